Context: an optimization exercise on an open-source flow, tuned for small area. The choices shown serve that exercise and are no tape-out recipe. The RTL was checked by simulation tests, not by an equivalence proof against the original design. The runs stand in the order in which they began. Some may have run side by side, so a run need not build on the results above it, and the first need not be the original design. Not every run is shown, and edits may drop behaviour that the tests do not exercise. Power is estimated from default activity; no workload was simulated.

## run.sh

```bash
#!/bin/bash
# synth_recipe.tcl (not shown) runs the flow's synth.tcl, then flattens the netlist and writes it again
# the make line also repeats each setting of config.mk as NAME=value (left out here)
make -C /OpenROAD-flow-scripts/flow DESIGN_CONFIG=/design/flow/config.mk WORK_HOME=/design/flow/orfs CLKGATE_MAP_FILE= SYNTH_SCRIPT=/design/flow/synth_recipe.tcl finish
```

## config.mk

```make
export PLATFORM = sky130hd
export DESIGN_NAME = pe_unit
export DESIGN_NICKNAME = pe_unit
export VERILOG_FILES = /design/flow/design.v
export SDC_FILE = /design/flow/constraint.sdc
export NUM_CORES = 4
export LEC_CHECK = 0
export CAP_MARGIN = 20
export CORE_MARGIN = 2
export CORE_UTILIZATION = 25
export PLACE_DENSITY = 0.38
export SLEW_MARGIN = 20
```

## constraint.sdc

```tcl
create_clock -name core_clock -period 9.5 [get_ports {clk}]
set_input_delay 1.9000 -clock core_clock [delete_from_list [all_inputs] [get_ports {clk}]]
set_output_delay 1.9000 -clock core_clock [all_outputs]
set_load 0.01 [all_outputs]
```

## design.v

```verilog
package poly_arith_pkg;
    parameter int DWIDTH        = 256;           
    parameter int KEEP_WIDTH    = DWIDTH / 8;    
    parameter int BYTE_SIZE     = 8;
    parameter int Q             = 3329;          
    parameter int N             = 256;           
    parameter int LOG_N         = 8;             
    parameter int COEFF_WIDTH   = 12;            
    parameter int STORE_WIDTH   = 16;            
    parameter int COEFFS_PER_BEAT = DWIDTH / STORE_WIDTH;
    parameter int BEATS_PER_POLY  = N / COEFFS_PER_BEAT;
    typedef logic [11:0] coeff_t;  
    parameter logic [11:0] OMEGA_4_NTT  = 12'd1729;    
    parameter logic [11:0] OMEGA_4_INTT = 12'd1600;    
    parameter logic [11:0] INV_2_MOD_Q  = 12'd1665;    
    typedef enum logic [3:0] {
        PE_MODE_CWM    = 4'b1000,  
        PE_MODE_NTT    = 4'b1010,  
        PE_MODE_INTT   = 4'b1111,  
        PE_MODE_ADDSUB = 4'b0011,  
        PE_MODE_COMP   = 4'b1100,  
        PE_MODE_DECOMP = 4'b0100   
    } pe_mode_e;
endpackage : poly_arith_pkg
module mod_add(
    input   poly_arith_pkg::coeff_t op1_i,
    input   poly_arith_pkg::coeff_t op2_i,
    output  poly_arith_pkg::coeff_t result_o
);
    logic [12:0] sum;
    logic [12:0] sum_minus_q;
    always_comb begin
        sum = op1_i + op2_i;
        sum_minus_q = sum - 13'(poly_arith_pkg::Q);
        if (sum >= 13'(poly_arith_pkg::Q)) begin
            result_o = sum_minus_q[11:0];
        end else begin
            result_o = sum[11:0];
        end
    end
endmodule
module mod_sub(
    input   poly_arith_pkg::coeff_t op1_i,
    input   poly_arith_pkg::coeff_t op2_i,
    output  poly_arith_pkg::coeff_t result_o
);
    logic [12:0] diff;
    logic [12:0] diff_plus_q;
    always_comb begin
        diff = op1_i - op2_i;
        diff_plus_q = diff + 13'(poly_arith_pkg::Q);
        if (diff[12]) begin
            result_o = diff_plus_q[11:0];
        end else begin
            result_o = diff[11:0];
        end
    end
endmodule
module mod_uni_add_sub(
    input   poly_arith_pkg::coeff_t op1_i,
    input   poly_arith_pkg::coeff_t op2_i,
    input   logic   is_sub_i,  
    output  poly_arith_pkg::coeff_t result_o
);
    poly_arith_pkg::coeff_t         op2_final;
    logic [12:0]    sum_raw;
    logic [12:0]    sum_reduced;
    always_comb begin
        if (is_sub_i) begin
            op2_final = 13'(poly_arith_pkg::Q) - op2_i;
        end else begin
            op2_final = op2_i;
        end
        sum_raw = op1_i + op2_final;
        sum_reduced = sum_raw - 13'(poly_arith_pkg::Q);
        if (sum_raw >= 13'(poly_arith_pkg::Q)) begin
            result_o = sum_reduced[11:0];
        end else begin
            result_o = sum_raw[11:0];
        end
    end
endmodule
module mod_div_by_2 (
    input   poly_arith_pkg::coeff_t op_i,
    output  poly_arith_pkg::coeff_t op_o
);
    logic [12:0] intermediate;  
    always_comb begin
        if (op_i[0]) begin
            intermediate = op_i + 12'(poly_arith_pkg::Q);
        end else begin
            intermediate = {1'b0, op_i};
        end
        op_o = intermediate[12:1];
    end
endmodule
module mod_mul (
    input   logic   clk,
    input   logic   rst,
    input   poly_arith_pkg::coeff_t op1_i,
    input   poly_arith_pkg::coeff_t op2_i,
    input   logic   valid_i,
    output  poly_arith_pkg::coeff_t result_o,
    output  logic   valid_o
);
    poly_arith_pkg::coeff_t op1_reg, op2_reg;
    logic   valid_reg1;
    always_ff @(posedge clk) begin
        if (rst) begin
            op1_reg    <= '0;
            op2_reg    <= '0;
            valid_reg1 <= 1'b0;
        end else begin
            op1_reg    <= op1_i;
            op2_reg    <= op2_i;
            valid_reg1 <= valid_i;
        end
    end
    logic [23:0] mul_result;
    assign mul_result = op1_reg * op2_reg;
    logic [3:0]  chunk_23_20, chunk_19_16, chunk_15_12;
    logic [11:0] chunk_11_00;
    assign chunk_23_20 = mul_result[23:20];
    assign chunk_19_16 = mul_result[19:16];
    assign chunk_15_12 = mul_result[15:12];
    assign chunk_11_00 = mul_result[11:0];
    logic [11:0] lut_val_15_12, lut_val_19_16, lut_val_23_20;
    always_comb begin
        case(chunk_15_12)
            4'd0:    lut_val_15_12 = 12'd0;    4'd1:    lut_val_15_12 = 12'd767;
            4'd2:    lut_val_15_12 = 12'd1534; 4'd3:    lut_val_15_12 = 12'd2301;
            4'd4:    lut_val_15_12 = 12'd3068; 4'd5:    lut_val_15_12 = 12'd506;
            4'd6:    lut_val_15_12 = 12'd1273; 4'd7:    lut_val_15_12 = 12'd2040;
            4'd8:    lut_val_15_12 = 12'd2807; 4'd9:    lut_val_15_12 = 12'd245;
            4'd10:   lut_val_15_12 = 12'd1012; 4'd11:   lut_val_15_12 = 12'd1779;
            4'd12:   lut_val_15_12 = 12'd2546; 4'd13:   lut_val_15_12 = 12'd3313;
            4'd14:   lut_val_15_12 = 12'd751;  4'd15:   lut_val_15_12 = 12'd1518;
            default: lut_val_15_12 = '0;
        endcase
        case(chunk_19_16)
            4'd0:    lut_val_19_16 = 12'd0;    4'd1:    lut_val_19_16 = 12'd2285;
            4'd2:    lut_val_19_16 = 12'd1241; 4'd3:    lut_val_19_16 = 12'd197;
            4'd4:    lut_val_19_16 = 12'd2482; 4'd5:    lut_val_19_16 = 12'd1438;
            4'd6:    lut_val_19_16 = 12'd394;  4'd7:    lut_val_19_16 = 12'd2679;
            4'd8:    lut_val_19_16 = 12'd1635; 4'd9:    lut_val_19_16 = 12'd591;
            4'd10:   lut_val_19_16 = 12'd2876; 4'd11:   lut_val_19_16 = 12'd1832;
            4'd12:   lut_val_19_16 = 12'd788;  4'd13:   lut_val_19_16 = 12'd3073;
            4'd14:   lut_val_19_16 = 12'd2029; 4'd15:   lut_val_19_16 = 12'd985;
            default: lut_val_19_16 = '0;
        endcase
        case(chunk_23_20)
            4'd0:    lut_val_23_20 = 12'd0;    4'd1:    lut_val_23_20 = 12'd3270;
            4'd2:    lut_val_23_20 = 12'd3211; 4'd3:    lut_val_23_20 = 12'd3152;
            4'd4:    lut_val_23_20 = 12'd3093; 4'd5:    lut_val_23_20 = 12'd3034;
            4'd6:    lut_val_23_20 = 12'd2975; 4'd7:    lut_val_23_20 = 12'd2916;
            4'd8:    lut_val_23_20 = 12'd2857; 4'd9:    lut_val_23_20 = 12'd2798;
            4'd10:   lut_val_23_20 = 12'd2739; 4'd11:   lut_val_23_20 = 12'd2680;
            4'd12:   lut_val_23_20 = 12'd2621; 4'd13:   lut_val_23_20 = 12'd2562;
            4'd14:   lut_val_23_20 = 12'd2503; 4'd15:   lut_val_23_20 = 12'd2444;
            default: lut_val_23_20 = '0;
        endcase
    end
    logic [13:0] stage1_sum;
    assign stage1_sum = lut_val_23_20 + lut_val_19_16 + lut_val_15_12 + chunk_11_00;
    logic [13:0] stage2_sum;
    logic valid_reg2;
    always_ff @(posedge clk) begin
        if (rst) begin
            stage2_sum <= '0;
            valid_reg2 <= 1'b0;
        end else begin
            stage2_sum <= stage1_sum;
            valid_reg2 <= valid_reg1;
        end
    end
    logic [1:0] stage2_sum_13_12;
    assign stage2_sum_13_12 = stage2_sum[13:12];
    logic [11:0] stage2_sum_11_0;
    assign stage2_sum_11_0 = stage2_sum[11:0];
    logic [11:0] lut_val_13_12;
    always_comb begin
        case (stage2_sum_13_12)
            2'd0:    lut_val_13_12 = 12'd0;
            2'd1:    lut_val_13_12 = 12'd767;
            2'd2:    lut_val_13_12 = 12'd1534;
            2'd3:    lut_val_13_12 = 12'd2301;
            default: lut_val_13_12 = 12'd0;
        endcase
    end
    logic [12:0] final_sum;
    assign final_sum = stage2_sum_11_0 + lut_val_13_12;
    logic [12:0] final_sub;
    assign final_sub = final_sum - 13'(poly_arith_pkg::Q);
    logic [11:0] final_result_wire;
    assign final_result_wire = (final_sub[12]) ? final_sum[11:0] : final_sub[11:0];
    always_ff @(posedge clk) begin
        if (rst) begin
            result_o <= '0;
            valid_o  <= 1'b0;
        end else begin
            result_o <= final_result_wire;
            valid_o  <= valid_reg2;
        end
    end
endmodule
module delay_n #(
    parameter int DWIDTH = 12,
    parameter int DEPTH = 3
) (
    input  logic                clk,
    input  logic                rst,
    input  logic [DWIDTH-1:0]   data_i,
    output logic [DWIDTH-1:0]   data_o
);
    logic [DEPTH-1:0][DWIDTH-1:0] shift_reg;
    always_ff @(posedge clk) begin
        if (rst) begin
            shift_reg <= '0;
        end else begin
            shift_reg[0] <= data_i;
            for (int i = 1; i < DEPTH; i++) begin
                shift_reg[i] <= shift_reg[i-1];
            end
        end
    end
    assign data_o = shift_reg[DEPTH-1];
endmodule
module pe0 (
    input   logic           clk,
    input   logic           rst,
    input   poly_arith_pkg::coeff_t         a0_i,
    input   poly_arith_pkg::coeff_t         b0_i,
    input   poly_arith_pkg::coeff_t         w0_i,
    input   poly_arith_pkg::pe_mode_e       ctrl_i,
    input   logic           valid_i,
    output  poly_arith_pkg::coeff_t         u0_o,
    output  poly_arith_pkg::coeff_t         v0_o,
    output  logic           valid_o
);
    logic   delay_4_valid_data_i;
    logic   delay_4_valid_data_o;
    logic   delay_3_valid_data_i;
    logic   delay_3_valid_data_o;
    logic   delay_1_valid_data_i;
    logic   delay_1_valid_data_o;
    poly_arith_pkg::coeff_t delay_1_w0_data_i;
    poly_arith_pkg::coeff_t delay_1_w0_data_o;
    poly_arith_pkg::coeff_t delay_3_data_i;
    poly_arith_pkg::coeff_t delay_3_data_o;
    poly_arith_pkg::coeff_t delay_1_add_data_i;
    poly_arith_pkg::coeff_t delay_1_add_data_o;
    poly_arith_pkg::coeff_t delay_1_sub_data_i;
    poly_arith_pkg::coeff_t delay_1_sub_data_o;
    poly_arith_pkg::coeff_t mod_add_op1_i;
    poly_arith_pkg::coeff_t mod_add_op2_i;
    poly_arith_pkg::coeff_t mod_add_result_o;
    poly_arith_pkg::coeff_t mod_sub_op1_i;
    poly_arith_pkg::coeff_t mod_sub_op2_i;
    poly_arith_pkg::coeff_t mod_sub_result_o;
    poly_arith_pkg::coeff_t mod_mul_op1_i;
    poly_arith_pkg::coeff_t mod_mul_op2_i;
    poly_arith_pkg::coeff_t mod_mul_result_o;
    poly_arith_pkg::coeff_t mod_div_by_2_op_i;
    poly_arith_pkg::coeff_t mod_div_by_2_op_o;
    delay_n #(
        .DWIDTH (1),
        .DEPTH  (4)
    ) u_delay_4_valid (
        .clk(clk),
        .rst(rst),
        .data_i(delay_4_valid_data_i),
        .data_o(delay_4_valid_data_o)
    );
    assign delay_4_valid_data_i = ( ctrl_i == poly_arith_pkg::PE_MODE_NTT ||
                                    ctrl_i == poly_arith_pkg::PE_MODE_INTT ||
                                    ctrl_i == poly_arith_pkg::PE_MODE_CWM) ? valid_i : 1'b0;
    delay_n #(
        .DWIDTH (1),
        .DEPTH  (3)
    ) u_delay_3_valid (
        .clk(clk),
        .rst(rst),
        .data_i(delay_3_valid_data_i),
        .data_o(delay_3_valid_data_o)
    );
    assign delay_3_valid_data_i = ( ctrl_i == poly_arith_pkg::PE_MODE_COMP ||
                                    ctrl_i == poly_arith_pkg::PE_MODE_DECOMP) ? valid_i : 1'b0;
    delay_n #(
        .DWIDTH (1),
        .DEPTH  (1)
    ) u_delay_1_valid (
        .clk(clk),
        .rst(rst),
        .data_i(delay_1_valid_data_i),
        .data_o(delay_1_valid_data_o)
    );
    assign delay_1_valid_data_i = (ctrl_i == poly_arith_pkg::PE_MODE_ADDSUB) ? valid_i : 1'b0;
    delay_n #(
        .DWIDTH (poly_arith_pkg::COEFF_WIDTH),  
        .DEPTH  (1)
    ) u_delay_1_w0 (
        .clk(clk),
        .rst(rst),
        .data_i(delay_1_w0_data_i),
        .data_o(delay_1_w0_data_o)
    );
    assign delay_1_w0_data_i    = w0_i;
    delay_n #(
        .DWIDTH (poly_arith_pkg::COEFF_WIDTH),  
        .DEPTH  (3)
    ) u_delay_3 (
        .clk(clk),
        .rst(rst),
        .data_i(delay_3_data_i),
        .data_o(delay_3_data_o)
    );
    assign delay_3_data_i = ctrl_i[0] ? mod_div_by_2_op_o : a0_i;
    delay_n #(
        .DWIDTH (poly_arith_pkg::COEFF_WIDTH),  
        .DEPTH  (1)
    ) u_delay_1_add (
        .clk(clk),
        .rst(rst),
        .data_i(delay_1_add_data_i),
        .data_o(delay_1_add_data_o)
    );
    assign delay_1_add_data_i = mod_add_result_o;
    delay_n #(
        .DWIDTH (poly_arith_pkg::COEFF_WIDTH),  
        .DEPTH  (1)
    ) u_delay_1_sub (
        .clk(clk),
        .rst(rst),
        .data_i(delay_1_sub_data_i),
        .data_o(delay_1_sub_data_o)
    );
    assign delay_1_sub_data_i = mod_sub_result_o;
    mod_add u_mod_add (
        .op1_i      (mod_add_op1_i),
        .op2_i      (mod_add_op2_i),
        .result_o   (mod_add_result_o)
    );
    assign mod_add_op1_i    = ctrl_i[0] ? a0_i : delay_3_data_o;
    assign mod_add_op2_i    = ctrl_i[0] ? b0_i : mod_mul_result_o;
    mod_sub u_mod_sub (
        .op1_i      (mod_sub_op1_i),
        .op2_i      (mod_sub_op2_i),
        .result_o   (mod_sub_result_o)
    );
    always_comb begin
        case(ctrl_i)
            poly_arith_pkg::PE_MODE_CWM : begin
                mod_sub_op1_i = mod_mul_result_o;
                mod_sub_op2_i = delay_3_data_o;
            end
            default : begin
                mod_sub_op1_i = ctrl_i[0] ? a0_i : delay_3_data_o;
                mod_sub_op2_i = ctrl_i[0] ? b0_i : mod_mul_result_o;
            end
        endcase
    end
    mod_mul u_mod_mul (
        .clk        (clk),
        .rst        (rst),
        .valid_i    (),
        .op1_i      (mod_mul_op1_i),
        .op2_i      (mod_mul_op2_i),
        .result_o   (mod_mul_result_o),
        .valid_o     ()
    );
    assign mod_mul_op1_i    = ctrl_i[0] ? delay_1_w0_data_o : w0_i;
    assign mod_mul_op2_i    = ctrl_i[0] ? delay_1_sub_data_o : b0_i;
    mod_div_by_2 u_mod_div_by_2 (
        .op_i       (mod_div_by_2_op_i),
        .op_o       (mod_div_by_2_op_o)
    );
    assign mod_div_by_2_op_i = delay_1_add_data_o;
    assign u0_o     = ctrl_i[2] ? delay_3_data_o : delay_1_add_data_o;
    assign v0_o     = ctrl_i[2] ? mod_mul_result_o : delay_1_sub_data_o;
    always_comb begin
        if (ctrl_i == poly_arith_pkg::PE_MODE_ADDSUB) begin
            valid_o = delay_1_valid_data_o;
        end else if (ctrl_i == poly_arith_pkg::PE_MODE_COMP || ctrl_i == poly_arith_pkg::PE_MODE_DECOMP) begin
            valid_o = delay_3_valid_data_o;
        end else begin
            valid_o = delay_4_valid_data_o;
        end
    end
endmodule
module pe1 (
    input   logic           clk,
    input   logic           rst,
    input   poly_arith_pkg::coeff_t         a1_i,
    input   poly_arith_pkg::coeff_t         b1_i,
    input   poly_arith_pkg::coeff_t         c0_i,
    input   poly_arith_pkg::coeff_t         c1_i,
    input   poly_arith_pkg::pe_mode_e       ctrl_i,
    input   logic           valid_i,
    output  poly_arith_pkg::coeff_t         u1_o,
    output  poly_arith_pkg::coeff_t         v1_o,
    output  logic           valid_o
);
    logic delay_4_valid_data_i, delay_4_valid_data_o;
    logic delay_1_valid_data_i, delay_1_valid_data_o;
    poly_arith_pkg::coeff_t delay_1_add_data_i, delay_1_add_data_o;
    poly_arith_pkg::coeff_t delay_1_uni_add_sub_data_i, delay_1_uni_add_sub_data_o;
    poly_arith_pkg::coeff_t delay_3_u1_data_i, delay_3_u1_data_o;
    poly_arith_pkg::coeff_t delay_3_v1_data_i, delay_3_v1_data_o;
    poly_arith_pkg::coeff_t mod_add_op1_i, mod_add_op2_i, mod_add_result_o;
    poly_arith_pkg::coeff_t mod_div_by_2_op_i, mod_div_by_2_op_o;
    poly_arith_pkg::coeff_t mod_uni_add_sub_op1_i, mod_uni_add_sub_op2_i, mod_uni_add_sub_result_o;
    logic   mod_uni_add_sub_is_sub_i;
    delay_n #(
        .DWIDTH(1),
        .DEPTH(4)
    ) u_delay_4_valid (
        .clk(clk),
        .rst(rst),
        .data_i(delay_4_valid_data_i),
        .data_o(delay_4_valid_data_o)
    );
    assign delay_4_valid_data_i = (ctrl_i[3] == 1'b1) ? valid_i : 1'b0;
    delay_n #(
        .DWIDTH(1),
        .DEPTH(1)
    ) u_delay_1_valid (
        .clk(clk),
        .rst(rst),
        .data_i(delay_1_valid_data_i),
        .data_o(delay_1_valid_data_o)
    );
    assign delay_1_valid_data_i = (ctrl_i[3] == 1'b0) ? valid_i : 1'b0;
    delay_n #(
        .DWIDTH(poly_arith_pkg::COEFF_WIDTH),
        .DEPTH(1)
    ) u_delay_1_add (
        .clk(clk),
        .rst(rst),
        .data_i(delay_1_add_data_i),
        .data_o(delay_1_add_data_o)
    );
    assign delay_1_add_data_i = mod_add_result_o;
    delay_n #(
        .DWIDTH(poly_arith_pkg::COEFF_WIDTH),
        .DEPTH(1)
    ) u_delay_1_uni_add_sub (
        .clk(clk),
        .rst(rst),
        .data_i(delay_1_uni_add_sub_data_i),
        .data_o(delay_1_uni_add_sub_data_o)
    );
    assign delay_1_uni_add_sub_data_i = mod_uni_add_sub_result_o;
    delay_n #(
        .DWIDTH(poly_arith_pkg::COEFF_WIDTH),
        .DEPTH(3)
    ) u_delay_3_u1 (
        .clk(clk),
        .rst(rst),
        .data_i(delay_3_u1_data_i),
        .data_o(delay_3_u1_data_o)
    );
    assign delay_3_u1_data_i = ctrl_i[2] ? mod_div_by_2_op_o : delay_1_add_data_o;
    delay_n #(
        .DWIDTH(poly_arith_pkg::COEFF_WIDTH),
        .DEPTH(3)
    ) u_delay_3_v1 (
        .clk(clk),
        .rst(rst),
        .data_i(delay_3_v1_data_i),
        .data_o(delay_3_v1_data_o)
    );
    assign delay_3_v1_data_i = delay_1_uni_add_sub_data_o;
    mod_add u_mod_add (
        .op1_i      (mod_add_op1_i),
        .op2_i      (mod_add_op2_i),
        .result_o   (mod_add_result_o)
    );
    assign mod_add_op1_i    = a1_i;
    assign mod_add_op2_i    = ctrl_i[1] ? b1_i : c1_i;
    mod_div_by_2 u_mod_div_by_2 (
        .op_i       (mod_div_by_2_op_i),
        .op_o       (mod_div_by_2_op_o)
    );
    assign mod_div_by_2_op_i = delay_1_add_data_o;
    mod_uni_add_sub u_uni_add_sub(
        .op1_i      (mod_uni_add_sub_op1_i),
        .op2_i      (mod_uni_add_sub_op2_i),
        .is_sub_i   (mod_uni_add_sub_is_sub_i),
        .result_o   (mod_uni_add_sub_result_o)
    );
    assign mod_uni_add_sub_op1_i = ctrl_i[1] ? a1_i : c0_i;
    assign mod_uni_add_sub_op2_i = b1_i;
    assign mod_uni_add_sub_is_sub_i = ctrl_i[1];
    assign u1_o = ctrl_i[3] ? delay_3_u1_data_o : delay_1_add_data_o;
    assign v1_o = ctrl_i[3] ? delay_3_v1_data_o : delay_1_uni_add_sub_data_o;
    always_comb begin
        if (ctrl_i[3] == 1'b1) begin
            valid_o = delay_4_valid_data_o;
        end else begin
            valid_o = delay_1_valid_data_o;
        end
    end
endmodule
module pe2 (
    input   logic           clk,
    input   logic           rst,
    input   poly_arith_pkg::coeff_t         a2_i,
    input   poly_arith_pkg::coeff_t         b2_i,
    input   poly_arith_pkg::coeff_t         w1_i,
    input   poly_arith_pkg::coeff_t         w2_i,
    input   poly_arith_pkg::pe_mode_e       ctrl_i,
    input   logic           valid_i,
    output  poly_arith_pkg::coeff_t         u2_o,
    output  poly_arith_pkg::coeff_t         v2_o,
    output  logic           valid_o,
    output  poly_arith_pkg::coeff_t         m_o,
    output  logic           valid_m_o
);
    logic delay_4_valid_data_i;
    logic delay_4_valid_data_o;
    logic delay_3_valid_data_i;
    logic delay_3_valid_data_o;
    logic delay_1_valid_data_i;
    logic delay_1_valid_data_o;
    poly_arith_pkg::coeff_t delay_1_w1_data_i;
    poly_arith_pkg::coeff_t delay_1_w1_data_o;
    poly_arith_pkg::coeff_t delay_1_w2_data_i;
    poly_arith_pkg::coeff_t delay_1_w2_data_o;
    poly_arith_pkg::coeff_t delay_1_add_data_i;
    poly_arith_pkg::coeff_t delay_1_add_data_o;
    poly_arith_pkg::coeff_t delay_1_sub_data_i;
    poly_arith_pkg::coeff_t delay_1_sub_data_o;
    poly_arith_pkg::coeff_t mod_mul_1_op1_i;
    poly_arith_pkg::coeff_t mod_mul_1_op2_i;
    poly_arith_pkg::coeff_t mod_mul_1_result_o;
    poly_arith_pkg::coeff_t mod_mul_2_op1_i;
    poly_arith_pkg::coeff_t mod_mul_2_op2_i;
    poly_arith_pkg::coeff_t mod_mul_2_result_o;
    poly_arith_pkg::coeff_t mod_add_op1_i;
    poly_arith_pkg::coeff_t mod_add_op2_i;
    poly_arith_pkg::coeff_t mod_add_result_o;
    poly_arith_pkg::coeff_t mod_sub_op1_i;
    poly_arith_pkg::coeff_t mod_sub_op2_i;
    poly_arith_pkg::coeff_t mod_sub_result_o;
    poly_arith_pkg::coeff_t u2_mux_i;
    poly_arith_pkg::coeff_t v2_mux_i;
    delay_n #(
        .DWIDTH(1),
        .DEPTH(4)
    ) u_delay_4_valid (
        .clk(clk),
        .rst(rst),
        .data_i(delay_4_valid_data_i),
        .data_o(delay_4_valid_data_o)
    );
    assign delay_4_valid_data_i = ( ctrl_i == poly_arith_pkg::PE_MODE_NTT  ||
                                    ctrl_i == poly_arith_pkg::PE_MODE_INTT ||
                                    ctrl_i == poly_arith_pkg::PE_MODE_CWM) ? valid_i : 1'b0;
    delay_n #(
        .DWIDTH(1),
        .DEPTH(3)
    ) u_delay_3_valid (
        .clk(clk),
        .rst(rst),
        .data_i(delay_3_valid_data_i),
        .data_o(delay_3_valid_data_o)
    );
    assign delay_3_valid_data_i = ( ctrl_i == poly_arith_pkg::PE_MODE_CWM  ||
                                    ctrl_i == poly_arith_pkg::PE_MODE_COMP ||
                                    ctrl_i == poly_arith_pkg::PE_MODE_DECOMP) ? valid_i : 1'b0;
    delay_n #(
        .DWIDTH(1),
        .DEPTH(1)
    ) u_delay_1_valid (
        .clk(clk),
        .rst(rst),
        .data_i(delay_1_valid_data_i),
        .data_o(delay_1_valid_data_o)
    );
    assign delay_1_valid_data_i = (ctrl_i == poly_arith_pkg::PE_MODE_ADDSUB) ? valid_i : 1'b0;
    delay_n #(
        .DWIDTH (poly_arith_pkg::COEFF_WIDTH),  
        .DEPTH  (1)
    ) u_delay_1_w1 (
        .clk(clk),
        .rst(rst),
        .data_i(delay_1_w1_data_i),
        .data_o(delay_1_w1_data_o)
    );
    assign delay_1_w1_data_i = w1_i;
    delay_n #(
        .DWIDTH (poly_arith_pkg::COEFF_WIDTH),  
        .DEPTH  (1)
    ) u_delay_1_w2 (
        .clk(clk),
        .rst(rst),
        .data_i(delay_1_w2_data_i),
        .data_o(delay_1_w2_data_o)
    );
    assign delay_1_w2_data_i = w2_i;
    delay_n #(
        .DWIDTH (poly_arith_pkg::COEFF_WIDTH),  
        .DEPTH  (1)
    ) u_delay_1_add (
        .clk(clk),
        .rst(rst),
        .data_i(delay_1_add_data_i),
        .data_o(delay_1_add_data_o)
    );
    assign delay_1_add_data_i = mod_add_result_o;
    delay_n #(
        .DWIDTH (poly_arith_pkg::COEFF_WIDTH),  
        .DEPTH  (1)
    ) u_delay_1_sub (
        .clk(clk),
        .rst(rst),
        .data_i(delay_1_sub_data_i),
        .data_o(delay_1_sub_data_o)
    );
    assign delay_1_sub_data_i = mod_sub_result_o;
    mod_mul u_mod_mul_1 (
        .clk           (clk),
        .rst           (rst),
        .valid_i       (),
        .op1_i         (mod_mul_1_op1_i),
        .op2_i         (mod_mul_1_op2_i),
        .result_o      (mod_mul_1_result_o),
        .valid_o       ()
    );
    assign mod_mul_1_op1_i = ctrl_i[0] ? delay_1_add_data_o : a2_i;
    assign mod_mul_1_op2_i = ctrl_i[0] ? delay_1_w1_data_o : w1_i;
    mod_mul u_mod_mul_2 (
        .clk           (clk),
        .rst           (rst),
        .valid_i       (),
        .op1_i         (mod_mul_2_op1_i),
        .op2_i         (mod_mul_2_op2_i),
        .result_o      (mod_mul_2_result_o),
        .valid_o       ()
    );
    assign mod_mul_2_op1_i = ctrl_i[0] ? delay_1_w2_data_o : w2_i;
    assign mod_mul_2_op2_i = ctrl_i[0] ? delay_1_sub_data_o : b2_i;
    mod_add u_mod_add (
        .op1_i      (mod_add_op1_i),
        .op2_i      (mod_add_op2_i),
        .result_o   (mod_add_result_o)
    );
    assign mod_add_op1_i    = ctrl_i[0] ? a2_i : mod_mul_1_result_o;
    assign mod_add_op2_i    = ctrl_i[0] ? b2_i : mod_mul_2_result_o;
    mod_sub u_mod_sub (
        .op1_i      (mod_sub_op1_i),
        .op2_i      (mod_sub_op2_i),
        .result_o   (mod_sub_result_o)
    );
    assign mod_sub_op1_i    = ctrl_i[0] ? a2_i : mod_mul_1_result_o;
    assign mod_sub_op2_i    = ctrl_i[0] ? b2_i : mod_mul_2_result_o;
    assign u2_mux_i = ctrl_i[2] ? mod_mul_1_result_o : delay_1_add_data_o;
    assign v2_mux_i = ctrl_i[2] ? mod_mul_2_result_o : delay_1_sub_data_o;
    assign u2_o = ctrl_i[1] ? u2_mux_i : mod_mul_1_result_o;
    assign v2_o = ctrl_i[1] ? v2_mux_i : mod_mul_2_result_o;
    assign m_o = delay_1_add_data_o;
    always_comb begin
        if (ctrl_i == poly_arith_pkg::PE_MODE_ADDSUB) begin
            valid_o = delay_1_valid_data_o;
        end else if (   ctrl_i == poly_arith_pkg::PE_MODE_CWM ||
                        ctrl_i == poly_arith_pkg::PE_MODE_COMP ||
                        ctrl_i == poly_arith_pkg::PE_MODE_DECOMP) begin
            valid_o = delay_3_valid_data_o;
        end else begin
            valid_o = delay_4_valid_data_o;
        end
    end
    assign valid_m_o = (ctrl_i == poly_arith_pkg::PE_MODE_CWM) ? delay_4_valid_data_o : 1'b0;
endmodule
module pe3 (
    input   logic           clk,
    input   logic           rst,
    input   poly_arith_pkg::coeff_t         a3_i,
    input   poly_arith_pkg::coeff_t         b3_i,
    input   poly_arith_pkg::coeff_t         w3_i,
    input   poly_arith_pkg::coeff_t         tf_omega_4_i,
    input   poly_arith_pkg::pe_mode_e       ctrl_i,
    input   logic           valid_i,
    output  poly_arith_pkg::coeff_t         u3_o,
    output  poly_arith_pkg::coeff_t         v3_o,
    output  logic           valid_o
);
    logic   delay_4_valid_data_i;
    logic   delay_4_valid_data_o;
    logic   delay_3_valid_data_i;
    logic   delay_3_valid_data_o;
    logic   delay_1_valid_data_i;
    logic   delay_1_valid_data_o;
    poly_arith_pkg::coeff_t delay_1_w_data_i;
    poly_arith_pkg::coeff_t delay_1_w_data_o;
    poly_arith_pkg::coeff_t delay_3_data_i;
    poly_arith_pkg::coeff_t delay_3_data_o;
    poly_arith_pkg::coeff_t delay_1_add_data_i;
    poly_arith_pkg::coeff_t delay_1_add_data_o;
    poly_arith_pkg::coeff_t delay_1_sub_data_i;
    poly_arith_pkg::coeff_t delay_1_sub_data_o;
    poly_arith_pkg::coeff_t mod_add_op1_i;
    poly_arith_pkg::coeff_t mod_add_op2_i;
    poly_arith_pkg::coeff_t mod_add_result_o;
    poly_arith_pkg::coeff_t mod_sub_op1_i;
    poly_arith_pkg::coeff_t mod_sub_op2_i;
    poly_arith_pkg::coeff_t mod_sub_result_o;
    poly_arith_pkg::coeff_t mod_mul_op1_i;
    poly_arith_pkg::coeff_t mod_mul_op2_i;
    poly_arith_pkg::coeff_t mod_mul_result_o;
    poly_arith_pkg::coeff_t mod_div_by_2_op_i;
    poly_arith_pkg::coeff_t mod_div_by_2_op_o;
    delay_n #(
        .DWIDTH (1),
        .DEPTH  (4)
    ) u_delay_4_valid (
        .clk(clk),
        .rst(rst),
        .data_i(delay_4_valid_data_i),
        .data_o(delay_4_valid_data_o)
    );
    assign delay_4_valid_data_i = ( ctrl_i == poly_arith_pkg::PE_MODE_NTT ||
                                    ctrl_i == poly_arith_pkg::PE_MODE_INTT ||
                                    ctrl_i == poly_arith_pkg::PE_MODE_CWM) ? valid_i : 1'b0;
    delay_n #(
        .DWIDTH (1),
        .DEPTH  (3)
    ) u_delay_3_valid (
        .clk(clk),
        .rst(rst),
        .data_i(delay_3_valid_data_i),
        .data_o(delay_3_valid_data_o)
    );
    assign delay_3_valid_data_i = ( ctrl_i == poly_arith_pkg::PE_MODE_COMP ||
                                    ctrl_i == poly_arith_pkg::PE_MODE_DECOMP) ? valid_i : 1'b0;
    delay_n #(
        .DWIDTH (1),
        .DEPTH  (1)
    ) u_delay_1_valid (
        .clk(clk),
        .rst(rst),
        .data_i(delay_1_valid_data_i),
        .data_o(delay_1_valid_data_o)
    );
    assign delay_1_valid_data_i = (ctrl_i == poly_arith_pkg::PE_MODE_ADDSUB) ? valid_i : 1'b0;
    delay_n #(
        .DWIDTH (poly_arith_pkg::COEFF_WIDTH),  
        .DEPTH  (1)
    ) u_delay_1_w (
        .clk(clk),
        .rst(rst),
        .data_i(delay_1_w_data_i),
        .data_o(delay_1_w_data_o)
    );
    assign delay_1_w_data_i = ctrl_i[1] ? tf_omega_4_i : w3_i;
    delay_n #(
        .DWIDTH (poly_arith_pkg::COEFF_WIDTH),  
        .DEPTH  (3)
    ) u_delay_3 (
        .clk(clk),
        .rst(rst),
        .data_i(delay_3_data_i),
        .data_o(delay_3_data_o)
    );
    assign delay_3_data_i = ctrl_i[0] ? mod_div_by_2_op_o : a3_i;
    delay_n #(
        .DWIDTH (poly_arith_pkg::COEFF_WIDTH),  
        .DEPTH  (1)
    ) u_delay_1_add (
        .clk(clk),
        .rst(rst),
        .data_i(delay_1_add_data_i),
        .data_o(delay_1_add_data_o)
    );
    assign delay_1_add_data_i = mod_add_result_o;
    delay_n #(
        .DWIDTH (poly_arith_pkg::COEFF_WIDTH),  
        .DEPTH  (1)
    ) u_delay_1_sub (
        .clk(clk),
        .rst(rst),
        .data_i(delay_1_sub_data_i),
        .data_o(delay_1_sub_data_o)
    );
    assign delay_1_sub_data_i = mod_sub_result_o;
    mod_add u_mod_add (
        .op1_i      (mod_add_op1_i),
        .op2_i      (mod_add_op2_i),
        .result_o   (mod_add_result_o)
    );
    assign mod_add_op1_i    = ctrl_i[0] ? a3_i : delay_3_data_o;
    assign mod_add_op2_i    = ctrl_i[0] ? b3_i : mod_mul_result_o;
    mod_sub u_mod_sub (
        .op1_i      (mod_sub_op1_i),
        .op2_i      (mod_sub_op2_i),
        .result_o   (mod_sub_result_o)
    );
    assign mod_sub_op1_i    = ctrl_i[0] ? a3_i : delay_3_data_o;
    assign mod_sub_op2_i    = ctrl_i[0] ? b3_i : mod_mul_result_o;
    mod_mul u_mod_mul (
        .clk        (clk),
        .rst        (rst),
        .valid_i    (),
        .op1_i      (mod_mul_op1_i),
        .op2_i      (mod_mul_op2_i),
        .result_o   (mod_mul_result_o),
        .valid_o     ()
    );
    assign mod_mul_op1_i    =   ctrl_i[0] ?
                                delay_1_w_data_o :
                                delay_1_w_data_i;
    assign mod_mul_op2_i    = ctrl_i[0] ? delay_1_sub_data_o : b3_i;
    mod_div_by_2 u_mod_div_by_2 (
        .op_i       (mod_div_by_2_op_i),
        .op_o       (mod_div_by_2_op_o)
    );
    assign mod_div_by_2_op_i = delay_1_add_data_o;
    assign u3_o     = ctrl_i[2] ? delay_3_data_o : delay_1_add_data_o;
    assign v3_o     = ctrl_i[2] ? mod_mul_result_o : delay_1_sub_data_o;
    always_comb begin
        if (ctrl_i == poly_arith_pkg::PE_MODE_ADDSUB) begin
            valid_o = delay_1_valid_data_o;
        end else if (ctrl_i == poly_arith_pkg::PE_MODE_COMP || ctrl_i == poly_arith_pkg::PE_MODE_DECOMP) begin
            valid_o = delay_3_valid_data_o;
        end else begin
            valid_o = delay_4_valid_data_o;
        end
    end
endmodule
module pe_unit (
    input   logic           clk,
    input   logic           rst,
    input   logic           valid_i,
    input   logic [3:0]                     ctrl_i,    
    input   logic           mode_i,
    input   poly_arith_pkg::coeff_t         op_a0_i,
    input   poly_arith_pkg::coeff_t         op_a1_i,
    input   poly_arith_pkg::coeff_t         op_a2_i,
    input   poly_arith_pkg::coeff_t         op_a3_i,
    input   poly_arith_pkg::coeff_t         op_b0_i,
    input   poly_arith_pkg::coeff_t         op_b1_i,
    input   poly_arith_pkg::coeff_t         op_b2_i,
    input   poly_arith_pkg::coeff_t         op_b3_i,
    output  poly_arith_pkg::coeff_t         z0_o,
    output  poly_arith_pkg::coeff_t         z1_o,
    output  poly_arith_pkg::coeff_t         z2_o,
    output  poly_arith_pkg::coeff_t         z3_o,
    output  logic           valid_o
);
    poly_arith_pkg::coeff_t     pe0_a0_i, pe0_b0_i, pe0_w0_i;
    poly_arith_pkg::coeff_t     pe0_u0_o, pe0_v0_o;
    poly_arith_pkg::pe_mode_e   pe0_ctrl_i;
    logic       pe0_valid_i, pe0_valid_o;
    poly_arith_pkg::coeff_t     pe1_a1_i, pe1_b1_i, pe1_c0_i, pe1_c1_i;
    poly_arith_pkg::coeff_t     pe1_u1_o, pe1_v1_o;
    poly_arith_pkg::pe_mode_e   pe1_ctrl_i;
    logic       pe1_valid_i, pe1_valid_o;
    poly_arith_pkg::coeff_t     pe2_a2_i, pe2_b2_i, pe2_w1_i, pe2_w2_i;
    poly_arith_pkg::coeff_t     pe2_u2_o, pe2_v2_o, pe2_m_o;
    poly_arith_pkg::pe_mode_e   pe2_ctrl_i;
    logic       pe2_valid_i, pe2_valid_o, pe2_valid_m_o;
    poly_arith_pkg::coeff_t     pe3_a3_i, pe3_b3_i, pe3_w3_i, pe3_tf_omega_4_i;
    poly_arith_pkg::coeff_t     pe3_u3_o, pe3_v3_o;
    poly_arith_pkg::pe_mode_e   pe3_ctrl_i;
    logic       pe3_valid_i, pe3_valid_o;
    poly_arith_pkg::coeff_t op_b0_d3, op_b0_d4;
    poly_arith_pkg::coeff_t op_b1_d4;
    poly_arith_pkg::coeff_t op_b2_d4;
    poly_arith_pkg::coeff_t op_b3_d4;
    delay_n #(.DWIDTH(12), .DEPTH(3)) u_delay_b0_3 (
        .clk(clk), .rst(rst), .data_i(op_b0_i), .data_o(op_b0_d3)
    );
    delay_n #(.DWIDTH(12), .DEPTH(1)) u_delay_b0_4 (
        .clk(clk), .rst(rst), .data_i(op_b0_d3), .data_o(op_b0_d4)  
    );
    delay_n #(.DWIDTH(12), .DEPTH(4)) u_delay_b1_4 (
        .clk(clk), .rst(rst), .data_i(op_b1_i), .data_o(op_b1_d4)
    );
    delay_n #(.DWIDTH(12), .DEPTH(4)) u_delay_b2_4 (
        .clk(clk), .rst(rst), .data_i(op_b2_i), .data_o(op_b2_d4)
    );
    delay_n #(.DWIDTH(12), .DEPTH(4)) u_delay_b3_4 (
        .clk(clk), .rst(rst), .data_i(op_b3_i), .data_o(op_b3_d4)
    );
    poly_arith_pkg::coeff_t pe3_u3_o_d1;
    logic   pe3_valid_o_d1;
    delay_n #(.DWIDTH(12), .DEPTH(1)) u_delay_pe3_u3_out (
        .clk(clk), .rst(rst), .data_i(pe3_u3_o), .data_o(pe3_u3_o_d1)
    );
    delay_n #(.DWIDTH(1), .DEPTH(1)) u_delay_pe3_valid_out (
        .clk(clk), .rst(rst), .data_i(pe3_valid_o), .data_o(pe3_valid_o_d1)
    );
    pe0 u_pe0 (
        .clk        (clk),
        .rst        (rst),
        .a0_i       (pe0_a0_i),
        .b0_i       (pe0_b0_i),
        .w0_i       (pe0_w0_i),
        .ctrl_i     (pe0_ctrl_i),
        .valid_i    (pe0_valid_i),
        .u0_o       (pe0_u0_o),
        .v0_o       (pe0_v0_o),
        .valid_o    (pe0_valid_o)
    );
    pe1 u_pe1 (
        .clk        (clk),
        .rst        (rst),
        .a1_i       (pe1_a1_i),
        .b1_i       (pe1_b1_i),
        .c0_i       (pe1_c0_i),
        .c1_i       (pe1_c1_i),
        .ctrl_i     (pe1_ctrl_i),
        .valid_i    (pe1_valid_i),
        .u1_o       (pe1_u1_o),
        .v1_o       (pe1_v1_o),
        .valid_o    (pe1_valid_o)
    );
    pe2 u_pe2 (
        .clk        (clk),
        .rst        (rst),
        .a2_i       (pe2_a2_i),
        .b2_i       (pe2_b2_i),
        .w1_i       (pe2_w1_i),
        .w2_i       (pe2_w2_i),
        .ctrl_i     (pe2_ctrl_i),
        .valid_i    (pe2_valid_i),
        .u2_o       (pe2_u2_o),
        .v2_o       (pe2_v2_o),
        .valid_o    (pe2_valid_o),
        .m_o        (pe2_m_o),
        .valid_m_o  (pe2_valid_m_o)
    );
    pe3 u_pe3 (
        .clk            (clk),
        .rst            (rst),
        .a3_i           (pe3_a3_i),
        .b3_i           (pe3_b3_i),
        .w3_i           (pe3_w3_i),
        .tf_omega_4_i   (pe3_tf_omega_4_i),
        .ctrl_i         (pe3_ctrl_i),
        .valid_i        (pe3_valid_i),
        .u3_o           (pe3_u3_o),
        .v3_o           (pe3_v3_o),
        .valid_o        (pe3_valid_o)
    );
    always_comb begin
        pe0_a0_i = '0; pe0_b0_i = '0; pe0_w0_i = '0;
        pe1_a1_i = '0; pe1_b1_i = '0; pe1_c0_i = '0; pe1_c1_i = '0;
        pe2_a2_i = '0; pe2_b2_i = '0; pe2_w1_i = '0; pe2_w2_i = '0;
        pe3_a3_i = '0; pe3_b3_i = '0; pe3_w3_i = '0; pe3_tf_omega_4_i = '0;
        z0_o = '0; z1_o = '0; z2_o = '0; z3_o = '0;
        pe0_ctrl_i = poly_arith_pkg::pe_mode_e'(ctrl_i); pe1_ctrl_i = poly_arith_pkg::pe_mode_e'(ctrl_i);
        pe2_ctrl_i = poly_arith_pkg::pe_mode_e'(ctrl_i); pe3_ctrl_i = poly_arith_pkg::pe_mode_e'(ctrl_i);
        pe0_valid_i = 1'b0; pe1_valid_i = 1'b0;
        pe2_valid_i = 1'b0; pe3_valid_i = 1'b0;
        valid_o = 1'b0;
        case(ctrl_i)
            poly_arith_pkg::PE_MODE_CWM : begin
                pe1_valid_i = valid_i;
                pe2_valid_i = valid_i;
                pe0_valid_i = pe1_valid_o & pe2_valid_m_o;  
                pe3_valid_i = pe2_valid_o;                  
                pe0_a0_i = pe2_m_o;    
                pe0_b0_i = pe1_u1_o;   
                pe0_w0_i = pe1_v1_o;   
                pe1_a1_i = op_a2_i;    
                pe1_b1_i = op_a1_i;    
                pe1_c0_i = op_a0_i;    
                pe1_c1_i = op_a3_i;    
                pe2_a2_i = op_a0_i;    
                pe2_b2_i = op_a3_i;    
                pe2_w1_i = op_a2_i;    
                pe2_w2_i = op_a1_i;    
                pe3_a3_i = pe2_u2_o;   
                pe3_b3_i = pe2_v2_o;   
                pe3_w3_i = op_b0_d3;   
                z1_o = pe3_u3_o_d1;    
                z2_o = pe0_v0_o;       
                valid_o = pe0_valid_o & pe3_valid_o_d1;  
            end
            poly_arith_pkg::PE_MODE_NTT : begin
                if (mode_i == 1'b0) begin
                    pe0_valid_i = valid_i;
                    pe2_valid_i = valid_i;
                    pe1_valid_i = pe0_valid_o & pe2_valid_o;
                    pe3_valid_i = pe0_valid_o & pe2_valid_o;
                    pe0_a0_i = op_a0_i;    
                    pe0_b0_i = op_a2_i;    
                    pe0_w0_i = op_b0_i;    
                    pe1_a1_i = pe0_u0_o;   
                    pe1_b1_i = pe2_u2_o;   
                    pe2_a2_i = op_a1_i;    
                    pe2_b2_i = op_a3_i;    
                    pe2_w1_i = op_b1_i;    
                    pe2_w2_i = op_b2_i;    
                    pe3_a3_i = pe0_v0_o;   
                    pe3_b3_i = pe2_v2_o;   
                    pe3_tf_omega_4_i = op_b3_d4;  
                    z0_o = pe1_u1_o;       
                    z1_o = pe1_v1_o;       
                    z2_o = pe3_u3_o;       
                    z3_o = pe3_v3_o;       
                    valid_o = pe1_valid_o & pe3_valid_o;
                end else begin
                    pe0_valid_i = valid_i;
                    pe2_valid_i = valid_i;
                    pe0_a0_i = op_a0_i;
                    pe0_b0_i = op_a2_i;
                    pe0_w0_i = op_b0_i;
                    pe2_a2_i = op_a1_i;
                    pe2_b2_i = op_a3_i;
                    pe2_w1_i = op_b1_i;  
                    pe2_w2_i = op_b2_i;
                    z0_o = pe0_u0_o;
                    z1_o = pe0_v0_o;
                    z2_o = pe2_u2_o;
                    z3_o = pe2_v2_o;
                    valid_o = pe0_valid_o & pe2_valid_o;
                end
            end
            poly_arith_pkg::PE_MODE_INTT : begin
                if (mode_i == 1'b0) begin
                    pe1_valid_i = valid_i;
                    pe3_valid_i = valid_i;
                    pe0_valid_i = pe1_valid_o & pe3_valid_o;
                    pe2_valid_i = pe1_valid_o & pe3_valid_o;
                    pe0_a0_i = pe3_u3_o;   
                    pe0_b0_i = pe1_u1_o;   
                    pe0_w0_i = op_b0_d4;   
                    pe1_a1_i = op_a2_i;    
                    pe1_b1_i = op_a3_i;    
                    pe2_a2_i = pe3_v3_o;   
                    pe2_b2_i = pe1_v1_o;   
                    pe2_w1_i = op_b1_d4;   
                    pe2_w2_i = op_b2_d4;   
                    pe3_a3_i = op_a0_i;    
                    pe3_b3_i = op_a1_i;    
                    pe3_tf_omega_4_i = op_b3_i;  
                    z0_o = pe0_u0_o;       
                    z1_o = pe2_u2_o;       
                    z2_o = pe0_v0_o;       
                    z3_o = pe2_v2_o;       
                    valid_o = pe0_valid_o & pe2_valid_o;
                end else begin
                    pe0_valid_i = valid_i;
                    pe2_valid_i = valid_i;
                    pe0_a0_i = op_a0_i;    
                    pe0_b0_i = op_a1_i;    
                    pe0_w0_i = op_b0_i;
                    pe2_a2_i = op_a2_i;    
                    pe2_b2_i = op_a3_i;    
                    pe2_w1_i = op_b1_i;    
                    pe2_w2_i = op_b2_i;
                    z0_o = pe0_u0_o;
                    z1_o = pe0_v0_o;
                    z2_o = pe2_u2_o;
                    z3_o = pe2_v2_o;
                    valid_o = pe0_valid_o & pe2_valid_o;
                end
            end
            poly_arith_pkg::PE_MODE_ADDSUB : begin
                pe0_valid_i = valid_i;
                pe1_valid_i = valid_i;
                pe2_valid_i = valid_i;
                pe3_valid_i = valid_i;
                pe0_a0_i = op_a0_i;
                pe0_b0_i = op_b0_i;
                pe1_a1_i = op_a1_i;
                pe1_b1_i = op_b1_i;
                pe2_a2_i = op_a2_i;
                pe2_b2_i = op_b2_i;
                pe3_a3_i = op_a3_i;
                pe3_b3_i = op_b3_i;
                if (mode_i == 1'b0) begin
                    z0_o = pe0_u0_o;
                    z1_o = pe1_u1_o;
                    z2_o = pe2_u2_o;
                    z3_o = pe3_u3_o;
                end else begin
                    z0_o = pe0_v0_o;
                    z1_o = pe1_v1_o;
                    z2_o = pe2_v2_o;
                    z3_o = pe3_v3_o;
                end
                valid_o = pe0_valid_o & pe1_valid_o & pe2_valid_o & pe3_valid_o;
            end
            poly_arith_pkg::PE_MODE_COMP, poly_arith_pkg::PE_MODE_DECOMP : begin
                pe0_valid_i = valid_i;
                pe2_valid_i = valid_i;
                pe3_valid_i = valid_i;
                pe0_b0_i = op_a0_i;    
                pe0_w0_i = op_b0_i;    
                pe2_a2_i = op_a1_i;    
                pe2_b2_i = op_a2_i;    
                pe2_w1_i = op_b1_i;    
                pe2_w2_i = op_b2_i;    
                pe3_b3_i = op_a3_i;    
                pe3_w3_i = op_b3_i;    
                z0_o = pe0_v0_o;       
                z1_o = pe2_u2_o;       
                z2_o = pe2_v2_o;       
                z3_o = pe3_v3_o;       
                valid_o = pe0_valid_o & pe2_valid_o & pe3_valid_o;
            end
            default : begin
            end
        endcase
    end
endmodule
```

==> impl_metrics.yaml, run 1 <==
synth:
  synth_top_family_by_area: "adder cells"
  synthSimpleGateAreaFrac: 0.1888
  synth_seq_cells: 722
  synthFlopType: "sky130_fd_sc_hd__dfxtp_1"
  synth_fp_nets: 8933
  synth_adder_area_share: 0.2678
  post_synth_instance_area_sq_um: 64560
  share_of_the_synthesized_area_in_compound_gates_ao_oa_aoi_oai: 0.1707
  yosys-mux-area-fraction: 0.03330
  yosys.area.top_type: "sky130_fd_sc_hd__dfxtp_1"
  yosys-top-cells-count: "878 x sky130_fd_sc_hd__inv_1, 789 x sky130_fd_sc_hd__nor2_1, 722 x sky130_fd_sc_hd__dfxtp_1"
  synth_sequential_area_ratio: 0.2239
  postSynth.asyncResetShare: 0
  yosys.area_share.xor_xnor: 0.04023
  count_of_flip_flops_with_a_built_in_enable_after_synthesis: 0
  yosysWarnings: 16
  synthesis.instances: 7752
  synth.avg_cell_area_sq_um: 8.328
  synth_cell_type_count: 93
  synth.most_common_cell: "sky130_fd_sc_hd__inv_1"
  synth_top_area_share: 0.2239
  synthTopCellsByArea: "sky130_fd_sc_hd__dfxtp_1 22%, sky130_fd_sc_hd__fa_1 16%, sky130_fd_sc_hd__ha_1 11%"
pwr:
  sw_frac_of_total: 0.3756
  power.switching_mw: 3.869
  cellPowerDensity_nw_per_um2: 140.5
  design_power_total_mw: 10.30
  ir_worst_vdd_v: 0.0001265
  seq_power_share: 0.355
  clockPowerShare: 0.329
  combinationalPowerShare: 0.316
  int_power_mw: 6.432
  total_leakage_power_nw: 31.63
hold_path:
  holdPathEnd: "u_pe1.u_delay_3_u1.shift_reg[18]"
  origin_of_the_worst_min_delay_path: "u_pe1.u_delay_3_u1.shift_reg[6]"
  whs_path_depth: 1
  min_path_type: "flop to flop"
sta:
  grt_setup_unrepaired: "no"
  timing_hold_violations_final: 0
  final_period_minus_worst_setup_slack_ns: 8.930
  normalized_max_slew_margin: 0.07479
  final_setup_violations: 0
  max_clock_freq_mhz: 112.0
  maxSlewViolCount: 0
  fin_crit_sh: 0.9400
  timing.clock.skew_ns: 0.05079
  worst-slew-pin-transition_ns: 1.349
  setup_tns_ns: 0
clocking:
  clockRootBuffer: "sky130_fd_sc_hd__clkbuf_16"
  cts_buffers: 89
  clkSlewWorstSetupHoldPaths_ns: 0.06
  worstSkewPairLatency_ns: 0.74
  cts_buffer_depth: 3
  tritoncts: "done"
  ctsHoldBuffers: 0
  cts.htree.levels: 3
  number_of_setup_buffers_added_after_cts: 0
  clock_sinks: 722
  cts-resized-gates: 0
placement:
  total_placed_cells_including_tap_cells: 11050
  detailed_place_hpwl_um: 204800
  place_congestion: 0.9342
  placement.cell_area_sq_um: 70110
  number_of_buffer_cells_added_on_primary_ports: 152
run_status:
  result_of_the_run: "timing/DRC/antenna clean"
floorplanning:
  std_cell_rows: 186
  top_level_ports: 153
  floorplan.die_area_sq_um: 262300
  fp.dieW_um: 512.2
  initial_utilization: 0.2513
  die_height_um: 512.2
  fp.coreArea_sq_um: 256900
worst_setup_path:
  worst_path_max_stage_delay_ns: 0.55
  biggest_fanout_along_the_worst_timing_path: 7
  cell_type_with_the_highest_occurrence_count_on_the_critical_path: "sky130_fd_sc_hd__fa_1"
  crit_slowest_cell: "sky130_fd_sc_hd__fa_1"
  critPathBufInv: 7
  worst_ep_required_time_ns: 10.12
  r2r.worst_path.cells: 35
  worst_r2r_endpoint: "u_pe2.u_mod_mul_2.stage2_sum[11]"
  critPathTopFamily: "adder cells"
  worst-r2r-setup-slack_ns: 0.57
  timing.rr.start: "u_pe2.u_mod_mul_2.op2_reg[5]"
  crit_cells: 35
  setup.worst_path.start_class: "flop"
  arr_time_crit_path_ns: 9.55
  worstSetupPathType: "flop to flop"
  worstSetupEndpointType: "flop"
global_routing:
  antenna_found_initial: 19
  track_usage: 0.1939
  grt_max_degree: 106
  grt_pass1_vias: 55660
  globalRoute.totalOverflow: 0
  global_route_wire_length_before_repair_um: 380200
route:
  vias: 55330
  detailedRoute.firstPassIterationCount: 11
  wl_um: 259100
  wl_per_cell_um: 23.09
  detail_route.drc_violations: 0
  drt_iter0_markers: 4694
  avgViaCountPerCell: 4.932
  count_of_antenna_violating_nets_left_after_detailed_routing: 0
finish:
  drive_above_1_share: 0.06836
  finish.utilization: 0.2853
  areaGrowthSynthToFinish_pct: 13.55
  layoutNonFillerInstCount: 11220
  final_area_sq_um: 73300
  nets: 8938
run:
  maxCapViolCount: 0
[cells by family (layout without fill, tap and decap cells)]
logic type      Yosys count  after routing
simple gates           2552           2552
compound gates         1627           1627
buf+inv                1289           1363
fa+ha+maj              1077           1077
flops                   722            722
xor+xnor                295            295
mux                     190            190
other cells               0              9
[final cells by class]
type                       count  area (sq um)
multi-input combinational   5741         45510
antenna                        9         22.52
inverter                     884          3318
tap                         3384          4234
clock buffer                 124          2549
clock inverter                36         361.6
fill                       27710        183600
timing repair buffer         319          2818
sequential                   722         14490
[per-layer routing]
metal	GRT usage	wire length, um
met1	0.2488	112600
met2	0.3166	118400
met3	0.02713	12820
met4	0.09857	15230
met5	0	29
[power groups by stage]
stage                     logic, mW  clock network [mW]  registers (mW)
after CTS                      3.23                3.49            3.65
after global placement         3.20                   0            3.71
after global routing           3.57                3.60            3.67
after floorplan                2.18                   0            3.46
final                          3.26                3.38            3.66
after detailed placement       3.20                   0            3.71
[cells in the final DEF (no fill, tap or decap), types with 58 or more instances in the layout]
cell type                         count
sky130_fd_sc_hd__inv_1              874
sky130_fd_sc_hd__and2_1             269
sky130_fd_sc_hd__a21o_1             101
sky130_fd_sc_hd__fa_1               508
sky130_fd_sc_hd__dfxtp_1            693
sky130_fd_sc_hd__nor2_1             789
sky130_fd_sc_hd__nand2_1            656
sky130_fd_sc_hd__a222oi_1            99
sky130_fd_sc_hd__o21ai_0            262
sky130_fd_sc_hd__a211oi_1            70
sky130_fd_sc_hd__nand3_1            105
sky130_fd_sc_hd__a31oi_1             58
sky130_fd_sc_hd__o21a_1              58
sky130_fd_sc_hd__buf_4              165
sky130_fd_sc_hd__nor3_1             100
sky130_fd_sc_hd__a21oi_1            456
sky130_fd_sc_hd__nor2b_1            368
sky130_fd_sc_hd__xnor2_1            193
sky130_fd_sc_hd__mux2i_1            121
sky130_fd_sc_hd__xor2_1              87
sky130_fd_sc_hd__ha_1               569
sky130_fd_sc_hd__clkbuf_16           89
sky130_fd_sc_hd__clkdlybuf4s50_1    147
[worst max path at each step]
stage | startpoint | endpoint | slack (ns)
CTS | u_pe0.u_mod_mul.op1_reg[3] | u_pe0.u_mod_mul.stage2_sum[12] | 0.16
global placement | u_pe0.u_mod_mul.op1_reg[3] | u_pe0.u_mod_mul.stage2_sum[12] | 0.22
finish | u_pe2.u_mod_mul_2.op2_reg[5] | u_pe2.u_mod_mul_2.stage2_sum[11] | 0.57
floorplan | u_pe3.u_mod_mul.op1_reg[7] | u_pe3.u_mod_mul.stage2_sum[12] | 0.73
detailed placement | u_pe0.u_mod_mul.op1_reg[3] | u_pe0.u_mod_mul.stage2_sum[12] | 0.15
global route | u_pe2.u_mod_mul_1.op2_reg[7] | u_pe2.u_mod_mul_1.stage2_sum[11] | 0.002
[worst register-to-register path: cells and delay by family, from the launching register on]
family | cells | cell delay, ns
AO/OA/AOI/OAI | 10 | 1.59
XOR/XNOR | 1 | 0.21
adder cells (fa/ha/maj) | 11 | 4.61
buffers and inverters | 7 | 0.61
flip-flops | 1 | 0.47
multiplexers | 2 | 0.76
AND/OR/NAND/NOR | 4 | 0.56
[per-stage QoR]
| step | hold WS [ns] | setup WS [ns] |
|---|---|---|
| 2_1_floorplan | 0.4138 | 0.7279 |
| 3_3_place_gp | 0.4148 | 0.2207 |
| 3_5_place_dp | 0.4212 | 0.1472 |
| 4_1_cts | 0.4104 | 0.1622 |
| 5_1_grt | 0.4315 | 0.001856 |
| 6_report | 0.4128 | 0.5704 |
==> run 2, diff against run 1 <==
==> design.v (replaced) <==
package poly_arith_pkg;
    parameter int DWIDTH        = 256;           
    parameter int KEEP_WIDTH    = DWIDTH / 8;    
    parameter int BYTE_SIZE     = 8;
    parameter int Q             = 3329;          
    parameter int N             = 256;           
    parameter int LOG_N         = 8;             
    parameter int COEFF_WIDTH   = 12;            
    parameter int STORE_WIDTH   = 16;            
    parameter int COEFFS_PER_BEAT = DWIDTH / STORE_WIDTH;
    parameter int BEATS_PER_POLY  = N / COEFFS_PER_BEAT;
    typedef logic [11:0] coeff_t;  
    parameter logic [11:0] OMEGA_4_NTT  = 12'd1729;    
    parameter logic [11:0] OMEGA_4_INTT = 12'd1600;    
    parameter logic [11:0] INV_2_MOD_Q  = 12'd1665;    
    typedef enum logic [3:0] {
        PE_MODE_CWM    = 4'b1000,  
        PE_MODE_NTT    = 4'b1010,  
        PE_MODE_INTT   = 4'b1111,  
        PE_MODE_ADDSUB = 4'b0011,  
        PE_MODE_COMP   = 4'b1100,  
        PE_MODE_DECOMP = 4'b0100   
    } pe_mode_e;
endpackage : poly_arith_pkg
module mod_uni_add_sub (
    input  logic [11:0] op1_i,
    input  logic [11:0] op2_i,
    input  logic        is_sub_i,
    output logic [11:0] result_o
);
    logic [12:0] op2, sum, red;
    assign op2 = is_sub_i ? (13'd3329 - 13'(op2_i)) : 13'(op2_i);
    assign sum = 13'(op1_i) + op2;
    assign red = sum - 13'd3329;
    assign result_o = red[12] ? sum[11:0] : red[11:0];
endmodule
module mod_div_by_2 (
    input  logic [11:0] op_i,
    output logic [11:0] op_o
);
    assign op_o = {1'b0, op_i[11:1]} + (op_i[0] ? 12'd1665 : 12'd0);
endmodule
module mm_stage1 (
    input  logic [11:0] a_i,
    input  logic [11:0] b_i,
    output logic [13:0] s_o
);
    logic [23:0] p;
    mul12 u_mul (.a(a_i), .b(b_i), .p(p));
    wire [3:0] l1_s = p[15:12];
    wire [11:0] l1;
    assign l1[0] = (l1_s == 4'd1) | (l1_s == 4'd3) | (l1_s == 4'd6) | (l1_s == 4'd8) | (l1_s == 4'd9) | (l1_s == 4'd11) | (l1_s == 4'd13) | (l1_s == 4'd14);
    assign l1[1] = (l1_s == 4'd1) | (l1_s == 4'd2) | (l1_s == 4'd5) | (l1_s == 4'd8) | (l1_s == 4'd11) | (l1_s == 4'd12) | (l1_s == 4'd14) | (l1_s == 4'd15);
    assign l1[2] = (l1_s == 4'd1) | (l1_s == 4'd2) | (l1_s == 4'd3) | (l1_s == 4'd4) | (l1_s == 4'd8) | (l1_s == 4'd9) | (l1_s == 4'd10) | (l1_s == 4'd14) | (l1_s == 4'd15);
    assign l1[3] = (l1_s == 4'd1) | (l1_s == 4'd2) | (l1_s == 4'd3) | (l1_s == 4'd4) | (l1_s == 4'd5) | (l1_s == 4'd6) | (l1_s == 4'd7) | (l1_s == 4'd14) | (l1_s == 4'd15);
    assign l1[4] = (l1_s == 4'd1) | (l1_s == 4'd2) | (l1_s == 4'd3) | (l1_s == 4'd4) | (l1_s == 4'd5) | (l1_s == 4'd6) | (l1_s == 4'd7) | (l1_s == 4'd8) | (l1_s == 4'd9) | (l1_s == 4'd10) | (l1_s == 4'd11) | (l1_s == 4'd12) | (l1_s == 4'd13);
    assign l1[5] = (l1_s == 4'd1) | (l1_s == 4'd2) | (l1_s == 4'd3) | (l1_s == 4'd4) | (l1_s == 4'd5) | (l1_s == 4'd6) | (l1_s == 4'd7) | (l1_s == 4'd8) | (l1_s == 4'd9) | (l1_s == 4'd10) | (l1_s == 4'd11) | (l1_s == 4'd12) | (l1_s == 4'd13) | (l1_s == 4'd14) | (l1_s == 4'd15);
    assign l1[6] = (l1_s == 4'd1) | (l1_s == 4'd2) | (l1_s == 4'd3) | (l1_s == 4'd4) | (l1_s == 4'd5) | (l1_s == 4'd6) | (l1_s == 4'd7) | (l1_s == 4'd8) | (l1_s == 4'd9) | (l1_s == 4'd10) | (l1_s == 4'd11) | (l1_s == 4'd12) | (l1_s == 4'd13) | (l1_s == 4'd14) | (l1_s == 4'd15);
    assign l1[7] = (l1_s == 4'd1) | (l1_s == 4'd2) | (l1_s == 4'd3) | (l1_s == 4'd4) | (l1_s == 4'd5) | (l1_s == 4'd6) | (l1_s == 4'd7) | (l1_s == 4'd8) | (l1_s == 4'd9) | (l1_s == 4'd10) | (l1_s == 4'd11) | (l1_s == 4'd12) | (l1_s == 4'd13) | (l1_s == 4'd14) | (l1_s == 4'd15);
    assign l1[8] = (l1_s == 4'd2) | (l1_s == 4'd4) | (l1_s == 4'd5) | (l1_s == 4'd7) | (l1_s == 4'd10) | (l1_s == 4'd12) | (l1_s == 4'd15);
    assign l1[9] = (l1_s == 4'd1) | (l1_s == 4'd4) | (l1_s == 4'd7) | (l1_s == 4'd8) | (l1_s == 4'd10) | (l1_s == 4'd11) | (l1_s == 4'd14);
    assign l1[10] = (l1_s == 4'd2) | (l1_s == 4'd6) | (l1_s == 4'd7) | (l1_s == 4'd11) | (l1_s == 4'd13) | (l1_s == 4'd15);
    assign l1[11] = (l1_s == 4'd3) | (l1_s == 4'd4) | (l1_s == 4'd8) | (l1_s == 4'd12) | (l1_s == 4'd13);
    wire [3:0] l2_s = p[19:16];
    wire [11:0] l2;
    assign l2[0] = (l2_s == 4'd1) | (l2_s == 4'd2) | (l2_s == 4'd3) | (l2_s == 4'd7) | (l2_s == 4'd8) | (l2_s == 4'd9) | (l2_s == 4'd13) | (l2_s == 4'd14) | (l2_s == 4'd15);
    assign l2[1] = (l2_s == 4'd4) | (l2_s == 4'd5) | (l2_s == 4'd6) | (l2_s == 4'd7) | (l2_s == 4'd8) | (l2_s == 4'd9);
    assign l2[2] = (l2_s == 4'd1) | (l2_s == 4'd3) | (l2_s == 4'd5) | (l2_s == 4'd7) | (l2_s == 4'd9) | (l2_s == 4'd10) | (l2_s == 4'd12) | (l2_s == 4'd14);
    assign l2[3] = (l2_s == 4'd1) | (l2_s == 4'd2) | (l2_s == 4'd5) | (l2_s == 4'd6) | (l2_s == 4'd9) | (l2_s == 4'd10) | (l2_s == 4'd11) | (l2_s == 4'd14) | (l2_s == 4'd15);
    assign l2[4] = (l2_s == 4'd2) | (l2_s == 4'd4) | (l2_s == 4'd5) | (l2_s == 4'd7) | (l2_s == 4'd10) | (l2_s == 4'd12) | (l2_s == 4'd15);
    assign l2[5] = (l2_s == 4'd1) | (l2_s == 4'd4) | (l2_s == 4'd7) | (l2_s == 4'd8) | (l2_s == 4'd10) | (l2_s == 4'd11) | (l2_s == 4'd14);
    assign l2[6] = (l2_s == 4'd1) | (l2_s == 4'd2) | (l2_s == 4'd3) | (l2_s == 4'd7) | (l2_s == 4'd8) | (l2_s == 4'd9) | (l2_s == 4'd14) | (l2_s == 4'd15);
    assign l2[7] = (l2_s == 4'd1) | (l2_s == 4'd2) | (l2_s == 4'd3) | (l2_s == 4'd4) | (l2_s == 4'd5) | (l2_s == 4'd6) | (l2_s == 4'd14) | (l2_s == 4'd15);
    assign l2[8] = (l2_s == 4'd4) | (l2_s == 4'd5) | (l2_s == 4'd6) | (l2_s == 4'd10) | (l2_s == 4'd11) | (l2_s == 4'd12) | (l2_s == 4'd14) | (l2_s == 4'd15);
    assign l2[9] = (l2_s == 4'd7) | (l2_s == 4'd8) | (l2_s == 4'd9) | (l2_s == 4'd10) | (l2_s == 4'd11) | (l2_s == 4'd12) | (l2_s == 4'd14) | (l2_s == 4'd15);
    assign l2[10] = (l2_s == 4'd2) | (l2_s == 4'd5) | (l2_s == 4'd8) | (l2_s == 4'd11) | (l2_s == 4'd13) | (l2_s == 4'd14);
    assign l2[11] = (l2_s == 4'd1) | (l2_s == 4'd4) | (l2_s == 4'd7) | (l2_s == 4'd10) | (l2_s == 4'd13);
    wire [3:0] l3_s = p[23:20];
    wire [11:0] l3;
    assign l3[0] = (l3_s == 4'd2) | (l3_s == 4'd4) | (l3_s == 4'd6) | (l3_s == 4'd8) | (l3_s == 4'd10);
    assign l3[1] = (l3_s == 4'd1) | (l3_s == 4'd2) | (l3_s == 4'd5) | (l3_s == 4'd6) | (l3_s == 4'd9) | (l3_s == 4'd10);
    assign l3[2] = (l3_s == 4'd1) | (l3_s == 4'd4) | (l3_s == 4'd6) | (l3_s == 4'd7) | (l3_s == 4'd9);
    assign l3[3] = (l3_s == 4'd2) | (l3_s == 4'd5) | (l3_s == 4'd6) | (l3_s == 4'd8) | (l3_s == 4'd9);
    assign l3[4] = (l3_s == 4'd3) | (l3_s == 4'd4) | (l3_s == 4'd5) | (l3_s == 4'd6) | (l3_s == 4'd10);
    assign l3[5] = (l3_s == 4'd7) | (l3_s == 4'd8) | (l3_s == 4'd9) | (l3_s == 4'd10);
    assign l3[6] = (l3_s == 4'd1) | (l3_s == 4'd3) | (l3_s == 4'd5) | (l3_s == 4'd7) | (l3_s == 4'd9);
    assign l3[7] = (l3_s == 4'd1) | (l3_s == 4'd2) | (l3_s == 4'd5) | (l3_s == 4'd6) | (l3_s == 4'd9) | (l3_s == 4'd10);
    assign l3[8] = (l3_s == 4'd5) | (l3_s == 4'd6) | (l3_s == 4'd7) | (l3_s == 4'd8);
    assign l3[9] = (l3_s == 4'd5) | (l3_s == 4'd6) | (l3_s == 4'd7) | (l3_s == 4'd8) | (l3_s == 4'd9) | (l3_s == 4'd10);
    assign l3[10] = (l3_s == 4'd1) | (l3_s == 4'd2) | (l3_s == 4'd3) | (l3_s == 4'd4);
    assign l3[11] = (l3_s == 4'd1) | (l3_s == 4'd2) | (l3_s == 4'd3) | (l3_s == 4'd4) | (l3_s == 4'd5) | (l3_s == 4'd6) | (l3_s == 4'd7) | (l3_s == 4'd8) | (l3_s == 4'd9) | (l3_s == 4'd10);
    assign s_o = 14'(l1) + 14'(l2) + 14'(l3) + 14'(p[11:0]);
endmodule
module mm_stage2 (
    input  logic [13:0] s_i,
    output logic [11:0] r_o
);
    logic [11:0] l4;
    logic [12:0] f, g;
    always_comb begin
        case (s_i[13:12])
            2'd0: l4 = 12'd0;
            2'd1: l4 = 12'd767;
            2'd2: l4 = 12'd1534;
            default: l4 = 12'd2301;
        endcase
    end
    assign f = 13'(s_i[11:0]) + 13'(l4);
    assign g = f - 13'd3329;
    assign r_o = g[12] ? f[11:0] : g[11:0];
endmodule
module mul12(input [11:0] a, input [11:0] b, output [23:0] p);
  wire [143:0] pp;
  assign pp[0] = (a[0] & b[0]);
  assign pp[1] = (a[0] & b[1]);
  assign pp[2] = (a[0] & b[2]);
  assign pp[3] = (a[0] & b[3]);
  assign pp[4] = (a[0] & b[4]);
  assign pp[5] = (a[0] & b[5]);
  assign pp[6] = (a[0] & b[6]);
  assign pp[7] = (a[0] & b[7]);
  assign pp[8] = (a[0] & b[8]);
  assign pp[9] = (a[0] & b[9]);
  assign pp[10] = (a[0] & b[10]);
  assign pp[11] = (a[0] & b[11]);
  assign pp[12] = (a[1] & b[0]);
  assign pp[13] = (a[1] & b[1]);
  assign pp[14] = (a[1] & b[2]);
  assign pp[15] = (a[1] & b[3]);
  assign pp[16] = (a[1] & b[4]);
  assign pp[17] = (a[1] & b[5]);
  assign pp[18] = (a[1] & b[6]);
  assign pp[19] = (a[1] & b[7]);
  assign pp[20] = (a[1] & b[8]);
  assign pp[21] = (a[1] & b[9]);
  assign pp[22] = (a[1] & b[10]);
  assign pp[23] = (a[1] & b[11]);
  assign pp[24] = (a[2] & b[0]);
  assign pp[25] = (a[2] & b[1]);
  assign pp[26] = (a[2] & b[2]);
  assign pp[27] = (a[2] & b[3]);
  assign pp[28] = (a[2] & b[4]);
  assign pp[29] = (a[2] & b[5]);
  assign pp[30] = (a[2] & b[6]);
  assign pp[31] = (a[2] & b[7]);
  assign pp[32] = (a[2] & b[8]);
  assign pp[33] = (a[2] & b[9]);
  assign pp[34] = (a[2] & b[10]);
  assign pp[35] = (a[2] & b[11]);
  assign pp[36] = (a[3] & b[0]);
  assign pp[37] = (a[3] & b[1]);
  assign pp[38] = (a[3] & b[2]);
  assign pp[39] = (a[3] & b[3]);
  assign pp[40] = (a[3] & b[4]);
  assign pp[41] = (a[3] & b[5]);
  assign pp[42] = (a[3] & b[6]);
  assign pp[43] = (a[3] & b[7]);
  assign pp[44] = (a[3] & b[8]);
  assign pp[45] = (a[3] & b[9]);
  assign pp[46] = (a[3] & b[10]);
  assign pp[47] = (a[3] & b[11]);
  assign pp[48] = (a[4] & b[0]);
  assign pp[49] = (a[4] & b[1]);
  assign pp[50] = (a[4] & b[2]);
  assign pp[51] = (a[4] & b[3]);
  assign pp[52] = (a[4] & b[4]);
  assign pp[53] = (a[4] & b[5]);
  assign pp[54] = (a[4] & b[6]);
  assign pp[55] = (a[4] & b[7]);
  assign pp[56] = (a[4] & b[8]);
  assign pp[57] = (a[4] & b[9]);
  assign pp[58] = (a[4] & b[10]);
  assign pp[59] = (a[4] & b[11]);
  assign pp[60] = (a[5] & b[0]);
  assign pp[61] = (a[5] & b[1]);
  assign pp[62] = (a[5] & b[2]);
  assign pp[63] = (a[5] & b[3]);
  assign pp[64] = (a[5] & b[4]);
  assign pp[65] = (a[5] & b[5]);
  assign pp[66] = (a[5] & b[6]);
  assign pp[67] = (a[5] & b[7]);
  assign pp[68] = (a[5] & b[8]);
  assign pp[69] = (a[5] & b[9]);
  assign pp[70] = (a[5] & b[10]);
  assign pp[71] = (a[5] & b[11]);
  assign pp[72] = (a[6] & b[0]);
  assign pp[73] = (a[6] & b[1]);
  assign pp[74] = (a[6] & b[2]);
  assign pp[75] = (a[6] & b[3]);
  assign pp[76] = (a[6] & b[4]);
  assign pp[77] = (a[6] & b[5]);
  assign pp[78] = (a[6] & b[6]);
  assign pp[79] = (a[6] & b[7]);
  assign pp[80] = (a[6] & b[8]);
  assign pp[81] = (a[6] & b[9]);
  assign pp[82] = (a[6] & b[10]);
  assign pp[83] = (a[6] & b[11]);
  assign pp[84] = (a[7] & b[0]);
  assign pp[85] = (a[7] & b[1]);
  assign pp[86] = (a[7] & b[2]);
  assign pp[87] = (a[7] & b[3]);
  assign pp[88] = (a[7] & b[4]);
  assign pp[89] = (a[7] & b[5]);
  assign pp[90] = (a[7] & b[6]);
  assign pp[91] = (a[7] & b[7]);
  assign pp[92] = (a[7] & b[8]);
  assign pp[93] = (a[7] & b[9]);
  assign pp[94] = (a[7] & b[10]);
  assign pp[95] = (a[7] & b[11]);
  assign pp[96] = (a[8] & b[0]);
  assign pp[97] = (a[8] & b[1]);
  assign pp[98] = (a[8] & b[2]);
  assign pp[99] = (a[8] & b[3]);
  assign pp[100] = (a[8] & b[4]);
  assign pp[101] = (a[8] & b[5]);
  assign pp[102] = (a[8] & b[6]);
  assign pp[103] = (a[8] & b[7]);
  assign pp[104] = (a[8] & b[8]);
  assign pp[105] = (a[8] & b[9]);
  assign pp[106] = (a[8] & b[10]);
  assign pp[107] = (a[8] & b[11]);
  assign pp[108] = (a[9] & b[0]);
  assign pp[109] = (a[9] & b[1]);
  assign pp[110] = (a[9] & b[2]);
  assign pp[111] = (a[9] & b[3]);
  assign pp[112] = (a[9] & b[4]);
  assign pp[113] = (a[9] & b[5]);
  assign pp[114] = (a[9] & b[6]);
  assign pp[115] = (a[9] & b[7]);
  assign pp[116] = (a[9] & b[8]);
  assign pp[117] = (a[9] & b[9]);
  assign pp[118] = (a[9] & b[10]);
  assign pp[119] = (a[9] & b[11]);
  assign pp[120] = (a[10] & b[0]);
  assign pp[121] = (a[10] & b[1]);
  assign pp[122] = (a[10] & b[2]);
  assign pp[123] = (a[10] & b[3]);
  assign pp[124] = (a[10] & b[4]);
  assign pp[125] = (a[10] & b[5]);
  assign pp[126] = (a[10] & b[6]);
  assign pp[127] = (a[10] & b[7]);
  assign pp[128] = (a[10] & b[8]);
  assign pp[129] = (a[10] & b[9]);
  assign pp[130] = (a[10] & b[10]);
  assign pp[131] = (a[10] & b[11]);
  assign pp[132] = (a[11] & b[0]);
  assign pp[133] = (a[11] & b[1]);
  assign pp[134] = (a[11] & b[2]);
  assign pp[135] = (a[11] & b[3]);
  assign pp[136] = (a[11] & b[4]);
  assign pp[137] = (a[11] & b[5]);
  assign pp[138] = (a[11] & b[6]);
  assign pp[139] = (a[11] & b[7]);
  assign pp[140] = (a[11] & b[8]);
  assign pp[141] = (a[11] & b[9]);
  assign pp[142] = (a[11] & b[10]);
  assign pp[143] = (a[11] & b[11]);
  wire mul12_t1 = pp[9] ^ pp[20];
  wire mul12_t2 = pp[9] & pp[20];
  wire mul12_t3 = pp[10] ^ pp[21] ^ pp[32];
  wire mul12_t4 = (pp[10] & pp[21]) | (pp[10] & pp[32]) | (pp[21] & pp[32]);
  wire mul12_t5 = pp[43] ^ pp[54];
  wire mul12_t6 = pp[43] & pp[54];
  wire mul12_t7 = pp[11] ^ pp[22] ^ pp[33];
  wire mul12_t8 = (pp[11] & pp[22]) | (pp[11] & pp[33]) | (pp[22] & pp[33]);
  wire mul12_t9 = pp[44] ^ pp[55] ^ pp[66];
  wire mul12_t10 = (pp[44] & pp[55]) | (pp[44] & pp[66]) | (pp[55] & pp[66]);
  wire mul12_t11 = pp[77] ^ pp[88];
  wire mul12_t12 = pp[77] & pp[88];
  wire mul12_t13 = pp[23] ^ pp[34] ^ pp[45];
  wire mul12_t14 = (pp[23] & pp[34]) | (pp[23] & pp[45]) | (pp[34] & pp[45]);
  wire mul12_t15 = pp[56] ^ pp[67] ^ pp[78];
  wire mul12_t16 = (pp[56] & pp[67]) | (pp[56] & pp[78]) | (pp[67] & pp[78]);
  wire mul12_t17 = pp[89] ^ pp[100];
  wire mul12_t18 = pp[89] & pp[100];
  wire mul12_t19 = pp[35] ^ pp[46] ^ pp[57];
  wire mul12_t20 = (pp[35] & pp[46]) | (pp[35] & pp[57]) | (pp[46] & pp[57]);
  wire mul12_t21 = pp[68] ^ pp[79] ^ pp[90];
  wire mul12_t22 = (pp[68] & pp[79]) | (pp[68] & pp[90]) | (pp[79] & pp[90]);
  wire mul12_t23 = pp[47] ^ pp[58] ^ pp[69];
  wire mul12_t24 = (pp[47] & pp[58]) | (pp[47] & pp[69]) | (pp[58] & pp[69]);
  wire mul12_t25 = pp[6] ^ pp[17];
  wire mul12_t26 = pp[6] & pp[17];
  wire mul12_t27 = pp[7] ^ pp[18] ^ pp[29];
  wire mul12_t28 = (pp[7] & pp[18]) | (pp[7] & pp[29]) | (pp[18] & pp[29]);
  wire mul12_t29 = pp[40] ^ pp[51];
  wire mul12_t30 = pp[40] & pp[51];
  wire mul12_t31 = pp[8] ^ pp[19] ^ pp[30];
  wire mul12_t32 = (pp[8] & pp[19]) | (pp[8] & pp[30]) | (pp[19] & pp[30]);
  wire mul12_t33 = pp[41] ^ pp[52] ^ pp[63];
  wire mul12_t34 = (pp[41] & pp[52]) | (pp[41] & pp[63]) | (pp[52] & pp[63]);
  wire mul12_t35 = pp[74] ^ pp[85];
  wire mul12_t36 = pp[74] & pp[85];
  wire mul12_t37 = mul12_t1 ^ pp[31] ^ pp[42];
  wire mul12_t38 = (mul12_t1 & pp[31]) | (mul12_t1 & pp[42]) | (pp[31] & pp[42]);
  wire mul12_t39 = pp[53] ^ pp[64] ^ pp[75];
  wire mul12_t40 = (pp[53] & pp[64]) | (pp[53] & pp[75]) | (pp[64] & pp[75]);
  wire mul12_t41 = pp[86] ^ pp[97] ^ pp[108];
  wire mul12_t42 = (pp[86] & pp[97]) | (pp[86] & pp[108]) | (pp[97] & pp[108]);
  wire mul12_t43 = mul12_t2 ^ mul12_t3 ^ mul12_t5;
  wire mul12_t44 = (mul12_t2 & mul12_t3) | (mul12_t2 & mul12_t5) | (mul12_t3 & mul12_t5);
  wire mul12_t45 = pp[65] ^ pp[76] ^ pp[87];
  wire mul12_t46 = (pp[65] & pp[76]) | (pp[65] & pp[87]) | (pp[76] & pp[87]);
  wire mul12_t47 = pp[98] ^ pp[109] ^ pp[120];
  wire mul12_t48 = (pp[98] & pp[109]) | (pp[98] & pp[120]) | (pp[109] & pp[120]);
  wire mul12_t49 = mul12_t4 ^ mul12_t6 ^ mul12_t7;
  wire mul12_t50 = (mul12_t4 & mul12_t6) | (mul12_t4 & mul12_t7) | (mul12_t6 & mul12_t7);
  wire mul12_t51 = mul12_t9 ^ mul12_t11 ^ pp[99];
  wire mul12_t52 = (mul12_t9 & mul12_t11) | (mul12_t9 & pp[99]) | (mul12_t11 & pp[99]);
  wire mul12_t53 = pp[110] ^ pp[121] ^ pp[132];
  wire mul12_t54 = (pp[110] & pp[121]) | (pp[110] & pp[132]) | (pp[121] & pp[132]);
  wire mul12_t55 = mul12_t8 ^ mul12_t10 ^ mul12_t12;
  wire mul12_t56 = (mul12_t8 & mul12_t10) | (mul12_t8 & mul12_t12) | (mul12_t10 & mul12_t12);
  wire mul12_t57 = mul12_t13 ^ mul12_t15 ^ mul12_t17;
  wire mul12_t58 = (mul12_t13 & mul12_t15) | (mul12_t13 & mul12_t17) | (mul12_t15 & mul12_t17);
  wire mul12_t59 = pp[111] ^ pp[122] ^ pp[133];
  wire mul12_t60 = (pp[111] & pp[122]) | (pp[111] & pp[133]) | (pp[122] & pp[133]);
  wire mul12_t61 = mul12_t14 ^ mul12_t16 ^ mul12_t18;
  wire mul12_t62 = (mul12_t14 & mul12_t16) | (mul12_t14 & mul12_t18) | (mul12_t16 & mul12_t18);
  wire mul12_t63 = mul12_t19 ^ mul12_t21 ^ pp[101];
  wire mul12_t64 = (mul12_t19 & mul12_t21) | (mul12_t19 & pp[101]) | (mul12_t21 & pp[101]);
  wire mul12_t65 = pp[112] ^ pp[123] ^ pp[134];
  wire mul12_t66 = (pp[112] & pp[123]) | (pp[112] & pp[134]) | (pp[123] & pp[134]);
  wire mul12_t67 = mul12_t20 ^ mul12_t22 ^ mul12_t23;
  wire mul12_t68 = (mul12_t20 & mul12_t22) | (mul12_t20 & mul12_t23) | (mul12_t22 & mul12_t23);
  wire mul12_t69 = pp[80] ^ pp[91] ^ pp[102];
  wire mul12_t70 = (pp[80] & pp[91]) | (pp[80] & pp[102]) | (pp[91] & pp[102]);
  wire mul12_t71 = pp[113] ^ pp[124] ^ pp[135];
  wire mul12_t72 = (pp[113] & pp[124]) | (pp[113] & pp[135]) | (pp[124] & pp[135]);
  wire mul12_t73 = mul12_t24 ^ pp[59] ^ pp[70];
  wire mul12_t74 = (mul12_t24 & pp[59]) | (mul12_t24 & pp[70]) | (pp[59] & pp[70]);
  wire mul12_t75 = pp[81] ^ pp[92] ^ pp[103];
  wire mul12_t76 = (pp[81] & pp[92]) | (pp[81] & pp[103]) | (pp[92] & pp[103]);
  wire mul12_t77 = pp[114] ^ pp[125] ^ pp[136];
  wire mul12_t78 = (pp[114] & pp[125]) | (pp[114] & pp[136]) | (pp[125] & pp[136]);
  wire mul12_t79 = pp[71] ^ pp[82] ^ pp[93];
  wire mul12_t80 = (pp[71] & pp[82]) | (pp[71] & pp[93]) | (pp[82] & pp[93]);
  wire mul12_t81 = pp[104] ^ pp[115] ^ pp[126];
  wire mul12_t82 = (pp[104] & pp[115]) | (pp[104] & pp[126]) | (pp[115] & pp[126]);
  wire mul12_t83 = pp[83] ^ pp[94] ^ pp[105];
  wire mul12_t84 = (pp[83] & pp[94]) | (pp[83] & pp[105]) | (pp[94] & pp[105]);
  wire mul12_t85 = pp[4] ^ pp[15];
  wire mul12_t86 = pp[4] & pp[15];
  wire mul12_t87 = pp[5] ^ pp[16] ^ pp[27];
  wire mul12_t88 = (pp[5] & pp[16]) | (pp[5] & pp[27]) | (pp[16] & pp[27]);
  wire mul12_t89 = pp[38] ^ pp[49];
  wire mul12_t90 = pp[38] & pp[49];
  wire mul12_t91 = mul12_t25 ^ pp[28] ^ pp[39];
  wire mul12_t92 = (mul12_t25 & pp[28]) | (mul12_t25 & pp[39]) | (pp[28] & pp[39]);
  wire mul12_t93 = pp[50] ^ pp[61] ^ pp[72];
  wire mul12_t94 = (pp[50] & pp[61]) | (pp[50] & pp[72]) | (pp[61] & pp[72]);
  wire mul12_t95 = mul12_t26 ^ mul12_t27 ^ mul12_t29;
  wire mul12_t96 = (mul12_t26 & mul12_t27) | (mul12_t26 & mul12_t29) | (mul12_t27 & mul12_t29);
  wire mul12_t97 = pp[62] ^ pp[73] ^ pp[84];
  wire mul12_t98 = (pp[62] & pp[73]) | (pp[62] & pp[84]) | (pp[73] & pp[84]);
  wire mul12_t99 = mul12_t28 ^ mul12_t30 ^ mul12_t31;
  wire mul12_t100 = (mul12_t28 & mul12_t30) | (mul12_t28 & mul12_t31) | (mul12_t30 & mul12_t31);
  wire mul12_t101 = mul12_t33 ^ mul12_t35 ^ pp[96];
  wire mul12_t102 = (mul12_t33 & mul12_t35) | (mul12_t33 & pp[96]) | (mul12_t35 & pp[96]);
  wire mul12_t103 = mul12_t32 ^ mul12_t34 ^ mul12_t36;
  wire mul12_t104 = (mul12_t32 & mul12_t34) | (mul12_t32 & mul12_t36) | (mul12_t34 & mul12_t36);
  wire mul12_t105 = mul12_t37 ^ mul12_t39 ^ mul12_t41;
  wire mul12_t106 = (mul12_t37 & mul12_t39) | (mul12_t37 & mul12_t41) | (mul12_t39 & mul12_t41);
  wire mul12_t107 = mul12_t38 ^ mul12_t40 ^ mul12_t42;
  wire mul12_t108 = (mul12_t38 & mul12_t40) | (mul12_t38 & mul12_t42) | (mul12_t40 & mul12_t42);
  wire mul12_t109 = mul12_t43 ^ mul12_t45 ^ mul12_t47;
  wire mul12_t110 = (mul12_t43 & mul12_t45) | (mul12_t43 & mul12_t47) | (mul12_t45 & mul12_t47);
  wire mul12_t111 = mul12_t44 ^ mul12_t46 ^ mul12_t48;
  wire mul12_t112 = (mul12_t44 & mul12_t46) | (mul12_t44 & mul12_t48) | (mul12_t46 & mul12_t48);
  wire mul12_t113 = mul12_t49 ^ mul12_t51 ^ mul12_t53;
  wire mul12_t114 = (mul12_t49 & mul12_t51) | (mul12_t49 & mul12_t53) | (mul12_t51 & mul12_t53);
  wire mul12_t115 = mul12_t50 ^ mul12_t52 ^ mul12_t54;
  wire mul12_t116 = (mul12_t50 & mul12_t52) | (mul12_t50 & mul12_t54) | (mul12_t52 & mul12_t54);
  wire mul12_t117 = mul12_t55 ^ mul12_t57 ^ mul12_t59;
  wire mul12_t118 = (mul12_t55 & mul12_t57) | (mul12_t55 & mul12_t59) | (mul12_t57 & mul12_t59);
  wire mul12_t119 = mul12_t56 ^ mul12_t58 ^ mul12_t60;
  wire mul12_t120 = (mul12_t56 & mul12_t58) | (mul12_t56 & mul12_t60) | (mul12_t58 & mul12_t60);
  wire mul12_t121 = mul12_t61 ^ mul12_t63 ^ mul12_t65;
  wire mul12_t122 = (mul12_t61 & mul12_t63) | (mul12_t61 & mul12_t65) | (mul12_t63 & mul12_t65);
  wire mul12_t123 = mul12_t62 ^ mul12_t64 ^ mul12_t66;
  wire mul12_t124 = (mul12_t62 & mul12_t64) | (mul12_t62 & mul12_t66) | (mul12_t64 & mul12_t66);
  wire mul12_t125 = mul12_t67 ^ mul12_t69 ^ mul12_t71;
  wire mul12_t126 = (mul12_t67 & mul12_t69) | (mul12_t67 & mul12_t71) | (mul12_t69 & mul12_t71);
  wire mul12_t127 = mul12_t68 ^ mul12_t70 ^ mul12_t72;
  wire mul12_t128 = (mul12_t68 & mul12_t70) | (mul12_t68 & mul12_t72) | (mul12_t70 & mul12_t72);
  wire mul12_t129 = mul12_t73 ^ mul12_t75 ^ mul12_t77;
  wire mul12_t130 = (mul12_t73 & mul12_t75) | (mul12_t73 & mul12_t77) | (mul12_t75 & mul12_t77);
  wire mul12_t131 = mul12_t74 ^ mul12_t76 ^ mul12_t78;
  wire mul12_t132 = (mul12_t74 & mul12_t76) | (mul12_t74 & mul12_t78) | (mul12_t76 & mul12_t78);
  wire mul12_t133 = mul12_t79 ^ mul12_t81 ^ pp[137];
  wire mul12_t134 = (mul12_t79 & mul12_t81) | (mul12_t79 & pp[137]) | (mul12_t81 & pp[137]);
  wire mul12_t135 = mul12_t80 ^ mul12_t82 ^ mul12_t83;
  wire mul12_t136 = (mul12_t80 & mul12_t82) | (mul12_t80 & mul12_t83) | (mul12_t82 & mul12_t83);
  wire mul12_t137 = pp[116] ^ pp[127] ^ pp[138];
  wire mul12_t138 = (pp[116] & pp[127]) | (pp[116] & pp[138]) | (pp[127] & pp[138]);
  wire mul12_t139 = mul12_t84 ^ pp[95] ^ pp[106];
  wire mul12_t140 = (mul12_t84 & pp[95]) | (mul12_t84 & pp[106]) | (pp[95] & pp[106]);
  wire mul12_t141 = pp[117] ^ pp[128] ^ pp[139];
  wire mul12_t142 = (pp[117] & pp[128]) | (pp[117] & pp[139]) | (pp[128] & pp[139]);
  wire mul12_t143 = pp[107] ^ pp[118] ^ pp[129];
  wire mul12_t144 = (pp[107] & pp[118]) | (pp[107] & pp[129]) | (pp[118] & pp[129]);
  wire mul12_t145 = pp[3] ^ pp[14];
  wire mul12_t146 = pp[3] & pp[14];
  wire mul12_t147 = mul12_t85 ^ pp[26] ^ pp[37];
  wire mul12_t148 = (mul12_t85 & pp[26]) | (mul12_t85 & pp[37]) | (pp[26] & pp[37]);
  wire mul12_t149 = mul12_t86 ^ mul12_t87 ^ mul12_t89;
  wire mul12_t150 = (mul12_t86 & mul12_t87) | (mul12_t86 & mul12_t89) | (mul12_t87 & mul12_t89);
  wire mul12_t151 = mul12_t88 ^ mul12_t90 ^ mul12_t91;
  wire mul12_t152 = (mul12_t88 & mul12_t90) | (mul12_t88 & mul12_t91) | (mul12_t90 & mul12_t91);
  wire mul12_t153 = mul12_t92 ^ mul12_t94 ^ mul12_t95;
  wire mul12_t154 = (mul12_t92 & mul12_t94) | (mul12_t92 & mul12_t95) | (mul12_t94 & mul12_t95);
  wire mul12_t155 = mul12_t96 ^ mul12_t98 ^ mul12_t99;
  wire mul12_t156 = (mul12_t96 & mul12_t98) | (mul12_t96 & mul12_t99) | (mul12_t98 & mul12_t99);
  wire mul12_t157 = mul12_t100 ^ mul12_t102 ^ mul12_t103;
  wire mul12_t158 = (mul12_t100 & mul12_t102) | (mul12_t100 & mul12_t103) | (mul12_t102 & mul12_t103);
  wire mul12_t159 = mul12_t104 ^ mul12_t106 ^ mul12_t107;
  wire mul12_t160 = (mul12_t104 & mul12_t106) | (mul12_t104 & mul12_t107) | (mul12_t106 & mul12_t107);
  wire mul12_t161 = mul12_t108 ^ mul12_t110 ^ mul12_t111;
  wire mul12_t162 = (mul12_t108 & mul12_t110) | (mul12_t108 & mul12_t111) | (mul12_t110 & mul12_t111);
  wire mul12_t163 = mul12_t112 ^ mul12_t114 ^ mul12_t115;
  wire mul12_t164 = (mul12_t112 & mul12_t114) | (mul12_t112 & mul12_t115) | (mul12_t114 & mul12_t115);
  wire mul12_t165 = mul12_t116 ^ mul12_t118 ^ mul12_t119;
  wire mul12_t166 = (mul12_t116 & mul12_t118) | (mul12_t116 & mul12_t119) | (mul12_t118 & mul12_t119);
  wire mul12_t167 = mul12_t120 ^ mul12_t122 ^ mul12_t123;
  wire mul12_t168 = (mul12_t120 & mul12_t122) | (mul12_t120 & mul12_t123) | (mul12_t122 & mul12_t123);
  wire mul12_t169 = mul12_t124 ^ mul12_t126 ^ mul12_t127;
  wire mul12_t170 = (mul12_t124 & mul12_t126) | (mul12_t124 & mul12_t127) | (mul12_t126 & mul12_t127);
  wire mul12_t171 = mul12_t128 ^ mul12_t130 ^ mul12_t131;
  wire mul12_t172 = (mul12_t128 & mul12_t130) | (mul12_t128 & mul12_t131) | (mul12_t130 & mul12_t131);
  wire mul12_t173 = mul12_t132 ^ mul12_t134 ^ mul12_t135;
  wire mul12_t174 = (mul12_t132 & mul12_t134) | (mul12_t132 & mul12_t135) | (mul12_t134 & mul12_t135);
  wire mul12_t175 = mul12_t136 ^ mul12_t138 ^ mul12_t139;
  wire mul12_t176 = (mul12_t136 & mul12_t138) | (mul12_t136 & mul12_t139) | (mul12_t138 & mul12_t139);
  wire mul12_t177 = mul12_t140 ^ mul12_t142 ^ mul12_t143;
  wire mul12_t178 = (mul12_t140 & mul12_t142) | (mul12_t140 & mul12_t143) | (mul12_t142 & mul12_t143);
  wire mul12_t179 = mul12_t144 ^ pp[119] ^ pp[130];
  wire mul12_t180 = (mul12_t144 & pp[119]) | (mul12_t144 & pp[130]) | (pp[119] & pp[130]);
  wire mul12_t181 = pp[2] ^ pp[13];
  wire mul12_t182 = pp[2] & pp[13];
  wire mul12_t183 = mul12_t145 ^ pp[25] ^ pp[36];
  wire mul12_t184 = (mul12_t145 & pp[25]) | (mul12_t145 & pp[36]) | (pp[25] & pp[36]);
  wire mul12_t185 = mul12_t146 ^ mul12_t147 ^ pp[48];
  wire mul12_t186 = (mul12_t146 & mul12_t147) | (mul12_t146 & pp[48]) | (mul12_t147 & pp[48]);
  wire mul12_t187 = mul12_t148 ^ mul12_t149 ^ pp[60];
  wire mul12_t188 = (mul12_t148 & mul12_t149) | (mul12_t148 & pp[60]) | (mul12_t149 & pp[60]);
  wire mul12_t189 = mul12_t150 ^ mul12_t151 ^ mul12_t93;
  wire mul12_t190 = (mul12_t150 & mul12_t151) | (mul12_t150 & mul12_t93) | (mul12_t151 & mul12_t93);
  wire mul12_t191 = mul12_t152 ^ mul12_t153 ^ mul12_t97;
  wire mul12_t192 = (mul12_t152 & mul12_t153) | (mul12_t152 & mul12_t97) | (mul12_t153 & mul12_t97);
  wire mul12_t193 = mul12_t154 ^ mul12_t155 ^ mul12_t101;
  wire mul12_t194 = (mul12_t154 & mul12_t155) | (mul12_t154 & mul12_t101) | (mul12_t155 & mul12_t101);
  wire mul12_t195 = mul12_t156 ^ mul12_t157 ^ mul12_t105;
  wire mul12_t196 = (mul12_t156 & mul12_t157) | (mul12_t156 & mul12_t105) | (mul12_t157 & mul12_t105);
  wire mul12_t197 = mul12_t158 ^ mul12_t159 ^ mul12_t109;
  wire mul12_t198 = (mul12_t158 & mul12_t159) | (mul12_t158 & mul12_t109) | (mul12_t159 & mul12_t109);
  wire mul12_t199 = mul12_t160 ^ mul12_t161 ^ mul12_t113;
  wire mul12_t200 = (mul12_t160 & mul12_t161) | (mul12_t160 & mul12_t113) | (mul12_t161 & mul12_t113);
  wire mul12_t201 = mul12_t162 ^ mul12_t163 ^ mul12_t117;
  wire mul12_t202 = (mul12_t162 & mul12_t163) | (mul12_t162 & mul12_t117) | (mul12_t163 & mul12_t117);
  wire mul12_t203 = mul12_t164 ^ mul12_t165 ^ mul12_t121;
  wire mul12_t204 = (mul12_t164 & mul12_t165) | (mul12_t164 & mul12_t121) | (mul12_t165 & mul12_t121);
  wire mul12_t205 = mul12_t166 ^ mul12_t167 ^ mul12_t125;
  wire mul12_t206 = (mul12_t166 & mul12_t167) | (mul12_t166 & mul12_t125) | (mul12_t167 & mul12_t125);
  wire mul12_t207 = mul12_t168 ^ mul12_t169 ^ mul12_t129;
  wire mul12_t208 = (mul12_t168 & mul12_t169) | (mul12_t168 & mul12_t129) | (mul12_t169 & mul12_t129);
  wire mul12_t209 = mul12_t170 ^ mul12_t171 ^ mul12_t133;
  wire mul12_t210 = (mul12_t170 & mul12_t171) | (mul12_t170 & mul12_t133) | (mul12_t171 & mul12_t133);
  wire mul12_t211 = mul12_t172 ^ mul12_t173 ^ mul12_t137;
  wire mul12_t212 = (mul12_t172 & mul12_t173) | (mul12_t172 & mul12_t137) | (mul12_t173 & mul12_t137);
  wire mul12_t213 = mul12_t174 ^ mul12_t175 ^ mul12_t141;
  wire mul12_t214 = (mul12_t174 & mul12_t175) | (mul12_t174 & mul12_t141) | (mul12_t175 & mul12_t141);
  wire mul12_t215 = mul12_t176 ^ mul12_t177 ^ pp[140];
  wire mul12_t216 = (mul12_t176 & mul12_t177) | (mul12_t176 & pp[140]) | (mul12_t177 & pp[140]);
  wire mul12_t217 = mul12_t178 ^ mul12_t179 ^ pp[141];
  wire mul12_t218 = (mul12_t178 & mul12_t179) | (mul12_t178 & pp[141]) | (mul12_t179 & pp[141]);
  wire mul12_t219 = mul12_t180 ^ pp[131] ^ pp[142];
  wire mul12_t220 = (mul12_t180 & pp[131]) | (mul12_t180 & pp[142]) | (pp[131] & pp[142]);
  wire [23:0] ra = {1'b0, mul12_t220, mul12_t218, mul12_t216, mul12_t214, mul12_t212, mul12_t210, mul12_t208, mul12_t206, mul12_t204, mul12_t202, mul12_t200, mul12_t198, mul12_t196, mul12_t194, mul12_t192, mul12_t190, mul12_t188, mul12_t186, mul12_t184, mul12_t182, mul12_t181, pp[1], pp[0]};
  wire [23:0] rb = {1'b0, pp[143], mul12_t219, mul12_t217, mul12_t215, mul12_t213, mul12_t211, mul12_t209, mul12_t207, mul12_t205, mul12_t203, mul12_t201, mul12_t199, mul12_t197, mul12_t195, mul12_t193, mul12_t191, mul12_t189, mul12_t187, mul12_t185, mul12_t183, pp[24], pp[12], 1'b0};
  assign p = ra + rb;
endmodule
module pe_unit (
    input   logic           clk,
    input   logic           rst,
    input   logic           valid_i,
    input   logic [3:0]     ctrl_i,
    input   logic           mode_i,
    input   poly_arith_pkg::coeff_t         op_a0_i,
    input   poly_arith_pkg::coeff_t         op_a1_i,
    input   poly_arith_pkg::coeff_t         op_a2_i,
    input   poly_arith_pkg::coeff_t         op_a3_i,
    input   poly_arith_pkg::coeff_t         op_b0_i,
    input   poly_arith_pkg::coeff_t         op_b1_i,
    input   poly_arith_pkg::coeff_t         op_b2_i,
    input   poly_arith_pkg::coeff_t         op_b3_i,
    output  poly_arith_pkg::coeff_t         z0_o,
    output  poly_arith_pkg::coeff_t         z1_o,
    output  poly_arith_pkg::coeff_t         z2_o,
    output  poly_arith_pkg::coeff_t         z3_o,
    output  logic           valid_o
);
    logic m_as, m_comp, m_intt, m_ntt, m_cwm;
    assign m_as   = ~ctrl_i[3] & ~ctrl_i[2];                
    assign m_comp =  ctrl_i[2] & ~ctrl_i[1];                
    assign m_intt =  ctrl_i[2] &  ctrl_i[1];                
    assign m_ntt  =  ctrl_i[3] & ~ctrl_i[2] &  ctrl_i[1];   
    assign m_cwm  =  ctrl_i[3] & ~ctrl_i[2] & ~ctrl_i[1];   
    logic r_as, r_comp, r_intt, r_ntt, r_cwm, r_intt4, r_lat4, r_mode;
    always_ff @(posedge clk) begin
        r_as    <= m_as;
        r_comp  <= m_comp;
        r_intt  <= m_intt;
        r_ntt   <= m_ntt;
        r_cwm   <= m_cwm;
        r_intt4 <= m_intt & ~mode_i;                 
        r_lat4  <= (m_ntt | m_intt) & mode_i;        
        r_mode  <= mode_i;
    end
    logic [8:1] v;
    always_ff @(posedge clk) begin
        if (rst) begin
            v <= '0;
        end else begin
            v[1] <= valid_i;
            v[2] <= v[1] & ~r_as;
            v[3] <= v[2];
            v[4] <= v[3] & ~r_comp;
            v[5] <= v[4] & ~r_lat4;
            v[6] <= v[5];
            v[7] <= v[6];
            v[8] <= v[7];
        end
    end
    assign valid_o = r_as ? v[1] : r_comp ? v[3] : r_lat4 ? v[4] : v[8];
    logic [7:0][11:0] b1;
    logic [13:0] s0, s1, s2, s3;
    logic [5:0][11:0] c2;
    logic [5:0][11:0] c3;
    logic [2:0][11:0] c4;
    logic [3:0][11:0] c5;
    logic [3:0][11:0] c6;
    logic [3:0][11:0] c7;
    logic [3:0][11:0] z;
    logic [11:0] ma0_a, ma0_b, ma1_a, ma1_b, ma2_a, ma2_b, ma3_a, ma3_b;
    logic [13:0] ma0_s, ma1_s, ma2_s, ma3_s;
    logic [11:0] rb0, rb1, rb2, rb3;
    assign ma0_a = r_intt4 ? c2[1] : b1[2];
    assign ma0_b = r_intt4 ? c2[3] : b1[4];
    assign ma1_a = r_intt4 ? c3[1] : b1[1];
    assign ma1_b = r_intt4 ? c3[5] : b1[5];
    assign ma2_a = r_intt4 ? c3[2] : b1[3];
    assign ma2_b = r_intt4 ? c3[4] : b1[6];
    assign ma3_a = (r_ntt | r_cwm) ? c3[3] : r_comp ? b1[0] : b1[2];
    assign ma3_b = (r_ntt | r_cwm) ? c3[4] : b1[7];
    mm_stage1 u_ma0 (.a_i(ma0_a), .b_i(ma0_b), .s_o(ma0_s));
    mm_stage1 u_ma1 (.a_i(ma1_a), .b_i(ma1_b), .s_o(ma1_s));
    mm_stage1 u_ma2 (.a_i(ma2_a), .b_i(ma2_b), .s_o(ma2_s));
    mm_stage1 u_ma3 (.a_i(ma3_a), .b_i(ma3_b), .s_o(ma3_s));
    mm_stage2 u_rb0 (.s_i(s0), .r_o(rb0));
    mm_stage2 u_rb1 (.s_i(s1), .r_o(rb1));
    mm_stage2 u_rb2 (.s_i(s2), .r_o(rb2));
    mm_stage2 u_rb3 (.s_i(s3), .r_o(rb3));
    logic [7:0][11:0] as_a;
    logic [7:0][11:0] as_b;
    logic [7:0]  as_sub;
    logic [7:0][11:0] as_r;
    assign as_a[0] = m_ntt ? c2[0] : op_a0_i;
    assign as_b[0] = m_ntt ? rb0 : m_as ? op_b0_i : op_a1_i;
    assign as_sub[0] = m_as & mode_i;
    assign as_a[1] = m_ntt ? c2[0] : m_as ? op_a1_i : op_a0_i;
    assign as_b[1] = m_ntt ? rb0 : m_as ? op_b1_i : op_a1_i;
    assign as_sub[1] = ~m_as | mode_i;
    assign as_a[2] = m_ntt ? rb1 : op_a2_i;
    assign as_b[2] = m_ntt ? rb2 : m_as ? op_b2_i : op_a3_i;
    assign as_sub[2] = m_as & mode_i;
    assign as_a[3] = (m_ntt | m_cwm) ? rb1 : m_as ? op_a3_i : op_a2_i;
    assign as_b[3] = (m_ntt | m_cwm) ? rb2 : m_as ? op_b3_i : op_a3_i;
    assign as_sub[3] = m_as ? mode_i : ~m_cwm;      
    assign as_a[4] = r_intt ? b1[0] : c4[0];
    assign as_b[4] = r_intt ? b1[1] : c4[2];
    assign as_sub[4] = 1'b0;
    assign as_a[5] = r_intt ? b1[0] : c4[0];
    assign as_b[5] = r_intt ? b1[1] : r_cwm ? rb3 : c4[2];
    assign as_sub[5] = ~r_cwm;
    assign as_a[6] = r_intt ? c2[2] : c4[1];
    assign as_b[6] = rb3;
    assign as_sub[6] = 1'b0;
    assign as_a[7] = r_cwm ? c3[1] : r_intt ? rb3 : c4[1];
    assign as_b[7] = r_cwm ? c3[5] : r_intt ? c2[2] : rb3;
    assign as_sub[7] = 1'b1;
    for (genvar k = 0; k < 8; k++) begin : g_as
        mod_uni_add_sub u_as (.op1_i(as_a[k]), .op2_i(as_b[k]), .is_sub_i(as_sub[k]), .result_o(as_r[k]));
    end
    logic [11:0] d_q, d_h, d_f;
    mod_div_by_2 u_div_q (.op_i(as_r[4]), .op_o(d_q));
    mod_div_by_2 u_div_h (.op_i(r_intt4 ? d_q : b1[0]), .op_o(d_h));
    mod_div_by_2 u_div_f (.op_i(as_r[5]), .op_o(d_f));
    always_ff @(posedge clk) begin
        b1[0] <= m_intt ? as_r[0] : op_a0_i;
        b1[1] <= m_intt ? as_r[2] : m_cwm ? op_a0_i : op_a1_i;
        b1[2] <= m_intt ? as_r[1] : m_cwm ? as_r[0] : op_a2_i;
        b1[3] <= m_intt ? as_r[3] : m_cwm ? op_a1_i : op_a3_i;
        b1[4] <= m_comp ? op_b2_i : m_cwm ? as_r[2] : op_b0_i;
        b1[5] <= m_cwm ? op_a2_i : op_b1_i;
        b1[6] <= m_cwm ? op_a3_i : m_comp ? op_b3_i : op_b2_i;
        b1[7] <= (m_comp | m_cwm) ? op_b0_i : op_b3_i;
        s0 <= ma0_s;
        s1 <= ma1_s;
        s2 <= ma2_s;
        s3 <= ma3_s;
        c2[0] <= r_intt ? d_h : b1[0];
        c2[1] <= r_intt ? d_f : b1[7];
        c2[2] <= b1[3];
        c2[3] <= r_cwm ? b1[7] : b1[4];
        c2[4] <= b1[5];
        c2[5] <= b1[6];
        c3[0] <= r_ntt ? as_r[0] : r_cwm ? rb1 : c2[0];
        c3[1] <= r_ntt ? as_r[1] : r_intt4 ? as_r[6] : rb0;
        c3[2] <= r_ntt ? as_r[2] : r_intt4 ? as_r[7] : rb1;
        c3[3] <= r_ntt ? as_r[3] : rb2;
        c3[4] <= r_ntt ? c2[1] : r_cwm ? c2[3] : c2[5];
        c3[5] <= r_cwm ? as_r[3] : c2[4];
        c4[0] <= c3[0];
        c4[1] <= r_ntt ? c3[1] : r_intt ? rb0 : as_r[7];
        c4[2] <= c3[2];
        c5[0] <= r_ntt ? as_r[4] : c4[0];
        c5[1] <= r_intt ? rb1 : as_r[5];
        c5[2] <= r_ntt ? as_r[6] : c4[1];
        c5[3] <= r_ntt ? as_r[7] : rb2;
        c6 <= c5;
        c7 <= c6;
        if (m_as) begin
            z[0] <= as_r[0]; z[1] <= as_r[1]; z[2] <= as_r[2]; z[3] <= as_r[3];
        end else if (r_comp) begin
            z[0] <= rb3; z[1] <= rb1; z[2] <= rb0; z[3] <= rb2;
        end else if (r_lat4) begin
            z[0] <= c3[0]; z[1] <= c3[1]; z[2] <= c3[2]; z[3] <= c3[3];
        end else begin
            z <= c7;
        end
    end
    assign z0_o = z[0];
    assign z1_o = z[1];
    assign z2_o = z[2];
    assign z3_o = z[3];
endmodule
==> run 2 against run 1 <==
Compared with the run above:
- clock skew fell by 0.0064 ns
- synthesized cell count fell by 8.4%
- fmax decreased by 2.4%
==> impl_metrics.yaml, run 2 <==
run_status:
  result_of_the_run: "timing/DRC/antenna clean"
sta:
  timing.clock.skew_ns: 0.04441
  worst-slew-pin-transition_ns: 1.178
  final_setup_violations: 0
  timing_hold_violations_final: 0
  final_period_minus_worst_setup_slack_ns: 9.151
  max_clock_freq_mhz: 109.3
  maxSlewViolCount: 0
  whs_ns: 0.2920
  setup_ws_ns: 0.3494
  normalized_max_slew_margin: 0.2092
  fin_crit_sh: 0.9632
  grt_setup_unrepaired: "yes"
synth:
  postSynth.asyncResetShare: 0
  synth_seq_cells: 539
  synth_fp_nets: 8103
  yosysWarnings: 2
  synth.avg_cell_area_sq_um: 8.075
  synth_sequential_area_ratio: 0.1882
  synth_cell_type_count: 110
  yosys-top-cells-count: "863 x sky130_fd_sc_hd__inv_1, 813 x sky130_fd_sc_hd__nor2_1, 617 x sky130_fd_sc_hd__nand2_1"
  synth.most_common_cell: "sky130_fd_sc_hd__inv_1"
  yosys.area.top_type: "sky130_fd_sc_hd__dfxtp_1"
  count_of_flip_flops_with_a_built_in_enable_after_synthesis: 0
  synthTopCellsByArea: "sky130_fd_sc_hd__dfxtp_1 19%, sky130_fd_sc_hd__fa_1 16%, sky130_fd_sc_hd__ha_1 9.4%"
  post_synth_instance_area_sq_um: 57330
  synthFlopType: "sky130_fd_sc_hd__dfxtp_1"
  synth_top_area_share: 0.1882
  synthesis.instances: 7100
floorplanning:
  floorplan.die_area_sq_um: 233200
  std_cell_rows: 175
  top_level_ports: 153
  initial_utilization: 0.2518
  die_height_um: 482.9
  fp.coreArea_sq_um: 227700
  fp.dieW_um: 482.9
worst_setup_path:
  critPathCapture: "s3[13]"
  cell_type_with_the_highest_occurrence_count_on_the_critical_path: "sky130_fd_sc_hd__a21oi_2"
  critical_path.startpoint: "r_comp"
  crit_slowest_cell: "sky130_fd_sc_hd__fa_1"
  worstSetupEndpointType: "flop"
  setup.worst_path.start_class: "flop"
  critPathTopFamily: "adder cells"
  biggest_fanout_along_the_worst_timing_path: 6
  worst_ep_required_time_ns: 10.07
  worst_path_max_stage_delay_ns: 0.56
  arr_time_crit_path_ns: 9.72
  timing.rr.start: "r_comp"
  worst_r2r_endpoint: "s3[13]"
  worst-r2r-setup-slack_ns: 0.35
  r2r.worst_path.cells: 42
  critPathBufInv: 9
  worstSetupPathType: "flop to flop"
  crit_cells: 42
clocking:
  worstSkewPairLatency_ns: 0.70
  cts_buffers: 74
  clockRootBuffer: "sky130_fd_sc_hd__clkbuf_16"
  clock_sinks: 539
  cts.htree.levels: 3
  cts_buffer_depth: 3
  tritoncts: "done"
  clkSlewWorstSetupHoldPaths_ns: 0.06
placement:
  number_of_buffer_cells_added_on_primary_ports: 151
  detailed_place_hpwl_um: 213200
  dpl_worst_slack_ns: -0.3913
  total_placed_cells_including_tap_cells: 10880
  place_congestion: 0.9915
finish:
  registers.top_by_ff_count: "b1"
  commonest_non_fill_non_tap_cell_in_the_layout: "sky130_fd_sc_hd__buf_4"
  register_area_sq_um: 10810
  drive_above_1_share: 0.2095
  mostFrequentLayoutCells: "901 x sky130_fd_sc_hd__buf_4, 830 x sky130_fd_sc_hd__inv_1, 806 x sky130_fd_sc_hd__nor2_1, 604 x sky130_fd_sc_hd__nand2_1, 532 x sky130_fd_sc_hd__dfxtp_1"
  areaGrowthSynthToFinish_pct: 28.88
  flip_flop_count_of_the_largest_register_after_layout: 96
  layoutNonFillerInstCount: 11090
  multi_input_comb_area_sq_um: 44210
  fillCellCount: 24200
  nets: 9015
route:
  vias: 53180
  count_of_antenna_violating_nets_left_after_detailed_routing: 0
  avgViaCountPerCell: 4.794
  wl_per_cell_um: 22.98
  drt_iter0_markers: 3463
  wl_um: 254900
  detail_route.drc_violations: 0
  detailedRoute.firstPassIterationCount: 6
global_routing:
  antenna_found_initial: 23
  grt_max_degree: 73
  globalRoute.totalOverflow: 0
  track_usage: 0.2144
  grt_pass1_vias: 52740
  global_route_wire_length_before_repair_um: 365700
run:
  maxCapViolCount: 0
hold_path:
  min_path_type: "flop to flop"
run 2: cell families after synthesis:
family                     Yosys count  share of synthesized area
AOI/OAI and AO/OA                 1601                     0.1759
xor gates and xnor gates           489                    0.07494
buffers and inverters             1138                    0.07488
and+or+nand+nor                   2068                     0.1620
adders and majority gates          899                     0.2575
muxes                              366                    0.06659
DFF                                539                     0.1882
run 2: final cells by class:
class,count,share of cell area
clock inverter,43,0.007722
timing repair buffer,1110,0.1253
antenna,15,0.0005080
multi-input combinational,5423,0.5983
tap,3009,0.05096
inverter,864,0.04393
sequential,539,0.1464
clock buffer,91,0.02687
run 2: routing by layer:
layer / track usage / share of wire / vias up
met5: 0 / 0.00010 / -
met4: 0.1279 / 0.066 / 4
met3: 0.01891 / 0.037 / 417
met2: 0.3480 / 0.46 / 1208
met1: 0.2767 / 0.43 / 25980
li1: - / - / 25570
run 2: through the flow:
step	TNS (ns)	util	cell area, sq um
floorplan	-0.02469	-	57470
global placement	-3.703	0.3018	68730
detailed placement	-3.509	0.3019	68740
CTS	0	0.3141	71520
global route	-0.5755	0.3244	73880
finish	0	0.3245	73890
run 2: timing repair:
item | in CTS | in global routing
setup endpoints to repair | 28 | 180
gates cloned | 0 | 3
setup buffers | 3 | 58
gates resized for setup | 55 | 401
hold buffers | 0 | 0
pin swaps | 10 | 181
run 2: how the worst min path moves through the flow:
stage | startpoint | to | slack, ns | cells after the start
after floorplan | c5[0] | c6[0] | 0.31 | 0
after global placement | c5[32] | c6[32] | 0.31 | 0
after CTS | c5[44] | c6[44] | 0.29 | 0
after global routing | c5[44] | c6[44] | 0.29 | 0
final | c5[44] | c6[44] | 0.29 | 0
after detailed placement | c5[3] | c6[3] | 0.31 | 0
Power of run 2 is left out: the tool's default activity adds up to more than one toggle a clock period on the data nets, which glitch-free logic cannot reach.
==> run 3, diff against run 2 <==
--- a/design.v
+++ b/design.v
@@ -23,4 +23,33 @@
     } pe_mode_e;
 endpackage : poly_arith_pkg
+module mod_add_sub_rc (
+    input  logic [11:0] op1_i,
+    input  logic [11:0] op2_i,
+    input  logic        is_sub_i,
+    output logic [11:0] result_o
+);
+    logic [12:0] t, u, k;
+    logic [13:0] c;
+    logic [12:0] cu;
+    logic [11:0] bx;
+    assign bx = op2_i ^ {12{is_sub_i}};
+    assign c[0] = is_sub_i;
+    for (genvar i = 0; i < 12; i++) begin : g_t
+        assign t[i] = op1_i[i] ^ bx[i] ^ c[i];
+        assign c[i+1] = (op1_i[i] & bx[i]) | (c[i] & (op1_i[i] ^ bx[i]));
+    end
+    assign t[12] = c[12] ^ is_sub_i;
+    assign k = is_sub_i ? 13'd3329 : 13'd4863;
+    assign cu[0] = 1'b0;
+    for (genvar i = 0; i < 13; i++) begin : g_u
+        assign u[i] = t[i] ^ k[i] ^ cu[i];
+        if (i < 12) begin : g_c
+            assign cu[i+1] = (t[i] & k[i]) | (cu[i] & (t[i] ^ k[i]));
+        end
+    end
+    logic sel;
+    assign sel = is_sub_i ? t[12] : ~u[12];
+    assign result_o = sel ? u[11:0] : t[11:0];
+endmodule
 module mod_uni_add_sub (
     input  logic [11:0] op1_i,
@@ -41,13 +70,18 @@
     assign op_o = {1'b0, op_i[11:1]} + (op_i[0] ? 12'd1665 : 12'd0);
 endmodule
-module mm_stage1 (
+module mm_mul (
     input  logic [11:0] a_i,
     input  logic [11:0] b_i,
-    output logic [13:0] s_o
+    output logic [23:0] p_o
 );
-    logic [23:0] p;
-    mul12 u_mul (.a(a_i), .b(b_i), .p(p));
-    wire [3:0] l1_s = p[15:12];
-    wire [11:0] l1;
+    mul12 u_mul (.a(a_i), .b(b_i), .p(p_o));
+endmodule
+module mm_red (
+    input  logic [23:0] p_i,
+    output logic [11:0] r_o
+);
+    logic [3:0] l1_s;
+    logic [11:0] l1;
+    assign l1_s = p_i[15:12];
     assign l1[0] = (l1_s == 4'd1) | (l1_s == 4'd3) | (l1_s == 4'd6) | (l1_s == 4'd8) | (l1_s == 4'd9) | (l1_s == 4'd11) | (l1_s == 4'd13) | (l1_s == 4'd14);
     assign l1[1] = (l1_s == 4'd1) | (l1_s == 4'd2) | (l1_s == 4'd5) | (l1_s == 4'd8) | (l1_s == 4'd11) | (l1_s == 4'd12) | (l1_s == 4'd14) | (l1_s == 4'd15);
@@ -62,6 +96,7 @@
     assign l1[10] = (l1_s == 4'd2) | (l1_s == 4'd6) | (l1_s == 4'd7) | (l1_s == 4'd11) | (l1_s == 4'd13) | (l1_s == 4'd15);
     assign l1[11] = (l1_s == 4'd3) | (l1_s == 4'd4) | (l1_s == 4'd8) | (l1_s == 4'd12) | (l1_s == 4'd13);
-    wire [3:0] l2_s = p[19:16];
-    wire [11:0] l2;
+    logic [3:0] l2_s;
+    logic [11:0] l2;
+    assign l2_s = p_i[19:16];
     assign l2[0] = (l2_s == 4'd1) | (l2_s == 4'd2) | (l2_s == 4'd3) | (l2_s == 4'd7) | (l2_s == 4'd8) | (l2_s == 4'd9) | (l2_s == 4'd13) | (l2_s == 4'd14) | (l2_s == 4'd15);
     assign l2[1] = (l2_s == 4'd4) | (l2_s == 4'd5) | (l2_s == 4'd6) | (l2_s == 4'd7) | (l2_s == 4'd8) | (l2_s == 4'd9);
@@ -76,6 +111,7 @@
     assign l2[10] = (l2_s == 4'd2) | (l2_s == 4'd5) | (l2_s == 4'd8) | (l2_s == 4'd11) | (l2_s == 4'd13) | (l2_s == 4'd14);
     assign l2[11] = (l2_s == 4'd1) | (l2_s == 4'd4) | (l2_s == 4'd7) | (l2_s == 4'd10) | (l2_s == 4'd13);
-    wire [3:0] l3_s = p[23:20];
-    wire [11:0] l3;
+    logic [3:0] l3_s;
+    logic [11:0] l3;
+    assign l3_s = p_i[23:20];
     assign l3[0] = (l3_s == 4'd2) | (l3_s == 4'd4) | (l3_s == 4'd6) | (l3_s == 4'd8) | (l3_s == 4'd10);
     assign l3[1] = (l3_s == 4'd1) | (l3_s == 4'd2) | (l3_s == 4'd5) | (l3_s == 4'd6) | (l3_s == 4'd9) | (l3_s == 4'd10);
@@ -90,23 +126,18 @@
     assign l3[10] = (l3_s == 4'd1) | (l3_s == 4'd2) | (l3_s == 4'd3) | (l3_s == 4'd4);
     assign l3[11] = (l3_s == 4'd1) | (l3_s == 4'd2) | (l3_s == 4'd3) | (l3_s == 4'd4) | (l3_s == 4'd5) | (l3_s == 4'd6) | (l3_s == 4'd7) | (l3_s == 4'd8) | (l3_s == 4'd9) | (l3_s == 4'd10);
-    assign s_o = 14'(l1) + 14'(l2) + 14'(l3) + 14'(p[11:0]);
-endmodule
-module mm_stage2 (
-    input  logic [13:0] s_i,
-    output logic [11:0] r_o
-);
-    logic [11:0] l4;
-    logic [12:0] f, g;
+    logic [13:0] s;
+    assign s = 14'(l1) + 14'(l2) + 14'(l3) + 14'(p_i[11:0]);
+    logic [12:0] k0, k1, f0, f1;
     always_comb begin
-        case (s_i[13:12])
-            2'd0: l4 = 12'd0;
-            2'd1: l4 = 12'd767;
-            2'd2: l4 = 12'd1534;
-            default: l4 = 12'd2301;
+        case (s[13:12])
+            2'd0: begin k0 = 13'd0; k1 = 13'd4863; end
+            2'd1: begin k0 = 13'd767; k1 = 13'd5630; end
+            2'd2: begin k0 = 13'd1534; k1 = 13'd6397; end
+            default: begin k0 = 13'd2301; k1 = 13'd7164; end
         endcase
     end
-    assign f = 13'(s_i[11:0]) + 13'(l4);
-    assign g = f - 13'd3329;
-    assign r_o = g[12] ? f[11:0] : g[11:0];
+    assign f0 = 13'(s[11:0]) + k0;    
+    assign f1 = 13'(s[11:0]) + k1;    
+    assign r_o = f1[12] ? f0[11:0] : f1[11:0];
 endmodule
 module mul12(input [11:0] a, input [11:0] b, output [23:0] p);
@@ -506,5 +537,5 @@
     assign m_ntt  =  ctrl_i[3] & ~ctrl_i[2] &  ctrl_i[1];   
     assign m_cwm  =  ctrl_i[3] & ~ctrl_i[2] & ~ctrl_i[1];   
-    logic r_as, r_comp, r_intt, r_ntt, r_cwm, r_intt4, r_lat4, r_mode;
+    logic r_as, r_comp, r_intt, r_ntt, r_cwm, r_intt4, r_lat4;
     always_ff @(posedge clk) begin
         r_as    <= m_as;
@@ -515,5 +546,4 @@
         r_intt4 <= m_intt & ~mode_i;                 
         r_lat4  <= (m_ntt | m_intt) & mode_i;        
-        r_mode  <= mode_i;
     end
     logic [8:1] v;
@@ -534,108 +564,111 @@
     assign valid_o = r_as ? v[1] : r_comp ? v[3] : r_lat4 ? v[4] : v[8];
     logic [7:0][11:0] b1;
-    logic [13:0] s0, s1, s2, s3;
-    logic [5:0][11:0] c2;
-    logic [5:0][11:0] c3;
-    logic [2:0][11:0] c4;
-    logic [3:0][11:0] c5;
-    logic [3:0][11:0] c6;
-    logic [3:0][11:0] c7;
+    logic [5:0][11:0] d2;
+    logic [3:0][11:0] d3;
+    logic [4:0][11:0] d4;
+    logic [2:0][11:0] d5;
+    logic [2:0][11:0] d6;
+    logic [3:0][11:0] d7;
     logic [3:0][11:0] z;
-    logic [11:0] ma0_a, ma0_b, ma1_a, ma1_b, ma2_a, ma2_b, ma3_a, ma3_b;
-    logic [13:0] ma0_s, ma1_s, ma2_s, ma3_s;
-    logic [11:0] rb0, rb1, rb2, rb3;
-    assign ma0_a = r_intt4 ? c2[1] : b1[2];
-    assign ma0_b = r_intt4 ? c2[3] : b1[4];
-    assign ma1_a = r_intt4 ? c3[1] : b1[1];
-    assign ma1_b = r_intt4 ? c3[5] : b1[5];
-    assign ma2_a = r_intt4 ? c3[2] : b1[3];
-    assign ma2_b = r_intt4 ? c3[4] : b1[6];
-    assign ma3_a = (r_ntt | r_cwm) ? c3[3] : r_comp ? b1[0] : b1[2];
-    assign ma3_b = (r_ntt | r_cwm) ? c3[4] : b1[7];
-    mm_stage1 u_ma0 (.a_i(ma0_a), .b_i(ma0_b), .s_o(ma0_s));
-    mm_stage1 u_ma1 (.a_i(ma1_a), .b_i(ma1_b), .s_o(ma1_s));
-    mm_stage1 u_ma2 (.a_i(ma2_a), .b_i(ma2_b), .s_o(ma2_s));
-    mm_stage1 u_ma3 (.a_i(ma3_a), .b_i(ma3_b), .s_o(ma3_s));
-    mm_stage2 u_rb0 (.s_i(s0), .r_o(rb0));
-    mm_stage2 u_rb1 (.s_i(s1), .r_o(rb1));
-    mm_stage2 u_rb2 (.s_i(s2), .r_o(rb2));
-    mm_stage2 u_rb3 (.s_i(s3), .r_o(rb3));
-    logic [7:0][11:0] as_a;
-    logic [7:0][11:0] as_b;
-    logic [7:0]  as_sub;
-    logic [7:0][11:0] as_r;
-    assign as_a[0] = m_ntt ? c2[0] : op_a0_i;
-    assign as_b[0] = m_ntt ? rb0 : m_as ? op_b0_i : op_a1_i;
+    logic [3:0][23:0] p;      
+    logic [3:0][11:0] r;      
+    logic [3:0][11:0] ma, mb;
+    logic [3:0][23:0] mp;
+    logic [3:0][11:0] mr;
+    assign ma[0] = r_intt4 ? d2[1] : b1[2];
+    assign mb[0] = r_intt4 ? d2[3] : b1[4];
+    assign ma[1] = r_intt4 ? d4[1] : b1[1];
+    assign mb[1] = r_intt4 ? d4[3] : b1[5];
+    assign ma[2] = r_intt4 ? d4[2] : b1[3];
+    assign mb[2] = r_intt4 ? d4[4] : b1[6];
+    assign ma[3] = (r_ntt | r_cwm) ? d4[3] : r_comp ? b1[0] : b1[2];
+    assign mb[3] = (r_ntt | r_cwm) ? d4[4] : b1[7];
+    for (genvar k = 0; k < 4; k++) begin : g_mm
+        mm_mul u_mul (.a_i(ma[k]), .b_i(mb[k]), .p_o(mp[k]));
+        mm_red u_red (.p_i(p[k]), .r_o(mr[k]));
+    end
+    logic [7:0][11:0] as_a, as_b, as_r;
+    logic [7:0]       as_sub;
+    assign as_a[0]   = m_ntt ? d3[0] : op_a0_i;
+    assign as_b[0]   = m_ntt ? r[0] : m_as ? op_b0_i : op_a1_i;
     assign as_sub[0] = m_as & mode_i;
-    assign as_a[1] = m_ntt ? c2[0] : m_as ? op_a1_i : op_a0_i;
-    assign as_b[1] = m_ntt ? rb0 : m_as ? op_b1_i : op_a1_i;
-    assign as_sub[1] = ~m_as | mode_i;
-    assign as_a[2] = m_ntt ? rb1 : op_a2_i;
-    assign as_b[2] = m_ntt ? rb2 : m_as ? op_b2_i : op_a3_i;
+    assign as_a[1]   = m_ntt ? d3[0] : m_as ? op_a1_i : op_a0_i;
+    assign as_b[1]   = m_ntt ? r[0] : m_as ? op_b1_i : op_a1_i;
+    assign as_sub[1] = m_as ? mode_i : ~m_cwm;
+    assign as_a[2]   = (m_ntt | m_cwm) ? r[1] : op_a2_i;
+    assign as_b[2]   = (m_ntt | m_cwm) ? r[2] : m_as ? op_b2_i : op_a3_i;
     assign as_sub[2] = m_as & mode_i;
-    assign as_a[3] = (m_ntt | m_cwm) ? rb1 : m_as ? op_a3_i : op_a2_i;
-    assign as_b[3] = (m_ntt | m_cwm) ? rb2 : m_as ? op_b3_i : op_a3_i;
-    assign as_sub[3] = m_as ? mode_i : ~m_cwm;      
-    assign as_a[4] = r_intt ? b1[0] : c4[0];
-    assign as_b[4] = r_intt ? b1[1] : c4[2];
+    assign as_a[3]   = m_ntt ? r[1] : m_as ? op_a3_i : op_a2_i;
+    assign as_b[3]   = m_ntt ? r[2] : m_as ? op_b3_i : op_a3_i;
+    assign as_sub[3] = m_as ? mode_i : ~m_cwm;
+    assign as_a[4]   = r_intt ? b1[0] : d4[0];
+    assign as_b[4]   = r_intt ? b1[1] : d4[2];
     assign as_sub[4] = 1'b0;
-    assign as_a[5] = r_intt ? b1[0] : c4[0];
-    assign as_b[5] = r_intt ? b1[1] : r_cwm ? rb3 : c4[2];
-    assign as_sub[5] = ~r_cwm;
-    assign as_a[6] = r_intt ? c2[2] : c4[1];
-    assign as_b[6] = rb3;
+    assign as_a[5]   = as_a[4];
+    assign as_b[5]   = as_b[4];
+    assign as_sub[5] = 1'b1;
+    assign as_a[6]   = r_intt ? d3[1] : d6[2];
+    assign as_b[6]   = r[3];
     assign as_sub[6] = 1'b0;
-    assign as_a[7] = r_cwm ? c3[1] : r_intt ? rb3 : c4[1];
-    assign as_b[7] = r_cwm ? c3[5] : r_intt ? c2[2] : rb3;
+    assign as_a[7]   = r_intt ? r[3] : d6[2];
+    assign as_b[7]   = r_intt ? d3[1] : r[3];
     assign as_sub[7] = 1'b1;
-    for (genvar k = 0; k < 8; k++) begin : g_as
+    for (genvar k = 0; k < 4; k++) begin : g_as_fast
         mod_uni_add_sub u_as (.op1_i(as_a[k]), .op2_i(as_b[k]), .is_sub_i(as_sub[k]), .result_o(as_r[k]));
     end
-    logic [11:0] d_q, d_h, d_f;
-    mod_div_by_2 u_div_q (.op_i(as_r[4]), .op_o(d_q));
-    mod_div_by_2 u_div_h (.op_i(r_intt4 ? d_q : b1[0]), .op_o(d_h));
-    mod_div_by_2 u_div_f (.op_i(as_r[5]), .op_o(d_f));
+    for (genvar k = 4; k < 8; k++) begin : g_as_rc
+        mod_add_sub_rc u_as (.op1_i(as_a[k]), .op2_i(as_b[k]), .is_sub_i(as_sub[k]), .result_o(as_r[k]));
+    end
+    logic [11:0] h_in, h_q, h_z0, h_z2;
+    mod_div_by_2 u_div_q  (.op_i(d2[0]), .op_o(h_q));
+    assign h_in = r_intt4 ? h_q : d2[0];
+    mod_div_by_2 u_div_z0 (.op_i(h_in), .op_o(h_z0));
+    mod_div_by_2 u_div_z2 (.op_i(r[0]), .op_o(h_z2));
     always_ff @(posedge clk) begin
         b1[0] <= m_intt ? as_r[0] : op_a0_i;
         b1[1] <= m_intt ? as_r[2] : m_cwm ? op_a0_i : op_a1_i;
-        b1[2] <= m_intt ? as_r[1] : m_cwm ? as_r[0] : op_a2_i;
+        b1[2] <= (m_intt | m_cwm) ? as_r[1] : op_a2_i;
         b1[3] <= m_intt ? as_r[3] : m_cwm ? op_a1_i : op_a3_i;
-        b1[4] <= m_comp ? op_b2_i : m_cwm ? as_r[2] : op_b0_i;
+        b1[4] <= m_cwm ? as_r[3] : m_comp ? op_b2_i : op_b0_i;
         b1[5] <= m_cwm ? op_a2_i : op_b1_i;
         b1[6] <= m_cwm ? op_a3_i : m_comp ? op_b3_i : op_b2_i;
         b1[7] <= (m_comp | m_cwm) ? op_b0_i : op_b3_i;
-        s0 <= ma0_s;
-        s1 <= ma1_s;
-        s2 <= ma2_s;
-        s3 <= ma3_s;
-        c2[0] <= r_intt ? d_h : b1[0];
-        c2[1] <= r_intt ? d_f : b1[7];
-        c2[2] <= b1[3];
-        c2[3] <= r_cwm ? b1[7] : b1[4];
-        c2[4] <= b1[5];
-        c2[5] <= b1[6];
-        c3[0] <= r_ntt ? as_r[0] : r_cwm ? rb1 : c2[0];
-        c3[1] <= r_ntt ? as_r[1] : r_intt4 ? as_r[6] : rb0;
-        c3[2] <= r_ntt ? as_r[2] : r_intt4 ? as_r[7] : rb1;
-        c3[3] <= r_ntt ? as_r[3] : rb2;
-        c3[4] <= r_ntt ? c2[1] : r_cwm ? c2[3] : c2[5];
-        c3[5] <= r_cwm ? as_r[3] : c2[4];
-        c4[0] <= c3[0];
-        c4[1] <= r_ntt ? c3[1] : r_intt ? rb0 : as_r[7];
-        c4[2] <= c3[2];
-        c5[0] <= r_ntt ? as_r[4] : c4[0];
-        c5[1] <= r_intt ? rb1 : as_r[5];
-        c5[2] <= r_ntt ? as_r[6] : c4[1];
-        c5[3] <= r_ntt ? as_r[7] : rb2;
-        c6 <= c5;
-        c7 <= c6;
+        p <= mp;
+        r <= mr;
+        d2[0] <= r_intt4 ? as_r[4] : b1[0];
+        d2[1] <= r_intt4 ? as_r[5] : b1[7];
+        d2[2] <= b1[3];
+        d2[3] <= b1[4];
+        d2[4] <= b1[5];
+        d2[5] <= b1[6];
+        d3[0] <= r_intt ? h_z0 : d2[0];
+        d3[1] <= r_intt4 ? d2[2] : d2[1];
+        d3[2] <= d2[4];
+        d3[3] <= d2[5];
+        d4[0] <= r_ntt ? as_r[0] : r_cwm ? r[0] : d3[0];
+        d4[1] <= r_ntt ? as_r[1] : r_cwm ? r[1] : as_r[6];
+        d4[2] <= r_intt ? as_r[7] : as_r[2];
+        d4[3] <= r_ntt ? as_r[3] : r_cwm ? r[2] : d3[2];
+        d4[4] <= r_intt ? d3[3] : d3[1];
+        d5[0] <= r_intt ? d4[0] : as_r[4];
+        d5[1] <= r_intt ? h_z2 : as_r[5];
+        d5[2] <= d4[1];
+        d6 <= d5;
+        d7[0] <= d6[0];
+        d7[1] <= r_intt ? r[1] : r_cwm ? as_r[6] : d6[1];
+        d7[2] <= r_ntt ? as_r[6] : d6[1];
+        d7[3] <= r_intt ? r[2] : as_r[7];
         if (m_as) begin
-            z[0] <= as_r[0]; z[1] <= as_r[1]; z[2] <= as_r[2]; z[3] <= as_r[3];
+            z <= as_r[3:0];
         end else if (r_comp) begin
-            z[0] <= rb3; z[1] <= rb1; z[2] <= rb0; z[3] <= rb2;
+            z[0] <= mr[3]; z[1] <= mr[1]; z[2] <= mr[0]; z[3] <= mr[2];
         end else if (r_lat4) begin
-            z[0] <= c3[0]; z[1] <= c3[1]; z[2] <= c3[2]; z[3] <= c3[3];
+            if (r_ntt) begin
+                z <= as_r[3:0];
+            end else begin
+                z[0] <= d3[0]; z[1] <= r[0]; z[2] <= r[1]; z[3] <= r[2];
+            end
         end else begin
-            z <= c7;
+            z <= d7;
         end
     end
==> run 3 against run 2 <==
Compared with the run above:
- clock skew up 0.012 ns
- core utilization is 3.8 points lower
- still clean
- highest routed layer unchanged
- sequential share of layout area up 3.7 points
- global-route usage shrank 2.2 points
- final cell count shrank 9.7%
- die area rose by 0.38%
- setup slack better by 0.39 ns
- count of clock-buffer cells in the layout up 9
- wire length is 10% lower
- largest cell class unchanged
==> impl_metrics.yaml, run 3 <==
global_routing:
  global_route.peak_usage_layer: "met2"
  track_usage: 0.1920
  globalRoute.totalOverflow: 0
  grt_util_met1: 0.2720
  grt_pass1_vias: 47710
  antenna_found_initial: 15
  grt_max_degree: 104
  met3_usage: 0.02361
  global_route_wire_length_before_repair_um: 332200
  met2_usage: 0.3049
synth:
  postSynth.asyncResetShare: 0
  yosysWarnings: 2
  synth_seq_cells: 603
  synth_fp_nets: 7888
  synthesis.instances: 6845
  synthFlopType: "sky130_fd_sc_hd__dfxtp_1"
  yosys.area.top_type: "sky130_fd_sc_hd__dfxtp_1"
  synth_cell_type_count: 92
  synthTopCellsByArea: "sky130_fd_sc_hd__dfxtp_1 21%, sky130_fd_sc_hd__fa_1 18%, sky130_fd_sc_hd__ha_1 9.3%"
  post_synth_instance_area_sq_um: 57550
  synth_top_area_share: 0.2098
  synth.avg_cell_area_sq_um: 8.408
  yosys-top-cells-count: "986 x sky130_fd_sc_hd__inv_1, 819 x sky130_fd_sc_hd__nor2_1, 603 x sky130_fd_sc_hd__dfxtp_1"
  synth_sequential_area_ratio: 0.2098
  synth.most_common_cell: "sky130_fd_sc_hd__inv_1"
  count_of_flip_flops_with_a_built_in_enable_after_synthesis: 0
floorplanning:
  fp.coreArea_sq_um: 229500
  top_level_ports: 153
  fp.dieW_um: 483.8
  std_cell_rows: 176
  die_height_um: 483.8
  initial_utilization: 0.2508
  floorplan.die_area_sq_um: 234100
run:
  maxCapViolCount: 0
worst_setup_path:
  crit_slowest_cell: "sky130_fd_sc_hd__a21oi_1"
  worstSetupPathType: "flop to flop"
  r2r.worst_path.cells: 39
  biggest_fanout_along_the_worst_timing_path: 10
  worstSetupEndpointType: "flop"
  timing.rr.start: "p[19]"
  cell_type_with_the_highest_occurrence_count_on_the_critical_path: "sky130_fd_sc_hd__a21oi_1"
  critPathTopFamily: "compound AO/OA/AOI/OAI gates"
  critPathBufInv: 3
  worst_ep_required_time_ns: 10.03
  critical_path.startpoint: "p[19]"
  setup.worst_path.start_class: "flop"
  worst_path_max_stage_delay_ns: 0.54
  crit_cells: 39
  arr_time_crit_path_ns: 9.29
route:
  vias: 47830
  wl_per_cell_um: 22.83
  detailedRoute.firstPassIterationCount: 7
  avgViaCountPerCell: 4.775
  detail_route.drc_violations: 0
  drt_iter0_markers: 3214
  count_of_antenna_violating_nets_left_after_detailed_routing: 0
  wl_um: 228700
finish:
  areaGrowthSynthToFinish_pct: 14.34
  drive_above_1_share: 0.09405
  mostFrequentLayoutCells: "986 x sky130_fd_sc_hd__inv_1, 816 x sky130_fd_sc_hd__nor2_1, 595 x sky130_fd_sc_hd__dfxtp_1, 512 x sky130_fd_sc_hd__fa_1, 427 x sky130_fd_sc_hd__ha_1"
  fillCellCount: 24730
  commonest_non_fill_non_tap_cell_in_the_layout: "sky130_fd_sc_hd__inv_1"
  multi_input_comb_area_sq_um: 40610
  register_area_sq_um: 12090
  nets: 7970
  final_area_sq_um: 65800
placement:
  detailed_place_hpwl_um: 185000
  place_congestion: 0.9030
  placement.cell_area_sq_um: 63050
  number_of_buffer_cells_added_on_primary_ports: 151
sta:
  timing_hold_violations_final: 0
  setup_tns_ns: 0
  normalized_max_slew_margin: 0.1791
  max_clock_freq_mhz: 114.2
  timing.clock.skew_ns: 0.05613
  worst-slew-pin-transition_ns: 1.223
  final_period_minus_worst_setup_slack_ns: 8.760
  whs_ns: 0.3217
  final_setup_violations: 0
  grt_setup_unrepaired: "no"
  maxSlewViolCount: 0
  fin_crit_sh: 0.9221
clocking:
  clkSlewWorstSetupHoldPaths_ns: 0.06
  cts_buffer_depth: 3
  cts_buffers: 75
  clockRootBuffer: "sky130_fd_sc_hd__clkbuf_16"
  clock_sinks: 603
  ctsHoldBuffers: 0
  tritoncts: "done"
  worstSkewPairLatency_ns: 0.70
  cts.htree.levels: 3
hold_path:
  min_path_type: "flop to flop"
  whs_path_depth: 0
  origin_of_the_worst_min_delay_path: "d2[48]"
run_status:
  result_of_the_run: "timing/DRC/antenna clean"
-- run 3: changes by cell type after synthesis, sizes merged, moves of 34 or more --
| cell | before | now |
|---|---|---|
| xnor2 | 326 | 230 |
| mux2 | 123 | 175 |
| fa | 468 | 512 |
| xor2 | 162 | 128 |
| clkbuf | 234 | 277 |
| o21ai | 422 | 349 |
| inv | 864 | 987 |
| nor2b | 59 | 108 |
| a21oi | 505 | 391 |
| dfxtp | 539 | 603 |
| nand2 | 618 | 394 |
| and3 | 59 | 20 |
-- run 3: final timing paths --
check,endpoint,slack (ns)
worst max-delay path,z[34],0.74
worst min-delay path,d3[24],0.32
worst max register to register,z[34],0.74
worst min register to register,d3[24],0.32
-- run 3: cell families (layout without fill, tap and decap cells) --
kind of cell | count (synthesis) | in the layout | share of synthesized area
xor gates and xnor gates | 365 | 365 | 0.05777
and+or+nand+nor | 1803 | 1803 | 0.1415
other | 0 | 5 | 0
muxes | 436 | 436 | 0.07964
adders and majority gates | 939 | 939 | 0.2709
buffers and inverters | 1315 | 1456 | 0.08694
AOI/OAI and AO/OA | 1384 | 1384 | 0.1535
DFF | 603 | 603 | 0.2098
-- run 3: layout make-up --
type	count	share of cell area
Antenna cell	5	0.0001901
Clock buffer	100	0.03179
Clock inverter	36	0.009260
Inverter	990	0.05647
Multi-Input combinational cell	4927	0.6172
Sequential cell	603	0.1838
Tap cell	3026	0.05754
Timing Repair Buffer	330	0.04377
-- run 3: routing by layer --
layer,wire length (um),vias up
li1,-,22780
met1,108800,23520
met2,101800,1278
met3,11150,251
met4,6925,4
met5,25,-
-- run 3: through the flow --
step	setup WS, ns	std cells	util
detailed placement	0.2889	9876	0.2748
global route	0.002077	10010	0.2867
global placement	0.3587	9876	0.2748
CTS	0.2520	10010	0.2866
floorplan	1.672	6845	-
finish	0.7402	10020	0.2868
-- run 3: what timing repair did --
| item | CTS | global route |
|---|---|---|
| setup buffers | 0 | 0 |
| endpoints found under the setup margin | 0 | 18 |
| resized for setup | 0 | 12 |
Power of run 3 is left out for the same reason.
==> run 4, diff against run 3 <==
--- a/design.v
+++ b/design.v
@@ -126,6 +126,14 @@
     assign l3[10] = (l3_s == 4'd1) | (l3_s == 4'd2) | (l3_s == 4'd3) | (l3_s == 4'd4);
     assign l3[11] = (l3_s == 4'd1) | (l3_s == 4'd2) | (l3_s == 4'd3) | (l3_s == 4'd4) | (l3_s == 4'd5) | (l3_s == 4'd6) | (l3_s == 4'd7) | (l3_s == 4'd8) | (l3_s == 4'd9) | (l3_s == 4'd10);
+    logic [11:0] x1, y1;
+    assign x1 = l1 ^ l2 ^ l3;
+    assign y1 = (l1 & l2) | (l1 & l3) | (l2 & l3);
+    logic [12:0] x2, y2, e1, e2;
+    assign e1 = {y1, 1'b0};
+    assign e2 = {1'b0, p_i[11:0]};
+    assign x2 = {1'b0, x1} ^ e1 ^ e2;
+    assign y2 = ({1'b0, x1} & e1) | ({1'b0, x1} & e2) | (e1 & e2);
     logic [13:0] s;
-    assign s = 14'(l1) + 14'(l2) + 14'(l3) + 14'(p_i[11:0]);
+    assign s = 14'(x2) + {y2, 1'b0};
     logic [12:0] k0, k1, f0, f1;
     always_comb begin
@@ -137,6 +145,15 @@
         endcase
     end
-    assign f0 = 13'(s[11:0]) + k0;    
-    assign f1 = 13'(s[11:0]) + k1;    
+    logic [13:0] c0, c1;
+    logic [12:0] sl;
+    assign sl = {1'b0, s[11:0]};
+    assign c0[0] = 1'b0;
+    assign c1[0] = 1'b0;
+    for (genvar i = 0; i < 13; i++) begin : g_f
+        assign f0[i] = sl[i] ^ k0[i] ^ c0[i];
+        assign c0[i+1] = (sl[i] & k0[i]) | (c0[i] & (sl[i] ^ k0[i]));
+        assign f1[i] = sl[i] ^ k1[i] ^ c1[i];
+        assign c1[i+1] = (sl[i] & k1[i]) | (c1[i] & (sl[i] ^ k1[i]));
+    end
     assign r_o = f1[12] ? f0[11:0] : f1[11:0];
 endmodule
@@ -509,5 +526,20 @@
   wire [23:0] ra = {1'b0, mul12_t220, mul12_t218, mul12_t216, mul12_t214, mul12_t212, mul12_t210, mul12_t208, mul12_t206, mul12_t204, mul12_t202, mul12_t200, mul12_t198, mul12_t196, mul12_t194, mul12_t192, mul12_t190, mul12_t188, mul12_t186, mul12_t184, mul12_t182, mul12_t181, pp[1], pp[0]};
   wire [23:0] rb = {1'b0, pp[143], mul12_t219, mul12_t217, mul12_t215, mul12_t213, mul12_t211, mul12_t209, mul12_t207, mul12_t205, mul12_t203, mul12_t201, mul12_t199, mul12_t197, mul12_t195, mul12_t193, mul12_t191, mul12_t189, mul12_t187, mul12_t185, mul12_t183, pp[24], pp[12], 1'b0};
-  assign p = ra + rb;
+  wire [6:0] lc; assign lc[0] = 1'b0;
+  wire [5:0] lo;
+  assign lo[0] = ra[0] ^ rb[0] ^ lc[0];
+  assign lc[1] = (ra[0] & rb[0]) | (lc[0] & (ra[0] ^ rb[0]));
+  assign lo[1] = ra[1] ^ rb[1] ^ lc[1];
+  assign lc[2] = (ra[1] & rb[1]) | (lc[1] & (ra[1] ^ rb[1]));
+  assign lo[2] = ra[2] ^ rb[2] ^ lc[2];
+  assign lc[3] = (ra[2] & rb[2]) | (lc[2] & (ra[2] ^ rb[2]));
+  assign lo[3] = ra[3] ^ rb[3] ^ lc[3];
+  assign lc[4] = (ra[3] & rb[3]) | (lc[3] & (ra[3] ^ rb[3]));
+  assign lo[4] = ra[4] ^ rb[4] ^ lc[4];
+  assign lc[5] = (ra[4] & rb[4]) | (lc[4] & (ra[4] ^ rb[4]));
+  assign lo[5] = ra[5] ^ rb[5] ^ lc[5];
+  assign lc[6] = (ra[5] & rb[5]) | (lc[5] & (ra[5] ^ rb[5]));
+  wire [17:0] hi = ra[23:6] + rb[23:6] + lc[6];
+  assign p = {hi, lo};
 endmodule
 module pe_unit (
==> run 4 against run 3 <==
Compared with the run above:
- still clean on timing, DRC and antenna
- count of clock-buffer cells in the layout rose by 2
- global-route usage is 0.46 points higher
- die area is 5.1% lower
- hold slack worse by 0.0089 ns
- fmax down 2.9%
- first-iteration DRC count up 3.4%
- design area fell by 3.1%
- core utilization increased by 0.67 points
- synthesized cell count shrank 9.9%
- sequential cell count did not move
- critical path type unchanged
==> impl_metrics.yaml, run 4 <==
route:
  detailedRoute.firstPassIterationCount: 6
  count_of_antenna_violating_nets_left_after_detailed_routing: 0
  detail_route.drc_violations: 0
  drt_iter0_markers: 3323
  wl_um: 221700
  vias: 44560
  avgViaCountPerCell: 4.776
  wl_per_cell_um: 23.76
clocking:
  clockRootBuffer: "sky130_fd_sc_hd__clkbuf_16"
  ctsHoldBuffers: 0
  clock_sinks: 603
  cts_buffer_depth: 3
  clkSlewWorstSetupHoldPaths_ns: 0.06
  cts.htree.levels: 3
  tritoncts: "done"
  worstSkewPairLatency_ns: 0.73
  cts_buffers: 79
worst_setup_path:
  worst_path_max_stage_delay_ns: 0.53
  worstSetupPathType: "flop to flop"
  cell_type_with_the_highest_occurrence_count_on_the_critical_path: "sky130_fd_sc_hd__fa_1"
  arr_time_crit_path_ns: 9.67
  setup.worst_path.start_class: "flop"
  worstSetupEndpointType: "flop"
  biggest_fanout_along_the_worst_timing_path: 7
  crit_slowest_cell: "sky130_fd_sc_hd__fa_1"
  worst_ep_required_time_ns: 10.15
synth:
  synth_seq_cells: 603
  count_of_flip_flops_with_a_built_in_enable_after_synthesis: 0
  synth_cell_type_count: 104
  synthFlopType: "sky130_fd_sc_hd__dfxtp_1"
  synth.avg_cell_area_sq_um: 8.849
  synth.most_common_cell: "sky130_fd_sc_hd__nor2_1"
  yosysWarnings: 2
  yosys.area.top_type: "sky130_fd_sc_hd__fa_1"
  postSynth.asyncResetShare: 0
  post_synth_instance_area_sq_um: 54570
  synth_top_area_share: 0.2289
  synthesis.instances: 6167
  synth_fp_nets: 7218
  synthTopCellsByArea: "sky130_fd_sc_hd__fa_1 23%, sky130_fd_sc_hd__dfxtp_1 22%, sky130_fd_sc_hd__ha_1 7.4%"
  yosys-top-cells-count: "803 x sky130_fd_sc_hd__nor2_1, 772 x sky130_fd_sc_hd__inv_1, 624 x sky130_fd_sc_hd__fa_1"
  synth_sequential_area_ratio: 0.2212
placement:
  total_placed_cells_including_tap_cells: 9181
  detailed_place_hpwl_um: 182100
  number_of_buffer_cells_added_on_primary_ports: 151
  placement.cell_area_sq_um: 60850
  place_congestion: 0.9197
  dpl_worst_slack_ns: -0.1688
sta:
  normalized_max_slew_margin: 0.2360
  final_setup_violations: 0
  worst-slew-pin-transition_ns: 1.114
  timing.clock.skew_ns: 0.06294
  setup_ws_ns: 0.4799
  max_clock_freq_mhz: 110.9
  maxSlewViolCount: 0
  timing_hold_violations_final: 0
  final_period_minus_worst_setup_slack_ns: 9.020
  fin_crit_sh: 0.9495
floorplanning:
  die_height_um: 471.2
  top_level_ports: 153
  fp.dieW_um: 471.2
  std_cell_rows: 171
  fp.coreArea_sq_um: 217200
  floorplan.die_area_sq_um: 222100
  initial_utilization: 0.2513
finish:
  commonest_non_fill_non_tap_cell_in_the_layout: "sky130_fd_sc_hd__nor2_1"
  register_area_sq_um: 12100
  multi_input_comb_area_sq_um: 38600
  final_area_sq_um: 63740
  nets: 7460
  fillCellCount: 22990
  layoutNonFillerInstCount: 9330
  drive_above_1_share: 0.1282
  areaGrowthSynthToFinish_pct: 16.79
  mostFrequentLayoutCells: "796 x sky130_fd_sc_hd__nor2_1, 772 x sky130_fd_sc_hd__inv_1, 600 x sky130_fd_sc_hd__fa_1, 591 x sky130_fd_sc_hd__dfxtp_1, 341 x sky130_fd_sc_hd__nand2_1"
global_routing:
  track_usage: 0.1966
  antenna_found_initial: 16
  global_route_wire_length_before_repair_um: 319400
  grt_max_degree: 62
  globalRoute.totalOverflow: 0
  grt_pass1_vias: 44760
run:
  maxCapViolCount: 0
run_status:
  result_of_the_run: "timing/DRC/antenna clean"
hold_path:
  min_path_type: "flop to flop"
[run 4: path summary, 6_finish.rpt]
path | start | to | slack, ns | cells past startpoint
setup / recovery | p[36] | z[23] | 0.48 | 38
hold / removal | d6[10] | d7[10] | 0.31 | 0
setup reg to reg | p[36] | z[23] | 0.48 | 38
hold reg to reg | d6[10] | d7[10] | 0.31 | 0
[run 4: timing repair]
| item | CTS | global route |
|---|---|---|
| gates resized for setup | 11 | 56 |
| setup buffers | 0 | 1 |
| pin swaps | 0 | 7 |
| endpoints found under the setup margin | 9 | 42 |
[run 4: critical path, delay by kind of cell (launching register included)]
kind | cells | cell delay, ns
xor gates and xnor gates | 3 | 0.46
DFF | 1 | 0.35
and+or+nand+nor | 3 | 0.28
adders and majority gates | 14 | 5.24
AOI/OAI and AO/OA | 10 | 1.59
buffers and inverters | 8 | 1.03
[run 4: area by class of cell]
type	count	area share
sequential	603	0.1899
antenna	4	0.0001570
clock buffer	102	0.03394
multi-input combinational	4477	0.6055
clock inverter	42	0.007479
tap	2854	0.05602
timing repair buffer	469	0.06109
inverter	779	0.04592
[run 4: metrics by stage]
step	TNS [ns]	util	hold slack (ns)
finish	0	0.2935	0.3129
detailed placement	-0.4056	0.2802	0.3121
global route	-0.04499	0.2935	0.3230
CTS	0	0.2925	0.3082
global placement	-0.3427	0.2802	0.3111
floorplan	0	-	0.3096
[run 4: metal layers]
layer  track usage  up-vias  share of wire
met5             0        -        0.00030
met4       0.06028       10          0.033
met3       0.02945      238          0.056
met2        0.3070     1178           0.44
met1        0.2779    22360           0.47
li1              -    20770              -
[run 4: kinds of logic (layout without fill, tap and decap cells)]
logic type                 after synthesis  in the layout  share of synthesized area
adders and majority gates              947            947                     0.3029
xor gates and xnor gates               260            260                    0.04370
AOI/OAI and AO/OA                     1172           1172                     0.1364
other                                    0              4                          0
DFF                                    603            603                     0.2212
muxes                                  413            413                    0.07926
buffers and inverters                 1087           1392                    0.07676
and+or+nand+nor                       1685           1685                     0.1398
Power of run 4 is left out for the same reason.
==> run 5, diff against run 4 <==
--- a/config.mk
+++ b/config.mk
@@ -8,5 +8,5 @@
 export CAP_MARGIN = 20
 export CORE_MARGIN = 2
-export CORE_UTILIZATION = 25
-export PLACE_DENSITY = 0.38
+export CORE_UTILIZATION = 45
+export PLACE_DENSITY = 0.65
 export SLEW_MARGIN = 20
==> run 5 against run 4 <==
Compared with the run above:
- design area is 3.0% lower
- via count is 3.3% higher
- critical path depth is 1 lower
- synthesized cell count stayed put
- sequential share of layout area is 0.58 points higher
- setup slack worse by 0.094 ns
- die area is 44% lower
==> impl_metrics.yaml, run 5 <==
sta:
  worst-slew-pin-transition_ns: 1.214
  fin_crit_sh: 0.9594
  maxSlewViolCount: 0
  timing_hold_violations_final: 0
  setup_tns_ns: 0
  final_setup_violations: 0
  normalized_max_slew_margin: 0.1823
  max_clock_freq_mhz: 109.7
  final_period_minus_worst_setup_slack_ns: 9.114
  timing.clock.skew_ns: 0.02721
clocking:
  clock_sinks: 603
  tritoncts: "done"
  clockRootBuffer: "sky130_fd_sc_hd__clkbuf_16"
  worstSkewPairLatency_ns: 0.69
  cts_buffers: 72
  cts_buffer_depth: 3
  clkSlewWorstSetupHoldPaths_ns: 0.06
  cts.htree.levels: 3
  ctsHoldBuffers: 0
synth:
  synth_sequential_area_ratio: 0.2212
  synthFlopType: "sky130_fd_sc_hd__dfxtp_1"
  synth_adder_area_share: 0.3029
  synth_fp_nets: 7218
  synthSimpleGateAreaFrac: 0.1398
  share_of_the_synthesized_area_in_compound_gates_ao_oa_aoi_oai: 0.1364
  yosys-top-cells-count: "803 x sky130_fd_sc_hd__nor2_1, 772 x sky130_fd_sc_hd__inv_1, 624 x sky130_fd_sc_hd__fa_1"
  synth_cell_type_count: 104
  synthTopCellsByArea: "sky130_fd_sc_hd__fa_1 23%, sky130_fd_sc_hd__dfxtp_1 22%, sky130_fd_sc_hd__ha_1 7.4%"
  synth_top_area_share: 0.2289
  synth.avg_cell_area_sq_um: 8.849
  yosys.area_share.xor_xnor: 0.04370
  count_of_flip_flops_with_a_built_in_enable_after_synthesis: 0
  synth_seq_cells: 603
  postSynth.asyncResetShare: 0
  synth_top_family_by_area: "adder cells"
  yosys-mux-area-fraction: 0.07926
  synthesis.instances: 6167
  post_synth_instance_area_sq_um: 54570
  yosysWarnings: 2
  synth.most_common_cell: "sky130_fd_sc_hd__nor2_1"
  yosys.area.top_type: "sky130_fd_sc_hd__fa_1"
route:
  detailedRoute.firstPassIterationCount: 6
  detail_route.drc_violations: 0
  wl_um: 195200
  count_of_antenna_violating_nets_left_after_detailed_routing: 0
  drt_iter0_markers: 4760
  avgViaCountPerCell: 5.716
  wl_per_cell_um: 24.24
  vias: 46050
placement:
  place_congestion: 1.022
  number_of_buffer_cells_added_on_primary_ports: 151
  detailed_place_hpwl_um: 157000
finish:
  commonest_non_fill_non_tap_cell_in_the_layout: "sky130_fd_sc_hd__nor2_1"
  mostFrequentLayoutCells: "796 x sky130_fd_sc_hd__nor2_1, 772 x sky130_fd_sc_hd__inv_1, 610 x sky130_fd_sc_hd__fa_1, 589 x sky130_fd_sc_hd__dfxtp_1, 340 x sky130_fd_sc_hd__nand2_1"
  nets: 7431
  areaGrowthSynthToFinish_pct: 13.32
  drive_above_1_share: 0.1240
worst_setup_path:
  r2r.worst_path.cells: 37
  setup.worst_path.start_class: "flop"
  worstSetupPathType: "flop to flop"
  timing.rr.start: "p[91]"
  worstSetupEndpointType: "flop"
  crit_slowest_cell: "sky130_fd_sc_hd__fa_1"
  worst_r2r_endpoint: "z[9]"
  biggest_fanout_along_the_worst_timing_path: 4
  worst_ep_required_time_ns: 10.13
  worst_path_max_stage_delay_ns: 0.48
  cell_type_with_the_highest_occurrence_count_on_the_critical_path: "sky130_fd_sc_hd__fa_1"
  arr_time_crit_path_ns: 9.74
  worst-r2r-setup-slack_ns: 0.39
global_routing:
  antenna_found_initial: 18
  globalRoute.totalOverflow: 0
  global_route_wire_length_before_repair_um: 288400
  track_usage: 0.3111
  grt_max_degree: 107
  grt_pass1_vias: 45210
floorplanning:
  top_level_ports: 153
  initial_utilization: 0.4543
  fp.coreArea_sq_um: 120100
  fp.dieW_um: 352.3
  std_cell_rows: 127
  floorplan.die_area_sq_um: 124100
  die_height_um: 352.3
hold_path:
  min_path_type: "flop to flop"
  whs_path_depth: 0
  holdPathEnd: "d6[10]"
  origin_of_the_worst_min_delay_path: "d5[10]"
run:
  maxCapViolCount: 0
run_status:
  result_of_the_run: "timing/DRC/antenna clean"
-- run 5: metal layers --
layer / track usage / part of all wire / vias up
met5: 0 / 0.00066 / -
met1: 0.4054 / 0.40 / 22730
met3: 0.07607 / 0.098 / 485
li1: - / - / 20740
met2: 0.4739 / 0.43 / 2072
met4: 0.1721 / 0.064 / 18
-- run 5: timing repair --
item                       4_1_cts  5_1_grt
setup buffers                    0        6
gates resized for setup          8       66
setup endpoints to repair        5       34
pin swaps                        3       14
-- run 5: how the worst max path moves through the flow --
stage,start,to,slack [ns],cells after the start
after floorplan,p[60],z[47],0.36,37
after global placement,p[60],z[47],-0.13,37
after detailed placement,p[36],z[21],-0.16,37
after CTS,p[91],z[9],0.01,37
after global routing,p[91],z[9],-0.03,37
final,p[91],z[9],0.39,37
-- run 5: final cells by class --
class	count	area, sq um
Clock inverter	43	510.5
Timing Repair Buffer	447	3754
Multi-Input combinational cell	4477	38610
Sequential cell	603	12100
Inverter	779	2927
Tap cell	1612	2017
Fill cell	11340	58290
Clock buffer	89	1916
Antenna cell	5	12.51
-- run 5: critical path, delay by kind of cell, from the launching register on --
family	cells	cell delay, ns
AOI/OAI and AO/OA	14	2.22
adders and majority gates	14	5.46
buffers and inverters	5	0.51
DFF	1	0.32
muxes	1	0.27
and+or+nand+nor	3	0.26
-- run 5: metrics by stage --
| stage | std cells | util | hold WS (ns) | cell area [sq um] | worst slack [ns] |
|---|---|---|---|---|---|
| global placement | 7912 | 0.4921 | 0.3098 | 59110 | -0.1339 |
| finish | 8055 | 0.5148 | 0.3200 | 61840 | 0.3858 |
| global route | 8050 | 0.5147 | 0.3274 | 61830 | -0.03066 |
| detailed placement | 7912 | 0.4921 | 0.3121 | 59110 | -0.1581 |
| floorplan | 6167 | - | 0.3096 | 54570 | 0.3582 |
| CTS | 8044 | 0.5125 | 0.3187 | 61560 | 0.01097 |
-- run 5: cell families (layout without fill, tap and decap cells) --
| kind of cell | count (synthesis) | after routing |
|---|---|---|
| simple gates | 1685 | 1685 |
| compound gates | 1172 | 1172 |
| buf+inv | 1087 | 1358 |
| fa+ha+maj | 947 | 947 |
| flops | 603 | 603 |
| mux | 413 | 413 |
| xor+xnor | 260 | 260 |
| other cells | 0 | 5 |
Power of run 5 is left out for the same reason.
==> run 6, diff against run 5 <==
--- a/config.mk
+++ b/config.mk
@@ -9,4 +9,5 @@
 export CORE_MARGIN = 2
 export CORE_UTILIZATION = 45
+export GPL_TIMING_DRIVEN = 0
 export PLACE_DENSITY = 0.65
 export SLEW_MARGIN = 20
==> run 6 against run 5 <==
Compared with the run above:
- design area shrank 0.17%
- sequential share of layout area grew 0.062 points
- register-to-register slack got worse by 0.15 ns
- critical path depth is 15 lower
- via count rose by 2.5%
- largest cell class unchanged
==> impl_metrics.yaml, run 6 <==
clocking:
  cts.htree.levels: 3
  clock_sinks: 603
  cts_buffer_depth: 3
  clkSlewWorstSetupHoldPaths_ns: 0.07
  worstSkewPairLatency_ns: 0.68
  cts_buffers: 73
  clockRootBuffer: "sky130_fd_sc_hd__clkbuf_16"
  tritoncts: "done"
synth:
  synth_sequential_area_ratio: 0.2212
  count_of_flip_flops_with_a_built_in_enable_after_synthesis: 0
  synthSimpleGateAreaFrac: 0.1398
  synth_adder_area_share: 0.3029
  yosysWarnings: 2
  synth_seq_cells: 603
  synth_top_family_by_area: "adder cells"
  postSynth.asyncResetShare: 0
  synth_cell_type_count: 104
  synth.most_common_cell: "sky130_fd_sc_hd__nor2_1"
  yosys-top-cells-count: "803 x sky130_fd_sc_hd__nor2_1, 772 x sky130_fd_sc_hd__inv_1, 624 x sky130_fd_sc_hd__fa_1"
  post_synth_instance_area_sq_um: 54570
  synth_top_area_share: 0.2289
  synthesis.instances: 6167
  synth_fp_nets: 7218
  yosys.area.top_type: "sky130_fd_sc_hd__fa_1"
  synthFlopType: "sky130_fd_sc_hd__dfxtp_1"
  yosys.area_share.xor_xnor: 0.04370
  share_of_the_synthesized_area_in_compound_gates_ao_oa_aoi_oai: 0.1364
  synthTopCellsByArea: "sky130_fd_sc_hd__fa_1 23%, sky130_fd_sc_hd__dfxtp_1 22%, sky130_fd_sc_hd__ha_1 7.4%"
  yosys-mux-area-fraction: 0.07926
  synth.avg_cell_area_sq_um: 8.849
route:
  drt_iter0_markers: 5081
  detail_route.drc_violations: 0
  vias: 47190
  wl_per_cell_um: 27.40
  wl_um: 221500
  avgViaCountPerCell: 5.836
  detailedRoute.firstPassIterationCount: 14
  count_of_antenna_violating_nets_left_after_detailed_routing: 0
sta:
  max_clock_freq_mhz: 107.9
  maxSlewViolCount: 0
  worst-slew-pin-transition_ns: 1.362
  final_setup_violations: 0
  final_period_minus_worst_setup_slack_ns: 9.264
  normalized_max_slew_margin: 0.06594
  timing.clock.skew_ns: 0.04077
  timing_hold_violations_final: 0
  fin_crit_sh: 0.9752
floorplanning:
  fp.coreArea_sq_um: 120100
  fp.dieW_um: 352.3
  floorplan.die_area_sq_um: 124100
  initial_utilization: 0.4543
  die_height_um: 352.3
  top_level_ports: 153
  std_cell_rows: 127
global_routing:
  global_route_wire_length_before_repair_um: 316500
  grt_pass1_vias: 46400
  grt_max_degree: 15
  globalRoute.totalOverflow: 0
  antenna_found_initial: 27
  track_usage: 0.3502
worst_setup_path:
  crit_path_cell_trace: "clkdlybuf4s50_1 -> or2_1 -> buf_4 -> inv_4 -> buf_4 -> clkbuf_1 -> buf_1 -> nand2_1 -> a31oi_1 -> ha_1 -> inv_1 -> fa_1 -> nor2b_1 -> o21a_1 -> o21a_1 -> nor2_1 -> nor3_1 -> nand4b_1 -> a21oi_1 -> mux2_2 -> o22ai_1 -> a21oi_1"
  biggest_fanout_along_the_worst_timing_path: 10
  arr_time_crit_path_ns: 9.66
  r2r.worst_path.cells: 37
  setup.worst_path.start_class: "input pin"
  critPathBufInv: 7
  worstSetupPathType: "input pin to flop"
  worstSetupEndpointType: "flop"
  worst_ep_required_time_ns: 9.89
  worst_path_max_stage_delay_ns: 1.04
  critPathTopFamily: "buffers and inverters"
  worst-r2r-setup-slack_ns: 0.24
  crit_slowest_cell: "sky130_fd_sc_hd__o22ai_1"
  worst_r2r_endpoint: "z[46]"
  timing.rr.start: "p[68]"
finish:
  drive_above_1_share: 0.1047
  multi_input_comb_area_sq_um: 39160
  commonest_non_fill_non_tap_cell_in_the_layout: "sky130_fd_sc_hd__nor2_1"
  mostFrequentLayoutCells: "795 x sky130_fd_sc_hd__nor2_1, 768 x sky130_fd_sc_hd__inv_1, 591 x sky130_fd_sc_hd__fa_1, 579 x sky130_fd_sc_hd__dfxtp_1, 340 x sky130_fd_sc_hd__nand2_1"
  areaGrowthSynthToFinish_pct: 13.13
  finish.utilization: 0.5139
  register_area_sq_um: 12120
  nets: 7453
  fillCellCount: 11340
run_status:
  result_of_the_run: "timing/DRC/antenna clean"
placement:
  place_congestion: 1.101
  number_of_buffer_cells_added_on_primary_ports: 149
  detailed_place_hpwl_um: 182500
hold_path:
  origin_of_the_worst_min_delay_path: "d5[13]"
  whs_path_depth: 0
  holdPathEnd: "d6[13]"
  min_path_type: "flop to flop"
run:
  maxCapViolCount: 0
-- run 6: changes by cell type in the layout (fill, tap and decap cells not counted), sizes merged --
cell,previous run,this run
diode,5,19
buf,297,81
clkbuf,89,328
inv,790,785
bufinv,5,7
clkdlybuf4s50,150,149
clkinvlp,5,2
clkinv,22,23
-- run 6: what timing repair did --
| action | in CTS | in global routing |
|---|---|---|
| hold buffers | 0 | 0 |
| setup endpoints to repair | 86 | 62 |
| setup buffers | 9 | 14 |
| pin swaps | 17 | 35 |
| gates resized for setup | 151 | 127 |
-- run 6: per-layer routing --
| metal | GRT usage | wire [um] | vias to the layer above |
|---|---|---|---|
| li1 | - | - | 20800 |
| met1 | 0.4346 | 85560 | 23080 |
| met2 | 0.5229 | 93740 | 2513 |
| met3 | 0.1134 | 24560 | 777 |
| met4 | 0.2233 | 17380 | 16 |
| met5 | 0.01231 | 271 | - |
-- run 6: worst max-delay path by stage --
stage / to / slack [ns] / depth (start not counted) / startpoint
global placement: z[46] / -1.65 / 35 / p[66]
floorplan: z[47] / 0.36 / 37 / p[60]
detailed placement: z[46] / -1.40 / 35 / p[66]
CTS: z[34] / -0.005 / 37 / p[19]
finish: b1[59] / 0.24 / 22 / ctrl_i[2]
global route: z[46] / -0.13 / 37 / p[69]
-- run 6: cell families after synthesis --
group | Yosys count
simple gates | 1685
compound gates | 1172
buf+inv | 1087
fa+ha+maj | 947
flops | 603
mux | 413
xor+xnor | 260
-- run 6: per-stage QoR --
stage | setup slack, ns | std cells | hold WS [ns] | cell area, sq um | setup TNS, ns
2_1_floorplan | 0.3582 | 6167 | 0.3096 | 54570 | 0
3_3_place_gp | -1.654 | 7928 | 0.3096 | 58080 | -39.25
3_5_place_dp | -1.396 | 7929 | 0.3121 | 58110 | -47.89
4_1_cts | -0.005105 | 8054 | 0.3011 | 61140 | -0.005105
5_1_grt | -0.1334 | 8079 | 0.3118 | 61720 | -0.2832
6_report | 0.2355 | 8086 | 0.3066 | 61740 | 0
-- run 6: worst register-to-register path, delay by kind of cell (launching register included) --
kind                     cells  cell delay (ns)
multiplexers                 1             0.18
AND/OR/NAND/NOR              6             0.80
AO/OA/AOI/OAI                9             1.78
flip-flops                   1             0.35
adder cells (fa/ha/maj)     15             5.50
buffers and inverters        6             0.50
-- run 6: area by class of cell --
class / instances / area share
buffer: 294 / 0.02118
antenna: 19 / 0.0007701
timing repair buffer: 174 / 0.02780
clock buffer: 90 / 0.03226
sequential: 603 / 0.1963
multi-input combinational: 4477 / 0.6342
clock inverter: 38 / 0.007417
tap: 1612 / 0.03267
inverter: 779 / 0.04740
Power of run 6 is left out for the same reason.
==> run 7, diff against run 6 <==
==> flow/run.sh (new file) <==
#!/bin/bash
# Standard layout, with one netlist clean-up between synthesis and floorplan:
# flow/fixinv.py removes the inverters that synthesis leaves between full-adder
# cells (a full adder is self-dual, so a cell can take complemented inputs and
# give complemented outputs). Registers, ports and all other cells are kept.
set -euo pipefail
R=orfs/results/${FLOW_PLATFORM}/pe_unit/base
bash standard.sh synth > synth.log 2>&1
cp "$R/1_2_yosys.v" "$R/1_2_yosys.orig.v"
python3 flow/fixinv.py "$R/1_2_yosys.orig.v" "$R/1_2_yosys.v" > fixinv.log 2>&1
rm -f "$R/1_synth.odb" "$R/1_synth.sdc"
bash standard.sh finish > finish.log 2>&1
==> flow/fixinv.py (new file) <==
#!/usr/bin/env python3
"""Remove inverters around full adders in a mapped sky130 netlist.

A full adder is self-dual: FA(~a, ~b, ~c) = (~sum, ~cout). Each FA cell may
therefore be "flipped" (fed complemented inputs, giving complemented outputs)
without changing what the design computes. This script collapses every
inverter, chooses by local search which FA cells to flip so that as few
signals as possible are needed in both polarities, and then puts back one
inverter for each signal that some load needs complemented. Flip-flops, ports
and every other cell keep their connections and polarity.

usage: fixinv.py IN.v OUT.v
"""
import re
import sys

INV = re.compile(r"^sky130_fd_sc_hd__(inv|clkinv)_\d+$")
FA = re.compile(r"^sky130_fd_sc_hd__fa_\d+$")
OUTPINS = {"X", "Y", "Q", "Q_N", "SUM", "COUT", "HI", "LO"}
FA_IN = ("A", "B", "CIN")


def main(src, dst):
    text = open(src).read()
    m = re.search(r"\bmodule\s+(\w+)\s*\((.*?)\);", text, re.S)
    body_start = m.end()
    end = text.rindex("endmodule")
    header, body = text[:body_start], text[body_start:end]
    ports = set()
    for d in re.finditer(r"^\s*(input|output|inout)\s+(\[[^\]]*\]\s*)?([^;]+);", body, re.M):
        for nm in d.group(3).split(","):
            ports.add(nm.strip())
    cell_re = re.compile(r"^\s*(sky130_fd_sc_hd__\w+)\s+(\S+)\s*\((.*?)\);\s*$", re.S | re.M)
    cells, order, decl_parts = {}, [], []
    pos = 0
    for cm in cell_re.finditer(body):
        decl_parts.append(body[pos:cm.start()])
        pos = cm.end()
        conns = {}
        for pm in re.finditer(r"\.(\w+)\(\s*(.*?)\s*\)\s*(,|$)", cm.group(3), re.S):
            conns[pm.group(1)] = pm.group(2)
        cells[cm.group(2)] = [cm.group(1), conns]
        order.append(cm.group(2))
    tail = body[pos:]
    decls = "".join(decl_parts)

    def is_port(net):
        return net.split("[")[0].strip() in ports

    drv = {}
    for n, (t, c) in cells.items():
        for p, net in c.items():
            if p in OUTPINS:
                drv[net] = (n, p)

    def is_inv(n):
        return INV.match(cells[n][0]) is not None

    # resolve a net through inverter chains to (source net, inverted)
    def resolve(net):
        inv = False
        seen = 0
        while True:
            d = drv.get(net)
            if d is None or not is_inv(d[0]) or seen > 50:
                return net, inv
            net = cells[d[0]][1]["A"]
            inv = not inv
            seen += 1

    # inverters whose output is a port must stay as they are (their input keeps
    # its polarity); keep them as ordinary cells
    keep_inv = set()
    for n in order:
        if is_inv(n) and is_port(cells[n][1]["Y"]):
            keep_inv.add(n)

    # loads in resolved form: list of (cell, pin, source, inverted)
    loads = []
    for n in order:
        t, c = cells[n]
        if is_inv(n) and n not in keep_inv:
            continue
        for p, net in c.items():
            if p in OUTPINS:
                continue
            if n in keep_inv:
                src_, inv = net, False   # keep exactly
            else:
                src_, inv = resolve(net)
            loads.append((n, p, src_, inv))
    # port outputs driven through inverters: the port net itself is a load
    # of its resolved source
    port_loads = []
    for net, (dn, dp) in drv.items():
        if is_port(net) and is_inv(dn) and dn not in keep_inv:
            pass  # (covered by keep_inv)

    fas = [n for n in order if FA.match(cells[n][0])
           and not is_port(cells[n][1]["SUM"]) and not is_port(cells[n][1]["COUT"])]
    x = {f: False for f in fas}

    # signal polarity: a signal driven by a flipped FA carries its complement
    def drv_flip(s):
        d = drv.get(s)
        return d is not None and d[0] in x and x[d[0]]

    by_src = {}
    for ld in loads:
        by_src.setdefault(ld[2], []).append(ld)

    def need_comp(s):
        # does any load of s need the complement of what the net carries?
        df = drv_flip(s)
        for (c, p, _, inv) in by_src.get(s, []):
            want = inv ^ (x[c] if c in x and p in FA_IN else False)
            if want ^ df:
                return True
        return False

    def touched(f):
        ss = set()
        c = cells[f][1]
        for p in FA_IN:
            ss.add(resolve(c[p])[0])
        for p in ("SUM", "COUT"):
            ss.add(c[p])
        return ss

    def cost(ss):
        return sum(1 for s in ss if need_comp(s))

    improved = True
    rounds = 0
    while improved and rounds < 20:
        improved = False
        rounds += 1
        for f in fas:
            ss = touched(f)
            before = cost(ss)
            x[f] = not x[f]
            after = cost(ss)
            if after < before:
                improved = True
            else:
                x[f] = not x[f]

    # rebuild the netlist
    newcells = {}
    neworder = []
    comp = {}
    newwires = []
    cnt = [0]

    def comp_net(s):
        if s not in comp:
            cnt[0] += 1
            nn = f"fixinv_n{cnt[0]}"
            newwires.append(nn)
            comp[s] = nn
            newcells[f"fixinv_i{cnt[0]}"] = ["sky130_fd_sc_hd__inv_1", {"A": R(s), "Y": nn}]
            neworder.append(f"fixinv_i{cnt[0]}")
        return comp[s]

    # outputs of flipped FAs carry the complement of the old net: new names
    ren = {}
    for f in fas:
        if x[f]:
            for p in ("SUM", "COUT"):
                cnt[0] += 1
                ren[cells[f][1][p]] = f"fixinv_c{cnt[0]}"
                newwires.append(f"fixinv_c{cnt[0]}")

    def R(net):
        return ren.get(net, net)

    n_inv_before = sum(1 for n in order if is_inv(n))
    for n in order:
        if is_inv(n) and n not in keep_inv:
            continue
        t, c = cells[n]
        nc = dict(c)
        if n not in keep_inv:
            for p, net in c.items():
                if p in OUTPINS:
                    continue
                s, inv = resolve(net)
                want = inv ^ (x[n] if n in x and p in FA_IN else False)
                nc[p] = comp_net(s) if (want ^ drv_flip(s)) else R(s)
        else:
            for p, net in c.items():
                if p not in OUTPINS:
                    nc[p] = R(net)
        for p, net in c.items():
            if p in OUTPINS:
                nc[p] = R(net)
        newcells[n] = [t, nc]
        neworder.insert(len(neworder), n)
    # a net that was driven by a removed inverter and read by nobody now needs no driver;
    # nets of flipped FA outputs keep their names (they now carry the complement)
    n_inv_after = sum(1 for n in neworder if INV.match(newcells[n][0]))
    out = [header, decls.rstrip("\n") + "\n"]
    for nn in newwires:
        out.append(f"  wire {nn};\n")
    for n in neworder:
        t, c = newcells[n]
        pins = ",\n".join(f"    .{p}({v} )" if v.startswith("\\") else f"    .{p}({v})"
                          for p, v in c.items())
        out.append(f"  {t} {n} (\n{pins}\n  );\n")
    out.append(tail)
    out.append(text[end:])
    open(dst, "w").write("".join(out))
    print(f"fixinv: {sum(x.values())} of {len(fas)} full adders flipped; "
          f"inverters {n_inv_before} -> {n_inv_after}", file=sys.stderr)


if __name__ == "__main__":
    main(sys.argv[1], sys.argv[2])
==> standard.sh (new file) <==
#!/bin/bash
# synth_recipe.tcl (not shown) runs the flow's synth.tcl, then flattens the netlist and writes it again
# the make line also repeats each setting of config.mk as NAME=value (left out here)
make -C /OpenROAD-flow-scripts/flow DESIGN_CONFIG=/design/flow/config.mk WORK_HOME=/design/flow/orfs CLKGATE_MAP_FILE= SYNTH_SCRIPT=/design/flow/synth_recipe.tcl "${@:-finish}"
--- a/config.mk
+++ b/config.mk
@@ -9,5 +9,4 @@
 export CORE_MARGIN = 2
 export CORE_UTILIZATION = 45
-export GPL_TIMING_DRIVEN = 0
 export PLACE_DENSITY = 0.65
 export SLEW_MARGIN = 20
removed: run.sh
==> run 7 against run 6 <==
Compared with the run above:
- setup slack gained 0.20 ns
- first-iteration DRC count shrank 6.7%
- via count shrank 6.5%
- register-to-register slack gained 0.20 ns
- sequential cell count is the same
- design area shrank 2.8%
- global-route usage shrank 3.4 points
- non-clock buffer count shrank 36
- clock skew grew 0.013 ns
- fmax grew 2.3%
- core utilization grew 0.18 points
- critical path depth grew 12
- highest routed layer unchanged
==> impl_metrics.yaml, run 7 <==
clocking:
  cts.htree.levels: 3
  clock_sinks: 603
  clkSlewWorstSetupHoldPaths_ns: 0.06
  cts_buffer_depth: 3
  ctsHoldBuffers: 0
  worstSkewPairLatency_ns: 0.67
  cts_buffers: 71
  tritoncts: "done"
  clockRootBuffer: "sky130_fd_sc_hd__clkbuf_16"
finish:
  commonest_non_fill_non_tap_cell_in_the_layout: "sky130_fd_sc_hd__nor2_1"
  finish.utilization: 0.5158
  nets: 6976
  final_area_sq_um: 60010
  areaGrowthSynthToFinish_pct: 13.40
  mostFrequentLayoutCells: "799 x sky130_fd_sc_hd__nor2_1, 600 x sky130_fd_sc_hd__fa_1, 589 x sky130_fd_sc_hd__dfxtp_1, 341 x sky130_fd_sc_hd__nand2_1, 335 x sky130_fd_sc_hd__inv_1"
  drive_above_1_share: 0.1301
global_routing:
  track_usage: 0.3158
  grt_pass1_vias: 43400
  met2_usage: 0.4763
  grt_util_met1: 0.4251
  antenna_found_initial: 9
  global_route_wire_length_before_repair_um: 282400
  met3_usage: 0.06702
  globalRoute.totalOverflow: 0
  grt_max_degree: 108
  global_route.peak_usage_layer: "met2"
worst_setup_path:
  setup.worst_path.start_class: "flop"
  cell_type_with_the_highest_occurrence_count_on_the_critical_path: "sky130_fd_sc_hd__fa_1"
  arr_time_crit_path_ns: 9.65
  worst-r2r-setup-slack_ns: 0.44
  worst_ep_required_time_ns: 10.09
  biggest_fanout_along_the_worst_timing_path: 5
  crit_slowest_cell: "sky130_fd_sc_hd__fa_1"
  critPathBufInv: 3
  worst_path_max_stage_delay_ns: 0.46
  critPathTopFamily: "adder cells"
  worstSetupPathType: "flop to flop"
  worstSetupEndpointType: "flop"
route:
  wl_per_cell_um: 25.55
  wl_um: 191800
  detailedRoute.firstPassIterationCount: 6
  count_of_antenna_violating_nets_left_after_detailed_routing: 0
  vias: 44100
  detail_route.drc_violations: 0
  avgViaCountPerCell: 5.873
  drt_iter0_markers: 4742
floorplanning:
  fp.coreArea_sq_um: 116400
  die_height_um: 346.9
  top_level_ports: 153
  fp.dieW_um: 346.9
  floorplan.die_area_sq_um: 120400
  std_cell_rows: 125
  initial_utilization: 0.4548
sta:
  timing_hold_violations_final: 0
  grt_setup_unrepaired: "yes"
  final_period_minus_worst_setup_slack_ns: 9.060
  setup_tns_ns: 0
  fin_crit_sh: 0.9537
  max_clock_freq_mhz: 110.4
  maxSlewViolCount: 0
  normalized_max_slew_margin: 0.2192
  final_setup_violations: 0
  timing.clock.skew_ns: 0.05387
  worst-slew-pin-transition_ns: 1.139
  whs_ns: 0.3076
synth:
  synth_fp_nets: 6779
  post_synth_instance_area_sq_um: 52920
  synthesis.instances: 5728
  synth.avg_cell_area_sq_um: 9.240
  yosysWarnings: 2
run:
  maxCapViolCount: 0
placement:
  detailed_place_hpwl_um: 154800
  placement.cell_area_sq_um: 57240
  number_of_buffer_cells_added_on_primary_ports: 151
  place_congestion: 1.046
hold_path:
  min_path_type: "flop to flop"
run_status:
  result_of_the_run: "timing/DRC/antenna clean"
[run 7: cell count changes in the layout (fill, tap and decap cells not counted), moves of 15 or more]
cell	delta
sky130_fd_sc_hd__inv_1	-433
sky130_fd_sc_hd__diode_2	-16
sky130_fd_sc_hd__buf_1	-20
sky130_fd_sc_hd__mux2i_1	+18
sky130_fd_sc_hd__clkbuf_1	-214
sky130_fd_sc_hd__buf_4	+242
sky130_fd_sc_hd__clkbuf_2	-15
[run 7: worst paths after layout]
check	endpoint	cells after the start	startpoint
setup / recovery	z[9]	34	p[91]
hold / removal	d3[27]	0	d2[51]
setup reg to reg	z[9]	34	p[91]
hold reg to reg	d3[27]	0	d2[51]
[run 7: cell type report]
| type | instances | area, sq um |
|---|---|---|
| inverters | 340 | 1276 |
| well taps | 1524 | 1907 |
| diodes | 3 | 7.507 |
| fillers | 10780 | 56350 |
| repair buffers | 432 | 3655 |
| flip-flops and latches | 603 | 12100 |
| clock buffers | 91 | 1942 |
| multi-input cells | 4477 | 38600 |
| clock inverters | 39 | 524.3 |
[run 7: worst reg2reg max path: cells and delay by family, from the launching register on]
| family | cells | cell delay, ns |
|---|---|---|
| AOI/OAI and AO/OA | 13 | 2.09 |
| adders and majority gates | 14 | 5.54 |
| buffers and inverters | 3 | 0.32 |
| DFF | 1 | 0.40 |
| muxes | 1 | 0.26 |
| and+or+nand+nor | 3 | 0.39 |
[run 7: through the flow]
| stage | setup slack, ns | std cells |
|---|---|---|
| finish | 0.4396 | 7509 |
| global route | -0.02253 | 7507 |
| CTS | 0.005246 | 7501 |
| detailed placement | -0.3646 | 7371 |
| global placement | -0.3533 | 7370 |
| floorplan | 0.003622 | 5728 |
[run 7: metal layers]
layer | part of all wire | vias up
met5 | 0.000068 | -
met4 | 0.063 | 2
met3 | 0.094 | 472
met2 | 0.43 | 2049
met1 | 0.41 | 21750
li1 | - | 19840
[run 7: repair_timing]
item / CTS / global route
resized for setup: 15 / 61
pin swaps: 2 / 19
buffers inserted: 0 / 5
endpoints found under the setup margin: 7 / 39
gates cloned: 0 / 0
Power of run 7 is left out for the same reason.
==> run 8, diff against run 7 <==
--- a/flow/run.sh
+++ b/flow/run.sh
@@ -4,4 +4,6 @@
 # cells (a full adder is self-dual, so a cell can take complemented inputs and
 # give complemented outputs). Registers, ports and all other cells are kept.
+# The port buffers that placement inserts are buf_1 cells (the standard flow
+# picks a larger cell for them); each port still gets its own buffer.
 set -euo pipefail
 R=orfs/results/${FLOW_PLATFORM}/pe_unit/base
@@ -10,3 +12,3 @@
 python3 flow/fixinv.py "$R/1_2_yosys.orig.v" "$R/1_2_yosys.v" > fixinv.log 2>&1
 rm -f "$R/1_synth.odb" "$R/1_synth.sdc"
-bash standard.sh finish > finish.log 2>&1
+bash standard.sh finish "BUFFER_PORTS_ARGS=-buffer_cell sky130_fd_sc_hd__buf_1" > finish.log 2>&1
--- a/config.mk
+++ b/config.mk
@@ -9,4 +9,5 @@
 export CORE_MARGIN = 2
 export CORE_UTILIZATION = 45
+export CTS_BUF_LIST = sky130_fd_sc_hd__clkbuf_4 sky130_fd_sc_hd__clkbuf_8
 export PLACE_DENSITY = 0.65
 export SLEW_MARGIN = 20
==> run 8 against run 7 <==
Compared with the run above:
- still clean on timing, DRC and antenna
- fmax is 1.0% lower
- global-route usage down 0.35 points
- wire length shrank 1.2%
- die area unchanged
- critical endpoint is now z[13]
==> impl_metrics.yaml, run 8 <==
run_status:
  result_of_the_run: "timing/DRC/antenna clean"
finish:
  mostFrequentLayoutCells: "797 x sky130_fd_sc_hd__nor2_1, 598 x sky130_fd_sc_hd__fa_1, 585 x sky130_fd_sc_hd__dfxtp_1, 340 x sky130_fd_sc_hd__nand2_1, 336 x sky130_fd_sc_hd__inv_1"
  areaGrowthSynthToFinish_pct: 11.94
  layoutNonFillerInstCount: 7579
  final_area_sq_um: 59240
  nets: 7019
  drive_above_1_share: 0.1438
  commonest_non_fill_non_tap_cell_in_the_layout: "sky130_fd_sc_hd__nor2_1"
  fillCellCount: 10800
global_routing:
  global_route_wire_length_before_repair_um: 280900
  globalRoute.totalOverflow: 0
  grt_max_degree: 74
  track_usage: 0.3124
  grt_pass1_vias: 43370
  antenna_found_initial: 16
route:
  detailedRoute.firstPassIterationCount: 6
  avgViaCountPerCell: 5.845
  drt_iter0_markers: 4875
  wl_per_cell_um: 25.00
  detail_route.drc_violations: 0
  count_of_antenna_violating_nets_left_after_detailed_routing: 0
  wl_um: 189500
  vias: 44300
placement:
  place_congestion: 1.032
  number_of_buffer_cells_added_on_primary_ports: 151
  detailed_place_hpwl_um: 152100
  total_placed_cells_including_tap_cells: 7380
  placement.cell_area_sq_um: 56340
sta:
  maxSlewViolCount: 0
  normalized_max_slew_margin: 0.2405
  fin_crit_sh: 0.9634
  timing_hold_violations_final: 0
  max_clock_freq_mhz: 109.3
  setup_tns_ns: 0
  final_setup_violations: 0
  worst-slew-pin-transition_ns: 1.117
  timing.clock.skew_ns: 0.06956
  final_period_minus_worst_setup_slack_ns: 9.152
run:
  maxCapViolCount: 0
worst_setup_path:
  biggest_fanout_along_the_worst_timing_path: 12
  worst_r2r_endpoint: "z[13]"
  r2r.worst_path.cells: 41
  timing.rr.start: "p[36]"
  setup.worst_path.start_class: "flop"
  arr_time_crit_path_ns: 9.80
  worst_ep_required_time_ns: 10.15
  worst-r2r-setup-slack_ns: 0.35
  worstSetupPathType: "flop to flop"
  crit_slowest_cell: "sky130_fd_sc_hd__fa_1"
  cell_type_with_the_highest_occurrence_count_on_the_critical_path: "sky130_fd_sc_hd__fa_1"
  worst_path_max_stage_delay_ns: 0.56
  worstSetupEndpointType: "flop"
floorplanning:
  fp.coreArea_sq_um: 116400
  die_height_um: 346.9
  fp.dieW_um: 346.9
  top_level_ports: 153
  initial_utilization: 0.4548
  floorplan.die_area_sq_um: 120400
  std_cell_rows: 125
hold_path:
  holdPathEnd: "d6[16]"
  whs_path_depth: 0
  origin_of_the_worst_min_delay_path: "d5[16]"
  min_path_type: "flop to flop"
clocking:
  worstSkewPairLatency_ns: 0.82
  cts_buffer_depth: 3
  clkSlewWorstSetupHoldPaths_ns: 0.07
  tritoncts: "done"
  cts.htree.levels: 3
  clockRootBuffer: "sky130_fd_sc_hd__clkbuf_8"
  cts_buffers: 104
  clock_sinks: 603
synth:
  synth_fp_nets: 6779
  synth.avg_cell_area_sq_um: 9.240
  synthesis.instances: 5728
  yosysWarnings: 2
  post_synth_instance_area_sq_um: 52920
[run 8: what timing repair did]
action / in CTS / in global routing
setup endpoints to repair: 11 / 45
endpoints found under the hold margin: 0 / 0
hold buffers: 0 / 0
pin swaps: 2 / 15
buffers inserted: 0 / 5
resized for setup: 14 / 68
[run 8: stage by stage]
| stage | hold WS [ns] | util | setup WS (ns) |
|---|---|---|---|
| final | 0.3240 | 0.5091 | 0.3481 |
| after CTS | 0.3172 | 0.5066 | 0.006473 |
| after detailed placement | 0.3121 | 0.4842 | -0.3905 |
| after global placement | 0.3099 | 0.4842 | -0.3806 |
| after floorplan | 0.3096 | - | 0.003622 |
| after global routing | 0.3269 | 0.5091 | -0.01034 |
[run 8: how the worst max path moves through the flow]
stage | slack (ns) | end | startpoint
after floorplan | 0.004 | z[47] | p[63]
after global placement | -0.38 | z[47] | p[60]
after detailed placement | -0.39 | z[47] | p[60]
after CTS | 0.006 | z[21] | p[36]
after global routing | -0.01 | z[9] | p[90]
final | 0.35 | z[13] | p[36]
[run 8: layer usage]
layer / track usage / part of all wire / up-vias
met2: 0.4694 / 0.43 / 2134
met4: 0.1700 / 0.065 / 8
met5: 0 / 0.00027 / -
li1: - / - / 19920
met1: 0.4154 / 0.41 / 21700
met3: 0.07340 / 0.098 / 533
[run 8: critical path: cells and delay by family, from the launching register on]
kind,cells,cell delay [ns]
AO/OA/AOI/OAI,9,1.72
XOR/XNOR,1,0.17
AND/OR/NAND/NOR,5,0.54
adder cells (fa/ha/maj),16,4.59
buffers and inverters,8,0.88
flip-flops,1,0.37
multiplexers,2,0.72
[run 8: cell type report]
class / instances / area (sq um) / share of cell area
antenna: 5 / 12.51 / 0.0002112
tap: 1524 / 1907 / 0.03219
timing repair buffer: 442 / 2791 / 0.04712
clock buffer: 153 / 1956 / 0.03301
sequential: 603 / 12110 / 0.2044
multi-input combinational: 4477 / 38590 / 0.6513
inverter: 340 / 1276 / 0.02154
clock inverter: 35 / 604.3 / 0.01020
Power of run 8 is left out for the same reason.
==> run 9, diff against run 8 <==
==> flow/run.sh (replaced) <==
#!/bin/bash
# Standard layout, with one netlist clean-up between synthesis and floorplan:
# flow/fixinv.py removes the inverters that synthesis leaves between full-adder
# cells (a full adder is self-dual, so a cell can take complemented inputs and
# give complemented outputs). Registers, ports and all other cells are kept.
set -euo pipefail
R=orfs/results/${FLOW_PLATFORM}/pe_unit/base
bash standard.sh synth > synth.log 2>&1
cp "$R/1_2_yosys.v" "$R/1_2_yosys.orig.v"
python3 flow/fixinv.py "$R/1_2_yosys.orig.v" "$R/1_2_yosys.v" > fixinv.log 2>&1
rm -f "$R/1_synth.odb" "$R/1_synth.sdc"
bash standard.sh finish > finish.log 2>&1
--- a/config.mk
+++ b/config.mk
@@ -9,5 +9,5 @@
 export CORE_MARGIN = 2
 export CORE_UTILIZATION = 45
-export CTS_BUF_LIST = sky130_fd_sc_hd__clkbuf_4 sky130_fd_sc_hd__clkbuf_8
+export CTS_BUF_LIST = sky130_fd_sc_hd__clkbuf_8
 export PLACE_DENSITY = 0.65
 export SLEW_MARGIN = 20
==> run 9 against run 8 <==
Compared with the run above:
- first-iteration DRC count shrank 5.7%
- register-to-register slack improved by 0.05 ns
- sequential share of layout area down 0.21 points
- global-route usage up 0.37 points
- wire length up 1.4%
- final cell count decreased by 0.15%
- critical path type unchanged
- critical endpoint is now z[47]
==> impl_metrics.yaml, run 9 <==
worst_setup_path:
  worstSetupPathType: "flop to flop"
  critical_path.startpoint: "p[60]"
  setup.worst_path.start_class: "flop"
  cell_type_with_the_highest_occurrence_count_on_the_critical_path: "sky130_fd_sc_hd__fa_2"
  arr_time_crit_path_ns: 9.77
  timing.rr.start: "p[60]"
  worst_path_max_stage_delay_ns: 0.56
  biggest_fanout_along_the_worst_timing_path: 5
  crit_slowest_cell: "sky130_fd_sc_hd__fa_1"
  worstSetupEndpointType: "flop"
  worst_ep_required_time_ns: 10.17
sta:
  maxSlewViolCount: 0
  worst-slew-pin-transition_ns: 1.216
  setup_tns_ns: 0
  timing.clock.skew_ns: 0.05839
  max_clock_freq_mhz: 109.8
  timing_hold_violations_final: 0
  normalized_max_slew_margin: 0.1890
  final_period_minus_worst_setup_slack_ns: 9.103
  final_setup_violations: 0
  fin_crit_sh: 0.9583
finish:
  areaGrowthSynthToFinish_pct: 13.08
  nets: 7008
  mostFrequentLayoutCells: "798 x sky130_fd_sc_hd__nor2_1, 600 x sky130_fd_sc_hd__fa_1, 589 x sky130_fd_sc_hd__dfxtp_1, 362 x sky130_fd_sc_hd__inv_1, 341 x sky130_fd_sc_hd__nand2_1"
  drive_above_1_share: 0.1364
  commonest_non_fill_non_tap_cell_in_the_layout: "sky130_fd_sc_hd__nor2_1"
clocking:
  clock_sinks: 603
  cts.htree.levels: 3
  worstSkewPairLatency_ns: 0.81
  clockRootBuffer: "sky130_fd_sc_hd__clkbuf_8"
  tritoncts: "done"
  clkSlewWorstSetupHoldPaths_ns: 0.06
  cts_buffers: 105
  ctsHoldBuffers: 0
  cts_buffer_depth: 3
placement:
  number_of_buffer_cells_added_on_primary_ports: 151
  place_congestion: 1.046
  detailed_place_hpwl_um: 154800
route:
  detail_route.drc_violations: 0
  drt_iter0_markers: 4599
  avgViaCountPerCell: 5.816
  wl_um: 192100
  count_of_antenna_violating_nets_left_after_detailed_routing: 0
  detailedRoute.firstPassIterationCount: 8
  vias: 44010
  wl_per_cell_um: 25.38
global_routing:
  track_usage: 0.3161
  global_route_wire_length_before_repair_um: 282500
  grt_pass1_vias: 43600
  grt_max_degree: 108
  globalRoute.totalOverflow: 0
  antenna_found_initial: 7
floorplanning:
  fp.dieW_um: 346.9
  floorplan.die_area_sq_um: 120400
  top_level_ports: 153
  die_height_um: 346.9
  std_cell_rows: 125
  initial_utilization: 0.4548
  fp.coreArea_sq_um: 116400
hold_path:
  origin_of_the_worst_min_delay_path: "d2[68]"
  min_path_type: "flop to flop"
synth:
  synth.avg_cell_area_sq_um: 9.240
  post_synth_instance_area_sq_um: 52920
  synth_fp_nets: 6779
  synthesis.instances: 5728
  yosysWarnings: 2
run_status:
  result_of_the_run: "timing/DRC/antenna clean"
run:
  maxCapViolCount: 0
## run 9: worst paths after layout
check / endpoint / slack, ns / cells past startpoint
max reg2reg: z[47] / 0.40 / 37
min: d3[44] / 0.28 / 0
max: z[47] / 0.40 / 37
min reg2reg: d3[44] / 0.28 / 0
## run 9: final cells by class
class                   instances  area, sq um
fillers                     10840        56520
multi-input cells            4477        38590
flip-flops and latches        603        12100
repair buffers                430         3640
well taps                    1524         1907
clock buffers                 130         1789
inverters                     340         1276
clock inverters                62        530.5
diodes                          2        5.005
## run 9: layer usage
metal / track usage / wire, um
met5: 0 / 39
met4: 0.1711 / 12220
met3: 0.07131 / 18640
met2: 0.4747 / 82580
met1: 0.4230 / 78630
## run 9: worst max-delay path, delay by kind of cell, from the launching register on
| family | cells | cell delay [ns] |
|---|---|---|
| AO/OA/AOI/OAI | 9 | 1.43 |
| XOR/XNOR | 3 | 0.45 |
| adder cells (fa/ha/maj) | 15 | 5.52 |
| flip-flops | 1 | 0.36 |
| AND/OR/NAND/NOR | 4 | 0.43 |
| buffers and inverters | 4 | 0.27 |
| multiplexers | 2 | 0.51 |
## run 9: per-stage QoR
step / std cells / util / hold WS [ns] / cell area [sq um] / setup WS [ns]
6_report: 7568 / 0.5143 / 0.2829 / 59840 / 0.3965
3_5_place_dp: 7371 / 0.4919 / 0.3121 / 57240 / -0.3646
2_1_floorplan: 5728 / - / 0.3096 / 52930 / 0.003622
5_1_grt: 7567 / 0.5143 / 0.3060 / 59840 / -0.01653
3_3_place_gp: 7370 / 0.4918 / 0.3098 / 57230 / -0.3533
4_1_cts: 7563 / 0.5123 / 0.2919 / 59610 / 0.001178
## run 9: timing repair
action / 4_1_cts / 5_1_grt
resized for setup: 14 / 63
setup buffers: 0 / 2
pin swaps: 2 / 19
setup endpoints to repair: 6 / 38
endpoints found under the hold margin: 0 / 0
Power of run 9 is left out for the same reason.
==> run 10, diff against run 9 <==
--- a/design.v
+++ b/design.v
@@ -68,16 +68,29 @@
     output logic [11:0] op_o
 );
-    assign op_o = {1'b0, op_i[11:1]} + (op_i[0] ? 12'd1665 : 12'd0);
+    localparam logic [11:0] H = 12'd1665;
+    logic [11:0] x, k;
+    logic [12:0] c;
+    assign x = {1'b0, op_i[11:1]};
+    assign k = H & {12{op_i[0]}};
+    assign c[0] = 1'b0;
+    for (genvar i = 0; i < 12; i++) begin : g_r
+        assign op_o[i] = x[i] ^ k[i] ^ c[i];
+        assign c[i+1] = (x[i] & k[i]) | (c[i] & (x[i] ^ k[i]));
+    end
 endmodule
 module mm_mul (
     input  logic [11:0] a_i,
     input  logic [11:0] b_i,
-    output logic [23:0] p_o
+    output logic [12:0] x_o,
+    output logic [12:0] y_o
 );
-    mul12 u_mul (.a(a_i), .b(b_i), .p(p_o));
+    logic [23:0] p;
+    mul12 u_mul (.a(a_i), .b(b_i), .p(p));
+    mm_red_a u_red_a (.p_i(p), .x_o(x_o), .y_o(y_o));
 endmodule
-module mm_red (
+module mm_red_a (
     input  logic [23:0] p_i,
-    output logic [11:0] r_o
+    output logic [12:0] x_o,
+    output logic [12:0] y_o
 );
     logic [3:0] l1_s;
@@ -129,11 +142,18 @@
     assign x1 = l1 ^ l2 ^ l3;
     assign y1 = (l1 & l2) | (l1 & l3) | (l2 & l3);
-    logic [12:0] x2, y2, e1, e2;
+    logic [12:0] e0, e1, e2;
+    assign e0 = {1'b0, x1};
     assign e1 = {y1, 1'b0};
     assign e2 = {1'b0, p_i[11:0]};
-    assign x2 = {1'b0, x1} ^ e1 ^ e2;
-    assign y2 = ({1'b0, x1} & e1) | ({1'b0, x1} & e2) | (e1 & e2);
+    assign x_o = e0 ^ e1 ^ e2;
+    assign y_o = (e0 & e1) | (e0 & e2) | (e1 & e2);
+endmodule
+module mm_red_b (
+    input  logic [12:0] x_i,
+    input  logic [12:0] y_i,
+    output logic [11:0] r_o
+);
     logic [13:0] s;
-    assign s = 14'(x2) + {y2, 1'b0};
+    assign s = 14'(x_i) + {y_i, 1'b0};
     logic [12:0] k0, k1, f0, f1;
     always_comb begin
@@ -603,8 +623,8 @@
     logic [3:0][11:0] d7;
     logic [3:0][11:0] z;
-    logic [3:0][23:0] p;      
+    logic [3:0][12:0] px, py;  
     logic [3:0][11:0] r;      
     logic [3:0][11:0] ma, mb;
-    logic [3:0][23:0] mp;
+    logic [3:0][12:0] mx, my;
     logic [3:0][11:0] mr;
     assign ma[0] = r_intt4 ? d2[1] : b1[2];
@@ -614,23 +634,23 @@
     assign ma[2] = r_intt4 ? d4[2] : b1[3];
     assign mb[2] = r_intt4 ? d4[4] : b1[6];
-    assign ma[3] = (r_ntt | r_cwm) ? d4[3] : r_comp ? b1[0] : b1[2];
+    assign ma[3] = ({12{r_ntt | r_cwm}} & d4[3]) | ({12{r_comp}} & b1[0]) | ({12{r_intt}} & b1[2]);
     assign mb[3] = (r_ntt | r_cwm) ? d4[4] : b1[7];
     for (genvar k = 0; k < 4; k++) begin : g_mm
-        mm_mul u_mul (.a_i(ma[k]), .b_i(mb[k]), .p_o(mp[k]));
-        mm_red u_red (.p_i(p[k]), .r_o(mr[k]));
+        mm_mul  u_mul (.a_i(ma[k]), .b_i(mb[k]), .x_o(mx[k]), .y_o(my[k]));
+        mm_red_b u_red (.x_i(px[k]), .y_i(py[k]), .r_o(mr[k]));
     end
     logic [7:0][11:0] as_a, as_b, as_r;
     logic [7:0]       as_sub;
     assign as_a[0]   = m_ntt ? d3[0] : op_a0_i;
-    assign as_b[0]   = m_ntt ? r[0] : m_as ? op_b0_i : op_a1_i;
+    assign as_b[0]   = ({12{m_ntt}} & r[0]) | ({12{m_as}} & op_b0_i) | ({12{m_intt | m_cwm}} & op_a1_i);
     assign as_sub[0] = m_as & mode_i;
-    assign as_a[1]   = m_ntt ? d3[0] : m_as ? op_a1_i : op_a0_i;
-    assign as_b[1]   = m_ntt ? r[0] : m_as ? op_b1_i : op_a1_i;
+    assign as_a[1]   = ({12{m_ntt}} & d3[0]) | ({12{m_as}} & op_a1_i) | ({12{m_intt | m_cwm}} & op_a0_i);
+    assign as_b[1]   = ({12{m_ntt}} & r[0]) | ({12{m_as}} & op_b1_i) | ({12{m_intt | m_cwm}} & op_a1_i);
     assign as_sub[1] = m_as ? mode_i : ~m_cwm;
     assign as_a[2]   = (m_ntt | m_cwm) ? r[1] : op_a2_i;
-    assign as_b[2]   = (m_ntt | m_cwm) ? r[2] : m_as ? op_b2_i : op_a3_i;
+    assign as_b[2]   = ({12{m_ntt | m_cwm}} & r[2]) | ({12{m_as}} & op_b2_i) | ({12{m_intt}} & op_a3_i);
     assign as_sub[2] = m_as & mode_i;
-    assign as_a[3]   = m_ntt ? r[1] : m_as ? op_a3_i : op_a2_i;
-    assign as_b[3]   = m_ntt ? r[2] : m_as ? op_b3_i : op_a3_i;
+    assign as_a[3]   = ({12{m_ntt}} & r[1]) | ({12{m_as}} & op_a3_i) | ({12{m_intt | m_cwm}} & op_a2_i);
+    assign as_b[3]   = ({12{m_ntt}} & r[2]) | ({12{m_as}} & op_b3_i) | ({12{m_intt | m_cwm}} & op_a3_i);
     assign as_sub[3] = m_as ? mode_i : ~m_cwm;
     assign as_a[4]   = r_intt ? b1[0] : d4[0];
@@ -659,12 +679,13 @@
     always_ff @(posedge clk) begin
         b1[0] <= m_intt ? as_r[0] : op_a0_i;
-        b1[1] <= m_intt ? as_r[2] : m_cwm ? op_a0_i : op_a1_i;
+        b1[1] <= ({12{m_intt}} & as_r[2]) | ({12{m_cwm}} & op_a0_i) | ({12{m_ntt | m_comp}} & op_a1_i);
         b1[2] <= (m_intt | m_cwm) ? as_r[1] : op_a2_i;
-        b1[3] <= m_intt ? as_r[3] : m_cwm ? op_a1_i : op_a3_i;
-        b1[4] <= m_cwm ? as_r[3] : m_comp ? op_b2_i : op_b0_i;
+        b1[3] <= ({12{m_intt}} & as_r[3]) | ({12{m_cwm}} & op_a1_i) | ({12{m_ntt | m_comp}} & op_a3_i);
+        b1[4] <= ({12{m_cwm}} & as_r[3]) | ({12{m_comp}} & op_b2_i) | ({12{m_ntt | m_intt}} & op_b0_i);
         b1[5] <= m_cwm ? op_a2_i : op_b1_i;
-        b1[6] <= m_cwm ? op_a3_i : m_comp ? op_b3_i : op_b2_i;
+        b1[6] <= ({12{m_cwm}} & op_a3_i) | ({12{m_comp}} & op_b3_i) | ({12{m_ntt | m_intt}} & op_b2_i);
         b1[7] <= (m_comp | m_cwm) ? op_b0_i : op_b3_i;
-        p <= mp;
+        px <= mx;
+        py <= my;
         r <= mr;
         d2[0] <= r_intt4 ? as_r[4] : b1[0];
@@ -678,8 +699,8 @@
         d3[2] <= d2[4];
         d3[3] <= d2[5];
-        d4[0] <= r_ntt ? as_r[0] : r_cwm ? r[0] : d3[0];
-        d4[1] <= r_ntt ? as_r[1] : r_cwm ? r[1] : as_r[6];
+        d4[0] <= ({12{r_ntt}} & as_r[0]) | ({12{r_cwm}} & r[0]) | ({12{r_intt}} & d3[0]);
+        d4[1] <= ({12{r_ntt}} & as_r[1]) | ({12{r_cwm}} & r[1]) | ({12{r_intt}} & as_r[6]);
         d4[2] <= r_intt ? as_r[7] : as_r[2];
-        d4[3] <= r_ntt ? as_r[3] : r_cwm ? r[2] : d3[2];
+        d4[3] <= ({12{r_ntt}} & as_r[3]) | ({12{r_cwm}} & r[2]) | ({12{r_intt}} & d3[2]);
         d4[4] <= r_intt ? d3[3] : d3[1];
         d5[0] <= r_intt ? d4[0] : as_r[4];
@@ -688,19 +709,14 @@
         d6 <= d5;
         d7[0] <= d6[0];
-        d7[1] <= r_intt ? r[1] : r_cwm ? as_r[6] : d6[1];
+        d7[1] <= ({12{r_intt}} & r[1]) | ({12{r_cwm}} & as_r[6]) | ({12{r_ntt}} & d6[1]);
         d7[2] <= r_ntt ? as_r[6] : d6[1];
         d7[3] <= r_intt ? r[2] : as_r[7];
-        if (m_as) begin
+        if (m_as | (r_ntt & r_lat4)) begin
             z <= as_r[3:0];
-        end else if (r_comp) begin
-            z[0] <= mr[3]; z[1] <= mr[1]; z[2] <= mr[0]; z[3] <= mr[2];
-        end else if (r_lat4) begin
-            if (r_ntt) begin
-                z <= as_r[3:0];
-            end else begin
-                z[0] <= d3[0]; z[1] <= r[0]; z[2] <= r[1]; z[3] <= r[2];
-            end
         end else begin
-            z <= d7;
+            z[0] <= ({12{r_comp}} & mr[3]) | ({12{r_intt & r_lat4}} & d3[0]) | ({12{~r_comp & ~r_lat4}} & d7[0]);
+            z[1] <= ({12{r_comp}} & mr[1]) | ({12{r_intt & r_lat4}} & r[0]) | ({12{~r_comp & ~r_lat4}} & d7[1]);
+            z[2] <= ({12{r_comp}} & mr[0]) | ({12{r_intt & r_lat4}} & r[1]) | ({12{~r_comp & ~r_lat4}} & d7[2]);
+            z[3] <= ({12{r_comp}} & mr[2]) | ({12{r_intt & r_lat4}} & r[2]) | ({12{~r_comp & ~r_lat4}} & d7[3]);
         end
     end
--- a/config.mk
+++ b/config.mk
@@ -9,5 +9,4 @@
 export CORE_MARGIN = 2
 export CORE_UTILIZATION = 45
-export CTS_BUF_LIST = sky130_fd_sc_hd__clkbuf_8
 export PLACE_DENSITY = 0.65
 export SLEW_MARGIN = 20
==> run 10 against run 9 <==
Compared with the run above:
- still clean
- area after synthesis rose by 2.0%
- fmax up 2.7%
- sequential cell count up 4
- non-clock buffer count shrank 124
- wire length is 2.6% lower
- synthesized cell count is 1.1% higher
- register-to-register slack gained 0.24 ns
- clock skew shrank 0.019 ns
- highest routed layer unchanged
==> impl_metrics.yaml, run 10 <==
synth:
  yosysWarnings: 2
  synth_fp_nets: 6862
  synthesis.instances: 5789
  post_synth_instance_area_sq_um: 53970
  synth.avg_cell_area_sq_um: 9.323
global_routing:
  globalRoute.totalOverflow: 0
  grt_max_degree: 77
  global_route_wire_length_before_repair_um: 276600
  track_usage: 0.3035
  grt_pass1_vias: 43790
  antenna_found_initial: 13
sta:
  setup_tns_ns: 0
  maxSlewViolCount: 0
  worst-slew-pin-transition_ns: 1.041
  timing_hold_violations_final: 0
  grt_setup_unrepaired: "no"
  max_clock_freq_mhz: 112.8
  final_period_minus_worst_setup_slack_ns: 8.862
  fin_crit_sh: 0.9329
  timing.clock.skew_ns: 0.03901
  final_setup_violations: 0
  normalized_max_slew_margin: 0.2922
worst_setup_path:
  setup.worst_path.start_class: "flop"
  arr_time_crit_path_ns: 9.39
  crit_path_cell_trace: "mux2i_1 -> nor2_1 -> fa_1 -> fa_1 -> fa_1 -> fa_1 -> fa_1 -> fa_1 -> inv_1 -> nor2b_1 -> o2111ai_1 -> nand3_1 -> a2111oi_0 -> nor2_1 -> xnor2_1 -> nor2_1 -> or3b_2 -> fa_1 -> inv_1 -> fa_1"
  biggest_fanout_along_the_worst_timing_path: 35
  worstSetupEndpointType: "flop"
  worst_path_max_stage_delay_ns: 0.95
  crit_slowest_cell: "sky130_fd_sc_hd__a2111oi_0"
  critPathBufInv: 2
  cell_type_with_the_highest_occurrence_count_on_the_critical_path: "sky130_fd_sc_hd__fa_1"
  worst_ep_required_time_ns: 10.03
  worstSetupPathType: "flop to flop"
  critPathTopFamily: "adder cells"
floorplanning:
  floorplan.die_area_sq_um: 122700
  top_level_ports: 153
  fp.dieW_um: 350.3
  fp.coreArea_sq_um: 119500
  die_height_um: 350.3
  initial_utilization: 0.4516
  std_cell_rows: 127
route:
  avgViaCountPerCell: 5.912
  wl_um: 187200
  wl_per_cell_um: 24.74
  detail_route.drc_violations: 0
  vias: 44720
  count_of_antenna_violating_nets_left_after_detailed_routing: 0
  detailedRoute.firstPassIterationCount: 8
  drt_iter0_markers: 5425
clocking:
  clock_sinks: 607
  cts.htree.levels: 3
  number_of_setup_buffers_added_after_cts: 0
  cts-resized-gates: 0
  cts_buffer_depth: 3
  tritoncts: "done"
  ctsHoldBuffers: 0
  worstSkewPairLatency_ns: 0.67
  clkSlewWorstSetupHoldPaths_ns: 0.07
  clockRootBuffer: "sky130_fd_sc_hd__clkbuf_16"
  cts_buffers: 69
finish:
  areaGrowthSynthToFinish_pct: 11.17
  mostFrequentLayoutCells: "664 x sky130_fd_sc_hd__nor2_1, 633 x sky130_fd_sc_hd__fa_1, 602 x sky130_fd_sc_hd__dfxtp_1, 468 x sky130_fd_sc_hd__inv_1, 415 x sky130_fd_sc_hd__nand2_1"
  flip_flop_count_of_the_largest_register_after_layout: 96
  registers.top_by_ff_count: "b1"
  commonest_non_fill_non_tap_cell_in_the_layout: "sky130_fd_sc_hd__nor2_1"
  fillCellCount: 11070
  nets: 6965
  drive_above_1_share: 0.1065
run_status:
  result_of_the_run: "timing/DRC/antenna clean"
placement:
  detailed_place_hpwl_um: 149000
  place_congestion: 1.057
  number_of_buffer_cells_added_on_primary_ports: 151
run:
  maxCapViolCount: 0
hold_path:
  min_path_type: "flop to flop"
run 10: changes by cell type in the layout (fill, tap and decap cells not counted), moves of 33 or more:
cell / previous run / this run
sky130_fd_sc_hd__inv_1: 362 / 468
sky130_fd_sc_hd__a21oi_1: 322 / 288
sky130_fd_sc_hd__nor2_1: 798 / 664
sky130_fd_sc_hd__nand2_1: 341 / 415
sky130_fd_sc_hd__fa_1: 600 / 633
sky130_fd_sc_hd__a22oi_1: 8 / 44
sky130_fd_sc_hd__a31oi_1: 75 / 29
sky130_fd_sc_hd__clkbuf_16: 0 / 69
sky130_fd_sc_hd__clkbuf_8: 130 / 10
sky130_fd_sc_hd__a211oi_1: 98 / 32
sky130_fd_sc_hd__a222oi_1: 0 / 51
sky130_fd_sc_hd__nor2b_1: 129 / 55
sky130_fd_sc_hd__buf_4: 273 / 154
run 10: worst reg2reg max path: cells and delay by family, from the launching register on:
kind                       cells  cell delay, ns
AOI/OAI and AO/OA              2            1.18
xor gates and xnor gates       1            0.65
adders and majority gates      8            3.79
buffers and inverters          2            0.14
DFF                            1            0.79
muxes                          1            0.79
and+or+nand+nor                6            1.38
run 10: final timing paths:
check                 to  slack, ns    start  cells after the start
hold reg to reg   d6[26]       0.32   d5[26]                      0
hold / removal    d6[26]       0.32   d5[26]                      0
setup reg to reg   px[7]       0.64  r_intt4                     20
setup / recovery   px[7]       0.64  r_intt4                     20
run 10: per-stage QoR:
stage	setup slack, ns	instances	hold WS [ns]	util	instance area [sq um]
floorplan	1.374	5789	0.3096	-	53970
global placement	0.9593	7433	0.3101	0.4820	57590
detailed placement	0.8622	7433	0.3121	0.4820	57590
CTS	0.8268	7555	0.3066	0.5019	59970
global route	0.1494	7558	0.3283	0.5019	59980
finish	0.6375	7565	0.3180	0.5021	59990
run 10: metal layers:
| layer | share of wire | GRT usage | wire length [um] |
|---|---|---|---|
| met3 | 0.11 | 0.09092 | 21320 |
| met2 | 0.43 | 0.4532 | 79850 |
| met5 | 0.00061 | 0.003925 | 115 |
| met4 | 0.063 | 0.1588 | 11710 |
| met1 | 0.40 | 0.3959 | 74170 |
run 10: final cells by class:
cell class | count | area (sq um) | area share
multi-input combinational | 4440 | 38970 | 0.6495
sequential | 607 | 12160 | 0.2027
timing repair buffer | 306 | 2688 | 0.04480
tap | 1612 | 2017 | 0.03362
clock buffer | 84 | 1883 | 0.03139
inverter | 468 | 1757 | 0.02928
clock inverter | 38 | 493.0 | 0.008217
antenna | 10 | 25.02 | 0.0004171
Power of run 10 is left out for the same reason.
==> run 11, diff against run 10 <==
--- a/flow/run.sh
+++ b/flow/run.sh
@@ -4,4 +4,6 @@
 # cells (a full adder is self-dual, so a cell can take complemented inputs and
 # give complemented outputs). Registers, ports and all other cells are kept.
+# The port buffers that placement inserts are buf_1 cells (the standard flow
+# picks a larger cell for them); each port still gets its own buffer.
 set -euo pipefail
 R=orfs/results/${FLOW_PLATFORM}/pe_unit/base
@@ -10,3 +12,3 @@
 python3 flow/fixinv.py "$R/1_2_yosys.orig.v" "$R/1_2_yosys.v" > fixinv.log 2>&1
 rm -f "$R/1_synth.odb" "$R/1_synth.sdc"
-bash standard.sh finish > finish.log 2>&1
+bash standard.sh finish "BUFFER_PORTS_ARGS=-buffer_cell sky130_fd_sc_hd__buf_1" > finish.log 2>&1
--- a/config.mk
+++ b/config.mk
@@ -9,4 +9,5 @@
 export CORE_MARGIN = 2
 export CORE_UTILIZATION = 45
+export CTS_BUF_LIST = sky130_fd_sc_hd__clkbuf_4 sky130_fd_sc_hd__clkbuf_8
 export PLACE_DENSITY = 0.65
 export SLEW_MARGIN = 20
==> run 11 against run 10 <==
Compared with the run above:
- via count barely moved
- hold slack got worse by 0.040 ns
- final cell count rose by 1.0%
- wire length rose by 2.0%
- non-clock buffer count rose by 15
- clock skew rose by 0.045 ns
- fmax rose by 2.0%
- synthesized cell count did not move
- design area fell by 1.4%
- area after synthesis did not move
- critical endpoint unchanged
==> impl_metrics.yaml, run 11 <==
finish:
  areaGrowthSynthToFinish_pct: 9.658
  flip_flop_count_of_the_largest_register_after_layout: 96
  registers.top_by_ff_count: "b1"
  nets: 7010
  mostFrequentLayoutCells: "664 x sky130_fd_sc_hd__nor2_1, 633 x sky130_fd_sc_hd__fa_1, 602 x sky130_fd_sc_hd__dfxtp_1, 468 x sky130_fd_sc_hd__inv_1, 415 x sky130_fd_sc_hd__nand2_1"
  final_area_sq_um: 59180
  drive_above_1_share: 0.1185
  commonest_non_fill_non_tap_cell_in_the_layout: "sky130_fd_sc_hd__nor2_1"
  fillCellCount: 11290
sta:
  fin_crit_sh: 0.9145
  normalized_max_slew_margin: 0.2325
  setup_tns_ns: 0
  timing_hold_violations_final: 0
  max_clock_freq_mhz: 115.1
  timing.clock.skew_ns: 0.08441
  final_setup_violations: 0
  maxSlewViolCount: 0
  setup_ws_ns: 0.8118
  worst-slew-pin-transition_ns: 1.119
  grt_setup_unrepaired: "no"
  final_period_minus_worst_setup_slack_ns: 8.688
  whs_ns: 0.2785
floorplanning:
  floorplan.die_area_sq_um: 122700
  fp.coreArea_sq_um: 119500
  std_cell_rows: 127
  fp.dieW_um: 350.3
  die_height_um: 350.3
  initial_utilization: 0.4516
  top_level_ports: 153
clocking:
  cts_buffer_depth: 3
  cts.htree.levels: 3
  ctsHoldBuffers: 0
  clock_sinks: 607
  tritoncts: "done"
  worstSkewPairLatency_ns: 0.82
  cts-resized-gates: 0
  cts_buffers: 99
  clkSlewWorstSetupHoldPaths_ns: 0.07
  clockRootBuffer: "sky130_fd_sc_hd__clkbuf_8"
  number_of_setup_buffers_added_after_cts: 0
hold_path:
  min_path_type: "flop to flop"
synth:
  synth_fp_nets: 6862
  post_synth_instance_area_sq_um: 53970
  synthesis.instances: 5789
  yosysWarnings: 2
  synth.avg_cell_area_sq_um: 9.323
placement:
  number_of_buffer_cells_added_on_primary_ports: 151
  detailed_place_hpwl_um: 153100
  dpl_worst_slack_ns: 0.8519
  place_congestion: 1.026
  placement.cell_area_sq_um: 56780
route:
  drt_iter0_markers: 5302
  avgViaCountPerCell: 5.850
  detailedRoute.firstPassIterationCount: 10
  wl_um: 190900
  detail_route.drc_violations: 0
  count_of_antenna_violating_nets_left_after_detailed_routing: 0
  wl_per_cell_um: 24.98
  vias: 44710
run:
  maxCapViolCount: 0
worst_setup_path:
  biggest_fanout_along_the_worst_timing_path: 24
  arr_time_crit_path_ns: 9.31
  worst_ep_required_time_ns: 10.13
  worstSetupPathType: "flop to flop"
  setup.worst_path.start_class: "flop"
  worstSetupEndpointType: "flop"
global_routing:
  global_route_wire_length_before_repair_um: 281300
  grt_max_degree: 70
  globalRoute.totalOverflow: 0
  antenna_found_initial: 20
  grt_pass1_vias: 43690
  track_usage: 0.3100
run_status:
  result_of_the_run: "timing/DRC/antenna clean"
==> run 11: worst paths after layout <==
check	cells after the start	slack, ns	end	startpoint
worst max-delay path	22	0.81	px[7]	r_intt4
worst min-delay path	0	0.28	d7[1]	d6[1]
worst max register to register	22	0.81	px[7]	r_intt4
worst min register to register	0	0.28	d7[1]	d6[1]
==> run 11: routing by layer <==
layer  GRT usage  wire length, um
met2      0.4688            82320
met3     0.07751            20070
met4      0.1457            10530
met5           0              129
met1      0.4159            77840
==> run 11: layout make-up <==
class                   count  area [sq um]  area share
well taps                1612          2017     0.03408
clock inverters            36         509.2    0.008605
repair buffers            321          1874     0.03167
flip-flops and latches    607         12160      0.2055
clock buffers             147          1854     0.03133
multi-input cells        4440         38980      0.6586
diodes                     12         30.03   0.0005074
inverters                 468          1757     0.02968
==> run 11: worst max-delay path: stages, from the launching register on <==
cell and delay [ns]:
sky130_fd_sc_hd__dfxtp_4 0.64, sky130_fd_sc_hd__buf_12 0.25, sky130_fd_sc_hd__mux2i_1 0.37, sky130_fd_sc_hd__buf_4 0.28, sky130_fd_sc_hd__nor2_1 0.09, sky130_fd_sc_hd__fa_1 0.57
sky130_fd_sc_hd__fa_1 0.47, sky130_fd_sc_hd__fa_1 0.51, sky130_fd_sc_hd__fa_1 0.43, sky130_fd_sc_hd__fa_1 0.49, sky130_fd_sc_hd__fa_1 0.42, sky130_fd_sc_hd__inv_1 0.09
sky130_fd_sc_hd__nor2b_1 0.06, sky130_fd_sc_hd__o2111ai_1 0.24, sky130_fd_sc_hd__nand3_1 0.21, sky130_fd_sc_hd__a2111oi_0 0.86, sky130_fd_sc_hd__nor2_1 0.14, sky130_fd_sc_hd__xnor2_1 0.59
sky130_fd_sc_hd__nor2_1 0.22, sky130_fd_sc_hd__or3b_2 0.53, sky130_fd_sc_hd__fa_1 0.50, sky130_fd_sc_hd__inv_1 0.06, sky130_fd_sc_hd__fa_1 0.46
==> run 11: per-stage QoR <==
step | util | std cells
6_report | 0.4953 | 7643
2_1_floorplan | - | 5789
3_5_place_dp | 0.4751 | 7448
5_1_grt | 0.4951 | 7634
4_1_cts | 0.4949 | 7631
3_3_place_gp | 0.4751 | 7448
Power of run 11 is left out for the same reason.
==> run 12, diff against run 11 <==
==> design.v: back to that of run 4 <==
--- a/config.mk
+++ b/config.mk
@@ -6,8 +6,8 @@
 export NUM_CORES = 4
 export LEC_CHECK = 0
-export CAP_MARGIN = 20
+export CAP_MARGIN = 5
 export CORE_MARGIN = 2
 export CORE_UTILIZATION = 45
 export CTS_BUF_LIST = sky130_fd_sc_hd__clkbuf_4 sky130_fd_sc_hd__clkbuf_8
 export PLACE_DENSITY = 0.65
-export SLEW_MARGIN = 20
+export SLEW_MARGIN = 5
==> run 12 against run 11 <==
Compared with the run above:
- still clean on timing, DRC and antenna
- hold slack better by 0.047 ns
- core utilization increased by 1.4 points
- clock skew fell by 0.014 ns
- critical path depth is 20 higher
- die area down 1.9%
- wire length fell by 0.56%
- non-clock buffer count up 120
- design area is essentially flat
- global-route usage up 0.24 points
- sequential cell count fell by 4
- area after synthesis down 1.9%
- critical path type unchanged
==> impl_metrics.yaml, run 12 <==
sta:
  whs_ns: 0.3254
  final_setup_violations: 0
  fin_crit_sh: 0.9704
  maxSlewViolCount: 0
  normalized_max_slew_margin: 0.1870
  timing_hold_violations_final: 0
  timing.clock.skew_ns: 0.06996
  final_period_minus_worst_setup_slack_ns: 9.219
  max_clock_freq_mhz: 108.5
  worst-slew-pin-transition_ns: 1.214
floorplanning:
  fp.coreArea_sq_um: 116400
  std_cell_rows: 125
  die_height_um: 346.9
  top_level_ports: 153
  floorplan.die_area_sq_um: 120400
  initial_utilization: 0.4548
  fp.dieW_um: 346.9
worst_setup_path:
  arr_time_crit_path_ns: 9.83
  r2r.worst_path.cells: 42
  worst-r2r-setup-slack_ns: 0.28
  worst_r2r_endpoint: "z[15]"
  cell_type_with_the_highest_occurrence_count_on_the_critical_path: "sky130_fd_sc_hd__fa_1"
  crit_slowest_cell: "sky130_fd_sc_hd__fa_1"
  worst_path_max_stage_delay_ns: 0.57
  worstSetupEndpointType: "flop"
  worstSetupPathType: "flop to flop"
  setup.worst_path.start_class: "flop"
  timing.rr.start: "p[36]"
  worst_ep_required_time_ns: 10.11
  biggest_fanout_along_the_worst_timing_path: 12
route:
  wl_um: 189800
  met2_wirelength_um: 81770
  detail_route.drc_violations: 0
  metal3_wl_um: 19100
  count_of_antenna_violating_nets_left_after_detailed_routing: 0
  highest-signal-layer: "met5"
  detailedRoute.firstPassIterationCount: 7
  detail_route.wirelength.met1_um: 76780
  drt_iter0_markers: 4748
  vias: 44330
  wl_per_cell_um: 25.05
  avgViaCountPerCell: 5.850
clocking:
  worstSkewPairLatency_ns: 0.81
  tritoncts: "done"
  cts_buffers: 104
  clkSlewWorstSetupHoldPaths_ns: 0.07
  clockRootBuffer: "sky130_fd_sc_hd__clkbuf_8"
  cts_buffer_depth: 3
  cts.htree.levels: 3
  clock_sinks: 603
placement:
  total_placed_cells_including_tap_cells: 7380
  place_congestion: 1.032
  placement.cell_area_sq_um: 56340
  number_of_buffer_cells_added_on_primary_ports: 151
  detailed_place_hpwl_um: 152100
run:
  maxCapViolCount: 0
global_routing:
  antenna_found_initial: 16
  globalRoute.totalOverflow: 0
  track_usage: 0.3124
  global_route_wire_length_before_repair_um: 280900
  grt_pass1_vias: 43370
  grt_max_degree: 74
finish:
  multi_input_comb_area_sq_um: 38580
  fillCellCount: 10800
  nets: 7018
  layoutNonFillerInstCount: 7578
  register_area_sq_um: 12110
  areaGrowthSynthToFinish_pct: 11.87
  mostFrequentLayoutCells: "797 x sky130_fd_sc_hd__nor2_1, 598 x sky130_fd_sc_hd__fa_1, 585 x sky130_fd_sc_hd__dfxtp_1, 340 x sky130_fd_sc_hd__nand2_1, 336 x sky130_fd_sc_hd__inv_1"
  final_area_sq_um: 59210
  drive_above_1_share: 0.1433
  commonest_non_fill_non_tap_cell_in_the_layout: "sky130_fd_sc_hd__nor2_1"
hold_path:
  whs_path_depth: 0
  min_path_type: "flop to flop"
  holdPathEnd: "d7[10]"
  origin_of_the_worst_min_delay_path: "d6[10]"
synth:
  synth.avg_cell_area_sq_um: 9.240
  synthesis.instances: 5728
  yosysWarnings: 2
  post_synth_instance_area_sq_um: 52920
  synth_fp_nets: 6779
run_status:
  result_of_the_run: "timing/DRC/antenna clean"
==> run 12: cell type report <==
cell class,count,area share
sequential,603,0.2045
tap,1524,0.03221
timing repair buffer,441,0.04668
clock inverter,35,0.01021
inverter,340,0.02156
antenna,5,0.0002113
clock buffer,153,0.03303
multi-input combinational,4477,0.6516
==> run 12: repair_timing <==
item | 4_1_cts | 5_1_grt
pin swaps | 2 | 15
hold endpoints to repair | 0 | 0
hold buffers | 0 | 0
setup buffers | 0 | 5
resized for setup | 14 | 68
endpoints found under the setup margin | 11 | 45
==> run 12: per-layer routing <==
| metal | GRT usage | vias up |
|---|---|---|
| met5 | 0 | - |
| met2 | 0.4694 | 2164 |
| li1 | - | 19920 |
| met4 | 0.1700 | 6 |
| met1 | 0.4154 | 21700 |
| met3 | 0.07340 | 542 |
==> run 12: worst max-delay path by stage <==
stage / cells past startpoint / slack [ns] / startpoint / end
2_1_floorplan: 36 / 0.004 / p[63] / z[47]
3_3_place_gp: 37 / -0.38 / p[60] / z[47]
3_5_place_dp: 37 / -0.39 / p[60] / z[47]
4_1_cts: 37 / 0.006 / p[36] / z[21]
6_report: 42 / 0.28 / p[36] / z[15]
5_1_grt: 34 / -0.01 / p[90] / z[9]
==> run 12: worst max-delay path: cells and delay by family, from the launching register on <==
kind	cells	cell delay, ns
xor gates and xnor gates	1	0.17
and+or+nand+nor	6	0.60
adders and majority gates	16	4.60
muxes	1	0.16
DFF	1	0.37
AOI/OAI and AO/OA	10	2.24
buffers and inverters	8	0.88
==> run 12: through the flow <==
| stage | utilization | TNS [ns] | setup slack, ns |
|---|---|---|---|
| after CTS | 0.5066 | 0 | 0.006473 |
| after global placement | 0.4842 | -0.6745 | -0.3806 |
| final | 0.5088 | 0 | 0.2808 |
| after global routing | 0.5088 | -0.01275 | -0.01034 |
| after detailed placement | 0.4842 | -0.9085 | -0.3905 |
| after floorplan | - | 0 | 0.003622 |
Power of run 12 is left out for the same reason.
==> run 13, diff against run 12 <==
--- a/config.mk
+++ b/config.mk
@@ -6,8 +6,8 @@
 export NUM_CORES = 4
 export LEC_CHECK = 0
-export CAP_MARGIN = 5
+export CAP_MARGIN = 20
 export CORE_MARGIN = 2
-export CORE_UTILIZATION = 45
+export CORE_UTILIZATION = 60
 export CTS_BUF_LIST = sky130_fd_sc_hd__clkbuf_4 sky130_fd_sc_hd__clkbuf_8
-export PLACE_DENSITY = 0.65
-export SLEW_MARGIN = 5
+export PLACE_DENSITY = 0.75
+export SLEW_MARGIN = 20
==> run 13 against run 12 <==
Compared with the run above:
- still clean
- global-route usage increased by 9.0 points
- sequential cell count unchanged
- clock skew increased by 0.038 ns
- count of clock-buffer cells in the layout down 13
- design area shrank 1.5%
- non-clock buffer count decreased by 37
- first-iteration DRC count increased by 10%
- setup slack better by 0.077 ns
==> impl_metrics.yaml, run 13 <==
finish:
  commonest_non_fill_non_tap_cell_in_the_layout: "sky130_fd_sc_hd__nor2_1"
  drive_above_1_share: 0.1398
  final_area_sq_um: 58320
  nets: 6978
  fillCellCount: 7042
  areaGrowthSynthToFinish_pct: 10.19
  mostFrequentLayoutCells: "794 x sky130_fd_sc_hd__nor2_1, 601 x sky130_fd_sc_hd__fa_1, 582 x sky130_fd_sc_hd__dfxtp_1, 341 x sky130_fd_sc_hd__nand2_1, 335 x sky130_fd_sc_hd__inv_1"
  finish.utilization: 0.6701
floorplanning:
  std_cell_rows: 108
  initial_utilization: 0.6082
  die_height_um: 301.0
  fp.dieW_um: 301.0
  top_level_ports: 153
  floorplan.die_area_sq_um: 90600
  fp.coreArea_sq_um: 87020
clocking:
  cts_buffers: 101
  tritoncts: "done"
  worstSkewPairLatency_ns: 0.84
  clockRootBuffer: "sky130_fd_sc_hd__clkbuf_8"
  cts_buffer_depth: 3
  clock_sinks: 603
  clkSlewWorstSetupHoldPaths_ns: 0.06
  cts.htree.levels: 3
route:
  detailedRoute.firstPassIterationCount: 9
  drt_iter0_markers: 5237
  wl_per_cell_um: 25.43
  count_of_antenna_violating_nets_left_after_detailed_routing: 0
  detail_route.drc_violations: 0
  wl_um: 182200
  vias: 44870
  avgViaCountPerCell: 6.264
synth:
  yosysWarnings: 2
  post_synth_instance_area_sq_um: 52920
  synthesis.instances: 5728
  synth_fp_nets: 6779
  synth.avg_cell_area_sq_um: 9.240
global_routing:
  grt_pass1_vias: 43900
  globalRoute.totalOverflow: 0
  antenna_found_initial: 18
  global_route_wire_length_before_repair_um: 270100
  grt_max_degree: 82
  track_usage: 0.4021
sta:
  maxSlewViolCount: 0
  timing.clock.skew_ns: 0.1076
  timing_hold_violations_final: 0
  final_setup_violations: 0
  setup_tns_ns: 0
  setup_ws_ns: 0.3575
  grt_setup_unrepaired: "yes"
  fin_crit_sh: 0.9624
  max_clock_freq_mhz: 109.4
  normalized_max_slew_margin: 0.1663
  final_period_minus_worst_setup_slack_ns: 9.143
  worst-slew-pin-transition_ns: 1.250
worst_setup_path:
  crit_slowest_cell: "sky130_fd_sc_hd__mux2i_1"
  worst-r2r-setup-slack_ns: 0.36
  worst_ep_required_time_ns: 10.12
  setup.worst_path.start_class: "flop"
  worstSetupEndpointType: "flop"
  arr_time_crit_path_ns: 9.76
  worstSetupPathType: "flop to flop"
  worst_path_max_stage_delay_ns: 0.64
  biggest_fanout_along_the_worst_timing_path: 10
placement:
  number_of_buffer_cells_added_on_primary_ports: 151
  place_congestion: 1.072
  dpl_worst_slack_ns: -0.3937
  placement.cell_area_sq_um: 55620
  detailed_place_hpwl_um: 145100
run:
  maxCapViolCount: 0
hold_path:
  min_path_type: "flop to flop"
run_status:
  result_of_the_run: "timing/DRC/antenna clean"
run 13: changes by cell type in the layout (fill, tap and decap cells not counted), moves of 4 or more:
cell | previous run | this run
sky130_fd_sc_hd__mux2i_1 | 256 | 238
sky130_fd_sc_hd__o21ai_0 | 272 | 268
sky130_fd_sc_hd__bufinv_16 | 14 | 10
sky130_fd_sc_hd__buf_4 | 288 | 250
sky130_fd_sc_hd__mux2i_2 | 4 | 22
sky130_fd_sc_hd__clkinv_2 | 9 | 16
sky130_fd_sc_hd__clkbuf_8 | 129 | 119
sky130_fd_sc_hd__diode_2 | 5 | 9
run 13: per-layer routing:
layer,global-route usage,vias up,wire length (um)
li1,-,19820,-
met2,0.5957,2599,77290
met5,0,-,189
met3,0.1299,624,23270
met1,0.5210,21800,69210
met4,0.2227,28,12210
run 13: cell type report:
type / count / area, sq um / share of cell area
multi-input cells: 4477 / 38650 / 0.6628
flip-flops and latches: 603 / 12120 / 0.2078
clock inverters: 36 / 525.5 / 0.009011
repair buffers: 404 / 2492 / 0.04274
clock buffers: 140 / 1789 / 0.03068
diodes: 9 / 22.52 / 0.0003862
well taps: 1155 / 1445 / 0.02478
inverters: 340 / 1276 / 0.02188
run 13: worst max-delay path, delay by kind of cell (launching register included):
kind | cells | cell delay [ns]
AO/OA/AOI/OAI | 11 | 1.84
adder cells (fa/ha/maj) | 16 | 5.00
multiplexers | 2 | 0.87
AND/OR/NAND/NOR | 4 | 0.37
buffers and inverters | 5 | 0.35
XOR/XNOR | 1 | 0.19
flip-flops | 1 | 0.35
run 13: what timing repair did:
action                     4_1_cts  5_1_grt
resized for setup               22       76
setup endpoints to repair        8       49
hold buffers                     0        0
hold endpoints to repair         0        0
setup buffers                    2        7
pin swaps                        6       19
run 13: final timing paths:
path	cells after the start	from	endpoint
min reg2reg	0	d2[64]	d3[40]
max reg2reg	39	p[13]	z[26]
min	0	d2[64]	d3[40]
max	39	p[13]	z[26]
run 13: metrics by stage:
stage	hold WS [ns]	cells
after floorplan	0.3096	5728
after global placement	0.3096	6968
after detailed placement	0.3121	6969
after CTS	0.3041	7147
after global routing	0.3031	7156
final	0.3210	7164
Power of run 13 is left out for the same reason.
==> run 14, diff against run 13 <==
==> design.v: back to that of run 10 <==
==> run 14 against run 13 <==
Compared with the run above:
- critical path depth fell by 18
- global-route usage is 0.85 points lower
- hold slack got worse by 0.032 ns
- non-clock buffer count shrank 94
- via count rose by 0.49%
- critical endpoint is now px[7]
==> impl_metrics.yaml, run 14 <==
run_status:
  result_of_the_run: "timing/DRC/antenna clean"
finish:
  areaGrowthSynthToFinish_pct: 8.184
  final_area_sq_um: 58380
  mostFrequentLayoutCells: "664 x sky130_fd_sc_hd__nor2_1, 633 x sky130_fd_sc_hd__fa_1, 602 x sky130_fd_sc_hd__dfxtp_1, 468 x sky130_fd_sc_hd__inv_1, 415 x sky130_fd_sc_hd__nand2_1"
  nets: 6996
  registers.top_by_ff_count: "b1"
  commonest_non_fill_non_tap_cell_in_the_layout: "sky130_fd_sc_hd__nor2_1"
  flip_flop_count_of_the_largest_register_after_layout: 96
  drive_above_1_share: 0.1153
synth:
  post_synth_instance_area_sq_um: 53970
  yosysWarnings: 2
  synth_fp_nets: 6862
  synth.avg_cell_area_sq_um: 9.323
  synthesis.instances: 5789
sta:
  worst-slew-pin-transition_ns: 1.221
  timing.clock.skew_ns: 0.08115
  fin_crit_sh: 0.9282
  normalized_max_slew_margin: 0.1862
  max_clock_freq_mhz: 113.4
  grt_setup_unrepaired: "no"
  timing_hold_violations_final: 0
  maxSlewViolCount: 0
  final_period_minus_worst_setup_slack_ns: 8.818
  final_setup_violations: 0
  setup_tns_ns: 0
worst_setup_path:
  worst_ep_required_time_ns: 10.10
  setup.worst_path.start_class: "flop"
  cell_type_with_the_highest_occurrence_count_on_the_critical_path: "sky130_fd_sc_hd__fa_1"
  r2r.worst_path.cells: 21
  worst_path_max_stage_delay_ns: 0.85
  worstSetupPathType: "flop to flop"
  worstSetupEndpointType: "flop"
  worst-r2r-setup-slack_ns: 0.68
  biggest_fanout_along_the_worst_timing_path: 13
  worst_r2r_endpoint: "px[7]"
  arr_time_crit_path_ns: 9.42
  timing.rr.start: "r_intt4"
  crit_path_cell_trace: "mux2i_1 -> nor2_1 -> ha_1 -> fa_1 -> fa_1 -> fa_1 -> fa_1 -> fa_1 -> fa_1 -> inv_1 -> nor2b_1 -> o2111ai_1 -> nand3_1 -> a2111oi_0 -> nor2_1 -> xnor2_1 -> nor2_1 -> or3b_2 -> fa_1 -> inv_1 -> fa_1"
  crit_slowest_cell: "sky130_fd_sc_hd__mux2i_1"
hold_path:
  origin_of_the_worst_min_delay_path: "d5[16]"
  whs_path_depth: 0
  min_path_type: "flop to flop"
  holdPathEnd: "d6[16]"
clocking:
  clock_sinks: 607
  clkSlewWorstSetupHoldPaths_ns: 0.07
  tritoncts: "done"
  cts_buffers: 96
  ctsHoldBuffers: 0
  cts-resized-gates: 0
  cts.htree.levels: 3
  clockRootBuffer: "sky130_fd_sc_hd__clkbuf_8"
  worstSkewPairLatency_ns: 0.80
  number_of_setup_buffers_added_after_cts: 0
  cts_buffer_depth: 3
global_routing:
  track_usage: 0.3936
  grt_max_degree: 67
  grt_pass1_vias: 44020
  antenna_found_initial: 8
  global_route_wire_length_before_repair_um: 272800
  globalRoute.totalOverflow: 0
route:
  count_of_antenna_violating_nets_left_after_detailed_routing: 0
  avgViaCountPerCell: 6.283
  wl_per_cell_um: 25.64
  detail_route.drc_violations: 0
  drt_iter0_markers: 5492
  wl_um: 184000
  vias: 45090
  detailedRoute.firstPassIterationCount: 13
floorplanning:
  fp.coreArea_sq_um: 88780
  floorplan.die_area_sq_um: 92360
  std_cell_rows: 109
  top_level_ports: 153
  fp.dieW_um: 303.9
  initial_utilization: 0.6079
  die_height_um: 303.9
placement:
  place_congestion: 1.072
  placement.cell_area_sq_um: 56110
  number_of_buffer_cells_added_on_primary_ports: 151
  detailed_place_hpwl_um: 147800
run:
  maxCapViolCount: 0
-- run 14: layout make-up --
| class | instances | area, sq um |
|---|---|---|
| Inverter | 468 | 1757 |
| Clock buffer | 140 | 1802 |
| Timing Repair Buffer | 310 | 1777 |
| Fill cell | 7311 | 30400 |
| Tap cell | 1165 | 1458 |
| Antenna cell | 12 | 30.03 |
| Clock inverter | 35 | 441.7 |
| Multi-Input combinational cell | 4440 | 38960 |
| Sequential cell | 607 | 12160 |
-- run 14: per-stage QoR --
stage               hold WS (ns)    util  cells  worst slack [ns]
floorplan                 0.3096       -   5789             1.374
detailed placement        0.3121  0.6320   6990            0.7742
global route              0.2854  0.6574   7171            0.1318
global placement          0.3099  0.6319   6989            0.9212
CTS                       0.2741  0.6573   7165            0.7168
finish                    0.2895  0.6576   7177            0.6822
-- run 14: critical path, delay by kind of cell, from the launching register on --
kind                       cells  cell delay [ns]
and+or+nand+nor                6             1.28
AOI/OAI and AO/OA              2             1.09
buffers and inverters          2             0.15
muxes                          1             0.85
xor gates and xnor gates       1             0.59
adders and majority gates      9             4.13
DFF                            1             0.51
-- run 14: how the worst max path moves through the flow --
stage / from / to / slack (ns) / cells past startpoint
after global routing: r_cwm / px[42] / 0.13 / 25
after CTS: px[42] / z[11] / 0.72 / 25
after global placement: py[42] / z[11] / 0.92 / 25
final: r_intt4 / px[7] / 0.68 / 21
after detailed placement: px[42] / z[11] / 0.77 / 25
after floorplan: r_intt4 / px[21] / 1.37 / 26
-- run 14: layer usage --
layer	GRT usage	vias to the layer above	wire (um)	part of all wire
met1	0.5144	21950	70610	0.38
met4	0.2485	8	14340	0.078
met3	0.09548	604	20490	0.11
met2	0.5879	2561	78510	0.43
li1	-	19970	-	-
met5	0	-	55	0.00030
Power of run 14 is left out for the same reason.
==> run 15, diff against run 14 <==
--- a/config.mk
+++ b/config.mk
@@ -8,6 +8,6 @@
 export CAP_MARGIN = 20
 export CORE_MARGIN = 2
-export CORE_UTILIZATION = 60
+export CORE_UTILIZATION = 70
 export CTS_BUF_LIST = sky130_fd_sc_hd__clkbuf_4 sky130_fd_sc_hd__clkbuf_8
-export PLACE_DENSITY = 0.75
+export PLACE_DENSITY = 0.85
 export SLEW_MARGIN = 20
==> run 15 against run 14 <==
Compared with the run above:
- register-to-register slack worse by 0.08 ns
- global-route usage is 8.4 points higher
- critical path type unchanged
- still clean
- sequential cell count stayed put
- fmax is 0.86% lower
==> impl_metrics.yaml, run 15 <==
run_status:
  result_of_the_run: "timing/DRC/antenna clean"
global_routing:
  track_usage: 0.4777
  grt_pass1_vias: 45530
  grt_util_met1: 0.5986
  grt_max_degree: 67
  globalRoute.totalOverflow: 0
  global_route_wire_length_before_repair_um: 279000
  met3_usage: 0.1428
  met2_usage: 0.6962
  antenna_found_initial: 14
  global_route.peak_usage_layer: "met2"
floorplanning:
  top_level_ports: 153
  std_cell_rows: 101
  floorplan.die_area_sq_um: 79340
  fp.dieW_um: 281.7
  initial_utilization: 0.7094
  fp.coreArea_sq_um: 76080
  die_height_um: 281.7
route:
  wl_um: 187700
  avgViaCountPerCell: 6.589
  detail_route.drc_violations: 0
  count_of_antenna_violating_nets_left_after_detailed_routing: 0
  vias: 46330
  detailedRoute.firstPassIterationCount: 9
  drt_iter0_markers: 6870
  wl_per_cell_um: 26.70
worst_setup_path:
  setup.worst_path.start_class: "flop"
  critPathTopFamily: "adder cells"
  worst_path_max_stage_delay_ns: 0.53
  worstSetupEndpointType: "flop"
  critPathBufInv: 0
  worst_ep_required_time_ns: 10.11
  worstSetupPathType: "flop to flop"
  crit_slowest_cell: "sky130_fd_sc_hd__o21a_1"
  arr_time_crit_path_ns: 9.51
  cell_type_with_the_highest_occurrence_count_on_the_critical_path: "sky130_fd_sc_hd__fa_1"
  biggest_fanout_along_the_worst_timing_path: 3
sta:
  fin_crit_sh: 0.9362
  timing_hold_violations_final: 0
  final_setup_violations: 0
  normalized_max_slew_margin: 0.1181
  worst-slew-pin-transition_ns: 1.309
  max_clock_freq_mhz: 112.4
  timing.clock.skew_ns: 0.07885
  maxSlewViolCount: 0
  setup_tns_ns: 0
  grt_setup_unrepaired: "no"
  final_period_minus_worst_setup_slack_ns: 8.894
placement:
  number_of_buffer_cells_added_on_primary_ports: 151
  place_congestion: 1.084
  detailed_place_hpwl_um: 146800
synth:
  post_synth_instance_area_sq_um: 53970
  yosysWarnings: 2
  synth.avg_cell_area_sq_um: 9.323
  synthesis.instances: 5789
  synth_fp_nets: 6862
finish:
  flip_flop_count_of_the_largest_register_after_layout: 96
  registers.top_by_ff_count: "b1"
  fillCellCount: 5329
  commonest_non_fill_non_tap_cell_in_the_layout: "sky130_fd_sc_hd__nor2_1"
  drive_above_1_share: 0.1140
  nets: 6986
  mostFrequentLayoutCells: "664 x sky130_fd_sc_hd__nor2_1, 633 x sky130_fd_sc_hd__fa_1, 602 x sky130_fd_sc_hd__dfxtp_1, 468 x sky130_fd_sc_hd__inv_1, 415 x sky130_fd_sc_hd__nand2_1"
  areaGrowthSynthToFinish_pct: 7.864
run:
  maxCapViolCount: 0
clocking:
  cts_buffers: 99
  clkSlewWorstSetupHoldPaths_ns: 0.07
  worstSkewPairLatency_ns: 0.79
  number_of_setup_buffers_added_after_cts: 0
  cts.htree.levels: 3
  cts_buffer_depth: 3
  tritoncts: "done"
  cts-resized-gates: 0
  clock_sinks: 607
  ctsHoldBuffers: 0
  clockRootBuffer: "sky130_fd_sc_hd__clkbuf_8"
hold_path:
  min_path_type: "flop to flop"
==> run 15: layer usage <==
metal / share of wire / routed length, um
met5: 0.00059 / 110
met4: 0.096 / 17940
met3: 0.13 / 23990
met2: 0.42 / 78180
met1: 0.36 / 67520
==> run 15: worst register-to-register path: stages, from the launching register on <==
cell and delay [ns]:
sky130_fd_sc_hd__dfxtp_1 0.30, sky130_fd_sc_hd__ha_1 0.24, sky130_fd_sc_hd__fa_1 0.45, sky130_fd_sc_hd__a21o_1 0.19
sky130_fd_sc_hd__a21oi_1 0.21, sky130_fd_sc_hd__o21bai_1 0.11, sky130_fd_sc_hd__a2111o_1 0.44, sky130_fd_sc_hd__a31o_2 0.25
sky130_fd_sc_hd__a21o_1 0.19, sky130_fd_sc_hd__a21o_1 0.18, sky130_fd_sc_hd__a21o_1 0.21, sky130_fd_sc_hd__ha_1 0.34
sky130_fd_sc_hd__fa_1 0.41, sky130_fd_sc_hd__fa_1 0.46, sky130_fd_sc_hd__fa_1 0.46, sky130_fd_sc_hd__fa_1 0.47
sky130_fd_sc_hd__fa_1 0.47, sky130_fd_sc_hd__fa_1 0.46, sky130_fd_sc_hd__fa_1 0.47, sky130_fd_sc_hd__fa_1 0.47
sky130_fd_sc_hd__fa_1 0.46, sky130_fd_sc_hd__fa_1 0.44, sky130_fd_sc_hd__xor2_1 0.21, sky130_fd_sc_hd__xnor2_1 0.15
sky130_fd_sc_hd__o21a_1 0.53, sky130_fd_sc_hd__o221ai_1 0.23
==> run 15: per-stage QoR <==
step	instance area (sq um)	std cells	worst slack, ns	util	hold WS, ns
after CTS	58180	7021	0.6581	0.7648	0.3186
after detailed placement	55840	6841	0.7305	0.7340	0.3121
after floorplan	53970	5789	1.374	-	0.3096
after global placement	55840	6841	0.8443	0.7340	0.3095
after global routing	58190	7024	0.1910	0.7650	0.3120
final	58210	7031	0.6057	0.7652	0.3097
==> run 15: worst paths after layout <==
path	end	slack [ns]	cells after the start	from
max	z[35]	0.61	25	py[0]
min	d6[13]	0.31	0	d5[13]
max reg2reg	z[35]	0.61	25	py[0]
min reg2reg	d6[13]	0.31	0	d5[13]
==> run 15: cell type report <==
class,instances,area (sq um),share of cell area
well taps,1030,1289,0.02214
multi-input cells,4440,38950,0.6692
diodes,9,22.52,0.0003869
inverters,468,1757,0.03018
repair buffers,297,1682,0.02889
clock buffers,139,1807,0.03104
flip-flops and latches,607,12160,0.2089
clock inverters,41,539.3,0.009264
Power of run 15 is left out for the same reason.
==> run 16, diff against run 15 <==
==> flow/run.sh (replaced) <==
#!/bin/bash
set -euo pipefail
R=orfs/results/${FLOW_PLATFORM}/pe_unit/base
bash standard.sh synth > synth.log 2>&1
cp "$R/1_2_yosys.v" "$R/1_2_yosys.orig.v"
python3 flow/fixinv.py "$R/1_2_yosys.orig.v" "$R/1_2_yosys.v" > fixinv.log 2>&1
rm -f "$R/1_synth.odb" "$R/1_synth.sdc"
bash standard.sh finish "BUFFER_PORTS_ARGS=-buffer_cell sky130_fd_sc_hd__buf_1" \
  "CTS_ARGS=-sink_clustering_enable -repair_clock_nets -buf_list {sky130_fd_sc_hd__clkbuf_4} -dont_use_dummy_load" \
  > finish.log 2>&1
--- a/config.mk
+++ b/config.mk
@@ -8,6 +8,6 @@
 export CAP_MARGIN = 20
 export CORE_MARGIN = 2
-export CORE_UTILIZATION = 70
-export CTS_BUF_LIST = sky130_fd_sc_hd__clkbuf_4 sky130_fd_sc_hd__clkbuf_8
-export PLACE_DENSITY = 0.85
+export CORE_UTILIZATION = 60
+export CTS_BUF_LIST = sky130_fd_sc_hd__clkbuf_4
+export PLACE_DENSITY = 0.75
 export SLEW_MARGIN = 20
==> run 16 against run 15 <==
Compared with the run above:
- non-clock buffer count grew 13
- core utilization shrank 12 points
- still clean
- sequential cell count is the same
- wire length shrank 2.1%
- count of clock-buffer cells in the layout grew 15
- highest routed layer unchanged
- design area shrank 1.6%
==> impl_metrics.yaml, run 16 <==
run_status:
  result_of_the_run: "timing/DRC/antenna clean"
worst_setup_path:
  worstSetupEndpointType: "flop"
  cell_type_with_the_highest_occurrence_count_on_the_critical_path: "sky130_fd_sc_hd__fa_1"
  arr_time_crit_path_ns: 9.75
  worst_r2r_endpoint: "px[44]"
  worst_path_max_stage_delay_ns: 0.87
  worst_ep_required_time_ns: 10.32
  crit_path_cell_trace: "nor2_1 -> buf_4 -> mux2i_1 -> buf_4 -> or2_2 -> fa_1 -> inv_1 -> fa_1 -> fa_1 -> fa_1 -> fa_1 -> ha_1 -> o21ai_0 -> nor2b_1 -> o31ai_1 -> a21oi_1 -> a21boi_0 -> o31ai_1 -> xnor2_1 -> nand2_1 -> mux2i_1 -> fa_1 -> fa_1 -> inv_1"
  worstSetupPathType: "flop to flop"
  timing.rr.start: "r_cwm"
  crit_slowest_cell: "sky130_fd_sc_hd__nor2_1"
  setup.worst_path.start_class: "flop"
  r2r.worst_path.cells: 24
  biggest_fanout_along_the_worst_timing_path: 11
  worst-r2r-setup-slack_ns: 0.57
route:
  vias: 45330
  count_of_antenna_violating_nets_left_after_detailed_routing: 0
  detailedRoute.firstPassIterationCount: 14
  drt_iter0_markers: 5657
  detail_route.drc_violations: 0
  avgViaCountPerCell: 6.335
  wl_per_cell_um: 25.70
  wl_um: 183800
sta:
  timing.clock.skew_ns: 0.1539
  max_clock_freq_mhz: 112.0
  final_setup_violations: 0
  worst-slew-pin-transition_ns: 1.205
  normalized_max_slew_margin: 0.1964
  maxSlewViolCount: 0
  final_period_minus_worst_setup_slack_ns: 8.932
  setup_tns_ns: 0
  fin_crit_sh: 0.9402
  timing_hold_violations_final: 0
  grt_setup_unrepaired: "no"
placement:
  placement.cell_area_sq_um: 56110
  detailed_place_hpwl_um: 147800
  number_of_buffer_cells_added_on_primary_ports: 151
  place_congestion: 1.072
global_routing:
  global_route_wire_length_before_repair_um: 272500
  track_usage: 0.3945
  grt_pass1_vias: 44160
  grt_max_degree: 67
  antenna_found_initial: 14
  globalRoute.totalOverflow: 0
clocking:
  cts-resized-gates: 0
  cts_buffers: 154
  clock_sinks: 607
  cts.htree.levels: 4
  cts_buffer_depth: 3
  ctsHoldBuffers: 0
  clockRootBuffer: "sky130_fd_sc_hd__clkbuf_4"
  worstSkewPairLatency_ns: 1.06
  tritoncts: "done"
  number_of_setup_buffers_added_after_cts: 0
  clkSlewWorstSetupHoldPaths_ns: 0.08
synth:
  synth_fp_nets: 6862
  synthesis.instances: 5789
  post_synth_instance_area_sq_um: 53970
  synth.avg_cell_area_sq_um: 9.323
  yosysWarnings: 2
finish:
  areaGrowthSynthToFinish_pct: 6.165
  fillCellCount: 7494
  nets: 7054
  drive_above_1_share: 0.1122
  registers.top_by_ff_count: "b1"
  final_area_sq_um: 57300
  flip_flop_count_of_the_largest_register_after_layout: 96
  mostFrequentLayoutCells: "664 x sky130_fd_sc_hd__nor2_1, 633 x sky130_fd_sc_hd__fa_1, 602 x sky130_fd_sc_hd__dfxtp_1, 468 x sky130_fd_sc_hd__inv_1, 415 x sky130_fd_sc_hd__nand2_1"
  commonest_non_fill_non_tap_cell_in_the_layout: "sky130_fd_sc_hd__nor2_1"
hold_path:
  min_path_type: "flop to flop"
  holdPathEnd: "d7[0]"
  whs_path_depth: 0
  origin_of_the_worst_min_delay_path: "d6[0]"
floorplanning:
  floorplan.die_area_sq_um: 92360
  die_height_um: 303.9
  fp.coreArea_sq_um: 88780
  initial_utilization: 0.6079
  top_level_ports: 153
  std_cell_rows: 109
  fp.dieW_um: 303.9
run:
  maxCapViolCount: 0
[run 16: layout make-up]
type,count,area [sq um],area share
well taps,1165,1458,0.02544
flip-flops and latches,607,12160,0.2123
clock buffers,154,1156,0.02018
inverters,468,1757,0.03066
repair buffers,310,1777,0.03101
multi-input cells,4440,38960,0.6799
diodes,11,27.53,0.0004804
[run 16: how the worst max path moves through the flow]
stage | from | to | slack, ns | depth (start not counted)
6_report | r_cwm | px[44] | 0.57 | 24
5_1_grt | r_cwm | px[44] | 0.05 | 28
4_1_cts | r_cwm | px[44] | 0.73 | 24
3_5_place_dp | px[42] | z[11] | 0.77 | 25
3_3_place_gp | py[42] | z[11] | 0.92 | 25
2_1_floorplan | r_intt4 | px[21] | 1.37 | 26
[run 16: metal layers]
layer / track usage / up-vias / part of all wire
met1: 0.5151 / 21930 / 0.38
met5: 0 / - / 0.00022
met3: 0.09917 / 634 / 0.11
li1: - / 20040 / -
met4: 0.2404 / 6 / 0.074
met2: 0.5912 / 2725 / 0.43
[run 16: through the flow]
step | hold WS [ns] | cells | setup slack [ns] | util
after floorplan | 0.3096 | 5789 | 1.374 | -
after global placement | 0.3099 | 6989 | 0.9212 | 0.6319
final | 0.2775 | 7155 | 0.5684 | 0.6453
after detailed placement | 0.3121 | 6990 | 0.7742 | 0.6320
after CTS | 0.2888 | 7144 | 0.7295 | 0.6450
after global routing | 0.2904 | 7147 | 0.04998 | 0.6451
[run 16: critical path, delay by kind of cell, from the launching register on]
family	cells	cell delay, ns
muxes	2	0.40
xor gates and xnor gates	1	0.44
and+or+nand+nor	4	1.70
AOI/OAI and AO/OA	5	1.43
adders and majority gates	8	3.78
DFF	1	0.33
buffers and inverters	4	0.62
Power of run 16 is left out for the same reason.
==> run 17, diff against run 16 <==
--- a/flow/run.sh
+++ b/flow/run.sh
@@ -7,4 +7,4 @@
 rm -f "$R/1_synth.odb" "$R/1_synth.sdc"
 bash standard.sh finish "BUFFER_PORTS_ARGS=-buffer_cell sky130_fd_sc_hd__buf_1" \
-  "CTS_ARGS=-sink_clustering_enable -repair_clock_nets -buf_list {sky130_fd_sc_hd__clkbuf_4} -dont_use_dummy_load" \
+  "CTS_ARGS=-sink_clustering_enable -repair_clock_nets -buf_list {sky130_fd_sc_hd__clkbuf_4 sky130_fd_sc_hd__clkbuf_8} -dont_use_dummy_load" \
   > finish.log 2>&1
--- a/config.mk
+++ b/config.mk
@@ -9,5 +9,5 @@
 export CORE_MARGIN = 2
 export CORE_UTILIZATION = 60
-export CTS_BUF_LIST = sky130_fd_sc_hd__clkbuf_4
+export CTS_BUF_LIST = sky130_fd_sc_hd__clkbuf_4 sky130_fd_sc_hd__clkbuf_8
 export PLACE_DENSITY = 0.75
 export SLEW_MARGIN = 20
==> run 17 against run 16 <==
Compared with the run above:
- still clean
- area after synthesis stayed put
- synthesized cell count stayed put
- clock skew is 0.030 ns lower
- count of clock-buffer cells in the layout is 58 lower
- die area stayed put
- largest cell class unchanged
- highest routed layer unchanged
==> impl_metrics.yaml, run 17 <==
run_status:
  result_of_the_run: "timing/DRC/antenna clean"
global_routing:
  antenna_found_initial: 7
  global_route.peak_usage_layer: "met2"
  grt_pass1_vias: 43840
  globalRoute.totalOverflow: 0
  track_usage: 0.3916
  global_route_wire_length_before_repair_um: 271300
  grt_max_degree: 67
  met3_usage: 0.09750
  grt_util_met1: 0.5107
  met2_usage: 0.5901
worst_setup_path:
  worst_ep_required_time_ns: 10.07
  setup.worst_path.start_class: "flop"
  arr_time_crit_path_ns: 9.45
  biggest_fanout_along_the_worst_timing_path: 11
  r2r.worst_path.cells: 23
  worstSetupPathType: "flop to flop"
  worstSetupEndpointType: "flop"
finish:
  areaGrowthSynthToFinish_pct: 6.466
  commonest_non_fill_non_tap_cell_in_the_layout: "sky130_fd_sc_hd__nor2_1"
  flip_flop_count_of_the_largest_register_after_layout: 96
  registers.top_by_ff_count: "b1"
  nets: 6996
  drive_above_1_share: 0.1035
  mostFrequentLayoutCells: "664 x sky130_fd_sc_hd__nor2_1, 633 x sky130_fd_sc_hd__fa_1, 602 x sky130_fd_sc_hd__dfxtp_1, 468 x sky130_fd_sc_hd__inv_1, 415 x sky130_fd_sc_hd__nand2_1"
  final_area_sq_um: 57460
synth:
  synthesis.instances: 5789
  synth_fp_nets: 6862
  synth.avg_cell_area_sq_um: 9.323
  yosysWarnings: 2
  post_synth_instance_area_sq_um: 53970
sta:
  setup_ws_ns: 0.6167
  normalized_max_slew_margin: 0.1209
  grt_setup_unrepaired: "no"
  maxSlewViolCount: 0
  fin_crit_sh: 0.9351
  setup_tns_ns: 0
  final_period_minus_worst_setup_slack_ns: 8.883
  timing_hold_violations_final: 0
  max_clock_freq_mhz: 112.6
  timing.clock.skew_ns: 0.1235
  worst-slew-pin-transition_ns: 1.305
  final_setup_violations: 0
placement:
  place_congestion: 1.072
  placement.cell_area_sq_um: 56110
  detailed_place_hpwl_um: 147800
  number_of_buffer_cells_added_on_primary_ports: 151
  dpl_worst_slack_ns: 0.7742
route:
  vias: 44810
  drt_iter0_markers: 5385
  wl_per_cell_um: 25.77
  count_of_antenna_violating_nets_left_after_detailed_routing: 0
  avgViaCountPerCell: 6.315
  wl_um: 182900
  detailedRoute.firstPassIterationCount: 9
  detail_route.drc_violations: 0
clocking:
  clock_sinks: 607
  cts_buffer_depth: 3
  clockRootBuffer: "sky130_fd_sc_hd__clkbuf_8"
  number_of_setup_buffers_added_after_cts: 0
  cts-resized-gates: 0
  cts_buffers: 96
  cts.htree.levels: 3
  clkSlewWorstSetupHoldPaths_ns: 0.06
  ctsHoldBuffers: 0
  worstSkewPairLatency_ns: 0.79
  tritoncts: "done"
floorplanning:
  std_cell_rows: 109
  top_level_ports: 153
  fp.coreArea_sq_um: 88780
  fp.dieW_um: 303.9
  initial_utilization: 0.6079
  die_height_um: 303.9
  floorplan.die_area_sq_um: 92360
hold_path:
  whs_path_depth: 0
  min_path_type: "flop to flop"
run:
  maxCapViolCount: 0
==> run 17: cell count changes in the layout (fill, tap and decap cells not counted) <==
cell	previous run	this run
sky130_fd_sc_hd__clkbuf_4	155	1
sky130_fd_sc_hd__clkbuf_8	0	96
sky130_fd_sc_hd__diode_2	11	10
==> run 17: cell type report <==
cell class	instances	area (sq um)
Clock buffer	96	1321
Timing Repair Buffer	310	1777
Multi-Input combinational cell	4440	38960
Antenna cell	10	25.02
Tap cell	1165	1458
Fill cell	7438	31330
Sequential cell	607	12160
Inverter	468	1757
==> run 17: routing by layer <==
metal | routed length, um | vias up
li1 | - | 19890
met1 | 70100 | 21780
met2 | 78990 | 2538
met3 | 20270 | 598
met4 | 13470 | 8
met5 | 40 | -
==> run 17: per-stage QoR <==
step,util,hold WS [ns],std cells
global route,0.6470,0.2694,7091
detailed placement,0.6320,0.3121,6990
floorplan,-,0.3096,5789
global placement,0.6319,0.3099,6989
CTS,0.6469,0.2611,7086
finish,0.6472,0.2689,7096
==> run 17: path summary, 6_finish.rpt <==
check         start  slack, ns      to
min          d5[16]       0.27  d6[16]
max           r_cwm       0.62  px[40]
min reg2reg  d5[16]       0.27  d6[16]
max reg2reg   r_cwm       0.62  px[40]
==> run 17: worst max-delay path, cell delays in order, from the launching register on <==
cell and delay, ns:
sky130_fd_sc_hd__dfxtp_2 0.32, sky130_fd_sc_hd__nor2_1 0.86, sky130_fd_sc_hd__buf_4 0.34, sky130_fd_sc_hd__mux2i_1 0.09
sky130_fd_sc_hd__buf_4 0.19, sky130_fd_sc_hd__or2_2 0.31, sky130_fd_sc_hd__fa_1 0.50, sky130_fd_sc_hd__inv_1 0.05
sky130_fd_sc_hd__fa_1 0.43, sky130_fd_sc_hd__fa_1 0.47, sky130_fd_sc_hd__fa_1 0.57, sky130_fd_sc_hd__fa_1 0.42
sky130_fd_sc_hd__ha_1 0.35, sky130_fd_sc_hd__o21ai_0 0.23, sky130_fd_sc_hd__nor2b_1 0.27, sky130_fd_sc_hd__o31ai_1 0.11
sky130_fd_sc_hd__a21oi_1 0.34, sky130_fd_sc_hd__a21boi_0 0.24, sky130_fd_sc_hd__o31ai_1 0.48, sky130_fd_sc_hd__xnor2_1 0.37
sky130_fd_sc_hd__or2_2 0.42, sky130_fd_sc_hd__and3_1 0.21, sky130_fd_sc_hd__fa_1 0.54, sky130_fd_sc_hd__fa_1 0.51
Power of run 17 is left out for the same reason.
==> run 18, diff against run 17 <==
--- a/flow/run.sh
+++ b/flow/run.sh
@@ -7,4 +7,5 @@
 rm -f "$R/1_synth.odb" "$R/1_synth.sdc"
 bash standard.sh finish "BUFFER_PORTS_ARGS=-buffer_cell sky130_fd_sc_hd__buf_1" \
+  "GLOBAL_PLACEMENT_ARGS=-keep_resize_below_overflow 0" \
   "CTS_ARGS=-sink_clustering_enable -repair_clock_nets -buf_list {sky130_fd_sc_hd__clkbuf_4 sky130_fd_sc_hd__clkbuf_8} -dont_use_dummy_load" \
   > finish.log 2>&1
==> run 18 against run 17 <==
Compared with the run above:
- wire length rose by 0.19%
- synthesized cell count did not move
- clock skew rose by 0.0042 ns
- core utilization fell by 0.063 points
- final cell count fell by 1.5%
- fmax fell by 2.8%
- hold slack got worse by 0.056 ns
- global-route usage rose by 0.18 points
- critical path depth rose by 1
- still clean
- sequential share of layout area barely moved
==> impl_metrics.yaml, run 18 <==
route:
  detailedRoute.firstPassIterationCount: 10
  wl_um: 183200
  met2_wirelength_um: 78450
  highest-signal-layer: "met5"
  metal3_wl_um: 21120
  detail_route.drc_violations: 0
  vias: 44670
  count_of_antenna_violating_nets_left_after_detailed_routing: 0
  detail_route.wirelength.met1_um: 70050
  wl_per_cell_um: 26.21
  avgViaCountPerCell: 6.390
  drt_iter0_markers: 5835
finish:
  drive_above_1_share: 0.1001
  commonest_non_fill_non_tap_cell_in_the_layout: "sky130_fd_sc_hd__nor2_1"
  register_area_sq_um: 12170
  finish.utilization: 0.6465
  fillCellCount: 7304
  multi_input_comb_area_sq_um: 39310
  mostFrequentLayoutCells: "663 x sky130_fd_sc_hd__nor2_1, 633 x sky130_fd_sc_hd__fa_1, 602 x sky130_fd_sc_hd__dfxtp_1, 464 x sky130_fd_sc_hd__inv_1, 414 x sky130_fd_sc_hd__nand2_1"
  areaGrowthSynthToFinish_pct: 6.362
  final_area_sq_um: 57400
  flip_flop_count_of_the_largest_register_after_layout: 96
  nets: 6892
  registers.top_by_ff_count: "b1"
sta:
  grt_setup_unrepaired: "yes"
  setup_ws_ns: 0.3579
  normalized_max_slew_margin: 0.1488
  worst-slew-pin-transition_ns: 1.241
  timing_hold_violations_final: 0
  timing.clock.skew_ns: 0.1277
  maxSlewViolCount: 0
  final_setup_violations: 0
  max_clock_freq_mhz: 109.4
  fin_crit_sh: 0.9623
  final_period_minus_worst_setup_slack_ns: 9.142
global_routing:
  grt_pass1_vias: 43740
  globalRoute.totalOverflow: 0
  global_route_wire_length_before_repair_um: 272500
  antenna_found_initial: 13
  grt_max_degree: 64
  track_usage: 0.3934
synth:
  synth_fp_nets: 6862
  post_synth_instance_area_sq_um: 53970
  synth.avg_cell_area_sq_um: 9.323
  yosysWarnings: 2
  synthesis.instances: 5789
clocking:
  clkSlewWorstSetupHoldPaths_ns: 0.06
  ctsHoldBuffers: 0
  worstSkewPairLatency_ns: 0.81
  number_of_setup_buffers_added_after_cts: 0
  tritoncts: "done"
  clockRootBuffer: "sky130_fd_sc_hd__clkbuf_8"
  cts_buffers: 99
  cts.htree.levels: 3
  clock_sinks: 607
  cts-resized-gates: 0
  cts_buffer_depth: 3
floorplanning:
  std_cell_rows: 109
  die_height_um: 303.9
  floorplan.die_area_sq_um: 92360
  top_level_ports: 153
  initial_utilization: 0.6079
  fp.dieW_um: 303.9
  fp.coreArea_sq_um: 88780
worst_setup_path:
  worstSetupEndpointType: "flop"
  arr_time_crit_path_ns: 9.71
  worstSetupPathType: "flop to flop"
  biggest_fanout_along_the_worst_timing_path: 47
  setup.worst_path.start_class: "flop"
  worst_ep_required_time_ns: 10.07
placement:
  detailed_place_hpwl_um: 145000
  placement.cell_area_sq_um: 55910
  number_of_buffer_cells_added_on_primary_ports: 151
  dpl_worst_slack_ns: 0.2812
  place_congestion: 1.042
run:
  maxCapViolCount: 0
hold_path:
  min_path_type: "flop to flop"
run_status:
  result_of_the_run: "timing/DRC/antenna clean"
==> run 18: routing by layer <==
metal | up-vias | track usage
met5 | - | 0.004651
met4 | 6 | 0.2430
met3 | 574 | 0.1029
met2 | 2645 | 0.5869
met1 | 21770 | 0.5118
li1 | 19680 | -
==> run 18: worst max-delay path, cell delays in order (launching register included) <==
cell and delay [ns]:
sky130_fd_sc_hd__dfxtp_4 0.53, sky130_fd_sc_hd__buf_16 0.29, sky130_fd_sc_hd__buf_16 0.36, sky130_fd_sc_hd__mux2i_2 0.87, sky130_fd_sc_hd__nor2_1 0.12, sky130_fd_sc_hd__ha_1 0.33
sky130_fd_sc_hd__fa_1 0.46, sky130_fd_sc_hd__fa_1 0.50, sky130_fd_sc_hd__fa_1 0.43, sky130_fd_sc_hd__fa_1 0.46, sky130_fd_sc_hd__fa_1 0.48, sky130_fd_sc_hd__fa_1 0.42
sky130_fd_sc_hd__inv_1 0.09, sky130_fd_sc_hd__nor2b_1 0.06, sky130_fd_sc_hd__o31a_1 0.28, sky130_fd_sc_hd__o211a_1 0.27, sky130_fd_sc_hd__nor3_1 0.28, sky130_fd_sc_hd__o31ai_1 0.13
sky130_fd_sc_hd__a2111oi_0 0.44, sky130_fd_sc_hd__a21oi_1 0.13, sky130_fd_sc_hd__xnor2_2 0.49, sky130_fd_sc_hd__nor2_1 0.15, sky130_fd_sc_hd__mux2_2 0.32, sky130_fd_sc_hd__fa_1 0.51
sky130_fd_sc_hd__fa_1 0.47
==> run 18: per-stage QoR <==
stage	std cells	hold WS, ns	TNS, ns
finish	6991	0.2128	0
global route	6983	0.2208	-0.05177
CTS	6981	0.2107	0
detailed placement	6882	0.3121	0
global placement	6831	0.3097	-1832.68
floorplan	5789	0.3096	0
==> run 18: layout make-up <==
class | count | share of cell area
antenna | 9 | 0.0003924
clock buffer | 99 | 0.02374
inverter | 468 | 0.03060
multi-input combinational | 4440 | 0.6847
sequential | 607 | 0.2120
tap | 1165 | 0.02539
timing repair buffer | 203 | 0.02315
==> run 18: path summary, 6_finish.rpt <==
kind,startpoint,endpoint,slack [ns],cells past startpoint
max,r_intt4,px[21],0.36,24
max reg2reg,r_intt4,px[21],0.36,24
min,d6[11],d7[11],0.21,0
min reg2reg,d6[11],d7[11],0.21,0
Power of run 18 is left out for the same reason.
==> run 19, diff against run 18 <==
--- a/design.v
+++ b/design.v
@@ -52,16 +52,4 @@
     assign result_o = sel ? u[11:0] : t[11:0];
 endmodule
-module mod_uni_add_sub (
-    input  logic [11:0] op1_i,
-    input  logic [11:0] op2_i,
-    input  logic        is_sub_i,
-    output logic [11:0] result_o
-);
-    logic [12:0] op2, sum, red;
-    assign op2 = is_sub_i ? (13'd3329 - 13'(op2_i)) : 13'(op2_i);
-    assign sum = 13'(op1_i) + op2;
-    assign red = sum - 13'd3329;
-    assign result_o = red[12] ? sum[11:0] : red[11:0];
-endmodule
 module mod_div_by_2 (
     input  logic [11:0] op_i,
@@ -666,6 +654,6 @@
     assign as_b[7]   = r_intt ? d3[1] : r[3];
     assign as_sub[7] = 1'b1;
-    for (genvar k = 0; k < 4; k++) begin : g_as_fast
-        mod_uni_add_sub u_as (.op1_i(as_a[k]), .op2_i(as_b[k]), .is_sub_i(as_sub[k]), .result_o(as_r[k]));
+    for (genvar k = 0; k < 4; k++) begin : g_as_lo
+        mod_add_sub_rc u_as (.op1_i(as_a[k]), .op2_i(as_b[k]), .is_sub_i(as_sub[k]), .result_o(as_r[k]));
     end
     for (genvar k = 4; k < 8; k++) begin : g_as_rc
==> flow/run.sh (replaced) <==
#!/bin/bash
set -euo pipefail
R=orfs/results/${FLOW_PLATFORM}/pe_unit/base
bash standard.sh synth > synth.log 2>&1
cp "$R/1_2_yosys.v" "$R/1_2_yosys.orig.v"
python3 flow/fixinv.py "$R/1_2_yosys.orig.v" "$R/1_2_yosys.v" > fixinv.log 2>&1
rm -f "$R/1_synth.odb" "$R/1_synth.sdc"
bash standard.sh finish "BUFFER_PORTS_ARGS=-buffer_cell sky130_fd_sc_hd__buf_1" \
  "CTS_ARGS=-sink_clustering_enable -repair_clock_nets -buf_list {sky130_fd_sc_hd__clkbuf_4} -dont_use_dummy_load" \
  > finish.log 2>&1
--- a/config.mk
+++ b/config.mk
@@ -9,5 +9,5 @@
 export CORE_MARGIN = 2
 export CORE_UTILIZATION = 60
-export CTS_BUF_LIST = sky130_fd_sc_hd__clkbuf_4 sky130_fd_sc_hd__clkbuf_8
+export CTS_BUF_LIST = sky130_fd_sc_hd__clkbuf_4
 export PLACE_DENSITY = 0.75
 export SLEW_MARGIN = 20
==> run 19 against run 18 <==
Compared with the run above:
- still clean on timing, DRC and antenna
- register-to-register slack improved by 0.41 ns
- final cell count fell by 3.0%
- sequential cell count did not move
- setup slack improved by 0.41 ns
- core utilization rose by 0.48 points
- critical path type unchanged
==> impl_metrics.yaml, run 19 <==
sta:
  timing.clock.skew_ns: 0.1477
  max_clock_freq_mhz: 114.5
  setup_tns_ns: 0
  final_period_minus_worst_setup_slack_ns: 8.731
  grt_setup_unrepaired: "no"
  worst-slew-pin-transition_ns: 1.266
  final_setup_violations: 0
  maxSlewViolCount: 0
  timing_hold_violations_final: 0
  fin_crit_sh: 0.9191
  normalized_max_slew_margin: 0.1474
global_routing:
  antenna_found_initial: 14
  grt_max_degree: 61
  global_route_wire_length_before_repair_um: 262500
  globalRoute.totalOverflow: 0
  grt_pass1_vias: 42000
  track_usage: 0.4020
finish:
  nets: 6725
  layoutNonFillerInstCount: 6778
  finish.utilization: 0.6513
  flip_flop_count_of_the_largest_register_after_layout: 96
  mostFrequentLayoutCells: "713 x sky130_fd_sc_hd__fa_1, 660 x sky130_fd_sc_hd__nor2_1, 603 x sky130_fd_sc_hd__dfxtp_1, 466 x sky130_fd_sc_hd__inv_1, 363 x sky130_fd_sc_hd__nand2_1"
  areaGrowthSynthToFinish_pct: 7.489
  drive_above_1_share: 0.1260
  registers.top_by_ff_count: "b1"
  fillCellCount: 7193
  commonest_non_fill_non_tap_cell_in_the_layout: "sky130_fd_sc_hd__fa_1"
route:
  wl_um: 177100
  detail_route.drc_violations: 0
  detailedRoute.firstPassIterationCount: 10
  count_of_antenna_violating_nets_left_after_detailed_routing: 0
  drt_iter0_markers: 4686
  wl_per_cell_um: 26.13
  vias: 41970
  avgViaCountPerCell: 6.192
synth:
  synthesis.instances: 5379
  synth.avg_cell_area_sq_um: 9.607
  yosysWarnings: 2
  post_synth_instance_area_sq_um: 51680
  synth_fp_nets: 6476
placement:
  detailed_place_hpwl_um: 142800
  total_placed_cells_including_tap_cells: 6609
  place_congestion: 1.066
  number_of_buffer_cells_added_on_primary_ports: 151
floorplanning:
  initial_utilization: 0.6060
  floorplan.die_area_sq_um: 88490
  std_cell_rows: 107
  die_height_um: 297.5
  top_level_ports: 153
  fp.coreArea_sq_um: 85280
  fp.dieW_um: 297.5
clocking:
  cts-resized-gates: 0
  cts_buffer_depth: 3
  clockRootBuffer: "sky130_fd_sc_hd__clkbuf_4"
  cts.htree.levels: 4
  ctsHoldBuffers: 0
  number_of_setup_buffers_added_after_cts: 0
  cts_buffers: 160
  clock_sinks: 607
  clkSlewWorstSetupHoldPaths_ns: 0.06
  worstSkewPairLatency_ns: 1.10
  tritoncts: "done"
worst_setup_path:
  worstSetupEndpointType: "flop"
  worst_ep_required_time_ns: 10.40
  setup.worst_path.start_class: "flop"
  biggest_fanout_along_the_worst_timing_path: 27
  arr_time_crit_path_ns: 9.63
  worstSetupPathType: "flop to flop"
hold_path:
  min_path_type: "flop to flop"
run_status:
  result_of_the_run: "timing/DRC/antenna clean"
run:
  maxCapViolCount: 0
==> run 19: metrics by stage <==
step                      setup slack, ns  cell area [sq um]  hold slack [ns]
after floorplan                 -0.001000              51680           0.3096
after global placement             0.1002              54320           0.3099
after detailed placement         -0.05307              54320           0.3121
after CTS                          0.8837              55520           0.2641
after global routing               0.5082              55530           0.2489
final                              0.7689              55550           0.2369
==> run 19: path summary, 6_finish.rpt <==
check | start | end | slack (ns) | cells after the start
worst max-delay path | r_ntt | px[44] | 0.77 | 23
worst max register to register | r_ntt | px[44] | 0.77 | 23
worst min register to register | d2[66] | d3[42] | 0.24 | 0
worst min-delay path | d2[66] | d3[42] | 0.24 | 0
==> run 19: routing by layer <==
metal | wire length, um | global-route usage | up-vias
met5 | 46 | 0 | -
met4 | 11150 | 0.2190 | 6
met3 | 19480 | 0.1115 | 567
met2 | 78760 | 0.6187 | 2320
met1 | 67660 | 0.5150 | 20630
li1 | - | - | 18450
==> run 19: worst max-delay path, cell delays in order, from the launching register on <==
cell and delay [ns]:
sky130_fd_sc_hd__dfxtp_1 0.81, sky130_fd_sc_hd__or2_2 0.59, sky130_fd_sc_hd__nand2_1 0.13, sky130_fd_sc_hd__a21boi_1 0.15, sky130_fd_sc_hd__buf_4 0.19, sky130_fd_sc_hd__or2_2 0.31, sky130_fd_sc_hd__fa_1 0.50, sky130_fd_sc_hd__inv_1 0.05
sky130_fd_sc_hd__fa_1 0.45, sky130_fd_sc_hd__fa_1 0.50, sky130_fd_sc_hd__fa_1 0.60, sky130_fd_sc_hd__fa_1 0.43, sky130_fd_sc_hd__ha_1 0.25, sky130_fd_sc_hd__or3_1 0.43, sky130_fd_sc_hd__or2_2 0.30, sky130_fd_sc_hd__o221ai_2 0.32
sky130_fd_sc_hd__nor2_1 0.10, sky130_fd_sc_hd__o31ai_1 0.20, sky130_fd_sc_hd__buf_4 0.21, sky130_fd_sc_hd__nand2_1 0.10, sky130_fd_sc_hd__nor3_1 0.73, sky130_fd_sc_hd__fa_1 0.57, sky130_fd_sc_hd__fa_1 0.55, sky130_fd_sc_hd__inv_1 0.04
==> run 19: cell type report <==
type                            count  area, sq um  area share
Tap cell                         1144         1431     0.02577
Multi-Input combinational cell   4022        36740      0.6614
Antenna cell                        8        20.02   0.0003604
Timing Repair Buffer              369         2233     0.04021
Sequential cell                   607        12160      0.2189
Clock buffer                      160         1201     0.02162
Inverter                          468         1760     0.03169
Power of run 19 is left out for the same reason.
==> run 20, diff against run 19 <==
--- a/design.v
+++ b/design.v
@@ -52,4 +52,16 @@
     assign result_o = sel ? u[11:0] : t[11:0];
 endmodule
+module mod_uni_add_sub (
+    input  logic [11:0] op1_i,
+    input  logic [11:0] op2_i,
+    input  logic        is_sub_i,
+    output logic [11:0] result_o
+);
+    logic [12:0] op2, sum, red;
+    assign op2 = is_sub_i ? (13'd3329 - 13'(op2_i)) : 13'(op2_i);
+    assign sum = 13'(op1_i) + op2;
+    assign red = sum - 13'd3329;
+    assign result_o = red[12] ? sum[11:0] : red[11:0];
+endmodule
 module mod_div_by_2 (
     input  logic [11:0] op_i,
@@ -654,6 +666,6 @@
     assign as_b[7]   = r_intt ? d3[1] : r[3];
     assign as_sub[7] = 1'b1;
-    for (genvar k = 0; k < 4; k++) begin : g_as_lo
-        mod_add_sub_rc u_as (.op1_i(as_a[k]), .op2_i(as_b[k]), .is_sub_i(as_sub[k]), .result_o(as_r[k]));
+    for (genvar k = 0; k < 4; k++) begin : g_as_fast
+        mod_uni_add_sub u_as (.op1_i(as_a[k]), .op2_i(as_b[k]), .is_sub_i(as_sub[k]), .result_o(as_r[k]));
     end
     for (genvar k = 4; k < 8; k++) begin : g_as_rc
--- a/config.mk
+++ b/config.mk
@@ -6,4 +6,5 @@
 export NUM_CORES = 4
 export LEC_CHECK = 0
+export ABC_AREA = 1
 export CAP_MARGIN = 20
 export CORE_MARGIN = 2
==> run 20 against run 19 <==
Compared with the run above:
- area after synthesis increased by 4.8%
- largest cell class unchanged
- synthesized cell count increased by 31%
- sequential share of layout area decreased by 0.65 points
- highest routed layer unchanged
- final cell count increased by 24%
- core utilization decreased by 1.3 points
- via count increased by 17%
- critical path depth increased by 2
- hold slack improved by 0.026 ns
- global-route usage about the same
- count of clock-buffer cells in the layout decreased by 4
- fmax increased by 1.5%
- first-iteration DRC count increased by 13%
==> impl_metrics.yaml, run 20 <==
run_status:
  result_of_the_run: "timing/DRC/antenna clean"
worst_setup_path:
  worstSetupEndpointType: "flop"
  critical_path.startpoint: "r_intt4"
  biggest_fanout_along_the_worst_timing_path: 54
  worst_path_max_stage_delay_ns: 0.69
  worst_ep_required_time_ns: 10.38
  arr_time_crit_path_ns: 9.48
  timing.rr.start: "r_intt4"
  crit_slowest_cell: "sky130_fd_sc_hd__dfxtp_4"
  worstSetupPathType: "flop to flop"
  setup.worst_path.start_class: "flop"
  critPathBufInv: 1
  critPathTopFamily: "adder cells"
  cell_type_with_the_highest_occurrence_count_on_the_critical_path: "sky130_fd_sc_hd__fa_1"
clocking:
  cts_buffers: 156
  tritoncts: "done"
  ctsHoldBuffers: 0
  clkSlewWorstSetupHoldPaths_ns: 0.08
  clock_sinks: 607
  clockRootBuffer: "sky130_fd_sc_hd__clkbuf_4"
  number_of_setup_buffers_added_after_cts: 0
  cts.htree.levels: 4
  cts_buffer_depth: 3
  worstSkewPairLatency_ns: 1.09
  cts-resized-gates: 0
floorplanning:
  top_level_ports: 153
  initial_utilization: 0.6036
  fp.dieW_um: 304.5
  die_height_um: 304.5
  fp.coreArea_sq_um: 89740
  floorplan.die_area_sq_um: 92700
  std_cell_rows: 110
finish:
  flip_flop_count_of_the_largest_register_after_layout: 96
  registers.top_by_ff_count: "b1"
  mostFrequentLayoutCells: "1716 x sky130_fd_sc_hd__nand2_1, 1000 x sky130_fd_sc_hd__inv_1, 756 x sky130_fd_sc_hd__nor2_1, 633 x sky130_fd_sc_hd__fa_1, 603 x sky130_fd_sc_hd__dfxtp_1"
  nets: 8311
  commonest_non_fill_non_tap_cell_in_the_layout: "sky130_fd_sc_hd__nand2_1"
  drive_above_1_share: 0.06122
  areaGrowthSynthToFinish_pct: 5.703
sta:
  grt_setup_unrepaired: "no"
  maxSlewViolCount: 0
  setup_ws_ns: 0.9013
  timing.clock.skew_ns: 0.1333
  normalized_max_slew_margin: 0.1000
  setup_tns_ns: 0
  timing_hold_violations_final: 0
  worst-slew-pin-transition_ns: 1.336
  final_period_minus_worst_setup_slack_ns: 8.599
  final_setup_violations: 0
  max_clock_freq_mhz: 116.3
  fin_crit_sh: 0.9051
route:
  wl_um: 184300
  detail_route.wirelength.met1_um: 68220
  detail_route.drc_violations: 0
  highest-signal-layer: "met5"
  wl_per_cell_um: 21.86
  met2_wirelength_um: 80440
  vias: 49170
  count_of_antenna_violating_nets_left_after_detailed_routing: 0
  drt_iter0_markers: 5310
  avgViaCountPerCell: 5.833
  detailedRoute.firstPassIterationCount: 8
  metal3_wl_um: 19870
global_routing:
  track_usage: 0.4016
  globalRoute.totalOverflow: 0
  antenna_found_initial: 20
  grt_pass1_vias: 48250
  global_route_wire_length_before_repair_um: 281000
  grt_max_degree: 76
hold_path:
  min_path_type: "flop to flop"
  origin_of_the_worst_min_delay_path: "d5[14]"
placement:
  place_congestion: 1.070
  dpl_worst_slack_ns: 1.081
  number_of_buffer_cells_added_on_primary_ports: 151
  detailed_place_hpwl_um: 149300
run:
  maxCapViolCount: 0
synth:
  synthesis.instances: 7043
  yosysWarnings: 2
  synth_fp_nets: 8116
  synth.avg_cell_area_sq_um: 7.691
  post_synth_instance_area_sq_um: 54170
[run 20: cell type report]
class                      count  area, sq um
antenna                       18        45.04
clock buffer                 156         1171
fill                        8039        32480
inverter                    1004         3769
multi-input combinational   5221        37330
sequential                   607        12160
tap                         1176         1471
timing repair buffer         248         1308
[run 20: path summary, 6_finish.rpt]
path	slack, ns	endpoint	depth (start not counted)
hold reg to reg	0.26	d6[14]	0
hold / removal	0.26	d6[14]	0
setup / recovery	0.90	px[27]	25
setup reg to reg	0.90	px[27]	25
[run 20: through the flow]
| step | std cells | instance area, sq um | util | hold slack (ns) |
|---|---|---|---|---|
| 2_1_floorplan | 7043 | 54170 | - | 0.3096 |
| 3_3_place_gp | 8255 | 56030 | 0.6244 | 0.3101 |
| 3_5_place_dp | 8255 | 56030 | 0.6244 | 0.3121 |
| 4_1_cts | 8411 | 57200 | 0.6374 | 0.2584 |
| 5_1_grt | 8413 | 57210 | 0.6376 | 0.2820 |
| 6_report | 8430 | 57250 | 0.6380 | 0.2629 |
[run 20: layer usage]
metal / vias up / track usage
met1: 23080 / 0.4941
met4: 8 / 0.2931
met2: 2778 / 0.6134
met5: - / 0
li1: 22560 / -
met3: 749 / 0.1031
[run 20: worst reg2reg max path, stage by stage, from the launching register on]
cell,delay [ns]
sky130_fd_sc_hd__dfxtp_4,0.69
sky130_fd_sc_hd__inv_2,0.43
sky130_fd_sc_hd__or2_2,0.39
sky130_fd_sc_hd__o21ai_1,0.52
sky130_fd_sc_hd__nor2_1,0.11
sky130_fd_sc_hd__ha_1,0.36
sky130_fd_sc_hd__fa_1,0.53
sky130_fd_sc_hd__fa_1,0.45
sky130_fd_sc_hd__fa_1,0.43
sky130_fd_sc_hd__fa_1,0.46
sky130_fd_sc_hd__fa_1,0.55
sky130_fd_sc_hd__fa_1,0.50
sky130_fd_sc_hd__nand3_1,0.09
sky130_fd_sc_hd__nand2_1,0.11
sky130_fd_sc_hd__nand3_1,0.10
sky130_fd_sc_hd__nand2_1,0.10
sky130_fd_sc_hd__nand2_1,0.08
sky130_fd_sc_hd__nand2_1,0.08
sky130_fd_sc_hd__xnor2_1,0.61
sky130_fd_sc_hd__nor2_1,0.15
sky130_fd_sc_hd__nand3_1,0.16
sky130_fd_sc_hd__o21ai_0,0.13
sky130_fd_sc_hd__nor3_1,0.32
sky130_fd_sc_hd__nand2_1,0.13
sky130_fd_sc_hd__fa_1,0.45
sky130_fd_sc_hd__fa_1,0.46
Power of run 20 is left out for the same reason.
==> run 21, diff against run 20 <==
--- a/design.v
+++ b/design.v
@@ -52,16 +52,4 @@
     assign result_o = sel ? u[11:0] : t[11:0];
 endmodule
-module mod_uni_add_sub (
-    input  logic [11:0] op1_i,
-    input  logic [11:0] op2_i,
-    input  logic        is_sub_i,
-    output logic [11:0] result_o
-);
-    logic [12:0] op2, sum, red;
-    assign op2 = is_sub_i ? (13'd3329 - 13'(op2_i)) : 13'(op2_i);
-    assign sum = 13'(op1_i) + op2;
-    assign red = sum - 13'd3329;
-    assign result_o = red[12] ? sum[11:0] : red[11:0];
-endmodule
 module mod_div_by_2 (
     input  logic [11:0] op_i,
@@ -154,6 +142,17 @@
     output logic [11:0] r_o
 );
-    logic [13:0] s;
-    assign s = 14'(x_i) + {y_i, 1'b0};
+    logic [13:0] s, ya;
+    logic [14:0] cs;
+    assign ya = {y_i, 1'b0};
+    assign cs[0] = 1'b0;
+    for (genvar i = 0; i < 14; i++) begin : g_s
+        if (i < 13) begin : g_x
+            assign s[i] = x_i[i] ^ ya[i] ^ cs[i];
+            assign cs[i+1] = (x_i[i] & ya[i]) | (cs[i] & (x_i[i] ^ ya[i]));
+        end else begin : g_top
+            assign s[i] = ya[i] ^ cs[i];
+            assign cs[i+1] = ya[i] & cs[i];
+        end
+    end
     logic [12:0] k0, k1, f0, f1;
     always_comb begin
@@ -666,6 +665,6 @@
     assign as_b[7]   = r_intt ? d3[1] : r[3];
     assign as_sub[7] = 1'b1;
-    for (genvar k = 0; k < 4; k++) begin : g_as_fast
-        mod_uni_add_sub u_as (.op1_i(as_a[k]), .op2_i(as_b[k]), .is_sub_i(as_sub[k]), .result_o(as_r[k]));
+    for (genvar k = 0; k < 4; k++) begin : g_as_lo
+        mod_add_sub_rc u_as (.op1_i(as_a[k]), .op2_i(as_b[k]), .is_sub_i(as_sub[k]), .result_o(as_r[k]));
     end
     for (genvar k = 4; k < 8; k++) begin : g_as_rc
--- a/config.mk
+++ b/config.mk
@@ -6,5 +6,4 @@
 export NUM_CORES = 4
 export LEC_CHECK = 0
-export ABC_AREA = 1
 export CAP_MARGIN = 20
 export CORE_MARGIN = 2
==> run 21 against run 20 <==
Compared with the run above:
- still clean on timing, DRC and antenna
- first-iteration DRC count is 1.2% higher
- global-route usage shrank 0.48 points
- hold slack lost 0.024 ns
- critical path type unchanged
- critical endpoint is now z[10]
==> impl_metrics.yaml, run 21 <==
run_status:
  result_of_the_run: "timing/DRC/antenna clean"
global_routing:
  globalRoute.totalOverflow: 0
  grt_max_degree: 81
  track_usage: 0.3968
  global_route_wire_length_before_repair_um: 250700
  antenna_found_initial: 11
  grt_pass1_vias: 39770
route:
  count_of_antenna_violating_nets_left_after_detailed_routing: 0
  wl_per_cell_um: 26.26
  detailedRoute.firstPassIterationCount: 11
  drt_iter0_markers: 5374
  detail_route.drc_violations: 0
  wl_um: 169600
  avgViaCountPerCell: 6.257
  vias: 40420
finish:
  fillCellCount: 6791
  layoutNonFillerInstCount: 6460
  commonest_non_fill_non_tap_cell_in_the_layout: "sky130_fd_sc_hd__fa_1"
  areaGrowthSynthToFinish_pct: 8.992
  nets: 6458
  mostFrequentLayoutCells: "664 x sky130_fd_sc_hd__fa_1, 644 x sky130_fd_sc_hd__nor2_1, 600 x sky130_fd_sc_hd__dfxtp_1, 425 x sky130_fd_sc_hd__inv_1, 283 x sky130_fd_sc_hd__mux2i_1"
  registers.top_by_ff_count: "b1"
  drive_above_1_share: 0.1609
  flip_flop_count_of_the_largest_register_after_layout: 96
clocking:
  cts_buffer_depth: 3
  clock_sinks: 607
  clkSlewWorstSetupHoldPaths_ns: 0.06
  worstSkewPairLatency_ns: 1.12
  clockRootBuffer: "sky130_fd_sc_hd__clkbuf_4"
  cts_buffers: 158
  tritoncts: "done"
  cts.htree.levels: 4
  ctsHoldBuffers: 0
hold_path:
  min_path_type: "flop to flop"
floorplanning:
  std_cell_rows: 106
  floorplan.die_area_sq_um: 86730
  top_level_ports: 153
  initial_utilization: 0.6060
  die_height_um: 294.5
  fp.coreArea_sq_um: 83560
  fp.dieW_um: 294.5
worst_setup_path:
  worstSetupEndpointType: "flop"
  worstSetupPathType: "flop to flop"
  worst-r2r-setup-slack_ns: 0.07
  biggest_fanout_along_the_worst_timing_path: 2
  arr_time_crit_path_ns: 10.37
  setup.worst_path.start_class: "flop"
  worst_ep_required_time_ns: 10.45
sta:
  normalized_max_slew_margin: 0.2613
  final_setup_violations: 0
  max_clock_freq_mhz: 106.1
  final_period_minus_worst_setup_slack_ns: 9.428
  timing.clock.skew_ns: 0.1361
  worst-slew-pin-transition_ns: 1.077
  maxSlewViolCount: 0
  fin_crit_sh: 0.9924
  whs_ns: 0.2392
  timing_hold_violations_final: 0
  grt_setup_unrepaired: "yes"
synth:
  synth_fp_nets: 6162
  post_synth_instance_area_sq_um: 50630
  synth.avg_cell_area_sq_um: 9.973
  synthesis.instances: 5077
  yosysWarnings: 2
run:
  maxCapViolCount: 0
placement:
  number_of_buffer_cells_added_on_primary_ports: 151
  place_congestion: 1.065
  total_placed_cells_including_tap_cells: 6288
  detailed_place_hpwl_um: 135100
-- run 21: path summary, 6_finish.rpt --
path / startpoint / endpoint / depth (start not counted)
max: py[39] / z[10] / 27
min: d2[63] / d3[39] / 0
max reg2reg: py[39] / z[10] / 27
min reg2reg: d2[63] / d3[39] / 0
-- run 21: metal layers --
metal / vias to the layer above / track usage / share of wire
met2: 2486 / 0.5699 / 0.42
met3: 481 / 0.1151 / 0.12
met1: 19840 / 0.5534 / 0.39
met4: 16 / 0.1840 / 0.056
met5: - / 0.009643 / 0.0015
li1: 17590 / - / -
-- run 21: what timing repair did --
item,4_1_cts,5_1_grt
endpoints found under the hold margin,0,0
setup endpoints to repair,12,29
cloned,1,0
pin swaps,52,43
gates resized for setup,26,19
setup buffers,1,2
-- run 21: per-stage QoR --
step           setup WS [ns]  instance area [sq um]  setup TNS, ns  utilization
2_1_floorplan       -0.01901                  50840       -0.01901            -
6_report             0.07187                  55190              0       0.6605
4_1_cts             -0.09365                  55070        -0.1288       0.6591
5_1_grt              -0.1687                  55180        -0.4067       0.6604
3_3_place_gp         -0.2811                  53790         -1.431       0.6438
3_5_place_dp         -0.4211                  53800         -2.695       0.6439
-- run 21: layout make-up --
cell class,instances,area [sq um],area share
inverter,426,1599,0.02897
timing repair buffer,420,2710,0.04911
sequential,607,12170,0.2204
antenna,9,22.52,0.0004081
multi-input combinational,3760,36150,0.6551
clock buffer,158,1186,0.02149
tap,1080,1351,0.02449
-- run 21: critical path: stages (launching register included) --
cell and delay [ns]:
sky130_fd_sc_hd__dfxtp_1 0.30, sky130_fd_sc_hd__ha_2 0.18, sky130_fd_sc_hd__fa_2 0.36, sky130_fd_sc_hd__fa_2 0.37, sky130_fd_sc_hd__fa_2 0.35, sky130_fd_sc_hd__fa_2 0.35, sky130_fd_sc_hd__fa_2 0.36, sky130_fd_sc_hd__fa_2 0.36
sky130_fd_sc_hd__fa_2 0.35, sky130_fd_sc_hd__fa_2 0.36, sky130_fd_sc_hd__fa_2 0.35, sky130_fd_sc_hd__fa_2 0.37, sky130_fd_sc_hd__fa_1 0.58, sky130_fd_sc_hd__ha_4 0.23, sky130_fd_sc_hd__fa_2 0.37, sky130_fd_sc_hd__fa_2 0.37
sky130_fd_sc_hd__fa_2 0.35, sky130_fd_sc_hd__fa_2 0.37, sky130_fd_sc_hd__fa_2 0.37, sky130_fd_sc_hd__fa_2 0.35, sky130_fd_sc_hd__fa_2 0.42, sky130_fd_sc_hd__fa_2 0.41, sky130_fd_sc_hd__fa_2 0.35, sky130_fd_sc_hd__fa_2 0.42
sky130_fd_sc_hd__inv_1 0.06, sky130_fd_sc_hd__mux2i_1 0.09, sky130_fd_sc_hd__a222oi_1 0.41, sky130_fd_sc_hd__o21ai_1 0.09
Power of run 21 is left out for the same reason.
==> run 22, diff against run 21 <==
--- a/design.v
+++ b/design.v
@@ -545,6 +545,6 @@
   wire [23:0] ra = {1'b0, mul12_t220, mul12_t218, mul12_t216, mul12_t214, mul12_t212, mul12_t210, mul12_t208, mul12_t206, mul12_t204, mul12_t202, mul12_t200, mul12_t198, mul12_t196, mul12_t194, mul12_t192, mul12_t190, mul12_t188, mul12_t186, mul12_t184, mul12_t182, mul12_t181, pp[1], pp[0]};
   wire [23:0] rb = {1'b0, pp[143], mul12_t219, mul12_t217, mul12_t215, mul12_t213, mul12_t211, mul12_t209, mul12_t207, mul12_t205, mul12_t203, mul12_t201, mul12_t199, mul12_t197, mul12_t195, mul12_t193, mul12_t191, mul12_t189, mul12_t187, mul12_t185, mul12_t183, pp[24], pp[12], 1'b0};
-  wire [6:0] lc; assign lc[0] = 1'b0;
-  wire [5:0] lo;
+  wire [12:0] lc; assign lc[0] = 1'b0;
+  wire [11:0] lo;
   assign lo[0] = ra[0] ^ rb[0] ^ lc[0];
   assign lc[1] = (ra[0] & rb[0]) | (lc[0] & (ra[0] ^ rb[0]));
@@ -559,5 +559,17 @@
   assign lo[5] = ra[5] ^ rb[5] ^ lc[5];
   assign lc[6] = (ra[5] & rb[5]) | (lc[5] & (ra[5] ^ rb[5]));
-  wire [17:0] hi = ra[23:6] + rb[23:6] + lc[6];
+  assign lo[6] = ra[6] ^ rb[6] ^ lc[6];
+  assign lc[7] = (ra[6] & rb[6]) | (lc[6] & (ra[6] ^ rb[6]));
+  assign lo[7] = ra[7] ^ rb[7] ^ lc[7];
+  assign lc[8] = (ra[7] & rb[7]) | (lc[7] & (ra[7] ^ rb[7]));
+  assign lo[8] = ra[8] ^ rb[8] ^ lc[8];
+  assign lc[9] = (ra[8] & rb[8]) | (lc[8] & (ra[8] ^ rb[8]));
+  assign lo[9] = ra[9] ^ rb[9] ^ lc[9];
+  assign lc[10] = (ra[9] & rb[9]) | (lc[9] & (ra[9] ^ rb[9]));
+  assign lo[10] = ra[10] ^ rb[10] ^ lc[10];
+  assign lc[11] = (ra[10] & rb[10]) | (lc[10] & (ra[10] ^ rb[10]));
+  assign lo[11] = ra[11] ^ rb[11] ^ lc[11];
+  assign lc[12] = (ra[11] & rb[11]) | (lc[11] & (ra[11] ^ rb[11]));
+  wire [11:0] hi = ra[23:12] + rb[23:12] + lc[12];
   assign p = {hi, lo};
 endmodule
==> run 22 against run 21 <==
Compared with the run above:
- hold slack improved by 0.041 ns
- still clean on timing, DRC and antenna
- sequential cell count unchanged
- largest cell class unchanged
- fmax is 0.13% lower
==> impl_metrics.yaml, run 22 <==
route:
  drt_iter0_markers: 5392
  vias: 39460
  detailedRoute.firstPassIterationCount: 15
  wl_um: 168600
  count_of_antenna_violating_nets_left_after_detailed_routing: 0
  wl_per_cell_um: 26.26
  detail_route.drc_violations: 0
  avgViaCountPerCell: 6.145
sta:
  timing.clock.skew_ns: 0.1324
  normalized_max_slew_margin: 0.1712
  final_setup_violations: 0
  timing_hold_violations_final: 0
  maxSlewViolCount: 0
  grt_setup_unrepaired: "yes"
  final_period_minus_worst_setup_slack_ns: 9.440
  worst-slew-pin-transition_ns: 1.230
  max_clock_freq_mhz: 105.9
  fin_crit_sh: 0.9937
hold_path:
  min_path_type: "flop to flop"
  origin_of_the_worst_min_delay_path: "d5[22]"
clocking:
  cts_buffers: 162
  tritoncts: "done"
  clock_sinks: 607
  worstSkewPairLatency_ns: 1.08
  cts.htree.levels: 4
  clkSlewWorstSetupHoldPaths_ns: 0.07
  cts_buffer_depth: 3
  clockRootBuffer: "sky130_fd_sc_hd__clkbuf_4"
floorplanning:
  fp.coreArea_sq_um: 81980
  std_cell_rows: 105
  top_level_ports: 153
  initial_utilization: 0.6045
  die_height_um: 291.4
  fp.dieW_um: 291.4
  floorplan.die_area_sq_um: 84900
worst_setup_path:
  timing.rr.start: "py[0]"
  worstSetupPathType: "flop to flop"
  cell_type_with_the_highest_occurrence_count_on_the_critical_path: "sky130_fd_sc_hd__fa_2"
  biggest_fanout_along_the_worst_timing_path: 2
  worst_ep_required_time_ns: 10.48
  crit_slowest_cell: "sky130_fd_sc_hd__fa_2"
  worstSetupEndpointType: "flop"
  setup.worst_path.start_class: "flop"
  arr_time_crit_path_ns: 10.42
  critical_path.startpoint: "py[0]"
  worst_path_max_stage_delay_ns: 0.58
synth:
  yosysWarnings: 2
  post_synth_instance_area_sq_um: 49550
  synth.avg_cell_area_sq_um: 10.16
  synth_fp_nets: 5964
  synthesis.instances: 4879
global_routing:
  grt_util_met1: 0.5607
  global_route_wire_length_before_repair_um: 250700
  antenna_found_initial: 23
  globalRoute.totalOverflow: 0
  met3_usage: 0.1116
  grt_max_degree: 67
  grt_pass1_vias: 39680
  met2_usage: 0.5936
  track_usage: 0.4019
  global_route.peak_usage_layer: "met2"
finish:
  flip_flop_count_of_the_largest_register_after_layout: 96
  mostFrequentLayoutCells: "685 x sky130_fd_sc_hd__fa_1, 606 x sky130_fd_sc_hd__nor2_1, 600 x sky130_fd_sc_hd__dfxtp_1, 400 x sky130_fd_sc_hd__inv_1, 395 x sky130_fd_sc_hd__buf_4"
  drive_above_1_share: 0.1916
  registers.top_by_ff_count: "b1"
  commonest_non_fill_non_tap_cell_in_the_layout: "sky130_fd_sc_hd__fa_1"
  nets: 6417
  areaGrowthSynthToFinish_pct: 12.19
  finish.utilization: 0.6781
placement:
  place_congestion: 1.055
  number_of_buffer_cells_added_on_primary_ports: 151
  detailed_place_hpwl_um: 136100
run:
  maxCapViolCount: 0
run_status:
  result_of_the_run: "timing/DRC/antenna clean"
[run 22: worst max-delay path: cells and delay by family, from the launching register on]
family                   cells  cell delay, ns
AO/OA/AOI/OAI                2            0.36
multiplexers                 1            0.34
flip-flops                   1            0.32
buffers and inverters        1            0.05
adder cells (fa/ha/maj)     23            8.23
[run 22: what timing repair did]
item,in CTS,in global routing
pin swaps,65,58
hold buffers,0,0
setup buffers,6,24
gates resized for setup,29,64
endpoints found under the setup margin,29,100
[run 22: metrics by stage]
stage / hold slack (ns) / TNS [ns] / worst slack [ns] / area (sq um) / instances
after global routing: 0.2659 / -0.6341 / -0.1565 / 55560 / 6410
after floorplan: 0.3096 / 0 / 0.003967 / 49800 / 4879
final: 0.2806 / 0 / 0.06001 / 55590 / 6421
after CTS: 0.2516 / -0.2842 / -0.1586 / 55140 / 6377
after global placement: 0.3099 / -2.682 / -0.5349 / 53760 / 6210
after detailed placement: 0.3121 / -5.766 / -0.6354 / 53760 / 6210
[run 22: worst paths after layout]
| path | cells past startpoint | endpoint | slack (ns) |
|---|---|---|---|
| max | 27 | z[34] | 0.06 |
| min | 0 | d6[22] | 0.28 |
| max reg2reg | 27 | z[34] | 0.06 |
| min reg2reg | 0 | d6[22] | 0.28 |
[run 22: layout make-up]
class	instances	area (sq um)
Timing Repair Buffer	572	3968
Fill cell	6521	26390
Sequential cell	607	12170
Tap cell	1070	1339
Antenna cell	21	52.55
Inverter	408	1531
Multi-Input combinational cell	3581	35320
Clock buffer	162	1216
[run 22: routing by layer]
layer,part of all wire,wire [um]
met1,0.39,66580
met3,0.13,21390
met4,0.046,7680
met5,0.00052,88
met2,0.43,72860
Power of run 22 is left out for the same reason.
==> run 23, diff against run 22 <==
--- a/design.v
+++ b/design.v
@@ -545,32 +545,53 @@
   wire [23:0] ra = {1'b0, mul12_t220, mul12_t218, mul12_t216, mul12_t214, mul12_t212, mul12_t210, mul12_t208, mul12_t206, mul12_t204, mul12_t202, mul12_t200, mul12_t198, mul12_t196, mul12_t194, mul12_t192, mul12_t190, mul12_t188, mul12_t186, mul12_t184, mul12_t182, mul12_t181, pp[1], pp[0]};
   wire [23:0] rb = {1'b0, pp[143], mul12_t219, mul12_t217, mul12_t215, mul12_t213, mul12_t211, mul12_t209, mul12_t207, mul12_t205, mul12_t203, mul12_t201, mul12_t199, mul12_t197, mul12_t195, mul12_t193, mul12_t191, mul12_t189, mul12_t187, mul12_t185, mul12_t183, pp[24], pp[12], 1'b0};
-  wire [12:0] lc; assign lc[0] = 1'b0;
-  wire [11:0] lo;
-  assign lo[0] = ra[0] ^ rb[0] ^ lc[0];
-  assign lc[1] = (ra[0] & rb[0]) | (lc[0] & (ra[0] ^ rb[0]));
-  assign lo[1] = ra[1] ^ rb[1] ^ lc[1];
-  assign lc[2] = (ra[1] & rb[1]) | (lc[1] & (ra[1] ^ rb[1]));
-  assign lo[2] = ra[2] ^ rb[2] ^ lc[2];
-  assign lc[3] = (ra[2] & rb[2]) | (lc[2] & (ra[2] ^ rb[2]));
-  assign lo[3] = ra[3] ^ rb[3] ^ lc[3];
-  assign lc[4] = (ra[3] & rb[3]) | (lc[3] & (ra[3] ^ rb[3]));
-  assign lo[4] = ra[4] ^ rb[4] ^ lc[4];
-  assign lc[5] = (ra[4] & rb[4]) | (lc[4] & (ra[4] ^ rb[4]));
-  assign lo[5] = ra[5] ^ rb[5] ^ lc[5];
-  assign lc[6] = (ra[5] & rb[5]) | (lc[5] & (ra[5] ^ rb[5]));
-  assign lo[6] = ra[6] ^ rb[6] ^ lc[6];
-  assign lc[7] = (ra[6] & rb[6]) | (lc[6] & (ra[6] ^ rb[6]));
-  assign lo[7] = ra[7] ^ rb[7] ^ lc[7];
-  assign lc[8] = (ra[7] & rb[7]) | (lc[7] & (ra[7] ^ rb[7]));
-  assign lo[8] = ra[8] ^ rb[8] ^ lc[8];
-  assign lc[9] = (ra[8] & rb[8]) | (lc[8] & (ra[8] ^ rb[8]));
-  assign lo[9] = ra[9] ^ rb[9] ^ lc[9];
-  assign lc[10] = (ra[9] & rb[9]) | (lc[9] & (ra[9] ^ rb[9]));
-  assign lo[10] = ra[10] ^ rb[10] ^ lc[10];
-  assign lc[11] = (ra[10] & rb[10]) | (lc[10] & (ra[10] ^ rb[10]));
-  assign lo[11] = ra[11] ^ rb[11] ^ lc[11];
-  assign lc[12] = (ra[11] & rb[11]) | (lc[11] & (ra[11] ^ rb[11]));
-  wire [11:0] hi = ra[23:12] + rb[23:12] + lc[12];
-  assign p = {hi, lo};
+  wire mul12_rs0 = ra[0] ^ rb[0] ^ 1'b0;
+  wire mul12_rc0 = (ra[0] & rb[0]) | (ra[0] & 1'b0) | (rb[0] & 1'b0);
+  wire mul12_rs1 = ra[1] ^ rb[1] ^ mul12_rc0;
+  wire mul12_rc1 = (ra[1] & rb[1]) | (ra[1] & mul12_rc0) | (rb[1] & mul12_rc0);
+  wire mul12_rs2 = ra[2] ^ rb[2] ^ mul12_rc1;
+  wire mul12_rc2 = (ra[2] & rb[2]) | (ra[2] & mul12_rc1) | (rb[2] & mul12_rc1);
+  wire mul12_rs3 = ra[3] ^ rb[3] ^ mul12_rc2;
+  wire mul12_rc3 = (ra[3] & rb[3]) | (ra[3] & mul12_rc2) | (rb[3] & mul12_rc2);
+  wire mul12_rs4 = ra[4] ^ rb[4] ^ mul12_rc3;
+  wire mul12_rc4 = (ra[4] & rb[4]) | (ra[4] & mul12_rc3) | (rb[4] & mul12_rc3);
+  wire mul12_rs5 = ra[5] ^ rb[5] ^ mul12_rc4;
+  wire mul12_rc5 = (ra[5] & rb[5]) | (ra[5] & mul12_rc4) | (rb[5] & mul12_rc4);
+  wire mul12_rs6 = ra[6] ^ rb[6] ^ mul12_rc5;
+  wire mul12_rc6 = (ra[6] & rb[6]) | (ra[6] & mul12_rc5) | (rb[6] & mul12_rc5);
+  wire mul12_rs7 = ra[7] ^ rb[7] ^ mul12_rc6;
+  wire mul12_rc7 = (ra[7] & rb[7]) | (ra[7] & mul12_rc6) | (rb[7] & mul12_rc6);
+  wire mul12_rs8 = ra[8] ^ rb[8] ^ mul12_rc7;
+  wire mul12_rc8 = (ra[8] & rb[8]) | (ra[8] & mul12_rc7) | (rb[8] & mul12_rc7);
+  wire mul12_rs9 = ra[9] ^ rb[9] ^ mul12_rc8;
+  wire mul12_rc9 = (ra[9] & rb[9]) | (ra[9] & mul12_rc8) | (rb[9] & mul12_rc8);
+  wire mul12_rs10 = ra[10] ^ rb[10] ^ mul12_rc9;
+  wire mul12_rc10 = (ra[10] & rb[10]) | (ra[10] & mul12_rc9) | (rb[10] & mul12_rc9);
+  wire mul12_rs11 = ra[11] ^ rb[11] ^ mul12_rc10;
+  wire mul12_rc11 = (ra[11] & rb[11]) | (ra[11] & mul12_rc10) | (rb[11] & mul12_rc10);
+  wire mul12_rs12 = ra[12] ^ rb[12] ^ mul12_rc11;
+  wire mul12_rc12 = (ra[12] & rb[12]) | (ra[12] & mul12_rc11) | (rb[12] & mul12_rc11);
+  wire mul12_rs13 = ra[13] ^ rb[13] ^ mul12_rc12;
+  wire mul12_rc13 = (ra[13] & rb[13]) | (ra[13] & mul12_rc12) | (rb[13] & mul12_rc12);
+  wire mul12_rs14 = ra[14] ^ rb[14] ^ mul12_rc13;
+  wire mul12_rc14 = (ra[14] & rb[14]) | (ra[14] & mul12_rc13) | (rb[14] & mul12_rc13);
+  wire mul12_rs15 = ra[15] ^ rb[15] ^ mul12_rc14;
+  wire mul12_rc15 = (ra[15] & rb[15]) | (ra[15] & mul12_rc14) | (rb[15] & mul12_rc14);
+  wire mul12_rs16 = ra[16] ^ rb[16] ^ mul12_rc15;
+  wire mul12_rc16 = (ra[16] & rb[16]) | (ra[16] & mul12_rc15) | (rb[16] & mul12_rc15);
+  wire mul12_rs17 = ra[17] ^ rb[17] ^ mul12_rc16;
+  wire mul12_rc17 = (ra[17] & rb[17]) | (ra[17] & mul12_rc16) | (rb[17] & mul12_rc16);
+  wire mul12_rs18 = ra[18] ^ rb[18] ^ mul12_rc17;
+  wire mul12_rc18 = (ra[18] & rb[18]) | (ra[18] & mul12_rc17) | (rb[18] & mul12_rc17);
+  wire mul12_rs19 = ra[19] ^ rb[19] ^ mul12_rc18;
+  wire mul12_rc19 = (ra[19] & rb[19]) | (ra[19] & mul12_rc18) | (rb[19] & mul12_rc18);
+  wire mul12_rs20 = ra[20] ^ rb[20] ^ mul12_rc19;
+  wire mul12_rc20 = (ra[20] & rb[20]) | (ra[20] & mul12_rc19) | (rb[20] & mul12_rc19);
+  wire mul12_rs21 = ra[21] ^ rb[21] ^ mul12_rc20;
+  wire mul12_rc21 = (ra[21] & rb[21]) | (ra[21] & mul12_rc20) | (rb[21] & mul12_rc20);
+  wire mul12_rs22 = ra[22] ^ rb[22] ^ mul12_rc21;
+  wire mul12_rc22 = (ra[22] & rb[22]) | (ra[22] & mul12_rc21) | (rb[22] & mul12_rc21);
+  wire mul12_rs23 = ra[23] ^ rb[23] ^ mul12_rc22;
+  wire mul12_rc23 = (ra[23] & rb[23]) | (ra[23] & mul12_rc22) | (rb[23] & mul12_rc22);
+  assign p = {mul12_rs23, mul12_rs22, mul12_rs21, mul12_rs20, mul12_rs19, mul12_rs18, mul12_rs17, mul12_rs16, mul12_rs15, mul12_rs14, mul12_rs13, mul12_rs12, mul12_rs11, mul12_rs10, mul12_rs9, mul12_rs8, mul12_rs7, mul12_rs6, mul12_rs5, mul12_rs4, mul12_rs3, mul12_rs2, mul12_rs1, mul12_rs0};
 endmodule
 module pe_unit (
==> run 23 against run 22 <==
Compared with the run above:
- critical path depth rose by 9
- sequential share of layout area fell by 0.39 points
- area after synthesis fell by 2.2%
- highest routed layer unchanged
- die area fell by 2.2%
- fmax fell by 13%
- design area rose by 1.8%
- register-to-register slack got worse by 1.4 ns
- now fails the layout checks on setup timing
- final cell count fell by 0.56%
- core utilization rose by 2.7 points
- global-route usage rose by 0.62 points
- critical endpoint is now px[44]
- hold slack got worse by 0.016 ns
==> impl_metrics.yaml, run 23 <==
finish:
  register_area_sq_um: 12170
  areaGrowthSynthToFinish_pct: 16.82
  multi_input_comb_area_sq_um: 35070
  registers.top_by_ff_count: "b1"
  fillCellCount: 5926
  final_area_sq_um: 56610
  drive_above_1_share: 0.2625
  mostFrequentLayoutCells: "600 x sky130_fd_sc_hd__dfxtp_1, 596 x sky130_fd_sc_hd__nor2_1, 584 x sky130_fd_sc_hd__fa_1, 515 x sky130_fd_sc_hd__buf_4, 389 x sky130_fd_sc_hd__inv_1"
  commonest_non_fill_non_tap_cell_in_the_layout: "sky130_fd_sc_hd__dfxtp_1"
  flip_flop_count_of_the_largest_register_after_layout: 96
  nets: 6401
run_status:
  result_of_the_run: "failed layout checks"
  checkFailReasons: "setup timing"
clocking:
  cts_buffers: 162
  cts_buffer_depth: 3
  cts.htree.levels: 4
  worstSkewPairLatency_ns: 1.07
  clkSlewWorstSetupHoldPaths_ns: 0.07
  clock_sinks: 607
  tritoncts: "done"
  clockRootBuffer: "sky130_fd_sc_hd__clkbuf_4"
sta:
  maxSlewViolCount: 0
  setup_ws_ns: -1.329
  grt_setup_unrepaired: "yes"
  timing.clock.skew_ns: 0.1348
  worst-slew-pin-transition_ns: 1.163
  final_period_minus_worst_setup_slack_ns: 10.83
  normalized_max_slew_margin: 0.2165
  final_setup_violations: 102
  timing_hold_violations_final: 0
  max_clock_freq_mhz: 92.34
  whs_ns: 0.2648
  fin_crit_sh: 1.140
floorplanning:
  die_height_um: 288.2
  floorplan.die_area_sq_um: 83050
  fp.coreArea_sq_um: 80290
  initial_utilization: 0.6035
  top_level_ports: 153
  fp.dieW_um: 288.2
  std_cell_rows: 104
global_routing:
  global_route_wire_length_before_repair_um: 244600
  track_usage: 0.4081
  globalRoute.totalOverflow: 0
  antenna_found_initial: 10
  grt_pass1_vias: 39010
  grt_max_degree: 75
synth:
  synth_fp_nets: 5814
  synthesis.instances: 4733
  synth.avg_cell_area_sq_um: 10.24
  post_synth_instance_area_sq_um: 48460
  yosysWarnings: 2
worst_setup_path:
  worst_path_max_stage_delay_ns: 0.56
  worst_ep_required_time_ns: 10.44
  arr_time_crit_path_ns: 11.77
  biggest_fanout_along_the_worst_timing_path: 9
  worstSetupPathType: "flop to flop"
  setup.worst_path.start_class: "flop"
  crit_slowest_cell: "sky130_fd_sc_hd__fa_1"
  cell_type_with_the_highest_occurrence_count_on_the_critical_path: "sky130_fd_sc_hd__fa_2"
  worstSetupEndpointType: "flop"
placement:
  detailed_place_hpwl_um: 134200
  dpl_worst_slack_ns: -1.355
  place_congestion: 1.047
  number_of_buffer_cells_added_on_primary_ports: 151
  placement.cell_area_sq_um: 54100
hold_path:
  min_path_type: "flop to flop"
route:
  detailedRoute.firstPassIterationCount: 15
  drt_iter0_markers: 4613
  detail_route.drc_violations: 0
  avgViaCountPerCell: 6.053
  wl_per_cell_um: 26.32
  wl_um: 168100
  vias: 38650
  count_of_antenna_violating_nets_left_after_detailed_routing: 0
run:
  maxCapViolCount: 0
[run 23: worst max-delay path: cells and delay by family, from the launching register on]
kind	cells	cell delay (ns)
flip-flops	1	0.36
AO/OA/AOI/OAI	1	0.50
AND/OR/NAND/NOR	5	0.64
buffers and inverters	7	0.84
adder cells (fa/ha/maj)	23	8.36
[run 23: path summary, 6_finish.rpt]
kind	start	depth (start not counted)	end	slack (ns)
setup / recovery	r_cwm	36	px[44]	-1.33
hold / removal	d5[33]	0	d6[33]	0.26
setup reg to reg	r_cwm	36	px[44]	-1.33
hold reg to reg	d5[33]	0	d6[33]	0.26
[run 23: layout make-up]
cell class / count / share of cell area
diodes: 7 / 0.0003095
clock buffers: 162 / 0.02149
inverters: 427 / 0.02840
multi-input cells: 3400 / 0.6195
flip-flops and latches: 607 / 0.2150
well taps: 1060 / 0.02343
repair buffers: 722 / 0.09191
[run 23: stage by stage]
step	utilization	instances	setup TNS, ns
after floorplan	-	4733	-59.15
after global routing	0.7049	6381	-122.21
after detailed placement	0.6738	6166	-114.43
after global placement	0.6738	6166	-101.69
after CTS	0.6978	6355	-95.03
final	0.7050	6385	-99.54
[run 23: repair_timing]
| item | in CTS | in global routing |
|---|---|---|
| gates resized for setup | 129 | 98 |
| endpoints found under the setup margin | 126 | 126 |
| hold buffers | 0 | 0 |
| buffers inserted | 29 | 27 |
| gates cloned | 1 | 0 |
| pin swaps | 104 | 96 |
[run 23: metal layers]
| metal | global-route usage | part of all wire | vias up |
|---|---|---|---|
| met4 | 0.2132 | 0.059 | 8 |
| met5 | 0 | 0.00036 | - |
| met1 | 0.5450 | 0.38 | 19140 |
| met2 | 0.5971 | 0.43 | 2388 |
| li1 | - | - | 16620 |
| met3 | 0.1316 | 0.13 | 494 |
Power of run 23 is left out for the same reason.

[separate check: timing with driven ports]
In the flow no input, the clock included, has a driving cell. The finished layouts below were timed again as built, in two steps.
Step 1 sets driving cells, clkbuf_16 on the clock port and buf_2 on the other inputs (assumed; they add their load-dependent delay and slew).
Step 2, shift: input delay + t, output delay - t, t = (earliest + latest rising clock arrival at the registers) / 2. This alone moves slack from input paths to output paths.
a / b / c = no drivers / after step 1 / after step 2; a / b = the first two.
run | t, ns | slack for setup (ns) | worst slew at a driven data input, ns
run 1 | 0.804 | 0.570 / 0.570 / 0.570 | 0.17
run 2 | 0.759 | 0.349 / 0.349 / 0.349 | 0.25
run 3 | 0.771 | 0.740 / 0.740 / 0.586 | 0.08
run 4 | 0.786 | 0.480 / 0.480 / 0.480 | 0.11
run 5 | 0.750 | 0.386 / 0.386 / 0.386 | 0.07
run 6 | 0.735 | 0.236 / 0.243 / -0.446 | 0.07
run 7 | 0.717 | 0.440 / 0.440 / 0.440 | 0.10
run 8 | 0.865 | 0.348 / 0.348 / 0.348 | 0.10
run 9 | 0.852 | 0.397 / 0.397 / 0.397 | 0.10
run 10 | 0.720 | 0.638 / 0.638 / 0.638 | 0.07
run 11 | 0.856 | 0.812 / 0.812 / 0.812 | 0.05
run 12 | 0.861 | 0.281 / 0.281 / 0.281 | 0.10
run 13 | 0.855 | 0.357 / 0.357 / 0.357 | 0.09
run 14 | 0.826 | 0.682 / 0.682 / 0.682 | 0.08
run 15 | 0.826 | 0.606 / 0.606 / 0.606 | 0.08
run 16 | 1.054 | 0.568 / 0.568 / 0.568 | 0.08
run 17 | 0.794 | 0.617 / 0.617 / 0.617 | 0.07
run 18 | 0.797 | 0.358 / 0.358 / -0.057 | 0.07
run 19 | 1.103 | 0.769 / 0.769 / -0.150 | 0.13
run 20 | 1.081 | 0.901 / 0.901 / 0.901 | 0.04
run 21 | 1.119 | 0.072 / 0.072 / -0.077 | 0.08
run 22 | 1.087 | 0.060 / 0.060 / -0.455 | 0.15
run 23 | 1.067 | -1.329 / -1.329 / -1.329 | 0.12
Met with ideal ports but missed after step 2: setup timing in 5 of these runs. For run 19, which loses most, drivers alone change the setup slack by 0.000 ns; drivers and shift together by -0.919 ns.
